What follows belongs to an exercise in optimizing a design on an open flow for small area, a short achievable clock period and few clock cycles per item; a production flow would make more cautious choices. At most, simulation tests tie the RTL to the original design; equivalence was not proved. Runs are listed by start time; runs that overlapped did not see each other's results, and the first one shown may already differ from the original design. Not every run is shown, and edits may drop behaviour that the tests do not exercise. No functional check of the RTL was part of runs 2 to 6, 14, 20, 21, 24, 25, 29, 30, 33 and 38. No activity file was given, so power comes from the tool's default toggle rates.

## config.mk

```make
export PLATFORM = sky130hd
export DESIGN_NAME = average
export DESIGN_NICKNAME = average
export VERILOG_FILES = /design/flow/design.v
export SDC_FILE = /design/flow/constraint.sdc
export NUM_CORES = 4
export LEC_CHECK = 0
export CAP_MARGIN = 20
export CORE_MARGIN = 2
export CORE_UTILIZATION = 40
export SLEW_MARGIN = 20
```

## constraint.sdc

```tcl
create_clock -name core_clock -period 6.0 [get_ports {clk}]
set_input_delay 1.2000 -clock core_clock [delete_from_list [all_inputs] [get_ports {clk}]]
set_output_delay 1.2000 -clock core_clock [all_outputs]
set_load 0.01 [all_outputs]
```

## design.v

```verilog
`timescale 1ns/1ps
module Sum #(
    parameter int NOF_BITS = 32
) (
    input  logic                clk,
    input  logic                rst_n,
    input  logic                data_first,
    input  logic                data_last,
    input  logic [NOF_BITS-1:0] data_in,
    output logic [NOF_BITS:0]   data_out,
    output logic                busy,
    output logic                done
);
    logic [NOF_BITS:0] sum_reg, sum_next;
    logic              busy_reg, busy_next;
    logic              done_reg, done_next;
    logic [NOF_BITS:0] data_out_reg, data_out_next;
    always_comb begin
        sum_next      = sum_reg;
        busy_next     = busy_reg;
        done_next     = 1'b0;         
        data_out_next = data_out_reg;
        if (data_first) begin
            sum_next  = {1'b0, data_in};  
            busy_next = 1'b1;
            if (data_last) begin
                 data_out_next = {1'b0, data_in};
                 done_next     = 1'b1;
                 busy_next     = 1'b0;
            end
        end
        else if (busy_reg) begin
            sum_next = sum_reg + {1'b0, data_in};  
            if (data_last) begin
                data_out_next = sum_reg + {1'b0, data_in};
                done_next     = 1'b1;
                busy_next     = 1'b0;
            end
        end
    end
    always_ff @(posedge clk or negedge rst_n) begin
        if (!rst_n) begin
            sum_reg      <= '0;
            busy_reg     <= 1'b0;
            done_reg     <= 1'b0;
            data_out_reg <= '0;
        end else begin
            sum_reg      <= sum_next;
            busy_reg     <= busy_next;
            done_reg     <= done_next;
            data_out_reg <= data_out_next;
        end
    end
    assign data_out = data_out_reg;
    assign busy     = busy_reg;
    assign done     = done_reg;
endmodule
module divu_int #(parameter WIDTH=5) (  
    input wire clk,               
    input wire rst_n,               
    input wire start,             
    output reg    busy,              
    output reg    done,              
    output reg    valid,             
    output reg    dbz,               
    input wire [WIDTH-1:0] a,     
    input wire [WIDTH-1:0] b,     
    output     reg [WIDTH-1:0] val,   
    output     reg [WIDTH-1:0] rem    
    );
    reg [WIDTH-1:0] b1;              
    reg [WIDTH-1:0] quo, quo_next;   
    reg [WIDTH:0] acc, acc_next;     
    reg [$clog2(WIDTH)-1:0] i;       
    always_comb begin
        if (acc >= {1'b0, b1}) begin
            acc_next = acc - b1;
            {acc_next, quo_next} = {acc_next[WIDTH-1:0], quo, 1'b1};   
        end else begin
            {acc_next, quo_next} = {acc, quo} << 1;
        end
    end
    always @(posedge clk or negedge rst_n) begin
        if (!rst_n) begin
            busy <= 0;
            done <= 0;
            valid <= 0;
            dbz <= 0;
            val <= 0;
            rem <= 0;
        end else begin
            done <= 0;
            if (start) begin
                valid <= 0;
                i <= 0;
                if (b == 0) begin   
                    busy <= 0;
                    done <= 1;
                    dbz <= 1;
                end else begin
                    busy <= 1;
                    dbz <= 0;
                    b1 <= b;
                    {acc, quo} <= {{WIDTH{1'b0}}, a, 1'b0};   
                end
            end else if (busy) begin
                if (i == WIDTH-1) begin   
                    busy <= 0;
                    done <= 1;
                    valid <= 1;
                    val <= quo_next;
                    rem <= acc_next[WIDTH:1];   
                end else begin   
                    i <= i + 1;
                    acc <= acc_next;
                    quo <= quo_next;
                end
            end
        end
    end
endmodule
`timescale 1ns/1ps
module average #(
    parameter int NOF_BITS = 32
) (
    input  logic                clk,
    input  logic                rst_n,
    input  logic                start,
    input  logic                data_first,
    input  logic                data_last,
    input  logic [NOF_BITS-1:0] data_in,
    output logic [NOF_BITS:0]   data_out,
    output logic                busy,
    output logic                TO,
    output logic                done
);
    localparam logic [1:0] ST_IDLE       = 2'b00;
    localparam logic [1:0] ST_WAIT_FIRST = 2'b01;
    localparam logic [1:0] ST_CALC       = 2'b10;
    localparam logic [1:0] ST_DIV        = 2'b11;
    localparam int TIMEOUT_LIMIT = 10;
    logic [1:0] state_reg, state_next;
    logic [$clog2(TIMEOUT_LIMIT+1)-1:0] wait_cnt_reg, wait_cnt_next;
    logic [NOF_BITS-1:0]                elem_cnt_reg, elem_cnt_next;
    logic [NOF_BITS:0] data_out_next;
    logic              busy_next;
    logic              TO_next;
    logic              done_next;
    logic [NOF_BITS:0] sum_val;
    logic              sum_busy, sum_done;
    logic [NOF_BITS:0] div_result;
    logic              div_done, div_valid;  
    Sum #(NOF_BITS) s_inst (
        .clk        (clk),
        .rst_n      (rst_n),
        .data_first (data_first),
        .data_last  (data_last),
        .data_in    (data_in),
        .data_out   (sum_val),
        .busy       (sum_busy),
        .done       (sum_done)
    );
    divu_int #(NOF_BITS+1) d_inst (
        .clk   (clk),
        .rst_n (rst_n),
        .start (sum_done),
        .busy  (),           
        .done  (div_done),
        .valid (div_valid),
        .dbz   (),
        .a     (sum_val),
        .b     ({1'b0, elem_cnt_reg}),
        .val   (div_result),
        .rem   ()
    );
    always_comb begin
        state_next    = state_reg;
        wait_cnt_next = wait_cnt_reg;
        elem_cnt_next = elem_cnt_reg;
        busy_next     = (state_reg != ST_IDLE);  
        TO_next       = 1'b0;
        done_next     = 1'b0;
        data_out_next = data_out;  
        case (state_reg)
            ST_IDLE: begin
                busy_next = 1'b0;
                if (start) begin
                    state_next    = ST_WAIT_FIRST;
                    wait_cnt_next = '0;
                    elem_cnt_next = '0;
                    busy_next     = 1'b1;
                end
            end
            ST_WAIT_FIRST: begin
                if (data_first) begin
                    wait_cnt_next = '0;
                    elem_cnt_next = {{(NOF_BITS-1){1'b0}}, 1'b1};  
                    if (data_last) begin
                         state_next = ST_DIV; 
                    end else begin
                         state_next = ST_CALC;
                    end
                end 
                else begin
                    if (wait_cnt_reg == TIMEOUT_LIMIT - 1) begin
                        state_next = ST_IDLE;
                        TO_next    = 1'b1;      
                        busy_next  = 1'b0;
                    end else begin
                        wait_cnt_next = wait_cnt_reg + 1'b1;
                    end
                end
            end
            ST_CALC: begin
                elem_cnt_next = elem_cnt_reg + 1'b1;
                if (data_last) begin
                    state_next = ST_DIV;
                end
            end
            ST_DIV: begin
                if (div_done) begin
                    data_out_next = div_result;
                    done_next     = 1'b1;
                    state_next    = ST_IDLE;
                    busy_next     = 1'b0;
                end
            end
            default: state_next = ST_IDLE;
        endcase
    end
    always_ff @(posedge clk or negedge rst_n) begin
        if (!rst_n) begin
            state_reg    <= ST_IDLE;
            wait_cnt_reg <= '0;
            elem_cnt_reg <= '0;
            data_out     <= '0;
            busy         <= 1'b0;
            TO           <= 1'b0;
            done         <= 1'b0;
        end else begin
            state_reg    <= state_next;
            wait_cnt_reg <= wait_cnt_next;
            elem_cnt_reg <= elem_cnt_next;
            data_out     <= data_out_next;
            busy         <= busy_next;
            TO           <= TO_next;
            done         <= done_next;
        end
    end
endmodule
```

## run.sh

```bash
#!/bin/bash
# synth_recipe.tcl (not shown) runs the flow's synth.tcl, then flattens the netlist and writes it again
# the make line also repeats each setting of config.mk as NAME=value (left out here)
make -C /OpenROAD-flow-scripts/flow DESIGN_CONFIG=/design/flow/config.mk WORK_HOME=/design/flow/orfs CLKGATE_MAP_FILE= SYNTH_SCRIPT=/design/flow/synth_recipe.tcl finish
```

==> flow_metrics.py, run 1 <==
metrics = {
    "run_status": {
        "run_status": "no timing/DRC/antenna violations",
    },
    "clocking": {
        "cts_resized": 0,
        "htree_levels": 2,
        "tritoncts": "yes",
        "cts.sinks": 282,
        "cts.clk_slew.worst_paths_ps": 60,
        "ctsRootBufferMaster": "clkbuf_16",
        "post-cts-setup-buffers": 0,
        "ctsHoldBuffers": 0,
        "cts_inserted_buffers": 34,
        "clk_latency_ps": 540,
        "clock_path_buffers": 3,
    },
    "logic_synthesis": {
        "synthTopCellsByCount": "nand2_1 (178), dfrtp_1 (177), nor2_1 (121)",
        "synth_cell_types": 67,
        "synth_top_area_share_pct": 28.7,
        "yosysWarnings": 3,
        "yosys-top-cells-area": "dfrtp_1 (29%), edfxtp_1 (20%), mux2_2 (7.2%)",
        "netlist_area_um2": 15400,
        "synth_edf_count": 105,
        "synth.net_count": 1628,
        "synth.yosys.seq_area_share_pct": 49.1,
        "synth-seq-cells": 282,
        "synthCells": 1513,
        "avgSynthCellArea_um2": 10.2,
        "synth_flop_cell": "dfrtp_1",
        "postSynth.asyncResetShare_pct": 62.8,
        "synth_top_area_cell": "dfrtp_1",
        "yosysMostFrequentCell": "nand2_1",
    },
    "placement": {
        "place_inst": 2041,
        "dp_hpwl_mm": 25.7,
        "port_buffers": 72,
        "place_ws_ps": 1310,
        "place_congestion": 0.853,
    },
    "critical_path": {
        "cp_data_arrival_time_ps": 4530,
        "cp.buffers_inverters": 1,
        "critPathMaxFanout": 5,
        "startpoint_type": "input pin",
        "crit_chain": "clkdlybuf4s50_1 > ha_1 > fa_1 > a21oi_1 > o211ai_1 > nand4_1 > a31oi_1 > a21oi_1 > nor3_1 > a311oi_1 > mux2i_1 > a221o_1",
        "regToRegSetupSlack_ps": 2070,
        "critPathMostFrequentCell": "a21oi_1",
        "cpPeakStageDelay_ps": 460,
        "cp_slowest_cell": "a311oi_1",
        "crit_type": "input pin to register",
        "cp_top_family": "compound AO/OA/AOI/OAI gates",
        "crit_required_ps": 6420,
        "end_kind": "register",
    },
    "floorplanning": {
        "start_util_pct": 40.8,
        "die_w_um": 200,
        "die_y_um": 200,
        "core.rowCount": 71,
        "core-area_um2": 37800,
        "io-pin-count": 73,
        "die-area_um2": 40200,
    },
    "global_route": {
        "grt_pass1_vias": 11100,
        "antenna_found_initial": 0,
        "grt_overflow": 0,
        "grt_pass1_wl_mm": 60.2,
        "grt_max_degree": 70,
        "grt_util_all_layers_pct": 18.5,
    },
    "sta": {
        "fmax_mhz": 244,
        "hold_viol_final": 0,
        "setup_slack_ps": 1890,
        "fin_tns_setup_ps": 0,
        "setup_viol": 0,
        "drv_slew": 0,
        "slew_headroom_pct": 29.5,
        "worstMarginPinSlew_ps": 1060,
        "rsz0062_at_grt": "no",
        "clock_skew_ps": 29.0,
        "period_needed_ps": 4110,
        "fin_crit_sh_pct": 68.4,
    },
    "route": {
        "detail-route-antenna-nets": 0,
        "wl_per_cell_um": 17.5,
        "dr.first_iter.drc_count": 609,
        "wl_mm": 36.9,
        "highest_layer": "met4",
        "drc": 0,
        "wirelength_met1_mm": 18.8,
        "vias": 11200,
        "wl_met2_mm": 16.1,
        "wl_met3_mm": 1.30,
        "drtPass1Iterations": 5,
        "via_per_inst": 5.34,
    },
    "finish": {
        "multiInputGateArea_um2": 7320,
        "fillerInstances": 3631,
        "nets": 1681,
        "regMostFlops": "d_inst.acc",
        "antenna_cells": 0,
        "seqCellArea_um2": 7580,
        "drive_gt1_share_pct": 11.8,
        "area_delta_synth_final_pct": 15.1,
        "finalNonFillerCells": 2102,
        "largest_reg_flops": 34,
    },
    "power": {
        "cellPowerDensity_nw_per_um2": 393,
        "irDropWorstVdd_mv": 0.280,
        "p_leak_nw": 7.60,
    },
    "worst_hold_path": {
        "hp-class": "register to register",
    },
    "flow_run": {
        "cap_viol_max_count": 0,
    },
}
[logic make-up after synthesis]
kind of cell               count (synthesis)  share of synthesized area [%]
adders and majority gates                 78                           6.42
xor gates and xnor gates                  73                           4.14
buffers and inverters                    139                           3.53
AOI/OAI and AO/OA                        351                           14.1
and+or+nand+nor                          467                           13.9
muxes                                    123                           8.78
DFF                                      282                           49.1
[tightest hold or removal path: cells and delay by family (launching register included)]
kind / cells / cell delay [ps]
AOI/OAI and AO/OA: 1 / 60
and+or+nand+nor: 1 / 50
DFF: 1 / 340
[final timing paths]
check	startpoint	endpoint	cells after the start
setup / recovery	data_in[0]	s_inst.sum_reg[30]	12
hold / removal	s_inst.data_out_reg[13]	s_inst.data_out_reg[13]	2
setup reg to reg	d_inst.acc[0]	d_inst.acc[5]	13
hold reg to reg	s_inst.data_out_reg[13]	s_inst.data_out_reg[13]	2
max in group asynchronous	rst_n	s_inst.done_reg	2
min in group asynchronous	rst_n	s_inst.sum_reg[8]	1
[placed cells by master, fill, tap and decap left out, types with 6 or more instances in the layout]
cell type        count
mux2_2              99
o21ai_0             88
a21oi_1            113
clkbuf_8             6
nand3_1             41
a211oi_1            13
a21o_1              30
xnor2_1             44
and3_1              23
o21bai_1            12
nor2b_1             10
edfxtp_1           105
nand2b_1             6
inv_1               70
dfrtp_1            176
nand4_1             17
clkinv_2             6
o211ai_1            12
clkdlybuf4s50_1     70
xor2_1              29
a31oi_1             21
mux2i_1             24
nor3_1              17
or3_1               19
o21a_1               8
ha_1                76
o31ai_1              7
nand2_1            177
nor2_1             120
nor4_1               8
clkbuf_16           35
buf_4               13
[per-layer routing]
metal,vias to the layer above,track usage (%)
met5,-,0
li1,5548,-
met3,42,2.93
met4,0,4.66
met2,176,28.0
met1,5458,27.6
[area by class of cell]
| class | instances | share of cell area [%] |
|---|---|---|
| clock inverter | 18 | 1.02 |
| multi-input combinational | 1092 | 41.2 |
| clock buffer | 43 | 5.38 |
| inverter | 71 | 1.50 |
| sequential | 282 | 42.7 |
| tap | 511 | 3.60 |
| timing repair buffer | 85 | 4.60 |
[per-stage QoR]
stage / util (%) / area, um^2 / hold slack, ps / power, mW
floorplan: - / 15400 / 433 / 4.18
global placement: 43.9 / 16600 / 459 / 4.87
detailed placement: 43.9 / 16600 / 467 / 4.92
CTS: 46.9 / 17800 / 480 / 7.05
global route: 46.9 / 17800 / 508 / 7.42
finish: 46.9 / 17800 / 475 / 6.98
[report_power, final]
| group | internal (mW) | switching, mW | leakage, nW |
|---|---|---|---|
| Combinational | 0.993 | 1.18 | 3.74 |
| Sequential | 2.45 | 0.271 | 3.30 |
| Clock | 1.26 | 0.828 | 0.559 |
| Total | 4.71 | 2.27 | 7.60 |
Testbench counts, summed over its fixed seeds: cycles 83,808, items 1,600.
==> run 2, diff against run 1 <==
==> design.v (replaced) <==
`timescale 1ns/1ps
module average #(
    parameter int NOF_BITS = 32
) (
    input  logic                clk,
    input  logic                rst_n,
    input  logic                start,
    input  logic                data_first,
    input  logic                data_last,
    input  logic [NOF_BITS-1:0] data_in,
    output logic [NOF_BITS:0]   data_out,
    output logic                busy,
    output logic                TO,
    output logic                done
);
    localparam int K   = 3;                           
    localparam int QW  = NOF_BITS + 1;                
    localparam int NC  = (QW + K - 1) / K;            
    localparam int DW  = NC * K;                      
    localparam int TIMEOUT_LIMIT = 10;
    localparam int CW  = $clog2((NC > TIMEOUT_LIMIT ? NC : TIMEOUT_LIMIT));
    logic          acc;        
    logic          div;        
    logic [CW-1:0] cnt;        
    logic [DW-1:0]       s;    
    logic [NOF_BITS-1:0] n;    
    logic [NOF_BITS-1:0] r;    
    wire waiting  = busy & ~acc & ~div;
    wire take     = acc | (waiting & data_first);
    wire to_now   = waiting & ~data_first & (cnt == CW'(TIMEOUT_LIMIT - 1));
    wire go_div   = take & data_last;
    wire div_last = div & (cnt == CW'(NC - 1));
    wire [QW-1:0] s_acc = ({QW{acc}} & s[QW-1:0]) + ({NOF_BITS{take}} & data_in);
    logic [NOF_BITS-1:0] r_st [0:K];
    logic [DW-1:0]       s_st [0:K];
    always_comb begin
        r_st[0] = r;
        s_st[0] = s;
        for (int j = 0; j < K; j++) begin
            logic [NOF_BITS:0] t, d;
            t = {r_st[j], s_st[j][DW-1]};
            d = t - {1'b0, n};
            if (!d[NOF_BITS]) begin
                r_st[j+1] = d[NOF_BITS-1:0];
                s_st[j+1] = {s_st[j][DW-2:0], 1'b1};
            end else begin
                r_st[j+1] = t[NOF_BITS-1:0];
                s_st[j+1] = {s_st[j][DW-2:0], 1'b0};
            end
        end
    end
    always_ff @(posedge clk) begin
        if (div) begin
            s <= s_st[K];
            r <= r_st[K];
        end else begin
            s <= DW'(s_acc);
            n <= ({NOF_BITS{acc}} & n) + NOF_BITS'(take);
            r <= '0;
        end
    end
    always_ff @(posedge clk or negedge rst_n) begin
        if (!rst_n) begin
            busy     <= 1'b0;
            acc      <= 1'b0;
            div      <= 1'b0;
            cnt      <= '0;
            TO       <= 1'b0;
            done     <= 1'b0;
            data_out <= '0;
        end else begin
            TO   <= to_now;
            done <= div_last;
            if (!busy) begin
                busy <= start;
                cnt  <= '0;
            end else begin
                if (to_now | div_last) busy <= 1'b0;
                cnt <= go_div ? '0 : cnt + 1'b1;
                if (go_div) acc <= 1'b0;
                else if (waiting & data_first) acc <= 1'b1;
                if (go_div) div <= 1'b1;
                else if (div_last) div <= 1'b0;
            end
            if (div_last) data_out <= s_st[K][QW-1:0];
        end
    end
endmodule
==> flow_metrics.py, run 2 <==
metrics = {
    "sta": {
        "fin_crit_sh_pct": 136,
        "worstMarginPinSlew_ps": 854,
        "setup_slack_ps": -2150,
        "hold_viol_final": 0,
        "rsz0062_at_grt": "yes",
        "setup_viol": 34,
        "slew_headroom_pct": 43.0,
        "drv_slew": 0,
        "period_needed_ps": 8150,
        "fmax_mhz": 123,
        "clock_skew_ps": 10.5,
    },
    "logic_synthesis": {
        "avgSynthCellArea_um2": 8.15,
        "synth_edf_count": 32,
        "synth_flop_cell": "dfxtp_1",
        "synth.yosys.seq_area_share_pct": 25.8,
        "synth-seq-cells": 139,
        "synthTopCellsByCount": "nand2_1 (244), ha_1 (132), a21oi_1 (110)",
        "netlist_area_um2": 12800,
        "yosysMostFrequentCell": "nand2_1",
        "postSynth.asyncResetShare_pct": 30.2,
        "synthCells": 1573,
        "synth_top_area_cell": "ha_1",
        "synth_top_area_share_pct": 12.9,
        "synth.net_count": 1746,
        "synth_cell_types": 69,
        "yosysWarnings": 3,
        "yosys-top-cells-area": "ha_1 (13%), dfxtp_1 (10%), dfrtp_1 (8.2%)",
    },
    "clocking": {
        "htree_levels": 4,
        "ctsRootBufferMaster": "clkbuf_16",
        "clock_path_buffers": 2,
        "cts.clk_slew.worst_paths_ps": 70,
        "ctsHoldBuffers": 0,
        "cts.sinks": 139,
        "clk_latency_ps": 450,
        "cts_inserted_buffers": 17,
        "tritoncts": "yes",
    },
    "finish": {
        "mostFrequentLayoutCells": "buf_4 (376), nand2_1 (242), a21oi_1 (97), ha_1 (97), nor2_1 (95)",
        "finalNonFillerCells": 2429,
        "largest_registers": "data_out x33, s x33",
        "fin_area_um2": 18400,
        "nets": 2187,
        "fin_util_pct": 58.4,
        "fillerInstances": 2825,
        "antenna_cells": 0,
        "area_delta_synth_final_pct": 43.6,
        "drive_gt1_share_pct": 29.7,
        "final_common_cell": "buf_4",
    },
    "floorplanning": {
        "die_w_um": 183,
        "core.rowCount": 65,
        "core-area_um2": 31600,
        "die_y_um": 183,
        "die-area_um2": 33500,
        "start_util_pct": 40.6,
        "io-pin-count": 73,
    },
    "placement": {
        "dp_hpwl_mm": 31.1,
        "placed_area_um2": 17000,
        "place_inst": 2369,
        "place_ws_ps": -2590,
        "place_congestion": 0.959,
        "port_buffers": 72,
    },
    "global_route": {
        "grt_max_degree": 87,
        "antenna_found_initial": 0,
        "grt_overflow": 0,
        "grt_pass1_wl_mm": 67.5,
        "grt_util_all_layers_pct": 25.1,
        "grt_pass1_vias": 13200,
    },
    "route": {
        "detail-route-antenna-nets": 0,
        "wl_per_cell_um": 16.8,
        "dr.first_iter.drc_count": 655,
        "wl_mm": 40.8,
        "drtPass1Iterations": 5,
        "drc": 0,
        "vias": 12900,
        "via_per_inst": 5.31,
    },
    "critical_path": {
        "critPathMaxFanout": 8,
        "startpoint_type": "register",
        "end_kind": "register",
        "crit_type": "register to register",
        "cp_slowest_cell": "or3b_4",
        "cpPeakStageDelay_ps": 380,
        "crit_required_ps": 6340,
        "regToRegSetupSlack_ps": -2150,
        "cp_data_arrival_time_ps": 8490,
        "critPathMostFrequentCell": "a21o_1",
    },
    "run_status": {
        "so.violations": "setup timing",
        "run_status": "finished with violations",
    },
    "flow_run": {
        "cap_viol_max_count": 0,
    },
    "worst_hold_path": {
        "hp-class": "register to register",
    },
}
-- run 2: cell types whose count changed in the layout (fill, tap and decap cells not counted), moves of 20 or more --
cell,change
ha_1,+21
mux2_4,+20
dfrtp_1,-135
a21o_1,+30
edfxtp_1,-73
mux2_2,-57
buf_4,+363
nor2_1,-25
xnor2_1,+47
ha_4,+33
nor2b_1,+34
dfxtp_1,+65
nand2_1,+65
and2_1,+30
-- run 2: logic make-up after synthesis --
family,after synthesis,synth area share (%)
compound gates,377,18.5
xor+xnor,139,9.79
fa+ha+maj,136,13.5
buf+inv,120,3.76
flops,139,25.8
mux,96,8.16
simple gates,566,20.5
-- run 2: timing repair --
item | CTS | global route
gates cloned | 3 | 0
pin swaps | 39 | 25
gates resized for setup | 71 | 42
endpoints found under the setup margin | 34 | 34
setup buffers | 18 | 11
-- run 2: through the flow --
stage,hold WS (ps),TNS (ps)
2_1_floorplan,419,-57330
3_3_place_gp,443,-76750
3_5_place_dp,442,-83290
4_1_cts,452,-69270
5_1_grt,484,-80150
6_report,446,-70210
-- run 2: cell type report --
class | instances | area, um^2 | share of cell area [%]
clock buffer | 19 | 464 | 2.52
clock inverter | 13 | 105 | 0.571
inverter | 73 | 274 | 1.49
multi-input combinational | 1314 | 9880 | 53.6
sequential | 139 | 3320 | 18.0
tap | 402 | 503 | 2.73
timing repair buffer | 469 | 3870 | 21.0
-- run 2: critical path, delay by kind of cell, from the launching register on --
| family | cells | cell delay [ps] |
|---|---|---|
| mux | 3 | 900 |
| xor+xnor | 3 | 440 |
| flops | 1 | 370 |
| simple gates | 5 | 1350 |
| buf+inv | 6 | 760 |
| compound gates | 18 | 3550 |
| fa+ha+maj | 3 | 630 |
-- run 2: worst paths after layout --
| check | startpoint | end | depth (start not counted) |
|---|---|---|---|
| worst max-delay path | n[18] | r[6] | 38 |
| worst min-delay path | s[24] | data_out[27] | 2 |
| worst max register to register | n[18] | r[6] | 38 |
| worst min register to register | s[24] | data_out[27] | 2 |
| max in group asynchronous | rst_n | div | 2 |
| min in group asynchronous | rst_n | data_out[16] | 2 |
-- run 2: per-layer routing --
| metal | track usage (%) | up-vias | share of wire (%) | wire length (um) |
|---|---|---|---|---|
| li1 | - | 6458 | - | - |
| met1 | 31.8 | 6109 | 45 | 18500 |
| met2 | 43.8 | 263 | 48 | 19700 |
| met3 | 3.65 | 74 | 3.5 | 1450 |
| met4 | 8.22 | 0 | 3.0 | 1210 |
| met5 | 0 | - | 0 | 0 |
Power of run 2 is left out: the tool's default activity adds up to more than one toggle a clock period on the data nets, which glitch-free logic cannot reach.
==> run 3, diff against run 2 <==
--- a/design.v
+++ b/design.v
@@ -13,7 +13,7 @@
     output logic                TO,
     output logic                done
 );
-    localparam int K   = 3;                           
+    localparam int K   = 2;                           
     localparam int QW  = NOF_BITS + 1;                
     localparam int NC  = (QW + K - 1) / K;            
     localparam int DW  = NC * K;                      
==> flow_metrics.py, run 3 <==
metrics = {
    "logic_synthesis": {
        "synth_flop_cell": "dfxtp_1",
        "synth_top_area_share_pct": 11.5,
        "synthCells": 1417,
        "synth.net_count": 1557,
        "postSynth.asyncResetShare_pct": 30.5,
        "yosysMostFrequentCell": "nand2_1",
        "synth_compound_area_share_pct": 18.5,
        "synth_top_area_cell": "dfxtp_1",
        "yosys-top-cells-area": "dfxtp_1 (12%), ha_1 (11%), dfrtp_1 (9.4%)",
        "synthAdderAreaFrac_pct": 11.4,
        "synth-simple-area-share_pct": 22.7,
        "yosysWarnings": 3,
        "synth_top_family_by_area": "simple AND/OR/NAND/NOR gates",
        "netlist_area_um2": 11500,
        "synth-seq-cells": 141,
        "synth.yosys.seq_area_share_pct": 29.2,
        "avgSynthCellArea_um2": 8.11,
        "synth_cell_types": 69,
        "synth-xor-area-share_pct": 7.92,
        "synthMuxAreaShare_pct": 6.25,
        "synth_edf_count": 32,
        "synthTopCellsByCount": "nand2_1 (249), ha_1 (100), nor2_1 (91)",
    },
    "flow_run": {
        "cap_viol_max_count": 0,
    },
    "worst_hold_path": {
        "hold_start": "s[12]",
        "hold_end": "data_out[14]",
        "worstHoldPathCells": 2,
        "hp-class": "register to register",
    },
    "sta": {
        "setup_slack_ps": 325,
        "fin_crit_sh_pct": 94.6,
        "clock_skew_ps": 12.2,
        "slew_headroom_pct": 46.8,
        "hold_viol_final": 0,
        "worstMarginPinSlew_ps": 798,
        "period_needed_ps": 5670,
        "drv_slew": 0,
        "fmax_mhz": 176,
        "setup_viol": 0,
    },
    "route": {
        "drc": 0,
        "dr.first_iter.drc_count": 644,
        "detail-route-antenna-nets": 0,
        "wl_mm": 29.5,
        "drtPass1Iterations": 7,
        "via_per_inst": 5.29,
        "vias": 10000,
        "wl_per_cell_um": 15.6,
    },
    "critical_path": {
        "cpPeakStageDelay_ps": 400,
        "reg2reg_to": "r[29]",
        "regToRegSetupSlack_ps": 330,
        "cp_data_arrival_time_ps": 6030,
        "critPathMaxFanout": 8,
        "cp_slowest_cell": "or3_1",
        "crit_required_ps": 6350,
        "startpoint_type": "register",
        "r2r_start": "s[33]",
        "reg2regPathDepth": 28,
        "critPathMostFrequentCell": "inv_1",
        "crit_type": "register to register",
        "end_kind": "register",
    },
    "global_route": {
        "use_met2_pct": 31.2,
        "grt_max_degree": 73,
        "grt_util_all_layers_pct": 19.4,
        "grt_pass1_vias": 9714,
        "grt_overflow": 0,
        "grt_pass1_wl_mm": 48.4,
        "antenna_found_initial": 0,
        "use_met3_pct": 2.79,
        "grt.busiest_layer": "met2",
        "grt_util_met1_pct": 27.4,
    },
    "finish": {
        "fin_area_um2": 13400,
        "nets": 1635,
        "fin_util_pct": 47.2,
        "largest_reg_flops": 34,
        "area_delta_synth_final_pct": 17.1,
        "final_common_cell": "nand2_1",
        "largest_registers": "s x34, data_out x33",
        "fillerInstances": 2832,
        "antenna_cells": 0,
        "regMostFlops": "s",
        "mostFrequentLayoutCells": "nand2_1 (249), ha_1 (98), nor2_1 (91)",
        "drive_gt1_share_pct": 8.29,
        "finalNonFillerCells": 1892,
    },
    "placement": {
        "place_congestion": 0.857,
        "place_inst": 1853,
        "placed_area_um2": 12700,
        "port_buffers": 72,
        "place_ws_ps": 107,
        "dp_hpwl_mm": 22.0,
    },
    "clocking": {
        "cts.sinks": 141,
        "clock_path_buffers": 2,
        "ctsRootBufferMaster": "clkbuf_16",
        "tritoncts": "yes",
        "ctsHoldBuffers": 0,
        "cts_inserted_buffers": 17,
        "htree_levels": 4,
        "clk_latency_ps": 430,
        "cts.clk_slew.worst_paths_ps": 70,
    },
    "floorplanning": {
        "die_w_um": 173,
        "die_y_um": 173,
        "io-pin-count": 73,
        "start_util_pct": 40.3,
        "core.rowCount": 62,
        "core-area_um2": 28500,
        "die-area_um2": 30100,
    },
    "run_status": {
        "run_status": "no timing/DRC/antenna violations",
    },
}
-- run 3: changes by cell type in the layout (fill, tap and decap cells not counted), sizes merged, moves of 7 or more --
cell    previous run  this run
nor3              30        23
xor2              45        34
nand2b            13        20
xnor2             94        69
ha               132       100
a21oi            110        88
inv               78        70
mux2              62        30
a21o              60        44
buf              398        34
-- run 3: layout make-up --
| class | instances | area [um^2] | area share, % |
|---|---|---|---|
| Clock buffer | 19 | 433 | 3.22 |
| Clock inverter | 13 | 139 | 1.03 |
| Inverter | 67 | 251 | 1.87 |
| Multi-Input combinational cell | 1161 | 7730 | 57.5 |
| Sequential cell | 141 | 3360 | 25.0 |
| Tap cell | 384 | 480 | 3.57 |
| Timing Repair Buffer | 107 | 1050 | 7.81 |
-- run 3: through the flow --
stage                     hold slack [ps]  setup TNS [ps]
after floorplan                       419               0
after global placement                441               0
after detailed placement              441               0
after CTS                             452               0
after global routing                  467           -45.8
final                                 450               0
-- run 3: metal layers --
layer	wire, um	vias to the layer above
met2	13400	183
li1	-	5124
met5	0	-
met3	1240	26
met1	14600	4671
met4	346	0
-- run 3: worst max-delay path by stage --
stage / start / end / slack [ps] / cells after the start
2_1_floorplan: n[0] / r[10] / 170 / 25
3_3_place_gp: n[0] / r[29] / 210 / 23
3_5_place_dp: n[0] / r[2] / 110 / 25
4_1_cts: n[2] / r[17] / 60 / 24
5_1_grt: n[7] / r[24] / -9 / 26
6_report: s[33] / r[29] / 330 / 28
-- run 3: logic make-up after synthesis --
kind of cell / after synthesis
AO/OA/AOI/OAI: 324
XOR/XNOR: 103
adder cells (fa/ha/maj): 103
buffers and inverters: 115
flip-flops: 141
multiplexers: 68
AND/OR/NAND/NOR: 563
-- run 3: critical path, delay by kind of cell (launching register included) --
kind | cells | cell delay [ps]
AOI/OAI and AO/OA | 12 | 2130
adders and majority gates | 3 | 930
buffers and inverters | 7 | 890
and+or+nand+nor | 3 | 720
muxes | 2 | 430
DFF | 1 | 300
xor gates and xnor gates | 1 | 190
-- run 3: what timing repair did --
| item | in CTS | in global routing |
|---|---|---|
| gates resized for setup | 0 | 15 |
| buffers inserted | 0 | 4 |
| setup endpoints to repair | 0 | 34 |
Power of run 3 is left out for the same reason.
==> run 4, diff against run 3 <==
--- a/design.v
+++ b/design.v
@@ -13,7 +13,7 @@
     output logic                TO,
     output logic                done
 );
-    localparam int K   = 2;                           
+    localparam int K   = 1;                           
     localparam int QW  = NOF_BITS + 1;                
     localparam int NC  = (QW + K - 1) / K;            
     localparam int DW  = NC * K;                      
@@ -30,7 +30,7 @@
     wire to_now   = waiting & ~data_first & (cnt == CW'(TIMEOUT_LIMIT - 1));
     wire go_div   = take & data_last;
     wire div_last = div & (cnt == CW'(NC - 1));
-    wire [QW-1:0] s_acc = ({QW{acc}} & s[QW-1:0]) + ({NOF_BITS{take}} & data_in);
+    wire [QW-1:0] s_acc = ({QW{acc}} & s[QW-1:0]) + data_in;
     logic [NOF_BITS-1:0] r_st [0:K];
     logic [DW-1:0]       s_st [0:K];
     always_comb begin
@@ -55,7 +55,7 @@
             r <= r_st[K];
         end else begin
             s <= DW'(s_acc);
-            n <= ({NOF_BITS{acc}} & n) + NOF_BITS'(take);
+            n <= acc ? n + 1'b1 : NOF_BITS'(1);
             r <= '0;
         end
     end
==> flow_metrics.py, run 4 <==
metrics = {
    "route": {
        "dr.first_iter.drc_count": 364,
        "vias": 7348,
        "drtPass1Iterations": 5,
        "detail-route-antenna-nets": 0,
        "wl_per_cell_um": 15.2,
        "via_per_inst": 5.33,
        "drc": 0,
        "wl_mm": 21.0,
    },
    "global_route": {
        "grt_util_all_layers_pct": 17.9,
        "grt_pass1_wl_mm": 35.5,
        "grt_pass1_vias": 7194,
        "antenna_found_initial": 0,
        "grt_max_degree": 72,
        "grt_overflow": 0,
    },
    "sta": {
        "period_needed_ps": 4070,
        "rsz0062_at_grt": "no",
        "setup_viol": 0,
        "fin_tns_setup_ps": 0,
        "slew_headroom_pct": 40.7,
        "clock_skew_ps": 12.8,
        "fmax_mhz": 246,
        "setup_slack_ps": 1930,
        "drv_slew": 0,
        "hold_viol_final": 0,
        "worstMarginPinSlew_ps": 882,
        "fin_crit_sh_pct": 67.9,
    },
    "logic_synthesis": {
        "synth_edf_count": 32,
        "synth_top_area_cell": "dfxtp_1",
        "synth_top_family_by_area": "simple AND/OR/NAND/NOR gates",
        "avgSynthCellArea_um2": 9.05,
        "synth.yosys.seq_area_share_pct": 36.3,
        "synthMuxAreaShare_pct": 6.49,
        "synth_flop_cell": "dfxtp_1",
        "yosysMostFrequentCell": "nand2_1",
        "synth_compound_area_share_pct": 16.9,
        "synthTopCellsByCount": "nand2_1 (93), a21oi_1 (71), ha_1 (68), nor2_1 (68), and2_1 (67)",
        "synth-seq-cells": 141,
        "synth_top_area_share_pct": 14.1,
        "yosysWarnings": 3,
        "synth-xor-area-share_pct": 8.23,
        "synth_cell_types": 64,
        "postSynth.asyncResetShare_pct": 31.2,
        "netlist_area_um2": 9250,
        "synth-simple-area-share_pct": 18.3,
        "synthCells": 1023,
        "synth.net_count": 1130,
        "synthAdderAreaFrac_pct": 9.63,
        "yosys-top-cells-area": "dfxtp_1 (14%), dfrtp_1 (12%), edfxtp_1 (10%)",
    },
    "clocking": {
        "cts.clk_slew.worst_paths_ps": 70,
        "cts.sinks": 141,
        "cts_resized": 0,
        "tritoncts": "yes",
        "ctsRootBufferMaster": "clkbuf_16",
        "clock_path_buffers": 2,
        "ctsHoldBuffers": 0,
        "htree_levels": 4,
        "cts_inserted_buffers": 17,
        "post-cts-setup-buffers": 0,
        "clk_latency_ps": 420,
    },
    "finish": {
        "largest_registers": "data_out x33, s x33",
        "fin_area_um2": 10800,
        "mostFrequentLayoutCells": "nand2_1 (93), a21oi_1 (71), clkdlybuf4s50_1 (71)",
        "area_delta_synth_final_pct": 16.3,
        "finalNonFillerCells": 1379,
        "final_common_cell": "nand2_1",
        "fillerInstances": 2217,
        "antenna_cells": 0,
        "nets": 1188,
        "drive_gt1_share_pct": 9.14,
    },
    "floorplanning": {
        "start_util_pct": 40.7,
        "die_y_um": 156,
        "io-pin-count": 73,
        "core.rowCount": 55,
        "die_w_um": 156,
        "core-area_um2": 22700,
        "die-area_um2": 24400,
    },
    "critical_path": {
        "cpPeakStageDelay_ps": 470,
        "crit_required_ps": 6290,
        "cp_slowest_cell": "a211oi_1",
        "crit_start": "data_in[0]",
        "crit_chain": "clkdlybuf4s50_1 > ha_1 > fa_1 > a211oi_1 > nor3_1 > o221ai_1 > o221ai_1 > o21a_1 > or2_2 > a211oi_1 > xor2_1 > o21ai_0",
        "r2r_start": "n[0]",
        "end_kind": "register",
        "startpoint_type": "input pin",
        "crit_type": "input pin to register",
        "critPathMaxFanout": 3,
        "cp_data_arrival_time_ps": 4360,
    },
    "power": {
        "cellPowerDensity_nw_per_um2": 440,
        "p_leak_nw": 4.51,
        "irDropWorstVdd_mv": 0.191,
        "p_total_mw": 4.73,
    },
    "placement": {
        "port_buffers": 72,
        "placed_area_um2": 10200,
        "place_congestion": 0.865,
        "dp_hpwl_mm": 14.9,
        "place_inst": 1347,
        "place_ws_ps": 1530,
    },
    "run_status": {
        "run_status": "no timing/DRC/antenna violations",
    },
    "worst_hold_path": {
        "hold_start": "s[22]",
        "hp-class": "register to register",
    },
    "flow_run": {
        "cap_viol_max_count": 0,
    },
}
run 4: cell types whose count changed after synthesis, moves of 12 or more:
cell / before / now
nand2_1: 249 / 93
nor2b_1: 42 / 7
ha_1: 100 / 68
and2_1: 41 / 67
nor2_1: 91 / 68
a21o_1: 44 / 22
mux2i_1: 38 / 18
nand3_1: 43 / 26
inv_1: 66 / 50
o21ai_0: 80 / 64
a21oi_1: 86 / 71
nand2b_1: 20 / 7
xnor2_1: 69 / 56
clkbuf_1: 39 / 27
run 4: area by class of cell:
| class | instances | area (um^2) | share of cell area, % |
|---|---|---|---|
| multi-input cells | 793 | 5520 | 51.3 |
| flip-flops and latches | 141 | 3360 | 31.3 |
| clock buffers | 20 | 458 | 4.26 |
| repair buffers | 77 | 756 | 7.02 |
| inverters | 51 | 191 | 1.78 |
| clock inverters | 12 | 108 | 1.00 |
| well taps | 285 | 357 | 3.31 |
run 4: routing by layer:
| layer | part of all wire, % | up-vias | wire, um | global-route usage, % |
|---|---|---|---|---|
| li1 | - | 3750 | - | - |
| met1 | 50 | 3470 | 10600 | 24.9 |
| met2 | 45 | 113 | 9540 | 29.0 |
| met3 | 3.2 | 15 | 674 | 3.31 |
| met4 | 0.92 | 0 | 194 | 4.24 |
| met5 | 0 | - | 0 | 0 |
run 4: where the power goes:
| group | switching, mW | internal [mW] |
|---|---|---|
| Clock | 0.431 | 0.597 |
| Combinational | 1.27 | 0.960 |
| Sequential | 0.194 | 1.28 |
| Total | 1.89 | 2.84 |
run 4: worst max-delay path: cells and delay by family:
kind                     cells  cell delay, ps
adder cells (fa/ha/maj)      2             680
XOR/XNOR                     1             160
AND/OR/NAND/NOR              2             420
AO/OA/AOI/OAI                6            1490
buffers and inverters        1             410
run 4: cells by family (layout without fill, tap and decap cells):
| kind of cell | Yosys count | count (layout) |
|---|---|---|
| AO/OA/AOI/OAI | 245 | 245 |
| XOR/XNOR | 87 | 87 |
| AND/OR/NAND/NOR | 336 | 336 |
| buffers and inverters | 89 | 160 |
| adder cells (fa/ha/maj) | 70 | 70 |
| multiplexers | 55 | 55 |
| flip-flops | 141 | 141 |
run 4: worst paths after layout:
| path | to | slack [ps] | cells past startpoint |
|---|---|---|---|
| min in group asynchronous | data_out[24] | 790 | 1 |
| max in group asynchronous | div | 4760 | 1 |
| hold / removal | s[23] | 460 | 2 |
| setup / recovery | s[26] | 1930 | 12 |
| setup reg to reg | r[9] | 2110 | 13 |
| hold reg to reg | s[23] | 460 | 2 |
run 4: metrics by stage:
stage | utilization (%) | hold WS [ps]
finish | 47.4 | 460
global route | 47.4 | 505
CTS | 47.4 | 466
detailed placement | 44.9 | 457
global placement | 44.9 | 453
floorplan | - | 423
==> run 5, diff against run 4 <==
--- a/design.v
+++ b/design.v
@@ -13,7 +13,7 @@
     output logic                TO,
     output logic                done
 );
-    localparam int K   = 1;                           
+    localparam int K   = 2;                           
     localparam int QW  = NOF_BITS + 1;                
     localparam int NC  = (QW + K - 1) / K;            
     localparam int DW  = NC * K;                      
==> flow_metrics.py, run 5 <==
metrics = {
    "run_status": {
        "run_status": "no timing/DRC/antenna violations",
    },
    "finish": {
        "final_common_cell": "nand2_1",
        "regMostFlops": "s",
        "nets": 1578,
        "seqCellArea_um2": 3360,
        "drive_gt1_share_pct": 7.79,
        "fillerInstances": 2689,
        "mostFrequentLayoutCells": "nand2_1 (234), ha_1 (99), a21oi_1 (86)",
        "antenna_cells": 0,
        "largest_reg_flops": 34,
        "multiInputGateArea_um2": 7440,
        "largest_registers": "s x34, data_out x33",
        "finalNonFillerCells": 1829,
        "area_delta_synth_final_pct": 16.7,
    },
    "critical_path": {
        "crit_required_ps": 6340,
        "end_kind": "register",
        "r2r_start": "n[0]",
        "regToRegSetupSlack_ps": 290,
        "crit_start": "n[0]",
        "crit_type": "register to register",
        "critPathMaxFanout": 24,
        "cp_data_arrival_time_ps": 6050,
        "startpoint_type": "register",
    },
    "route": {
        "vias": 9597,
        "drtPass1Iterations": 5,
        "dr.first_iter.drc_count": 540,
        "wl_mm": 28.3,
        "via_per_inst": 5.25,
        "wl_per_cell_um": 15.5,
        "drc": 0,
        "detail-route-antenna-nets": 0,
    },
    "clocking": {
        "cts_inserted_buffers": 17,
        "htree_levels": 4,
        "cts.sinks": 141,
        "tritoncts": "yes",
        "cts.clk_slew.worst_paths_ps": 70,
        "clock_path_buffers": 2,
        "ctsHoldBuffers": 0,
        "clk_latency_ps": 430,
        "ctsRootBufferMaster": "clkbuf_16",
    },
    "placement": {
        "port_buffers": 72,
        "place_congestion": 0.898,
        "place_inst": 1794,
        "dp_hpwl_mm": 21.0,
    },
    "logic_synthesis": {
        "synth_top_area_share_pct": 11.8,
        "synthTopCellsByCount": "nand2_1 (234), ha_1 (100), a21oi_1 (87)",
        "postSynth.asyncResetShare_pct": 30.5,
        "netlist_area_um2": 11200,
        "synth_top_area_cell": "dfxtp_1",
        "yosys-top-cells-area": "dfxtp_1 (12%), ha_1 (11%), dfrtp_1 (9.6%)",
        "synth.yosys.seq_area_share_pct": 29.9,
        "synthCells": 1365,
        "yosysMostFrequentCell": "nand2_1",
        "synth_edf_count": 32,
        "avgSynthCellArea_um2": 8.22,
        "synth_flop_cell": "dfxtp_1",
        "yosysWarnings": 3,
        "synth.net_count": 1505,
        "synth-seq-cells": 141,
        "synth_cell_types": 75,
    },
    "flow_run": {
        "cap_viol_max_count": 0,
    },
    "worst_hold_path": {
        "hold_start": "s[17]",
        "hp-class": "register to register",
    },
    "global_route": {
        "grt_pass1_wl_mm": 46.5,
        "grt_overflow": 0,
        "grt_pass1_vias": 9293,
        "grt_max_degree": 107,
        "grt_util_all_layers_pct": 19.6,
        "antenna_found_initial": 0,
    },
    "sta": {
        "fmax_mhz": 175,
        "worstMarginPinSlew_ps": 1020,
        "fin_crit_sh_pct": 95.1,
        "slew_headroom_pct": 31.7,
        "drv_slew": 0,
        "hold_viol_final": 0,
        "fin_tns_setup_ps": 0,
        "period_needed_ps": 5710,
        "clock_skew_ps": 10.3,
        "whs_ps": 451,
        "setup_viol": 0,
    },
    "floorplanning": {
        "io-pin-count": 73,
        "die_y_um": 172,
        "die-area_um2": 29400,
        "core.rowCount": 61,
        "die_w_um": 172,
        "start_util_pct": 40.5,
        "core-area_um2": 27700,
    },
}
[run 5: cell count changes after synthesis, sizes merged, moves of 7 or more]
| cell | delta |
|---|---|
| a211oi | -10 |
| a21o | +25 |
| a21oi | +15 |
| ha | +32 |
| inv | +30 |
| mux2i | +19 |
| nand2 | +141 |
| nand2b | +7 |
| nand3 | +17 |
| nor3 | +8 |
| o21ai | +15 |
| xnor2 | +12 |
[run 5: final cells by class]
type                            count  area share, %
Multi-Input combinational cell   1103           56.8
Tap cell                          378           3.61
Clock inverter                     15           1.22
Clock buffer                       17           3.25
Sequential cell                   141           25.7
Inverter                           81           2.32
Timing Repair Buffer               94           7.14
[run 5: path summary, 6_finish.rpt]
check,cells past startpoint,end
worst max register to register,24,r[23]
worst max-delay path,24,r[23]
max in group asynchronous,2,div
worst min-delay path,2,data_out[19]
min in group asynchronous,2,data_out[21]
worst min register to register,2,data_out[19]
[run 5: timing repair]
item,4_1_cts,5_1_grt
setup buffers,0,2
resized for setup,0,12
setup endpoints to repair,0,34
[run 5: critical path, stage by stage (launching register included)]
cell and delay, ps:
edfxtp_1 460, ha_1 240, inv_1 70, fa_2 240, a211oi_2 80, o311a_1 360
o31ai_4 280, o2111ai_2 200, a21oi_2 230, o21ai_2 110, xnor2_4 180, buf_12 190
mux2_2 370, ha_1 350, a21o_1 180, a21o_1 180, a221oi_1 350, nor3_1 80
a21o_1 200, o221ai_1 340, o21ai_2 160, xor2_4 170, buf_12 140, buf_12 180
mux2i_1 250
[run 5: through the flow]
step	instance area (um^2)	util, %	setup slack [ps]
after floorplan	11200	-	649
after global placement	12400	44.8	205
after detailed placement	12400	44.8	105
after CTS	13000	47.0	42.6
after global routing	13100	47.3	-10.3
final	13100	47.3	292
[run 5: cells by family (layout without fill, tap and decap cells)]
group,after synthesis,count (layout),synth area share (%)
AOI/OAI and AO/OA,318,318,18.1
adders and majority gates,103,103,11.7
muxes,68,68,6.44
xor gates and xnor gates,100,100,7.93
and+or+nand+nor,514,514,21.6
buffers and inverters,121,207,4.36
DFF,141,141,29.9
[run 5: routing by layer]
metal	share of wire, %	routed length, um	vias to the layer above	GRT usage [%]
li1	-	-	4955	-
met1	51	14300	4441	27.9
met2	44	12500	179	31.1
met3	4.2	1200	22	3.54
met4	0.93	263	0	3.83
met5	0	0	-	0
Power of run 5 is not shown: default switching activity piles up to over one toggle a cycle in this logic, so the estimate is an artifact.
==> run 6, diff against run 5 <==
==> design.v (replaced) <==
`timescale 1ns/1ps
module average #(
    parameter int NOF_BITS = 32
) (
    input  logic                clk,
    input  logic                rst_n,
    input  logic                start,
    input  logic                data_first,
    input  logic                data_last,
    input  logic [NOF_BITS-1:0] data_in,
    output logic [NOF_BITS:0]   data_out,
    output logic                busy,
    output logic                TO,
    output logic                done
);
    localparam int QW  = NOF_BITS + 1;                
    localparam int NC  = (QW + 1) / 2;                
    localparam int DW  = NC * 2;                      
    localparam int RW  = NOF_BITS;                    
    localparam int TIMEOUT_LIMIT = 10;
    localparam int CW  = $clog2((NC > TIMEOUT_LIMIT ? NC : TIMEOUT_LIMIT));
    logic          acc;        
    logic          div;        
    logic [CW-1:0] cnt;        
    logic [DW-1:0]   s;        
    logic [RW-1:0]   n;        
    logic [RW+1:0]   n3;       
    logic [RW-1:0]   r;        
    wire waiting  = busy & ~acc & ~div;
    wire to_now   = waiting & ~data_first & (cnt == CW'(TIMEOUT_LIMIT - 1));
    wire go_div   = (acc | (waiting & data_first)) & data_last;
    wire div_last = div & (cnt == CW'(NC - 1));
    wire [QW-1:0] s_acc = ({QW{acc}} & s[QW-1:0]) + data_in;
    wire [RW+1:0] t  = {r, s[DW-1:DW-2]};
    wire [RW+2:0] d1 = {1'b0, t} - {3'b0, n};
    wire [RW+2:0] d2 = {1'b0, t} - {2'b0, n, 1'b0};
    wire [RW+2:0] d3 = {1'b0, t} - {1'b0, n3};
    wire          q1 = ~d1[RW+2];
    wire          q2 = ~d2[RW+2];
    wire          q3 = ~d3[RW+2];
    wire [RW-1:0] r_div = q2 ? (q3 ? d3[RW-1:0] : d2[RW-1:0])
                             : (q1 ? d1[RW-1:0] : t[RW-1:0]);
    wire [DW-1:0] s_div = {s[DW-3:0], q2, q3 | (q1 & ~q2)};
    always_ff @(posedge clk) begin
        if (div) begin
            s <= s_div;
            r <= r_div;
        end else begin
            s  <= DW'(s_acc);
            n  <= acc ? n + 1'b1 : RW'(1);
            n3 <= acc ? n3 + 2'd3 : (RW+2)'(3);
            r  <= '0;
        end
    end
    always_ff @(posedge clk or negedge rst_n) begin
        if (!rst_n) begin
            busy     <= 1'b0;
            acc      <= 1'b0;
            div      <= 1'b0;
            cnt      <= '0;
            TO       <= 1'b0;
            done     <= 1'b0;
            data_out <= '0;
        end else begin
            TO   <= to_now;
            done <= div_last;
            if (!busy) begin
                busy <= start;
                cnt  <= '0;
            end else begin
                if (to_now | div_last) busy <= 1'b0;
                cnt <= go_div ? '0 : cnt + 1'b1;
                if (go_div) acc <= 1'b0;
                else if (waiting & data_first) acc <= 1'b1;
                if (go_div) div <= 1'b1;
                else if (div_last) div <= 1'b0;
            end
            if (div_last) data_out <= s_div[QW-1:0];
        end
    end
endmodule
==> flow_metrics.py, run 6 <==
metrics = {
    "run_status": {
        "run_status": "no timing/DRC/antenna violations",
    },
    "critical_path": {
        "end_kind": "register",
        "startpoint_type": "input pin",
        "crit_type": "input pin to register",
        "cp_slowest_cell": "a2111oi_0",
        "critPathMaxFanout": 4,
        "crit_chain": "clkdlybuf4s50_1 > ha_1 > a2111oi_0 > o21a_1 > o31ai_1 > a211o_1 > o2bb2ai_1 > o21ai_0 > o21ai_0 > xnor2_1 > o21ai_0",
        "cp_data_arrival_time_ps": 4270,
        "crit_required_ps": 6320,
        "critPathMostFrequentCell": "o21ai_0",
        "cpPeakStageDelay_ps": 590,
    },
    "clocking": {
        "clock_path_buffers": 2,
        "cts_resized": 0,
        "cts_inserted_buffers": 17,
        "clk_latency_ps": 460,
        "post-cts-setup-buffers": 0,
        "cts.sinks": 175,
        "htree_levels": 4,
        "cts.clk_slew.worst_paths_ps": 80,
        "ctsRootBufferMaster": "clkbuf_16",
        "ctsHoldBuffers": 0,
        "tritoncts": "yes",
    },
    "sta": {
        "period_needed_ps": 3950,
        "hold_viol_final": 0,
        "worstMarginPinSlew_ps": 1030,
        "setup_slack_ps": 2050,
        "rsz0062_at_grt": "no",
        "slew_headroom_pct": 29.8,
        "fin_tns_setup_ps": 0,
        "fmax_mhz": 253,
        "fin_crit_sh_pct": 65.9,
        "clock_skew_ps": 15.7,
        "drv_slew": 0,
        "setup_viol": 0,
    },
    "finish": {
        "antenna_cells": 0,
        "drive_gt1_share_pct": 4.25,
        "nets": 1975,
        "area_delta_synth_final_pct": 12.2,
        "largest_registers": "n3 x34, s x34, data_out x33",
        "fin_util_pct": 45.6,
        "final_common_cell": "nand2_1",
        "mostFrequentLayoutCells": "nand2_1 (228), ha_1 (135), xnor2_1 (121)",
    },
    "global_route": {
        "antenna_found_initial": 0,
        "grt_pass1_vias": 12300,
        "grt_pass1_wl_mm": 61.9,
        "grt_util_all_layers_pct": 19.9,
        "grt_overflow": 0,
        "grt_max_degree": 55,
    },
    "route": {
        "wl_per_cell_um": 16.4,
        "vias": 12400,
        "wl_mm": 37.2,
        "drtPass1Iterations": 5,
        "drc": 0,
        "via_per_inst": 5.46,
        "dr.first_iter.drc_count": 846,
        "detail-route-antenna-nets": 0,
    },
    "floorplanning": {
        "io-pin-count": 73,
        "core.rowCount": 69,
        "start_util_pct": 40.7,
        "die_y_um": 194,
        "die_w_um": 194,
        "die-area_um2": 37800,
        "core-area_um2": 35700,
    },
    "logic_synthesis": {
        "synth_top_area_cell": "edfxtp_1",
        "synth_cell_types": 81,
        "synth-seq-cells": 175,
        "postSynth.asyncResetShare_pct": 24.6,
        "synth.yosys.seq_area_share_pct": 30.2,
        "yosysWarnings": 1,
        "synth_edf_count": 66,
        "synthCells": 1755,
        "synth.net_count": 1931,
        "netlist_area_um2": 14500,
        "synth_flop_cell": "edfxtp_1",
        "yosysMostFrequentCell": "nand2_1",
        "synth_top_area_share_pct": 13.7,
        "yosys-top-cells-area": "edfxtp_1 (14%), ha_1 (12%), dfxtp_1 (9.1%)",
        "avgSynthCellArea_um2": 8.26,
        "synthTopCellsByCount": "nand2_1 (228), ha_1 (135), xnor2_1 (121)",
    },
    "placement": {
        "place_ws_ps": 1660,
        "port_buffers": 72,
        "dp_hpwl_mm": 28.3,
        "place_congestion": 0.864,
    },
    "flow_run": {
        "cap_viol_max_count": 0,
    },
    "worst_hold_path": {
        "hp-class": "register to register",
    },
}
run 6: changes by cell type after synthesis, moves of 28 or more:
cell / before / now
mux2_2: 30 / 2
a211oi_1: 8 / 40
a21oi_1: 87 / 119
xnor2_1: 67 / 121
nor2_1: 64 / 107
edfxtp_1: 32 / 66
ha_1: 100 / 135
mux2i_1: 36 / 5
run 6: cell families (layout without fill, tap and decap cells):
family                   after synthesis  count (layout)  share of synthesized area [%]
AND/OR/NAND/NOR                      620             620                           20.4
AO/OA/AOI/OAI                        489             489                           22.5
flip-flops                           175             175                           30.2
XOR/XNOR                             160             160                           9.67
buffers and inverters                165             222                           4.53
adder cells (fa/ha/maj)              139             139                           12.2
multiplexers                           7               7                          0.501
run 6: critical path, delay by kind of cell:
family	cells	cell delay, ps
adder cells (fa/ha/maj)	1	350
XOR/XNOR	1	150
buffers and inverters	1	410
AO/OA/AOI/OAI	8	2170
run 6: layer usage:
metal / part of all wire (%) / global-route usage, % / vias to the layer above
met5: 0 / 0 / -
met4: 1.2 / 4.93 / 0
met3: 3.2 / 2.85 / 22
met2: 45 / 33.1 / 199
met1: 50 / 27.3 / 5818
li1: - / - / 6366
run 6: area by class of cell:
| type | count | area [um^2] |
|---|---|---|
| clock buffers | 17 | 425 |
| clock inverters | 15 | 214 |
| fillers | 3499 | 19400 |
| inverters | 107 | 403 |
| multi-input cells | 1415 | 9470 |
| flip-flops and latches | 175 | 4380 |
| well taps | 461 | 577 |
| repair buffers | 83 | 798 |
run 6: path summary, 6_finish.rpt:
path | startpoint | endpoint | slack, ps | cells after the start
max | data_in[4] | s[31] | 2050 | 11
min in group asynchronous | rst_n | data_out[26] | 820 | 2
min reg2reg | s[24] | data_out[26] | 450 | 2
min | s[24] | data_out[26] | 450 | 2
max reg2reg | acc | s[31] | 2090 | 11
max in group asynchronous | rst_n | acc | 4740 | 2
run 6: through the flow:
step / cells / hold WS (ps) / area (um^2)
2_1_floorplan: 1755 / 419 / 14500
3_3_place_gp: 2241 / 439 / 15600
3_5_place_dp: 2241 / 441 / 15600
4_1_cts: 2273 / 453 / 16300
5_1_grt: 2273 / 487 / 16300
6_report: 2273 / 447 / 16300
Power of run 6 is not shown: the default activity estimate is doubtful for this run.
==> run 7, diff against run 6 <==
==> design.v (replaced) <==
`timescale 1ns/1ps
module average #(
    parameter int NOF_BITS = 32
) (
    input  logic                clk,
    input  logic                rst_n,
    input  logic                start,
    input  logic                data_first,
    input  logic                data_last,
    input  logic [NOF_BITS-1:0] data_in,
    output logic [NOF_BITS:0]   data_out,
    output logic                busy,
    output logic                TO,
    output logic                done
);
    localparam int W = NOF_BITS;
    localparam int TIMEOUT_LIMIT = 10;
    logic       acc;       
    logic       v;         
    logic       div;       
    logic [4:0] cnt;       
    logic [W:0]   x;       
    logic [W:0]   b;       
    logic [W-1:0] y;       
    wire waiting  = busy & ~acc & ~v & ~div;
    wire take     = acc | (waiting & data_first);
    wire to_now   = waiting & ~data_first & (cnt == 5'(TIMEOUT_LIMIT - 1));
    wire fin      = v & ~acc;                  
    wire sum_on   = v & acc;                   
    wire div_last = div & (&cnt);
    wire [W+1:0] sum = {1'b0, x} + {1'b0, b} + (W+2)'(b[W]);
    wire         ge  = sum[W+1];               
    always_ff @(posedge clk) begin
        if (div)
            x <= {ge ? sum[W-1:0] : x[W-1:0], y[W-1]};
        else if (fin)
            x <= {{(W-1){1'b0}}, sum[W:W-1]};
        else if (sum_on)
            x <= sum[W:0];
        else
            x <= '0;
        if (div)
            y <= {y[W-2:0], ge};
        else if (fin)
            y <= {sum[W-2:0], 1'b0};
        else
            y <= acc ? y + 1'b1 : W'(1);
        if (fin)
            b <= {1'b1, ~y};
        else if (!div)
            b <= {1'b0, data_in};
    end
    always_ff @(posedge clk or negedge rst_n) begin
        if (!rst_n) begin
            busy     <= 1'b0;
            acc      <= 1'b0;
            v        <= 1'b0;
            div      <= 1'b0;
            cnt      <= '0;
            TO       <= 1'b0;
            done     <= 1'b0;
            data_out <= '0;
        end else begin
            TO   <= to_now;
            done <= div_last;
            v    <= take;
            if (!busy) begin
                busy <= start;
                cnt  <= '0;
            end else begin
                if (to_now | div_last) busy <= 1'b0;
                cnt <= fin ? '0 : cnt + 1'b1;
                if (take) acc <= ~data_last;
                div <= fin | (div & ~div_last);
            end
            if (div_last) data_out <= {1'b0, y[W-2:0], ge};
        end
    end
endmodule
==> flow_metrics.py, run 7 <==
metrics = {
    "finish": {
        "mostFrequentLayoutCells": "nand2_1 (135), nand3_1 (84), o21ai_0 (80)",
        "largest_registers": "b x33, x x33",
        "nets": 1011,
        "drive_gt1_share_pct": 8.64,
        "antenna_cells": 0,
        "final_common_cell": "nand2_1",
        "area_delta_synth_final_pct": 16.9,
    },
    "critical_path": {
        "regToRegSetupSlack_ps": 2810,
        "crit_type": "register to register",
        "cp_data_arrival_time_ps": 3480,
        "startpoint_type": "register",
        "critPathMaxFanout": 29,
        "r2r_start": "b[1]",
        "crit_required_ps": 6290,
        "end_kind": "register",
        "reg2reg_to": "x[18]",
        "reg2regPathDepth": 11,
    },
    "clocking": {
        "cts_resized": 0,
        "htree_levels": 4,
        "cts.clk_slew.worst_paths_ps": 60,
        "tritoncts": "yes",
        "cts_inserted_buffers": 17,
        "post-cts-setup-buffers": 0,
        "clk_latency_ps": 420,
        "ctsRootBufferMaster": "clkbuf_16",
        "ctsHoldBuffers": 0,
        "cts.sinks": 141,
        "clock_path_buffers": 2,
    },
    "global_route": {
        "use_met3_pct": 3.17,
        "antenna_found_initial": 0,
        "grt_util_met1_pct": 29.8,
        "grt.busiest_layer": "met1",
        "grt_util_all_layers_pct": 19.8,
        "use_met2_pct": 29.2,
        "grt_max_degree": 80,
        "grt_pass1_vias": 6285,
        "grt_pass1_wl_mm": 34.1,
        "grt_overflow": 0,
    },
    "sta": {
        "fmax_mhz": 314,
        "slew_headroom_pct": 27.9,
        "rsz0062_at_grt": "no",
        "clock_skew_ps": 7.76,
        "setup_viol": 0,
        "fin_tns_setup_ps": 0,
        "period_needed_ps": 3190,
        "hold_viol_final": 0,
        "drv_slew": 0,
        "fin_crit_sh_pct": 53.1,
        "worstMarginPinSlew_ps": 1080,
    },
    "route": {
        "wl_mm": 21.1,
        "via_per_inst": 5.65,
        "vias": 6863,
        "wl_per_cell_um": 17.4,
        "drc": 0,
        "dr.first_iter.drc_count": 606,
        "drtPass1Iterations": 5,
        "detail-route-antenna-nets": 0,
    },
    "logic_synthesis": {
        "yosys-top-cells-area": "dfxtp_1 (16%), dfrtp_1 (13%), edfxtp_1 (12%)",
        "synth_top_area_cell": "dfxtp_1",
        "netlist_area_um2": 8060,
        "avgSynthCellArea_um2": 9.01,
        "synth_edf_count": 32,
        "synth.net_count": 969,
        "synth_top_area_share_pct": 16.4,
        "synthTopCellsByCount": "nand2_1 (135), nand3_1 (84), o21ai_0 (80)",
        "synthCells": 894,
        "synth_cell_types": 78,
        "yosysWarnings": 1,
        "synth.yosys.seq_area_share_pct": 41.7,
        "synth-seq-cells": 141,
        "synth_flop_cell": "dfxtp_1",
        "postSynth.asyncResetShare_pct": 30.5,
        "yosysMostFrequentCell": "nand2_1",
    },
    "floorplanning": {
        "die_w_um": 146,
        "die-area_um2": 21300,
        "core-area_um2": 19600,
        "start_util_pct": 41.1,
        "core.rowCount": 51,
        "die_y_um": 146,
        "io-pin-count": 73,
    },
    "worst_hold_path": {
        "hold_end": "TO",
        "hold_start": "cnt[4]",
        "worstHoldPathCells": 1,
        "hp-class": "register to register",
    },
    "placement": {
        "port_buffers": 71,
        "dp_hpwl_mm": 15.2,
        "place_congestion": 0.911,
    },
    "run_status": {
        "run_status": "no timing/DRC/antenna violations",
    },
    "flow_run": {
        "cap_viol_max_count": 0,
    },
}
## run 7: cell types whose count changed after synthesis, moves of 43 or more
cell	delta
xnor2_1	-83
nand3_1	+43
ha_1	-99
nor2_1	-76
a21oi_1	-77
and2_1	-90
inv_1	-85
nand2_1	-93
## run 7: worst max-delay path, stage by stage, from the launching register on
cell and delay [ps]:
edfxtp_1 390, ha_1 300, a21oi_1 80, nand4b_1 220
a21oi_1 290, o211ai_1 200, a21oi_2 280, a41oi_2 230
o311ai_4 300, buf_4 400, mux2i_1 240, o22ai_1 100
## run 7: how the worst max path moves through the flow
stage / startpoint / end
5_1_grt: b[1] / y[24]
3_5_place_dp: b[0] / x[32]
6_report: b[1] / x[18]
2_1_floorplan: b[32] / y[23]
3_3_place_gp: b[0] / x[32]
4_1_cts: b[1] / y[24]
## run 7: metal layers
metal,up-vias,wire (um)
li1,3318,-
met1,3286,10100
met2,230,9220
met3,29,1320
met4,0,392
met5,-,0
## run 7: stage by stage
step / hold WS, ps / setup slack (ps) / std cells / cell area, um^2 / utilization (%)
6_report: 476 / 2810 / 1214 / 9420 / 48.1
4_1_cts: 479 / 2810 / 1214 / 9420 / 48.1
3_5_place_dp: 463 / 2840 / 1182 / 8860 / 45.2
3_3_place_gp: 473 / 2870 / 1182 / 8860 / 45.2
5_1_grt: 503 / 2520 / 1214 / 9420 / 48.1
2_1_floorplan: 426 / 3420 / 894 / 8060 / -
## run 7: layout make-up
type | count | area (um^2)
Fill cell | 1898 | 10200
Clock buffer | 23 | 499
Multi-Input combinational cell | 673 | 4310
Inverter | 23 | 86.3
Timing Repair Buffer | 80 | 773
Sequential cell | 141 | 3360
Clock inverter | 9 | 57.6
Tap cell | 265 | 332
## run 7: kinds of logic after synthesis
| kind of cell | after synthesis | synth area share, % |
|---|---|---|
| buffers and inverters | 80 | 5.09 |
| and+or+nand+nor | 319 | 18.8 |
| adders and majority gates | 38 | 6.09 |
| DFF | 141 | 41.7 |
| AOI/OAI and AO/OA | 231 | 18.4 |
| muxes | 30 | 4.07 |
| xor gates and xnor gates | 54 | 5.87 |
| other | 1 | 0.0465 |
Testbench counts for the RTL of run 7, summed over its fixed seeds: cycles 80,608, items 1,600.
Power of run 7 is not shown: the default activity estimate is doubtful for this run.
==> run 8, diff against run 7 <==
--- a/config.mk
+++ b/config.mk
@@ -8,4 +8,5 @@
 export CAP_MARGIN = 20
 export CORE_MARGIN = 2
 export CORE_UTILIZATION = 40
+export SETUP_SLACK_MARGIN = 3.0
 export SLEW_MARGIN = 20
==> flow_metrics.py, run 8 <==
metrics = {
    "run_status": {
        "run_status": "no timing/DRC/antenna violations",
    },
    "sta": {
        "slew_headroom_pct": 27.6,
        "period_needed_ps": 2930,
        "fin_tns_setup_ps": 0,
        "hold_viol_final": 0,
        "worstMarginPinSlew_ps": 1090,
        "rsz0062_at_grt": "yes",
        "fmax_mhz": 341,
        "fin_crit_sh_pct": 48.8,
        "setup_viol": 0,
        "whs_ps": 475,
        "drv_slew": 0,
        "clock_skew_ps": 10.1,
    },
    "placement": {
        "place_congestion": 0.911,
        "placed_area_um2": 8860,
        "port_buffers": 71,
        "dp_hpwl_mm": 15.2,
    },
    "worst_hold_path": {
        "worstHoldPathCells": 1,
        "hp-class": "register to register",
        "hold_start": "cnt[4]",
    },
    "flow_run": {
        "cap_viol_max_count": 0,
    },
    "logic_synthesis": {
        "synthCells": 894,
        "yosysMostFrequentCell": "nand2_1",
        "synth.net_count": 969,
        "netlist_area_um2": 8060,
        "yosys-top-cells-area": "dfxtp_1 (16%), dfrtp_1 (13%), edfxtp_1 (12%)",
        "synth.yosys.seq_area_share_pct": 41.7,
        "synth_edf_count": 32,
        "synth_top_area_cell": "dfxtp_1",
        "synthTopCellsByCount": "nand2_1 (135), nand3_1 (84), o21ai_0 (80)",
        "yosysWarnings": 1,
        "avgSynthCellArea_um2": 9.01,
        "synth_cell_types": 78,
        "postSynth.asyncResetShare_pct": 30.5,
        "synth_flop_cell": "dfxtp_1",
        "synth_top_area_share_pct": 16.4,
        "synth-seq-cells": 141,
    },
    "global_route": {
        "grt.busiest_layer": "met1",
        "grt_overflow": 0,
        "grt_pass1_wl_mm": 34.4,
        "use_met2_pct": 29.5,
        "grt_util_met1_pct": 30.0,
        "grt_max_degree": 80,
        "antenna_found_initial": 0,
        "grt_pass1_vias": 6311,
        "grt_util_all_layers_pct": 20.0,
        "use_met3_pct": 3.04,
    },
    "floorplanning": {
        "core.rowCount": 51,
        "core-area_um2": 19600,
        "die_y_um": 146,
        "start_util_pct": 41.1,
        "die-area_um2": 21300,
        "die_w_um": 146,
        "io-pin-count": 73,
    },
    "critical_path": {
        "crit_required_ps": 6310,
        "startpoint_type": "register",
        "cpPeakStageDelay_ps": 580,
        "crit_start": "b[15]",
        "end_kind": "register",
        "crit_chain": "ha_1 > inv_1 > or4_1 > a211oi_4 > buf_4 > nor3_4 > o21bai_2 > buf_4 > xnor2_1 > mux2i_1 > a22o_1",
        "reg2regPathDepth": 11,
        "cp_top_family": "compound AO/OA/AOI/OAI gates",
        "crit_type": "register to register",
        "timing.critical_path.depth": 11,
        "cp_slowest_cell": "or4_1",
        "regToRegSetupSlack_ps": 3070,
        "cp.buffers_inverters": 3,
        "critPathMostFrequentCell": "buf_4",
        "critPathMaxFanout": 6,
        "cp_data_arrival_time_ps": 3240,
        "r2r_start": "b[15]",
    },
    "clocking": {
        "cts_inserted_buffers": 17,
        "cts.sinks": 141,
        "cts.clk_slew.worst_paths_ps": 60,
        "clk_latency_ps": 420,
        "clock_path_buffers": 2,
        "ctsRootBufferMaster": "clkbuf_16",
        "tritoncts": "yes",
        "ctsHoldBuffers": 0,
        "htree_levels": 4,
    },
    "finish": {
        "antenna_cells": 0,
        "area_delta_synth_final_pct": 21.5,
        "fin_util_pct": 50.0,
        "drive_gt1_share_pct": 13.0,
        "largest_registers": "b x33, x x33",
        "fillerInstances": 1854,
        "nets": 1023,
        "mostFrequentLayoutCells": "nand2_1 (135), nand3_1 (84), o21ai_0 (77)",
        "fin_area_um2": 9790,
        "final_common_cell": "nand2_1",
    },
    "route": {
        "wl_mm": 21.7,
        "drc": 0,
        "drtPass1Iterations": 5,
        "wl_per_cell_um": 17.7,
        "dr.first_iter.drc_count": 588,
        "detail-route-antenna-nets": 0,
        "vias": 6885,
        "via_per_inst": 5.62,
    },
}
## run 8: cell counts after synthesis
No cell type changed its count.
## run 8: path summary, 6_finish.rpt
check / to
max in group asynchronous: div
setup / recovery: x[21]
hold reg to reg: TO
setup reg to reg: x[21]
hold / removal: TO
min in group asynchronous: data_out[8]
## run 8: logic make-up after synthesis
family / share of synthesized area [%]
fa+ha+maj: 6.09
flops: 41.7
simple gates: 18.8
buf+inv: 5.09
mux: 4.07
xor+xnor: 5.87
other cells: 0.0465
compound gates: 18.4
## run 8: cell type report
type	count	area [um^2]	share of cell area (%)
Timing Repair Buffer	92	906	9.25
Clock inverter	9	57.6	0.588
Sequential cell	141	3370	34.4
Clock buffer	23	499	5.10
Multi-Input combinational cell	673	4540	46.4
Tap cell	265	332	3.39
Inverter	23	86.3	0.882
## run 8: what timing repair did
| item | in CTS | in global routing |
|---|---|---|
| pin swaps | 4 | 14 |
| buffers inserted | 4 | 7 |
| resized for setup | 9 | 43 |
| gates cloned | 0 | 1 |
| endpoints found under the setup margin | 43 | 48 |
## run 8: metrics by stage
step,instances,setup WS (ps)
3_5_place_dp,1182,2840
6_report,1226,3070
2_1_floorplan,894,3420
5_1_grt,1226,2930
4_1_cts,1218,2980
3_3_place_gp,1182,2870
## run 8: routing by layer
metal  vias to the layer above  wire length (um)
met5                         -                 0
met3                        25              1020
met4                         0               336
li1                       3340                 -
met1                      3320             10600
met2                       200              9710
Power of run 8 is not shown: the default activity estimate is doubtful for this run.
==> run 9, diff against run 8 <==
--- a/design.v
+++ b/design.v
@@ -20,7 +20,7 @@
     logic       div;       
     logic [4:0] cnt;       
     logic [W:0]   x;       
-    logic [W:0]   b;       
+    logic [W-1:0] b;       
     logic [W-1:0] y;       
     wire waiting  = busy & ~acc & ~v & ~div;
     wire take     = acc | (waiting & data_first);
@@ -28,10 +28,13 @@
     wire fin      = v & ~acc;                  
     wire sum_on   = v & acc;                   
     wire div_last = div & (&cnt);
-    wire [W+1:0] sum = {1'b0, x} + {1'b0, b} + (W+2)'(b[W]);
+    wire skip     = div & ~|x & ~|y[W-1:W-3] & ~&cnt[4:2];
+    wire [W+1:0] sum = {1'b0, x} + {1'b0, div, b} + (W+2)'(div);
     wire         ge  = sum[W+1];               
     always_ff @(posedge clk) begin
-        if (div)
+        if (skip)
+            x <= {{W{1'b0}}, y[W-4]};
+        else if (div)
             x <= {ge ? sum[W-1:0] : x[W-1:0], y[W-1]};
         else if (fin)
             x <= {{(W-1){1'b0}}, sum[W:W-1]};
@@ -39,16 +42,18 @@
             x <= sum[W:0];
         else
             x <= '0;
-        if (div)
+        if (skip)
+            y <= {y[W-5:0], 4'b0};
+        else if (div)
             y <= {y[W-2:0], ge};
         else if (fin)
             y <= {sum[W-2:0], 1'b0};
         else
             y <= acc ? y + 1'b1 : W'(1);
         if (fin)
-            b <= {1'b1, ~y};
+            b <= ~y;
         else if (!div)
-            b <= {1'b0, data_in};
+            b <= data_in;
     end
     always_ff @(posedge clk or negedge rst_n) begin
         if (!rst_n) begin
@@ -69,7 +74,7 @@
                 cnt  <= '0;
             end else begin
                 if (to_now | div_last) busy <= 1'b0;
-                cnt <= fin ? '0 : cnt + 1'b1;
+                cnt <= fin ? '0 : cnt + (skip ? 5'd4 : 5'd1);
                 if (take) acc <= ~data_last;
                 div <= fin | (div & ~div_last);
             end
==> flow_metrics.py, run 9 <==
metrics = {
    "clocking": {
        "htree_levels": 4,
        "tritoncts": "yes",
        "cts.clk_slew.worst_paths_ps": 70,
        "cts_inserted_buffers": 17,
        "cts.sinks": 140,
        "ctsRootBufferMaster": "clkbuf_16",
        "clock_path_buffers": 2,
        "clk_latency_ps": 430,
    },
    "logic_synthesis": {
        "synth-seq-cells": 140,
        "synth_cell_types": 69,
        "synth_top_area_share_pct": 15.4,
        "synthCells": 1030,
        "synth_edf_count": 32,
        "postSynth.asyncResetShare_pct": 30.7,
        "synth.yosys.seq_area_share_pct": 39.4,
        "synth.net_count": 1105,
        "netlist_area_um2": 8470,
        "synthTopCellsByCount": "nand2_1 (207), o21ai_0 (93), nor2_1 (70)",
        "synth_flop_cell": "dfxtp_1",
        "yosys-top-cells-area": "dfxtp_1 (15%), dfrtp_1 (13%), edfxtp_1 (11%)",
        "yosysWarnings": 1,
        "synth_top_area_cell": "dfxtp_1",
        "avgSynthCellArea_um2": 8.23,
        "yosysMostFrequentCell": "nand2_1",
    },
    "route": {
        "drtPass1Iterations": 5,
        "dr.first_iter.drc_count": 644,
        "detail-route-antenna-nets": 0,
        "wl_mm": 26.1,
        "via_per_inst": 5.77,
        "wl_per_cell_um": 19.3,
        "vias": 7832,
        "drc": 0,
    },
    "floorplanning": {
        "start_util_pct": 40.6,
        "io-pin-count": 73,
        "die_y_um": 150,
        "die-area_um2": 22400,
        "core.rowCount": 53,
        "die_w_um": 150,
        "core-area_um2": 20900,
    },
    "critical_path": {
        "cpPeakStageDelay_ps": 440,
        "crit_required_ps": 6350,
        "crit_chain": "fa_2 > inv_1 > fa_1 > nand2b_1 > a21oi_4 > buf_4 > nor3_4 > o211ai_1 > o21ai_2 > buf_4 > nand4_1 > o311ai_4 > o2bb2ai_1",
        "startpoint_type": "register",
        "end_kind": "register",
        "cp_slowest_cell": "fa_2",
        "crit_type": "register to register",
        "cp_data_arrival_time_ps": 3290,
        "critPathMostFrequentCell": "buf_4",
        "critPathMaxFanout": 4,
    },
    "placement": {
        "dp_hpwl_mm": 18.9,
        "place_congestion": 0.890,
        "port_buffers": 71,
        "place_ws_ps": 2490,
    },
    "sta": {
        "slew_headroom_pct": 37.8,
        "fin_crit_sh_pct": 48.9,
        "setup_viol": 0,
        "fmax_mhz": 341,
        "hold_viol_final": 0,
        "clock_skew_ps": 11.1,
        "rsz0062_at_grt": "yes",
        "period_needed_ps": 2930,
        "fin_tns_setup_ps": 0,
        "drv_slew": 0,
        "setup_slack_ps": 3070,
        "worstMarginPinSlew_ps": 933,
    },
    "global_route": {
        "antenna_found_initial": 0,
        "grt_overflow": 0,
        "grt_pass1_wl_mm": 41.2,
        "grt_max_degree": 53,
        "grt_pass1_vias": 7388,
        "grt_util_all_layers_pct": 23.7,
    },
    "worst_hold_path": {
        "hp-class": "register to register",
    },
    "flow_run": {
        "cap_viol_max_count": 0,
    },
    "finish": {
        "mostFrequentLayoutCells": "nand2_1 (206), o21ai_0 (89), clkdlybuf4s50_1 (70)",
        "regMostFlops": "x",
        "largest_reg_flops": 33,
        "fillerInstances": 1993,
        "seqCellArea_um2": 3340,
        "multiInputGateArea_um2": 4940,
        "area_delta_synth_final_pct": 19.0,
        "antenna_cells": 0,
        "nets": 1144,
        "final_common_cell": "nand2_1",
        "drive_gt1_share_pct": 7.76,
    },
    "run_status": {
        "run_status": "no timing/DRC/antenna violations",
    },
}
==> run 9: changes by cell type after synthesis, sizes merged, moves of 9 or more <==
cell / before / now
nand2: 135 / 207
nand3: 84 / 23
nor2: 32 / 71
o21ai: 85 / 109
mux2: 22 / 0
a21oi: 43 / 61
nor3: 5 / 21
a221oi: 7 / 20
a22oi: 15 / 2
mux2i: 8 / 20
o22ai: 4 / 15
o211ai: 3 / 13
xor2: 16 / 25
==> run 9: per-stage QoR <==
stage	cell area, um^2	cells	hold slack, ps	util, %
after floorplan	8470	1030	460	-
after global placement	9330	1322	461	44.7
after detailed placement	9330	1322	463	44.7
after CTS	9940	1355	480	47.6
after global routing	10100	1357	503	48.3
final	10100	1357	473	48.3
==> run 9: kinds of logic after synthesis <==
group	Yosys count	share of synthesized area, %
AOI/OAI and AO/OA	295	21.8
buffers and inverters	87	4.31
DFF	140	39.4
adders and majority gates	38	5.79
muxes	20	2.36
and+or+nand+nor	393	20.5
xor gates and xnor gates	56	5.79
other	1	0.0443
==> run 9: worst max-delay path: cells and delay by family, from the launching register on <==
family	cells	cell delay, ps
buffers and inverters	3	380
flip-flops	1	400
adder cells (fa/ha/maj)	2	640
AND/OR/NAND/NOR	3	590
AO/OA/AOI/OAI	5	830
==> run 9: cell type report <==
| class | count | area share [%] |
|---|---|---|
| clock buffer | 18 | 4.36 |
| clock inverter | 14 | 1.15 |
| inverter | 22 | 0.819 |
| multi-input combinational | 803 | 49.0 |
| sequential | 140 | 33.1 |
| tap | 275 | 3.41 |
| timing repair buffer | 85 | 8.17 |
==> run 9: per-layer routing <==
metal,up-vias,part of all wire [%],wire length [um],GRT usage (%)
met5,-,0,0,0
met2,249,45,11700,36.1
met1,3758,48,12600,34.9
met4,0,1.8,459,6.48
met3,36,5.3,1400,3.54
li1,3789,-,-,-
==> run 9: path summary, 6_finish.rpt <==
kind,start,end,slack [ps],depth (start not counted)
worst max-delay path,b[0],x[30],3070,13
worst min register to register,data_out[11],data_out[11],470,2
max in group asynchronous,rst_n,data_out[12],4850,1
min in group asynchronous,rst_n,data_out[27],750,1
worst max register to register,b[0],x[30],3070,13
worst min-delay path,data_out[11],data_out[11],470,2
==> run 9: timing repair <==
action | 4_1_cts | 5_1_grt
endpoints found under the setup margin | 40 | 45
buffers inserted | 1 | 2
hold buffers | 0 | 0
pin swaps | 2 | 4
gates resized for setup | 13 | 29
endpoints found under the hold margin | 0 | 0
Testbench counts for the RTL of run 9, summed over its fixed seeds: cycles 72,898, items 1,600.
Power of run 9 is not shown: the default activity estimate is doubtful for this run.
==> run 10, diff against run 9 <==
--- a/config.mk
+++ b/config.mk
@@ -8,5 +8,5 @@
 export CAP_MARGIN = 20
 export CORE_MARGIN = 2
 export CORE_UTILIZATION = 40
-export SETUP_SLACK_MARGIN = 3.0
+export SETUP_SLACK_MARGIN = 3.3
 export SLEW_MARGIN = 20
==> flow_metrics.py, run 10 <==
metrics = {
    "logic_synthesis": {
        "yosysWarnings": 1,
        "synth.yosys.seq_area_share_pct": 39.4,
        "synth_compound_area_share_pct": 21.8,
        "synthMuxAreaShare_pct": 2.36,
        "synth-simple-area-share_pct": 20.5,
        "synth_top_family_by_area": "compound AO/OA/AOI/OAI gates",
        "synth-xor-area-share_pct": 5.79,
        "synth_edf_count": 32,
        "yosys-top-cells-area": "dfxtp_1 (15%), dfrtp_1 (13%), edfxtp_1 (11%)",
        "synth_top_area_share_pct": 15.4,
        "synth-seq-cells": 140,
        "postSynth.asyncResetShare_pct": 30.7,
        "synthAdderAreaFrac_pct": 5.79,
        "synth_cell_types": 69,
        "synthCells": 1030,
        "synth_flop_cell": "dfxtp_1",
        "yosysMostFrequentCell": "nand2_1",
        "synth_top_area_cell": "dfxtp_1",
        "avgSynthCellArea_um2": 8.23,
        "netlist_area_um2": 8470,
        "synth.net_count": 1105,
        "synthTopCellsByCount": "nand2_1 (207), o21ai_0 (93), nor2_1 (70)",
    },
    "worst_hold_path": {
        "hp-class": "register to register",
        "hold_start": "data_out[11]",
    },
    "critical_path": {
        "startpoint_type": "register",
        "crit_type": "register to register",
        "critPathMaxFanout": 4,
        "cp_data_arrival_time_ps": 3070,
        "r2r_start": "b[0]",
        "crit_required_ps": 6320,
        "end_kind": "register",
        "crit_start": "b[0]",
    },
    "route": {
        "drtPass1Iterations": 5,
        "vias": 8010,
        "detail-route-antenna-nets": 0,
        "drc": 0,
        "wl_mm": 27.0,
        "dr.first_iter.drc_count": 783,
        "wl_per_cell_um": 19.8,
        "via_per_inst": 5.86,
    },
    "placement": {
        "dp_hpwl_mm": 18.9,
        "place_congestion": 0.890,
        "place_ws_ps": 2490,
        "port_buffers": 71,
    },
    "sta": {
        "setup_viol": 0,
        "fin_crit_sh_pct": 45.9,
        "clock_skew_ps": 9.54,
        "fmax_mhz": 363,
        "fin_tns_setup_ps": 0,
        "slew_headroom_pct": 38.5,
        "period_needed_ps": 2750,
        "rsz0062_at_grt": "yes",
        "hold_viol_final": 0,
        "worstMarginPinSlew_ps": 922,
        "drv_slew": 0,
        "setup_slack_ps": 3250,
    },
    "finish": {
        "nets": 1154,
        "largest_reg_flops": 33,
        "regMostFlops": "x",
        "final_common_cell": "nand2_1",
        "mostFrequentLayoutCells": "nand2_1 (200), o21ai_0 (85), clkdlybuf4s50_1 (70)",
        "drive_gt1_share_pct": 14.3,
        "antenna_cells": 0,
        "area_delta_synth_final_pct": 25.4,
    },
    "global_route": {
        "grt_pass1_vias": 7474,
        "grt_util_all_layers_pct": 24.0,
        "grt_pass1_wl_mm": 41.7,
        "grt_overflow": 0,
        "grt_max_degree": 53,
        "antenna_found_initial": 0,
    },
    "clocking": {
        "ctsHoldBuffers": 0,
        "cts_inserted_buffers": 17,
        "clock_path_buffers": 2,
        "cts.sinks": 140,
        "htree_levels": 4,
        "cts.clk_slew.worst_paths_ps": 70,
        "tritoncts": "yes",
        "clk_latency_ps": 430,
        "ctsRootBufferMaster": "clkbuf_16",
    },
    "floorplanning": {
        "die_w_um": 150,
        "core.rowCount": 53,
        "core-area_um2": 20900,
        "start_util_pct": 40.6,
        "io-pin-count": 73,
        "die-area_um2": 22400,
        "die_y_um": 150,
    },
    "run_status": {
        "run_status": "no timing/DRC/antenna violations",
    },
    "flow_run": {
        "cap_viol_max_count": 0,
    },
}
==> run 10: cell counts after synthesis <==
No cell type changed its count.
==> run 10: cell type report <==
type | instances | area (um^2)
inverters | 22 | 82.6
well taps | 275 | 344
clock inverters | 14 | 116
multi-input cells | 803 | 5330
fillers | 1925 | 10300
repair buffers | 95 | 963
clock buffers | 18 | 439
flip-flops and latches | 140 | 3340
==> run 10: kinds of logic (layout without fill, tap and decap cells) <==
family                     Yosys count  count (layout)
AOI/OAI and AO/OA                  295             295
xor gates and xnor gates            56              56
adders and majority gates           38              38
buffers and inverters               87             149
DFF                                140             140
muxes                               20              20
other                                1               1
and+or+nand+nor                    393             393
==> run 10: worst paths after layout <==
check,endpoint,slack [ps],cells past startpoint
setup / recovery,x[31],3250,12
hold / removal,data_out[11],470,2
setup reg to reg,x[31],3250,12
hold reg to reg,data_out[11],470,2
max in group asynchronous,busy,4830,1
min in group asynchronous,data_out[27],760,1
==> run 10: through the flow <==
| step | util [%] | cells | instance area, um^2 | hold slack (ps) |
|---|---|---|---|---|
| after floorplan | - | 1030 | 8470 | 460 |
| after global placement | 44.7 | 1322 | 9330 | 461 |
| after detailed placement | 44.7 | 1322 | 9330 | 463 |
| after CTS | 48.9 | 1360 | 10200 | 480 |
| after global routing | 50.8 | 1367 | 10600 | 503 |
| final | 50.8 | 1367 | 10600 | 473 |
==> run 10: routing by layer <==
metal  vias to the layer above  wire length, um  track usage, %
met3                        36             1610            3.45
met4                         0              499            6.71
met2                       304            12200            36.7
li1                       3819                -               -
met5                         -                0               0
met1                      3851            12700            35.2
==> run 10: repair_timing <==
item	CTS	global route
gates cloned	0	2
pin swaps	13	24
endpoints found under the setup margin	58	90
buffers inserted	6	5
endpoints found under the hold margin	0	0
resized for setup	66	66
==> run 10: critical path, cell delays in order, from the launching register on <==
cell and delay, ps:
edfxtp_1 400, fa_2 430, inv_2 80, fa_2 190, nand2b_4 140, a21oi_4 80, buf_6 130, nor3_4 220
o211ai_1 160, o21ai_2 280, buf_4 180, o311ai_4 130, a21bo_2 230
Power of run 10 is not shown: the default activity estimate is doubtful for this run.
==> run 11, diff against run 10 <==
--- a/config.mk
+++ b/config.mk
@@ -8,5 +8,6 @@
 export CAP_MARGIN = 20
 export CORE_MARGIN = 2
 export CORE_UTILIZATION = 40
-export SETUP_SLACK_MARGIN = 3.3
+export CTS_BUF_LIST = sky130_fd_sc_hd__clkbuf_2 sky130_fd_sc_hd__clkbuf_4 sky130_fd_sc_hd__clkbuf_8
+export SETUP_SLACK_MARGIN = 3.0
 export SLEW_MARGIN = 20
==> flow_metrics.py, run 11 <==
metrics = {
    "logic_synthesis": {
        "yosys-top-cells-area": "dfxtp_1 (15%), dfrtp_1 (13%), edfxtp_1 (11%)",
        "synth-seq-cells": 140,
        "postSynth.asyncResetShare_pct": 30.7,
        "synthTopCellsByCount": "nand2_1 (207), o21ai_0 (93), nor2_1 (70)",
        "synth_flop_cell": "dfxtp_1",
        "avgSynthCellArea_um2": 8.23,
        "synth_top_area_share_pct": 15.4,
        "synth.net_count": 1105,
        "synthCells": 1030,
        "synth_top_area_cell": "dfxtp_1",
        "yosysMostFrequentCell": "nand2_1",
        "synth_edf_count": 32,
        "synth_cell_types": 69,
        "synth.yosys.seq_area_share_pct": 39.4,
        "yosysWarnings": 1,
        "netlist_area_um2": 8470,
    },
    "sta": {
        "setup_viol": 0,
        "hold_viol_final": 0,
        "drv_slew": 0,
        "rsz0062_at_grt": "yes",
        "clock_skew_ps": 16.5,
        "fin_tns_setup_ps": 0,
        "fin_crit_sh_pct": 49.2,
        "period_needed_ps": 2950,
        "worstMarginPinSlew_ps": 912,
        "setup_slack_ps": 3050,
        "slew_headroom_pct": 39.2,
        "fmax_mhz": 339,
    },
    "finish": {
        "area_delta_synth_final_pct": 17.2,
        "antenna_cells": 0,
        "fillerInstances": 2002,
        "regMostFlops": "x",
        "mostFrequentLayoutCells": "nand2_1 (206), o21ai_0 (88), clkdlybuf4s50_1 (70)",
        "nets": 1144,
        "drive_gt1_share_pct": 8.32,
        "final_common_cell": "nand2_1",
        "seqCellArea_um2": 3340,
        "largest_reg_flops": 33,
        "multiInputGateArea_um2": 4970,
    },
    "critical_path": {
        "cp_data_arrival_time_ps": 3370,
        "startpoint_type": "register",
        "critPathMaxFanout": 3,
        "end_kind": "register",
        "crit_required_ps": 6410,
        "r2r_start": "b[0]",
        "reg2regPathDepth": 13,
        "reg2reg_to": "x[31]",
        "regToRegSetupSlack_ps": 3050,
        "crit_type": "register to register",
    },
    "route": {
        "wl_mm": 26.1,
        "detail-route-antenna-nets": 0,
        "dr.first_iter.drc_count": 622,
        "drtPass1Iterations": 5,
        "drc": 0,
        "wl_per_cell_um": 19.3,
        "vias": 7811,
        "via_per_inst": 5.76,
    },
    "clocking": {
        "ctsHoldBuffers": 0,
        "cts.clk_slew.worst_paths_ps": 90,
        "htree_levels": 4,
        "clock_path_buffers": 2,
        "ctsRootBufferMaster": "clkbuf_8",
        "cts.sinks": 140,
        "tritoncts": "yes",
        "clk_latency_ps": 470,
        "cts_inserted_buffers": 17,
    },
    "global_route": {
        "antenna_found_initial": 0,
        "grt_util_all_layers_pct": 23.7,
        "grt_pass1_vias": 7369,
        "grt_max_degree": 53,
        "grt_overflow": 0,
        "grt_pass1_wl_mm": 41.2,
    },
    "worst_hold_path": {
        "worstHoldPathCells": 2,
        "hp-class": "register to register",
        "hold_start": "data_out[11]",
        "hold_end": "data_out[11]",
    },
    "floorplanning": {
        "start_util_pct": 40.6,
        "io-pin-count": 73,
        "die-area_um2": 22400,
        "core.rowCount": 53,
        "die_y_um": 150,
        "die_w_um": 150,
        "core-area_um2": 20900,
    },
    "placement": {
        "place_ws_ps": 2490,
        "place_congestion": 0.890,
        "port_buffers": 71,
        "dp_hpwl_mm": 18.9,
    },
    "flow_run": {
        "cap_viol_max_count": 0,
    },
    "run_status": {
        "run_status": "no timing/DRC/antenna violations",
    },
}
run 11: cell counts after synthesis:
No cell type changed its count.
run 11: kinds of logic (layout without fill, tap and decap cells):
kind of cell,count (synthesis),after routing,synth area share (%)
AOI/OAI and AO/OA,295,295,21.8
xor gates and xnor gates,56,56,5.79
adders and majority gates,38,38,5.79
buffers and inverters,87,139,4.31
DFF,140,140,39.4
muxes,20,20,2.36
other,1,1,0.0443
and+or+nand+nor,393,393,20.5
run 11: what timing repair did:
action	CTS	global route
cloned	0	0
endpoints found under the setup margin	40	48
resized for setup	12	37
pin swaps	2	6
setup buffers	1	2
run 11: cell type report:
| type | count | area share, % |
|---|---|---|
| Clock buffer | 18 | 2.49 |
| Clock inverter | 14 | 1.17 |
| Inverter | 22 | 0.832 |
| Multi-Input combinational cell | 803 | 50.1 |
| Sequential cell | 140 | 33.6 |
| Tap cell | 275 | 3.47 |
| Timing Repair Buffer | 85 | 8.33 |
run 11: worst max-delay path, stage by stage, from the launching register on:
cell and delay, ps:
edfxtp_1 410, fa_2 440, inv_1 80, fa_1 210, nand2b_1 160, a21oi_2 90
buf_4 150, nor3_4 250, o211ai_1 150, o21ai_2 290, buf_4 160, nand4_1 150
o311ai_4 160, a21bo_2 190
run 11: routing by layer:
metal / track usage [%] / up-vias / routed length, um
li1: - / 3784 / -
met1: 34.9 / 3760 / 12700
met2: 36.1 / 228 / 11600
met3: 3.63 / 39 / 1270
met4: 6.38 / 0 / 509
met5: 0 / - / 0
run 11: how the worst max path moves through the flow:
stage | startpoint | end
floorplan | div | y[20]
global placement | x[0] | x[31]
detailed placement | x[0] | x[31]
CTS | b[0] | x[31]
global route | b[26] | x[31]
finish | b[0] | x[31]
run 11: metrics by stage:
stage	utilization (%)	std cells	hold slack [ps]	cell area [um^2]
2_1_floorplan	-	1030	460	8470
3_3_place_gp	44.7	1322	461	9330
3_5_place_dp	44.7	1322	463	9330
4_1_cts	46.7	1355	487	9750
5_1_grt	47.5	1357	508	9930
6_report	47.5	1357	479	9930
Power of run 11 is not shown: the default activity estimate is doubtful for this run.
==> run 12, diff against run 11 <==
--- a/config.mk
+++ b/config.mk
@@ -8,6 +8,6 @@
 export CAP_MARGIN = 20
 export CORE_MARGIN = 2
 export CORE_UTILIZATION = 40
-export CTS_BUF_LIST = sky130_fd_sc_hd__clkbuf_2 sky130_fd_sc_hd__clkbuf_4 sky130_fd_sc_hd__clkbuf_8
+export CTS_BUF_LIST = sky130_fd_sc_hd__clkbuf_8
 export SETUP_SLACK_MARGIN = 3.0
 export SLEW_MARGIN = 20
==> flow_metrics.py, run 12 <==
metrics = {
    "floorplanning": {
        "die_w_um": 150,
        "die-area_um2": 22400,
        "core.rowCount": 53,
        "start_util_pct": 40.6,
        "core-area_um2": 20900,
        "io-pin-count": 73,
        "die_y_um": 150,
    },
    "clocking": {
        "clk_latency_ps": 470,
        "ctsRootBufferMaster": "clkbuf_8",
        "tritoncts": "yes",
        "cts_inserted_buffers": 17,
        "cts.clk_slew.worst_paths_ps": 90,
        "ctsHoldBuffers": 0,
        "clock_path_buffers": 2,
        "cts.sinks": 140,
        "htree_levels": 4,
    },
    "sta": {
        "rsz0062_at_grt": "yes",
        "clock_skew_ps": 16.5,
        "drv_slew": 0,
        "setup_viol": 0,
        "fin_crit_sh_pct": 49.2,
        "hold_viol_final": 0,
        "period_needed_ps": 2950,
        "fmax_mhz": 339,
        "worstMarginPinSlew_ps": 912,
        "slew_headroom_pct": 39.2,
        "fin_tns_setup_ps": 0,
    },
    "logic_synthesis": {
        "yosysMostFrequentCell": "nand2_1",
        "synthTopCellsByCount": "nand2_1 (207), o21ai_0 (93), nor2_1 (70)",
        "synth-seq-cells": 140,
        "netlist_area_um2": 8470,
        "synth_cell_types": 69,
        "synth.net_count": 1105,
        "synth_top_area_share_pct": 15.4,
        "yosys-top-cells-area": "dfxtp_1 (15%), dfrtp_1 (13%), edfxtp_1 (11%)",
        "synth_top_area_cell": "dfxtp_1",
        "avgSynthCellArea_um2": 8.23,
        "synth_flop_cell": "dfxtp_1",
        "yosysWarnings": 1,
        "postSynth.asyncResetShare_pct": 30.7,
        "synth.yosys.seq_area_share_pct": 39.4,
        "synthCells": 1030,
        "synth_edf_count": 32,
    },
    "global_route": {
        "antenna_found_initial": 0,
        "grt_util_all_layers_pct": 23.7,
        "grt_pass1_vias": 7369,
        "grt_pass1_wl_mm": 41.2,
        "grt_overflow": 0,
        "grt_max_degree": 53,
    },
    "finish": {
        "drive_gt1_share_pct": 8.32,
        "regMostFlops": "x",
        "finalNonFillerCells": 1357,
        "area_delta_synth_final_pct": 17.2,
        "fin_area_um2": 9930,
        "mostFrequentLayoutCells": "nand2_1 (206), o21ai_0 (88), clkdlybuf4s50_1 (70)",
        "final_common_cell": "nand2_1",
        "nets": 1144,
        "antenna_cells": 0,
        "largest_reg_flops": 33,
    },
    "route": {
        "wl_mm": 26.1,
        "wl_per_cell_um": 19.3,
        "detail-route-antenna-nets": 0,
        "vias": 7811,
        "dr.first_iter.drc_count": 622,
        "drtPass1Iterations": 5,
        "via_per_inst": 5.76,
        "drc": 0,
    },
    "critical_path": {
        "crit_type": "register to register",
        "cp_data_arrival_time_ps": 3370,
        "end_kind": "register",
        "startpoint_type": "register",
        "crit_start": "b[0]",
        "r2r_start": "b[0]",
        "crit_required_ps": 6410,
        "critPathMaxFanout": 3,
    },
    "placement": {
        "place_inst": 1322,
        "place_congestion": 0.890,
        "port_buffers": 71,
        "dp_hpwl_mm": 18.9,
        "placed_area_um2": 9330,
    },
    "flow_run": {
        "cap_viol_max_count": 0,
    },
    "worst_hold_path": {
        "hold_start": "data_out[11]",
        "hp-class": "register to register",
    },
    "run_status": {
        "run_status": "no timing/DRC/antenna violations",
    },
}
[run 12: cell counts after synthesis]
Identical to the previous run, type by type.
[run 12: cell type report]
type                            instances  area (um^2)
Sequential cell                       140         3340
Timing Repair Buffer                   85          827
Multi-Input combinational cell        803         4970
Clock buffer                           18          248
Tap cell                              275          344
Clock inverter                         14          116
Fill cell                            2002        11000
Inverter                               22         82.6
[run 12: path summary, 6_finish.rpt]
kind	endpoint	slack, ps	cells past startpoint
min in group asynchronous	data_out[27]	710	1
max	x[31]	3050	13
min reg2reg	data_out[11]	480	2
min	data_out[11]	480	2
max in group asynchronous	data_out[12]	4890	1
max reg2reg	x[31]	3050	13
[run 12: repair_timing]
item / 4_1_cts / 5_1_grt
pin swaps: 2 / 6
setup buffers: 1 / 2
endpoints found under the setup margin: 40 / 48
resized for setup: 12 / 37
[run 12: cell families after synthesis]
group           Yosys count  synth area share [%]
simple gates            393                  20.5
other cells               1                0.0443
flops                   140                  39.4
buf+inv                  87                  4.31
xor+xnor                 56                  5.79
fa+ha+maj                38                  5.79
compound gates          295                  21.8
mux                      20                  2.36
[run 12: critical path: stages, from the launching register on]
cell      delay (ps)
edfxtp_1         410
fa_2             440
inv_1             80
fa_1             210
nand2b_1         160
a21oi_2           90
buf_4            150
nor3_4           250
o211ai_1         150
o21ai_2          290
buf_4            160
nand4_1          150
o311ai_4         160
a21bo_2          190
[run 12: layer usage]
metal / global-route usage, % / share of wire [%] / wire length (um)
met4: 6.38 / 1.9 / 509
met2: 36.1 / 45 / 11600
met5: 0 / 0 / 0
met1: 34.9 / 49 / 12700
met3: 3.63 / 4.8 / 1270
[run 12: metrics by stage]
stage / setup slack (ps) / hold WS (ps) / utilization (%)
6_report: 3050 / 479 / 47.5
5_1_grt: 2900 / 508 / 47.5
4_1_cts: 2940 / 487 / 46.7
3_5_place_dp: 2490 / 463 / 44.7
3_3_place_gp: 2460 / 461 / 44.7
2_1_floorplan: 3350 / 460 / -
Power of run 12 is not shown: the default activity estimate is doubtful for this run.
==> run 13, diff against run 12 <==
==> flow/run.sh (new file) <==
#!/bin/bash
# The standard layout, except that the port buffers are the smallest
# plain buffer (buf_1) rather than the delay buffer buffer_ports picks by
# default; the resizer still upsizes any of them that timing needs.
set -euo pipefail
export BUFFER_PORTS_ARGS="-buffer_cell sky130_fd_sc_hd__buf_1"
bash standard.sh > standard_flow.log 2>&1
==> standard.sh (new file) <==
#!/bin/bash
# synth_recipe.tcl (not shown) runs the flow's synth.tcl, then flattens the netlist and writes it again
# the make line also repeats each setting of config.mk as NAME=value (left out here)
make -C /OpenROAD-flow-scripts/flow DESIGN_CONFIG=/design/flow/config.mk WORK_HOME=/design/flow/orfs CLKGATE_MAP_FILE= SYNTH_SCRIPT=/design/flow/synth_recipe.tcl "${@:-finish}"
removed: run.sh
==> flow_metrics.py, run 13 <==
metrics = {
    "run_status": {
        "run_status": "no timing/DRC/antenna violations",
    },
    "floorplanning": {
        "core.rowCount": 53,
        "core-area_um2": 20900,
        "die_w_um": 150,
        "io-pin-count": 73,
        "start_util_pct": 40.6,
        "die_y_um": 150,
        "die-area_um2": 22400,
    },
    "finish": {
        "mostFrequentLayoutCells": "nand2_1 (206), o21ai_0 (89), buf_1 (70)",
        "largest_reg_flops": 33,
        "final_common_cell": "nand2_1",
        "fillerInstances": 2126,
        "drive_gt1_share_pct": 7.74,
        "nets": 1147,
        "antenna_cells": 0,
        "regMostFlops": "x",
        "area_delta_synth_final_pct": 11.7,
    },
    "placement": {
        "dp_hpwl_mm": 18.8,
        "port_buffers": 71,
        "place_ws_ps": 2400,
        "place_congestion": 0.938,
    },
    "route": {
        "drc": 0,
        "highest_layer": "met4",
        "via_per_inst": 5.82,
        "wl_met3_mm": 1.49,
        "wirelength_met1_mm": 12.1,
        "wl_met2_mm": 11.8,
        "vias": 7917,
        "wl_per_cell_um": 19.0,
        "wl_mm": 25.8,
        "dr.first_iter.drc_count": 734,
        "drtPass1Iterations": 7,
        "detail-route-antenna-nets": 0,
    },
    "sta": {
        "hold_viol_final": 0,
        "fmax_mhz": 344,
        "whs_ps": 477,
        "setup_slack_ps": 3090,
        "drv_slew": 0,
        "slew_headroom_pct": 35.1,
        "rsz0062_at_grt": "yes",
        "fin_tns_setup_ps": 0,
        "period_needed_ps": 2910,
        "clock_skew_ps": 8.40,
        "setup_viol": 0,
        "fin_crit_sh_pct": 48.5,
        "worstMarginPinSlew_ps": 974,
    },
    "logic_synthesis": {
        "postSynth.asyncResetShare_pct": 30.7,
        "yosysMostFrequentCell": "nand2_1",
        "synthTopCellsByCount": "nand2_1 (207), o21ai_0 (93), nor2_1 (70)",
        "synth-seq-cells": 140,
        "synth.yosys.seq_area_share_pct": 39.4,
        "synth_cell_types": 69,
        "synth_flop_cell": "dfxtp_1",
        "netlist_area_um2": 8470,
        "avgSynthCellArea_um2": 8.23,
        "synthCells": 1030,
        "synth_top_area_share_pct": 15.4,
        "synth_edf_count": 32,
        "synth.net_count": 1105,
        "synth_top_area_cell": "dfxtp_1",
        "yosys-top-cells-area": "dfxtp_1 (15%), dfrtp_1 (13%), edfxtp_1 (11%)",
        "yosysWarnings": 1,
    },
    "global_route": {
        "grt_overflow": 0,
        "grt_pass1_vias": 7226,
        "grt_util_all_layers_pct": 23.5,
        "antenna_found_initial": 0,
        "grt_pass1_wl_mm": 40.6,
        "grt_max_degree": 50,
    },
    "critical_path": {
        "end_kind": "register",
        "regToRegSetupSlack_ps": 3090,
        "critPathMaxFanout": 15,
        "r2r_start": "b[18]",
        "crit_type": "register to register",
        "reg2reg_to": "x[31]",
        "reg2regPathDepth": 10,
        "crit_start": "b[18]",
        "endpoint": "x[31]",
        "startpoint_type": "register",
        "cp_data_arrival_time_ps": 3330,
        "crit_required_ps": 6420,
    },
    "clocking": {
        "ctsHoldBuffers": 0,
        "tritoncts": "yes",
        "htree_levels": 4,
        "cts.clk_slew.worst_paths_ps": 80,
        "ctsRootBufferMaster": "clkbuf_8",
        "cts.sinks": 140,
        "clock_path_buffers": 2,
        "clk_latency_ps": 460,
        "cts_inserted_buffers": 17,
    },
    "flow_run": {
        "cap_viol_max_count": 0,
    },
    "worst_hold_path": {
        "hold_start": "data_out[6]",
        "hp-class": "register to register",
    },
}
[run 13: what timing repair did]
| item | CTS | global route |
|---|---|---|
| pin swaps | 0 | 4 |
| resized for setup | 16 | 25 |
| buffers inserted | 1 | 3 |
| setup endpoints to repair | 56 | 47 |
[run 13: layout make-up]
| type | count | area, um^2 | area share, % |
|---|---|---|---|
| inverters | 22 | 82.6 | 0.873 |
| repair buffers | 88 | 402 | 4.24 |
| clock buffers | 17 | 234 | 2.47 |
| multi-input cells | 803 | 4920 | 52.0 |
| well taps | 275 | 344 | 3.64 |
| clock inverters | 15 | 136 | 1.44 |
| flip-flops and latches | 140 | 3340 | 35.3 |
[run 13: how the worst min path moves through the flow]
stage | endpoint | slack [ps] | cells after the start
after global routing | data_out[28] | 500 | 2
after CTS | data_out[6] | 480 | 2
after detailed placement | data_out[6] | 460 | 2
after floorplan | data_out[2] | 460 | 2
final | data_out[6] | 480 | 2
after global placement | data_out[29] | 460 | 2
[run 13: kinds of logic (layout without fill, tap and decap cells)]
kind of cell,count (synthesis),count (layout),synth area share [%]
AOI/OAI and AO/OA,295,295,21.8
xor gates and xnor gates,56,56,5.79
adders and majority gates,38,38,5.79
buffers and inverters,87,142,4.31
DFF,140,140,39.4
muxes,20,20,2.36
other,1,1,0.0443
and+or+nand+nor,393,393,20.5
[run 13: critical path, cell delays in order, from the launching register on]
cell,delay (ps)
edfxtp_1,430
ha_1,440
a21oi_4,230
nor2_1,70
o32a_1,370
and3_1,200
or3_4,470
buf_6,210
nor3_1,140
a21oi_1,60
a21bo_2,220
[run 13: routing by layer]
metal  track usage, %  vias up
met5                0        -
met4             6.00        0
met3             3.08       31
met2             36.7      286
met1             34.2     3808
li1                 -     3792
[run 13: per-stage QoR]
| stage | utilization [%] | instance area, um^2 | cells |
|---|---|---|---|
| floorplan | - | 8470 | 1030 |
| global placement | 42.6 | 8910 | 1324 |
| detailed placement | 42.6 | 8910 | 1324 |
| CTS | 44.7 | 9340 | 1357 |
| global route | 45.3 | 9460 | 1360 |
| finish | 45.3 | 9460 | 1360 |
Power of run 13 is not shown: the default activity estimate is doubtful for this run.
==> run 14, diff against run 13 <==
--- a/design.v
+++ b/design.v
@@ -28,12 +28,14 @@
     wire fin      = v & ~acc;                  
     wire sum_on   = v & acc;                   
     wire div_last = div & (&cnt);
-    wire skip     = div & ~|x & ~|y[W-1:W-3] & ~&cnt[4:2];
+    wire [W:0] cmp = {1'b0, x[W-4:0], y[W-1:W-3]} + {1'b0, b} + 1'b1;
+    wire       lt  = ~|x[W:W-3] & ~cmp[W];
+    wire skip     = div & lt & ~&cnt[4:2];
     wire [W+1:0] sum = {1'b0, x} + {1'b0, div, b} + (W+2)'(div);
     wire         ge  = sum[W+1];               
     always_ff @(posedge clk) begin
         if (skip)
-            x <= {{W{1'b0}}, y[W-4]};
+            x <= {x[W-4:0], y[W-1:W-4]};
         else if (div)
             x <= {ge ? sum[W-1:0] : x[W-1:0], y[W-1]};
         else if (fin)
==> flow_metrics.py, run 14 <==
metrics = {
    "clocking": {
        "htree_levels": 4,
        "cts.clk_slew.worst_paths_ps": 80,
        "tritoncts": "yes",
        "cts_inserted_buffers": 17,
        "ctsRootBufferMaster": "clkbuf_8",
        "clock_path_buffers": 2,
        "clk_latency_ps": 460,
        "cts.sinks": 140,
    },
    "logic_synthesis": {
        "postSynth.asyncResetShare_pct": 30.7,
        "netlist_area_um2": 9130,
        "synth.net_count": 1177,
        "synthCells": 1071,
        "synth-seq-cells": 140,
        "yosys-top-cells-area": "dfxtp_1 (14%), dfrtp_1 (12%), edfxtp_1 (11%)",
        "yosysMostFrequentCell": "nand2_1",
        "synthTopCellsByCount": "nand2_1 (174), a21oi_1 (92), nor2_1 (90)",
        "synth_flop_cell": "dfxtp_1",
        "synth_top_area_share_pct": 14.2,
        "synth.yosys.seq_area_share_pct": 36.6,
        "synth_cell_types": 70,
        "synth_edf_count": 32,
        "yosysWarnings": 1,
        "avgSynthCellArea_um2": 8.53,
        "synth_top_area_cell": "dfxtp_1",
    },
    "floorplanning": {
        "core-area_um2": 22500,
        "io-pin-count": 73,
        "core.rowCount": 55,
        "start_util_pct": 40.6,
        "die_y_um": 155,
        "die_w_um": 155,
        "die-area_um2": 24100,
    },
    "finish": {
        "drive_gt1_share_pct": 17.1,
        "antenna_cells": 0,
        "nets": 1251,
        "fillerInstances": 2112,
        "mostFrequentLayoutCells": "nand2_1 (172), nor2_1 (85), a21oi_1 (78)",
        "multiInputGateArea_um2": 6000,
        "seqCellArea_um2": 3340,
        "regMostFlops": "x",
        "largest_reg_flops": 33,
        "area_delta_synth_final_pct": 19.9,
        "final_common_cell": "nand2_1",
    },
    "placement": {
        "place_congestion": 0.915,
        "dp_hpwl_mm": 18.8,
        "port_buffers": 71,
    },
    "global_route": {
        "grt_pass1_vias": 8275,
        "grt_overflow": 0,
        "antenna_found_initial": 0,
        "grt_max_degree": 72,
        "grt_pass1_wl_mm": 45.0,
        "grt_util_all_layers_pct": 23.5,
    },
    "critical_path": {
        "startpoint_type": "register",
        "end_kind": "register",
        "cp_slowest_cell": "edfxtp_1",
        "critPathMaxFanout": 6,
        "cp_data_arrival_time_ps": 3520,
        "cp.buffers_inverters": 0,
        "crit_type": "register to register",
        "crit_required_ps": 6360,
        "crit_chain": "ha_1 > a21o_1 > a2111oi_2 > a21oi_1 > a41oi_2 > nor3_1 > or3_1 > xnor2_2 > o221ai_1 > o21a_1",
        "cpPeakStageDelay_ps": 470,
        "cp_top_family": "compound AO/OA/AOI/OAI gates",
    },
    "sta": {
        "drv_slew": 0,
        "setup_viol": 0,
        "rsz0062_at_grt": "yes",
        "fin_tns_setup_ps": 0,
        "fin_crit_sh_pct": 52.6,
        "worstMarginPinSlew_ps": 1170,
        "fmax_mhz": 317,
        "clock_skew_ps": 13.2,
        "period_needed_ps": 3150,
        "slew_headroom_pct": 21.3,
        "hold_viol_final": 0,
    },
    "route": {
        "dr.first_iter.drc_count": 647,
        "via_per_inst": 5.86,
        "wl_per_cell_um": 19.7,
        "drtPass1Iterations": 5,
        "detail-route-antenna-nets": 0,
        "vias": 8463,
        "drc": 0,
        "wl_mm": 28.4,
    },
    "run_status": {
        "run_status": "no timing/DRC/antenna violations",
    },
    "flow_run": {
        "cap_viol_max_count": 0,
    },
    "worst_hold_path": {
        "hp-class": "register to register",
    },
}
## run 14: cell count changes in the layout (fill, tap and decap cells not counted), moves of 12 or more
cell	change
a221oi_1	-17
a22oi_1	+19
mux2i_1	-13
ha_1	+20
xor2_1	-12
nor2_1	+16
nand2_1	-34
a21oi_1	+23
a221o_1	+17
o22ai_1	-13
mux2_2	+15
buf_4	+20
o21ai_0	-14
## run 14: logic make-up (layout without fill, tap and decap cells)
| logic type | after synthesis | in the layout | synth area share [%] |
|---|---|---|---|
| compound gates | 321 | 321 | 23.0 |
| xor+xnor | 58 | 58 | 5.56 |
| fa+ha+maj | 69 | 69 | 9.62 |
| buf+inv | 89 | 174 | 4.00 |
| flops | 140 | 140 | 36.6 |
| mux | 34 | 34 | 4.10 |
| other cells | 1 | 1 | 0.0411 |
| simple gates | 359 | 361 | 17.1 |
## run 14: repair_timing
item,in CTS,in global routing
hold buffers,0,0
cloned,3,1
resized for setup,67,60
buffers inserted,25,11
pin swaps,33,42
endpoints found under the setup margin,71,70
## run 14: stage by stage
| step | hold slack, ps | utilization [%] | instances | instance area, um^2 | setup slack [ps] |
|---|---|---|---|---|---|
| after floorplan | 464 | - | 1071 | 9140 | 3000 |
| after CTS | 482 | 47.0 | 1431 | 10600 | 2860 |
| after global routing | 500 | 48.7 | 1443 | 11000 | 2810 |
| final | 478 | 48.7 | 1443 | 11000 | 2850 |
| after detailed placement | 461 | 42.5 | 1371 | 9570 | 2120 |
| after global placement | 462 | 42.5 | 1371 | 9570 | 2170 |
## run 14: worst register-to-register path, delay by kind of cell, from the launching register on
kind,cells,cell delay (ps)
adders and majority gates,1,440
AOI/OAI and AO/OA,6,1360
and+or+nand+nor,2,490
xor gates and xnor gates,1,290
DFF,1,470
## run 14: final cells by class
cell class	count	area share [%]
Clock buffer	19	2.39
Clock inverter	13	1.36
Inverter	22	0.777
Multi-Input combinational cell	844	54.7
Sequential cell	140	30.5
Tap cell	285	3.26
Timing Repair Buffer	120	6.94
## run 14: worst paths after layout
| kind | from | endpoint | slack, ps | cells past startpoint |
|---|---|---|---|---|
| setup / recovery | b[23] | x[32] | 2850 | 10 |
| hold / removal | data_out[25] | data_out[25] | 480 | 2 |
| setup reg to reg | b[23] | x[32] | 2850 | 10 |
| hold reg to reg | data_out[25] | data_out[25] | 480 | 2 |
| max in group asynchronous | rst_n | div | 4870 | 1 |
| min in group asynchronous | rst_n | data_out[27] | 720 | 1 |
## run 14: metal layers
metal / vias up / GRT usage, % / part of all wire [%] / wire [um]
met1: 4088 / 32.8 / 46 / 13000
met2: 278 / 37.2 / 46 / 13100
met4: 0 / 8.60 / 2.7 / 777
met3: 58 / 3.51 / 5.5 / 1560
met5: - / 0 / 0 / 0
li1: 4039 / - / - / -
Power of run 14 is not shown: the default activity estimate is doubtful for this run.
==> run 15, diff against run 14 <==
--- a/design.v
+++ b/design.v
@@ -28,14 +28,12 @@
     wire fin      = v & ~acc;                  
     wire sum_on   = v & acc;                   
     wire div_last = div & (&cnt);
-    wire [W:0] cmp = {1'b0, x[W-4:0], y[W-1:W-3]} + {1'b0, b} + 1'b1;
-    wire       lt  = ~|x[W:W-3] & ~cmp[W];
-    wire skip     = div & lt & ~&cnt[4:2];
+    wire skip     = div & ~|x & ~|y[W-1:W-3] & ~&cnt[4:2];
     wire [W+1:0] sum = {1'b0, x} + {1'b0, div, b} + (W+2)'(div);
     wire         ge  = sum[W+1];               
     always_ff @(posedge clk) begin
         if (skip)
-            x <= {x[W-4:0], y[W-1:W-4]};
+            x <= {{W{1'b0}}, y[W-4]};
         else if (div)
             x <= {ge ? sum[W-1:0] : x[W-1:0], y[W-1]};
         else if (fin)
--- a/config.mk
+++ b/config.mk
@@ -7,7 +7,7 @@
 export LEC_CHECK = 0
 export CAP_MARGIN = 20
 export CORE_MARGIN = 2
-export CORE_UTILIZATION = 40
+export CORE_UTILIZATION = 60
 export CTS_BUF_LIST = sky130_fd_sc_hd__clkbuf_8
 export SETUP_SLACK_MARGIN = 3.0
 export SLEW_MARGIN = 20
==> flow_metrics.py, run 15 <==
metrics = {
    "finish": {
        "antenna_cells": 0,
        "final_common_cell": "nand2_1",
        "largest_reg_flops": 33,
        "mostFrequentLayoutCells": "nand2_1 (206), o21ai_0 (88), nor2_1 (70), buf_1 (70), dfxtp_1 (65)",
        "drive_gt1_share_pct": 7.76,
        "nets": 1145,
        "finalNonFillerCells": 1263,
        "regMostFlops": "x",
        "area_delta_synth_final_pct": 11.3,
    },
    "logic_synthesis": {
        "yosysWarnings": 1,
        "synth.net_count": 1105,
        "synth_flop_cell": "dfxtp_1",
        "synth_cell_types": 69,
        "yosys-top-cells-area": "dfxtp_1 (15%), dfrtp_1 (13%), edfxtp_1 (11%)",
        "synth.yosys.seq_area_share_pct": 39.4,
        "postSynth.asyncResetShare_pct": 30.7,
        "yosysMostFrequentCell": "nand2_1",
        "synthCells": 1030,
        "synth_edf_count": 32,
        "synth-seq-cells": 140,
        "avgSynthCellArea_um2": 8.23,
        "synth_top_area_cell": "dfxtp_1",
        "netlist_area_um2": 8470,
        "synth_top_area_share_pct": 15.4,
        "synthTopCellsByCount": "nand2_1 (207), o21ai_0 (93), nor2_1 (70)",
    },
    "global_route": {
        "grt_util_all_layers_pct": 34.7,
        "grt_max_degree": 54,
        "grt_pass1_wl_mm": 39.9,
        "antenna_found_initial": 0,
        "grt_overflow": 0,
        "grt_pass1_vias": 7326,
    },
    "route": {
        "dr.first_iter.drc_count": 1097,
        "detail-route-antenna-nets": 0,
        "drc": 0,
        "drtPass1Iterations": 5,
        "via_per_inst": 6.34,
        "wl_per_cell_um": 20.1,
        "wl_mm": 25.4,
        "vias": 8013,
    },
    "sta": {
        "fin_tns_setup_ps": 0,
        "drv_slew": 0,
        "fin_crit_sh_pct": 48.5,
        "worstMarginPinSlew_ps": 943,
        "hold_viol_final": 0,
        "clock_skew_ps": 16.0,
        "fmax_mhz": 343,
        "setup_viol": 0,
        "slew_headroom_pct": 37.1,
        "rsz0062_at_grt": "yes",
        "period_needed_ps": 2910,
    },
    "critical_path": {
        "crit_chain": "ha_1 > a21oi_1 > o21ai_0 > a31oi_1 > o21ai_1 > or3_1 > buf_6 > nor3_1 > a21oi_1 > a21bo_2",
        "cp_slowest_cell": "ha_1",
        "regToRegSetupSlack_ps": 3090,
        "cpPeakStageDelay_ps": 540,
        "critPathMaxFanout": 22,
        "reg2regPathDepth": 10,
        "startpoint_type": "register",
        "end_kind": "register",
        "cp_data_arrival_time_ps": 3260,
        "reg2reg_to": "x[31]",
        "r2r_start": "b[26]",
        "endpoint": "x[31]",
        "crit_type": "register to register",
        "crit_start": "b[26]",
        "crit_required_ps": 6350,
        "critPathMostFrequentCell": "a21oi_1",
    },
    "floorplanning": {
        "die_w_um": 123,
        "start_util_pct": 61.3,
        "die_y_um": 123,
        "die-area_um2": 15100,
        "core-area_um2": 13800,
        "core.rowCount": 43,
        "io-pin-count": 73,
    },
    "flow_run": {
        "cap_viol_max_count": 0,
    },
    "clocking": {
        "cts_inserted_buffers": 17,
        "cts.sinks": 140,
        "clock_path_buffers": 2,
        "ctsHoldBuffers": 0,
        "htree_levels": 4,
        "clk_latency_ps": 460,
        "cts.clk_slew.worst_paths_ps": 80,
        "ctsRootBufferMaster": "clkbuf_8",
        "tritoncts": "yes",
    },
    "placement": {
        "port_buffers": 71,
        "place_congestion": 0.914,
        "place_inst": 1228,
        "dp_hpwl_mm": 17.6,
    },
    "run_status": {
        "run_status": "no timing/DRC/antenna violations",
    },
    "worst_hold_path": {
        "hp-class": "register to register",
    },
}
[run 15: what timing repair did]
action / 4_1_cts / 5_1_grt
setup buffers: 1 / 0
pin swaps: 1 / 3
setup endpoints to repair: 50 / 48
gates cloned: 2 / 0
resized for setup: 12 / 32
[run 15: final cells by class]
| cell class | instances | area (um^2) |
|---|---|---|
| Multi-Input combinational cell | 803 | 4940 |
| Fill cell | 1169 | 4400 |
| Sequential cell | 140 | 3340 |
| Timing Repair Buffer | 86 | 447 |
| Clock buffer | 18 | 248 |
| Tap cell | 180 | 225 |
| Clock inverter | 14 | 145 |
| Inverter | 22 | 82.6 |
[run 15: metrics by stage]
step	setup slack, ps	hold WS, ps	instance area, um^2	utilization [%]
6_report	3090	478	9430	68.2
5_1_grt	2970	502	9430	68.2
4_1_cts	2920	487	9280	67.1
3_5_place_dp	2460	461	8780	63.5
3_3_place_gp	2590	456	8780	63.5
2_1_floorplan	3350	460	8470	-
[run 15: worst min path at each step]
stage / start / endpoint / slack (ps) / cells after the start
2_1_floorplan: y[1] / data_out[2] / 460 / 2
3_3_place_gp: data_out[11] / data_out[11] / 460 / 2
3_5_place_dp: data_out[2] / data_out[2] / 460 / 2
4_1_cts: data_out[8] / data_out[8] / 490 / 2
5_1_grt: data_out[23] / data_out[23] / 500 / 2
6_report: data_out[23] / data_out[23] / 480 / 2
[run 15: cells by family after synthesis]
logic type | share of synthesized area, %
AO/OA/AOI/OAI | 21.8
other | 0.0443
AND/OR/NAND/NOR | 20.5
flip-flops | 39.4
multiplexers | 2.36
buffers and inverters | 4.31
adder cells (fa/ha/maj) | 5.79
XOR/XNOR | 5.79
[run 15: per-layer routing]
metal | wire length, um | global-route usage (%)
met1 | 11700 | 52.0
met2 | 11000 | 49.5
met3 | 2080 | 6.97
met4 | 561 | 11.9
met5 | 0 | 0
[run 15: critical path, delay by kind of cell, from the launching register on]
kind,cells,cell delay [ps]
AND/OR/NAND/NOR,2,270
buffers and inverters,1,280
flip-flops,1,380
adder cells (fa/ha/maj),1,540
AO/OA/AOI/OAI,6,1340
Testbench counts for the RTL of run 15, summed over its fixed seeds: cycles 72,898, items 1,600.
Power of run 15 is not shown: the default activity estimate is doubtful for this run.
==> run 16, diff against run 15 <==
--- a/config.mk
+++ b/config.mk
@@ -5,9 +5,10 @@
 export SDC_FILE = /design/flow/constraint.sdc
 export NUM_CORES = 4
 export LEC_CHECK = 0
+export ABC_AREA = 1
 export CAP_MARGIN = 20
 export CORE_MARGIN = 2
-export CORE_UTILIZATION = 60
+export CORE_UTILIZATION = 40
 export CTS_BUF_LIST = sky130_fd_sc_hd__clkbuf_8
 export SETUP_SLACK_MARGIN = 3.0
 export SLEW_MARGIN = 20
==> flow_metrics.py, run 16 <==
metrics = {
    "logic_synthesis": {
        "synthCells": 1470,
        "synth_cell_types": 47,
        "synth.yosys.seq_area_share_pct": 35.1,
        "postSynth.asyncResetShare_pct": 30.7,
        "synth_flop_cell": "dfxtp_1",
        "avgSynthCellArea_um2": 6.47,
        "yosysWarnings": 1,
        "synthTopCellsByCount": "nand2_1 (542), inv_1 (180), nand3_1 (125)",
        "synth_top_area_share_pct": 21.4,
        "synth_top_area_cell": "nand2_1",
        "yosysMostFrequentCell": "nand2_1",
        "synth-seq-cells": 140,
        "synth_edf_count": 32,
        "netlist_area_um2": 9500,
        "synth.net_count": 1545,
        "yosys-top-cells-area": "nand2_1 (21%), dfxtp_1 (14%), dfrtp_1 (11%)",
    },
    "critical_path": {
        "crit_chain": "ha_1 > a21oi_1 > inv_1 > nand2_1 > nand3_1 > a21oi_1 > nand2_2 > nor2_2 > buf_4 > nand2_1 > nand2_1 > nor2_1 > nor2_1",
        "critPathMaxFanout": 31,
        "crit_type": "register to register",
        "end_kind": "register",
        "critPathMostFrequentCell": "nand2_1",
        "cp.buffers_inverters": 2,
        "cp_slowest_cell": "edfxtp_1",
        "cp_data_arrival_time_ps": 3200,
        "startpoint_type": "register",
        "crit_required_ps": 6400,
        "cp_top_family": "simple AND/OR/NAND/NOR gates",
        "cpPeakStageDelay_ps": 470,
    },
    "clocking": {
        "ctsHoldBuffers": 0,
        "cts.clk_slew.worst_paths_ps": 90,
        "htree_levels": 4,
        "cts.sinks": 140,
        "ctsRootBufferMaster": "clkbuf_8",
        "clock_path_buffers": 2,
        "cts_inserted_buffers": 17,
        "tritoncts": "yes",
        "clk_latency_ps": 460,
    },
    "global_route": {
        "grt.busiest_layer": "met2",
        "antenna_found_initial": 0,
        "use_met3_pct": 3.91,
        "grt_util_all_layers_pct": 26.0,
        "grt_max_degree": 75,
        "use_met2_pct": 39.2,
        "grt_pass1_vias": 9067,
        "grt_pass1_wl_mm": 49.6,
        "grt_overflow": 0,
        "grt_util_met1_pct": 37.7,
    },
    "placement": {
        "dp_hpwl_mm": 24.2,
        "placed_area_um2": 10000,
        "place_congestion": 0.942,
        "port_buffers": 71,
    },
    "route": {
        "vias": 9772,
        "wl_mm": 31.5,
        "wl_per_cell_um": 16.9,
        "via_per_inst": 5.25,
        "dr.first_iter.drc_count": 1080,
        "drtPass1Iterations": 5,
        "drc": 0,
        "detail-route-antenna-nets": 0,
    },
    "finish": {
        "fin_area_um2": 10400,
        "drive_gt1_share_pct": 4.67,
        "nets": 1603,
        "largest_reg_flops": 33,
        "fillerInstances": 2536,
        "antenna_cells": 0,
        "final_common_cell": "nand2_1",
        "mostFrequentLayoutCells": "nand2_1 (541), inv_1 (182), nand3_1 (125)",
        "regMostFlops": "x",
        "area_delta_synth_final_pct": 9.87,
    },
    "sta": {
        "clock_skew_ps": 15.9,
        "whs_ps": 480,
        "drv_slew": 0,
        "fmax_mhz": 357,
        "slew_headroom_pct": 35.1,
        "period_needed_ps": 2800,
        "setup_viol": 0,
        "hold_viol_final": 0,
        "rsz0062_at_grt": "no",
        "worstMarginPinSlew_ps": 974,
        "fin_crit_sh_pct": 46.7,
        "fin_tns_setup_ps": 0,
    },
    "run_status": {
        "run_status": "no timing/DRC/antenna violations",
    },
    "floorplanning": {
        "core-area_um2": 23400,
        "start_util_pct": 40.6,
        "die-area_um2": 25000,
        "core.rowCount": 56,
        "die_y_um": 158,
        "io-pin-count": 73,
        "die_w_um": 158,
    },
    "flow_run": {
        "cap_viol_max_count": 0,
    },
    "worst_hold_path": {
        "hp-class": "register to register",
    },
}
==> run 16: logic make-up after synthesis <==
group           after synthesis  synth area share (%)
buf+inv                     231                  9.70
flops                       140                  35.1
compound gates              186                  10.8
xor+xnor                     20                  1.84
fa+ha+maj                    38                  5.16
other cells                   1                0.0395
simple gates                854                  37.4
==> run 16: metal layers <==
| layer | vias up | wire (um) |
|---|---|---|
| met1 | 4520 | 14900 |
| met3 | 59 | 1990 |
| li1 | 4826 | - |
| met5 | - | 0 |
| met2 | 367 | 13700 |
| met4 | 0 | 920 |
==> run 16: path summary, 6_finish.rpt <==
path	start	slack, ps	end	depth (start not counted)
worst max-delay path	b[22]	3200	x[23]	13
min in group asynchronous	rst_n	890	data_out[26]	1
worst min-delay path	data_out[0]	480	data_out[0]	2
worst max register to register	b[22]	3200	x[23]	13
worst min register to register	data_out[0]	480	data_out[0]	2
max in group asynchronous	rst_n	4390	div	1
==> run 16: metrics by stage <==
step	std cells	utilization, %	setup WS [ps]
2_1_floorplan	1470	-	3670
3_3_place_gp	1825	42.9	3010
3_5_place_dp	1825	42.9	2940
4_1_cts	1857	44.5	3140
5_1_grt	1860	44.6	3020
6_report	1860	44.6	3200
==> run 16: layout make-up <==
cell class	count	area [um^2]	share of cell area, %
clock inverters	15	135	1.29
inverters	186	701	6.71
well taps	319	399	3.82
repair buffers	84	369	3.53
flip-flops and latches	140	3340	32.0
multi-input cells	1099	5260	50.4
clock buffers	17	234	2.24
==> run 16: tightest hold or removal path: stages (launching register included) <==
cell,delay (ps)
dfrtp_1,340
nand2_1,50
nand2_1,50
==> run 16: repair_timing <==
item	in CTS	in global routing
pin swaps	0	0
gates resized for setup	2	2
endpoints found under the setup margin	10	21
setup buffers	0	3
Power of run 16 is not shown: the default activity estimate is doubtful for this run.
==> run 17, diff against run 16 <==
--- a/config.mk
+++ b/config.mk
@@ -5,10 +5,9 @@
 export SDC_FILE = /design/flow/constraint.sdc
 export NUM_CORES = 4
 export LEC_CHECK = 0
-export ABC_AREA = 1
 export CAP_MARGIN = 20
 export CORE_MARGIN = 2
 export CORE_UTILIZATION = 40
 export CTS_BUF_LIST = sky130_fd_sc_hd__clkbuf_8
-export SETUP_SLACK_MARGIN = 3.0
+export SETUP_SLACK_MARGIN = 3.4
 export SLEW_MARGIN = 20
==> flow_metrics.py, run 17 <==
metrics = {
    "finish": {
        "mostFrequentLayoutCells": "nand2_1 (202), o21ai_0 (76), buf_1 (70)",
        "largest_reg_flops": 33,
        "antenna_cells": 0,
        "final_common_cell": "nand2_1",
        "fillerInstances": 1963,
        "regMostFlops": "x",
        "drive_gt1_share_pct": 18.9,
        "nets": 1188,
        "fin_util_pct": 50.9,
        "seqCellArea_um2": 3340,
        "area_delta_synth_final_pct": 25.6,
        "multiInputGateArea_um2": 5640,
        "fin_area_um2": 10600,
    },
    "logic_synthesis": {
        "synth.net_count": 1105,
        "yosysMostFrequentCell": "nand2_1",
        "synth_top_area_share_pct": 15.4,
        "yosys-top-cells-area": "dfxtp_1 (15%), dfrtp_1 (13%), edfxtp_1 (11%)",
        "yosysWarnings": 1,
        "netlist_area_um2": 8470,
        "synthCells": 1030,
        "synth_flop_cell": "dfxtp_1",
        "synth_cell_types": 69,
        "synth_edf_count": 32,
        "avgSynthCellArea_um2": 8.23,
        "synthTopCellsByCount": "nand2_1 (207), o21ai_0 (93), nor2_1 (70)",
        "synth-seq-cells": 140,
        "synth.yosys.seq_area_share_pct": 39.4,
        "synth_top_area_cell": "dfxtp_1",
        "postSynth.asyncResetShare_pct": 30.7,
    },
    "global_route": {
        "grt_pass1_vias": 7753,
        "antenna_found_initial": 0,
        "grt_max_degree": 80,
        "grt_util_all_layers_pct": 24.8,
        "grt_overflow": 0,
        "grt_pass1_wl_mm": 43.1,
    },
    "critical_path": {
        "crit_chain": "fa_2 > inv_2 > fa_2 > nand2b_4 > a21oi_4 > buf_4 > nor3_4 > o211ai_1 > o21ai_2 > buf_6 > nand4_1 > o311ai_4 > a21bo_2",
        "end_kind": "register",
        "crit_required_ps": 6410,
        "cpPeakStageDelay_ps": 440,
        "critPathMostFrequentCell": "fa_2",
        "critPathMaxFanout": 4,
        "startpoint_type": "register",
        "cp_top_family": "compound AO/OA/AOI/OAI gates",
        "crit_type": "register to register",
        "cp_slowest_cell": "fa_2",
        "cp.buffers_inverters": 3,
        "cp_data_arrival_time_ps": 3180,
    },
    "route": {
        "dr.first_iter.drc_count": 834,
        "wl_per_cell_um": 20.4,
        "drc": 0,
        "via_per_inst": 5.90,
        "vias": 8260,
        "drtPass1Iterations": 5,
        "wl_mm": 28.5,
        "detail-route-antenna-nets": 0,
    },
    "sta": {
        "whs_ps": 476,
        "slew_headroom_pct": 32.7,
        "clock_skew_ps": 9.33,
        "setup_viol": 0,
        "drv_slew": 0,
        "rsz0062_at_grt": "yes",
        "worstMarginPinSlew_ps": 1010,
        "fmax_mhz": 360,
        "fin_tns_setup_ps": 0,
        "period_needed_ps": 2780,
        "hold_viol_final": 0,
        "fin_crit_sh_pct": 46.3,
    },
    "placement": {
        "dp_hpwl_mm": 18.7,
        "place_congestion": 0.920,
        "placed_area_um2": 8930,
        "port_buffers": 71,
    },
    "floorplanning": {
        "core.rowCount": 53,
        "start_util_pct": 40.6,
        "die_w_um": 150,
        "die_y_um": 150,
        "core-area_um2": 20900,
        "io-pin-count": 73,
        "die-area_um2": 22400,
    },
    "worst_hold_path": {
        "hp-class": "register to register",
    },
    "clocking": {
        "cts.clk_slew.worst_paths_ps": 80,
        "ctsRootBufferMaster": "clkbuf_8",
        "ctsHoldBuffers": 0,
        "htree_levels": 4,
        "tritoncts": "yes",
        "cts.sinks": 140,
        "cts_inserted_buffers": 17,
        "clk_latency_ps": 450,
        "clock_path_buffers": 2,
    },
    "flow_run": {
        "cap_viol_max_count": 0,
    },
    "run_status": {
        "run_status": "no timing/DRC/antenna violations",
    },
}
-- run 17: cell types whose count changed after synthesis, sizes merged, moves of 20 or more --
| cell | previous run | this run |
|---|---|---|
| nand2 | 545 | 207 |
| nor2 | 113 | 71 |
| inv | 185 | 21 |
| mux2i | 0 | 20 |
| clkbuf | 25 | 48 |
| xnor2 | 5 | 31 |
| nand3 | 126 | 23 |
-- run 17: worst register-to-register path, delay by kind of cell, from the launching register on --
kind                     cells  cell delay (ps)
AO/OA/AOI/OAI                5              820
buffers and inverters        3              380
adder cells (fa/ha/maj)      2              630
flip-flops                   1              410
AND/OR/NAND/NOR              3              500
-- run 17: cells by family (layout without fill, tap and decap cells) --
group / after synthesis / after routing / synth area share (%)
DFF: 140 / 140 / 39.4
xor gates and xnor gates: 56 / 56 / 5.79
AOI/OAI and AO/OA: 295 / 295 / 21.8
adders and majority gates: 38 / 38 / 5.79
and+or+nand+nor: 393 / 397 / 20.5
buffers and inverters: 87 / 178 / 4.31
other: 1 / 1 / 0.0443
muxes: 20 / 20 / 2.36
-- run 17: path summary, 6_finish.rpt --
kind | startpoint | endpoint | slack, ps | cells past startpoint
max in group asynchronous | rst_n | data_out[10] | 4760 | 2
min reg2reg | data_out[25] | data_out[25] | 480 | 2
max reg2reg | b[0] | x[31] | 3220 | 13
max | b[0] | x[31] | 3220 | 13
min in group asynchronous | rst_n | data_out[30] | 720 | 1
min | data_out[25] | data_out[25] | 480 | 2
-- run 17: final cells by class --
type                       count  area share, %
clock buffer                  17           2.20
clock inverter                14           1.90
inverter                      22          0.776
multi-input combinational    807           53.0
sequential                   140           31.4
tap                          275           3.23
timing repair buffer         125           7.50
-- run 17: layer usage --
layer  up-vias  track usage (%)  wire length, um
li1       3888                -                -
met1      3971             34.3            12600
met2       336             40.0            13300
met3        65             3.57             1810
met4         0             7.86              803
met5         -                0                0
-- run 17: metrics by stage --
step,cells,setup slack (ps)
finish,1400,3220
global route,1400,3150
CTS,1371,3320
detailed placement,1324,2700
global placement,1323,2550
floorplan,1030,3420
-- run 17: timing repair --
action,in CTS,in global routing
resized for setup,100,97
buffers inserted,11,25
gates cloned,5,4
pin swaps,25,41
endpoints found under the setup margin,62,59
Power of run 17 is not shown: the default activity estimate is doubtful for this run.
==> run 18, diff against run 17 <==
--- a/config.mk
+++ b/config.mk
@@ -9,5 +9,5 @@
 export CORE_MARGIN = 2
 export CORE_UTILIZATION = 40
 export CTS_BUF_LIST = sky130_fd_sc_hd__clkbuf_8
-export SETUP_SLACK_MARGIN = 3.4
+export SETUP_SLACK_MARGIN = 2.7
 export SLEW_MARGIN = 20
==> flow_metrics.py, run 18 <==
metrics = {
    "clocking": {
        "htree_levels": 4,
        "clk_latency_ps": 460,
        "clock_path_buffers": 2,
        "post-cts-setup-buffers": 0,
        "ctsHoldBuffers": 0,
        "ctsRootBufferMaster": "clkbuf_8",
        "cts_resized": 3,
        "cts.clk_slew.worst_paths_ps": 80,
        "cts.sinks": 140,
        "tritoncts": "yes",
        "cts_inserted_buffers": 17,
    },
    "sta": {
        "fin_tns_setup_ps": 0,
        "rsz0062_at_grt": "yes",
        "drv_slew": 0,
        "hold_viol_final": 0,
        "period_needed_ps": 3230,
        "fin_crit_sh_pct": 53.9,
        "fmax_mhz": 309,
        "clock_skew_ps": 9.13,
        "whs_ps": 477,
        "slew_headroom_pct": 37.5,
        "setup_viol": 0,
        "worstMarginPinSlew_ps": 937,
    },
    "floorplanning": {
        "die-area_um2": 22400,
        "die_w_um": 150,
        "die_y_um": 150,
        "core.rowCount": 53,
        "start_util_pct": 40.6,
        "core-area_um2": 20900,
        "io-pin-count": 73,
    },
    "logic_synthesis": {
        "synth_cell_types": 69,
        "synth.yosys.seq_area_share_pct": 39.4,
        "postSynth.asyncResetShare_pct": 30.7,
        "synth-simple-area-share_pct": 20.5,
        "yosysWarnings": 1,
        "synth_top_family_by_area": "compound AO/OA/AOI/OAI gates",
        "synth.net_count": 1105,
        "synth_top_area_cell": "dfxtp_1",
        "synthAdderAreaFrac_pct": 5.79,
        "synth_top_area_share_pct": 15.4,
        "avgSynthCellArea_um2": 8.23,
        "synth-seq-cells": 140,
        "netlist_area_um2": 8470,
        "synth-xor-area-share_pct": 5.79,
        "synth_edf_count": 32,
        "synth_compound_area_share_pct": 21.8,
        "yosys-top-cells-area": "dfxtp_1 (15%), dfrtp_1 (13%), edfxtp_1 (11%)",
        "synthTopCellsByCount": "nand2_1 (207), o21ai_0 (93), nor2_1 (70)",
        "synthMuxAreaShare_pct": 2.36,
        "yosysMostFrequentCell": "nand2_1",
        "synthCells": 1030,
        "synth_flop_cell": "dfxtp_1",
    },
    "finish": {
        "antenna_cells": 0,
        "area_delta_synth_final_pct": 10.1,
        "final_common_cell": "nand2_1",
        "nets": 1143,
        "regMostFlops": "x",
        "finalNonFillerCells": 1356,
        "drive_gt1_share_pct": 5.55,
        "largest_reg_flops": 33,
        "fin_util_pct": 44.6,
        "mostFrequentLayoutCells": "nand2_1 (207), o21ai_0 (92), nor2_1 (70), buf_1 (70), dfxtp_1 (65)",
    },
    "critical_path": {
        "crit_start": "b[26]",
        "cp_data_arrival_time_ps": 3600,
        "end_kind": "register",
        "crit_chain": "ha_1 > a21oi_1 > o21ai_0 > a31oi_1 > o21ai_0 > or3_4 > buf_4 > nor3_1 > a21oi_1 > a21bo_2",
        "cp_slowest_cell": "o21ai_0",
        "cpPeakStageDelay_ps": 530,
        "cp_top_family": "compound AO/OA/AOI/OAI gates",
        "crit_required_ps": 6370,
        "r2r_start": "b[26]",
        "cp.buffers_inverters": 1,
        "critPathMaxFanout": 15,
        "regToRegSetupSlack_ps": 2770,
        "reg2regPathDepth": 10,
        "timing.critical_path.depth": 10,
        "crit_type": "register to register",
        "endpoint": "x[31]",
        "startpoint_type": "register",
        "reg2reg_to": "x[31]",
    },
    "global_route": {
        "grt_pass1_wl_mm": 40.4,
        "grt_max_degree": 50,
        "grt_overflow": 0,
        "grt_util_all_layers_pct": 23.4,
        "antenna_found_initial": 0,
        "grt_pass1_vias": 7208,
    },
    "placement": {
        "place_congestion": 0.938,
        "dp_hpwl_mm": 18.8,
        "port_buffers": 71,
        "place_inst": 1324,
    },
    "route": {
        "via_per_inst": 5.80,
        "wl_met2_mm": 11.7,
        "wl_mm": 25.6,
        "wl_per_cell_um": 18.9,
        "wirelength_met1_mm": 12.1,
        "detail-route-antenna-nets": 0,
        "vias": 7863,
        "dr.first_iter.drc_count": 756,
        "drc": 0,
        "highest_layer": "met4",
        "drtPass1Iterations": 7,
        "wl_met3_mm": 1.42,
    },
    "run_status": {
        "run_status": "no timing/DRC/antenna violations",
    },
    "worst_hold_path": {
        "hp-class": "register to register",
        "worstHoldPathCells": 2,
    },
    "flow_run": {
        "cap_viol_max_count": 0,
    },
}
[run 18: cell type report]
cell class	count	area, um^2
clock inverters	15	136
inverters	22	82.6
multi-input cells	803	4820
repair buffers	84	368
fillers	2131	11600
clock buffers	17	234
well taps	275	344
flip-flops and latches	140	3340
[run 18: worst min path at each step]
stage            startpoint            to
2_1_floorplan          y[1]   data_out[2]
3_3_place_gp   data_out[29]  data_out[29]
3_5_place_dp    data_out[6]   data_out[6]
4_1_cts         data_out[6]   data_out[6]
5_1_grt        data_out[28]  data_out[28]
6_report        data_out[6]   data_out[6]
[run 18: worst min-delay path, cell delays in order (launching register included)]
cell,delay [ps]
dfrtp_1,340
nand2_1,50
nand2_1,60
[run 18: through the flow]
| step | area, um^2 | setup WS, ps |
|---|---|---|
| global route | 9320 | 2630 |
| finish | 9320 | 2770 |
| floorplan | 8470 | 3350 |
| CTS | 9280 | 2710 |
| detailed placement | 8910 | 2400 |
| global placement | 8910 | 2480 |
[run 18: kinds of logic after synthesis]
logic type | Yosys count
mux | 20
fa+ha+maj | 38
buf+inv | 87
other cells | 1
compound gates | 295
simple gates | 393
flops | 140
xor+xnor | 56
[run 18: routing by layer]
layer	up-vias	track usage, %
met2	288	36.5
met1	3753	34.2
met4	0	6.00
li1	3790	-
met5	-	0
met3	32	3.08
Power of run 18 is not shown: the default activity estimate is doubtful for this run.
==> run 19, diff against run 18 <==
--- a/config.mk
+++ b/config.mk
@@ -9,5 +9,7 @@
 export CORE_MARGIN = 2
 export CORE_UTILIZATION = 40
 export CTS_BUF_LIST = sky130_fd_sc_hd__clkbuf_8
-export SETUP_SLACK_MARGIN = 2.7
+export CTS_CLUSTER_DIAMETER = 100
+export CTS_CLUSTER_SIZE = 40
+export SETUP_SLACK_MARGIN = 3.0
 export SLEW_MARGIN = 20
==> flow_metrics.py, run 19 <==
metrics = {
    "run_status": {
        "run_status": "no timing/DRC/antenna violations",
    },
    "route": {
        "via_per_inst": 5.82,
        "dr.first_iter.drc_count": 734,
        "wl_per_cell_um": 19.0,
        "drc": 0,
        "detail-route-antenna-nets": 0,
        "vias": 7917,
        "wl_mm": 25.8,
        "drtPass1Iterations": 7,
    },
    "logic_synthesis": {
        "synth_top_area_share_pct": 15.4,
        "yosys-top-cells-area": "dfxtp_1 (15%), dfrtp_1 (13%), edfxtp_1 (11%)",
        "netlist_area_um2": 8470,
        "synth_flop_cell": "dfxtp_1",
        "synth.net_count": 1105,
        "postSynth.asyncResetShare_pct": 30.7,
        "synth_top_area_cell": "dfxtp_1",
        "synth-seq-cells": 140,
        "synth_cell_types": 69,
        "yosysMostFrequentCell": "nand2_1",
        "synth.yosys.seq_area_share_pct": 39.4,
        "yosysWarnings": 1,
        "synthCells": 1030,
        "synthTopCellsByCount": "nand2_1 (207), o21ai_0 (93), nor2_1 (70)",
        "synth_edf_count": 32,
        "avgSynthCellArea_um2": 8.23,
    },
    "placement": {
        "dp_hpwl_mm": 18.8,
        "port_buffers": 71,
        "place_ws_ps": 2400,
        "place_congestion": 0.938,
    },
    "finish": {
        "largest_reg_flops": 33,
        "multiInputGateArea_um2": 4920,
        "nets": 1147,
        "area_delta_synth_final_pct": 11.7,
        "final_common_cell": "nand2_1",
        "mostFrequentLayoutCells": "nand2_1 (206), o21ai_0 (89), buf_1 (70)",
        "regMostFlops": "x",
        "fin_util_pct": 45.3,
        "drive_gt1_share_pct": 7.74,
        "antenna_cells": 0,
        "seqCellArea_um2": 3340,
        "fillerInstances": 2126,
    },
    "critical_path": {
        "end_kind": "register",
        "reg2regPathDepth": 10,
        "critPathMaxFanout": 15,
        "cp_top_family": "simple AND/OR/NAND/NOR gates",
        "startpoint_type": "register",
        "timing.critical_path.depth": 10,
        "cpPeakStageDelay_ps": 470,
        "cp.buffers_inverters": 1,
        "cp_data_arrival_time_ps": 3330,
        "cp_slowest_cell": "or3_4",
        "r2r_start": "b[18]",
        "crit_type": "register to register",
        "crit_required_ps": 6420,
        "crit_chain": "ha_1 > a21oi_4 > nor2_1 > o32a_1 > and3_1 > or3_4 > buf_6 > nor3_1 > a21oi_1 > a21bo_2",
        "crit_start": "b[18]",
    },
    "sta": {
        "hold_viol_final": 0,
        "fin_tns_setup_ps": 0,
        "clock_skew_ps": 8.40,
        "fmax_mhz": 344,
        "drv_slew": 0,
        "whs_ps": 477,
        "worstMarginPinSlew_ps": 974,
        "slew_headroom_pct": 35.1,
        "fin_crit_sh_pct": 48.5,
        "setup_slack_ps": 3090,
        "rsz0062_at_grt": "yes",
        "period_needed_ps": 2910,
        "setup_viol": 0,
    },
    "clocking": {
        "htree_levels": 4,
        "tritoncts": "yes",
        "clk_latency_ps": 460,
        "cts.sinks": 140,
        "cts_inserted_buffers": 17,
        "cts.clk_slew.worst_paths_ps": 80,
        "ctsRootBufferMaster": "clkbuf_8",
        "ctsHoldBuffers": 0,
        "clock_path_buffers": 2,
    },
    "global_route": {
        "grt_overflow": 0,
        "grt_pass1_wl_mm": 40.6,
        "grt_util_all_layers_pct": 23.5,
        "grt_pass1_vias": 7226,
        "antenna_found_initial": 0,
        "grt_max_degree": 50,
    },
    "worst_hold_path": {
        "hp-class": "register to register",
        "hold_start": "data_out[6]",
        "worstHoldPathCells": 2,
    },
    "floorplanning": {
        "core.rowCount": 53,
        "die-area_um2": 22400,
        "io-pin-count": 73,
        "core-area_um2": 20900,
        "die_w_um": 150,
        "die_y_um": 150,
        "start_util_pct": 40.6,
    },
    "flow_run": {
        "cap_viol_max_count": 0,
    },
}
==> run 19: cell families after synthesis <==
group | after synthesis | synth area share (%)
compound gates | 295 | 21.8
mux | 20 | 2.36
buf+inv | 87 | 4.31
fa+ha+maj | 38 | 5.79
xor+xnor | 56 | 5.79
other cells | 1 | 0.0443
simple gates | 393 | 20.5
flops | 140 | 39.4
==> run 19: final timing paths <==
path                       slack, ps            to
min in group asynchronous        720  data_out[28]
setup / recovery                3090         x[31]
setup reg to reg                3090         x[31]
hold / removal                   480   data_out[6]
max in group asynchronous       4860           div
hold reg to reg                  480   data_out[6]
==> run 19: worst min-delay path, stage by stage, from the launching register on <==
cell	delay, ps
dfrtp_1	340
nand2_1	50
nand2_1	60
==> run 19: layout make-up <==
class                      count  share of cell area (%)
multi-input combinational    803                    52.0
clock buffer                  17                    2.47
clock inverter                15                    1.44
inverter                      22                   0.873
timing repair buffer          88                    4.24
tap                          275                    3.64
sequential                   140                    35.3
==> run 19: repair_timing <==
item / CTS / global route
cloned: 0 / 0
setup endpoints to repair: 56 / 47
gates resized for setup: 16 / 25
pin swaps: 0 / 4
setup buffers: 1 / 3
==> run 19: through the flow <==
| stage | std cells | cell area [um^2] |
|---|---|---|
| after global placement | 1324 | 8910 |
| after CTS | 1357 | 9340 |
| after floorplan | 1030 | 8470 |
| after global routing | 1360 | 9460 |
| after detailed placement | 1324 | 8910 |
| final | 1360 | 9460 |
==> run 19: layer usage <==
layer	GRT usage, %	share of wire, %	vias to the layer above
met5	0	0	-
met4	6.00	1.7	0
met3	3.08	5.8	31
met2	36.7	46	286
met1	34.2	47	3808
li1	-	-	3792
Power of run 19 is not shown: the default activity estimate is doubtful for this run.
==> run 20, diff against run 19 <==
--- a/design.v
+++ b/design.v
@@ -18,6 +18,8 @@
     logic       acc;       
     logic       v;         
     logic       div;       
+    logic       sub;       
+    logic       lead;      
     logic [4:0] cnt;       
     logic [W:0]   x;       
     logic [W-1:0] b;       
@@ -28,31 +30,33 @@
     wire fin      = v & ~acc;                  
     wire sum_on   = v & acc;                   
     wire div_last = div & (&cnt);
-    wire skip     = div & ~|x & ~|y[W-1:W-3] & ~&cnt[4:2];
-    wire [W+1:0] sum = {1'b0, x} + {1'b0, div, b} + (W+2)'(div);
-    wire         ge  = sum[W+1];               
+    wire skip     = lead & ~|x[1:0] & ~|y[W-1:W-3] & ~&cnt[4:2];
+    wire [W:0] sum = x + {sub, b} + (W+1)'(sub);
+    wire       q   = ~sum[W];                  
     always_ff @(posedge clk) begin
         if (skip)
             x <= {{W{1'b0}}, y[W-4]};
         else if (div)
-            x <= {ge ? sum[W-1:0] : x[W-1:0], y[W-1]};
+            x <= {sum[W-1:0], y[W-1]};
         else if (fin)
             x <= {{(W-1){1'b0}}, sum[W:W-1]};
         else if (sum_on)
-            x <= sum[W:0];
+            x <= sum;
         else
             x <= '0;
         if (skip)
             y <= {y[W-5:0], 4'b0};
         else if (div)
-            y <= {y[W-2:0], ge};
+            y <= {y[W-2:0], q};
         else if (fin)
             y <= {sum[W-2:0], 1'b0};
         else
             y <= acc ? y + 1'b1 : W'(1);
         if (fin)
             b <= ~y;
-        else if (!div)
+        else if (div)
+            b <= b ^ {W{~skip & (q ^ sub)}};
+        else
             b <= data_in;
     end
     always_ff @(posedge clk or negedge rst_n) begin
@@ -61,6 +65,8 @@
             acc      <= 1'b0;
             v        <= 1'b0;
             div      <= 1'b0;
+            sub      <= 1'b0;
+            lead     <= 1'b0;
             cnt      <= '0;
             TO       <= 1'b0;
             done     <= 1'b0;
@@ -78,7 +84,14 @@
                 if (take) acc <= ~data_last;
                 div <= fin | (div & ~div_last);
             end
-            if (div_last) data_out <= {1'b0, y[W-2:0], ge};
+            if (fin)
+                sub <= 1'b1;
+            else if (div_last)
+                sub <= 1'b0;
+            else if (div & ~skip)
+                sub <= q;
+            lead <= fin | skip;
+            if (div_last) data_out <= {1'b0, y[W-2:0], q};
         end
     end
 endmodule
--- a/config.mk
+++ b/config.mk
@@ -9,7 +9,5 @@
 export CORE_MARGIN = 2
 export CORE_UTILIZATION = 40
 export CTS_BUF_LIST = sky130_fd_sc_hd__clkbuf_8
-export CTS_CLUSTER_DIAMETER = 100
-export CTS_CLUSTER_SIZE = 40
 export SETUP_SLACK_MARGIN = 3.0
 export SLEW_MARGIN = 20
==> flow_metrics.py, run 20 <==
metrics = {
    "logic_synthesis": {
        "synth_edf_count": 0,
        "avgSynthCellArea_um2": 8.45,
        "synth_cell_types": 66,
        "synth-seq-cells": 142,
        "synth.yosys.seq_area_share_pct": 36.9,
        "yosysMostFrequentCell": "dfxtp_1",
        "yosysWarnings": 1,
        "netlist_area_um2": 8300,
        "synth_flop_cell": "dfxtp_1",
        "synth_top_area_cell": "dfxtp_1",
        "yosys-top-cells-area": "dfxtp_1 (23%), dfrtp_1 (14%), a21oi_1 (5.6%)",
        "synth_top_area_share_pct": 23.4,
        "synthCells": 983,
        "postSynth.asyncResetShare_pct": 31.7,
        "synthTopCellsByCount": "dfxtp_1 (97), a21oi_1 (93), o21ai_0 (89)",
        "synth.net_count": 1057,
    },
    "global_route": {
        "grt_max_degree": 55,
        "grt_pass1_vias": 7407,
        "grt_pass1_wl_mm": 41.1,
        "antenna_found_initial": 0,
        "grt_overflow": 0,
        "grt_util_all_layers_pct": 23.6,
    },
    "critical_path": {
        "crit_required_ps": 6330,
        "cp_slowest_cell": "nor4_2",
        "cp_data_arrival_time_ps": 3390,
        "cp.buffers_inverters": 1,
        "startpoint_type": "register",
        "end_kind": "register",
        "crit_type": "register to register",
        "critPathMostFrequentCell": "o21a_1",
        "cpPeakStageDelay_ps": 690,
        "crit_chain": "ha_1 > o21a_1 > a21oi_2 > o21a_1 > o21ai_2 > nor4_2 > a31oi_4 > buf_8 > and3_1 > nor3_1 > o22ai_1",
        "cp_top_family": "simple AND/OR/NAND/NOR gates",
        "critPathMaxFanout": 36,
    },
    "route": {
        "drtPass1Iterations": 5,
        "drc": 0,
        "via_per_inst": 5.92,
        "dr.first_iter.drc_count": 618,
        "wl_mm": 26.2,
        "vias": 7780,
        "detail-route-antenna-nets": 0,
        "wl_per_cell_um": 19.9,
    },
    "finish": {
        "final_common_cell": "dfxtp_1",
        "mostFrequentLayoutCells": "dfxtp_1 (95), o21ai_0 (89), a21oi_1 (83)",
        "seqCellArea_um2": 3070,
        "regMostFlops": "x",
        "finalNonFillerCells": 1315,
        "largest_reg_flops": 33,
        "area_delta_synth_final_pct": 16.9,
        "antenna_cells": 0,
        "multiInputGateArea_um2": 5220,
        "fin_area_um2": 9710,
        "drive_gt1_share_pct": 15.8,
        "nets": 1106,
        "fillerInstances": 1996,
    },
    "run_status": {
        "run_status": "no timing/DRC/antenna violations",
    },
    "floorplanning": {
        "io-pin-count": 73,
        "die_w_um": 148,
        "start_util_pct": 40.9,
        "die_y_um": 148,
        "die-area_um2": 21900,
        "core-area_um2": 20300,
        "core.rowCount": 52,
    },
    "clocking": {
        "cts_inserted_buffers": 17,
        "ctsHoldBuffers": 0,
        "htree_levels": 4,
        "tritoncts": "yes",
        "cts.clk_slew.worst_paths_ps": 90,
        "cts.sinks": 142,
        "ctsRootBufferMaster": "clkbuf_8",
        "clock_path_buffers": 2,
        "clk_latency_ps": 470,
    },
    "worst_hold_path": {
        "hp-class": "register to register",
    },
    "placement": {
        "placed_area_um2": 8670,
        "place_inst": 1261,
        "port_buffers": 71,
        "dp_hpwl_mm": 17.0,
        "place_ws_ps": 2030,
        "place_congestion": 0.899,
    },
    "sta": {
        "slew_headroom_pct": 39.9,
        "worstMarginPinSlew_ps": 894,
        "drv_slew": 0,
        "fin_tns_setup_ps": 0,
        "hold_viol_final": 0,
        "fin_crit_sh_pct": 51.0,
        "setup_slack_ps": 2940,
        "clock_skew_ps": 15.5,
        "rsz0062_at_grt": "yes",
        "setup_viol": 0,
        "period_needed_ps": 3060,
        "fmax_mhz": 327,
    },
    "flow_run": {
        "cap_viol_max_count": 0,
    },
}
## run 20: changes by cell type after synthesis, sizes merged, moves of 28 or more
cell / previous run / this run
nand2: 207 / 74
edfxtp: 32 / 0
dfxtp: 65 / 97
a21oi: 61 / 94
mux2: 0 / 28
and3: 15 / 49
o22ai: 15 / 54
## run 20: kinds of logic after synthesis
logic type	after synthesis	synth area share (%)
AO/OA/AOI/OAI	331	24.7
XOR/XNOR	61	6.43
adder cells (fa/ha/maj)	37	5.76
buffers and inverters	93	4.99
flip-flops	142	36.9
multiplexers	28	3.80
other	1	0.0452
AND/OR/NAND/NOR	290	17.3
## run 20: layer usage
metal / track usage [%] / wire [um] / part of all wire [%] / vias up
li1: - / - / - / 3725
met1: 33.7 / 12400 / 47 / 3745
met2: 36.1 / 11800 / 45 / 260
met3: 3.65 / 1400 / 5.3 / 50
met4: 9.10 / 680 / 2.6 / 0
met5: 0 / 0 / 0 / -
## run 20: what timing repair did
action                                  CTS  global route
setup buffers                            13             3
resized for setup                        30            45
pin swaps                                 9            32
endpoints found under the setup margin   53            52
cloned                                    3             3
## run 20: worst register-to-register path: stages, from the launching register on
cell	delay (ps)
dfxtp_1	330
ha_1	370
o21a_1	250
a21oi_2	230
o21a_1	180
o21ai_2	120
nor4_2	690
a31oi_4	80
buf_8	220
and3_1	220
nor3_1	140
o22ai_1	100
## run 20: layout make-up
class,instances,area share (%)
Inverter,19,0.734
Timing Repair Buffer,101,6.22
Sequential cell,142,31.6
Multi-Input combinational cell,751,53.7
Clock buffer,18,2.55
Clock inverter,14,1.64
Tap cell,270,3.48
## run 20: final timing paths
path,start,end,slack [ps],cells past startpoint
max in group asynchronous,rst_n,div,4760,2
worst max register to register,b[26],b[24],2940,11
worst max-delay path,b[26],b[24],2940,11
min in group asynchronous,rst_n,data_out[25],800,2
worst min register to register,data_out[16],data_out[16],510,2
worst min-delay path,data_out[16],data_out[16],510,2
## run 20: stage by stage
step                      util, %  hold slack, ps
after CTS                    46.2             502
after detailed placement     42.7             477
after global routing         47.8             528
after global placement       42.7             472
final                        47.8             507
after floorplan                 -             449
Power of run 20 is not shown: default switching activity piles up to over one toggle a cycle in this logic, so the estimate is an artifact.
==> run 21, diff against run 20 <==
--- a/config.mk
+++ b/config.mk
@@ -9,5 +9,5 @@
 export CORE_MARGIN = 2
 export CORE_UTILIZATION = 40
 export CTS_BUF_LIST = sky130_fd_sc_hd__clkbuf_8
-export SETUP_SLACK_MARGIN = 3.0
+export SETUP_SLACK_MARGIN = 3.2
 export SLEW_MARGIN = 20
==> flow_metrics.py, run 21 <==
metrics = {
    "sta": {
        "whs_ps": 500,
        "rsz0062_at_grt": "yes",
        "fmax_mhz": 324,
        "clock_skew_ps": 15.9,
        "fin_crit_sh_pct": 51.5,
        "slew_headroom_pct": 31.3,
        "fin_tns_setup_ps": 0,
        "hold_viol_final": 0,
        "worstMarginPinSlew_ps": 1030,
        "drv_slew": 0,
        "setup_slack_ps": 2910,
        "setup_viol": 0,
        "period_needed_ps": 3090,
    },
    "logic_synthesis": {
        "synth_top_area_share_pct": 23.4,
        "synthTopCellsByCount": "dfxtp_1 (97), a21oi_1 (93), o21ai_0 (89)",
        "synth_edf_count": 0,
        "yosysWarnings": 1,
        "synth-seq-cells": 142,
        "synth.net_count": 1057,
        "yosys-top-cells-area": "dfxtp_1 (23%), dfrtp_1 (14%), a21oi_1 (5.6%)",
        "netlist_area_um2": 8300,
        "avgSynthCellArea_um2": 8.45,
        "synth.yosys.seq_area_share_pct": 36.9,
        "synth_cell_types": 66,
        "synth_flop_cell": "dfxtp_1",
        "synthCells": 983,
        "yosysMostFrequentCell": "dfxtp_1",
        "postSynth.asyncResetShare_pct": 31.7,
        "synth_top_area_cell": "dfxtp_1",
    },
    "global_route": {
        "grt.busiest_layer": "met2",
        "antenna_found_initial": 0,
        "use_met3_pct": 4.33,
        "grt_pass1_vias": 7692,
        "use_met2_pct": 38.5,
        "grt_overflow": 0,
        "grt_pass1_wl_mm": 42.5,
        "grt_max_degree": 53,
        "grt_util_all_layers_pct": 24.5,
        "grt_util_met1_pct": 34.5,
    },
    "finish": {
        "area_delta_synth_final_pct": 30.3,
        "final_common_cell": "dfxtp_1",
        "fillerInstances": 1866,
        "nets": 1150,
        "regMostFlops": "x",
        "antenna_cells": 0,
        "finalNonFillerCells": 1359,
        "largest_reg_flops": 33,
        "drive_gt1_share_pct": 26.9,
        "mostFrequentLayoutCells": "dfxtp_1 (90), o21ai_0 (79), a21oi_1 (72)",
    },
    "worst_hold_path": {
        "hp-class": "register to register",
    },
    "critical_path": {
        "startpoint_type": "register",
        "crit_chain": "ha_1 > o21a_1 > a21oi_2 > o21a_1 > o21ai_2 > nand3_1 > o211a_4 > buf_6 > and3_1 > nor3_2 > o22ai_1",
        "cpPeakStageDelay_ps": 440,
        "cp_top_family": "compound AO/OA/AOI/OAI gates",
        "end_kind": "register",
        "cp.buffers_inverters": 1,
        "critPathMaxFanout": 7,
        "crit_type": "register to register",
        "critPathMostFrequentCell": "o21a_1",
        "cp_slowest_cell": "ha_1",
        "crit_required_ps": 6340,
        "cp_data_arrival_time_ps": 3440,
    },
    "clocking": {
        "clk_latency_ps": 480,
        "htree_levels": 4,
        "tritoncts": "yes",
        "clock_path_buffers": 2,
        "ctsRootBufferMaster": "clkbuf_8",
        "cts.sinks": 142,
        "cts.clk_slew.worst_paths_ps": 90,
        "cts_inserted_buffers": 17,
        "ctsHoldBuffers": 0,
    },
    "floorplanning": {
        "start_util_pct": 40.9,
        "io-pin-count": 73,
        "core-area_um2": 20300,
        "die_w_um": 148,
        "die-area_um2": 21900,
        "core.rowCount": 52,
        "die_y_um": 148,
    },
    "route": {
        "vias": 8240,
        "dr.first_iter.drc_count": 732,
        "drtPass1Iterations": 5,
        "drc": 0,
        "via_per_inst": 6.06,
        "wl_per_cell_um": 21.3,
        "detail-route-antenna-nets": 0,
        "wl_mm": 28.9,
    },
    "flow_run": {
        "cap_viol_max_count": 0,
    },
    "placement": {
        "port_buffers": 71,
        "place_congestion": 0.882,
        "dp_hpwl_mm": 17.0,
        "place_ws_ps": 1850,
        "place_inst": 1261,
    },
    "run_status": {
        "run_status": "no timing/DRC/antenna violations",
    },
}
run 21: final timing paths:
kind | from | endpoint | slack [ps] | cells after the start
worst min register to register | data_out[16] | data_out[16] | 500 | 2
worst max register to register | b[27] | b[2] | 2910 | 11
worst max-delay path | b[27] | b[2] | 2910 | 11
min in group asynchronous | rst_n | data_out[25] | 790 | 2
worst min-delay path | data_out[16] | data_out[16] | 500 | 2
max in group asynchronous | rst_n | div | 4760 | 2
run 21: cell families (layout without fill, tap and decap cells):
kind of cell / after synthesis / in the layout / synth area share, %
AOI/OAI and AO/OA: 331 / 336 / 24.7
xor gates and xnor gates: 61 / 61 / 6.43
DFF: 142 / 142 / 36.9
buffers and inverters: 93 / 194 / 4.99
muxes: 28 / 28 / 3.80
other: 1 / 1 / 0.0452
adders and majority gates: 37 / 37 / 5.76
and+or+nand+nor: 290 / 290 / 17.3
run 21: metrics by stage:
stage | cell area (um^2) | util (%)
3_5_place_dp | 8670 | 42.7
5_1_grt | 10800 | 53.3
4_1_cts | 9890 | 48.7
6_report | 10800 | 53.3
3_3_place_gp | 8670 | 42.7
2_1_floorplan | 8320 | -
run 21: area by class of cell:
class	count	area (um^2)	share of cell area (%)
multi-input cells	753	5840	54.0
flip-flops and latches	142	3080	28.5
repair buffers	143	1050	9.69
well taps	270	338	3.12
clock buffers	19	262	2.42
clock inverters	13	179	1.65
inverters	19	75.1	0.694
run 21: per-layer routing:
| metal | routed length [um] | up-vias | share of wire [%] |
|---|---|---|---|
| met3 | 1980 | 66 | 6.8 |
| li1 | - | 3836 | - |
| met2 | 13000 | 328 | 45 |
| met5 | 0 | - | 0 |
| met4 | 834 | 0 | 2.9 |
| met1 | 13100 | 4010 | 45 |
run 21: timing repair:
action	CTS	global route
cloned	6	7
endpoints found under the hold margin	0	0
buffers inserted	30	23
endpoints found under the setup margin	72	84
pin swaps	42	100
gates resized for setup	89	125
run 21: worst min-delay path, stage by stage, from the launching register on:
cell and delay [ps]:
dfrtp_1 350, nand2_1 50, o21ai_0 70
Power of run 21 is left out for the same reason.
==> run 22, diff against run 21 <==
--- a/design.v
+++ b/design.v
@@ -18,8 +18,6 @@
     logic       acc;       
     logic       v;         
     logic       div;       
-    logic       sub;       
-    logic       lead;      
     logic [4:0] cnt;       
     logic [W:0]   x;       
     logic [W-1:0] b;       
@@ -30,33 +28,31 @@
     wire fin      = v & ~acc;                  
     wire sum_on   = v & acc;                   
     wire div_last = div & (&cnt);
-    wire skip     = lead & ~|x[1:0] & ~|y[W-1:W-3] & ~&cnt[4:2];
-    wire [W:0] sum = x + {sub, b} + (W+1)'(sub);
-    wire       q   = ~sum[W];                  
+    wire skip     = div & ~|x & ~|y[W-1:W-3] & ~&cnt[4:2];
+    wire [W+1:0] sum = {1'b0, x} + {1'b0, div, b} + (W+2)'(div);
+    wire         ge  = sum[W+1];               
     always_ff @(posedge clk) begin
         if (skip)
             x <= {{W{1'b0}}, y[W-4]};
         else if (div)
-            x <= {sum[W-1:0], y[W-1]};
+            x <= {ge ? sum[W-1:0] : x[W-1:0], y[W-1]};
         else if (fin)
             x <= {{(W-1){1'b0}}, sum[W:W-1]};
         else if (sum_on)
-            x <= sum;
+            x <= sum[W:0];
         else
             x <= '0;
         if (skip)
             y <= {y[W-5:0], 4'b0};
         else if (div)
-            y <= {y[W-2:0], q};
+            y <= {y[W-2:0], ge};
         else if (fin)
             y <= {sum[W-2:0], 1'b0};
         else
             y <= acc ? y + 1'b1 : W'(1);
         if (fin)
             b <= ~y;
-        else if (div)
-            b <= b ^ {W{~skip & (q ^ sub)}};
-        else
+        else if (!div)
             b <= data_in;
     end
     always_ff @(posedge clk or negedge rst_n) begin
@@ -65,8 +61,6 @@
             acc      <= 1'b0;
             v        <= 1'b0;
             div      <= 1'b0;
-            sub      <= 1'b0;
-            lead     <= 1'b0;
             cnt      <= '0;
             TO       <= 1'b0;
             done     <= 1'b0;
@@ -84,14 +78,7 @@
                 if (take) acc <= ~data_last;
                 div <= fin | (div & ~div_last);
             end
-            if (fin)
-                sub <= 1'b1;
-            else if (div_last)
-                sub <= 1'b0;
-            else if (div & ~skip)
-                sub <= q;
-            lead <= fin | skip;
-            if (div_last) data_out <= {1'b0, y[W-2:0], q};
+            if (div_last) data_out <= {1'b0, y[W-2:0], ge};
         end
     end
 endmodule
--- a/config.mk
+++ b/config.mk
@@ -9,5 +9,5 @@
 export CORE_MARGIN = 2
 export CORE_UTILIZATION = 40
 export CTS_BUF_LIST = sky130_fd_sc_hd__clkbuf_8
-export SETUP_SLACK_MARGIN = 3.2
+export SETUP_SLACK_MARGIN = 3.1
 export SLEW_MARGIN = 20
==> flow_metrics.py, run 22 <==
metrics = {
    "run_status": {
        "run_status": "no timing/DRC/antenna violations",
    },
    "global_route": {
        "grt_util_all_layers_pct": 23.5,
        "grt_pass1_wl_mm": 40.6,
        "grt_pass1_vias": 7236,
        "grt_overflow": 0,
        "antenna_found_initial": 0,
        "grt_max_degree": 50,
    },
    "clocking": {
        "cts.clk_slew.worst_paths_ps": 80,
        "ctsHoldBuffers": 0,
        "tritoncts": "yes",
        "cts.sinks": 140,
        "clock_path_buffers": 2,
        "htree_levels": 4,
        "ctsRootBufferMaster": "clkbuf_8",
        "clk_latency_ps": 460,
        "cts_inserted_buffers": 17,
    },
    "critical_path": {
        "cp_slowest_cell": "dfrtp_4",
        "cp_data_arrival_time_ps": 3240,
        "crit_required_ps": 6390,
        "critPathMaxFanout": 5,
        "crit_chain": "fa_2 > inv_1 > fa_1 > nand2b_1 > a21oi_4 > o211ai_1 > a21oi_2 > a2bb2oi_2 > xnor2_1 > or3_1 > a21oi_1",
        "r2r_start": "div",
        "crit_start": "div",
        "startpoint_type": "register",
        "end_kind": "register",
        "cpPeakStageDelay_ps": 470,
        "reg2regPathDepth": 11,
        "crit_type": "register to register",
        "endpoint": "x[29]",
        "reg2reg_to": "x[29]",
        "regToRegSetupSlack_ps": 3150,
    },
    "route": {
        "detail-route-antenna-nets": 0,
        "drc": 0,
        "via_per_inst": 5.81,
        "vias": 7915,
        "wl_mm": 25.9,
        "wl_per_cell_um": 19.0,
        "dr.first_iter.drc_count": 683,
        "drtPass1Iterations": 5,
    },
    "logic_synthesis": {
        "synth-xor-area-share_pct": 5.79,
        "synth_top_area_share_pct": 15.4,
        "synth_compound_area_share_pct": 21.8,
        "synthTopCellsByCount": "nand2_1 (207), o21ai_0 (93), nor2_1 (70)",
        "synthCells": 1030,
        "synth_flop_cell": "dfxtp_1",
        "synth_top_area_cell": "dfxtp_1",
        "synth-simple-area-share_pct": 20.5,
        "yosysMostFrequentCell": "nand2_1",
        "synthMuxAreaShare_pct": 2.36,
        "synthAdderAreaFrac_pct": 5.79,
        "yosys-top-cells-area": "dfxtp_1 (15%), dfrtp_1 (13%), edfxtp_1 (11%)",
        "synth_edf_count": 32,
        "postSynth.asyncResetShare_pct": 30.7,
        "synth.net_count": 1105,
        "yosysWarnings": 1,
        "synth-seq-cells": 140,
        "netlist_area_um2": 8470,
        "synth_cell_types": 69,
        "synth.yosys.seq_area_share_pct": 39.4,
        "synth_top_family_by_area": "compound AO/OA/AOI/OAI gates",
        "avgSynthCellArea_um2": 8.23,
    },
    "sta": {
        "slew_headroom_pct": 35.7,
        "rsz0062_at_grt": "yes",
        "period_needed_ps": 2850,
        "drv_slew": 0,
        "fin_crit_sh_pct": 47.5,
        "setup_viol": 0,
        "fmax_mhz": 351,
        "clock_skew_ps": 9.18,
        "hold_viol_final": 0,
        "worstMarginPinSlew_ps": 964,
        "fin_tns_setup_ps": 0,
    },
    "floorplanning": {
        "start_util_pct": 40.6,
        "die_y_um": 150,
        "io-pin-count": 73,
        "core-area_um2": 20900,
        "die_w_um": 150,
        "die-area_um2": 22400,
        "core.rowCount": 53,
    },
    "finish": {
        "antenna_cells": 0,
        "area_delta_synth_final_pct": 12.8,
        "drive_gt1_share_pct": 9.02,
        "mostFrequentLayoutCells": "nand2_1 (206), o21ai_0 (87), buf_1 (70)",
        "nets": 1149,
        "final_common_cell": "nand2_1",
        "largest_reg_flops": 33,
        "regMostFlops": "x",
    },
    "placement": {
        "dp_hpwl_mm": 18.8,
        "port_buffers": 71,
        "place_congestion": 0.938,
    },
    "flow_run": {
        "cap_viol_max_count": 0,
    },
    "worst_hold_path": {
        "hp-class": "register to register",
    },
}
## run 22: cell count changes in the layout (fill, tap and decap cells not counted), moves of 18 or more
cell      change
a221oi_1     +18
edfxtp_1     +32
mux2i_1      +20
nand2_1     +135
a21oi_1      -21
and3_1       -18
o22ai_1      -36
buf_4        -24
mux2_2       -27
nor3_2       -23
dfxtp_1      -25
## run 22: layout make-up
type                       count  area [um^2]
clock buffer                  17          234
clock inverter                15          136
fill                        2116        11300
inverter                      22         82.6
multi-input combinational    803         5000
sequential                   140         3340
tap                          275          344
timing repair buffer          90          417
## run 22: metrics by stage
| stage | setup WS, ps | std cells | hold WS [ps] | util, % | instance area [um^2] |
|---|---|---|---|---|---|
| after global placement | 2480 | 1324 | 458 | 42.6 | 8910 |
| after global routing | 3020 | 1362 | 504 | 45.8 | 9560 |
| after CTS | 3050 | 1358 | 481 | 44.9 | 9380 |
| after floorplan | 3350 | 1030 | 460 | - | 8470 |
| final | 3150 | 1362 | 476 | 45.8 | 9560 |
| after detailed placement | 2400 | 1324 | 462 | 42.6 | 8910 |
## run 22: logic make-up after synthesis
family,after synthesis
simple gates,393
compound gates,295
flops,140
buf+inv,87
xor+xnor,56
fa+ha+maj,38
mux,20
other cells,1
## run 22: per-layer routing
metal | wire length [um] | up-vias | part of all wire [%] | track usage, %
met4 | 413 | 0 | 1.6 | 6.00
met3 | 1350 | 32 | 5.2 | 3.08
met1 | 12200 | 3826 | 47 | 34.4
met5 | 0 | - | 0 | 0
li1 | - | 3795 | - | -
met2 | 12000 | 262 | 46 | 36.8
## run 22: worst min-delay path by stage
stage,start,to,slack [ps],cells past startpoint
4_1_cts,data_out[6],data_out[6],480,2
2_1_floorplan,y[1],data_out[2],460,2
6_report,data_out[6],data_out[6],480,2
5_1_grt,data_out[28],data_out[28],500,2
3_5_place_dp,data_out[6],data_out[6],460,2
3_3_place_gp,data_out[29],data_out[29],460,2
## run 22: critical path: cells and delay by family (launching register included)
| kind | cells | cell delay, ps |
|---|---|---|
| adders and majority gates | 2 | 650 |
| buffers and inverters | 1 | 70 |
| xor gates and xnor gates | 1 | 140 |
| DFF | 1 | 470 |
| and+or+nand+nor | 2 | 580 |
| AOI/OAI and AO/OA | 5 | 870 |
## run 22: what timing repair did
action / 4_1_cts / 5_1_grt
gates resized for setup: 24 / 34
setup endpoints to repair: 59 / 46
pin swaps: 1 / 4
setup buffers: 2 / 4
Testbench counts for the RTL of run 22, summed over its fixed seeds: cycles 72,898, items 1,600.
Power of run 22 is not shown: the default activity estimate is doubtful for this run.
==> run 23, diff against run 22 <==
--- a/config.mk
+++ b/config.mk
@@ -9,5 +9,5 @@
 export CORE_MARGIN = 2
 export CORE_UTILIZATION = 40
 export CTS_BUF_LIST = sky130_fd_sc_hd__clkbuf_8
-export SETUP_SLACK_MARGIN = 3.1
+export SETUP_SLACK_MARGIN = 3.3
 export SLEW_MARGIN = 20
==> flow_metrics.py, run 23 <==
metrics = {
    "critical_path": {
        "cp_data_arrival_time_ps": 3090,
        "startpoint_type": "register",
        "crit_type": "register to register",
        "end_kind": "register",
        "critPathMaxFanout": 6,
        "crit_required_ps": 6360,
    },
    "finish": {
        "nets": 1164,
        "antenna_cells": 0,
        "largest_reg_flops": 33,
        "mostFrequentLayoutCells": "nand2_1 (202), o21ai_0 (81), buf_1 (70)",
        "area_delta_synth_final_pct": 18.5,
        "regMostFlops": "x",
        "drive_gt1_share_pct": 14.7,
        "final_common_cell": "nand2_1",
    },
    "sta": {
        "rsz0062_at_grt": "yes",
        "period_needed_ps": 2720,
        "fmax_mhz": 367,
        "fin_tns_setup_ps": 0,
        "clock_skew_ps": 9.56,
        "hold_viol_final": 0,
        "slew_headroom_pct": 35.1,
        "fin_crit_sh_pct": 45.4,
        "setup_viol": 0,
        "worstMarginPinSlew_ps": 973,
        "drv_slew": 0,
    },
    "logic_synthesis": {
        "yosys-top-cells-area": "dfxtp_1 (15%), dfrtp_1 (13%), edfxtp_1 (11%)",
        "synthCells": 1030,
        "synth.net_count": 1105,
        "yosysMostFrequentCell": "nand2_1",
        "synth_top_area_cell": "dfxtp_1",
        "synth_cell_types": 69,
        "netlist_area_um2": 8470,
        "synth_top_area_share_pct": 15.4,
        "postSynth.asyncResetShare_pct": 30.7,
        "synth-seq-cells": 140,
        "avgSynthCellArea_um2": 8.23,
        "synth_edf_count": 32,
        "synth_flop_cell": "dfxtp_1",
        "yosysWarnings": 1,
        "synth.yosys.seq_area_share_pct": 39.4,
        "synthTopCellsByCount": "nand2_1 (207), o21ai_0 (93), nor2_1 (70)",
    },
    "worst_hold_path": {
        "hp-class": "register to register",
    },
    "clocking": {
        "clk_latency_ps": 460,
        "cts.sinks": 140,
        "htree_levels": 4,
        "cts_inserted_buffers": 17,
        "tritoncts": "yes",
        "ctsRootBufferMaster": "clkbuf_8",
        "clock_path_buffers": 2,
        "ctsHoldBuffers": 0,
        "cts.clk_slew.worst_paths_ps": 80,
    },
    "placement": {
        "port_buffers": 71,
        "place_congestion": 0.938,
        "dp_hpwl_mm": 18.8,
    },
    "floorplanning": {
        "die_w_um": 150,
        "io-pin-count": 73,
        "die-area_um2": 22400,
        "start_util_pct": 40.6,
        "core.rowCount": 53,
        "core-area_um2": 20900,
        "die_y_um": 150,
    },
    "route": {
        "drc": 0,
        "wl_mm": 27.0,
        "dr.first_iter.drc_count": 690,
        "vias": 8060,
        "wl_per_cell_um": 19.6,
        "detail-route-antenna-nets": 0,
        "via_per_inst": 5.85,
        "drtPass1Iterations": 5,
    },
    "global_route": {
        "antenna_found_initial": 0,
        "grt_pass1_vias": 7378,
        "grt_max_degree": 50,
        "grt_util_all_layers_pct": 24.0,
        "grt_pass1_wl_mm": 41.5,
        "grt_overflow": 0,
    },
    "flow_run": {
        "cap_viol_max_count": 0,
    },
    "run_status": {
        "run_status": "no timing/DRC/antenna violations",
    },
}
run 23: cell count changes in the layout (fill, tap and decap cells not counted), moves of 6 or more:
cell / before / now
o21ai_0: 87 / 81
a221oi_2: 0 / 6
ha_1: 32 / 23
ha_4: 2 / 9
a221oi_1: 20 / 14
buf_4: 19 / 32
run 23: worst paths after layout:
check,slack (ps),endpoint,from,cells past startpoint
max in group asynchronous,4870,div,rst_n,1
max reg2reg,3280,x[31],b[17],9
min reg2reg,480,data_out[7],data_out[7],2
min in group asynchronous,720,data_out[28],rst_n,1
min,480,data_out[7],data_out[7],2
max,3280,x[31],b[17],9
run 23: repair_timing:
action	4_1_cts	5_1_grt
gates resized for setup	54	78
endpoints found under the setup margin	63	55
pin swaps	11	30
buffers inserted	9	12
run 23: cells by family (layout without fill, tap and decap cells):
logic type / after synthesis / in the layout / synth area share [%]
buffers and inverters: 87 / 159 / 4.31
other: 1 / 1 / 0.0443
adders and majority gates: 38 / 38 / 5.79
AOI/OAI and AO/OA: 295 / 295 / 21.8
DFF: 140 / 140 / 39.4
xor gates and xnor gates: 56 / 56 / 5.79
and+or+nand+nor: 393 / 393 / 20.5
muxes: 20 / 20 / 2.36
run 23: cell type report:
cell class,instances,area [um^2]
clock buffers,17,234
multi-input cells,803,5350
fillers,2061,10900
well taps,275,344
inverters,22,82.6
repair buffers,105,546
clock inverters,15,136
flip-flops and latches,140,3350
run 23: critical path, stage by stage, from the launching register on:
cell       delay (ps)
edfxtp_1          390
ha_1              450
nand2_2           190
nor4_4            320
nand2_1           130
and3_1            230
a2111oi_2         400
a211oi_2          120
a21oi_1           160
a21bo_2           240
run 23: metrics by stage:
step	cells	hold WS, ps	util [%]	cell area [um^2]	worst slack (ps)
after detailed placement	1324	462	42.6	8910	2400
after CTS	1365	481	45.8	9570	3240
after global routing	1377	504	48.1	10000	3180
after floorplan	1030	460	-	8470	3350
final	1377	476	48.1	10000	3280
after global placement	1324	458	42.6	8910	2480
run 23: layer usage:
metal / GRT usage [%] / part of all wire [%] / up-vias / routed length, um
li1: - / - / 3824 / -
met1: 34.5 / 46 / 3930 / 12400
met2: 37.8 / 47 / 269 / 12700
met3: 3.23 / 5.2 / 37 / 1390
met4: 6.57 / 1.7 / 0 / 471
met5: 0 / 0 / - / 0
Power of run 23 is not shown: the default activity estimate is doubtful for this run.
==> run 24, diff against run 23 <==
--- a/design.v
+++ b/design.v
@@ -29,6 +29,18 @@
     wire sum_on   = v & acc;                   
     wire div_last = div & (&cnt);
     wire skip     = div & ~|x & ~|y[W-1:W-3] & ~&cnt[4:2];
+    logic [W/4-1:0] g_all, g_pre;    
+    logic [W-1:0]   y_inc;
+    always_comb begin
+        for (int g = 0; g < W / 4; g++) g_all[g] = &y[4*g +: 4];
+        for (int g = 0; g < W / 4; g++) begin
+            g_pre[g] = 1'b1;
+            for (int h = 0; h < g; h++) g_pre[g] = g_pre[g] & g_all[h];
+        end
+        for (int g = 0; g < W / 4; g++)
+            for (int k = 0; k < 4; k++)
+                y_inc[4*g + k] = y[4*g + k] ^ (g_pre[g] & &(y[4*g +: 4] | ~4'((1 << k) - 1)));
+    end
     wire [W+1:0] sum = {1'b0, x} + {1'b0, div, b} + (W+2)'(div);
     wire         ge  = sum[W+1];               
     always_ff @(posedge clk) begin
@@ -49,7 +61,7 @@
         else if (fin)
             y <= {sum[W-2:0], 1'b0};
         else
-            y <= acc ? y + 1'b1 : W'(1);
+            y <= acc ? y_inc : W'(1);
         if (fin)
             b <= ~y;
         else if (!div)
--- a/config.mk
+++ b/config.mk
@@ -9,5 +9,5 @@
 export CORE_MARGIN = 2
 export CORE_UTILIZATION = 40
 export CTS_BUF_LIST = sky130_fd_sc_hd__clkbuf_8
-export SETUP_SLACK_MARGIN = 3.3
+export SETUP_SLACK_MARGIN = 3.1
 export SLEW_MARGIN = 20
==> flow_metrics.py, run 24 <==
metrics = {
    "critical_path": {
        "reg2regPathDepth": 11,
        "cpPeakStageDelay_ps": 480,
        "startpoint_type": "register",
        "cp.buffers_inverters": 2,
        "reg2reg_to": "x[1]",
        "crit_type": "register to register",
        "end_kind": "register",
        "crit_chain": "ha_1 > a21oi_1 > o21ai_1 > a22o_1 > o311ai_4 > buf_4 > a21bo_2 > buf_4 > a21oi_1 > a31oi_1 > a21oi_1",
        "critPathMostFrequentCell": "a21oi_1",
        "cp_top_family": "compound AO/OA/AOI/OAI gates",
        "crit_required_ps": 6310,
        "cp_slowest_cell": "o311ai_4",
        "r2r_start": "b[6]",
        "cp_data_arrival_time_ps": 3220,
        "regToRegSetupSlack_ps": 3090,
        "critPathMaxFanout": 6,
    },
    "finish": {
        "fillerInstances": 1909,
        "final_common_cell": "nand2_1",
        "antenna_cells": 0,
        "drive_gt1_share_pct": 13.4,
        "largest_reg_flops": 33,
        "finalNonFillerCells": 1270,
        "regMostFlops": "x",
        "mostFrequentLayoutCells": "nand2_1 (193), nor2_1 (79), buf_1 (70)",
        "area_delta_synth_final_pct": 16.8,
        "nets": 1061,
    },
    "logic_synthesis": {
        "yosysMostFrequentCell": "nand2_1",
        "synth_flop_cell": "edfxtp_1",
        "synth_top_area_cell": "edfxtp_1",
        "synth_edf_count": 60,
        "avgSynthCellArea_um2": 8.84,
        "netlist_area_um2": 8150,
        "yosysWarnings": 1,
        "postSynth.asyncResetShare_pct": 30.7,
        "synthCells": 922,
        "synth-seq-cells": 140,
        "synth_top_area_share_pct": 22.1,
        "synth.yosys.seq_area_share_pct": 44.4,
        "synth_cell_types": 78,
        "synth.net_count": 996,
        "yosys-top-cells-area": "edfxtp_1 (22%), dfrtp_1 (13%), dfxtp_1 (9.1%)",
        "synthTopCellsByCount": "nand2_1 (193), nor2_1 (81), o21ai_0 (72)",
    },
    "sta": {
        "clock_skew_ps": 19.7,
        "fin_crit_sh_pct": 48.5,
        "setup_viol": 0,
        "hold_viol_final": 0,
        "period_needed_ps": 2910,
        "slew_headroom_pct": 43.6,
        "fin_tns_setup_ps": 0,
        "worstMarginPinSlew_ps": 846,
        "fmax_mhz": 343,
        "drv_slew": 0,
        "rsz0062_at_grt": "yes",
    },
    "route": {
        "dr.first_iter.drc_count": 599,
        "wl_per_cell_um": 19.5,
        "via_per_inst": 5.81,
        "drc": 0,
        "detail-route-antenna-nets": 0,
        "wl_mm": 24.8,
        "vias": 7384,
        "drtPass1Iterations": 7,
    },
    "floorplanning": {
        "die-area_um2": 21500,
        "start_util_pct": 40.6,
        "die_y_um": 147,
        "die_w_um": 147,
        "core.rowCount": 52,
        "io-pin-count": 73,
        "core-area_um2": 20100,
    },
    "flow_run": {
        "cap_viol_max_count": 0,
    },
    "clocking": {
        "clk_latency_ps": 440,
        "cts.sinks": 140,
        "clock_path_buffers": 2,
        "cts_inserted_buffers": 17,
        "cts.clk_slew.worst_paths_ps": 80,
        "tritoncts": "yes",
        "ctsHoldBuffers": 0,
        "htree_levels": 4,
        "ctsRootBufferMaster": "clkbuf_8",
    },
    "global_route": {
        "grt_overflow": 0,
        "grt_pass1_wl_mm": 38.5,
        "antenna_found_initial": 0,
        "grt_max_degree": 66,
        "grt_pass1_vias": 6795,
        "grt_util_all_layers_pct": 22.7,
    },
    "worst_hold_path": {
        "hold_end": "data_out[9]",
        "hp-class": "register to register",
        "hold_start": "data_out[9]",
        "worstHoldPathCells": 2,
    },
    "placement": {
        "place_inst": 1221,
        "dp_hpwl_mm": 17.4,
        "place_congestion": 0.917,
        "port_buffers": 71,
    },
    "run_status": {
        "run_status": "no timing/DRC/antenna violations",
    },
}
## run 24: changes by cell type after synthesis, sizes merged, moves of 14 or more
cell / delta
xor2: -15
dfxtp: -28
xnor2: -14
clkbuf: -16
o21ai: -24
edfxtp: +28
## run 24: area by class of cell
cell class                 count  area [um^2]  share of cell area (%)
multi-input combinational    723         4640                    48.8
sequential                   140         3620                    38.0
clock buffer                  19          262                    2.75
clock inverter                13          138                    1.45
timing repair buffer          93          475                    4.99
tap                          270          338                    3.55
inverter                      12         45.0                   0.473
## run 24: cell families (layout without fill, tap and decap cells)
kind of cell / after synthesis / in the layout / share of synthesized area [%]
AO/OA/AOI/OAI: 262 / 264 / 20.6
other: 1 / 1 / 0.0460
flip-flops: 140 / 140 / 44.4
buffers and inverters: 62 / 137 / 3.53
multiplexers: 14 / 14 / 1.72
XOR/XNOR: 27 / 27 / 2.90
adder cells (fa/ha/maj): 37 / 37 / 5.86
AND/OR/NAND/NOR: 379 / 380 / 21.0
## run 24: metal layers
metal | global-route usage [%] | vias to the layer above | part of all wire (%) | wire (um)
li1 | - | 3462 | - | -
met1 | 33.6 | 3575 | 47 | 11700
met2 | 34.5 | 294 | 45 | 11000
met3 | 3.17 | 53 | 6.0 | 1490
met4 | 7.09 | 0 | 2.4 | 597
met5 | 0 | - | 0 | 0
## run 24: worst max-delay path by stage
stage | to | cells past startpoint | from
final | x[1] | 11 | b[6]
after global routing | x[2] | 10 | b[3]
after CTS | y[28] | 9 | b[4]
after detailed placement | y[25] | 11 | x[0]
after global placement | y[25] | 11 | x[0]
after floorplan | x[32] | 11 | b[0]
## run 24: worst min-delay path, stage by stage (launching register included)
cell and delay [ps]:
dfrtp_1 350, nand2_1 50, nand2_1 50
## run 24: through the flow
stage	hold WS [ps]	cell area (um^2)	setup slack [ps]	utilization, %
after floorplan	449	8160	3220	-
after global placement	459	8590	2730	42.7
after detailed placement	461	8590	2790	42.7
after CTS	481	9250	3070	46.0
after global routing	504	9520	2980	47.3
final	477	9520	3090	47.3
## run 24: repair_timing
action,in CTS,in global routing
pin swaps,10,17
cloned,1,2
buffers inserted,7,6
endpoints found under the setup margin,51,65
resized for setup,35,45
hold endpoints to repair,0,0
Power of run 24 is not shown: the default activity estimate is doubtful for this run.
==> run 25, diff against run 24 <==
--- a/config.mk
+++ b/config.mk
@@ -9,5 +9,5 @@
 export CORE_MARGIN = 2
 export CORE_UTILIZATION = 40
 export CTS_BUF_LIST = sky130_fd_sc_hd__clkbuf_8
-export SETUP_SLACK_MARGIN = 3.1
+export SETUP_SLACK_MARGIN = 3.2
 export SLEW_MARGIN = 20
==> flow_metrics.py, run 25 <==
metrics = {
    "run_status": {
        "run_status": "no timing/DRC/antenna violations",
    },
    "route": {
        "vias": 7481,
        "via_per_inst": 5.79,
        "detail-route-antenna-nets": 0,
        "drtPass1Iterations": 5,
        "drc": 0,
        "dr.first_iter.drc_count": 709,
        "wl_per_cell_um": 20.0,
        "wl_mm": 25.9,
    },
    "floorplanning": {
        "core.rowCount": 52,
        "io-pin-count": 73,
        "die-area_um2": 21500,
        "core-area_um2": 20100,
        "die_y_um": 147,
        "start_util_pct": 40.6,
        "die_w_um": 147,
    },
    "clocking": {
        "htree_levels": 4,
        "ctsRootBufferMaster": "clkbuf_8",
        "ctsHoldBuffers": 0,
        "clk_latency_ps": 440,
        "tritoncts": "yes",
        "cts.sinks": 140,
        "cts.clk_slew.worst_paths_ps": 90,
        "cts_inserted_buffers": 17,
        "clock_path_buffers": 2,
    },
    "placement": {
        "port_buffers": 71,
        "place_congestion": 0.917,
        "dp_hpwl_mm": 17.4,
    },
    "logic_synthesis": {
        "synth.yosys.seq_area_share_pct": 44.4,
        "synthTopCellsByCount": "nand2_1 (193), nor2_1 (81), o21ai_0 (72)",
        "postSynth.asyncResetShare_pct": 30.7,
        "synth_top_area_share_pct": 22.1,
        "synth_top_area_cell": "edfxtp_1",
        "yosysWarnings": 1,
        "synth_edf_count": 60,
        "netlist_area_um2": 8150,
        "synth.net_count": 996,
        "yosysMostFrequentCell": "nand2_1",
        "synth_cell_types": 78,
        "yosys-top-cells-area": "edfxtp_1 (22%), dfrtp_1 (13%), dfxtp_1 (9.1%)",
        "avgSynthCellArea_um2": 8.84,
        "synth_flop_cell": "edfxtp_1",
        "synthCells": 922,
        "synth-seq-cells": 140,
    },
    "critical_path": {
        "critPathMaxFanout": 7,
        "startpoint_type": "register",
        "crit_required_ps": 6330,
        "cp_data_arrival_time_ps": 3240,
        "crit_type": "register to register",
        "end_kind": "register",
    },
    "global_route": {
        "antenna_found_initial": 0,
        "grt_overflow": 0,
        "grt_util_all_layers_pct": 23.4,
        "grt_pass1_wl_mm": 39.5,
        "grt_pass1_vias": 6893,
        "grt_max_degree": 66,
    },
    "sta": {
        "clock_skew_ps": 19.8,
        "fmax_mhz": 343,
        "slew_headroom_pct": 43.2,
        "rsz0062_at_grt": "yes",
        "fin_crit_sh_pct": 48.6,
        "fin_tns_setup_ps": 0,
        "period_needed_ps": 2920,
        "setup_viol": 0,
        "worstMarginPinSlew_ps": 851,
        "drv_slew": 0,
        "hold_viol_final": 0,
    },
    "finish": {
        "final_common_cell": "nand2_1",
        "fillerInstances": 1839,
        "largest_reg_flops": 33,
        "regMostFlops": "x",
        "fin_util_pct": 49.9,
        "area_delta_synth_final_pct": 23.1,
        "antenna_cells": 0,
        "drive_gt1_share_pct": 18.9,
        "mostFrequentLayoutCells": "nand2_1 (192), nor2_1 (78), buf_1 (70)",
        "nets": 1083,
    },
    "flow_run": {
        "cap_viol_max_count": 0,
    },
    "worst_hold_path": {
        "hp-class": "register to register",
    },
}
[run 25: cell count changes in the layout (fill, tap and decap cells not counted), moves of 4 or more]
cell,change
buf_6,+9
a21oi_2,+7
o21ai_0,-8
a21oi_1,-10
and3_1,-5
o21ai_2,+4
ha_4,+4
buf_4,+9
and3_4,+5
[run 25: path summary, 6_finish.rpt]
check / slack [ps] / to / depth (start not counted) / from
setup / recovery: 3080 / x[32] / 9 / b[23]
hold / removal: 480 / data_out[9] / 2 / data_out[9]
setup reg to reg: 3080 / x[32] / 9 / b[23]
hold reg to reg: 480 / data_out[9] / 2 / data_out[9]
max in group asynchronous: 4840 / div / 1 / rst_n
min in group asynchronous: 740 / data_out[25] / 1 / rst_n
[run 25: worst max-delay path, stage by stage, from the launching register on]
cell	delay (ps)
edfxtp_1	430
ha_1	410
a211oi_1	310
o21bai_1	170
a211oi_1	380
o31a_1	180
o21ai_0	140
or3_4	370
a32o_1	260
o21a_1	160
[run 25: layout make-up]
type / count / area (um^2) / area share [%]
well taps: 270 / 338 / 3.37
multi-input cells: 722 / 4880 / 48.7
clock inverters: 13 / 138 / 1.37
repair buffers: 116 / 747 / 7.44
clock buffers: 19 / 262 / 2.61
inverters: 12 / 45.0 / 0.449
flip-flops and latches: 140 / 3620 / 36.1
[run 25: logic make-up (layout without fill, tap and decap cells)]
group                    count (synthesis)  in the layout  share of synthesized area [%]
flip-flops                             140            140                           44.4
other                                    1              1                         0.0460
AND/OR/NAND/NOR                        379            379                           21.0
buffers and inverters                   62            160                           3.53
AO/OA/AOI/OAI                          262            264                           20.6
multiplexers                            14             14                           1.72
adder cells (fa/ha/maj)                 37             37                           5.86
XOR/XNOR                                27             27                           2.90
[run 25: metal layers]
layer | part of all wire, % | GRT usage (%) | vias to the layer above
li1 | - | - | 3505
met1 | 46 | 34.1 | 3640
met2 | 46 | 36.5 | 293
met3 | 5.8 | 3.29 | 43
met4 | 1.7 | 6.46 | 0
met5 | 0 | 0 | -
[run 25: metrics by stage]
stage	hold WS, ps	cells	instance area (um^2)	setup slack (ps)
after floorplan	449	922	8160	3220
after global placement	459	1221	8590	2730
after detailed placement	461	1221	8590	2790
after CTS	481	1279	9590	3130
after global routing	504	1292	10000	3010
final	477	1292	10000	3080
[run 25: what timing repair did]
| item | in CTS | in global routing |
|---|---|---|
| buffers inserted | 22 | 12 |
| gates cloned | 4 | 0 |
| pin swaps | 36 | 23 |
| setup endpoints to repair | 64 | 67 |
| resized for setup | 76 | 73 |
| endpoints found under the hold margin | 0 | 0 |
Power of run 25 is not shown: the default activity estimate is doubtful for this run.
==> run 26, diff against run 25 <==
--- a/design.v
+++ b/design.v
@@ -29,18 +29,6 @@
     wire sum_on   = v & acc;                   
     wire div_last = div & (&cnt);
     wire skip     = div & ~|x & ~|y[W-1:W-3] & ~&cnt[4:2];
-    logic [W/4-1:0] g_all, g_pre;    
-    logic [W-1:0]   y_inc;
-    always_comb begin
-        for (int g = 0; g < W / 4; g++) g_all[g] = &y[4*g +: 4];
-        for (int g = 0; g < W / 4; g++) begin
-            g_pre[g] = 1'b1;
-            for (int h = 0; h < g; h++) g_pre[g] = g_pre[g] & g_all[h];
-        end
-        for (int g = 0; g < W / 4; g++)
-            for (int k = 0; k < 4; k++)
-                y_inc[4*g + k] = y[4*g + k] ^ (g_pre[g] & &(y[4*g +: 4] | ~4'((1 << k) - 1)));
-    end
     wire [W+1:0] sum = {1'b0, x} + {1'b0, div, b} + (W+2)'(div);
     wire         ge  = sum[W+1];               
     always_ff @(posedge clk) begin
@@ -61,7 +49,7 @@
         else if (fin)
             y <= {sum[W-2:0], 1'b0};
         else
-            y <= acc ? y_inc : W'(1);
+            y <= acc ? y + 1'b1 : W'(1);
         if (fin)
             b <= ~y;
         else if (!div)
==> flow_metrics.py, run 26 <==
metrics = {
    "clocking": {
        "ctsRootBufferMaster": "clkbuf_8",
        "cts.clk_slew.worst_paths_ps": 80,
        "tritoncts": "yes",
        "cts_inserted_buffers": 17,
        "clock_path_buffers": 2,
        "clk_latency_ps": 470,
        "htree_levels": 4,
        "cts.sinks": 140,
    },
    "logic_synthesis": {
        "synth.net_count": 1105,
        "avgSynthCellArea_um2": 8.23,
        "synth_edf_count": 32,
        "yosys-top-cells-area": "dfxtp_1 (15%), dfrtp_1 (13%), edfxtp_1 (11%)",
        "postSynth.asyncResetShare_pct": 30.7,
        "synth_cell_types": 69,
        "yosysWarnings": 1,
        "synth-seq-cells": 140,
        "yosysMostFrequentCell": "nand2_1",
        "synth_flop_cell": "dfxtp_1",
        "synth_top_area_cell": "dfxtp_1",
        "synth_top_area_share_pct": 15.4,
        "synth.yosys.seq_area_share_pct": 39.4,
        "netlist_area_um2": 8470,
        "synthCells": 1030,
        "synthTopCellsByCount": "nand2_1 (207), o21ai_0 (93), nor2_1 (70)",
    },
    "route": {
        "wl_per_cell_um": 19.1,
        "drc": 0,
        "wl_met3_mm": 1.37,
        "vias": 7895,
        "wl_mm": 26.0,
        "wl_met2_mm": 12.1,
        "drtPass1Iterations": 5,
        "dr.first_iter.drc_count": 683,
        "detail-route-antenna-nets": 0,
        "wirelength_met1_mm": 12.2,
        "via_per_inst": 5.79,
        "highest_layer": "met4",
    },
    "sta": {
        "fin_crit_sh_pct": 46.4,
        "rsz0062_at_grt": "yes",
        "drv_slew": 0,
        "clock_skew_ps": 11.6,
        "fin_tns_setup_ps": 0,
        "setup_viol": 0,
        "slew_headroom_pct": 36.8,
        "worstMarginPinSlew_ps": 948,
        "whs_ps": 477,
        "fmax_mhz": 359,
        "period_needed_ps": 2780,
        "hold_viol_final": 0,
    },
    "critical_path": {
        "cpPeakStageDelay_ps": 450,
        "cp_data_arrival_time_ps": 3200,
        "critPathMaxFanout": 15,
        "end_kind": "register",
        "crit_chain": "ha_4 > a21o_1 > or2_0 > o32a_1 > and3_1 > or3_4 > buf_6 > nor3_1 > a21oi_1 > a21bo_2",
        "cp_top_family": "simple AND/OR/NAND/NOR gates",
        "crit_type": "register to register",
        "startpoint_type": "register",
        "regToRegSetupSlack_ps": 3220,
        "reg2reg_to": "x[31]",
        "crit_required_ps": 6420,
        "reg2regPathDepth": 10,
        "cp_slowest_cell": "edfxtp_1",
        "cp.buffers_inverters": 1,
        "r2r_start": "b[24]",
    },
    "floorplanning": {
        "core.rowCount": 53,
        "start_util_pct": 40.6,
        "core-area_um2": 20900,
        "die-area_um2": 22400,
        "die_w_um": 150,
        "io-pin-count": 73,
        "die_y_um": 150,
    },
    "global_route": {
        "grt_util_all_layers_pct": 23.6,
        "antenna_found_initial": 0,
        "grt_pass1_wl_mm": 40.8,
        "grt_overflow": 0,
        "grt_pass1_vias": 7252,
        "grt_max_degree": 50,
    },
    "finish": {
        "largest_reg_flops": 33,
        "final_common_cell": "nand2_1",
        "mostFrequentLayoutCells": "nand2_1 (205), o21ai_0 (87), buf_1 (70)",
        "drive_gt1_share_pct": 11.0,
        "area_delta_synth_final_pct": 14.6,
        "nets": 1151,
        "regMostFlops": "x",
        "antenna_cells": 0,
    },
    "worst_hold_path": {
        "hp-class": "register to register",
        "hold_start": "data_out[6]",
        "worstHoldPathCells": 2,
        "hold_end": "data_out[6]",
    },
    "placement": {
        "dp_hpwl_mm": 18.8,
        "place_congestion": 0.938,
        "port_buffers": 71,
    },
    "run_status": {
        "run_status": "no timing/DRC/antenna violations",
    },
    "flow_run": {
        "cap_viol_max_count": 0,
    },
}
[run 26: cell types whose count changed after synthesis, sizes merged, moves of 14 or more]
cell    before  now
clkbuf      32   48
dfxtp       37   65
edfxtp      60   32
o21ai       85  109
xnor2       17   31
xor2        10   25
[run 26: worst register-to-register path, stage by stage, from the launching register on]
cell and delay [ps]:
edfxtp_1 450, ha_4 280, a21o_1 220, or2_0 210, o32a_1 360, and3_1 200, or3_4 400, buf_6 190
nor3_1 160, a21oi_1 60, a21bo_2 220
[run 26: how the worst max path moves through the flow]
stage,cells after the start,end,from,slack (ps)
floorplan,10,y[20],div,3350
detailed placement,10,x[31],div,2400
finish,10,x[31],b[24],3220
CTS,10,x[31],b[26],3140
global route,10,x[31],b[24],3050
global placement,10,x[31],div,2480
[run 26: layer usage]
layer	up-vias	GRT usage, %
met3	30	3.05
met1	3810	34.4
met4	0	5.90
met2	252	37.1
met5	-	0
li1	3803	-
[run 26: per-stage QoR]
step                      std cells  worst slack, ps  cell area, um^2  util [%]
after CTS                      1359             3140             9430      45.1
after global routing           1364             3050             9710      46.5
after floorplan                1030             3350             8470         -
final                          1364             3220             9710      46.5
after global placement         1324             2480             8910      42.6
after detailed placement       1324             2400             8910      42.6
[run 26: layout make-up]
| cell class | instances | area, um^2 |
|---|---|---|
| inverter | 22 | 82.6 |
| timing repair buffer | 92 | 435 |
| multi-input combinational | 803 | 5130 |
| clock inverter | 15 | 136 |
| sequential | 140 | 3340 |
| clock buffer | 17 | 234 |
| fill | 2094 | 11200 |
| tap | 275 | 344 |
[run 26: cell families (layout without fill, tap and decap cells)]
group,Yosys count,count (layout),synth area share (%)
compound gates,295,295,21.8
fa+ha+maj,38,38,5.79
mux,20,20,2.36
simple gates,393,393,20.5
xor+xnor,56,56,5.79
buf+inv,87,146,4.31
flops,140,140,39.4
other cells,1,1,0.0443
[run 26: timing repair]
| item | 4_1_cts | 5_1_grt |
|---|---|---|
| endpoints found under the setup margin | 61 | 54 |
| setup buffers | 3 | 5 |
| hold endpoints to repair | 0 | 0 |
| gates resized for setup | 35 | 50 |
| hold buffers | 0 | 0 |
| pin swaps | 4 | 21 |
Testbench counts for the RTL of run 26, summed over its fixed seeds: cycles 72,898, items 1,600.
Power of run 26 is not shown: the default activity estimate is doubtful for this run.
==> run 27, diff against run 26 <==
--- a/config.mk
+++ b/config.mk
@@ -5,9 +5,9 @@
 export SDC_FILE = /design/flow/constraint.sdc
 export NUM_CORES = 4
 export LEC_CHECK = 0
-export CAP_MARGIN = 20
+export CAP_MARGIN = 0
 export CORE_MARGIN = 2
 export CORE_UTILIZATION = 40
 export CTS_BUF_LIST = sky130_fd_sc_hd__clkbuf_8
 export SETUP_SLACK_MARGIN = 3.2
-export SLEW_MARGIN = 20
+export SLEW_MARGIN = 0
==> flow_metrics.py, run 27 <==
metrics = {
    "finish": {
        "mostFrequentLayoutCells": "nand2_1 (205), o21ai_0 (87), buf_1 (70)",
        "fillerInstances": 2094,
        "drive_gt1_share_pct": 11.0,
        "regMostFlops": "x",
        "antenna_cells": 0,
        "seqCellArea_um2": 3340,
        "largest_reg_flops": 33,
        "multiInputGateArea_um2": 5130,
        "nets": 1151,
        "final_common_cell": "nand2_1",
        "area_delta_synth_final_pct": 14.6,
    },
    "critical_path": {
        "startpoint_type": "register",
        "cp_top_family": "simple AND/OR/NAND/NOR gates",
        "timing.critical_path.depth": 10,
        "cpPeakStageDelay_ps": 440,
        "cp_data_arrival_time_ps": 3200,
        "crit_chain": "ha_4 > a21o_1 > or2_0 > o32a_1 > and3_1 > or3_4 > buf_6 > nor3_1 > a21oi_1 > a21bo_2",
        "crit_start": "b[24]",
        "cp.buffers_inverters": 1,
        "r2r_start": "b[24]",
        "reg2reg_to": "x[31]",
        "cp_slowest_cell": "edfxtp_1",
        "crit_type": "register to register",
        "regToRegSetupSlack_ps": 3210,
        "crit_required_ps": 6420,
        "reg2regPathDepth": 10,
        "end_kind": "register",
        "critPathMaxFanout": 15,
        "endpoint": "x[31]",
    },
    "logic_synthesis": {
        "netlist_area_um2": 8470,
        "synth.yosys.seq_area_share_pct": 39.4,
        "synth_top_area_share_pct": 15.4,
        "synth-seq-cells": 140,
        "synthTopCellsByCount": "nand2_1 (207), o21ai_0 (93), nor2_1 (70)",
        "synth_flop_cell": "dfxtp_1",
        "avgSynthCellArea_um2": 8.23,
        "postSynth.asyncResetShare_pct": 30.7,
        "synth_cell_types": 69,
        "synth.net_count": 1105,
        "yosysWarnings": 1,
        "yosysMostFrequentCell": "nand2_1",
        "synth_edf_count": 32,
        "yosys-top-cells-area": "dfxtp_1 (15%), dfrtp_1 (13%), edfxtp_1 (11%)",
        "synthCells": 1030,
        "synth_top_area_cell": "dfxtp_1",
    },
    "route": {
        "wl_per_cell_um": 19.2,
        "vias": 7869,
        "drc": 0,
        "detail-route-antenna-nets": 0,
        "wl_mm": 26.2,
        "via_per_inst": 5.77,
        "drtPass1Iterations": 5,
        "dr.first_iter.drc_count": 736,
    },
    "sta": {
        "fin_tns_setup_ps": 0,
        "setup_viol": 0,
        "clock_skew_ps": 9.17,
        "slew_headroom_pct": 27.9,
        "hold_viol_final": 0,
        "fin_crit_sh_pct": 46.5,
        "worstMarginPinSlew_ps": 1080,
        "drv_slew": 0,
        "fmax_mhz": 359,
        "period_needed_ps": 2790,
        "rsz0062_at_grt": "yes",
    },
    "floorplanning": {
        "core-area_um2": 20900,
        "core.rowCount": 53,
        "die_y_um": 150,
        "io-pin-count": 73,
        "die_w_um": 150,
        "die-area_um2": 22400,
        "start_util_pct": 40.6,
    },
    "clocking": {
        "cts.clk_slew.worst_paths_ps": 80,
        "tritoncts": "yes",
        "cts.sinks": 140,
        "htree_levels": 4,
        "clock_path_buffers": 2,
        "clk_latency_ps": 460,
        "ctsRootBufferMaster": "clkbuf_8",
        "cts_inserted_buffers": 17,
    },
    "global_route": {
        "grt_max_degree": 50,
        "grt_pass1_vias": 7252,
        "grt_overflow": 0,
        "antenna_found_initial": 0,
        "grt_util_all_layers_pct": 23.6,
        "grt_pass1_wl_mm": 40.8,
    },
    "run_status": {
        "run_status": "no timing/DRC/antenna violations",
    },
    "placement": {
        "place_congestion": 0.938,
        "port_buffers": 71,
        "dp_hpwl_mm": 18.8,
    },
    "worst_hold_path": {
        "hp-class": "register to register",
    },
    "flow_run": {
        "cap_viol_max_count": 0,
    },
}
==> run 27: final cells by class <==
| type | count | area share (%) |
|---|---|---|
| inverter | 22 | 0.851 |
| clock buffer | 17 | 2.41 |
| tap | 275 | 3.55 |
| multi-input combinational | 803 | 52.9 |
| timing repair buffer | 92 | 4.46 |
| sequential | 140 | 34.4 |
| clock inverter | 15 | 1.41 |
==> run 27: what timing repair did <==
item | 4_1_cts | 5_1_grt
pin swaps | 4 | 21
endpoints found under the setup margin | 61 | 54
hold buffers | 0 | 0
resized for setup | 35 | 50
buffers inserted | 3 | 5
==> run 27: stage by stage <==
stage,cells,utilization (%),cell area (um^2),setup slack [ps],hold WS (ps)
after global routing,1364,46.5,9710,3050,504
after floorplan,1030,-,8470,3350,460
after global placement,1324,42.6,8910,2480,458
final,1364,46.5,9710,3210,476
after detailed placement,1324,42.6,8910,2400,462
after CTS,1359,45.1,9430,3140,481
==> run 27: layer usage <==
layer,up-vias,share of wire [%],global-route usage (%)
met1,3800,47,34.4
li1,3798,-,-
met5,-,0,0
met4,0,1.5,5.90
met2,242,46,37.1
met3,29,5.3,3.05
==> run 27: cell families after synthesis <==
logic type	Yosys count	synth area share (%)
flops	140	39.4
compound gates	295	21.8
simple gates	393	20.5
other cells	1	0.0443
mux	20	2.36
fa+ha+maj	38	5.79
xor+xnor	56	5.79
buf+inv	87	4.31
==> run 27: tightest hold or removal path: cells and delay by family, from the launching register on <==
kind	cells	cell delay (ps)
flops	1	340
simple gates	2	110
==> run 27: how the worst min path moves through the flow <==
stage                 start      endpoint  slack [ps]  cells past startpoint
3_5_place_dp    data_out[6]   data_out[6]         460                      2
4_1_cts         data_out[6]   data_out[6]         480                      2
6_report        data_out[6]   data_out[6]         480                      2
5_1_grt        data_out[28]  data_out[28]         500                      2
3_3_place_gp   data_out[29]  data_out[29]         460                      2
2_1_floorplan          y[1]   data_out[2]         460                      2
Power of run 27 is not shown: the default activity estimate is doubtful for this run.
==> run 28, diff against run 27 <==
--- a/config.mk
+++ b/config.mk
@@ -5,9 +5,10 @@
 export SDC_FILE = /design/flow/constraint.sdc
 export NUM_CORES = 4
 export LEC_CHECK = 0
-export CAP_MARGIN = 0
+export CAP_MARGIN = 20
 export CORE_MARGIN = 2
 export CORE_UTILIZATION = 40
 export CTS_BUF_LIST = sky130_fd_sc_hd__clkbuf_8
+export PLACE_DENSITY = 0.75
 export SETUP_SLACK_MARGIN = 3.2
-export SLEW_MARGIN = 0
+export SLEW_MARGIN = 20
==> flow_metrics.py, run 28 <==
metrics = {
    "logic_synthesis": {
        "yosysMostFrequentCell": "nand2_1",
        "netlist_area_um2": 8470,
        "synthTopCellsByCount": "nand2_1 (207), o21ai_0 (93), nor2_1 (70)",
        "synth_top_area_share_pct": 15.4,
        "avgSynthCellArea_um2": 8.23,
        "synth_flop_cell": "dfxtp_1",
        "synth-seq-cells": 140,
        "yosysWarnings": 1,
        "postSynth.asyncResetShare_pct": 30.7,
        "synth_edf_count": 32,
        "synth_cell_types": 69,
        "synth_top_area_cell": "dfxtp_1",
        "synthCells": 1030,
        "synth.net_count": 1105,
        "synth.yosys.seq_area_share_pct": 39.4,
        "yosys-top-cells-area": "dfxtp_1 (15%), dfrtp_1 (13%), edfxtp_1 (11%)",
    },
    "floorplanning": {
        "die_y_um": 150,
        "start_util_pct": 40.6,
        "io-pin-count": 73,
        "core-area_um2": 20900,
        "core.rowCount": 53,
        "die-area_um2": 22400,
        "die_w_um": 150,
    },
    "route": {
        "detail-route-antenna-nets": 0,
        "dr.first_iter.drc_count": 930,
        "drtPass1Iterations": 5,
        "via_per_inst": 5.99,
        "drc": 0,
        "wl_per_cell_um": 18.6,
        "wl_mm": 25.4,
        "vias": 8168,
    },
    "clocking": {
        "ctsRootBufferMaster": "clkbuf_8",
        "cts_inserted_buffers": 17,
        "tritoncts": "yes",
        "htree_levels": 4,
        "clock_path_buffers": 2,
        "clk_latency_ps": 460,
        "cts.clk_slew.worst_paths_ps": 80,
        "cts.sinks": 140,
    },
    "sta": {
        "period_needed_ps": 2800,
        "whs_ps": 476,
        "fin_tns_setup_ps": 0,
        "worstMarginPinSlew_ps": 896,
        "setup_slack_ps": 3200,
        "fin_crit_sh_pct": 46.7,
        "slew_headroom_pct": 40.2,
        "rsz0062_at_grt": "yes",
        "fmax_mhz": 357,
        "drv_slew": 0,
        "hold_viol_final": 0,
        "setup_viol": 0,
        "clock_skew_ps": 11.3,
    },
    "placement": {
        "port_buffers": 71,
        "dp_hpwl_mm": 17.8,
        "place_congestion": 0.984,
        "place_ws_ps": 2700,
    },
    "global_route": {
        "grt_pass1_wl_mm": 39.1,
        "grt_pass1_vias": 7362,
        "grt_overflow": 0,
        "grt_util_all_layers_pct": 22.0,
        "grt_max_degree": 80,
        "antenna_found_initial": 0,
    },
    "finish": {
        "antenna_cells": 0,
        "nets": 1151,
        "largest_reg_flops": 33,
        "area_delta_synth_final_pct": 15.3,
        "mostFrequentLayoutCells": "nand2_1 (205), o21ai_0 (85), buf_1 (70)",
        "regMostFlops": "x",
        "drive_gt1_share_pct": 11.5,
        "final_common_cell": "nand2_1",
        "fin_util_pct": 46.8,
    },
    "flow_run": {
        "cap_viol_max_count": 0,
    },
    "critical_path": {
        "end_kind": "register",
        "crit_type": "register to register",
        "critPathMaxFanout": 3,
        "cp_data_arrival_time_ps": 3200,
        "startpoint_type": "register",
        "crit_required_ps": 6390,
    },
    "run_status": {
        "run_status": "no timing/DRC/antenna violations",
    },
    "worst_hold_path": {
        "hp-class": "register to register",
    },
}
[run 28: layout make-up]
cell class                 instances  area [um^2]
clock inverter                    15          149
sequential                       140         3340
inverter                          22         82.6
fill                            1977        11100
multi-input combinational        804         5170
clock buffer                      17          234
timing repair buffer              91          444
tap                              275          344
[run 28: metal layers]
layer	wire (um)	vias to the layer above	part of all wire [%]	global-route usage, %
met5	0	-	0	0
met4	806	0	3.2	8.38
met3	1820	61	7.1	2.93
met2	12100	346	48	35.9
met1	10700	3962	42	29.7
li1	-	3799	-	-
[run 28: repair_timing]
item / CTS / global route
endpoints found under the setup margin: 50 / 81
gates cloned: 0 / 1
pin swaps: 6 / 21
resized for setup: 36 / 61
hold buffers: 0 / 0
setup buffers: 1 / 7
[run 28: worst max-delay path, stage by stage (launching register included)]
cell and delay, ps:
dfrtp_1 410, fa_2 290, inv_2 50, fa_2 360, nand2b_4 160, a21oi_4 180
o211ai_1 180, a21oi_2 310, a2bb2oi_2 210, xnor2_2 130, or3_1 340, a21oi_2 110
[run 28: final timing paths]
kind | start | endpoint | slack, ps | depth (start not counted)
max | div | x[29] | 3200 | 11
min | data_out[24] | data_out[24] | 480 | 2
max reg2reg | div | x[29] | 3200 | 11
min reg2reg | data_out[24] | data_out[24] | 480 | 2
max in group asynchronous | rst_n | data_out[8] | 4870 | 1
min in group asynchronous | rst_n | data_out[30] | 730 | 1
[run 28: cells by family (layout without fill, tap and decap cells)]
family / after synthesis / after routing / synth area share (%)
simple gates: 393 / 394 / 20.5
compound gates: 295 / 295 / 21.8
flops: 140 / 140 / 39.4
buf+inv: 87 / 145 / 4.31
xor+xnor: 56 / 56 / 5.79
fa+ha+maj: 38 / 38 / 5.79
mux: 20 / 20 / 2.36
other cells: 1 / 1 / 0.0443
[run 28: through the flow]
| step | area [um^2] | instances |
|---|---|---|
| after floorplan | 8470 | 1030 |
| after global placement | 8900 | 1323 |
| after detailed placement | 8900 | 1323 |
| after CTS | 9430 | 1356 |
| after global routing | 9770 | 1364 |
| final | 9770 | 1364 |
Power of run 28 is not shown: the default activity estimate is doubtful for this run.
==> run 29, diff against run 28 <==
--- a/design.v
+++ b/design.v
@@ -29,7 +29,7 @@
     wire sum_on   = v & acc;                   
     wire div_last = div & (&cnt);
     wire skip     = div & ~|x & ~|y[W-1:W-3] & ~&cnt[4:2];
-    wire [W+1:0] sum = {1'b0, x} + {1'b0, div, b} + (W+2)'(div);
+    wire [W+1:0] sum = {1'b0, x} + {1'b0, div, b};
     wire         ge  = sum[W+1];               
     always_ff @(posedge clk) begin
         if (skip)
@@ -49,9 +49,9 @@
         else if (fin)
             y <= {sum[W-2:0], 1'b0};
         else
-            y <= acc ? y + 1'b1 : W'(1);
+            y <= acc ? y + 1'b1 : '0;
         if (fin)
-            b <= ~y;
+            b <= ~y;                           
         else if (!div)
             b <= data_in;
     end
--- a/config.mk
+++ b/config.mk
@@ -9,6 +9,5 @@
 export CORE_MARGIN = 2
 export CORE_UTILIZATION = 40
 export CTS_BUF_LIST = sky130_fd_sc_hd__clkbuf_8
-export PLACE_DENSITY = 0.75
 export SETUP_SLACK_MARGIN = 3.2
 export SLEW_MARGIN = 20
==> flow_metrics.py, run 29 <==
metrics = {
    "run_status": {
        "run_status": "no timing/DRC/antenna violations",
    },
    "clocking": {
        "clk_latency_ps": 470,
        "cts.clk_slew.worst_paths_ps": 80,
        "ctsRootBufferMaster": "clkbuf_8",
        "htree_levels": 4,
        "cts.sinks": 140,
        "tritoncts": "yes",
        "ctsHoldBuffers": 0,
        "clock_path_buffers": 2,
        "cts_inserted_buffers": 17,
    },
    "sta": {
        "rsz0062_at_grt": "yes",
        "drv_slew": 0,
        "setup_viol": 0,
        "slew_headroom_pct": 33.3,
        "fmax_mhz": 353,
        "worstMarginPinSlew_ps": 999,
        "whs_ps": 477,
        "fin_crit_sh_pct": 47.2,
        "hold_viol_final": 0,
        "period_needed_ps": 2830,
        "clock_skew_ps": 15.6,
        "fin_tns_setup_ps": 0,
    },
    "critical_path": {
        "cp_data_arrival_time_ps": 3220,
        "crit_required_ps": 6390,
        "crit_chain": "ha_4 > nand4_1 > buf_4 > nor3_2 > nand2_1 > a211oi_4 > o211ai_4 > and2_4 > buf_4 > buf_6 > or3_1 > a31oi_1",
        "crit_type": "register to register",
        "cp_slowest_cell": "edfxtp_1",
        "reg2regPathDepth": 12,
        "startpoint_type": "register",
        "r2r_start": "b[20]",
        "critPathMostFrequentCell": "buf_4",
        "cpPeakStageDelay_ps": 450,
        "regToRegSetupSlack_ps": 3170,
        "end_kind": "register",
        "reg2reg_to": "x[32]",
        "cp_top_family": "simple AND/OR/NAND/NOR gates",
        "cp.buffers_inverters": 3,
        "critPathMaxFanout": 13,
    },
    "floorplanning": {
        "start_util_pct": 40.3,
        "die_y_um": 152,
        "die_w_um": 152,
        "die-area_um2": 23000,
        "core-area_um2": 21600,
        "core.rowCount": 54,
        "io-pin-count": 73,
    },
    "global_route": {
        "grt_util_all_layers_pct": 23.7,
        "antenna_found_initial": 0,
        "grt_max_degree": 78,
        "grt_pass1_wl_mm": 42.1,
        "grt_overflow": 0,
        "grt_pass1_vias": 7598,
    },
    "finish": {
        "antenna_cells": 0,
        "fin_area_um2": 10300,
        "drive_gt1_share_pct": 15.8,
        "largest_reg_flops": 33,
        "fillerInstances": 2071,
        "area_delta_synth_final_pct": 18.7,
        "seqCellArea_um2": 3350,
        "final_common_cell": "nand2_1",
        "mostFrequentLayoutCells": "nand2_1 (204), o21ai_0 (86), buf_1 (70)",
        "regMostFlops": "x",
        "nets": 1179,
        "multiInputGateArea_um2": 5590,
    },
    "logic_synthesis": {
        "synth.net_count": 1124,
        "synth.yosys.seq_area_share_pct": 38.3,
        "synthCells": 1049,
        "netlist_area_um2": 8720,
        "yosysMostFrequentCell": "nand2_1",
        "synth_top_area_cell": "dfxtp_1",
        "synthTopCellsByCount": "nand2_1 (209), o21ai_0 (89), dfxtp_1 (65)",
        "synth_flop_cell": "dfxtp_1",
        "postSynth.asyncResetShare_pct": 30.7,
        "yosysWarnings": 1,
        "synth_top_area_share_pct": 14.9,
        "synth-seq-cells": 140,
        "synth_edf_count": 32,
        "avgSynthCellArea_um2": 8.31,
        "yosys-top-cells-area": "dfxtp_1 (15%), dfrtp_1 (12%), edfxtp_1 (11%)",
        "synth_cell_types": 80,
    },
    "worst_hold_path": {
        "hold_start": "data_out[12]",
        "hold_end": "data_out[12]",
        "hp-class": "register to register",
        "worstHoldPathCells": 2,
    },
    "route": {
        "detail-route-antenna-nets": 0,
        "via_per_inst": 5.93,
        "dr.first_iter.drc_count": 624,
        "wl_mm": 27.8,
        "drc": 0,
        "drtPass1Iterations": 6,
        "vias": 8282,
        "wl_per_cell_um": 19.9,
    },
    "placement": {
        "placed_area_um2": 9080,
        "dp_hpwl_mm": 19.3,
        "port_buffers": 71,
        "place_congestion": 0.872,
    },
    "flow_run": {
        "cap_viol_max_count": 0,
    },
}
[run 29: cell types whose count changed in the layout (fill, tap and decap cells not counted), sizes merged, moves of 7 or more]
cell	delta
a221o	+8
buf	+19
nand3	+12
nand4	+7
nor2	-18
nor4	+11
o21ai	-8
xor2	-7
[run 29: kinds of logic after synthesis]
| logic type | Yosys count | share of synthesized area, % |
|---|---|---|
| simple gates | 414 | 21.8 |
| compound gates | 282 | 21.5 |
| other cells | 1 | 0.0430 |
| xor+xnor | 53 | 5.32 |
| fa+ha+maj | 38 | 5.54 |
| buf+inv | 96 | 4.54 |
| mux | 25 | 2.96 |
| flops | 140 | 38.3 |
[run 29: cell type report]
cell class / instances / share of cell area [%]
clock buffer: 20 / 2.66
clock inverter: 12 / 1.20
inverter: 20 / 0.750
multi-input combinational: 814 / 54.0
sequential: 140 / 32.4
tap: 280 / 3.39
timing repair buffer: 111 / 5.65
[run 29: worst max-delay path by stage]
stage	from	endpoint	slack (ps)	cells after the start
after detailed placement	div	y[27]	2560	8
final	b[20]	x[32]	3170	12
after global placement	div	y[29]	2660	8
after CTS	x[0]	y[25]	3160	12
after global routing	b[20]	x[32]	3040	12
after floorplan	b[18]	x[1]	3250	10
[run 29: worst register-to-register path, delay by kind of cell, from the launching register on]
family / cells / cell delay [ps]
flip-flops: 1 / 450
adder cells (fa/ha/maj): 1 / 370
buffers and inverters: 3 / 440
AO/OA/AOI/OAI: 3 / 570
AND/OR/NAND/NOR: 5 / 920
[run 29: metal layers]
| layer | up-vias | track usage (%) | wire length, um |
|---|---|---|---|
| met3 | 67 | 3.95 | 1780 |
| met5 | - | 0 | 0 |
| li1 | 3926 | - | - |
| met2 | 317 | 37.2 | 12700 |
| met1 | 3972 | 33.6 | 12600 |
| met4 | 0 | 7.18 | 757 |
[run 29: timing repair]
action | in CTS | in global routing
pin swaps | 8 | 39
endpoints found under the hold margin | 0 | 0
endpoints found under the setup margin | 54 | 51
buffers inserted | 8 | 24
gates resized for setup | 45 | 74
cloned | 0 | 1
[run 29: through the flow]
step | setup WS (ps) | util [%] | std cells
floorplan | 3250 | - | 1049
global placement | 2660 | 42.0 | 1332
detailed placement | 2560 | 42.0 | 1332
CTS | 3160 | 45.2 | 1372
global route | 3040 | 47.9 | 1397
finish | 3170 | 47.9 | 1397
Power of run 29 is not shown: the default activity estimate is doubtful for this run.
==> run 30, diff against run 29 <==
--- a/design.v
+++ b/design.v
@@ -28,12 +28,12 @@
     wire fin      = v & ~acc;                  
     wire sum_on   = v & acc;                   
     wire div_last = div & (&cnt);
-    wire skip     = div & ~|x & ~|y[W-1:W-3] & ~&cnt[4:2];
-    wire [W+1:0] sum = {1'b0, x} + {1'b0, div, b};
+    wire skip     = div & ~|x & ~|y[W-1:W-5] & (cnt <= 5'd25);
+    wire [W+1:0] sum = {1'b0, x} + {1'b0, div, b} + (W+2)'(div);
     wire         ge  = sum[W+1];               
     always_ff @(posedge clk) begin
         if (skip)
-            x <= {{W{1'b0}}, y[W-4]};
+            x <= {{W{1'b0}}, y[W-6]};
         else if (div)
             x <= {ge ? sum[W-1:0] : x[W-1:0], y[W-1]};
         else if (fin)
@@ -43,15 +43,15 @@
         else
             x <= '0;
         if (skip)
-            y <= {y[W-5:0], 4'b0};
+            y <= {y[W-7:0], 6'b0};
         else if (div)
             y <= {y[W-2:0], ge};
         else if (fin)
             y <= {sum[W-2:0], 1'b0};
         else
-            y <= acc ? y + 1'b1 : '0;
+            y <= acc ? y + 1'b1 : W'(1);
         if (fin)
-            b <= ~y;                           
+            b <= ~y;
         else if (!div)
             b <= data_in;
     end
@@ -74,7 +74,7 @@
                 cnt  <= '0;
             end else begin
                 if (to_now | div_last) busy <= 1'b0;
-                cnt <= fin ? '0 : cnt + (skip ? 5'd4 : 5'd1);
+                cnt <= fin ? '0 : cnt + (skip ? 5'd6 : 5'd1);
                 if (take) acc <= ~data_last;
                 div <= fin | (div & ~div_last);
             end
==> flow_metrics.py, run 30 <==
metrics = {
    "finish": {
        "drive_gt1_share_pct": 14.9,
        "largest_reg_flops": 33,
        "regMostFlops": "x",
        "mostFrequentLayoutCells": "nand2_1 (207), buf_1 (70), o21ai_0 (68)",
        "final_common_cell": "nand2_1",
        "fin_area_um2": 10200,
        "nets": 1147,
        "fin_util_pct": 48.2,
        "antenna_cells": 0,
        "area_delta_synth_final_pct": 17.9,
    },
    "route": {
        "drc": 0,
        "dr.first_iter.drc_count": 610,
        "vias": 7680,
        "via_per_inst": 5.65,
        "wl_per_cell_um": 19.1,
        "detail-route-antenna-nets": 0,
        "wl_mm": 26.0,
        "drtPass1Iterations": 6,
    },
    "sta": {
        "worstMarginPinSlew_ps": 681,
        "fmax_mhz": 350,
        "slew_headroom_pct": 54.6,
        "setup_viol": 0,
        "clock_skew_ps": 13.2,
        "fin_tns_setup_ps": 0,
        "rsz0062_at_grt": "yes",
        "hold_viol_final": 0,
        "period_needed_ps": 2860,
        "drv_slew": 0,
        "fin_crit_sh_pct": 47.6,
    },
    "logic_synthesis": {
        "synth.yosys.seq_area_share_pct": 38.6,
        "synthTopCellsByCount": "nand2_1 (207), o21ai_0 (72), dfxtp_1 (65)",
        "postSynth.asyncResetShare_pct": 30.7,
        "yosysWarnings": 1,
        "synth_top_area_share_pct": 15.0,
        "yosysMostFrequentCell": "nand2_1",
        "synth_cell_types": 78,
        "synthCells": 1014,
        "synth_edf_count": 32,
        "netlist_area_um2": 8650,
        "yosys-top-cells-area": "dfxtp_1 (15%), dfrtp_1 (12%), edfxtp_1 (11%)",
        "synth-seq-cells": 140,
        "synth_top_area_cell": "dfxtp_1",
        "avgSynthCellArea_um2": 8.53,
        "synth.net_count": 1090,
        "synth_flop_cell": "dfxtp_1",
    },
    "critical_path": {
        "reg2regPathDepth": 11,
        "crit_type": "register to register",
        "endpoint": "y[30]",
        "critPathMaxFanout": 4,
        "crit_start": "b[4]",
        "startpoint_type": "register",
        "regToRegSetupSlack_ps": 3140,
        "end_kind": "register",
        "crit_required_ps": 6360,
        "reg2reg_to": "y[30]",
        "cp_data_arrival_time_ps": 3220,
        "r2r_start": "b[4]",
    },
    "floorplanning": {
        "core.rowCount": 53,
        "die_y_um": 151,
        "die-area_um2": 22800,
        "start_util_pct": 40.9,
        "core-area_um2": 21200,
        "die_w_um": 151,
        "io-pin-count": 73,
    },
    "clocking": {
        "ctsRootBufferMaster": "clkbuf_8",
        "htree_levels": 4,
        "tritoncts": "yes",
        "clk_latency_ps": 480,
        "ctsHoldBuffers": 0,
        "cts_inserted_buffers": 17,
        "cts.sinks": 140,
        "clock_path_buffers": 2,
        "cts.clk_slew.worst_paths_ps": 100,
    },
    "global_route": {
        "grt_pass1_wl_mm": 40.2,
        "grt_util_all_layers_pct": 22.9,
        "grt_pass1_vias": 7285,
        "grt_max_degree": 77,
        "antenna_found_initial": 0,
        "grt_overflow": 0,
    },
    "placement": {
        "place_congestion": 0.901,
        "dp_hpwl_mm": 17.9,
        "placed_area_um2": 9020,
        "port_buffers": 71,
    },
    "run_status": {
        "run_status": "no timing/DRC/antenna violations",
    },
    "flow_run": {
        "cap_viol_max_count": 0,
    },
    "worst_hold_path": {
        "hp-class": "register to register",
    },
}
==> run 30: area by class of cell <==
class	count	area (um^2)
sequential	140	3340
inverter	31	116
timing repair buffer	107	628
tap	275	344
fill	2007	11000
clock inverter	15	175
clock buffer	17	234
multi-input combinational	774	5360
==> run 30: cells by family (layout without fill, tap and decap cells) <==
| group | Yosys count | in the layout | synth area share, % |
|---|---|---|---|
| muxes | 38 | 38 | 4.44 |
| buffers and inverters | 101 | 170 | 5.38 |
| xor gates and xnor gates | 55 | 55 | 5.57 |
| adders and majority gates | 39 | 39 | 5.90 |
| AOI/OAI and AO/OA | 264 | 265 | 20.6 |
| and+or+nand+nor | 376 | 376 | 19.5 |
| other | 1 | 1 | 0.0434 |
| DFF | 140 | 140 | 38.6 |
==> run 30: worst min-delay path by stage <==
stage	depth (start not counted)	end	slack, ps	startpoint
after floorplan	2	data_out[31]	460	y[30]
final	2	data_out[8]	480	data_out[8]
after global placement	2	data_out[8]	460	data_out[8]
after detailed placement	2	data_out[24]	460	data_out[24]
after CTS	2	data_out[24]	480	data_out[24]
after global routing	2	data_out[16]	490	data_out[16]
==> run 30: metal layers <==
layer	global-route usage [%]	up-vias	routed length [um]
met2	36.0	224	12100
met3	3.67	30	1350
met5	0	-	0
li1	-	3717	-
met1	32.7	3709	12100
met4	6.73	0	405
==> run 30: through the flow <==
stage | worst slack, ps | hold WS [ps] | instances
2_1_floorplan | 3260 | 455 | 1014
4_1_cts | 3180 | 483 | 1351
5_1_grt | 3050 | 493 | 1359
3_3_place_gp | 2390 | 458 | 1302
3_5_place_dp | 2330 | 461 | 1302
6_report | 3140 | 479 | 1359
==> run 30: critical path, cell delays in order (launching register included) <==
cell and delay (ps):
edfxtp_1 450, ha_4 310, o211ai_1 180, nor4_2 290, a22oi_2 130, buf_6 150, a2111oi_4 360, buf_4 190
o22ai_4 90, xnor2_2 190, a221oi_1 310, o21ai_1 100
==> run 30: timing repair <==
action,in CTS,in global routing
endpoints found under the setup margin,71,56
pin swaps,22,10
resized for setup,64,36
cloned,1,1
setup buffers,16,7
Power of run 30 is not shown: the default activity estimate is doubtful for this run.
==> run 31, diff against run 30 <==
--- a/design.v
+++ b/design.v
@@ -28,12 +28,12 @@
     wire fin      = v & ~acc;                  
     wire sum_on   = v & acc;                   
     wire div_last = div & (&cnt);
-    wire skip     = div & ~|x & ~|y[W-1:W-5] & (cnt <= 5'd25);
+    wire skip     = div & ~|x & ~|y[W-1:W-3] & ~&cnt[4:2];
     wire [W+1:0] sum = {1'b0, x} + {1'b0, div, b} + (W+2)'(div);
     wire         ge  = sum[W+1];               
     always_ff @(posedge clk) begin
         if (skip)
-            x <= {{W{1'b0}}, y[W-6]};
+            x <= {{W{1'b0}}, y[W-4]};
         else if (div)
             x <= {ge ? sum[W-1:0] : x[W-1:0], y[W-1]};
         else if (fin)
@@ -43,7 +43,7 @@
         else
             x <= '0;
         if (skip)
-            y <= {y[W-7:0], 6'b0};
+            y <= {y[W-5:0], 4'b0};
         else if (div)
             y <= {y[W-2:0], ge};
         else if (fin)
@@ -74,7 +74,7 @@
                 cnt  <= '0;
             end else begin
                 if (to_now | div_last) busy <= 1'b0;
-                cnt <= fin ? '0 : cnt + (skip ? 5'd6 : 5'd1);
+                cnt <= fin ? '0 : cnt + (skip ? 5'd4 : 5'd1);
                 if (take) acc <= ~data_last;
                 div <= fin | (div & ~div_last);
             end
--- a/config.mk
+++ b/config.mk
@@ -7,7 +7,7 @@
 export LEC_CHECK = 0
 export CAP_MARGIN = 20
 export CORE_MARGIN = 2
-export CORE_UTILIZATION = 40
+export CORE_UTILIZATION = 50
 export CTS_BUF_LIST = sky130_fd_sc_hd__clkbuf_8
 export SETUP_SLACK_MARGIN = 3.2
 export SLEW_MARGIN = 20
==> flow_metrics.py, run 31 <==
metrics = {
    "finish": {
        "regMostFlops": "x",
        "nets": 1156,
        "area_delta_synth_final_pct": 15.2,
        "final_common_cell": "nand2_1",
        "largest_reg_flops": 33,
        "drive_gt1_share_pct": 12.3,
        "mostFrequentLayoutCells": "nand2_1 (204), o21ai_0 (85), buf_1 (70)",
        "antenna_cells": 0,
    },
    "critical_path": {
        "cp_data_arrival_time_ps": 3180,
        "cp_slowest_cell": "edfxtp_1",
        "r2r_start": "b[24]",
        "critPathMaxFanout": 17,
        "crit_required_ps": 6400,
        "end_kind": "register",
        "cpPeakStageDelay_ps": 450,
        "cp_top_family": "simple AND/OR/NAND/NOR gates",
        "crit_type": "register to register",
        "crit_start": "b[24]",
        "timing.critical_path.depth": 10,
        "endpoint": "x[31]",
        "crit_chain": "ha_4 > a21o_1 > or2_0 > o32a_1 > and3_1 > or3_4 > buf_8 > nor3_2 > a21oi_1 > a21bo_2",
        "cp.buffers_inverters": 1,
        "regToRegSetupSlack_ps": 3230,
        "reg2regPathDepth": 10,
        "reg2reg_to": "x[31]",
        "startpoint_type": "register",
    },
    "floorplanning": {
        "core-area_um2": 16600,
        "die_y_um": 134,
        "core.rowCount": 47,
        "start_util_pct": 51.1,
        "die-area_um2": 18000,
        "die_w_um": 134,
        "io-pin-count": 73,
    },
    "logic_synthesis": {
        "yosysWarnings": 1,
        "synth_cell_types": 69,
        "synth_edf_count": 32,
        "synth.net_count": 1105,
        "yosysMostFrequentCell": "nand2_1",
        "synth_top_area_share_pct": 15.4,
        "synth-seq-cells": 140,
        "postSynth.asyncResetShare_pct": 30.7,
        "synth_top_area_cell": "dfxtp_1",
        "avgSynthCellArea_um2": 8.23,
        "synth.yosys.seq_area_share_pct": 39.4,
        "netlist_area_um2": 8470,
        "synth_flop_cell": "dfxtp_1",
        "synthCells": 1030,
        "synthTopCellsByCount": "nand2_1 (207), o21ai_0 (93), nor2_1 (70)",
        "yosys-top-cells-area": "dfxtp_1 (15%), dfrtp_1 (13%), edfxtp_1 (11%)",
    },
    "clocking": {
        "htree_levels": 4,
        "ctsRootBufferMaster": "clkbuf_8",
        "cts.sinks": 140,
        "ctsHoldBuffers": 0,
        "cts.clk_slew.worst_paths_ps": 90,
        "cts_inserted_buffers": 17,
        "clock_path_buffers": 2,
        "clk_latency_ps": 460,
        "tritoncts": "yes",
    },
    "route": {
        "wl_per_cell_um": 20.1,
        "via_per_inst": 6.07,
        "vias": 7981,
        "drc": 0,
        "wl_mm": 26.4,
        "detail-route-antenna-nets": 0,
        "drtPass1Iterations": 5,
        "dr.first_iter.drc_count": 701,
    },
    "sta": {
        "fmax_mhz": 360,
        "rsz0062_at_grt": "yes",
        "setup_viol": 0,
        "worstMarginPinSlew_ps": 916,
        "drv_slew": 0,
        "period_needed_ps": 2770,
        "clock_skew_ps": 11.6,
        "hold_viol_final": 0,
        "fin_crit_sh_pct": 46.2,
        "slew_headroom_pct": 38.9,
        "fin_tns_setup_ps": 0,
    },
    "global_route": {
        "grt_util_all_layers_pct": 29.6,
        "grt_pass1_vias": 7225,
        "grt_max_degree": 81,
        "grt_overflow": 0,
        "antenna_found_initial": 0,
        "grt_pass1_wl_mm": 41.2,
    },
    "placement": {
        "port_buffers": 71,
        "place_congestion": 0.944,
        "dp_hpwl_mm": 18.4,
    },
    "worst_hold_path": {
        "hp-class": "register to register",
        "worstHoldPathCells": 2,
    },
    "flow_run": {
        "cap_viol_max_count": 0,
    },
    "run_status": {
        "run_status": "no timing/DRC/antenna violations",
    },
}
## run 31: how the worst min path moves through the flow
| stage | startpoint | slack [ps] | end |
|---|---|---|---|
| finish | data_out[25] | 480 | data_out[25] |
| global route | data_out[6] | 500 | data_out[6] |
| CTS | data_out[25] | 480 | data_out[25] |
| detailed placement | data_out[25] | 460 | data_out[25] |
| global placement | data_out[7] | 460 | data_out[7] |
| floorplan | y[1] | 460 | data_out[2] |
## run 31: metal layers
| layer | track usage [%] | share of wire (%) | up-vias |
|---|---|---|---|
| li1 | - | - | 3801 |
| met1 | 45.0 | 47 | 3825 |
| met2 | 43.0 | 44 | 308 |
| met3 | 4.84 | 7.0 | 47 |
| met4 | 9.36 | 2.5 | 0 |
| met5 | 0 | 0 | - |
## run 31: through the flow
step | instance area (um^2) | hold slack (ps) | setup slack [ps] | utilization, % | cells
final | 9760 | 479 | 3230 | 58.8 | 1314
after global placement | 8840 | 459 | 2710 | 53.3 | 1270
after floorplan | 8470 | 460 | 3350 | - | 1030
after global routing | 9760 | 504 | 3090 | 58.8 | 1314
after detailed placement | 8840 | 461 | 2630 | 53.3 | 1270
after CTS | 9500 | 483 | 3100 | 57.3 | 1310
## run 31: layout make-up
cell class	count	area [um^2]
clock buffer	18	248
clock inverter	14	120
fill	1585	6830
inverter	22	82.6
multi-input combinational	803	5180
sequential	140	3340
tap	220	275
timing repair buffer	97	512
## run 31: worst reg2reg max path: stages, from the launching register on
cell	delay, ps
edfxtp_1	450
ha_4	290
a21o_1	220
or2_0	210
o32a_1	370
and3_1	210
or3_4	390
buf_8	180
nor3_2	120
a21oi_1	60
a21bo_2	210
## run 31: repair_timing
| action | 4_1_cts | 5_1_grt |
|---|---|---|
| gates cloned | 1 | 0 |
| resized for setup | 47 | 49 |
| buffers inserted | 7 | 4 |
| pin swaps | 8 | 24 |
| setup endpoints to repair | 57 | 47 |
## run 31: cell families (layout without fill, tap and decap cells)
kind of cell	after synthesis	after routing	share of synthesized area (%)
simple gates	393	393	20.5
compound gates	295	295	21.8
flops	140	140	39.4
buf+inv	87	151	4.31
xor+xnor	56	56	5.79
fa+ha+maj	38	38	5.79
mux	20	20	2.36
other cells	1	1	0.0443
Testbench counts for the RTL of run 31, summed over its fixed seeds: cycles 72,898, items 1,600.
Power of run 31 is not shown: the default activity estimate is doubtful for this run.
==> run 32, diff against run 31 <==
--- a/design.v
+++ b/design.v
@@ -28,12 +28,14 @@
     wire fin      = v & ~acc;                  
     wire sum_on   = v & acc;                   
     wire div_last = div & (&cnt);
-    wire skip     = div & ~|x & ~|y[W-1:W-3] & ~&cnt[4:2];
+    wire [4:0] x8 = {x[1:0], y[W-1:W-3]};
+    wire [4:0] n5 = ~b[4:0];
+    wire skip     = div & ~|x[W:2] & ~&cnt[4:2] & (~&b[W-1:5] | (x8 < n5));
     wire [W+1:0] sum = {1'b0, x} + {1'b0, div, b} + (W+2)'(div);
     wire         ge  = sum[W+1];               
     always_ff @(posedge clk) begin
         if (skip)
-            x <= {{W{1'b0}}, y[W-4]};
+            x <= {{(W-5){1'b0}}, x[1:0], y[W-1:W-4]};
         else if (div)
             x <= {ge ? sum[W-1:0] : x[W-1:0], y[W-1]};
         else if (fin)
--- a/config.mk
+++ b/config.mk
@@ -7,7 +7,7 @@
 export LEC_CHECK = 0
 export CAP_MARGIN = 20
 export CORE_MARGIN = 2
-export CORE_UTILIZATION = 50
+export CORE_UTILIZATION = 40
 export CTS_BUF_LIST = sky130_fd_sc_hd__clkbuf_8
 export SETUP_SLACK_MARGIN = 3.2
 export SLEW_MARGIN = 20
==> flow_metrics.py, run 32 <==
metrics = {
    "clocking": {
        "tritoncts": "yes",
        "cts.sinks": 140,
        "ctsRootBufferMaster": "clkbuf_8",
        "cts_inserted_buffers": 17,
        "clock_path_buffers": 2,
        "ctsHoldBuffers": 0,
        "clk_latency_ps": 450,
        "cts.clk_slew.worst_paths_ps": 80,
        "htree_levels": 4,
    },
    "route": {
        "drtPass1Iterations": 6,
        "wl_per_cell_um": 20.0,
        "wl_mm": 28.1,
        "drc": 0,
        "detail-route-antenna-nets": 0,
        "vias": 8243,
        "via_per_inst": 5.87,
        "dr.first_iter.drc_count": 803,
    },
    "critical_path": {
        "end_kind": "register",
        "startpoint_type": "register",
        "reg2regPathDepth": 11,
        "crit_required_ps": 6340,
        "crit_type": "register to register",
        "regToRegSetupSlack_ps": 3080,
        "critPathMaxFanout": 5,
        "cp_data_arrival_time_ps": 3260,
    },
    "logic_synthesis": {
        "synth_cell_types": 76,
        "synth_top_area_cell": "dfxtp_1",
        "synth_flop_cell": "dfxtp_1",
        "yosysWarnings": 1,
        "postSynth.asyncResetShare_pct": 30.7,
        "synthTopCellsByCount": "nand2_1 (204), o21ai_0 (73), dfxtp_1 (65)",
        "synth.yosys.seq_area_share_pct": 38.7,
        "yosysMostFrequentCell": "nand2_1",
        "synth-seq-cells": 140,
        "netlist_area_um2": 8630,
        "avgSynthCellArea_um2": 8.37,
        "synth.net_count": 1109,
        "synth_top_area_share_pct": 15.1,
        "yosys-top-cells-area": "dfxtp_1 (15%), dfrtp_1 (12%), edfxtp_1 (11%)",
        "synthCells": 1030,
        "synth_edf_count": 32,
    },
    "sta": {
        "slew_headroom_pct": 33.3,
        "hold_viol_final": 0,
        "whs_ps": 481,
        "rsz0062_at_grt": "yes",
        "fin_crit_sh_pct": 48.7,
        "drv_slew": 0,
        "setup_viol": 0,
        "fin_tns_setup_ps": 0,
        "fmax_mhz": 342,
        "clock_skew_ps": 15.0,
        "worstMarginPinSlew_ps": 1000,
        "period_needed_ps": 2920,
    },
    "placement": {
        "place_congestion": 0.905,
        "placed_area_um2": 9000,
        "port_buffers": 71,
        "dp_hpwl_mm": 18.5,
    },
    "worst_hold_path": {
        "hp-class": "register to register",
        "worstHoldPathCells": 2,
    },
    "finish": {
        "drive_gt1_share_pct": 19.3,
        "fin_area_um2": 10900,
        "fin_util_pct": 51.5,
        "area_delta_synth_final_pct": 25.8,
        "largest_reg_flops": 33,
        "mostFrequentLayoutCells": "nand2_1 (199), buf_1 (70), o21ai_0 (65)",
        "multiInputGateArea_um2": 5720,
        "nets": 1195,
        "seqCellArea_um2": 3350,
        "final_common_cell": "nand2_1",
        "fillerInstances": 1966,
        "antenna_cells": 0,
        "regMostFlops": "x",
    },
    "floorplanning": {
        "start_util_pct": 40.9,
        "die_y_um": 151,
        "die_w_um": 151,
        "core.rowCount": 53,
        "io-pin-count": 73,
        "core-area_um2": 21100,
        "die-area_um2": 22800,
    },
    "global_route": {
        "grt_overflow": 0,
        "grt_pass1_vias": 7704,
        "grt_pass1_wl_mm": 42.8,
        "grt_max_degree": 77,
        "grt_util_all_layers_pct": 24.2,
        "antenna_found_initial": 0,
    },
    "run_status": {
        "run_status": "no timing/DRC/antenna violations",
    },
    "flow_run": {
        "cap_viol_max_count": 0,
    },
}
## run 32: what timing repair did
action / CTS / global route
cloned: 3 / 2
pin swaps: 24 / 52
resized for setup: 86 / 76
setup endpoints to repair: 71 / 55
setup buffers: 19 / 36
## run 32: worst max-delay path: stages (launching register included)
cell	delay (ps)
dfrtp_4	490
fa_2	390
fa_2	370
a211oi_2	230
o21ai_2	160
o211ai_1	190
buf_4	160
nand4_1	130
a21oi_2	200
xnor2_2	150
a221oi_2	270
nor2_1	60
## run 32: logic make-up after synthesis
kind of cell / Yosys count / synth area share, %
compound gates: 265 / 19.7
xor+xnor: 58 / 5.89
fa+ha+maj: 42 / 6.27
buf+inv: 92 / 4.67
flops: 140 / 38.7
mux: 31 / 3.63
other cells: 1 / 0.0435
simple gates: 401 / 21.1
## run 32: final cells by class
class / count / share of cell area, %
clock buffer: 17 / 2.16
sequential: 140 / 30.8
tap: 275 / 3.17
inverter: 17 / 0.657
timing repair buffer: 140 / 8.82
timing repair inverter: 1 / 0.0461
multi-input combinational: 799 / 52.7
clock inverter: 15 / 1.61
## run 32: metrics by stage
stage	setup WS (ps)	instances
floorplan	3160	1030
global placement	2060	1311
detailed placement	2020	1312
CTS	3080	1366
global route	2910	1404
finish	3080	1404
## run 32: worst paths after layout
check | start | to
min | data_out[28] | data_out[28]
min in group asynchronous | rst_n | data_out[21]
max in group asynchronous | rst_n | div
min reg2reg | data_out[28] | data_out[28]
max reg2reg | div | y[23]
max | div | y[23]
## run 32: metal layers
metal  global-route usage (%)  wire length, um  vias to the layer above
li1                         -                -                     3887
met5                        0                0                        -
met2                     38.2            13200                      316
met3                     3.16             1540                       56
met4                     6.82              706                        0
met1                     34.8            12700                     3984
Testbench counts for the RTL of run 32, summed over its fixed seeds: cycles 66,598, items 1,600.
Power of run 32 is not shown: the default activity estimate is doubtful for this run.
==> run 33, diff against run 32 <==
--- a/design.v
+++ b/design.v
@@ -28,14 +28,16 @@
     wire fin      = v & ~acc;                  
     wire sum_on   = v & acc;                   
     wire div_last = div & (&cnt);
-    wire [4:0] x8 = {x[1:0], y[W-1:W-3]};
-    wire [4:0] n5 = ~b[4:0];
-    wire skip     = div & ~|x[W:2] & ~&cnt[4:2] & (~&b[W-1:5] | (x8 < n5));
+    wire x_le1    = ~|x[W:1];
+    wire n_ge8    = ~&b[W-1:3];
+    wire n_ge16   = ~&b[W-1:4];
+    wire skip     = div & x_le1 & ~&cnt[4:2]
+                  & (x[0] ? n_ge16 : (n_ge8 | ~|y[W-1:W-3]));
     wire [W+1:0] sum = {1'b0, x} + {1'b0, div, b} + (W+2)'(div);
     wire         ge  = sum[W+1];               
     always_ff @(posedge clk) begin
         if (skip)
-            x <= {{(W-5){1'b0}}, x[1:0], y[W-1:W-4]};
+            x <= {{(W-4){1'b0}}, x[0], y[W-1:W-4]};
         else if (div)
             x <= {ge ? sum[W-1:0] : x[W-1:0], y[W-1]};
         else if (fin)
==> flow_metrics.py, run 33 <==
metrics = {
    "clocking": {
        "cts.clk_slew.worst_paths_ps": 80,
        "cts_inserted_buffers": 17,
        "cts.sinks": 140,
        "tritoncts": "yes",
        "ctsRootBufferMaster": "clkbuf_8",
        "htree_levels": 4,
        "clock_path_buffers": 2,
        "clk_latency_ps": 450,
    },
    "logic_synthesis": {
        "postSynth.asyncResetShare_pct": 30.7,
        "synth-seq-cells": 140,
        "synthTopCellsByCount": "nand2_1 (176), o21ai_0 (85), dfxtp_1 (65)",
        "synth_edf_count": 32,
        "yosysWarnings": 1,
        "synth.net_count": 1051,
        "synth.yosys.seq_area_share_pct": 39.6,
        "yosys-top-cells-area": "dfxtp_1 (15%), dfrtp_1 (13%), edfxtp_1 (11%)",
        "yosysMostFrequentCell": "nand2_1",
        "synth_cell_types": 71,
        "synth_top_area_share_pct": 15.4,
        "avgSynthCellArea_um2": 8.64,
        "synth_top_area_cell": "dfxtp_1",
        "synthCells": 976,
        "synth_flop_cell": "dfxtp_1",
        "netlist_area_um2": 8430,
    },
    "floorplanning": {
        "die_y_um": 149,
        "die-area_um2": 22300,
        "core.rowCount": 53,
        "die_w_um": 149,
        "io-pin-count": 73,
        "core-area_um2": 20900,
        "start_util_pct": 40.4,
    },
    "route": {
        "drtPass1Iterations": 5,
        "drc": 0,
        "detail-route-antenna-nets": 0,
        "wl_per_cell_um": 19.9,
        "vias": 7887,
        "via_per_inst": 5.85,
        "wl_mm": 26.9,
        "dr.first_iter.drc_count": 641,
    },
    "critical_path": {
        "crit_required_ps": 6330,
        "cp.buffers_inverters": 3,
        "end_kind": "register",
        "startpoint_type": "register",
        "timing.critical_path.depth": 13,
        "cp_top_family": "compound AO/OA/AOI/OAI gates",
        "cpPeakStageDelay_ps": 510,
        "cp_data_arrival_time_ps": 3660,
        "reg2regPathDepth": 13,
        "crit_type": "register to register",
        "critPathMaxFanout": 4,
        "crit_chain": "fa_2 > fa_2 > a21o_1 > a221oi_4 > buf_4 > buf_6 > buf_6 > o311ai_4 > nand3_2 > a21oi_2 > or3_1 > a32oi_1 > a21oi_1",
        "cp_slowest_cell": "dfrtp_4",
    },
    "sta": {
        "period_needed_ps": 3330,
        "worstMarginPinSlew_ps": 1060,
        "clock_skew_ps": 9.77,
        "fin_crit_sh_pct": 55.5,
        "fmax_mhz": 300,
        "setup_slack_ps": 2670,
        "hold_viol_final": 0,
        "slew_headroom_pct": 29.0,
        "setup_viol": 0,
        "drv_slew": 0,
        "rsz0062_at_grt": "yes",
        "fin_tns_setup_ps": 0,
    },
    "finish": {
        "area_delta_synth_final_pct": 22.3,
        "largest_reg_flops": 33,
        "nets": 1135,
        "final_common_cell": "nand2_1",
        "fillerInstances": 1986,
        "drive_gt1_share_pct": 15.6,
        "antenna_cells": 0,
        "mostFrequentLayoutCells": "nand2_1 (173), o21ai_0 (72), buf_1 (70)",
        "regMostFlops": "x",
    },
    "global_route": {
        "grt_util_all_layers_pct": 24.1,
        "antenna_found_initial": 0,
        "grt_max_degree": 73,
        "grt_pass1_wl_mm": 41.8,
        "grt_overflow": 0,
        "grt_pass1_vias": 7345,
    },
    "worst_hold_path": {
        "hp-class": "register to register",
        "worstHoldPathCells": 2,
    },
    "placement": {
        "place_ws_ps": 2250,
        "dp_hpwl_mm": 18.6,
        "port_buffers": 71,
        "place_congestion": 0.907,
    },
    "flow_run": {
        "cap_viol_max_count": 0,
    },
    "run_status": {
        "run_status": "no timing/DRC/antenna violations",
    },
}
[run 33: cell count changes after synthesis, sizes merged, moves of 5 or more]
cell | before | now
nand2 | 204 | 176
clkbuf | 59 | 43
nor3 | 22 | 11
nor2 | 60 | 50
o21ai | 95 | 104
xor2 | 13 | 22
nand4 | 30 | 22
xnor2 | 45 | 37
nand3b | 1 | 8
o31ai | 10 | 3
a211oi | 10 | 5
and3 | 9 | 14
nor4 | 15 | 10
o211ai | 5 | 10
[run 33: worst paths after layout]
path                              startpoint            to  slack, ps
max in group asynchronous              rst_n           div       4740
worst max register to register           div         x[32]       2670
worst min register to register  data_out[29]  data_out[29]        480
worst min-delay path            data_out[29]  data_out[29]        480
worst max-delay path                     div         x[32]       2670
min in group asynchronous              rst_n  data_out[20]        820
[run 33: cell families (layout without fill, tap and decap cells)]
group                      after synthesis  in the layout  synth area share [%]
other                                    1              1                0.0445
xor gates and xnor gates                59             59                  6.13
buffers and inverters                   79            175                  4.24
DFF                                    140            140                  39.6
muxes                                   34             34                  4.06
AOI/OAI and AO/OA                      278            279                  21.3
adders and majority gates               38             38                  5.82
and+or+nand+nor                        347            347                  18.8
[run 33: through the flow]
stage	hold slack, ps	cells	util, %	instance area [um^2]
finish	479	1348	49.4	10300
global route	508	1348	49.4	10300
CTS	483	1332	47.5	9930
detailed placement	463	1275	42.4	8860
global placement	458	1275	42.4	8860
floorplan	459	976	-	8440
[run 33: layer usage]
metal	up-vias	share of wire (%)	global-route usage, %
met2	276	46	37.2
met3	42	5.7	3.36
li1	3717	-	-
met5	-	0	0
met1	3852	46	35.3
met4	0	2.1	6.95
[run 33: worst min-delay path, stage by stage (launching register included)]
cell and delay (ps):
dfrtp_1 350, nand2_1 50, nand2_1 50
[run 33: what timing repair did]
action,CTS,global route
hold buffers,0,0
pin swaps,56,46
gates cloned,2,1
endpoints found under the setup margin,64,63
setup buffers,23,15
resized for setup,80,51
[run 33: final cells by class]
cell class | count | area, um^2 | share of cell area [%]
clock buffers | 17 | 234 | 2.27
repair buffers | 122 | 796 | 7.72
well taps | 275 | 344 | 3.34
clock inverters | 15 | 150 | 1.46
inverters | 21 | 86.3 | 0.837
multi-input cells | 758 | 5360 | 52.0
flip-flops and latches | 140 | 3340 | 32.4
Power of run 33 is not shown: the default activity estimate is doubtful for this run.
==> run 34, diff against run 33 <==
--- a/design.v
+++ b/design.v
@@ -28,16 +28,14 @@
     wire fin      = v & ~acc;                  
     wire sum_on   = v & acc;                   
     wire div_last = div & (&cnt);
-    wire x_le1    = ~|x[W:1];
-    wire n_ge8    = ~&b[W-1:3];
-    wire n_ge16   = ~&b[W-1:4];
-    wire skip     = div & x_le1 & ~&cnt[4:2]
-                  & (x[0] ? n_ge16 : (n_ge8 | ~|y[W-1:W-3]));
+    wire [4:0] x8 = {x[1:0], y[W-1:W-3]};
+    wire [4:0] n5 = ~b[4:0];
+    wire skip     = div & ~|x[W:2] & ~&cnt[4:2] & (~&b[W-1:5] | (x8 < n5));
     wire [W+1:0] sum = {1'b0, x} + {1'b0, div, b} + (W+2)'(div);
     wire         ge  = sum[W+1];               
     always_ff @(posedge clk) begin
         if (skip)
-            x <= {{(W-4){1'b0}}, x[0], y[W-1:W-4]};
+            x <= {{(W-5){1'b0}}, x[1:0], y[W-1:W-4]};
         else if (div)
             x <= {ge ? sum[W-1:0] : x[W-1:0], y[W-1]};
         else if (fin)
--- a/config.mk
+++ b/config.mk
@@ -9,5 +9,5 @@
 export CORE_MARGIN = 2
 export CORE_UTILIZATION = 40
 export CTS_BUF_LIST = sky130_fd_sc_hd__clkbuf_8
-export SETUP_SLACK_MARGIN = 3.2
+export SETUP_SLACK_MARGIN = 2.8
 export SLEW_MARGIN = 20
==> flow_metrics.py, run 34 <==
metrics = {
    "route": {
        "dr.first_iter.drc_count": 595,
        "drc": 0,
        "wl_mm": 26.2,
        "wl_per_cell_um": 19.4,
        "detail-route-antenna-nets": 0,
        "via_per_inst": 5.80,
        "drtPass1Iterations": 5,
        "vias": 7841,
    },
    "run_status": {
        "run_status": "no timing/DRC/antenna violations",
    },
    "clocking": {
        "clock_path_buffers": 2,
        "cts.sinks": 140,
        "htree_levels": 4,
        "tritoncts": "yes",
        "clk_latency_ps": 460,
        "ctsRootBufferMaster": "clkbuf_8",
        "cts_inserted_buffers": 17,
        "cts.clk_slew.worst_paths_ps": 80,
    },
    "logic_synthesis": {
        "postSynth.asyncResetShare_pct": 30.7,
        "synth_flop_cell": "dfxtp_1",
        "synth.net_count": 1109,
        "synth.yosys.seq_area_share_pct": 38.7,
        "synth_edf_count": 32,
        "avgSynthCellArea_um2": 8.37,
        "yosysMostFrequentCell": "nand2_1",
        "yosys-top-cells-area": "dfxtp_1 (15%), dfrtp_1 (12%), edfxtp_1 (11%)",
        "synth_cell_types": 76,
        "synth_top_area_cell": "dfxtp_1",
        "synthCells": 1030,
        "synthTopCellsByCount": "nand2_1 (204), o21ai_0 (73), dfxtp_1 (65)",
        "yosysWarnings": 1,
        "synth_top_area_share_pct": 15.1,
        "synth-seq-cells": 140,
        "netlist_area_um2": 8630,
    },
    "sta": {
        "fin_crit_sh_pct": 52.7,
        "hold_viol_final": 0,
        "setup_slack_ps": 2840,
        "rsz0062_at_grt": "yes",
        "fin_tns_setup_ps": 0,
        "period_needed_ps": 3160,
        "setup_viol": 0,
        "drv_slew": 0,
        "worstMarginPinSlew_ps": 1060,
        "clock_skew_ps": 11.1,
        "whs_ps": 473,
        "fmax_mhz": 317,
        "slew_headroom_pct": 29.3,
    },
    "placement": {
        "placed_area_um2": 8980,
        "dp_hpwl_mm": 18.7,
        "port_buffers": 71,
        "place_ws_ps": 2350,
        "place_congestion": 0.872,
    },
    "finish": {
        "area_delta_synth_final_pct": 12.8,
        "drive_gt1_share_pct": 8.26,
        "largest_reg_flops": 33,
        "fin_area_um2": 9730,
        "nets": 1144,
        "mostFrequentLayoutCells": "nand2_1 (202), o21ai_0 (70), buf_1 (70)",
        "fillerInstances": 2116,
        "regMostFlops": "x",
        "seqCellArea_um2": 3340,
        "antenna_cells": 0,
        "multiInputGateArea_um2": 5050,
        "final_common_cell": "nand2_1",
    },
    "critical_path": {
        "cpPeakStageDelay_ps": 450,
        "cp.buffers_inverters": 0,
        "crit_required_ps": 6340,
        "cp_top_family": "compound AO/OA/AOI/OAI gates",
        "startpoint_type": "register",
        "cp_data_arrival_time_ps": 3500,
        "critPathMostFrequentCell": "fa_2",
        "cp_slowest_cell": "fa_2",
        "crit_chain": "fa_2 > fa_2 > a211oi_4 > o21ai_2 > nand4_1 > a21oi_1 > o31ai_4 > xnor2_2 > a221oi_1 > nor3_1",
        "crit_type": "register to register",
        "end_kind": "register",
        "critPathMaxFanout": 5,
    },
    "global_route": {
        "grt_overflow": 0,
        "grt_pass1_vias": 7312,
        "grt_util_all_layers_pct": 23.2,
        "grt_max_degree": 56,
        "antenna_found_initial": 0,
        "grt_pass1_wl_mm": 40.6,
    },
    "floorplanning": {
        "start_util_pct": 40.9,
        "die-area_um2": 22800,
        "core-area_um2": 21100,
        "die_y_um": 151,
        "die_w_um": 151,
        "core.rowCount": 53,
        "io-pin-count": 73,
    },
    "flow_run": {
        "cap_viol_max_count": 0,
    },
    "worst_hold_path": {
        "hp-class": "register to register",
    },
}
## run 34: cell types whose count changed after synthesis, sizes merged, moves of 7 or more
| cell | previous run | this run |
|---|---|---|
| nand2 | 176 | 204 |
| clkbuf | 43 | 59 |
| nor3 | 11 | 22 |
| nor2 | 50 | 60 |
| o21ai | 104 | 95 |
| xor2 | 22 | 13 |
| nand4 | 22 | 30 |
| xnor2 | 37 | 45 |
| nand3b | 8 | 1 |
| o31ai | 3 | 10 |
## run 34: cells by family after synthesis
family	count (synthesis)	synth area share, %
AOI/OAI and AO/OA	265	19.7
xor gates and xnor gates	58	5.89
adders and majority gates	42	6.27
buffers and inverters	92	4.67
DFF	140	38.7
muxes	31	3.63
other	1	0.0435
and+or+nand+nor	401	21.1
## run 34: worst paths after layout
kind,startpoint,end,slack (ps),cells past startpoint
max,b[0],y[29],2840,10
max in group asynchronous,rst_n,data_out[6],4900,1
min reg2reg,data_out[28],data_out[28],470,2
min in group asynchronous,rst_n,data_out[21],730,1
min,data_out[28],data_out[28],470,2
max reg2reg,b[0],y[29],2840,10
## run 34: through the flow
stage                     util [%]  cells
after detailed placement      42.6   1312
final                         46.1   1353
after global placement        42.6   1312
after global routing          46.1   1353
after CTS                     45.1   1347
after floorplan                  -   1030
## run 34: per-layer routing
| layer | global-route usage (%) | up-vias | share of wire, % | routed length (um) |
|---|---|---|---|---|
| met5 | 0 | - | 0 | 0 |
| met4 | 7.43 | 0 | 2.3 | 603 |
| met2 | 35.8 | 260 | 46 | 12000 |
| li1 | - | 3794 | - | - |
| met1 | 33.2 | 3748 | 46 | 12100 |
| met3 | 3.73 | 39 | 5.5 | 1450 |
## run 34: area by class of cell
class / instances / share of cell area, %
Tap cell: 275 / 3.54
Multi-Input combinational cell: 799 / 51.9
Sequential cell: 140 / 34.3
Clock inverter: 15 / 2.28
Clock buffer: 17 / 2.40
Inverter: 17 / 0.694
Timing Repair Buffer: 90 / 4.90
## run 34: repair_timing
action	in CTS	in global routing
pin swaps	3	2
gates cloned	1	2
endpoints found under the setup margin	45	42
setup buffers	2	4
gates resized for setup	12	28
hold buffers	0	0
## run 34: worst register-to-register path, delay by kind of cell (launching register included)
| kind | cells | cell delay [ps] |
|---|---|---|
| AND/OR/NAND/NOR | 2 | 240 |
| adder cells (fa/ha/maj) | 2 | 870 |
| flip-flops | 1 | 430 |
| XOR/XNOR | 1 | 140 |
| AO/OA/AOI/OAI | 5 | 1360 |
Testbench counts for the RTL of run 34, summed over its fixed seeds: cycles 66,598, items 1,600.
Power of run 34 is not shown: the default activity estimate is doubtful for this run.
==> run 35, diff against run 34 <==
--- a/config.mk
+++ b/config.mk
@@ -9,5 +9,5 @@
 export CORE_MARGIN = 2
 export CORE_UTILIZATION = 40
 export CTS_BUF_LIST = sky130_fd_sc_hd__clkbuf_8
-export SETUP_SLACK_MARGIN = 2.8
+export SETUP_SLACK_MARGIN = 3.1
 export SLEW_MARGIN = 20
==> flow_metrics.py, run 35 <==
metrics = {
    "logic_synthesis": {
        "synthCells": 1030,
        "synth_cell_types": 76,
        "synth.net_count": 1109,
        "synthTopCellsByCount": "nand2_1 (204), o21ai_0 (73), dfxtp_1 (65)",
        "synth_top_area_share_pct": 15.1,
        "avgSynthCellArea_um2": 8.37,
        "netlist_area_um2": 8630,
        "postSynth.asyncResetShare_pct": 30.7,
        "synth.yosys.seq_area_share_pct": 38.7,
        "synth_top_area_cell": "dfxtp_1",
        "yosysWarnings": 1,
        "yosys-top-cells-area": "dfxtp_1 (15%), dfrtp_1 (12%), edfxtp_1 (11%)",
        "yosysMostFrequentCell": "nand2_1",
        "synth_flop_cell": "dfxtp_1",
        "synth_edf_count": 32,
        "synth-seq-cells": 140,
    },
    "clocking": {
        "clk_latency_ps": 450,
        "cts.sinks": 140,
        "ctsRootBufferMaster": "clkbuf_8",
        "tritoncts": "yes",
        "htree_levels": 4,
        "cts.clk_slew.worst_paths_ps": 80,
        "ctsHoldBuffers": 0,
        "cts_inserted_buffers": 17,
        "clock_path_buffers": 2,
    },
    "route": {
        "detail-route-antenna-nets": 0,
        "wl_mm": 27.5,
        "drtPass1Iterations": 7,
        "wl_per_cell_um": 19.9,
        "drc": 0,
        "dr.first_iter.drc_count": 717,
        "via_per_inst": 5.93,
        "vias": 8173,
    },
    "sta": {
        "slew_headroom_pct": 31.4,
        "setup_viol": 0,
        "fin_crit_sh_pct": 48.9,
        "rsz0062_at_grt": "yes",
        "setup_slack_ps": 3070,
        "hold_viol_final": 0,
        "fmax_mhz": 341,
        "period_needed_ps": 2930,
        "clock_skew_ps": 10.3,
        "fin_tns_setup_ps": 0,
        "drv_slew": 0,
        "worstMarginPinSlew_ps": 1030,
        "whs_ps": 479,
    },
    "floorplanning": {
        "die-area_um2": 22800,
        "die_y_um": 151,
        "core.rowCount": 53,
        "start_util_pct": 40.9,
        "die_w_um": 151,
        "core-area_um2": 21100,
        "io-pin-count": 73,
    },
    "finish": {
        "mostFrequentLayoutCells": "nand2_1 (201), buf_1 (70), o21ai_0 (68)",
        "nets": 1169,
        "final_common_cell": "nand2_1",
        "antenna_cells": 0,
        "regMostFlops": "x",
        "largest_reg_flops": 33,
        "fillerInstances": 2057,
        "drive_gt1_share_pct": 14.1,
        "area_delta_synth_final_pct": 19.1,
    },
    "flow_run": {
        "cap_viol_max_count": 0,
    },
    "global_route": {
        "grt_util_all_layers_pct": 23.8,
        "use_met3_pct": 3.10,
        "grt_pass1_wl_mm": 42.1,
        "grt_overflow": 0,
        "use_met2_pct": 37.6,
        "grt.busiest_layer": "met2",
        "grt_max_degree": 56,
        "antenna_found_initial": 0,
        "grt_util_met1_pct": 33.8,
        "grt_pass1_vias": 7609,
    },
    "placement": {
        "port_buffers": 71,
        "dp_hpwl_mm": 18.9,
        "place_ws_ps": 2320,
        "place_congestion": 0.875,
    },
    "critical_path": {
        "critPathMostFrequentCell": "fa_2",
        "cp_slowest_cell": "fa_2",
        "critPathMaxFanout": 4,
        "startpoint_type": "register",
        "cp_data_arrival_time_ps": 3270,
        "crit_required_ps": 6330,
        "cp.buffers_inverters": 1,
        "crit_chain": "fa_2 > fa_2 > a211oi_2 > o21ai_2 > o211ai_1 > buf_4 > nand4_1 > a21oi_2 > xnor2_2 > a221oi_1 > nor2_1",
        "cpPeakStageDelay_ps": 450,
        "crit_type": "register to register",
        "end_kind": "register",
        "cp_top_family": "compound AO/OA/AOI/OAI gates",
    },
    "worst_hold_path": {
        "hp-class": "register to register",
    },
    "run_status": {
        "run_status": "no timing/DRC/antenna violations",
    },
}
-- run 35: changes by cell type in the layout (fill, tap and decap cells not counted), sizes merged --
cell / change
buf: +23
bufbuf: +1
bufinv: -2
clkbuf: +2
clkinv: -1
clkinvlp: -1
inv: +3
-- run 35: metrics by stage --
| stage | std cells | util, % | instance area, um^2 |
|---|---|---|---|
| 2_1_floorplan | 1030 | - | 8640 |
| 3_3_place_gp | 1312 | 42.6 | 8990 |
| 3_5_place_dp | 1312 | 42.6 | 8990 |
| 4_1_cts | 1353 | 45.9 | 9690 |
| 5_1_grt | 1378 | 48.7 | 10300 |
| 6_report | 1378 | 48.7 | 10300 |
-- run 35: final timing paths --
path	startpoint	endpoint	slack, ps	depth (start not counted)
max reg2reg	b[0]	y[23]	3070	11
min	data_out[29]	data_out[29]	480	2
min reg2reg	data_out[29]	data_out[29]	480	2
max in group asynchronous	rst_n	div	4770	1
max	b[0]	y[23]	3070	11
min in group asynchronous	rst_n	data_out[20]	770	1
-- run 35: cell families (layout without fill, tap and decap cells) --
kind of cell / Yosys count / in the layout / synth area share, %
simple gates: 401 / 401 / 21.1
compound gates: 265 / 266 / 19.7
flops: 140 / 140 / 38.7
buf+inv: 92 / 164 / 4.67
xor+xnor: 58 / 58 / 5.89
fa+ha+maj: 42 / 42 / 6.27
mux: 31 / 31 / 3.63
other cells: 1 / 1 / 0.0435
-- run 35: layout make-up --
cell class              count  area [um^2]  area share (%)
well taps                 275          344            3.35
clock inverters            14          170            1.66
clock buffers              18          248            2.41
inverters                  17         63.8           0.621
repair buffers            115          716            6.97
multi-input cells         799         5390            52.4
flip-flops and latches    140         3340            32.6
-- run 35: worst min-delay path, stage by stage (launching register included) --
cell and delay, ps:
dfrtp_1 350, nand2_1 50, nand2_1 50
-- run 35: what timing repair did --
action,in CTS,in global routing
buffers inserted,7,23
pin swaps,10,35
endpoints found under the setup margin,65,54
cloned,2,2
gates resized for setup,43,61
-- run 35: routing by layer --
metal	vias to the layer above	part of all wire, %
li1	3847	-
met1	3949	45
met2	327	47
met3	50	6.2
met4	0	2.6
met5	-	0
Power of run 35 is not shown: the default activity estimate is doubtful for this run.
==> run 36, diff against run 35 <==
--- a/config.mk
+++ b/config.mk
@@ -9,5 +9,5 @@
 export CORE_MARGIN = 2
 export CORE_UTILIZATION = 40
 export CTS_BUF_LIST = sky130_fd_sc_hd__clkbuf_8
-export SETUP_SLACK_MARGIN = 3.1
+export SETUP_SLACK_MARGIN = 3.0
 export SLEW_MARGIN = 20
==> flow_metrics.py, run 36 <==
metrics = {
    "sta": {
        "fin_tns_setup_ps": 0,
        "fmax_mhz": 343,
        "hold_viol_final": 0,
        "period_needed_ps": 2910,
        "worstMarginPinSlew_ps": 1080,
        "fin_crit_sh_pct": 48.5,
        "clock_skew_ps": 12.2,
        "rsz0062_at_grt": "yes",
        "slew_headroom_pct": 28.0,
        "setup_viol": 0,
        "drv_slew": 0,
    },
    "finish": {
        "fillerInstances": 2070,
        "nets": 1151,
        "final_common_cell": "nand2_1",
        "largest_reg_flops": 33,
        "mostFrequentLayoutCells": "nand2_1 (200), buf_1 (70), o21ai_0 (69)",
        "antenna_cells": 0,
        "regMostFlops": "x",
        "area_delta_synth_final_pct": 14.9,
        "drive_gt1_share_pct": 10.9,
    },
    "logic_synthesis": {
        "synth.net_count": 1109,
        "synth-seq-cells": 140,
        "avgSynthCellArea_um2": 8.37,
        "synthTopCellsByCount": "nand2_1 (204), o21ai_0 (73), dfxtp_1 (65)",
        "synth_top_area_share_pct": 15.1,
        "synth_edf_count": 32,
        "yosysMostFrequentCell": "nand2_1",
        "synth_cell_types": 76,
        "synth_top_area_cell": "dfxtp_1",
        "postSynth.asyncResetShare_pct": 30.7,
        "synth_flop_cell": "dfxtp_1",
        "netlist_area_um2": 8630,
        "yosys-top-cells-area": "dfxtp_1 (15%), dfrtp_1 (12%), edfxtp_1 (11%)",
        "synth.yosys.seq_area_share_pct": 38.7,
        "yosysWarnings": 1,
        "synthCells": 1030,
    },
    "worst_hold_path": {
        "hp-class": "register to register",
        "hold_start": "data_out[28]",
    },
    "route": {
        "wl_mm": 26.8,
        "drtPass1Iterations": 5,
        "via_per_inst": 5.85,
        "dr.first_iter.drc_count": 636,
        "vias": 7960,
        "wl_per_cell_um": 19.7,
        "detail-route-antenna-nets": 0,
        "drc": 0,
    },
    "global_route": {
        "antenna_found_initial": 0,
        "grt_pass1_wl_mm": 41.9,
        "grt_max_degree": 77,
        "grt_pass1_vias": 7523,
        "grt_util_all_layers_pct": 23.7,
        "grt_overflow": 0,
    },
    "clocking": {
        "cts.sinks": 140,
        "clock_path_buffers": 2,
        "cts.clk_slew.worst_paths_ps": 90,
        "ctsRootBufferMaster": "clkbuf_8",
        "clk_latency_ps": 450,
        "htree_levels": 4,
        "cts_inserted_buffers": 17,
        "ctsHoldBuffers": 0,
        "tritoncts": "yes",
    },
    "floorplanning": {
        "core-area_um2": 21100,
        "die_w_um": 151,
        "die_y_um": 151,
        "start_util_pct": 40.9,
        "io-pin-count": 73,
        "die-area_um2": 22800,
        "core.rowCount": 53,
    },
    "critical_path": {
        "end_kind": "register",
        "critPathMaxFanout": 5,
        "crit_start": "b[16]",
        "crit_required_ps": 6380,
        "startpoint_type": "register",
        "cp_data_arrival_time_ps": 3290,
        "crit_type": "register to register",
        "r2r_start": "b[16]",
    },
    "placement": {
        "port_buffers": 71,
        "place_congestion": 0.900,
        "dp_hpwl_mm": 18.7,
    },
    "flow_run": {
        "cap_viol_max_count": 0,
    },
    "run_status": {
        "run_status": "no timing/DRC/antenna violations",
    },
}
## run 36: cell count changes in the layout (fill, tap and decap cells not counted), sizes merged
cell / change
inv: -1
clkinv: +3
buf: -16
clkinvlp: -1
clkbuf: -2
bufbuf: -1
## run 36: stage by stage
| stage | std cells | hold WS (ps) | setup slack, ps | utilization (%) | instance area (um^2) |
|---|---|---|---|---|---|
| global route | 1360 | 500 | 2970 | 47.0 | 9910 |
| finish | 1360 | 476 | 3090 | 47.0 | 9910 |
| global placement | 1313 | 458 | 2540 | 42.7 | 8990 |
| CTS | 1353 | 484 | 3000 | 45.6 | 9610 |
| floorplan | 1030 | 456 | 3020 | - | 8630 |
| detailed placement | 1313 | 462 | 2430 | 42.7 | 8990 |
## run 36: critical path, stage by stage, from the launching register on
cell,delay (ps)
edfxtp_1,460
ha_1,450
nand2_1,130
or4b_4,610
nand4_1,100
nand2_1,90
xnor2_1,560
a22oi_1,190
a211oi_2,250
## run 36: cells by family after synthesis
logic type | synth area share [%]
and+or+nand+nor | 21.1
DFF | 38.7
xor gates and xnor gates | 5.89
buffers and inverters | 4.67
other | 0.0435
adders and majority gates | 6.27
AOI/OAI and AO/OA | 19.7
muxes | 3.63
## run 36: cell type report
class	instances	area, um^2	area share, %
clock buffers	17	234	2.36
clock inverters	15	173	1.74
multi-input cells	799	5200	52.5
flip-flops and latches	140	3340	33.7
well taps	275	344	3.47
inverters	17	63.8	0.644
repair buffers	97	547	5.52
## run 36: metal layers
metal	global-route usage [%]	up-vias	wire length, um
li1	-	3800	-
met1	33.5	3808	12200
met2	37.6	312	12300
met3	3.58	40	1640
met4	7.20	0	601
met5	0	-	0
## run 36: timing repair
action	4_1_cts	5_1_grt
setup endpoints to repair	58	52
pin swaps	6	12
buffers inserted	7	6
cloned	1	1
resized for setup	27	41
## run 36: path summary, 6_finish.rpt
path,to,depth (start not counted),slack [ps]
max,x[25],8,3090
min,data_out[28],2,480
max reg2reg,x[25],8,3090
min reg2reg,data_out[28],2,480
max in group asynchronous,div,2,4760
min in group asynchronous,data_out[21],2,810
Power of run 36 is not shown: the default activity estimate is doubtful for this run.
==> run 37, diff against run 36 <==
--- a/config.mk
+++ b/config.mk
@@ -7,7 +7,7 @@
 export LEC_CHECK = 0
 export CAP_MARGIN = 20
 export CORE_MARGIN = 2
-export CORE_UTILIZATION = 40
+export CORE_UTILIZATION = 45
 export CTS_BUF_LIST = sky130_fd_sc_hd__clkbuf_8
 export SETUP_SLACK_MARGIN = 3.0
 export SLEW_MARGIN = 20
==> flow_metrics.py, run 37 <==
metrics = {
    "finish": {
        "nets": 1144,
        "final_common_cell": "nand2_1",
        "mostFrequentLayoutCells": "nand2_1 (201), buf_1 (70), o21ai_0 (69)",
        "area_delta_synth_final_pct": 12.8,
        "drive_gt1_share_pct": 10.4,
        "antenna_cells": 0,
        "regMostFlops": "x",
        "largest_reg_flops": 33,
        "fin_area_um2": 9730,
        "finalNonFillerCells": 1312,
    },
    "sta": {
        "period_needed_ps": 2950,
        "hold_viol_final": 0,
        "slew_headroom_pct": 31.6,
        "fmax_mhz": 338,
        "whs_ps": 477,
        "fin_tns_setup_ps": 0,
        "worstMarginPinSlew_ps": 1030,
        "clock_skew_ps": 11.5,
        "rsz0062_at_grt": "yes",
        "setup_viol": 0,
        "drv_slew": 0,
        "fin_crit_sh_pct": 49.2,
    },
    "floorplanning": {
        "die_y_um": 142,
        "die_w_um": 142,
        "io-pin-count": 73,
        "start_util_pct": 46.0,
        "core.rowCount": 50,
        "core-area_um2": 18800,
        "die-area_um2": 20300,
    },
    "route": {
        "wl_per_cell_um": 19.7,
        "drc": 0,
        "dr.first_iter.drc_count": 662,
        "drtPass1Iterations": 6,
        "vias": 7810,
        "wl_mm": 25.9,
        "detail-route-antenna-nets": 0,
        "via_per_inst": 5.95,
    },
    "logic_synthesis": {
        "synth.yosys.seq_area_share_pct": 38.7,
        "yosys-top-cells-area": "dfxtp_1 (15%), dfrtp_1 (12%), edfxtp_1 (11%)",
        "yosysWarnings": 1,
        "synthTopCellsByCount": "nand2_1 (204), o21ai_0 (73), dfxtp_1 (65)",
        "synth_edf_count": 32,
        "synth_flop_cell": "dfxtp_1",
        "synth_cell_types": 76,
        "synth-seq-cells": 140,
        "netlist_area_um2": 8630,
        "synthCells": 1030,
        "synth.net_count": 1109,
        "avgSynthCellArea_um2": 8.37,
        "synth_top_area_share_pct": 15.1,
        "yosysMostFrequentCell": "nand2_1",
        "synth_top_area_cell": "dfxtp_1",
        "postSynth.asyncResetShare_pct": 30.7,
    },
    "global_route": {
        "use_met3_pct": 3.53,
        "grt_util_met1_pct": 37.0,
        "grt_pass1_wl_mm": 40.0,
        "antenna_found_initial": 0,
        "use_met2_pct": 40.7,
        "grt_pass1_vias": 7167,
        "grt.busiest_layer": "met2",
        "grt_util_all_layers_pct": 25.7,
        "grt_max_degree": 56,
        "grt_overflow": 0,
    },
    "worst_hold_path": {
        "worstHoldPathCells": 2,
        "hold_start": "data_out[13]",
        "hold_end": "data_out[13]",
        "hp-class": "register to register",
    },
    "critical_path": {
        "crit_start": "b[1]",
        "r2r_start": "b[1]",
        "reg2regPathDepth": 13,
        "end_kind": "register",
        "reg2reg_to": "cnt[4]",
        "crit_required_ps": 6350,
        "crit_type": "register to register",
        "critPathMaxFanout": 31,
        "startpoint_type": "register",
        "regToRegSetupSlack_ps": 3050,
        "cp_data_arrival_time_ps": 3310,
    },
    "clocking": {
        "ctsRootBufferMaster": "clkbuf_8",
        "cts_inserted_buffers": 17,
        "cts.sinks": 140,
        "tritoncts": "yes",
        "ctsHoldBuffers": 0,
        "htree_levels": 4,
        "cts.clk_slew.worst_paths_ps": 80,
        "clk_latency_ps": 460,
        "clock_path_buffers": 2,
    },
    "placement": {
        "dp_hpwl_mm": 18.4,
        "place_inst": 1273,
        "port_buffers": 71,
        "place_congestion": 0.893,
        "placed_area_um2": 8950,
    },
    "run_status": {
        "run_status": "no timing/DRC/antenna violations",
    },
    "flow_run": {
        "cap_viol_max_count": 0,
    },
}
-- run 37: cell types whose count changed in the layout (fill, tap and decap cells not counted), moves of 2 or more --
cell        previous run  this run
buf_8                  0         2
nor3_2                 2         0
ha_2                   3         6
buf_4                 19        13
clkinvlp_4             2         5
a221oi_2               2         4
buf_6                  1         3
a221oi_1              15        13
ha_4                   5         1
buf_12                 5         1
-- run 37: how the worst max path moves through the flow --
stage / end / cells past startpoint
detailed placement: x[11] / 10
finish: cnt[4] / 13
global route: cnt[4] / 12
floorplan: cnt[4] / 15
CTS: y[11] / 10
global placement: x[11] / 10
-- run 37: kinds of logic (layout without fill, tap and decap cells) --
kind of cell / after synthesis / count (layout) / synth area share, %
buffers and inverters: 92 / 139 / 4.67
adders and majority gates: 42 / 42 / 6.27
and+or+nand+nor: 401 / 401 / 21.1
DFF: 140 / 140 / 38.7
other: 1 / 1 / 0.0435
muxes: 31 / 31 / 3.63
AOI/OAI and AO/OA: 265 / 266 / 19.7
xor gates and xnor gates: 58 / 58 / 5.89
-- run 37: cell type report --
cell class	count	area, um^2
Fill cell	1805	9040
Tap cell	234	293
Multi-Input combinational cell	799	5190
Clock buffer	17	234
Timing Repair Buffer	90	449
Sequential cell	140	3340
Inverter	17	63.8
Clock inverter	15	151
-- run 37: timing repair --
action                                  CTS  global route
pin swaps                                 5            10
cloned                                    1             0
resized for setup                        29            42
setup buffers                             4             2
endpoints found under the setup margin   62            47
-- run 37: metal layers --
layer	routed length, um	part of all wire (%)
met1	12300	47
met2	11800	45
met3	1510	5.8
met4	338	1.3
met5	0	0
-- run 37: through the flow --
| stage | worst slack (ps) | utilization [%] |
|---|---|---|
| floorplan | 3020 | - |
| global placement | 2400 | 47.7 |
| detailed placement | 2340 | 47.7 |
| CTS | 3000 | 50.6 |
| global route | 2920 | 51.8 |
| finish | 3050 | 51.8 |
-- run 37: critical path: stages (launching register included) --
cell      delay [ps]
edfxtp_1         400
ha_1             310
o21a_1           110
o21a_1           160
o21ai_1          160
a21oi_1          100
or4_4            570
buf_12           190
ha_1             220
ha_1             210
a21oi_1          140
nor2b_1           70
xnor2_1          120
nor2_1            50
Power of run 37 is not shown: the default activity estimate is doubtful for this run.
==> run 38, diff against run 37 <==
--- a/design.v
+++ b/design.v
@@ -28,14 +28,21 @@
     wire fin      = v & ~acc;                  
     wire sum_on   = v & acc;                   
     wire div_last = div & (&cnt);
-    wire [4:0] x8 = {x[1:0], y[W-1:W-3]};
-    wire [4:0] n5 = ~b[4:0];
-    wire skip     = div & ~|x[W:2] & ~&cnt[4:2] & (~&b[W-1:5] | (x8 < n5));
+    wire       x_small = ~|x[W:3];
+    wire       n_ge64  = ~&b[W-1:6];
+    wire [5:0] n6      = ~b[5:0];
+    wire       skip4   = div & x_small & ~&cnt[4:2]
+                       & (n_ge64 | ({x[2:0], y[W-1:W-3]} < n6));
+    wire       skip2   = div & x_small & ~&cnt[4:1] & ~skip4
+                       & (n_ge64 | ({2'b0, x[2:0], y[W-1]} < n6));
+    wire       skip    = skip4 | skip2;
     wire [W+1:0] sum = {1'b0, x} + {1'b0, div, b} + (W+2)'(div);
     wire         ge  = sum[W+1];               
     always_ff @(posedge clk) begin
-        if (skip)
-            x <= {{(W-5){1'b0}}, x[1:0], y[W-1:W-4]};
+        if (skip4)
+            x <= {{(W-6){1'b0}}, x[2:0], y[W-1:W-4]};
+        else if (skip2)
+            x <= {{(W-4){1'b0}}, x[2:0], y[W-1:W-2]};
         else if (div)
             x <= {ge ? sum[W-1:0] : x[W-1:0], y[W-1]};
         else if (fin)
@@ -44,8 +51,10 @@
             x <= sum[W:0];
         else
             x <= '0;
-        if (skip)
+        if (skip4)
             y <= {y[W-5:0], 4'b0};
+        else if (skip2)
+            y <= {y[W-3:0], 2'b0};
         else if (div)
             y <= {y[W-2:0], ge};
         else if (fin)
@@ -76,7 +85,7 @@
                 cnt  <= '0;
             end else begin
                 if (to_now | div_last) busy <= 1'b0;
-                cnt <= fin ? '0 : cnt + (skip ? 5'd4 : 5'd1);
+                cnt <= fin ? '0 : cnt + (skip4 ? 5'd4 : skip2 ? 5'd2 : 5'd1);
                 if (take) acc <= ~data_last;
                 div <= fin | (div & ~div_last);
             end
--- a/config.mk
+++ b/config.mk
@@ -7,7 +7,7 @@
 export LEC_CHECK = 0
 export CAP_MARGIN = 20
 export CORE_MARGIN = 2
-export CORE_UTILIZATION = 45
+export CORE_UTILIZATION = 40
 export CTS_BUF_LIST = sky130_fd_sc_hd__clkbuf_8
 export SETUP_SLACK_MARGIN = 3.0
 export SLEW_MARGIN = 20
==> flow_metrics.py, run 38 <==
metrics = {
    "sta": {
        "slew_headroom_pct": 35.2,
        "fmax_mhz": 329,
        "clock_skew_ps": 22.8,
        "rsz0062_at_grt": "yes",
        "worstMarginPinSlew_ps": 969,
        "period_needed_ps": 3040,
        "drv_slew": 0,
        "setup_viol": 0,
        "hold_viol_final": 0,
        "fin_crit_sh_pct": 50.7,
        "fin_tns_setup_ps": 0,
    },
    "clocking": {
        "htree_levels": 4,
        "clk_latency_ps": 470,
        "clock_path_buffers": 2,
        "tritoncts": "yes",
        "cts.sinks": 140,
        "ctsRootBufferMaster": "clkbuf_8",
        "cts_inserted_buffers": 17,
        "cts.clk_slew.worst_paths_ps": 90,
    },
    "logic_synthesis": {
        "yosysWarnings": 1,
        "synth_top_area_cell": "dfxtp_1",
        "synth_edf_count": 32,
        "synth_cell_types": 67,
        "synth-seq-cells": 140,
        "synth_compound_area_share_pct": 23.6,
        "synth-xor-area-share_pct": 5.45,
        "synthTopCellsByCount": "nand2_1 (128), o21ai_0 (107), a21oi_1 (89)",
        "postSynth.asyncResetShare_pct": 30.7,
        "synthAdderAreaFrac_pct": 6.66,
        "netlist_area_um2": 9170,
        "yosysMostFrequentCell": "nand2_1",
        "synthMuxAreaShare_pct": 5.70,
        "synth.yosys.seq_area_share_pct": 36.4,
        "synthCells": 1078,
        "yosys-top-cells-area": "dfxtp_1 (14%), dfrtp_1 (12%), edfxtp_1 (10%)",
        "synth_top_family_by_area": "compound AO/OA/AOI/OAI gates",
        "synth-simple-area-share_pct": 18.1,
        "synth.net_count": 1162,
        "avgSynthCellArea_um2": 8.50,
        "synth_top_area_share_pct": 14.2,
        "synth_flop_cell": "dfxtp_1",
    },
    "worst_hold_path": {
        "worstHoldPathCells": 1,
        "hp-class": "register to register",
        "hold_end": "data_out[9]",
        "hold_start": "data_out[9]",
    },
    "critical_path": {
        "crit_type": "register to register",
        "startpoint_type": "register",
        "crit_required_ps": 6390,
        "cp_top_family": "simple AND/OR/NAND/NOR gates",
        "crit_chain": "ha_4 > nand2_4 > or3_4 > or4_4 > o32ai_4 > mux2i_1 > a311oi_2 > buf_4 > mux2i_1 > o22a_1 > nor2_1",
        "cp_data_arrival_time_ps": 3440,
        "cp.buffers_inverters": 1,
        "crit_start": "b[14]",
        "regToRegSetupSlack_ps": 2960,
        "critPathMaxFanout": 4,
        "end_kind": "register",
        "reg2reg_to": "x[23]",
        "reg2regPathDepth": 11,
        "cpPeakStageDelay_ps": 470,
        "cp_slowest_cell": "edfxtp_1",
        "critPathMostFrequentCell": "mux2i_1",
        "r2r_start": "b[14]",
    },
    "finish": {
        "final_common_cell": "nand2_1",
        "regMostFlops": "x",
        "mostFrequentLayoutCells": "nand2_1 (122), o21ai_0 (99), a21oi_1 (81)",
        "drive_gt1_share_pct": 18.6,
        "largest_reg_flops": 33,
        "antenna_cells": 0,
        "area_delta_synth_final_pct": 18.0,
        "fin_area_um2": 10800,
        "fillerInstances": 2172,
        "nets": 1221,
    },
    "route": {
        "drtPass1Iterations": 5,
        "via_per_inst": 6.06,
        "dr.first_iter.drc_count": 829,
        "vias": 8697,
        "drc": 0,
        "wl_per_cell_um": 21.4,
        "detail-route-antenna-nets": 0,
        "wl_mm": 30.7,
    },
    "placement": {
        "placed_area_um2": 9590,
        "port_buffers": 71,
        "dp_hpwl_mm": 21.5,
        "place_congestion": 0.913,
    },
    "run_status": {
        "run_status": "no timing/DRC/antenna violations",
    },
    "global_route": {
        "grt_overflow": 0,
        "grt_pass1_vias": 8162,
        "antenna_found_initial": 0,
        "grt_max_degree": 66,
        "grt_pass1_wl_mm": 47.2,
        "grt_util_all_layers_pct": 25.2,
    },
    "floorplanning": {
        "die_w_um": 155,
        "core.rowCount": 55,
        "core-area_um2": 22600,
        "die_y_um": 155,
        "die-area_um2": 24100,
        "io-pin-count": 73,
        "start_util_pct": 40.6,
    },
    "flow_run": {
        "cap_viol_max_count": 0,
    },
}
## run 38: cell count changes after synthesis, moves of 6 or more
| cell | before | now |
|---|---|---|
| mux2i_1 | 29 | 14 |
| xnor2_1 | 45 | 33 |
| xor2_1 | 13 | 24 |
| o21ai_0 | 73 | 107 |
| a31oi_1 | 8 | 2 |
| clkbuf_1 | 57 | 66 |
| a211oi_1 | 9 | 19 |
| nor2_1 | 59 | 78 |
| o211ai_1 | 5 | 17 |
| a21oi_1 | 51 | 89 |
| o21ai_1 | 21 | 0 |
| nand2_1 | 204 | 128 |
| mux2_2 | 2 | 34 |
## run 38: worst max-delay path by stage
stage          cells past startpoint  slack (ps)     end
3_3_place_gp                      12        2080  cnt[3]
4_1_cts                           12        2960  cnt[4]
3_5_place_dp                      11        1970  cnt[4]
2_1_floorplan                     12        3080   y[29]
5_1_grt                           12        2900   y[15]
6_report                          11        2960   x[23]
## run 38: area by class of cell
type / instances / area [um^2] / share of cell area [%]
clock buffers: 20 / 275 / 2.54
clock inverters: 12 / 136 / 1.26
inverters: 19 / 78.8 / 0.729
multi-input cells: 843 / 6000 / 55.5
flip-flops and latches: 140 / 3350 / 30.9
well taps: 285 / 357 / 3.30
repair buffers: 115 / 617 / 5.70
repair inverters: 1 / 5.00 / 0.0463
## run 38: per-layer routing
layer / GRT usage, % / part of all wire [%]
met5: 0 / 0
met4: 7.51 / 2.7
met3: 3.68 / 6.8
met2: 40.0 / 45
met1: 35.7 / 46
## run 38: cell families after synthesis
kind of cell    count (synthesis)
fa+ha+maj                      47
simple gates                  350
xor+xnor                       57
mux                            48
flops                         140
other cells                     1
buf+inv                        96
compound gates                339
## run 38: what timing repair did
action	CTS	global route
hold buffers	0	0
pin swaps	18	16
resized for setup	56	58
gates cloned	2	0
buffers inserted	18	16
setup endpoints to repair	70	55
## run 38: through the flow
| stage | setup slack (ps) | hold slack, ps | util (%) | std cells |
|---|---|---|---|---|
| 5_1_grt | 2900 | 532 | 47.9 | 1435 |
| 3_3_place_gp | 2080 | 489 | 42.5 | 1367 |
| 3_5_place_dp | 1970 | 494 | 42.5 | 1367 |
| 2_1_floorplan | 3080 | 499 | - | 1078 |
| 6_report | 2960 | 510 | 47.9 | 1435 |
| 4_1_cts | 2960 | 515 | 46.2 | 1419 |
Power of run 38 is not shown: the default activity estimate is doubtful for this run.
==> run 39, diff against run 38 <==
--- a/design.v
+++ b/design.v
@@ -28,21 +28,14 @@
     wire fin      = v & ~acc;                  
     wire sum_on   = v & acc;                   
     wire div_last = div & (&cnt);
-    wire       x_small = ~|x[W:3];
-    wire       n_ge64  = ~&b[W-1:6];
-    wire [5:0] n6      = ~b[5:0];
-    wire       skip4   = div & x_small & ~&cnt[4:2]
-                       & (n_ge64 | ({x[2:0], y[W-1:W-3]} < n6));
-    wire       skip2   = div & x_small & ~&cnt[4:1] & ~skip4
-                       & (n_ge64 | ({2'b0, x[2:0], y[W-1]} < n6));
-    wire       skip    = skip4 | skip2;
+    wire [4:0] x8 = {x[1:0], y[W-1:W-3]};
+    wire [4:0] n5 = ~b[4:0];
+    wire skip     = div & ~|x[W:2] & ~&cnt[4:2] & (~&b[W-1:5] | (x8 < n5));
     wire [W+1:0] sum = {1'b0, x} + {1'b0, div, b} + (W+2)'(div);
     wire         ge  = sum[W+1];               
     always_ff @(posedge clk) begin
-        if (skip4)
-            x <= {{(W-6){1'b0}}, x[2:0], y[W-1:W-4]};
-        else if (skip2)
-            x <= {{(W-4){1'b0}}, x[2:0], y[W-1:W-2]};
+        if (skip)
+            x <= {{(W-5){1'b0}}, x[1:0], y[W-1:W-4]};
         else if (div)
             x <= {ge ? sum[W-1:0] : x[W-1:0], y[W-1]};
         else if (fin)
@@ -51,10 +44,8 @@
             x <= sum[W:0];
         else
             x <= '0;
-        if (skip4)
+        if (skip)
             y <= {y[W-5:0], 4'b0};
-        else if (skip2)
-            y <= {y[W-3:0], 2'b0};
         else if (div)
             y <= {y[W-2:0], ge};
         else if (fin)
@@ -85,7 +76,7 @@
                 cnt  <= '0;
             end else begin
                 if (to_now | div_last) busy <= 1'b0;
-                cnt <= fin ? '0 : cnt + (skip4 ? 5'd4 : skip2 ? 5'd2 : 5'd1);
+                cnt <= fin ? '0 : cnt + (skip ? 5'd4 : 5'd1);
                 if (take) acc <= ~data_last;
                 div <= fin | (div & ~div_last);
             end
--- a/config.mk
+++ b/config.mk
@@ -9,5 +9,6 @@
 export CORE_MARGIN = 2
 export CORE_UTILIZATION = 40
 export CTS_BUF_LIST = sky130_fd_sc_hd__clkbuf_8
+export GPL_ROUTABILITY_DRIVEN = 0
 export SETUP_SLACK_MARGIN = 3.0
 export SLEW_MARGIN = 20
==> flow_metrics.py, run 39 <==
metrics = {
    "run_status": {
        "run_status": "no timing/DRC/antenna violations",
    },
    "logic_synthesis": {
        "yosysWarnings": 1,
        "synth_cell_types": 76,
        "netlist_area_um2": 8630,
        "synth_flop_cell": "dfxtp_1",
        "synth_top_area_share_pct": 15.1,
        "synth.net_count": 1109,
        "yosysMostFrequentCell": "nand2_1",
        "synth_edf_count": 32,
        "synth-seq-cells": 140,
        "synth_top_area_cell": "dfxtp_1",
        "postSynth.asyncResetShare_pct": 30.7,
        "avgSynthCellArea_um2": 8.37,
        "yosys-top-cells-area": "dfxtp_1 (15%), dfrtp_1 (12%), edfxtp_1 (11%)",
        "synthCells": 1030,
        "synthTopCellsByCount": "nand2_1 (204), o21ai_0 (73), dfxtp_1 (65)",
        "synth.yosys.seq_area_share_pct": 38.7,
    },
    "clocking": {
        "cts.clk_slew.worst_paths_ps": 90,
        "tritoncts": "yes",
        "cts_inserted_buffers": 17,
        "clock_path_buffers": 2,
        "cts.sinks": 140,
        "clk_latency_ps": 450,
        "htree_levels": 4,
        "ctsRootBufferMaster": "clkbuf_8",
    },
    "route": {
        "detail-route-antenna-nets": 0,
        "drc": 0,
        "wl_mm": 26.8,
        "via_per_inst": 5.85,
        "drtPass1Iterations": 5,
        "vias": 7960,
        "wl_per_cell_um": 19.7,
        "dr.first_iter.drc_count": 636,
    },
    "sta": {
        "worstMarginPinSlew_ps": 1080,
        "fmax_mhz": 343,
        "slew_headroom_pct": 28.0,
        "clock_skew_ps": 12.2,
        "rsz0062_at_grt": "yes",
        "setup_viol": 0,
        "fin_crit_sh_pct": 48.5,
        "drv_slew": 0,
        "period_needed_ps": 2910,
        "hold_viol_final": 0,
        "fin_tns_setup_ps": 0,
    },
    "placement": {
        "dp_hpwl_mm": 18.7,
        "port_buffers": 71,
    },
    "global_route": {
        "grt_util_all_layers_pct": 23.7,
        "grt_overflow": 0,
        "antenna_found_initial": 0,
        "grt_pass1_vias": 7523,
        "grt_pass1_wl_mm": 41.9,
        "grt_max_degree": 77,
    },
    "critical_path": {
        "end_kind": "register",
        "cp_top_family": "simple AND/OR/NAND/NOR gates",
        "critPathMaxFanout": 5,
        "crit_chain": "ha_1 > nand2_1 > or4b_4 > nand4_1 > nand2_1 > xnor2_1 > a22oi_1 > a211oi_2",
        "cp_data_arrival_time_ps": 3290,
        "cp.buffers_inverters": 0,
        "cp_slowest_cell": "or4b_4",
        "critPathMostFrequentCell": "nand2_1",
        "cpPeakStageDelay_ps": 610,
        "startpoint_type": "register",
        "crit_required_ps": 6380,
        "crit_type": "register to register",
    },
    "finish": {
        "largest_reg_flops": 33,
        "seqCellArea_um2": 3340,
        "mostFrequentLayoutCells": "nand2_1 (200), buf_1 (70), o21ai_0 (69)",
        "final_common_cell": "nand2_1",
        "area_delta_synth_final_pct": 14.9,
        "regMostFlops": "x",
        "fillerInstances": 2070,
        "multiInputGateArea_um2": 5200,
        "nets": 1151,
        "fin_util_pct": 47.0,
        "drive_gt1_share_pct": 10.9,
        "antenna_cells": 0,
    },
    "floorplanning": {
        "core-area_um2": 21100,
        "core.rowCount": 53,
        "die_y_um": 151,
        "die_w_um": 151,
        "io-pin-count": 73,
        "die-area_um2": 22800,
        "start_util_pct": 40.9,
    },
    "worst_hold_path": {
        "hp-class": "register to register",
    },
    "flow_run": {
        "cap_viol_max_count": 0,
    },
}
-- run 39: changes by cell type in the layout (fill, tap and decap cells not counted), sizes merged, moves of 9 or more --
cell    before  now
o211ai      17    5
mux2i       14   29
buf        115   95
mux2        34    2
nand2      130  204
a211oi      19   10
o21ai      107   96
nor2        78   60
xor2        24   13
a21oi       89   52
xnor2       33   45
-- run 39: layer usage --
metal	share of wire, %	global-route usage (%)	wire, um	vias up
met4	2.2	7.20	601	0
met3	6.1	3.58	1640	40
met1	46	33.5	12200	3808
met2	46	37.6	12300	312
li1	-	-	-	3800
met5	0	0	0	-
-- run 39: cells by family after synthesis --
group	synth area share, %
AND/OR/NAND/NOR	21.1
AO/OA/AOI/OAI	19.7
flip-flops	38.7
buffers and inverters	4.67
XOR/XNOR	5.89
adder cells (fa/ha/maj)	6.27
multiplexers	3.63
other	0.0435
-- run 39: timing repair --
| action | in CTS | in global routing |
|---|---|---|
| setup buffers | 7 | 6 |
| pin swaps | 6 | 12 |
| gates resized for setup | 27 | 41 |
| endpoints found under the setup margin | 58 | 52 |
| hold buffers | 0 | 0 |
| gates cloned | 1 | 1 |
-- run 39: through the flow --
step                instances  hold slack, ps  setup WS, ps  instance area (um^2)
floorplan                1030             456          3020                  8630
global placement         1313             458          2540                  8990
detailed placement       1313             462          2430                  8990
CTS                      1353             484          3000                  9610
global route             1360             500          2970                  9910
finish                   1360             476          3090                  9910
-- run 39: worst paths after layout --
check | start | endpoint | slack (ps) | depth (start not counted)
worst max register to register | b[16] | x[25] | 3090 | 8
worst min register to register | data_out[28] | data_out[28] | 480 | 2
worst max-delay path | b[16] | x[25] | 3090 | 8
max in group asynchronous | rst_n | div | 4760 | 2
worst min-delay path | data_out[28] | data_out[28] | 480 | 2
min in group asynchronous | rst_n | data_out[21] | 810 | 2
-- run 39: worst min-delay path: stages (launching register included) --
cell,delay (ps)
dfrtp_1,340
nand2_1,50
nand2_1,60
-- run 39: area by class of cell --
cell class / count / share of cell area, %
Multi-Input combinational cell: 799 / 52.5
Sequential cell: 140 / 33.7
Timing Repair Buffer: 97 / 5.52
Tap cell: 275 / 3.47
Clock buffer: 17 / 2.36
Clock inverter: 15 / 1.74
Inverter: 17 / 0.644
Testbench counts for the RTL of run 39, summed over its fixed seeds: cycles 66,598, items 1,600.
Power of run 39 is not shown: the default activity estimate is doubtful for this run.
==> run 40, diff against run 39 <==
--- a/config.mk
+++ b/config.mk
@@ -7,8 +7,7 @@
 export LEC_CHECK = 0
 export CAP_MARGIN = 20
 export CORE_MARGIN = 2
-export CORE_UTILIZATION = 40
+export CORE_UTILIZATION = 35
 export CTS_BUF_LIST = sky130_fd_sc_hd__clkbuf_8
-export GPL_ROUTABILITY_DRIVEN = 0
 export SETUP_SLACK_MARGIN = 3.0
 export SLEW_MARGIN = 20
==> flow_metrics.py, run 40 <==
metrics = {
    "logic_synthesis": {
        "postSynth.asyncResetShare_pct": 30.7,
        "netlist_area_um2": 8630,
        "synth_top_area_cell": "dfxtp_1",
        "yosys-top-cells-area": "dfxtp_1 (15%), dfrtp_1 (12%), edfxtp_1 (11%)",
        "synthTopCellsByCount": "nand2_1 (204), o21ai_0 (73), dfxtp_1 (65)",
        "synth_top_area_share_pct": 15.1,
        "synthCells": 1030,
        "synth.yosys.seq_area_share_pct": 38.7,
        "synth_flop_cell": "dfxtp_1",
        "synth-seq-cells": 140,
        "avgSynthCellArea_um2": 8.37,
        "yosysWarnings": 1,
        "yosysMostFrequentCell": "nand2_1",
        "synth_edf_count": 32,
        "synth_cell_types": 76,
        "synth.net_count": 1109,
    },
    "finish": {
        "largest_reg_flops": 33,
        "seqCellArea_um2": 3340,
        "antenna_cells": 0,
        "fin_util_pct": 40.3,
        "nets": 1141,
        "final_common_cell": "nand2_1",
        "area_delta_synth_final_pct": 13.3,
        "mostFrequentLayoutCells": "nand2_1 (202), buf_1 (70), o21ai_0 (69)",
        "regMostFlops": "x",
        "drive_gt1_share_pct": 9.67,
        "multiInputGateArea_um2": 5110,
        "fillerInstances": 2509,
        "fin_area_um2": 9770,
    },
    "critical_path": {
        "crit_chain": "ha_1 > nand2_1 > nor4_1 > nand2b_1 > a21oi_2 > nor3_2 > xnor2_1 > a221oi_1 > nor3_1",
        "critPathMaxFanout": 8,
        "regToRegSetupSlack_ps": 3010,
        "cpPeakStageDelay_ps": 490,
        "crit_required_ps": 6390,
        "crit_start": "b[19]",
        "cp_slowest_cell": "ha_1",
        "cp_data_arrival_time_ps": 3380,
        "startpoint_type": "register",
        "crit_type": "register to register",
        "end_kind": "register",
        "r2r_start": "b[19]",
    },
    "clocking": {
        "htree_levels": 4,
        "cts.sinks": 140,
        "clk_latency_ps": 460,
        "ctsRootBufferMaster": "clkbuf_8",
        "clock_path_buffers": 2,
        "cts_inserted_buffers": 17,
        "ctsHoldBuffers": 0,
        "cts.clk_slew.worst_paths_ps": 80,
        "tritoncts": "yes",
    },
    "floorplanning": {
        "core.rowCount": 57,
        "start_util_pct": 35.6,
        "io-pin-count": 73,
        "core-area_um2": 24200,
        "die-area_um2": 25900,
        "die_w_um": 161,
        "die_y_um": 161,
    },
    "sta": {
        "fin_crit_sh_pct": 49.9,
        "drv_slew": 0,
        "hold_viol_final": 0,
        "slew_headroom_pct": 25.6,
        "setup_viol": 0,
        "setup_slack_ps": 3010,
        "rsz0062_at_grt": "yes",
        "clock_skew_ps": 11.0,
        "period_needed_ps": 2990,
        "fmax_mhz": 334,
        "fin_tns_setup_ps": 0,
        "worstMarginPinSlew_ps": 1120,
    },
    "placement": {
        "place_congestion": 0.883,
        "dp_hpwl_mm": 18.9,
        "port_buffers": 71,
        "placed_area_um2": 9040,
        "place_ws_ps": 2420,
    },
    "route": {
        "detail-route-antenna-nets": 0,
        "wl_mm": 25.9,
        "drc": 0,
        "vias": 7785,
        "drtPass1Iterations": 5,
        "dr.first_iter.drc_count": 663,
        "wl_per_cell_um": 18.5,
        "via_per_inst": 5.56,
    },
    "global_route": {
        "use_met3_pct": 3.16,
        "grt_pass1_vias": 7362,
        "grt.busiest_layer": "met2",
        "grt_pass1_wl_mm": 40.6,
        "grt_util_met1_pct": 27.6,
        "use_met2_pct": 31.5,
        "grt_overflow": 0,
        "antenna_found_initial": 2,
        "grt_util_all_layers_pct": 19.8,
        "grt_max_degree": 78,
    },
    "flow_run": {
        "cap_viol_max_count": 0,
    },
    "run_status": {
        "run_status": "no timing/DRC/antenna violations",
    },
    "worst_hold_path": {
        "hold_start": "data_out[25]",
        "hp-class": "register to register",
    },
}
run 40: repair_timing:
item                       CTS  global route
hold endpoints to repair     0             0
setup buffers                2             5
resized for setup           24            31
setup endpoints to repair   59            36
pin swaps                    3            15
run 40: routing by layer:
metal	vias up	wire length [um]
met5	-	13
met4	2	573
met3	44	1330
met2	245	11900
met1	3722	12000
li1	3772	-
run 40: worst paths after layout:
check,end,depth (start not counted)
min in group asynchronous,data_out[18],1
worst max-delay path,y[25],9
max in group asynchronous,data_out[10],1
worst min register to register,data_out[25],2
worst min-delay path,data_out[25],2
worst max register to register,y[25],9
run 40: critical path: cells and delay by family, from the launching register on:
family	cells	cell delay (ps)
XOR/XNOR	1	470
AND/OR/NAND/NOR	5	1060
flip-flops	1	470
AO/OA/AOI/OAI	2	420
adder cells (fa/ha/maj)	1	490
run 40: final cells by class:
cell class	count	area share (%)
multi-input cells	798	52.3
clock inverters	15	2.02
inverters	17	0.704
clock buffers	17	2.39
repair buffers	88	4.25
flip-flops and latches	140	34.2
well taps	324	4.15
run 40: cell families after synthesis:
logic type,synth area share (%)
and+or+nand+nor,21.1
AOI/OAI and AO/OA,19.7
DFF,38.7
buffers and inverters,4.67
xor gates and xnor gates,5.89
adders and majority gates,6.27
muxes,3.63
other,0.0435
run 40: per-stage QoR:
stage / hold WS [ps] / cells
2_1_floorplan: 456 / 1030
3_3_place_gp: 459 / 1360
3_5_place_dp: 461 / 1360
4_1_cts: 481 / 1394
5_1_grt: 504 / 1399
6_report: 476 / 1399
Power of run 40 is not shown: the default activity estimate is doubtful for this run.

what the ideal ports hide:
The results above use ideal ports. As a check the final layouts listed here were re-extracted and re-timed, cells and wires unchanged. Step 1 (the two cells are an assumption about what drives the block):
set clk [get_ports {clk}]
set_driving_cell -lib_cell sky130_fd_sc_hd__clkbuf_16 $clk
set_driving_cell -lib_cell sky130_fd_sc_hd__buf_2 [delete_from_list [all_inputs] $clk]
Step 2 moves the port delays by t, midway between the first and last clock arrival at a register: inputs arrive t later, outputs are due t later. That takes back most of the time a late clock gives input paths. Three values: no drivers, after step 1, after step 2; two values: the first two.
run | t, ns | slack for setup (ns) | latest minus earliest clock arrival (ns) | cell pins on the clock port's net
run 1 | 0.575 | 1.893 / 1.924 / 1.350 | 0.029 / 0.029 | 1
run 2 | 0.497 | -2.146 / -2.146 / -2.146 | 0.011 / 0.011 | 1
run 3 | 0.471 | 0.325 / 0.325 / 0.325 | 0.012 / 0.012 | 1
run 4 | 0.465 | 1.927 / 1.952 / 1.487 | 0.014 / 0.014 | 1
run 5 | 0.470 | 0.292 / 0.292 / 0.292 | 0.010 / 0.010 | 1
run 6 | 0.501 | 2.048 / 2.076 / 1.575 | 0.016 / 0.016 | 1
run 7 | 0.454 | 2.812 / 2.812 / 2.812 | 0.008 / 0.008 | 1
run 8 | 0.456 | 3.070 / 3.070 / 3.070 | 0.010 / 0.010 | 1
run 9 | 0.476 | 3.066 / 3.066 / 3.066 | 0.012 / 0.012 | 1
run 10 | 0.469 | 3.248 / 3.248 / 3.248 | 0.010 / 0.010 | 1
run 11 | 0.506 | 3.047 / 3.047 / 3.047 | 0.017 / 0.017 | 1
run 12 | 0.506 | 3.047 / 3.047 / 3.047 | 0.017 / 0.017 | 1
run 13 | 0.498 | 3.090 / 3.090 / 3.090 | 0.009 / 0.009 | 1
run 14 | 0.495 | 2.846 / 2.846 / 2.846 | 0.013 / 0.013 | 1
run 15 | 0.493 | 3.088 / 3.088 / 3.088 | 0.016 / 0.016 | 1
run 16 | 0.496 | 3.196 / 3.196 / 3.196 | 0.016 / 0.016 | 1
run 17 | 0.488 | 3.223 / 3.223 / 3.223 | 0.010 / 0.009 | 1
run 18 | 0.498 | 2.769 / 2.769 / 2.769 | 0.010 / 0.010 | 1
run 19 | 0.498 | 3.090 / 3.090 / 3.090 | 0.009 / 0.009 | 1
run 20 | 0.503 | 2.940 / 2.940 / 2.940 | 0.015 / 0.016 | 1
run 21 | 0.512 | 2.909 / 2.909 / 2.909 | 0.016 / 0.016 | 1
run 22 | 0.495 | 3.152 / 3.152 / 3.152 | 0.009 / 0.010 | 1
run 23 | 0.500 | 3.278 / 3.278 / 3.278 | 0.010 / 0.010 | 1
run 24 | 0.473 | 3.087 / 3.087 / 3.087 | 0.022 / 0.022 | 1
run 25 | 0.476 | 3.084 / 3.084 / 3.084 | 0.022 / 0.022 | 1
run 26 | 0.501 | 3.217 / 3.217 / 3.217 | 0.012 / 0.012 | 1
run 27 | 0.499 | 3.212 / 3.212 / 3.212 | 0.009 / 0.010 | 1
run 28 | 0.491 | 3.195 / 3.195 / 3.195 | 0.012 / 0.011 | 1
run 29 | 0.499 | 3.168 / 3.168 / 3.168 | 0.016 / 0.016 | 1
run 30 | 0.512 | 3.143 / 3.143 / 3.143 | 0.014 / 0.013 | 1
run 31 | 0.495 | 3.225 / 3.225 / 3.225 | 0.012 / 0.012 | 1
run 32 | 0.488 | 3.078 / 3.078 / 3.078 | 0.015 / 0.015 | 1
run 33 | 0.481 | 2.670 / 2.670 / 2.670 | 0.010 / 0.009 | 1
run 34 | 0.495 | 2.841 / 2.841 / 2.841 | 0.011 / 0.011 | 1
run 35 | 0.479 | 3.067 / 3.067 / 3.067 | 0.011 / 0.011 | 1
run 36 | 0.483 | 3.088 / 3.088 / 3.088 | 0.012 / 0.012 | 1
run 37 | 0.493 | 3.045 / 3.045 / 3.045 | 0.012 / 0.012 | 1
run 38 | 0.502 | 2.958 / 2.958 / 2.958 | 0.023 / 0.023 | 1
run 39 | 0.483 | 3.088 / 3.088 / 3.088 | 0.012 / 0.012 | 1
run 40 | 0.493 | 3.008 / 3.008 / 3.008 | 0.011 / 0.011 | 1
The setup slack of run 1, which loses most, moves by +0.031 ns with the drivers and by -0.543 ns with both steps.
